This is an optimization exercise on Yosys and OpenROAD, whose aim is small area, a short achievable clock period and few clock cycles per item, not a production implementation.
Where RTL was checked, it was by simulation tests only, not by an equivalence proof against the original.
Order is by start time. A run may have started before the one above it ended, and the first run may already hold edits.
The series may have gaps, and a smaller design here may also do less where the tests do not look.
No functional check of the RTL was part of runs 3 to 11, 18 to 25, 33, 38, 40, 44, 45, 49 and 50.

$ cat flow/run.sh
#!/bin/bash
# synth_recipe.tcl (not shown) runs the flow's synth.tcl, then flattens the netlist and writes it again
# the make line also repeats each setting of config.mk as NAME=value (left out here)
make -C /OpenROAD-flow-scripts/flow DESIGN_CONFIG=/design/flow/config.mk WORK_HOME=/design/flow/orfs CLKGATE_MAP_FILE= SYNTH_SCRIPT=/design/flow/synth_recipe.tcl finish
$ cat flow/config.mk
export PLATFORM = sky130hd
export DESIGN_NAME = mult_controller
export DESIGN_NICKNAME = mult_controller
export VERILOG_FILES = /design/flow/design.v
export SDC_FILE = /design/flow/constraint.sdc
export NUM_CORES = 4
export LEC_CHECK = 0
export CAP_MARGIN = 20
export CORE_MARGIN = 2
export CORE_UTILIZATION = 40
export SLEW_MARGIN = 20
$ cat flow/constraint.sdc
create_clock -name core_clock -period 4.5 [get_ports {clk}]
set_input_delay 0.9000 -clock core_clock [delete_from_list [all_inputs] [get_ports {clk}]]
set_output_delay 0.9000 -clock core_clock [all_outputs]
set_load 0.01 [all_outputs]
$ cat flow/design.v
module mult_controller #(
    parameter integer WIDTH = 32
)
(
    input logic clk,
    input logic rst_n,
    input logic start,
    input logic signed [WIDTH - 1: 0] multiplicand,
    input logic signed [WIDTH - 1: 0] multiplier,
    output logic signed [2 * WIDTH - 1: 0] product,   
    output logic done
);
    logic clear_product;
    logic shift_product;
    logic add_multiplicand;
    logic [$clog2(WIDTH)+1:0] bit_count;   
    logic signed [WIDTH-1:0] multiplicand_reg;   
    logic signed [2*WIDTH: 0] product_reg;  
    logic sign_adjustment_needed;  
    typedef enum logic [2:0] {
        IDLE,
        LOAD,
        CHECK,
        ADD,
        SHIFT,
        ADJUST,
        COMPLETE
    } state_t;
    state_t state;   
    always_ff @(posedge clk or negedge rst_n) begin
        if (!rst_n) begin
            state <= IDLE;
            bit_count <= '0;
            shift_product <= 1'b0;
            clear_product <= 1'b0;
            add_multiplicand <= 1'b0;
            done <= 1'b0;
            sign_adjustment_needed <= 1'b0;
        end else begin
            case (state) 
                IDLE: begin
                    if (start) begin
                        state <= LOAD;
                        clear_product <= 1'b1;
                        done <= 1'b0;
                    end
                end
                LOAD: begin
                    clear_product <= 1'b0;
                    state <= CHECK;
                    bit_count <= '0;   
                    sign_adjustment_needed <= multiplier[WIDTH-1];
                end
                CHECK: begin
                    if (product_reg[0]) begin
                        state <= ADD;
                        add_multiplicand <= 1'b1;
                    end else begin
                        state <= SHIFT;
                        shift_product <= 1'b1;   
                    end
                end
                ADD: begin   
                    add_multiplicand <= 1'b0;
                    state <= SHIFT;
                    shift_product <= 1'b1;
                end
                SHIFT: begin
                    shift_product <= 1'b0;
                    bit_count <= bit_count + 1;
                    if (bit_count == WIDTH-1) begin
                        state <= sign_adjustment_needed ? ADJUST : COMPLETE;   
                    end else begin
                        state <= CHECK;
                    end
                end
                ADJUST: begin
                    add_multiplicand <= 1'b1;
                    state <= COMPLETE;
                end
                COMPLETE: begin
                    add_multiplicand <= 1'b0;
                    state <= IDLE;
                    done <= 1'b1;
                end
            endcase
        end
    end
    always_ff @(posedge clk or negedge rst_n) begin
        if (!rst_n) begin
            multiplicand_reg <= '0;
            product_reg <= '0;
        end else begin
            if (clear_product) begin
                multiplicand_reg <= multiplicand;
                product_reg <= {{(WIDTH+1){1'b0}}, multiplier};
            end else if (add_multiplicand) begin
                if (state == COMPLETE) begin   
                    product_reg[2*WIDTH:WIDTH] <= product_reg[2*WIDTH:WIDTH] - {multiplicand_reg[WIDTH-1], multiplicand_reg};
                end else begin
                    product_reg[2*WIDTH:WIDTH] <= product_reg[2*WIDTH:WIDTH] + {multiplicand_reg[WIDTH-1], multiplicand_reg};
                end
            end else if (shift_product) begin
                product_reg <= product_reg >>> 1;
            end
        end
    end
    assign product = product_reg[2*WIDTH-1:0];
endmodule
==> summary.md, run 1 <==
| Metric | Value |
|---|---|
| Status | timing/DRC/antenna clean |
| Hold_ws | 540.2 ps |
| Detailed placement HPWL | 15630 um |
| Syn Area/Cell | slightly below 9 um2 |
| Total track usage | 19.97% |
| Post-Layout Cell Count | between 1000 and 1500 |
| Hold Fails Final Rpt | 0 |
| Synth top area share | a little over a third |
| Worst slew pin tran | around 860 ps |
| Register bit total from synthesis | 112 |
| Most frequent cell after synthesis | dfrtp_1 |
| Antenna viol nets, final | 0 |
| Footprint of the multi-input gates | roughly 4500 um2 |
| Min cycle time layout | 4226 ps |
| First-pass GRT wire length | 34210 um |
| Number of port buffers | 131 |
| P&R area growth vs syn | 18.71% |
| Max frequency | around 0.24 GHz |
| Met1 Resource Use GR | 26.95% |
| Worst path buffer plus inverter count | 1 |
| Final nets | 1062 |
| Slowest-stage cell, CP | or4_1 |
| Startpoint class of the critical path | register |
| Sequential area share after synthesis | 35.02% |
| Drt total wl | ~21000 um |
| 1st-pass router iterations | 7 |
| Clock slew at reported path FFs | 80 ps |
| Synthesized area | between 8000 and 9000 um2 |
| Setup Crit Path Kind | reg2reg |
| TritonCTS clock tree | done |
| Row count | 51 |
| Synth Flop Type | dfrtp_1 |
| Distinct cell type count after synthesis | 57 |
| EDFF count, synth | 0 |
| CP required | 4730 ps |
| CP delay by family, top | simple AND/OR/NAND/NOR gates |
| Synth area leader | dfrtp_1 |
| Ant diodes | 0 |
| WL/cell | between 15 and 20 um |
| Ys Warns | 1 |
| Num CTS Buffers | 9 |
| Cells after Synth | approximately 910 |
| Critical-path cell list | or4_1 -> or4_1 -> or4_4 -> nor2_1 -> a21oi_1 -> xnor2_1 -> ha_2 -> nand2_1 -> or3_2 -> a211oi_1 -> buf_4 -> mux2i_1 -> o2111ai_1 |
| Number of remaining DRC errors | 0 |
| Die X | 145.5 um |
| RSZ-0062 raised after global routing | false |
| Synth top area cells | dfrtp_1, buf_4, mux2i_1 |
| Via density per instance | 5.391 |
| Initial Utilization | 40.99% |
| Crit end category | register |
| Drt initial violations | 488 |
| Placed cells | 1214 |
| Met3 Use GR | under 10% |
| Ratio of cells with drive above 1 in the final layout | ~10% |
| Final core occ | around 50% |
| Gr busiest metal | met2 |
| Fin crit share | between 90% and 100% |
| Sequential standard cell area | 2808 um2 |
| Max Slew Vio Count | 0 |
| Max-cap violations | 0 |
| Commonest cells post-synth | dfrtp_1, o21ai_0, nand2_1 |
| Number of global-route vias before repair | 6360 |
| Ports | 132 |
| CTS root buf | clkbuf_16 |
| CP arrival | between 4000 and 5000 ps |
| Fin Setup TNS | 0 ps |
| Finish-stage setup viols | 0 |
| Die height | 145.5 um |
| Full die area | 21160 um2 |
| Worst path max stage delay | ~540 ps |
| GR Overflow Total | 0 |
| Gpl congestion | between 0.8 and 0.9 |
| Layout fillers | 1890 |
| CTS Sinks | 112 |
| Via count | 6631 |
| Worst-Skew Late Latency | between 300 and 400 ps |
| GRT met2 Usage | around 32% |
| CORE AREA | 19530 um2 |
| Syn Nets | 1008 |
| Worst slew margin | 42.85% |
| CTS H-Tree Depth | 3 |
| Clock Tree Buf Depth | 2 |
| Share of synthesized flip-flops with an asynchronous set or reset | 100.0% |
| Antenna violations before repair | 0 |
| Top cell by count, worst path | or4_1 |
| Worst hold path type | reg2reg |
| Final Skew | 12.85 ps |
| Crit-path max FO | 11 |
| Largest net degree at the start of global routing | 91 |
| Max FFs per register | 65 |
[metrics by stage]
stage	area [um2]	setup WS [ps]
finish	9502	273.6
global route	9502	60.90
CTS	9482	65.26
detailed placement	9164	92.45
global placement	9164	163.6
floorplan	8004	170.0
[cell usage in the layout (no fill, tap or decap), types with 13 or more instances in the layout]
master and instances:
a21o_1 21, a211oi_1 25, inv_1 20, nand3_1 15, dfrtp_1 110, o21ai_0 88, mux2i_1 44, nand2_1 85
a21oi_1 61, mux2_2 37, buf_4 27, nor2_1 60, clkdlybuf4s50_1 130, xnor2_1 23, ha_1 33, nor3_1 13
xor2_1 27
[final timing paths]
| kind | cells after the start | end | startpoint | slack, ps |
|---|---|---|---|---|
| setup / recovery | 13 | product_reg[64] | multiplicand_reg[21] | 270 |
| hold / removal | 1 | sign_adjustment_needed | sign_adjustment_needed | 540 |
| setup reg to reg | 13 | product_reg[64] | multiplicand_reg[21] | 270 |
| hold reg to reg | 1 | sign_adjustment_needed | sign_adjustment_needed | 540 |
| max in group asynchronous | 2 | product_reg[64] | rst_n | 2940 |
| min in group asynchronous | 1 | product_reg[45] | rst_n | 610 |
[what timing repair did]
action | CTS | global route
hold buffers | 0 | 0
buffers inserted | 0 | 0
endpoints found under the setup margin | 0 | 4
gates resized for setup | 0 | 5
[cells by family after synthesis]
| kind of cell | count (synthesis) | share of synthesized area (%) |
|---|---|---|
| AOI/OAI and AO/OA | 259 | 20.03 |
| xor gates and xnor gates | 50 | 5.471 |
| adders and majority gates | 36 | 5.690 |
| buffers and inverters | 135 | 9.520 |
| DFF | 112 | 35.02 |
| muxes | 81 | 10.71 |
| and+or+nand+nor | 233 | 13.57 |
[final cells by class]
class	instances	area share, %
clock buffers	9	2.370
well taps	265	3.490
flip-flops and latches	112	29.55
clock inverters	7	0.9745
inverters	21	0.8296
repair buffers	157	15.83
multi-input cells	659	46.96
[per-layer routing]
layer,vias up,wire [um]
met5,-,0
met4,0,363
met3,27,1179
met2,182,9758
met1,3120,9942
li1,3302,-
Testbench counts, summed over its fixed seeds: cycles 133,720, items 1,600.
Power of run 1 is not shown: the default activity estimate is doubtful for this run.
==> run 2, diff against run 1 <==
==> flow/design.v (replaced) <==
module mult_controller #(
    parameter integer WIDTH = 32
)
(
    input logic clk,
    input logic rst_n,
    input logic start,
    input logic signed [WIDTH - 1: 0] multiplicand,
    input logic signed [WIDTH - 1: 0] multiplier,
    output logic signed [2 * WIDTH - 1: 0] product,
    output logic done
);
    localparam integer D  = 2;                
    localparam integer N  = WIDTH / (2 * D);  
    localparam integer CW = (N > 1) ? $clog2(N) : 1;
    localparam integer SW = WIDTH + 2 * D;    
    logic [2*WIDTH-1:0] p;       
    logic               busy;
    logic [CW-1:0]      cnt;
    logic [WIDTH:0]     bx;
    logic [2*D:0]       win;
    assign bx  = {multiplier, 1'b0};
    assign win = bx[2*D*cnt +: 2*D+1];
    logic signed [SW-1:0] sum;
    always_comb begin
        logic [2:0] w;
        logic signed [WIDTH:0] mag;
        logic signed [WIDTH-1:0] acc;
        logic signed [SW-1:0] pp, ng;
        acc = p[2*WIDTH-1:WIDTH] & {WIDTH{busy}};
        sum = acc;
        for (int i = 0; i < D; i++) begin
            w = win[2*i +: 3];
            if (w == 3'b001 || w == 3'b010 || w == 3'b101 || w == 3'b110)
                mag = {multiplicand[WIDTH-1], multiplicand};
            else if (w == 3'b011 || w == 3'b100)
                mag = {multiplicand, 1'b0};
            else
                mag = '0;
            if (w[2]) mag = ~mag;
            pp = mag;
            ng = '0;
            ng[0] = w[2];
            sum = sum + (pp <<< (2*i)) + (ng <<< (2*i));
        end
    end
    always_ff @(posedge clk or negedge rst_n) begin
        if (!rst_n) begin
            busy <= 1'b0;
            done <= 1'b0;
            cnt  <= '0;
        end else if (busy) begin
            cnt <= cnt + 1'b1;
            if (cnt == CW'(N-1)) begin
                busy <= 1'b0;
                done <= 1'b1;
            end
        end else if (start) begin
            if (N > 1) begin
                cnt  <= 1;
                busy <= 1'b1;
                done <= 1'b0;
            end else begin
                done <= 1'b1;
            end
        end
    end
    always_ff @(posedge clk) begin
        if (busy || start)
            p <= {sum[SW-1:2*D], sum[2*D-1:0], p[WIDTH-1:2*D]};
    end
    assign product = p;
endmodule
==> run 2 against run 1 <==
  * The layout now fails its checks (setup timing)
  * Clock skew rose by 6.2 ps
  * Cell count grew 22%
  * Wire length is 36% higher
  * Area after synthesis down 2.1%
  * Largest cell class unchanged
  * Highest routed layer unchanged
==> summary.md, run 2 <==
| Metric | Value |
|---|---|
| Status | complete, but fails checks |
| Violated Checks | setup timing |
| Antenna violations before repair | 0 (unchanged) |
| Worst slew margin | 53.20% (+10 points) |
| Register bit total from synthesis | 69 (-38%) |
| Distinct cell type count after synthesis | 64 (+12%) |
| Gpl congestion | 0.9250 (+4.2%) |
| Met3 Wirelength | 1777 um (+51%) |
| Fin crit share | 111.5% (+18 points) |
| Syn Area/Cell | 9.071 um2 (+2.7%) |
| Ant diodes | 0 (unchanged) |
| Hold-fix buffers, CTS | 0 (unchanged) |
| Initial Utilization | 40.54% (-0.45 points) |
| Detailed placement HPWL | 20310 um (+30%) |
| Crit-path max FO | 5 (-6) |
| CP startpoint | multiplier[22] |
| WL/cell | 19.22 um (+11%) |
| R2R depth | 20 (+7) |
| Hold_ws | 445.3 ps (-94.84 ps) |
| CTS root buf | clkbuf_16 |
| TritonCTS clock tree | done |
| Commonest cells after routing, fill and taps aside | buf_4, clkdlybuf4s50_1, nand2_1, edfxtp_1, o21ai_0 |
| Hold Path Depth | 0 (-1) |
| Die height | 144.0 um (-1.0%) |
| P&R area growth vs syn | 73.16% |
| EDFF count, synth | 64 (+64) |
| Startpoint class of the critical path | primary input |
| Drt initial violations | 575 (+18%) |
| Min-delay src | p[18] |
| Slowest-stage cell, CP | fa_1 |
| RSZ-0062 raised after global routing | true |
| First-pass GRT wire length | 44140 um (+29%) |
| Worst path buffer plus inverter count | 4 (+3) |
| Synth top area cells | edfxtp_1, ha_1, fa_1 |
| Drt total wl | 28940 um (+36%) |
| Sequential area share after synthesis | 26.12% (-8.9 points) |
| Final nets | 1406 (+32%) |
| Met2 wire length | 13730 um (+41%) |
| CORE AREA | 19330 um2 (-0.98%) |
| Finish-stage setup viols | 27 (+27) |
| Commonest non-fill, non-tap cell in the layout | buf_4 |
| Hold Path End | p[14] |
| Cells after Synth | 864 (-4.6%) |
| Post-Place Setup Slack | -1375 ps (-1468 ps) |
| Flop-to-flop setup slack | -410 ps (-680 ps) |
| Setup Crit Path Kind | in2reg |
| Via count | 8440 (+27%) |
| Largest net degree at the start of global routing | 44 (-52%) |
| Highest routed layer | met4 |
| Ports | 132 (unchanged) |
| Clock slew at reported path FFs | 60 ps (-20 ps) |
| Num CTS Buffers | 9 (unchanged) |
| Full die area | 20730 um2 (-2.0%) |
| Number of global-route vias before repair | 8249 (+30%) |
| 1st-pass router iterations | 6 (-1) |
| Most frequent cell after synthesis | o21ai_0 |
| Ys Warns | 1 (unchanged) |
| Clock Tree Buf Depth | 2 (unchanged) |
| Placed cell area | 11390 um2 (+24%) |
| Commonest cells post-synth | o21ai_0, nand2_1, ha_1 |
| CTS Sinks | 69 (-38%) |
| Synth Flop Type | edfxtp_1 |
| Via density per instance | 5.604 (+4.0%) |
| Ratio of cells with drive above 1 in the final layout | 44.88% (+35 points) |
| CTS H-Tree Depth | 3 (unchanged) |
| Syn Nets | 1034 (+2.6%) |
| Worst hold path type | reg2reg |
| Synthesized area | 7838 um2 (-2.1%) |
| Worst slew pin tran | 702.0 ps (-155.2 ps) |
| Final Instance Area | 13570 um2 (+43%) |
| Crit end category | register |
| Max-cap violations | 0 (unchanged) |
| Worst path max stage delay | 590 ps (+50 ps) |
| Critical-path cell list | clkdlybuf4s15_1 -> mux4_2 -> mux2i_4 -> buf_6 -> or2_4 -> buf_12 -> buf_8 -> o21ai_2 -> o21ai_2 -> nand2_2 -> fa_1 -> ha_4 -> ha_4 -> nand4_1 -> o221ai_4 -> a31oi_4 -> a31o_4 -> a2111oi_4 -> a311oi_1 |
| Synth area leader | edfxtp_1 |
| Die X | 144.0 um (-1.0%) |
| Max FFs per register | 64 (-1.5%) |
| Antenna viol nets, final | 0 (unchanged) |
| Number of remaining DRC errors | 0 (unchanged) |
| GR Overflow Total | 0 (unchanged) |
| Met1 wire length | 12630 um (+27%) |
| Synth top area share | 24.52% (-10 points) |
| RR Startpoint | cnt[0] |
| Number of port buffers | 131 (unchanged) |
| Min cycle time layout | 5017 ps (+790.6 ps) |
| Reg2reg end | p[55] |
| Worst-Skew Late Latency | 360 ps (about the same) |
| Row count | 51 (unchanged) |
| Share of synthesized flip-flops with an asynchronous set or reset | 7.246% (-93 points) |
| Total track usage | 27.45% (+7.5 points) |
| CP arrival | 5110 ps (+650 ps) |
| CP delay by family, top | compound AO/OA/AOI/OAI gates |
| Final Skew | 19.03 ps (+6.184 ps) |
| CP required | 4590 ps (-140 ps) |
| Max Slew Vio Count | 0 (unchanged) |
| Max frequency | 0.1993 GHz (-16%) |
| Hold Fails Final Rpt | 0 (unchanged) |
| Setup WS post-layout | -517.0 ps (-790.6 ps) |
-- run 2: cell types whose count changed in the layout (fill, tap and decap cells not counted), sizes merged, moves of 17 or more --
cell | previous run | this run
a22oi | 2 | 34
mux2i | 44 | 10
ha | 34 | 69
dfrtp | 112 | 5
a221oi | 2 | 31
a211oi | 25 | 8
edfxtp | 0 | 64
buf | 27 | 311
clkdlybuf4s50 | 130 | 99
fa | 1 | 34
xor2 | 27 | 9
and2 | 1 | 30
-- run 2: cell type report --
class                      instances  area [um2]
tap                              265       331.6
clock buffer                       9       225.2
fill                            1440        5763
clock inverter                     7       103.9
inverter                          31       116.4
multi-input combinational        702        6893
sequential                        69        2047
timing repair buffer             423        3855
-- run 2: worst reg2reg max path, delay by kind of cell (launching register included) --
| kind | cells | cell delay, ps |
|---|---|---|
| AOI/OAI and AO/OA | 7 | 1320 |
| adders and majority gates | 3 | 1090 |
| buffers and inverters | 5 | 650 |
| DFF | 1 | 370 |
| muxes | 2 | 710 |
| and+or+nand+nor | 3 | 510 |
-- run 2: logic make-up after synthesis --
family | after synthesis | synth area share, %
AO/OA/AOI/OAI | 292 | 24.01
flip-flops | 69 | 26.12
buffers and inverters | 93 | 5.156
adder cells (fa/ha/maj) | 103 | 19.70
multiplexers | 47 | 8.046
AND/OR/NAND/NOR | 232 | 13.84
XOR/XNOR | 28 | 3.129
-- run 2: how the worst max path moves through the flow --
| stage | endpoint | cells after the start |
|---|---|---|
| 4_1_cts | p[63] | 20 |
| 3_3_place_gp | p[60] | 20 |
| 3_5_place_dp | p[63] | 19 |
| 5_1_grt | p[49] | 21 |
| 2_1_floorplan | p[63] | 19 |
| 6_report | p[55] | 19 |
-- run 2: routing by layer --
layer	track usage, %	vias up
met3	4.735	59
met2	45.19	300
met4	10.17	0
met1	36.32	4097
met5	0	-
li1	-	3984
-- run 2: per-stage QoR --
stage               TNS, ps  instances  util (%)
finish                -9242       1506     70.19
global route         -12670       1506     70.19
CTS                   -7473       1490     68.27
detailed placement   -33620       1426     58.91
global placement     -33250       1426     58.91
floorplan             -4226        864         -
-- run 2: what timing repair did --
item,CTS,global route
gates cloned,5,0
endpoints found under the setup margin,30,28
setup buffers,53,27
pin swaps,90,62
resized for setup,299,70
Testbench counts for the RTL of run 2, summed over its fixed seeds: cycles 12,808, items 1,600.
Power of run 2 is left out: the tool's default activity adds up to more than one toggle a clock period on the data nets, which glitch-free logic cannot reach.
--- run 3: outline of the changes from run 2 ---
flow/design.v: 73 -> 593 lines; modules unchanged: 0
  mult_controller: edited, 73 -> 593 lines, shown in part
==> module mult_controller, changes in run 3, first 28 of 627 lines <==
@@ -12,36 +12,565 @@
 );
-    localparam integer D  = 2;                
-    localparam integer N  = WIDTH / (2 * D);  
-    localparam integer CW = (N > 1) ? $clog2(N) : 1;
-    localparam integer SW = WIDTH + 2 * D;    
-    logic [2*WIDTH-1:0] p;       
-    logic               busy;
-    logic [CW-1:0]      cnt;
-    logic [WIDTH:0]     bx;
-    logic [2*D:0]       win;
-    assign bx  = {multiplier, 1'b0};
-    assign win = bx[2*D*cnt +: 2*D+1];
-    logic signed [SW-1:0] sum;
-    always_comb begin
-        logic [2:0] w;
-        logic signed [WIDTH:0] mag;
-        logic signed [WIDTH-1:0] acc;
-        logic signed [SW-1:0] pp, ng;
-        acc = p[2*WIDTH-1:WIDTH] & {WIDTH{busy}};
-        sum = acc;
-        for (int i = 0; i < D; i++) begin
-            w = win[2*i +: 3];
-            if (w == 3'b001 || w == 3'b010 || w == 3'b101 || w == 3'b110)
-                mag = {multiplicand[WIDTH-1], multiplicand};
-            else if (w == 3'b011 || w == 3'b100)
-                mag = {multiplicand, 1'b0};
-            else
==> run 3 against run 2 <==
  * Highest routed layer is now met5
  * Still fails the layout checks on setup timing
  * Clock-buffer cell count unchanged
  * Global-route usage up 6.4 points
  * Cell count up 140%
  * Critical path depth up 6
  * Critical endpoint is now p[50]
  * Wire length rose to 2.8 times the previous value
  * Worst hold slack better by 4.1 ps
==> summary.md, run 3 <==
| Metric | Value |
|---|---|
| Violated Checks | setup timing |
| Register bit total from synthesis | 66 (-4.3%) |
| Number of global-route vias before repair | 20731 (+150%) |
| Drt initial violations | 2030 (+250%) |
| Status | complete, but fails checks |
| Finish-stage setup viols | 42 (+56%) |
| Worst-Skew Late Latency | 380 ps (+20 ps) |
| Min cycle time layout | 6368 ps (+1351 ps) |
| Worst hold path type | reg2reg |
| GRT met2 Usage | 55.57% (+10 points) |
| Num CTS Buffers | 9 (unchanged) |
| Ant diodes | 0 (unchanged) |
| Antenna violations before repair | 2 (+2) |
| Met3 Use GR | 6.906% (+2.2 points) |
| Setup Crit Path Kind | reg2reg |
| Total track usage | 33.80% (+6.4 points) |
| Cells after Synth | 2468 (+190%) |
| Fin crit share | 141.5% (+30 points) |
| Final Skew | 13.73 ps (-5.297 ps) |
| 1st-pass router iterations | 8 (+2) |
| Worst path max stage delay | 560 ps (-30 ps) |
| Commonest cells after routing, fill and taps aside | nor2_1, buf_4, inv_1, fa_1, o21ai_0 |
| CP required | 4620 ps (+30 ps) |
| Antenna viol nets, final | 0 (unchanged) |
| Footprint of the multi-input gates | 16360 um2 (+140%) |
| Placed cell area | 24220 um2 (+110%) |
| Synth top area share | 23.52% (-1.0 points) |
| Via count | 21141 (+150%) |
| Synth top area cells | fa_1, nor2_1, edfxtp_1 |
| Detailed placement HPWL | 58920 um (+190%) |
| Number of port buffers | 131 (unchanged) |
| EDFF count, synth | 64 (unchanged) |
| Final Instance Area | 27680 um2 (+100%) |
| Ys Warns | 1 (unchanged) |
| Max FFs per register | 64 (unchanged) |
| Startpoint class of the critical path | register |
| Clock slew at reported path FFs | 60 ps (about the same) |
| Die height | 215.9 um (+50%) |
| Setup WS post-layout | -1868 ps (-1351 ps) |
| Sequential area share after synthesis | 10.98% (-15 points) |
| Synth Flop Type | edfxtp_1 |
| TritonCTS clock tree | done |
| Drt total wl | 80740 um (+180%) |
| WL/cell | 22.48 um (+17%) |
| Gr busiest metal | met2 |
| Synth area leader | fa_1 |
| Gpl congestion | 0.9714 (+5.0%) |
| Via density per instance | 5.886 (+5.0%) |
| Ratio of cells with drive above 1 in the final layout | 33.77% (-11 points) |
| Worst path buffer plus inverter count | 7 (+3) |
| Worst slew margin | 55.05% (+1.9 points) |
| Distinct cell type count after synthesis | 66 (+3.1%) |
| CORE AREA | 44320 um2 (+130%) |
| RSZ-0062 raised after global routing | true |
| GR Overflow Total | 0 (unchanged) |
| Worst slew pin tran | 674.2 ps (-27.76 ps) |
| Die X | 215.9 um (+50%) |
| Commonest cells post-synth | nor2_1, inv_1, clkbuf_1 |
| Final nets | 3358 (+140%) |
| Full die area | 46620 um2 (+120%) |
| Ports | 132 (unchanged) |
| Most frequent cell after synthesis | nor2_1 |
| Syn Nets | 2831 (+170%) |
| First-pass GRT wire length | 120900 um (+170%) |
| Max-cap violations | 0 (unchanged) |
| Max Slew Vio Count | 0 (unchanged) |
| CP arrival | 6480 ps (+1370 ps) |
| Met1 Resource Use GR | 40.89% (+4.6 points) |
| Share of synthesized flip-flops with an asynchronous set or reset | 3.030% (-4.2 points) |
| Top cell by count, worst path | fa_1 |
| Crit-path max FO | 12 (+7) |
| Commonest non-fill, non-tap cell in the layout | nor2_1 |
| Syn Area/Cell | 7.278 um2 (-20%) |
| P&R area growth vs syn | 54.07% |
| CP delay by family, top | adder cells |
| CTS root buf | clkbuf_16 |
| Layout fillers | 3775 (+160%) |
| Synthesized area | 17960 um2 (+130%) |
| CTS Sinks | 66 (-4.3%) |
| Sequential standard cell area | 1973 um2 (-3.6%) |
| Clock Tree Buf Depth | 2 (unchanged) |
| Initial Utilization | 40.53% (about the same) |
| CTS H-Tree Depth | 3 (unchanged) |
| Largest net degree at the start of global routing | 38 (-14%) |
| Hold Fails Final Rpt | 0 (unchanged) |
| Max frequency | 0.1570 GHz (-21%) |
| Row count | 77 (+51%) |
| Crit end category | register |
| Number of remaining DRC errors | 0 (unchanged) |
| Slowest-stage cell, CP | fa_1 |
==> run 3: cell types whose count changed after synthesis, moves of 97 or more <==
| cell | previous run | this run |
|---|---|---|
| o21ai_0 | 93 | 217 |
| clkbuf_1 | 41 | 224 |
| inv_1 | 31 | 226 |
| nor2_1 | 59 | 539 |
| a22oi_1 | 33 | 130 |
| fa_1 | 34 | 211 |
==> run 3: per-layer routing <==
| layer | part of all wire [%] | vias up |
|---|---|---|
| met1 | 37 | 10285 |
| met3 | 8.8 | 305 |
| met5 | 0.015 | - |
| met4 | 6.8 | 2 |
| met2 | 47 | 1141 |
| li1 | - | 9408 |
==> run 3: logic make-up after synthesis <==
logic type / after synthesis / synth area share, %
simple gates: 864 / 20.03
xor+xnor: 88 / 4.291
flops: 66 / 10.98
compound gates: 645 / 23.58
fa+ha+maj: 296 / 29.44
mux: 20 / 1.233
buf+inv: 489 / 10.45
==> run 3: final timing paths <==
path,startpoint,end,slack [ps],cells after the start
setup / recovery,busy,p[50],-1870,25
max in group asynchronous,rst_n,busy,3670,1
hold / removal,p[23],p[7],450,0
hold reg to reg,p[23],p[7],450,0
min in group asynchronous,rst_n,done,690,1
setup reg to reg,busy,p[50],-1870,25
==> run 3: worst register-to-register path: stages (launching register included) <==
cell and delay [ps]:
dfrtp_2 480, buf_12 180, buf_4 140, mux2_4 320
xnor2_2 150, and2_4 190, buf_12 160, buf_4 140
a22oi_1 180, o21ai_2 110, fa_1 520, fa_1 560
inv_1 60, fa_1 560, inv_2 50, fa_1 530
ha_4 330, nand4_1 250, nor3_2 300, nand2_1 130
nor3_4 170, buf_12 150, nor2_4 30, nand3b_1 140
a41oi_2 120, xnor2_1 160
==> run 3: area by class of cell <==
type | count | area share [%]
tap | 592 | 2.676
timing repair buffer | 778 | 26.92
sequential | 66 | 7.130
clock buffer | 9 | 0.8138
inverter | 226 | 3.074
clock inverter | 7 | 0.2758
multi-input combinational | 1914 | 59.11
==> run 3: timing repair <==
item	4_1_cts	5_1_grt
pin swaps	204	39
setup endpoints to repair	43	43
hold buffers	0	0
cloned	12	0
buffers inserted	86	8
resized for setup	483	79
==> run 3: stage by stage <==
step	TNS (ps)	hold WS (ps)	instances	setup WS (ps)	util [%]
after global placement	-95910	432.4	3483	-2854	54.64
final	-58580	449.5	3592	-1868	62.45
after detailed placement	-98020	437.4	3483	-2930	54.64
after global routing	-66440	466.6	3592	-2060	62.45
after floorplan	-49750	499.0	2468	-1784	-
after CTS	-57100	452.1	3585	-1869	61.57
Power of run 3 is left out for the same reason.
## Run 4: large edit since run 3, in outline
flow/design.v: 593 -> 323 lines; modules unchanged: 0
  mult_controller: edited, 593 -> 323 lines, shown in part
==> module mult_controller, changes in run 4, first 26 of 831 lines <==
@@ -13,8 +13,9 @@
     logic [63:0] p;      
-    logic busy;          
+    logic busy;
+    logic [1:0] cnt;
     wire [32:0] bx = {multiplier, 1'b0};
-    wire [16:0] win = busy ? bx[32:16] : bx[16:0];
+    wire [8:0] win = bx[8*cnt +: 9];
     wire [32:0] am = {multiplicand[31], multiplicand};   
     wire [32:0] a2 = {multiplicand, 1'b0};               
-    wire [7:0] ng;
+    wire [3:0] ng;
     wire [2:0] w0 = win[2:0];
@@ -39,538 +40,262 @@
     wire [32:0] x3 = ((am & {33{one3}}) | (a2 & {33{two3}})) ^ {33{ng[3]}};
-    wire [2:0] w4 = win[10:8];
-    wire one4 = w4[0] ^ w4[1];
-    wire two4 = (w4[2] & ~w4[1] & ~w4[0]) | (~w4[2] & w4[1] & w4[0]);
-    assign ng[4] = w4[2];
-    wire [32:0] x4 = ((am & {33{one4}}) | (a2 & {33{two4}})) ^ {33{ng[4]}};
-    wire [2:0] w5 = win[12:10];
-    wire one5 = w5[0] ^ w5[1];
-    wire two5 = (w5[2] & ~w5[1] & ~w5[0]) | (~w5[2] & w5[1] & w5[0]);
-    assign ng[5] = w5[2];
-    wire [32:0] x5 = ((am & {33{one5}}) | (a2 & {33{two5}})) ^ {33{ng[5]}};
-    wire [2:0] w6 = win[14:12];
==> run 4 against run 3 <==
  * Still fails the layout checks on setup timing
  * Maximum frequency up 10%
  * Die area decreased by 34%
  * Clock-buffer cell count unchanged
  * Clock skew grew 2.3 ps
  * Sequential share of layout area rose by 3.8 points
  * Register-to-register slack gained 710 ps
  * Synthesized cell count shrank 43%
  * Utilization grew 1.8 points
  * First-iteration DRC count down 58%
  * Worst hold slack worse by 1.6 ps
  * Setup slack improved by 600 ps
  * Critical endpoint is now p[61]
  * Largest cell class unchanged
==> summary.md, run 4 <==
| Metric | Value |
|---|---|
| Status | complete, but fails checks |
| Violated Checks | setup timing |
| Flop-to-flop setup slack | -1160 ps (+710 ps) |
| Top cell by count, worst path | fa_1 |
| Distinct cell type count after synthesis | 62 (-6.1%) |
| Num CTS Buffers | 9 (unchanged) |
| Post-Place Setup Slack | -1953 ps (+976.4 ps) |
| RSZ-0062 raised after global routing | true |
| Number of remaining DRC errors | 0 (unchanged) |
| Placed cell area | 15660 um2 (-35%) |
| Die X | 175.8 um (-19%) |
| Largest net degree at the start of global routing | 36 (-5.3%) |
| Commonest cells after routing, fill and taps aside | buf_4, nand2_1, a21oi_1, nor2_1, clkdlybuf4s50_1 |
| P&R area growth vs syn | 56.97% |
| Ports | 132 (unchanged) |
| Synth top area share | 16.28% (-7.2 points) |
| EDFF count, synth | 64 (unchanged) |
| Commonest non-fill, non-tap cell in the layout | buf_4 |
| Synth area leader | edfxtp_1 |
| Final nets | 2042 (-39%) |
| Worst slew margin | 64.63% (+9.6 points) |
| Setup Crit Path Kind | in2reg |
| Placed cells | 2092 (-40%) |
| WL/cell | 19.06 um (-15%) |
| Ant diodes | 0 (unchanged) |
| Worst path max stage delay | 640 ps (+80 ps) |
| Antenna violations before repair | 2 (unchanged) |
| First-pass GRT wire length | 63850 um (-47%) |
| Number of global-route vias before repair | 12120 (-42%) |
| Sequential area share after synthesis | 17.13% (+6.2 points) |
| Full die area | 30900 um2 (-34%) |
| Clock slew at reported path FFs | 60 ps (about the same) |
| CTS Sinks | 68 (+3.0%) |
| Clock Tree Buf Depth | 2 (unchanged) |
| Fin Setup TNS | -33120 ps (+25460 ps) |
| Setup WS post-layout | -1270 ps (+598.1 ps) |
| Ys Warns | 1 (unchanged) |
| Syn Nets | 1641 (-42%) |
| Drt initial violations | 859 (-58%) |
| Syn Area/Cell | 8.383 um2 (+15%) |
| Share of synthesized flip-flops with an asynchronous set or reset | 5.882% (+2.9 points) |
| Number of port buffers | 131 (unchanged) |
| Worst path buffer plus inverter count | 6 (-1) |
| Final Skew | 16.06 ps (+2.325 ps) |
| Fin crit share | 128.2% (-13 points) |
| CP required | 4580 ps (-40 ps) |
| Final core occ | 64.20% (+1.8 points) |
| Critical-path cell list | buf_6 -> mux4_2 -> xnor2_4 -> nor2_4 -> buf_12 -> buf_8 -> a221oi_4 -> fa_1 -> fa_1 -> inv_1 -> fa_1 -> inv_2 -> ha_4 -> buf_6 -> nand4_1 -> nor2_1 -> o21ai_1 -> nor3b_4 -> a21oi_4 -> a21oi_4 -> o41ai_2 -> xor2_1 |
| Hold-fix buffers, CTS | 0 (unchanged) |
| Synth Flop Type | edfxtp_1 |
| Total track usage | 25.97% (-7.8 points) |
| Hold_ws | 447.8 ps (-1.649 ps) |
| Die height | 175.8 um (-19%) |
| Worst slew pin tran | 530.6 ps (-143.7 ps) |
| Initial Utilization | 40.90% (+0.37 points) |
| GR Overflow Total | 0 (unchanged) |
| Synthesized area | 11800 um2 (-34%) |
| Max-cap violations | 0 (unchanged) |
| 1st-pass router iterations | 5 (-3) |
| CP delay by family, top | adder cells |
| Row count | 62 (-19%) |
| Startpoint class of the critical path | primary input |
| Via density per instance | 5.589 (-5.0%) |
| Min cycle time layout | 5770 ps (-598.1 ps) |
| Antenna viol nets, final | 0 (unchanged) |
| Crit end category | register |
| Crit-path max FO | 7 (-5) |
| Layout fillers | 2289 (-39%) |
| Post-Layout Cell Count | 2198 (-39%) |
| Drt total wl | 41890 um (-48%) |
| CP arrival | 5850 ps (-630 ps) |
| Ratio of cells with drive above 1 in the final layout | 43.16% (+9.4 points) |
| Via count | 12285 (-42%) |
| Hold Fails Final Rpt | 0 (unchanged) |
| CORE AREA | 28860 um2 (-35%) |
| Register bit total from synthesis | 68 (+3.0%) |
| Detailed placement HPWL | 30060 um (-49%) |
| Finish-stage setup viols | 35 (-17%) |
| Gpl congestion | 0.9203 (-5.3%) |
| Worst hold path type | reg2reg |
| Max FFs per register | 64 (unchanged) |
| Synth top area cells | edfxtp_1, fa_1, a221oi_2 |
| Commonest cells post-synth | nand2_1, a21oi_1, nor2_1 |
| Worst-Skew Late Latency | 340 ps (-40 ps) |
| Most frequent cell after synthesis | nand2_1 |
| CTS root buf | clkbuf_16 |
| Cells after Synth | 1408 (-43%) |
| Slowest-stage cell, CP | mux4_2 |
| Max frequency | 0.1733 GHz (+10%) |
| Max Slew Vio Count | 0 (unchanged) |
| Final Instance Area | 18530 um2 (-33%) |
| CTS H-Tree Depth | 3 (unchanged) |
| TritonCTS clock tree | done |
## run 4: cell types whose count changed after synthesis, moves of 97 or more
cell / delta
a221oi_1: -109
a221oi_2: +102
a22oi_1: -120
clkbuf_1: -179
fa_1: -121
inv_1: -184
nand2_1: +155
nor2_1: -396
nor3_1: -97
o21ai_0: -193
## run 4: worst register-to-register path: stages, from the launching register on
cell and delay, ps:
dfrtp_1 360, buf_4 180, mux4_2 610, buf_6 170, xnor2_4 140, nor2b_4 280
buf_12 200, a221oi_4 80, fa_1 620, fa_2 480, fa_1 510, ha_4 320
buf_6 90, nand4_1 140, or3_4 390, o211ai_1 180, buf_4 180, a31oi_4 120
o21ai_1 150, a21oi_1 90, xnor2_1 130
## run 4: kinds of logic (layout without fill, tap and decap cells)
family                     after synthesis  in the layout  synth area share [%]
DFF                                     68             68                 17.13
AOI/OAI and AO/OA                      391            391                 27.55
xor gates and xnor gates                45             45                 3.403
buffers and inverters                  201            605                 7.951
and+or+nand+nor                        522            524                 18.50
muxes                                   14             14                 2.057
adders and majority gates              167            167                 23.41
## run 4: what timing repair did
item / CTS / global route
cloned: 9 / 1
setup buffers: 63 / 29
gates resized for setup: 315 / 130
setup endpoints to repair: 35 / 36
pin swaps: 132 / 102
## run 4: final timing paths
kind / start / to / cells past startpoint
worst max-delay path: multiplier[27] / p[61] / 22
worst min-delay path: p[20] / p[12] / 0
worst max register to register: cnt[0] / p[62] / 20
worst min register to register: p[20] / p[12] / 0
max in group asynchronous: rst_n / cnt[0] / 1
min in group asynchronous: rst_n / cnt[1] / 1
## run 4: cell type report
| type | instances | area (um2) | share of cell area, % |
|---|---|---|---|
| Clock inverter | 7 | 75.07 | 0.4052 |
| Multi-Input combinational cell | 1141 | 10490 | 56.60 |
| Timing Repair Buffer | 547 | 5081 | 27.43 |
| Sequential cell | 68 | 2022 | 10.91 |
| Inverter | 42 | 157.7 | 0.8509 |
| Tap cell | 384 | 480.5 | 2.593 |
| Clock buffer | 9 | 225.2 | 1.216 |
## run 4: layer usage
layer / vias up / routed length (um) / track usage [%]
met2: 415 / 21800 / 46.93
li1: 5754 / - / -
met3: 104 / 1793 / 2.554
met5: - / 13 / 0
met4: 2 / 1788 / 11.19
met1: 6010 / 16490 / 31.34
Power of run 4 is left out for the same reason.
==> run 5, diff against run 4 <==
==> flow/design.v (replaced) <==
module mult_controller #(
    parameter integer WIDTH = 32
)
(
    input logic clk,
    input logic rst_n,
    input logic start,
    input logic signed [WIDTH - 1: 0] multiplicand,
    input logic signed [WIDTH - 1: 0] multiplier,
    output logic signed [2 * WIDTH - 1: 0] product,
    output logic done
);
    logic busy;                   
    logic [2:0] cnt;             
    logic [31:0] pl;              
    logic bprev;                  
    logic [32:0] s, c;          
    logic cy;                     
    wire [31:0] msrc = busy ? pl : multiplier;
    wire [4:0] win = {msrc[3:0], bprev & busy};
    wire [32:0] am = {multiplicand[31], multiplicand};   
    wire [32:0] a2 = {multiplicand, 1'b0};               
    wire [1:0] ng;
    wire [2:0] w0 = win[2:0];
    wire one0 = w0[0] ^ w0[1];
    wire two0 = (w0[2] & ~w0[1] & ~w0[0]) | (~w0[2] & w0[1] & w0[0]);
    assign ng[0] = w0[2];
    wire [32:0] x0 = ((am & {33{one0}}) | (a2 & {33{two0}})) ^ {33{ng[0]}};
    wire [2:0] w1 = win[4:2];
    wire one1 = w1[0] ^ w1[1];
    wire two1 = (w1[2] & ~w1[1] & ~w1[0]) | (~w1[2] & w1[1] & w1[0]);
    assign ng[1] = w1[2];
    wire [32:0] x1 = ((am & {33{one1}}) | (a2 & {33{two1}})) ^ {33{ng[1]}};
    wire [32:0] as = s & {33{busy}};
    wire [32:0] ac = c & {33{busy}};
    wire s1 = x0[2] ^ x1[0];
    wire c2 = x0[2] & x1[0];
    wire s3 = x0[3] ^ x1[1];
    wire c4 = x0[3] & x1[1];
    wire s5 = x0[4] ^ x1[2];
    wire c6 = x0[4] & x1[2];
    wire s7 = x0[5] ^ x1[3];
    wire c8 = x0[5] & x1[3];
    wire s9 = x0[6] ^ x1[4];
    wire c10 = x0[6] & x1[4];
    wire s11 = x0[7] ^ x1[5];
    wire c12 = x0[7] & x1[5];
    wire s13 = x0[8] ^ x1[6];
    wire c14 = x0[8] & x1[6];
    wire s15 = x0[9] ^ x1[7];
    wire c16 = x0[9] & x1[7];
    wire s17 = x0[10] ^ x1[8];
    wire c18 = x0[10] & x1[8];
    wire s19 = x0[11] ^ x1[9];
    wire c20 = x0[11] & x1[9];
    wire s21 = x0[12] ^ x1[10];
    wire c22 = x0[12] & x1[10];
    wire s23 = x0[13] ^ x1[11];
    wire c24 = x0[13] & x1[11];
    wire s25 = x0[14] ^ x1[12];
    wire c26 = x0[14] & x1[12];
    wire s27 = x0[15] ^ x1[13];
    wire c28 = x0[15] & x1[13];
    wire s29 = x0[16] ^ x1[14];
    wire c30 = x0[16] & x1[14];
    wire s31 = x0[17] ^ x1[15];
    wire c32 = x0[17] & x1[15];
    wire s33 = x0[18] ^ x1[16];
    wire c34 = x0[18] & x1[16];
    wire s35 = x0[19] ^ x1[17];
    wire c36 = x0[19] & x1[17];
    wire s37 = x0[20] ^ x1[18];
    wire c38 = x0[20] & x1[18];
    wire s39 = x0[21] ^ x1[19];
    wire c40 = x0[21] & x1[19];
    wire s41 = x0[22] ^ x1[20];
    wire c42 = x0[22] & x1[20];
    wire s43 = x0[23] ^ x1[21];
    wire c44 = x0[23] & x1[21];
    wire s45 = x0[24] ^ x1[22];
    wire c46 = x0[24] & x1[22];
    wire s47 = x0[25] ^ x1[23];
    wire c48 = x0[25] & x1[23];
    wire s49 = x0[26] ^ x1[24];
    wire c50 = x0[26] & x1[24];
    wire s51 = x0[27] ^ x1[25];
    wire c52 = x0[27] & x1[25];
    wire s53 = x0[28] ^ x1[26];
    wire c54 = x0[28] & x1[26];
    wire s55 = x0[29] ^ x1[27];
    wire c56 = x0[29] & x1[27];
    wire s57 = x0[30] ^ x1[28];
    wire c58 = x0[30] & x1[28];
    wire s59 = x0[31] ^ x1[29];
    wire c60 = x0[31] & x1[29];
    wire s61 = ~x0[32] ^ x1[30];
    wire c62 = ~x0[32] & x1[30];
    wire s63 = x0[0] ^ ng[0];
    wire c64 = x0[0] & ng[0];
    wire s65 = x0[1] ^ as[1];
    wire c66 = x0[1] & as[1];
    wire s67 = s1 ^ ng[1] ^ as[2];
    wire c68 = (s1 & ng[1]) | (s1 & as[2]) | (ng[1] & as[2]);
    wire s69 = s3 ^ as[3] ^ ac[3];
    wire c70 = (s3 & as[3]) | (s3 & ac[3]) | (as[3] & ac[3]);
    wire s71 = s5 ^ as[4] ^ ac[4];
    wire c72 = (s5 & as[4]) | (s5 & ac[4]) | (as[4] & ac[4]);
    wire s73 = s7 ^ as[5] ^ ac[5];
    wire c74 = (s7 & as[5]) | (s7 & ac[5]) | (as[5] & ac[5]);
    wire s75 = s9 ^ as[6] ^ ac[6];
    wire c76 = (s9 & as[6]) | (s9 & ac[6]) | (as[6] & ac[6]);
    wire s77 = s11 ^ as[7] ^ ac[7];
    wire c78 = (s11 & as[7]) | (s11 & ac[7]) | (as[7] & ac[7]);
    wire s79 = s13 ^ as[8] ^ ac[8];
    wire c80 = (s13 & as[8]) | (s13 & ac[8]) | (as[8] & ac[8]);
    wire s81 = s15 ^ as[9] ^ ac[9];
    wire c82 = (s15 & as[9]) | (s15 & ac[9]) | (as[9] & ac[9]);
    wire s83 = s17 ^ as[10] ^ ac[10];
    wire c84 = (s17 & as[10]) | (s17 & ac[10]) | (as[10] & ac[10]);
    wire s85 = s19 ^ as[11] ^ ac[11];
    wire c86 = (s19 & as[11]) | (s19 & ac[11]) | (as[11] & ac[11]);
    wire s87 = s21 ^ as[12] ^ ac[12];
    wire c88 = (s21 & as[12]) | (s21 & ac[12]) | (as[12] & ac[12]);
    wire s89 = s23 ^ as[13] ^ ac[13];
    wire c90 = (s23 & as[13]) | (s23 & ac[13]) | (as[13] & ac[13]);
    wire s91 = s25 ^ as[14] ^ ac[14];
    wire c92 = (s25 & as[14]) | (s25 & ac[14]) | (as[14] & ac[14]);
    wire s93 = s27 ^ as[15] ^ ac[15];
    wire c94 = (s27 & as[15]) | (s27 & ac[15]) | (as[15] & ac[15]);
    wire s95 = s29 ^ as[16] ^ ac[16];
    wire c96 = (s29 & as[16]) | (s29 & ac[16]) | (as[16] & ac[16]);
    wire s97 = s31 ^ as[17] ^ ac[17];
    wire c98 = (s31 & as[17]) | (s31 & ac[17]) | (as[17] & ac[17]);
    wire s99 = s33 ^ as[18] ^ ac[18];
    wire c100 = (s33 & as[18]) | (s33 & ac[18]) | (as[18] & ac[18]);
    wire s101 = s35 ^ as[19] ^ ac[19];
    wire c102 = (s35 & as[19]) | (s35 & ac[19]) | (as[19] & ac[19]);
    wire s103 = s37 ^ as[20] ^ ac[20];
    wire c104 = (s37 & as[20]) | (s37 & ac[20]) | (as[20] & ac[20]);
    wire s105 = s39 ^ as[21] ^ ac[21];
    wire c106 = (s39 & as[21]) | (s39 & ac[21]) | (as[21] & ac[21]);
    wire s107 = s41 ^ as[22] ^ ac[22];
    wire c108 = (s41 & as[22]) | (s41 & ac[22]) | (as[22] & ac[22]);
    wire s109 = s43 ^ as[23] ^ ac[23];
    wire c110 = (s43 & as[23]) | (s43 & ac[23]) | (as[23] & ac[23]);
    wire s111 = s45 ^ as[24] ^ ac[24];
    wire c112 = (s45 & as[24]) | (s45 & ac[24]) | (as[24] & ac[24]);
    wire s113 = s47 ^ as[25] ^ ac[25];
    wire c114 = (s47 & as[25]) | (s47 & ac[25]) | (as[25] & ac[25]);
    wire s115 = s49 ^ as[26] ^ ac[26];
    wire c116 = (s49 & as[26]) | (s49 & ac[26]) | (as[26] & ac[26]);
    wire s117 = s51 ^ as[27] ^ ac[27];
    wire c118 = (s51 & as[27]) | (s51 & ac[27]) | (as[27] & ac[27]);
    wire s119 = s53 ^ as[28] ^ ac[28];
    wire c120 = (s53 & as[28]) | (s53 & ac[28]) | (as[28] & ac[28]);
    wire s121 = s55 ^ as[29] ^ ac[29];
    wire c122 = (s55 & as[29]) | (s55 & ac[29]) | (as[29] & ac[29]);
    wire s123 = s57 ^ as[30] ^ ac[30];
    wire c124 = (s57 & as[30]) | (s57 & ac[30]) | (as[30] & ac[30]);
    wire s125 = s59 ^ as[31] ^ ac[31];
    wire c126 = (s59 & as[31]) | (s59 & ac[31]) | (as[31] & ac[31]);
    wire s127 = s61 ^ as[32] ^ ac[32];
    wire c128 = (s61 & as[32]) | (s61 & ac[32]) | (as[32] & ac[32]);
    wire s129 = s63 ^ as[0];
    wire c130 = s63 & as[0];
    wire s131 = s65 ^ ac[1] ^ c64;
    wire c132 = (s65 & ac[1]) | (s65 & c64) | (ac[1] & c64);
    wire s133 = s67 ^ ac[2] ^ c66;
    wire c134 = (s67 & ac[2]) | (s67 & c66) | (ac[2] & c66);
    wire s135 = s69 ^ c2 ^ c68;
    wire c136 = (s69 & c2) | (s69 & c68) | (c2 & c68);
    wire s137 = s71 ^ c4 ^ c70;
    wire c138 = (s71 & c4) | (s71 & c70) | (c4 & c70);
    wire s139 = s73 ^ c6 ^ c72;
    wire c140 = (s73 & c6) | (s73 & c72) | (c6 & c72);
    wire s141 = s75 ^ c8 ^ c74;
    wire c142 = (s75 & c8) | (s75 & c74) | (c8 & c74);
    wire s143 = s77 ^ c10 ^ c76;
    wire c144 = (s77 & c10) | (s77 & c76) | (c10 & c76);
    wire s145 = s79 ^ c12 ^ c78;
    wire c146 = (s79 & c12) | (s79 & c78) | (c12 & c78);
    wire s147 = s81 ^ c14 ^ c80;
    wire c148 = (s81 & c14) | (s81 & c80) | (c14 & c80);
    wire s149 = s83 ^ c16 ^ c82;
    wire c150 = (s83 & c16) | (s83 & c82) | (c16 & c82);
    wire s151 = s85 ^ c18 ^ c84;
    wire c152 = (s85 & c18) | (s85 & c84) | (c18 & c84);
    wire s153 = s87 ^ c20 ^ c86;
    wire c154 = (s87 & c20) | (s87 & c86) | (c20 & c86);
    wire s155 = s89 ^ c22 ^ c88;
    wire c156 = (s89 & c22) | (s89 & c88) | (c22 & c88);
    wire s157 = s91 ^ c24 ^ c90;
    wire c158 = (s91 & c24) | (s91 & c90) | (c24 & c90);
    wire s159 = s93 ^ c26 ^ c92;
    wire c160 = (s93 & c26) | (s93 & c92) | (c26 & c92);
    wire s161 = s95 ^ c28 ^ c94;
    wire c162 = (s95 & c28) | (s95 & c94) | (c28 & c94);
    wire s163 = s97 ^ c30 ^ c96;
    wire c164 = (s97 & c30) | (s97 & c96) | (c30 & c96);
    wire s165 = s99 ^ c32 ^ c98;
    wire c166 = (s99 & c32) | (s99 & c98) | (c32 & c98);
    wire s167 = s101 ^ c34 ^ c100;
    wire c168 = (s101 & c34) | (s101 & c100) | (c34 & c100);
    wire s169 = s103 ^ c36 ^ c102;
    wire c170 = (s103 & c36) | (s103 & c102) | (c36 & c102);
    wire s171 = s105 ^ c38 ^ c104;
    wire c172 = (s105 & c38) | (s105 & c104) | (c38 & c104);
    wire s173 = s107 ^ c40 ^ c106;
    wire c174 = (s107 & c40) | (s107 & c106) | (c40 & c106);
    wire s175 = s109 ^ c42 ^ c108;
    wire c176 = (s109 & c42) | (s109 & c108) | (c42 & c108);
    wire s177 = s111 ^ c44 ^ c110;
    wire c178 = (s111 & c44) | (s111 & c110) | (c44 & c110);
    wire s179 = s113 ^ c46 ^ c112;
    wire c180 = (s113 & c46) | (s113 & c112) | (c46 & c112);
    wire s181 = s115 ^ c48 ^ c114;
    wire c182 = (s115 & c48) | (s115 & c114) | (c48 & c114);
    wire s183 = s117 ^ c50 ^ c116;
    wire c184 = (s117 & c50) | (s117 & c116) | (c50 & c116);
    wire s185 = s119 ^ c52 ^ c118;
    wire c186 = (s119 & c52) | (s119 & c118) | (c52 & c118);
    wire s187 = s121 ^ c54 ^ c120;
    wire c188 = (s121 & c54) | (s121 & c120) | (c54 & c120);
    wire s189 = s123 ^ c56 ^ c122;
    wire c190 = (s123 & c56) | (s123 & c122) | (c56 & c122);
    wire s191 = s125 ^ c58 ^ c124;
    wire c192 = (s125 & c58) | (s125 & c124) | (c58 & c124);
    wire s193 = s127 ^ c60 ^ c126;
    wire c194 = (s127 & c60) | (s127 & c126) | (c60 & c126);
    wire s195 = x1[31] ^ c62 ^ c128;
    wire c196 = (x1[31] & c62) | (x1[31] & c128) | (c62 & c128);
    wire [36:0] r0 = {1'b0, 1'b0, ~x1[32], s195, s193, s191, s189, s187, s185, s183, s181, s179, s177, s175, s173, s171, s169, s167, s165, s163, s161, s159, s157, s155, s153, s151, s149, s147, s145, s143, s141, s139, s137, s135, s133, s131, s129};
    wire [36:0] r1 = {1'b0, 1'b0, c196, c194, c192, c190, c188, c186, c184, c182, c180, c178, c176, c174, c172, c170, c168, c166, c164, c162, c160, c158, c156, c154, c152, c150, c148, c146, c144, c142, c140, c138, c136, c134, c132, c130, ac[0]};
    wire [4:0] lo = r0[3:0] + r1[3:0] + (cy & busy);
    always_ff @(posedge clk or negedge rst_n) begin
        if (!rst_n) begin
            busy <= 1'b0;
            cnt  <= '0;
            done <= 1'b0;
        end else if (busy) begin
            cnt <= cnt + 1'b1;
            if (cnt == 3'd7) begin
                busy <= 1'b0;
                done <= 1'b1;
            end
        end else if (start) begin
            cnt  <= 3'd1;
            busy <= 1'b1;
            done <= 1'b0;
        end
    end
    always_ff @(posedge clk) begin
        if (busy || start) begin
            pl <= {lo[3:0], msrc[31:4]};
            s  <= r0[36:4];
            c  <= r1[36:4];
            cy <= lo[4];
            bprev <= msrc[3];
        end
    end
    wire [31:0] ph = s[31:0] + c[31:0] + 32'hAAAAAAAB + cy;
    assign product = {ph, pl};
endmodule
==> run 5 against run 4 <==
  * Critical path type is now reg2out
  * Now clean on timing, DRC and antenna
  * Clock skew down 4.2 ps
  * Maximum frequency up 31%
  * Critical path depth down 12
  * Critical endpoint is now product[63]
  * Die area down 16%
==> summary.md, run 5 <==
| Metric | Value |
|---|---|
| Synth area leader | edfxtp_1 |
| Startpoint class of the critical path | register |
| R2R depth | 13 (-35%) |
| Crit-path max FO | 6 (-1) |
| Drt initial violations | 555 (-35%) |
| First-pass GRT wire length | 38280 um (-40%) |
| Clock slew at reported path FFs | 70 ps (about the same) |
| GR Overflow Total | 0 (unchanged) |
| Via count | 7649 (-38%) |
| P&R area growth vs syn | 21.37% |
| Initial Utilization | 40.64% (-0.26 points) |
| CORE AREA | 24320 um2 (-16%) |
| Worst-Skew Late Latency | 360 ps (+20 ps) |
| Largest net degree at the start of global routing | 51 (+42%) |
| Number of remaining DRC errors | 0 (unchanged) |
| Final Instance Area | 12000 um2 (-35%) |
| Met3 Use GR | 2.491% (-0.063 points) |
| Reg2reg end | cy |
| Max frequency | 0.2273 GHz (+31%) |
| Hold Path End | cnt[0] |
| GRT met2 Usage | 30.16% (-17 points) |
| Final core occ | 49.33% (-15 points) |
| WL/cell | 15.57 um (-18%) |
| Number of port buffers | 131 (unchanged) |
| Share of synthesized flip-flops with an asynchronous set or reset | 4.950% (-0.93 points) |
| CTS Sinks | 101 (+49%) |
| Flop-to-flop setup slack | 810 ps (+1970 ps) |
| Layout fillers | 2298 (+0.39%) |
| Ant diodes | 0 (unchanged) |
| CTS H-Tree Depth | 3 (unchanged) |
| Drt total wl | 23390 um (-44%) |
| Ratio of cells with drive above 1 in the final layout | 8.829% (-34 points) |
| Ys Warns | 1 (unchanged) |
| Synth top area cells | edfxtp_1, ha_1, fa_1 |
| Max-cap violations | 0 (unchanged) |
| Die height | 161.2 um (-8.3%) |
| Commonest cells post-synth | inv_1, ha_1, edfxtp_1 |
| RSZ-0062 raised after global routing | true |
| Hold_ws | 486.1 ps (+38.28 ps) |
| Synth Flop Type | edfxtp_1 |
| Ports | 132 (unchanged) |
| RR Startpoint | busy |
| Syn Area/Cell | 9.396 um2 (+12%) |
| Distinct cell type count after synthesis | 65 (+4.8%) |
| Setup Crit Path Kind | reg2out |
| Synth top area share | 29.16% (+13 points) |
| Hold Fails Final Rpt | 0 (unchanged) |
| Full die area | 25980 um2 (-16%) |
| EDFF count, synth | 96 (+50%) |
| CP arrival | 3500 ps (-2350 ps) |
| Die X | 161.2 um (-8.3%) |
| Register bit total from synthesis | 101 (+49%) |
| Final nets | 1406 (-31%) |
| Gpl congestion | 0.8278 (-10%) |
| Hold Path Depth | 1 (+1) |
| Most frequent cell after synthesis | inv_1 |
| Row count | 57 (-8.1%) |
| Antenna viol nets, final | 0 (unchanged) |
| Min cycle time layout | 4399 ps (-1371 ps) |
| Max Slew Vio Count | 0 (unchanged) |
| Hold-fix buffers, CTS | 0 (unchanged) |
| Antenna violations before repair | 0 (-2) |
| 1st-pass router iterations | 7 (+2) |
| Max FFs per register | 32 (-50%) |
| Clock Tree Buf Depth | 2 (unchanged) |
| Worst slew pin tran | 614.2 ps (+83.60 ps) |
| CP required | 3600 ps (-980 ps) |
| Detailed placement HPWL | 18480 um (-39%) |
| Num CTS Buffers | 9 (unchanged) |
| Final Skew | 11.90 ps (-4.162 ps) |
| Number of global-route vias before repair | 7478 (-38%) |
| Status | timing/DRC/antenna clean |
| Commonest cells after routing, fill and taps aside | inv_1, clkdlybuf4s50_1, ha_1, edfxtp_1, nand2_1 |
| TritonCTS clock tree | done |
| Worst slew margin | 58.62% (-6.0 points) |
| Fin crit share | 97.76% (-30 points) |
| Via density per instance | 5.093 (-8.9%) |
| Gr busiest metal | met2 |
| Sequential area share after synthesis | 30.43% (+13 points) |
| Worst hold path type | reg2reg |
| Placed cell area | 11620 um2 (-26%) |
| CTS root buf | clkbuf_16 |
| Met1 Resource Use GR | 25.63% (-5.7 points) |
| Fin Setup TNS | 0 ps (+33120 ps) |
| Cells after Synth | 1052 (-25%) |
| Finish-stage setup viols | 0 (-100%) |
| Crit end category | output port |
| Syn Nets | 1285 (-22%) |
| Commonest non-fill, non-tap cell in the layout | inv_1 |
| Synthesized area | 9884 um2 (-16%) |
| Total track usage | 18.44% (-7.5 points) |
| Min-delay src | cnt[0] |
==> run 5: cell types whose count changed in the layout (fill, tap and decap cells not counted), moves of 37 or more <==
cell / previous run / this run
a21oi_2: 41 / 3
xnor2_1: 17 / 56
a221oi_2: 81 / 0
buf_4: 320 / 25
nand2_1: 271 / 82
inv_1: 35 / 193
a22oi_1: 10 / 62
buf_6: 61 / 0
o21ai_0: 12 / 49
ha_1: 52 / 101
a21oi_1: 124 / 29
nor2_1: 124 / 78
==> run 5: logic make-up after synthesis <==
kind of cell | synth area share [%]
AND/OR/NAND/NOR | 11.11
buffers and inverters | 9.494
AO/OA/AOI/OAI | 14.00
flip-flops | 30.43
multiplexers | 3.494
XOR/XNOR | 5.671
adder cells (fa/ha/maj) | 25.80
==> run 5: critical path, cell delays in order (launching register included) <==
cell	delay (ps)
edfxtp_1	420
ha_1	310
ha_1	440
and3_1	260
nand4_1	240
nor3b_2	300
o21ai_2	140
nand2_1	140
o221ai_1	130
a41oi_2	190
clkdlybuf4s50_1	570
==> run 5: area by class of cell <==
cell class,count,area [um2],share of cell area (%)
inverters,195,733.2,6.112
well taps,324,405.4,3.379
clock buffers,10,229.0,1.909
repair buffers,157,1511,12.60
multi-input cells,709,6051,50.44
flip-flops and latches,101,3012,25.10
clock inverters,6,55.05,0.4589
==> run 5: worst max path at each step <==
stage,depth (start not counted),slack (ps),endpoint,start
after global routing,13,-40,product[61],c[1]
after CTS,10,10,product[63],c[22]
after floorplan,15,490,cy,multiplier[1]
after global placement,14,190,product[58],c[0]
final,10,100,product[63],c[22]
after detailed placement,14,140,product[58],c[0]
==> run 5: routing by layer <==
metal / wire, um / share of wire, %
met1: 10850 / 46
met2: 11190 / 48
met3: 949 / 4.1
met4: 403 / 1.7
met5: 0 / 0
==> run 5: metrics by stage <==
step           instances  setup slack (ps)
3_3_place_gp        1484             189.6
6_report            1502             100.9
5_1_grt             1502            -38.64
3_5_place_dp        1484             144.2
2_1_floorplan       1052             488.8
4_1_cts             1502             14.88
==> run 5: repair_timing <==
action,CTS,global route
resized for setup,10,19
endpoints found under the hold margin,0,0
setup endpoints to repair,10,14
buffers inserted,2,0
pin swaps,4,4
Power of run 5 is left out for the same reason.
==> run 6, diff against run 5 <==
==> flow/design.v (replaced) <==
module mult_controller #(
    parameter integer WIDTH = 32
)
(
    input logic clk,
    input logic rst_n,
    input logic start,
    input logic signed [WIDTH - 1: 0] multiplicand,
    input logic signed [WIDTH - 1: 0] multiplier,
    output logic signed [2 * WIDTH - 1: 0] product,
    output logic done
);
    logic busy;                   
    logic [2:0] cnt;             
    logic [31:0] pl;              
    logic bprev;                  
    logic [31:0] ph;              
    wire [31:0] msrc = busy ? pl : multiplier;
    wire [4:0] win = {msrc[3:0], bprev & busy};
    wire [32:0] am = {multiplicand[31], multiplicand};   
    wire [32:0] a2 = {multiplicand, 1'b0};               
    wire [1:0] ng;
    wire [2:0] w0 = win[2:0];
    wire one0 = w0[0] ^ w0[1];
    wire two0 = (w0[2] & ~w0[1] & ~w0[0]) | (~w0[2] & w0[1] & w0[0]);
    assign ng[0] = w0[2];
    wire [32:0] x0 = ((am & {33{one0}}) | (a2 & {33{two0}})) ^ {33{ng[0]}};
    wire [2:0] w1 = win[4:2];
    wire one1 = w1[0] ^ w1[1];
    wire two1 = (w1[2] & ~w1[1] & ~w1[0]) | (~w1[2] & w1[1] & w1[0]);
    assign ng[1] = w1[2];
    wire [32:0] x1 = ((am & {33{one1}}) | (a2 & {33{two1}})) ^ {33{ng[1]}};
    wire [31:0] acc = ph & {32{busy}};
    wire s1 = x0[2] ^ x1[0];
    wire c2 = x0[2] & x1[0];
    wire s3 = x0[3] ^ x1[1];
    wire c4 = x0[3] & x1[1];
    wire s5 = x0[4] ^ x1[2];
    wire c6 = x0[4] & x1[2];
    wire s7 = x0[5] ^ x1[3];
    wire c8 = x0[5] & x1[3];
    wire s9 = x0[6] ^ x1[4];
    wire c10 = x0[6] & x1[4];
    wire s11 = x0[7] ^ x1[5];
    wire c12 = x0[7] & x1[5];
    wire s13 = x0[8] ^ x1[6];
    wire c14 = x0[8] & x1[6];
    wire s15 = x0[9] ^ x1[7];
    wire c16 = x0[9] & x1[7];
    wire s17 = x0[10] ^ x1[8];
    wire c18 = x0[10] & x1[8];
    wire s19 = x0[11] ^ x1[9];
    wire c20 = x0[11] & x1[9];
    wire s21 = x0[12] ^ x1[10];
    wire c22 = x0[12] & x1[10];
    wire s23 = x0[13] ^ x1[11];
    wire c24 = x0[13] & x1[11];
    wire s25 = x0[14] ^ x1[12];
    wire c26 = x0[14] & x1[12];
    wire s27 = x0[15] ^ x1[13];
    wire c28 = x0[15] & x1[13];
    wire s29 = x0[16] ^ x1[14];
    wire c30 = x0[16] & x1[14];
    wire s31 = x0[17] ^ x1[15];
    wire c32 = x0[17] & x1[15];
    wire s33 = x0[18] ^ x1[16];
    wire c34 = x0[18] & x1[16];
    wire s35 = x0[19] ^ x1[17];
    wire c36 = x0[19] & x1[17];
    wire s37 = x0[20] ^ x1[18];
    wire c38 = x0[20] & x1[18];
    wire s39 = x0[21] ^ x1[19];
    wire c40 = x0[21] & x1[19];
    wire s41 = x0[22] ^ x1[20];
    wire c42 = x0[22] & x1[20];
    wire s43 = x0[23] ^ x1[21];
    wire c44 = x0[23] & x1[21];
    wire s45 = x0[24] ^ x1[22];
    wire c46 = x0[24] & x1[22];
    wire s47 = x0[25] ^ x1[23];
    wire c48 = x0[25] & x1[23];
    wire s49 = x0[26] ^ x1[24];
    wire c50 = x0[26] & x1[24];
    wire s51 = x0[27] ^ x1[25];
    wire c52 = x0[27] & x1[25];
    wire s53 = x0[28] ^ x1[26];
    wire c54 = x0[28] & x1[26];
    wire s55 = x0[29] ^ x1[27];
    wire c56 = x0[29] & x1[27];
    wire s57 = x0[30] ^ x1[28];
    wire c58 = x0[30] & x1[28];
    wire s59 = x0[31] ^ x1[29] ^ ~acc[31];
    wire c60 = (x0[31] & x1[29]) | (x0[31] & ~acc[31]) | (x1[29] & ~acc[31]);
    wire s61 = x0[0] ^ ng[0];
    wire c62 = x0[0] & ng[0];
    wire s63 = x0[1] ^ acc[1];
    wire c64 = x0[1] & acc[1];
    wire s65 = s1 ^ ng[1] ^ acc[2];
    wire c66 = (s1 & ng[1]) | (s1 & acc[2]) | (ng[1] & acc[2]);
    wire s67 = s3 ^ acc[3] ^ c2;
    wire c68 = (s3 & acc[3]) | (s3 & c2) | (acc[3] & c2);
    wire s69 = s5 ^ acc[4] ^ c4;
    wire c70 = (s5 & acc[4]) | (s5 & c4) | (acc[4] & c4);
    wire s71 = s7 ^ acc[5] ^ c6;
    wire c72 = (s7 & acc[5]) | (s7 & c6) | (acc[5] & c6);
    wire s73 = s9 ^ acc[6] ^ c8;
    wire c74 = (s9 & acc[6]) | (s9 & c8) | (acc[6] & c8);
    wire s75 = s11 ^ acc[7] ^ c10;
    wire c76 = (s11 & acc[7]) | (s11 & c10) | (acc[7] & c10);
    wire s77 = s13 ^ acc[8] ^ c12;
    wire c78 = (s13 & acc[8]) | (s13 & c12) | (acc[8] & c12);
    wire s79 = s15 ^ acc[9] ^ c14;
    wire c80 = (s15 & acc[9]) | (s15 & c14) | (acc[9] & c14);
    wire s81 = s17 ^ acc[10] ^ c16;
    wire c82 = (s17 & acc[10]) | (s17 & c16) | (acc[10] & c16);
    wire s83 = s19 ^ acc[11] ^ c18;
    wire c84 = (s19 & acc[11]) | (s19 & c18) | (acc[11] & c18);
    wire s85 = s21 ^ acc[12] ^ c20;
    wire c86 = (s21 & acc[12]) | (s21 & c20) | (acc[12] & c20);
    wire s87 = s23 ^ acc[13] ^ c22;
    wire c88 = (s23 & acc[13]) | (s23 & c22) | (acc[13] & c22);
    wire s89 = s25 ^ acc[14] ^ c24;
    wire c90 = (s25 & acc[14]) | (s25 & c24) | (acc[14] & c24);
    wire s91 = s27 ^ acc[15] ^ c26;
    wire c92 = (s27 & acc[15]) | (s27 & c26) | (acc[15] & c26);
    wire s93 = s29 ^ acc[16] ^ c28;
    wire c94 = (s29 & acc[16]) | (s29 & c28) | (acc[16] & c28);
    wire s95 = s31 ^ acc[17] ^ c30;
    wire c96 = (s31 & acc[17]) | (s31 & c30) | (acc[17] & c30);
    wire s97 = s33 ^ acc[18] ^ c32;
    wire c98 = (s33 & acc[18]) | (s33 & c32) | (acc[18] & c32);
    wire s99 = s35 ^ acc[19] ^ c34;
    wire c100 = (s35 & acc[19]) | (s35 & c34) | (acc[19] & c34);
    wire s101 = s37 ^ acc[20] ^ c36;
    wire c102 = (s37 & acc[20]) | (s37 & c36) | (acc[20] & c36);
    wire s103 = s39 ^ acc[21] ^ c38;
    wire c104 = (s39 & acc[21]) | (s39 & c38) | (acc[21] & c38);
    wire s105 = s41 ^ acc[22] ^ c40;
    wire c106 = (s41 & acc[22]) | (s41 & c40) | (acc[22] & c40);
    wire s107 = s43 ^ acc[23] ^ c42;
    wire c108 = (s43 & acc[23]) | (s43 & c42) | (acc[23] & c42);
    wire s109 = s45 ^ acc[24] ^ c44;
    wire c110 = (s45 & acc[24]) | (s45 & c44) | (acc[24] & c44);
    wire s111 = s47 ^ acc[25] ^ c46;
    wire c112 = (s47 & acc[25]) | (s47 & c46) | (acc[25] & c46);
    wire s113 = s49 ^ acc[26] ^ c48;
    wire c114 = (s49 & acc[26]) | (s49 & c48) | (acc[26] & c48);
    wire s115 = s51 ^ acc[27] ^ c50;
    wire c116 = (s51 & acc[27]) | (s51 & c50) | (acc[27] & c50);
    wire s117 = s53 ^ acc[28] ^ c52;
    wire c118 = (s53 & acc[28]) | (s53 & c52) | (acc[28] & c52);
    wire s119 = s55 ^ acc[29] ^ c54;
    wire c120 = (s55 & acc[29]) | (s55 & c54) | (acc[29] & c54);
    wire s121 = s57 ^ acc[30] ^ c56;
    wire c122 = (s57 & acc[30]) | (s57 & c56) | (acc[30] & c56);
    wire s123 = s59 ^ 1'b1 ^ c58;
    wire c124 = (s59 & 1'b1) | (s59 & c58) | (1'b1 & c58);
    wire s125 = ~x0[32] ^ x1[30] ^ c60;
    wire c126 = (~x0[32] & x1[30]) | (~x0[32] & c60) | (x1[30] & c60);
    wire s127 = x1[31] ^ 1'b1;
    wire c128 = x1[31] & 1'b1;
    wire [35:0] r0 = {1'b1, ~x1[32], s127, s125, s123, s121, s119, s117, s115, s113, s111, s109, s107, s105, s103, s101, s99, s97, s95, s93, s91, s89, s87, s85, s83, s81, s79, s77, s75, s73, s71, s69, s67, s65, s63, s61};
    wire [35:0] r1 = {1'b0, c128, c126, c124, c122, c120, c118, c116, c114, c112, c110, c108, c106, c104, c102, c100, c98, c96, c94, c92, c90, c88, c86, c84, c82, c80, c78, c76, c74, c72, c70, c68, c66, c64, c62, acc[0]};
    wire [35:0] sum = r0 + r1;
    always_ff @(posedge clk or negedge rst_n) begin
        if (!rst_n) begin
            busy <= 1'b0;
            cnt  <= '0;
            done <= 1'b0;
        end else if (busy) begin
            cnt <= cnt + 1'b1;
            if (cnt == 3'd7) begin
                busy <= 1'b0;
                done <= 1'b1;
            end
        end else if (start) begin
            cnt  <= 3'd1;
            busy <= 1'b1;
            done <= 1'b0;
        end
    end
    always_ff @(posedge clk) begin
        if (busy || start) begin
            pl <= {sum[3:0], msrc[31:4]};
            ph <= sum[35:4];
            bprev <= msrc[3];
        end
    end
    assign product = {ph, pl};
endmodule
==> run 6 against run 5 <==
  * Now fails the layout checks on setup timing
  * Setup slack worse by 250 ps
  * First-iteration DRC count fell by 23%
  * Largest cell class unchanged
  * Wire length is 0.76% higher
  * Critical endpoint is now ph[31]
==> summary.md, run 6 <==
| Metric | Value |
|---|---|
| Status | complete, but fails checks |
| Violated Checks | setup timing |
| Hold Path End | cnt[0] |
| Reg2reg end | ph[31] |
| Share of synthesized flip-flops with an asynchronous set or reset | 7.143% (+2.2 points) |
| Max Slew Vio Count | 0 (unchanged) |
| Layout fillers | 1440 (-37%) |
| Min cycle time layout | 4653 ps (+254.1 ps) |
| Post-synthesis adder-cell area fraction | 20.28% (-5.5 points) |
| Cells after Synth | 788 (-25%) |
| Worst slew margin | 50.40% (-8.2 points) |
| Finish-stage setup viols | 8 (+8) |
| Most frequent cell after synthesis | nor2_1 |
| Worst hold path type | reg2reg |
| Gr busiest metal | met2 |
| 1st-pass router iterations | 27 (+20) |
| Sequential area share after synthesis | 28.01% (-2.4 points) |
| Antenna viol nets, final | 0 (unchanged) |
| Max frequency | 0.2149 GHz (-5.5%) |
| Syn Area/Cell | 9.411 um2 (+0.16%) |
| Commonest cells post-synth | nor2_1, ha_1, edfxtp_1 |
| CP required | 4660 ps (+1060 ps) |
| Synth area leader | edfxtp_1 |
| Distinct cell type count after synthesis | 59 (-9.2%) |
| Final nets | 1262 (-10%) |
| Gpl congestion | 0.9156 (+11%) |
| Number of port buffers | 131 (unchanged) |
| Setup Crit Path Kind | in2reg |
| Largest net degree at the start of global routing | 68 (+33%) |
| WL/cell | 17.74 um (+14%) |
| Final core occ | 63.75% (+14 points) |
| Synth top area cells | edfxtp_1, ha_1, fa_1 |
| Met1 Resource Use GR | 32.84% (+7.2 points) |
| RSZ-0062 raised after global routing | true |
| GR Overflow Total | 0 (unchanged) |
| R2R depth | 16 (+3) |
| Commonest non-fill, non-tap cell in the layout | buf_4 |
| Ant diodes | 0 (unchanged) |
| Min-delay src | cnt[0] |
| EDFF count, synth | 65 (-32%) |
| Largest family of logic cells by synthesized area | compound AO/OA/AOI/OAI gates |
| Die X | 140.2 um (-13%) |
| Multiplexer share of the synthesized area | 4.825% (+1.3 points) |
| Startpoint class of the critical path | primary input |
| Number of global-route vias before repair | 7153 (-4.3%) |
| Register bit total from synthesis | 70 (-31%) |
| RR Startpoint | busy |
| Ports | 132 (unchanged) |
| Met3 Use GR | 4.171% (+1.7 points) |
| Hold Fails Final Rpt | 0 (unchanged) |
| Slowest-stage cell, CP | fa_1 |
| CTS root buf | clkbuf_16 |
| Worst path max stage delay | 600 ps (+30 ps) |
| Ys Warns | 1 (unchanged) |
| Hold Path Depth | 1 (unchanged) |
| CTS Sinks | 70 (-31%) |
| Die height | 140.2 um (-13%) |
| CORE AREA | 18090 um2 (-26%) |
| CP arrival | 4820 ps (+1320 ps) |
| Hold-fix buffers, CTS | 0 (unchanged) |
| Synth top area share | 26.32% (-2.8 points) |
| Critical-path cell list | buf_8 -> mux2i_4 -> buf_4 -> and2_0 -> buf_6 -> buf_4 -> a221oi_2 -> ha_1 -> fa_1 -> ha_4 -> a21o_1 -> a31oi_4 -> or3b_4 -> a311o_1 -> nand2_2 -> a21oi_4 -> a311oi_2 |
| Fin crit share | 103.4% (+5.6 points) |
| Complex-gate fraction of the synthesized area | 21.22% (+7.2 points) |
| Via density per instance | 5.377 (+5.6%) |
| Clock slew at reported path FFs | 60 ps (about the same) |
| Worst slew pin tran | 744.1 ps (+129.9 ps) |
| GRT met2 Usage | 38.18% (+8.0 points) |
| Detailed placement HPWL | 17660 um (-4.4%) |
| Setup WS post-layout | -153.2 ps (-254.1 ps) |
| First-pass GRT wire length | 36930 um (-3.5%) |
| Final Instance Area | 11530 um2 (-3.9%) |
| Antenna violations before repair | 0 (unchanged) |
| P&R area growth vs syn | 55.47% |
| Top cell by count, worst path | buf_4 |
| Num CTS Buffers | 9 (unchanged) |
| Synthesized area | 7416 um2 (-25%) |
| Full die area | 19640 um2 (-24%) |
| Worst path buffer plus inverter count | 4 (+3) |
| Placed cell area | 10290 um2 (-11%) |
| CTS H-Tree Depth | 3 (unchanged) |
| Max-cap violations | 0 (unchanged) |
| Simple-Gate Fraction of Synth Area | 12.65% (+1.5 points) |
| Syn Nets | 956 (-26%) |
| Row count | 49 (-14%) |
| Drt total wl | 23560 um (+0.76%) |
| Final Skew | 11.43 ps (-0.4724 ps) |
| Clock Tree Buf Depth | 2 (unchanged) |
| TritonCTS clock tree | done |
| Crit-path max FO | 9 (+3) |
| CP delay by family, top | compound AO/OA/AOI/OAI gates |
| Via count | 7141 (-6.6%) |
| Initial Utilization | 41.00% (+0.36 points) |
| Ratio of cells with drive above 1 in the final layout | 33.67% (+25 points) |
| Total track usage | 23.53% (+5.1 points) |
| Worst-Skew Late Latency | 350 ps (about the same) |
| Commonest cells after routing, fill and taps aside | buf_4, clkdlybuf4s50_1, nor2_1, edfxtp_1, xnor2_1 |
| Number of remaining DRC errors | 0 (unchanged) |
| Crit end category | register |
| Post-synthesis xor/xnor area fraction | 8.149% (+2.5 points) |
| Drt initial violations | 426 (-23%) |
| Synth Flop Type | edfxtp_1 |
| Flop-to-flop setup slack | -90 ps (-900 ps) |
run 6: timing repair:
item | 4_1_cts | 5_1_grt
buffers inserted | 14 | 22
setup endpoints to repair | 24 | 17
pin swaps | 31 | 41
resized for setup | 68 | 69
gates cloned | 3 | 0
run 6: final cells by class:
type	count	area, um2	share of cell area, %
Clock buffer	11	252.7	2.192
Clock inverter	5	56.30	0.4883
Inverter	37	141.4	1.226
Multi-Input combinational cell	631	5569	48.30
Sequential cell	70	2078	18.02
Tap cell	229	286.5	2.485
Timing Repair Buffer	345	3146	27.28
run 6: how the worst max path moves through the flow:
stage	endpoint	cells after the start	slack [ps]	startpoint
floorplan	ph[30]	18	-120	multiplier[1]
global route	ph[31]	19	-310	multiplier[2]
CTS	ph[31]	19	-110	multiplier[1]
detailed placement	ph[31]	19	-1010	multiplier[2]
global placement	ph[31]	19	-960	multiplier[2]
finish	ph[31]	17	-150	multiplier[1]
run 6: kinds of logic after synthesis:
kind of cell,Yosys count
multiplexers,31
adder cells (fa/ha/maj),101
AO/OA/AOI/OAI,220
AND/OR/NAND/NOR,210
buffers and inverters,87
XOR/XNOR,69
flip-flops,70
run 6: per-layer routing:
metal  vias to the layer above  part of all wire [%]
met3                        26                   5.8
met1                      3405                    46
met2                       245                    47
met4                         0                   1.6
li1                       3465                     -
met5                         -                     0
run 6: stage by stage:
stage	hold WS [ps]	std cells	setup slack (ps)	setup TNS (ps)
after CTS	491.0	1307	-111.2	-395.3
final	485.9	1328	-153.2	-860.5
after detailed placement	482.8	1274	-1013	-18800
after floorplan	453.7	788	-118.9	-390.5
after global placement	467.2	1274	-959.7	-16440
after global routing	516.9	1328	-310.2	-2440
Power of run 6 is left out for the same reason.
==> run 7, diff against run 6 <==
==> flow/design.v (replaced) <==
module mult_controller #(
    parameter integer WIDTH = 32
)
(
    input logic clk,
    input logic rst_n,
    input logic start,
    input logic signed [WIDTH - 1: 0] multiplicand,
    input logic signed [WIDTH - 1: 0] multiplier,
    output logic signed [2 * WIDTH - 1: 0] product,
    output logic done
);
    logic busy;                   
    logic [2:0] cnt;             
    logic [31:0] pl;              
    logic bprev;                  
    logic [31:0] ph;              
    logic [35:0] q0, q1;          
    wire [31:0] mx = multiplier;
    wire [3:0] mb = busy ? pl[3:0] : mx[3:0];
    wire [4:0] win = {mb, bprev & busy};
    wire [32:0] am = {multiplicand[31], multiplicand};   
    wire [32:0] a2 = {multiplicand, 1'b0};               
    wire [1:0] ng;
    wire [2:0] w0 = win[2:0];
    wire one0 = w0[0] ^ w0[1];
    wire two0 = (w0[2] & ~w0[1] & ~w0[0]) | (~w0[2] & w0[1] & w0[0]);
    assign ng[0] = w0[2];
    wire [32:0] x0 = ((am & {33{one0}}) | (a2 & {33{two0}})) ^ {33{ng[0]}};
    wire [2:0] w1 = win[4:2];
    wire one1 = w1[0] ^ w1[1];
    wire two1 = (w1[2] & ~w1[1] & ~w1[0]) | (~w1[2] & w1[1] & w1[0]);
    assign ng[1] = w1[2];
    wire [32:0] x1 = ((am & {33{one1}}) | (a2 & {33{two1}})) ^ {33{ng[1]}};
    wire s1 = x0[2] ^ x1[0];
    wire c2 = x0[2] & x1[0];
    wire s3 = x0[3] ^ x1[1];
    wire c4 = x0[3] & x1[1];
    wire s5 = x0[4] ^ x1[2];
    wire c6 = x0[4] & x1[2];
    wire s7 = x0[5] ^ x1[3];
    wire c8 = x0[5] & x1[3];
    wire s9 = x0[6] ^ x1[4];
    wire c10 = x0[6] & x1[4];
    wire s11 = x0[7] ^ x1[5];
    wire c12 = x0[7] & x1[5];
    wire s13 = x0[8] ^ x1[6];
    wire c14 = x0[8] & x1[6];
    wire s15 = x0[9] ^ x1[7];
    wire c16 = x0[9] & x1[7];
    wire s17 = x0[10] ^ x1[8];
    wire c18 = x0[10] & x1[8];
    wire s19 = x0[11] ^ x1[9];
    wire c20 = x0[11] & x1[9];
    wire s21 = x0[12] ^ x1[10];
    wire c22 = x0[12] & x1[10];
    wire s23 = x0[13] ^ x1[11];
    wire c24 = x0[13] & x1[11];
    wire s25 = x0[14] ^ x1[12];
    wire c26 = x0[14] & x1[12];
    wire s27 = x0[15] ^ x1[13];
    wire c28 = x0[15] & x1[13];
    wire s29 = x0[16] ^ x1[14];
    wire c30 = x0[16] & x1[14];
    wire s31 = x0[17] ^ x1[15];
    wire c32 = x0[17] & x1[15];
    wire s33 = x0[18] ^ x1[16];
    wire c34 = x0[18] & x1[16];
    wire s35 = x0[19] ^ x1[17];
    wire c36 = x0[19] & x1[17];
    wire s37 = x0[20] ^ x1[18];
    wire c38 = x0[20] & x1[18];
    wire s39 = x0[21] ^ x1[19];
    wire c40 = x0[21] & x1[19];
    wire s41 = x0[22] ^ x1[20];
    wire c42 = x0[22] & x1[20];
    wire s43 = x0[23] ^ x1[21];
    wire c44 = x0[23] & x1[21];
    wire s45 = x0[24] ^ x1[22];
    wire c46 = x0[24] & x1[22];
    wire s47 = x0[25] ^ x1[23];
    wire c48 = x0[25] & x1[23];
    wire s49 = x0[26] ^ x1[24];
    wire c50 = x0[26] & x1[24];
    wire s51 = x0[27] ^ x1[25];
    wire c52 = x0[27] & x1[25];
    wire s53 = x0[28] ^ x1[26];
    wire c54 = x0[28] & x1[26];
    wire s55 = x0[29] ^ x1[27];
    wire c56 = x0[29] & x1[27];
    wire s57 = x0[30] ^ x1[28];
    wire c58 = x0[30] & x1[28];
    wire s59 = x0[31] ^ x1[29] ^ 1'b1;
    wire c60 = (x0[31] & x1[29]) | (x0[31] & 1'b1) | (x1[29] & 1'b1);
    wire s61 = ~x0[32] ^ x1[30];
    wire c62 = ~x0[32] & x1[30];
    wire s63 = x1[31] ^ 1'b1;
    wire c64 = x1[31] & 1'b1;
    always_ff @(posedge clk) begin
        q0 <= {1'b1, ~x1[32], s63, s61, s59, s57, s55, s53, s51, s49, s47, s45, s43, s41, s39, s37, s35, s33, s31, s29, s27, s25, s23, s21, s19, s17, s15, s13, s11, s9, s7, s5, s3, s1, x0[1], x0[0]};
        q1 <= {1'b0, c64, c62, c60, c58, c56, c54, c52, c50, c48, c46, c44, c42, c40, c38, c36, c34, c32, c30, c28, c26, c24, c22, c20, c18, c16, c14, c12, c10, c8, c6, c4, c2, ng[1], 1'b0, ng[0]};
    end
    wire [35:0] acc = {4'd0, ~ph[31], ph[30:0]};
    wire [35:0] t0 = acc ^ q0 ^ q1;
    wire [35:0] t1 = {(acc[34:0] & q0[34:0]) | (acc[34:0] & q1[34:0]) | (q0[34:0] & q1[34:0]), 1'b0};
    wire [35:0] sum = t0 + t1;
    always_ff @(posedge clk or negedge rst_n) begin
        if (!rst_n) begin
            busy <= 1'b0;
            cnt  <= '0;
            done <= 1'b0;
        end else if (busy) begin
            cnt  <= cnt + 1'b1;
            if (cnt == 3'd7) begin
                busy <= 1'b0;
                done <= 1'b1;
            end
        end else if (start) begin
            busy <= 1'b1;
            cnt  <= '0;
            done <= 1'b0;
        end
    end
    always_ff @(posedge clk) begin
        if (busy) begin
            pl    <= {sum[3:0], pl[31:4]};
            ph    <= sum[35:4];
            bprev <= pl[3];
        end else if (start) begin
            ph    <= '0;
            pl    <= {4'd0, mx[31:4]};
            bprev <= mx[3];
        end
    end
    assign product = {ph, pl};
endmodule
==> run 7 against run 6 <==
  * The run now finishes clean
  * Synthesized cell count up 6.3%
  * Largest cell class unchanged
  * Cell count down 6.1%
  * Sequential share of layout area up 13 points
  * Worst hold slack better by 10 ps
  * Final area down 4.0%
  * First-iteration DRC count down 12%
  * Area after synthesis up 20%
  * Die area up 19%
==> summary.md, run 7 <==
| Metric | Value |
|---|---|
| Fin Setup TNS | 0 ps (+860.5 ps) |
| P&R area growth vs syn | 24.52% |
| Worst path buffer plus inverter count | 3 (-1) |
| Number of global-route vias before repair | 7065 (-1.2%) |
| Antenna violations before repair | 0 (unchanged) |
| Slowest-stage cell, CP | a2111oi_0 |
| EDFF count, synth | 65 (unchanged) |
| Hold Fails Final Rpt | 0 (unchanged) |
| Placed cells | 1215 (-4.6%) |
| Top cell by count, worst path | inv_1 |
| Commonest cells post-synth | a21oi_1, ha_1, dfxtp_1 |
| Synth top area share | 21.97% (-4.4 points) |
| Die X | 153.0 um (+9.2%) |
| Setup Buffers After CTS | 0 (-14) |
| Clock slew at reported path FFs | 80 ps (+20 ps) |
| Final Skew | 13.35 ps (+1.923 ps) |
| Drt total wl | 23840 um (+1.2%) |
| Status | timing/DRC/antenna clean |
| Antenna viol nets, final | 0 (unchanged) |
| TritonCTS clock tree | done |
| Min cycle time layout | 3665 ps (-988.1 ps) |
| Syn Nets | 1008 (+5.4%) |
| Initial Utilization | 40.71% (-0.29 points) |
| Crit end category | register |
| Hold-fix buffers, CTS | 0 (unchanged) |
| Worst slew margin | 39.68% (-11 points) |
| Startpoint class of the critical path | register |
| Ratio of cells with drive above 1 in the final layout | 12.51% (-21 points) |
| Synthesized area | 8885 um2 (+20%) |
| Syn Area/Cell | 10.60 um2 (+13%) |
| RSZ-0062 raised after global routing | false |
| Worst slew pin tran | 904.8 ps (+160.8 ps) |
| Gpl congestion | 0.8424 (-8.0%) |
| Post-Layout Cell Count | 1247 (-6.1%) |
| Max frequency | 0.2728 GHz (+27%) |
| CP required | 4670 ps (about the same) |
| Final nets | 1124 (-11%) |
| Via count | 6898 (-3.4%) |
| Largest net degree at the start of global routing | 55 (-19%) |
| Num CTS Buffers | 17 (+8) |
| Full die area | 23420 um2 (+19%) |
| CTS H-Tree Depth | 4 (+1) |
| Max FFs per register | 35 |
| GR Overflow Total | 0 (unchanged) |
| Flop-to-flop setup slack | 830 ps (+920 ps) |
| Commonest cells after routing, fill and taps aside | clkdlybuf4s50_1, a21oi_1, ha_1, dfxtp_1, edfxtp_1 |
| Ports | 132 (unchanged) |
| Critical-path cell list | inv_1 -> fa_1 -> inv_1 -> ha_1 -> inv_1 -> fa_1 -> nor2b_1 -> o2111a_1 -> o211ai_2 -> a2111oi_0 -> o21a_1 -> or3_1 -> nand3_1 |
| Row count | 54 (+10%) |
| CP arrival | 3840 ps (-980 ps) |
| CP delay by family, top | compound AO/OA/AOI/OAI gates |
| Commonest non-fill, non-tap cell in the layout | clkdlybuf4s50_1 |
| CORE AREA | 21820 um2 (+21%) |
| Synth Flop Type | dfxtp_1 |
| Sequential area share after synthesis | 38.92% (+11 points) |
| Synth top area cells | edfxtp_1, dfxtp_1, ha_1 |
| Number of remaining DRC errors | 0 (unchanged) |
| Post-CTS sizing | 0 (-100%) |
| Finish-stage setup viols | 0 (-8) |
| Setup Crit Path Kind | reg2reg |
| Total track usage | 20.80% (-2.7 points) |
| Detailed placement HPWL | 17200 um (-2.6%) |
| Drt initial violations | 373 (-12%) |
| 1st-pass router iterations | 5 (-81%) |
| Max Slew Vio Count | 0 (unchanged) |
| Most frequent cell after synthesis | a21oi_1 |
| Die height | 153.0 um (+9.2%) |
| Layout fillers | 2014 (+40%) |
| Worst-Skew Late Latency | 440 ps (+90 ps) |
| WL/cell | 19.12 um (+7.8%) |
| Ys Warns | 1 (unchanged) |
| Ant diodes | 0 (unchanged) |
| CTS root buf | clkbuf_16 |
| Via density per instance | 5.532 (+2.9%) |
| Register bit total from synthesis | 139 (+99%) |
| Crit-path max FO | 5 (-4) |
| Max-cap violations | 0 (unchanged) |
| Worst path max stage delay | 760 ps (+160 ps) |
| Fin crit share | 81.45% (-22 points) |
| Number of port buffers | 131 (unchanged) |
| Clock Tree Buf Depth | 2 (unchanged) |
| Distinct cell type count after synthesis | 67 (+14%) |
| Share of synthesized flip-flops with an asynchronous set or reset | 3.597% (-3.5 points) |
| Synth area leader | edfxtp_1 |
| First-pass GRT wire length | 38540 um (+4.4%) |
| CTS Sinks | 139 (+99%) |
| Worst hold path type | reg2reg |
| Cells after Synth | 838 (+6.3%) |
run 7: cell types whose count changed after synthesis, sizes merged, moves of 8 or more:
| cell | change |
|---|---|
| xor2 | -8 |
| nor3 | +8 |
| inv | -9 |
| o21ai | -27 |
| and2 | -25 |
| a21oi | +39 |
| mux2 | +30 |
| dfxtp | +69 |
| xnor2 | -8 |
| nor2 | -64 |
run 7: final cells by class:
type	count	area (um2)	share of cell area, %
inverter	27	101.3	0.9161
clock buffer	17	425.4	3.845
clock inverter	15	153.9	1.391
multi-input combinational	623	5136	46.43
sequential	139	3460	31.27
tap	280	350.3	3.167
timing repair buffer	146	1436	12.98
run 7: worst paths after layout:
kind	startpoint	end	cells after the start
min in group asynchronous	rst_n	cnt[0]	1
worst max register to register	ph[0]	ph[29]	13
max in group asynchronous	rst_n	busy	1
worst min register to register	cnt[0]	cnt[0]	1
worst min-delay path	cnt[0]	cnt[0]	1
worst max-delay path	ph[0]	ph[29]	13
run 7: cells by family (layout without fill, tap and decap cells):
family	Yosys count	count (layout)	share of synthesized area (%)
AOI/OAI and AO/OA	243	243	18.45
xor gates and xnor gates	53	53	5.225
adders and majority gates	104	104	17.32
buffers and inverters	76	205	3.380
DFF	139	139	38.92
muxes	65	65	8.140
and+or+nand+nor	158	158	8.562
run 7: worst reg2reg max path, cell delays in order, from the launching register on:
cell,delay (ps)
edfxtp_1,390
inv_1,80
fa_1,430
inv_1,60
ha_1,150
inv_1,60
fa_1,430
nor2b_1,200
o2111a_1,280
o211ai_2,140
a2111oi_0,760
o21a_1,250
or3_1,100
nand3_1,70
run 7: per-layer routing:
metal	vias to the layer above	part of all wire [%]	global-route usage, %
li1	3365	-	-
met1	3329	46	27.63
met2	185	47	33.99
met3	19	5.3	5.302
met4	0	1.4	5.247
met5	-	0	0
run 7: metrics by stage:
stage	utilization, %	hold slack, ps	cell area [um2]	worst slack [ps]
2_1_floorplan	-	453.6	8885	1236
3_3_place_gp	48.04	482.4	10480	711.0
3_5_place_dp	48.04	484.7	10480	650.4
4_1_cts	50.69	503.0	11060	879.3
5_1_grt	50.69	518.3	11060	545.1
6_report	50.69	496.0	11060	834.8
Power of run 7 is left out for the same reason.
==> run 8, diff against run 7 <==
--- a/flow/config.mk
+++ b/flow/config.mk
@@ -10,2 +10,3 @@
 export CORE_UTILIZATION = 40
+export SETUP_SLACK_MARGIN = 1.0
 export SLEW_MARGIN = 20
==> run 8 against run 7 <==
  * Final area is 0.60% higher
  * Maximum frequency is 8.7% higher
  * Worst hold slack hardly changed
  * Highest routed layer unchanged
==> summary.md, run 8 <==
| Metric | Value |
|---|---|
| Status | timing/DRC/antenna clean |
| Initial Utilization | 40.71% (unchanged) |
| Worst slew pin tran | 873.6 ps (-31.21 ps) |
| Number of remaining DRC errors | 0 (unchanged) |
| EDFF count, synth | 65 (unchanged) |
| Hold_ws | 495.8 ps (-0.1970 ps) |
| Max Slew Vio Count | 0 (unchanged) |
| Hold Path Depth | 1 (unchanged) |
| Slowest-stage cell, CP | fa_1 |
| Placed cells | 1215 (unchanged) |
| Critical path depth | 10 (-3) |
| Hold Fails Final Rpt | 0 (unchanged) |
| Via density per instance | 5.533 (about the same) |
| Number of global-route vias before repair | 7070 (+0.071%) |
| Post-Layout Cell Count | 1251 (+0.32%) |
| Fin Setup TNS | 0 ps (unchanged) |
| 1st-pass router iterations | 7 (+2) |
| R2R depth | 10 (-3) |
| Synth Flop Type | dfxtp_1 |
| CORE AREA | 21820 um2 (unchanged) |
| Drt total wl | 23880 um (+0.13%) |
| Ys Warns | 1 (unchanged) |
| Worst slew margin | 41.76% (+2.1 points) |
| Worst-Skew Late Latency | 440 ps (about the same) |
| Min cycle time layout | 3372 ps (-293.3 ps) |
| Setup Crit Path Kind | reg2reg |
| Worst path max stage delay | 590 ps (-170 ps) |
| Ratio of cells with drive above 1 in the final layout | 13.90% (+1.4 points) |
| Via count | 6922 (+0.35%) |
| Num CTS Buffers | 17 (unchanged) |
| Syn Area/Cell | 10.60 um2 (unchanged) |
| Worst hold path type | reg2reg |
| Clock slew at reported path FFs | 70 ps (about the same) |
| GR Overflow Total | 0 (unchanged) |
| Sequential area share after synthesis | 38.92% (unchanged) |
| Ant diodes | 0 (unchanged) |
| Synth top area share | 21.97% (unchanged) |
| CTS root buf | clkbuf_16 |
| Flop-to-flop setup slack | 1130 ps (+290 ps) |
| TritonCTS clock tree | done |
| Setup WS post-layout | 1128 ps (+293.3 ps) |
| Min-delay src | cnt[0] |
| Row count | 54 (unchanged) |
| Synth top area cells | edfxtp_1, dfxtp_1, ha_1 |
| First-pass GRT wire length | 38530 um (about the same) |
| Share of synthesized flip-flops with an asynchronous set or reset | 3.597% (unchanged) |
| Clock Tree Buf Depth | 2 (unchanged) |
| Fin crit share | 74.93% (-6.5 points) |
| Number of port buffers | 131 (unchanged) |
| RR Startpoint | ph[2] |
| CP required | 4680 ps (about the same) |
| Crit end category | register |
| Antenna violations before repair | 0 (unchanged) |
| Finish-stage setup viols | 0 (unchanged) |
| Critical-path cell list | fa_1 -> inv_1 -> fa_2 -> nor2b_2 -> o2111a_2 -> o211ai_4 -> a211o_1 -> a2111oi_4 -> or4_1 -> nand4_1 |
| Synthesized area | 8885 um2 (unchanged) |
| Distinct cell type count after synthesis | 67 (unchanged) |
| Max-cap violations | 0 (unchanged) |
| Total track usage | 20.79% (about the same) |
| Ports | 132 (unchanged) |
| Largest net degree at the start of global routing | 55 (unchanged) |
| P&R area growth vs syn | 25.26% |
| Syn Nets | 1008 (unchanged) |
| Commonest cells post-synth | a21oi_1, ha_1, dfxtp_1 |
| Max FFs per register | 35 (unchanged) |
| Cells after Synth | 838 (unchanged) |
| Final nets | 1128 (+0.36%) |
| Final Skew | 11.65 ps (-1.695 ps) |
| Crit-path max FO | 5 (unchanged) |
| Gpl congestion | 0.8424 (unchanged) |
| CP arrival | 3560 ps (-280 ps) |
| CTS Sinks | 139 (unchanged) |
| WL/cell | 19.08 um (-0.19%) |
| Register bit total from synthesis | 139 (unchanged) |
| CP delay by family, top | compound AO/OA/AOI/OAI gates |
| Worst path buffer plus inverter count | 1 (-2) |
| Startpoint class of the critical path | register |
| Synth area leader | edfxtp_1 |
| Reg2reg end | ph[31] |
| Drt initial violations | 396 (+6.2%) |
| Hold Path End | cnt[0] |
| Die height | 153.0 um (unchanged) |
| Detailed placement HPWL | 17200 um (unchanged) |
| RSZ-0062 raised after global routing | false |
| Full die area | 23420 um2 (unchanged) |
| Post-Place Setup Slack | 650.4 ps (unchanged) |
| Commonest non-fill, non-tap cell in the layout | clkdlybuf4s50_1 |
| Most frequent cell after synthesis | a21oi_1 |
| CTS H-Tree Depth | 4 (unchanged) |
| Die X | 153.0 um (unchanged) |
| Antenna viol nets, final | 0 (unchanged) |
| Max frequency | 0.2966 GHz (+8.7%) |
| Commonest cells after routing, fill and taps aside | clkdlybuf4s50_1, a21oi_1, dfxtp_1, ha_1, edfxtp_1 |
run 8: kinds of logic (layout without fill, tap and decap cells):
family	after synthesis	count (layout)	synth area share [%]
muxes	65	65	8.140
buffers and inverters	76	209	3.380
AOI/OAI and AO/OA	243	243	18.45
and+or+nand+nor	158	158	8.562
adders and majority gates	104	104	17.32
DFF	139	139	38.92
xor gates and xnor gates	53	53	5.225
run 8: routing by layer:
| layer | vias up | global-route usage [%] | wire length [um] | part of all wire [%] |
|---|---|---|---|---|
| li1 | 3375 | - | - | - |
| met1 | 3348 | 27.56 | 10930 | 46 |
| met2 | 181 | 33.99 | 11380 | 48 |
| met3 | 18 | 5.387 | 1230 | 5.2 |
| met4 | 0 | 5.247 | 330 | 1.4 |
| met5 | - | 0 | 0 | 0 |
run 8: through the flow:
stage / area [um2] / utilization [%]
after floorplan: 8885 / -
after global placement: 10480 / 48.04
after detailed placement: 10480 / 48.04
after CTS: 11070 / 50.71
after global routing: 11130 / 51.00
final: 11130 / 51.00
run 8: worst max path at each step:
stage | startpoint | end | slack [ps]
floorplan | ph[0] | ph[31] | 1240
detailed placement | multiplier[1] | q0[20] | 650
global placement | multiplier[1] | q0[18] | 710
global route | ph[15] | ph[31] | 1000
CTS | ph[0] | ph[31] | 1020
finish | ph[2] | ph[31] | 1130
run 8: cell type report:
cell class,count,area (um2)
inverters,27,101.3
clock inverters,15,153.9
fillers,2010,10690
well taps,280,350.3
clock buffers,17,425.4
flip-flops and latches,139,3460
repair buffers,150,1466
multi-input cells,623,5172
run 8: what timing repair did:
| action | CTS | global route |
|---|---|---|
| endpoints found under the setup margin | 6 | 22 |
| resized for setup | 3 | 10 |
| hold buffers | 0 | 0 |
| pin swaps | 1 | 4 |
| setup buffers | 0 | 4 |
Power of run 8 is left out for the same reason.
==> run 9, diff against run 8 <==
--- a/flow/config.mk
+++ b/flow/config.mk
@@ -10,3 +10,3 @@
 export CORE_UTILIZATION = 40
-export SETUP_SLACK_MARGIN = 1.0
+export SETUP_SLACK_MARGIN = 1.5
 export SLEW_MARGIN = 20
==> run 9 against run 8 <==
  * Still clean
  * Die area unchanged
  * Non-clock buffer count up 21
  * Setup slack better by 150 ps
  * Final area up 4.4%
  * Clock-buffer cell count unchanged
  * Area after synthesis unchanged
==> summary.md, run 9 <==
| Metric | Value |
|---|---|
| CTS Sinks | 139 (unchanged) |
| Worst path max stage delay | 540 ps (-50 ps) |
| Num CTS Buffers | 17 (unchanged) |
| Worst slew margin | 44.79% (+3.0 points) |
| CTS root buf | clkbuf_16 |
| Ports | 132 (unchanged) |
| Crit end category | register |
| Final Skew | 11.31 ps (-0.3477 ps) |
| Cells after Synth | 838 (unchanged) |
| R2R depth | 11 (+1) |
| Worst-Skew Late Latency | 430 ps (about the same) |
| Die X | 153.0 um (unchanged) |
| First-pass GRT wire length | 38770 um (+0.63%) |
| Hold Fails Final Rpt | 0 (unchanged) |
| Detailed placement HPWL | 17300 um (+0.53%) |
| Initial Utilization | 40.71% (unchanged) |
| Number of global-route vias before repair | 7188 (+1.7%) |
| P&R area growth vs syn | 30.76% |
| Ys Warns | 1 (unchanged) |
| Min-delay src | cnt[0] |
| Antenna viol nets, final | 0 (unchanged) |
| CP required | 4680 ps (about the same) |
| Commonest non-fill, non-tap cell in the layout | clkdlybuf4s50_1 |
| Post-Place Setup Slack | 757.4 ps (+107.0 ps) |
| Commonest cells post-synth | a21oi_1, ha_1, dfxtp_1 |
| CTS H-Tree Depth | 4 (unchanged) |
| Status | timing/DRC/antenna clean |
| Synth top area cells | edfxtp_1, dfxtp_1, ha_1 |
| CP arrival | 3410 ps (-150 ps) |
| Antenna violations before repair | 0 (unchanged) |
| Slowest-stage cell, CP | fa_1 |
| Synth Flop Type | dfxtp_1 |
| Setup WS post-layout | 1276 ps (+147.3 ps) |
| Max Slew Vio Count | 0 (unchanged) |
| Via count | 7109 (+2.7%) |
| Max FFs per register | 35 (unchanged) |
| Total track usage | 20.66% (-0.13 points) |
| WL/cell | 18.99 um (-0.51%) |
| Fin Setup TNS | 0 ps (unchanged) |
| Hold_ws | 490.0 ps (-5.774 ps) |
| Max-cap violations | 0 (unchanged) |
| Number of port buffers | 131 (unchanged) |
| Share of synthesized flip-flops with an asynchronous set or reset | 3.597% (unchanged) |
| Hold Path Depth | 1 (unchanged) |
| Finish-stage setup viols | 0 (unchanged) |
| Setup Crit Path Kind | reg2reg |
| Crit-path max FO | 4 (-1) |
| Clock slew at reported path FFs | 70 ps (about the same) |
| TritonCTS clock tree | done |
| Syn Area/Cell | 10.60 um2 (unchanged) |
| Max frequency | 0.3101 GHz (+4.6%) |
| Drt total wl | 24150 um (+1.2%) |
| Hold-fix buffers, CTS | 0 (unchanged) |
| Via density per instance | 5.589 (+1.0%) |
| Layout fillers | 1931 (-3.9%) |
| Row count | 54 (unchanged) |
| Fin crit share | 71.66% (-3.3 points) |
| Min cycle time layout | 3224 ps (-147.3 ps) |
| Drt initial violations | 507 (+28%) |
| RSZ-0062 raised after global routing | true |
| Startpoint class of the critical path | register |
| Hold Path End | cnt[0] |
| Largest net degree at the start of global routing | 58 (+5.5%) |
| Synth area leader | edfxtp_1 |
| GR Overflow Total | 0 (unchanged) |
| Reg2reg end | ph[19] |
| Gpl congestion | 0.8591 (+2.0%) |
| Ant diodes | 0 (unchanged) |
| Ratio of cells with drive above 1 in the final layout | 19.86% (+6.0 points) |
| Critical-path cell list | fa_1 -> inv_2 -> fa_2 -> nor2b_4 -> o2111a_2 -> o211ai_4 -> a211o_1 -> buf_4 -> a31o_1 -> and3_1 -> o21a_1 |
| CORE AREA | 21820 um2 (unchanged) |
| Final nets | 1149 (+1.9%) |
| Post-Layout Cell Count | 1272 (+1.7%) |
| Worst hold path type | reg2reg |
| Syn Nets | 1008 (unchanged) |
| Most frequent cell after synthesis | a21oi_1 |
| Die height | 153.0 um (unchanged) |
| Number of remaining DRC errors | 0 (unchanged) |
| EDFF count, synth | 65 (unchanged) |
| Distinct cell type count after synthesis | 67 (unchanged) |
| 1st-pass router iterations | 5 (-2) |
| Register bit total from synthesis | 139 (unchanged) |
| RR Startpoint | ph[2] |
| Commonest cells after routing, fill and taps aside | clkdlybuf4s50_1, a21oi_1, dfxtp_1, edfxtp_1, mux2_2 |
| Worst slew pin tran | 828.2 ps (-45.48 ps) |
| Synth top area share | 21.97% (unchanged) |
| Full die area | 23420 um2 (unchanged) |
| Synthesized area | 8885 um2 (unchanged) |
| Flop-to-flop setup slack | 1280 ps (+150 ps) |
| Sequential area share after synthesis | 38.92% (unchanged) |
| Placed cells | 1214 (-0.082%) |
| Clock Tree Buf Depth | 2 (unchanged) |
-- run 9: cell families after synthesis --
group | synth area share, %
buf+inv | 3.380
xor+xnor | 5.225
fa+ha+maj | 17.32
mux | 8.140
flops | 38.92
compound gates | 18.45
simple gates | 8.562
-- run 9: cell type report --
class	count	area (um2)	share of cell area, %
multi-input cells	623	5477	47.14
well taps	280	350.3	3.016
clock inverters	15	173.9	1.497
clock buffers	17	425.4	3.662
inverters	27	101.3	0.8724
flip-flops and latches	139	3462	29.80
repair buffers	171	1628	14.01
-- run 9: worst max-delay path, delay by kind of cell, from the launching register on --
kind / cells / cell delay [ps]
AOI/OAI and AO/OA: 5 / 1120
DFF: 1 / 430
buffers and inverters: 2 / 210
adders and majority gates: 2 / 920
and+or+nand+nor: 2 / 300
-- run 9: worst max path at each step --
stage	slack (ps)	from	endpoint
after floorplan	1440	ph[2]	ph[27]
after global placement	830	multiplier[1]	q0[17]
after detailed placement	760	multiplier[2]	q0[21]
after CTS	1320	ph[2]	ph[31]
after global routing	1250	ph[2]	ph[31]
final	1280	ph[2]	ph[19]
-- run 9: metrics by stage --
| stage | util (%) | instance area (um2) |
|---|---|---|
| after detailed placement | 48.06 | 10490 |
| after CTS | 52.12 | 11370 |
| after global routing | 53.23 | 11620 |
| after global placement | 48.06 | 10490 |
| final | 53.23 | 11620 |
| after floorplan | - | 8896 |
-- run 9: timing repair --
action / in CTS / in global routing
setup buffers: 14 / 12
gates resized for setup: 36 / 36
setup endpoints to repair: 47 / 52
pin swaps: 13 / 22
-- run 9: per-layer routing --
metal	share of wire, %	track usage [%]	up-vias
met5	0	0	-
met4	0.80	4.409	0
met3	5.5	5.472	17
met2	47	33.89	181
met1	46	27.56	3501
li1	-	-	3410
Power of run 9 is left out for the same reason.
==> run 10, diff against run 9 <==
--- a/flow/config.mk
+++ b/flow/config.mk
@@ -10,3 +10,3 @@
 export CORE_UTILIZATION = 40
-export SETUP_SLACK_MARGIN = 1.5
+export SETUP_SLACK_MARGIN = 2.0
 export SLEW_MARGIN = 20
==> run 10 against run 9 <==
  * Via count rose by 2.8%
  * Utilization rose by 4.2 points
  * Die area did not move
  * Highest routed layer unchanged
  * Critical path type unchanged
  * Largest cell class unchanged
  * Area after synthesis did not move
  * Worst hold slack improved by 0.50 ps
  * Setup slack improved by 66 ps
  * Global-route usage rose by 1.1 points
  * Final area rose by 7.8%
==> summary.md, run 10 <==
| Metric | Value |
|---|---|
| Status | timing/DRC/antenna clean |
| Hold Fails Final Rpt | 0 (unchanged) |
| Max Slew Vio Count | 0 (unchanged) |
| Synth Flop Type | dfxtp_1 |
| Clock slew at reported path FFs | 60 ps (about the same) |
| Antenna viol nets, final | 0 (unchanged) |
| Via count | 7305 (+2.8%) |
| Drt initial violations | 375 (-26%) |
| First-pass GRT wire length | 40240 um (+3.8%) |
| Ports | 132 (unchanged) |
| Detailed placement HPWL | 17780 um (+2.8%) |
| CP arrival | 3320 ps (-90 ps) |
| Synth top area cells | edfxtp_1, dfxtp_1, ha_1 |
| Hold-fix buffers, CTS | 0 (unchanged) |
| Commonest cells post-synth | a21oi_1, ha_1, dfxtp_1 |
| Num CTS Buffers | 17 (unchanged) |
| Worst-Skew Late Latency | 420 ps (about the same) |
| Share of synthesized flip-flops with an asynchronous set or reset | 3.597% (unchanged) |
| Row count | 54 (unchanged) |
| 1st-pass router iterations | 7 (+2) |
| Number of remaining DRC errors | 0 (unchanged) |
| WL/cell | 19.71 um (+3.8%) |
| Cells after Synth | 838 (unchanged) |
| TritonCTS clock tree | done |
| Worst hold path type | reg2reg |
| Die height | 153.0 um (unchanged) |
| Ratio of cells with drive above 1 in the final layout | 29.34% (+9.5 points) |
| Clock Tree Buf Depth | 2 (unchanged) |
| Max frequency | 0.3166 GHz (+2.1%) |
| Setup Crit Path Kind | reg2reg |
| Max-cap violations | 0 (unchanged) |
| Crit end category | register |
| CTS Sinks | 139 (unchanged) |
| Drt total wl | 25740 um (+6.6%) |
| RSZ-0062 raised after global routing | true |
| CTS H-Tree Depth | 4 (unchanged) |
| Max FFs per register | 35 (unchanged) |
| Crit-path max FO | 3 (-1) |
| Number of port buffers | 131 (unchanged) |
| Antenna violations before repair | 0 (unchanged) |
| Total track usage | 21.75% (+1.1 points) |
| Commonest cells after routing, fill and taps aside | clkdlybuf4s50_1, dfxtp_1, edfxtp_1, buf_4, a21oi_1 |
| Worst slew margin | 57.91% (+13 points) |
| Syn Area/Cell | 10.60 um2 (unchanged) |
| CP required | 4660 ps (-20 ps) |
| Ys Warns | 1 (unchanged) |
| Met1 Resource Use GR | 32.45% (+4.9 points) |
| Worst slew pin tran | 631.4 ps (-196.7 ps) |
| P&R area growth vs syn | 40.95% |
| Distinct cell type count after synthesis | 67 (unchanged) |
| Most frequent cell after synthesis | a21oi_1 |
| Synth area leader | edfxtp_1 |
| GRT met2 Usage | 32.53% (-1.4 points) |
| Sequential area share after synthesis | 38.92% (unchanged) |
| Die X | 153.0 um (unchanged) |
| Initial Utilization | 40.71% (unchanged) |
| Number of global-route vias before repair | 7280 (+1.3%) |
| Startpoint class of the critical path | register |
| Synth top area share | 21.97% (unchanged) |
| Final Skew | 8.273 ps (-3.033 ps) |
| Final nets | 1183 (+3.0%) |
| EDFF count, synth | 65 (unchanged) |
| Min cycle time layout | 3159 ps (-65.76 ps) |
| Met3 Use GR | 3.289% (-2.2 points) |
| Gr busiest metal | met2 |
| Synthesized area | 8885 um2 (unchanged) |
| CTS root buf | clkbuf_16 |
| CORE AREA | 21820 um2 (unchanged) |
| Fin Setup TNS | 0 ps (unchanged) |
| Syn Nets | 1008 (unchanged) |
| GR Overflow Total | 0 (unchanged) |
| Full die area | 23420 um2 (unchanged) |
| Fin crit share | 70.19% (-1.5 points) |
| Commonest non-fill, non-tap cell in the layout | clkdlybuf4s50_1 |
| Via density per instance | 5.593 (about the same) |
| Ant diodes | 0 (unchanged) |
| Gpl congestion | 0.8767 (+2.0%) |
| Largest net degree at the start of global routing | 55 (-5.2%) |
| Register bit total from synthesis | 139 (unchanged) |
| Finish-stage setup viols | 0 (unchanged) |
[run 10: changes by cell type in the layout (fill, tap and decap cells not counted), sizes merged]
cell / change
clkinv: +1
dlygate4sd2: +1
clkdlybuf4s50: -2
clkinvlp: +1
buf: +33
inv: -7
clkbuf: +7
[run 10: worst max-delay path, cell delays in order, from the launching register on]
cell       delay, ps
edfxtp_1         430
fa_1             520
inv_1             60
fa_2             360
nor2b_4          130
o2111a_2         230
o211ai_4          90
buf_6            140
buf_6            110
a2111oi_4        410
o21a_1           220
or3_1            120
nand3_1           80
[run 10: through the flow]
step / utilization, % / cell area, um2 / std cells / setup WS, ps / hold slack (ps)
5_1_grt: 57.38 / 12520 / 1306 / 1237 / 526.4
4_1_cts: 55.13 / 12030 / 1287 / 1270 / 489.0
3_5_place_dp: 49.05 / 10710 / 1213 / 841.6 / 483.9
6_report: 57.38 / 12520 / 1306 / 1341 / 490.6
3_3_place_gp: 49.05 / 10710 / 1213 / 818.8 / 479.3
2_1_floorplan: - / 9229 / 838 / 1455 / 453.6
[run 10: layer usage]
layer / part of all wire [%] / wire length (um)
met5: 0 / 0
met2: 43 / 11170
met1: 49 / 12630
met4: 2.2 / 555
met3: 5.4 / 1384
[run 10: layout make-up]
class / count / area (um2)
fillers: 1830 / 9300
multi-input cells: 623 / 6010
flip-flops and latches: 139 / 3460
repair buffers: 204 / 1997
clock buffers: 23 / 510.5
well taps: 280 / 350.3
inverters: 27 / 107.6
clock inverters: 9 / 81.33
repair inverters: 1 / 7.507
[run 10: cells by family (layout without fill, tap and decap cells)]
| family | Yosys count | count (layout) | synth area share (%) |
|---|---|---|---|
| AOI/OAI and AO/OA | 243 | 243 | 18.45 |
| xor gates and xnor gates | 53 | 53 | 5.225 |
| adders and majority gates | 104 | 104 | 17.32 |
| buffers and inverters | 76 | 264 | 3.380 |
| DFF | 139 | 139 | 38.92 |
| muxes | 65 | 65 | 8.140 |
| and+or+nand+nor | 158 | 158 | 8.562 |
[run 10: repair_timing]
action / CTS / global route
gates cloned: 3 / 1
pin swaps: 55 / 50
gates resized for setup: 85 / 74
endpoints found under the setup margin: 118 / 111
buffers inserted: 39 / 18
[run 10: final timing paths]
check | start | endpoint | slack (ps) | depth (start not counted)
worst max-delay path | ph[2] | ph[29] | 1340 | 12
worst max register to register | ph[2] | ph[29] | 1340 | 12
min in group asynchronous | rst_n | done | 720 | 1
worst min register to register | cnt[0] | cnt[0] | 490 | 1
worst min-delay path | cnt[0] | cnt[0] | 490 | 1
max in group asynchronous | rst_n | busy | 3540 | 1
Power of run 10 is left out for the same reason.
==> run 11, diff against run 10 <==
==> flow/design.v (replaced) <==
module mult_controller #(
    parameter integer WIDTH = 32
)
(
    input logic clk,
    input logic rst_n,
    input logic start,
    input logic signed [WIDTH - 1: 0] multiplicand,
    input logic signed [WIDTH - 1: 0] multiplier,
    output logic signed [2 * WIDTH - 1: 0] product,
    output logic done
);
    logic busy;                   
    logic [2:0] cnt;             
    logic [35:0] pl;              
    logic bprev;                  
    logic [31:0] ph;              
    logic [37:0] q0, q1;          
    wire [35:0] mx = {{4{multiplier[31]}}, multiplier};
    wire [5:0] mb = busy ? pl[5:0] : mx[5:0];
    wire [6:0] win = {mb, bprev & busy};
    wire [32:0] am = {multiplicand[31], multiplicand};   
    wire [32:0] a2 = {multiplicand, 1'b0};               
    wire [2:0] ng;
    wire [2:0] w0 = win[2:0];
    wire one0 = w0[0] ^ w0[1];
    wire two0 = (w0[2] & ~w0[1] & ~w0[0]) | (~w0[2] & w0[1] & w0[0]);
    assign ng[0] = w0[2];
    wire [32:0] x0 = ((am & {33{one0}}) | (a2 & {33{two0}})) ^ {33{ng[0]}};
    wire [2:0] w1 = win[4:2];
    wire one1 = w1[0] ^ w1[1];
    wire two1 = (w1[2] & ~w1[1] & ~w1[0]) | (~w1[2] & w1[1] & w1[0]);
    assign ng[1] = w1[2];
    wire [32:0] x1 = ((am & {33{one1}}) | (a2 & {33{two1}})) ^ {33{ng[1]}};
    wire [2:0] w2 = win[6:4];
    wire one2 = w2[0] ^ w2[1];
    wire two2 = (w2[2] & ~w2[1] & ~w2[0]) | (~w2[2] & w2[1] & w2[0]);
    assign ng[2] = w2[2];
    wire [32:0] x2 = ((am & {33{one2}}) | (a2 & {33{two2}})) ^ {33{ng[2]}};
    wire s1 = x0[4] ^ x1[2];
    wire c2 = x0[4] & x1[2];
    wire s3 = x0[5] ^ x1[3];
    wire c4 = x0[5] & x1[3];
    wire s5 = x0[6] ^ x1[4];
    wire c6 = x0[6] & x1[4];
    wire s7 = x0[7] ^ x1[5];
    wire c8 = x0[7] & x1[5];
    wire s9 = x0[8] ^ x1[6];
    wire c10 = x0[8] & x1[6];
    wire s11 = x0[9] ^ x1[7];
    wire c12 = x0[9] & x1[7];
    wire s13 = x0[10] ^ x1[8];
    wire c14 = x0[10] & x1[8];
    wire s15 = x0[11] ^ x1[9];
    wire c16 = x0[11] & x1[9];
    wire s17 = x0[12] ^ x1[10];
    wire c18 = x0[12] & x1[10];
    wire s19 = x0[13] ^ x1[11];
    wire c20 = x0[13] & x1[11];
    wire s21 = x0[14] ^ x1[12];
    wire c22 = x0[14] & x1[12];
    wire s23 = x0[15] ^ x1[13];
    wire c24 = x0[15] & x1[13];
    wire s25 = x0[16] ^ x1[14];
    wire c26 = x0[16] & x1[14];
    wire s27 = x0[17] ^ x1[15];
    wire c28 = x0[17] & x1[15];
    wire s29 = x0[18] ^ x1[16];
    wire c30 = x0[18] & x1[16];
    wire s31 = x0[19] ^ x1[17];
    wire c32 = x0[19] & x1[17];
    wire s33 = x0[20] ^ x1[18];
    wire c34 = x0[20] & x1[18];
    wire s35 = x0[21] ^ x1[19];
    wire c36 = x0[21] & x1[19];
    wire s37 = x0[22] ^ x1[20];
    wire c38 = x0[22] & x1[20];
    wire s39 = x0[23] ^ x1[21];
    wire c40 = x0[23] & x1[21];
    wire s41 = x0[24] ^ x1[22];
    wire c42 = x0[24] & x1[22];
    wire s43 = x0[25] ^ x1[23];
    wire c44 = x0[25] & x1[23];
    wire s45 = x0[26] ^ x1[24];
    wire c46 = x0[26] & x1[24];
    wire s47 = x0[27] ^ x1[25];
    wire c48 = x0[27] & x1[25];
    wire s49 = x0[28] ^ x1[26];
    wire c50 = x0[28] & x1[26];
    wire s51 = x0[29] ^ x1[27];
    wire c52 = x0[29] & x1[27];
    wire s53 = x0[30] ^ x1[28];
    wire c54 = x0[30] & x1[28];
    wire s55 = x0[31] ^ x1[29] ^ x2[27];
    wire c56 = (x0[31] & x1[29]) | (x0[31] & x2[27]) | (x1[29] & x2[27]);
    wire s57 = ~x0[32] ^ x1[30];
    wire c58 = ~x0[32] & x1[30];
    wire s59 = x1[31] ^ x2[29];
    wire c60 = x1[31] & x2[29];
    wire s61 = x0[2] ^ x1[0];
    wire c62 = x0[2] & x1[0];
    wire s63 = x0[3] ^ x1[1];
    wire c64 = x0[3] & x1[1];
    wire s65 = s1 ^ x2[0] ^ ng[2];
    wire c66 = (s1 & x2[0]) | (s1 & ng[2]) | (x2[0] & ng[2]);
    wire s67 = s3 ^ x2[1] ^ c2;
    wire c68 = (s3 & x2[1]) | (s3 & c2) | (x2[1] & c2);
    wire s69 = s5 ^ x2[2] ^ c4;
    wire c70 = (s5 & x2[2]) | (s5 & c4) | (x2[2] & c4);
    wire s71 = s7 ^ x2[3] ^ c6;
    wire c72 = (s7 & x2[3]) | (s7 & c6) | (x2[3] & c6);
    wire s73 = s9 ^ x2[4] ^ c8;
    wire c74 = (s9 & x2[4]) | (s9 & c8) | (x2[4] & c8);
    wire s75 = s11 ^ x2[5] ^ c10;
    wire c76 = (s11 & x2[5]) | (s11 & c10) | (x2[5] & c10);
    wire s77 = s13 ^ x2[6] ^ c12;
    wire c78 = (s13 & x2[6]) | (s13 & c12) | (x2[6] & c12);
    wire s79 = s15 ^ x2[7] ^ c14;
    wire c80 = (s15 & x2[7]) | (s15 & c14) | (x2[7] & c14);
    wire s81 = s17 ^ x2[8] ^ c16;
    wire c82 = (s17 & x2[8]) | (s17 & c16) | (x2[8] & c16);
    wire s83 = s19 ^ x2[9] ^ c18;
    wire c84 = (s19 & x2[9]) | (s19 & c18) | (x2[9] & c18);
    wire s85 = s21 ^ x2[10] ^ c20;
    wire c86 = (s21 & x2[10]) | (s21 & c20) | (x2[10] & c20);
    wire s87 = s23 ^ x2[11] ^ c22;
    wire c88 = (s23 & x2[11]) | (s23 & c22) | (x2[11] & c22);
    wire s89 = s25 ^ x2[12] ^ c24;
    wire c90 = (s25 & x2[12]) | (s25 & c24) | (x2[12] & c24);
    wire s91 = s27 ^ x2[13] ^ c26;
    wire c92 = (s27 & x2[13]) | (s27 & c26) | (x2[13] & c26);
    wire s93 = s29 ^ x2[14] ^ c28;
    wire c94 = (s29 & x2[14]) | (s29 & c28) | (x2[14] & c28);
    wire s95 = s31 ^ x2[15] ^ c30;
    wire c96 = (s31 & x2[15]) | (s31 & c30) | (x2[15] & c30);
    wire s97 = s33 ^ x2[16] ^ c32;
    wire c98 = (s33 & x2[16]) | (s33 & c32) | (x2[16] & c32);
    wire s99 = s35 ^ x2[17] ^ c34;
    wire c100 = (s35 & x2[17]) | (s35 & c34) | (x2[17] & c34);
    wire s101 = s37 ^ x2[18] ^ c36;
    wire c102 = (s37 & x2[18]) | (s37 & c36) | (x2[18] & c36);
    wire s103 = s39 ^ x2[19] ^ c38;
    wire c104 = (s39 & x2[19]) | (s39 & c38) | (x2[19] & c38);
    wire s105 = s41 ^ x2[20] ^ c40;
    wire c106 = (s41 & x2[20]) | (s41 & c40) | (x2[20] & c40);
    wire s107 = s43 ^ x2[21] ^ c42;
    wire c108 = (s43 & x2[21]) | (s43 & c42) | (x2[21] & c42);
    wire s109 = s45 ^ x2[22] ^ c44;
    wire c110 = (s45 & x2[22]) | (s45 & c44) | (x2[22] & c44);
    wire s111 = s47 ^ x2[23] ^ c46;
    wire c112 = (s47 & x2[23]) | (s47 & c46) | (x2[23] & c46);
    wire s113 = s49 ^ x2[24] ^ c48;
    wire c114 = (s49 & x2[24]) | (s49 & c48) | (x2[24] & c48);
    wire s115 = s51 ^ x2[25] ^ c50;
    wire c116 = (s51 & x2[25]) | (s51 & c50) | (x2[25] & c50);
    wire s117 = s53 ^ x2[26] ^ c52;
    wire c118 = (s53 & x2[26]) | (s53 & c52) | (x2[26] & c52);
    wire s119 = s55 ^ 1'b1 ^ c54;
    wire c120 = (s55 & 1'b1) | (s55 & c54) | (1'b1 & c54);
    wire s121 = s57 ^ x2[28] ^ c56;
    wire c122 = (s57 & x2[28]) | (s57 & c56) | (x2[28] & c56);
    wire s123 = s59 ^ 1'b1 ^ c58;
    wire c124 = (s59 & 1'b1) | (s59 & c58) | (1'b1 & c58);
    wire s125 = ~x1[32] ^ x2[30] ^ c60;
    wire c126 = (~x1[32] & x2[30]) | (~x1[32] & c60) | (x2[30] & c60);
    wire s127 = x2[31] ^ 1'b1;
    wire c128 = x2[31] & 1'b1;
    always_ff @(posedge clk) begin
        q0 <= {1'b1, ~x2[32], s127, s125, s123, s121, s119, s117, s115, s113, s111, s109, s107, s105, s103, s101, s99, s97, s95, s93, s91, s89, s87, s85, s83, s81, s79, s77, s75, s73, s71, s69, s67, s65, s63, s61, x0[1], x0[0]};
        q1 <= {1'b0, c128, c126, c124, c122, c120, c118, c116, c114, c112, c110, c108, c106, c104, c102, c100, c98, c96, c94, c92, c90, c88, c86, c84, c82, c80, c78, c76, c74, c72, c70, c68, c66, c64, c62, ng[1], 1'b0, ng[0]};
    end
    wire [37:0] acc = {6'd0, ~ph[31], ph[30:0]};
    wire [37:0] t0 = acc ^ q0 ^ q1;
    wire [37:0] t1 = {(acc[36:0] & q0[36:0]) | (acc[36:0] & q1[36:0]) | (q0[36:0] & q1[36:0]), 1'b0};
    wire [37:0] sum = t0 + t1;
    always_ff @(posedge clk or negedge rst_n) begin
        if (!rst_n) begin
            busy <= 1'b0;
            cnt  <= '0;
            done <= 1'b0;
        end else if (busy) begin
            cnt  <= cnt + 1'b1;
            if (cnt == 3'd5) begin
                busy <= 1'b0;
                done <= 1'b1;
            end
        end else if (start) begin
            busy <= 1'b1;
            cnt  <= '0;
            done <= 1'b0;
        end
    end
    always_ff @(posedge clk) begin
        if (busy) begin
            pl    <= {sum[5:0], pl[35:6]};
            ph    <= sum[37:6];
            bprev <= pl[5];
        end else if (start) begin
            ph    <= '0;
            pl    <= {6'd0, mx[35:6]};
            bprev <= mx[5];
        end
    end
    assign product = {ph[27:0], pl};
endmodule
--- a/flow/config.mk
+++ b/flow/config.mk
@@ -10,3 +10,3 @@
 export CORE_UTILIZATION = 40
-export SETUP_SLACK_MARGIN = 2.0
+export SETUP_SLACK_MARGIN = 1.0
 export SLEW_MARGIN = 20
==> run 11 against run 10 <==
  * Still clean on timing, DRC and antenna
  * Maximum frequency fell by 6.5%
  * Clock skew rose by 1.4 ps
  * Area after synthesis increased by 24%
  * Worst hold slack improved by 30 ps
  * Sequential cell count grew 8
  * Sequential share of layout area increased by 0.66 points
  * Clock-buffer cell count decreased by 3
  * Synthesized cell count grew 25%
  * Largest cell class unchanged
==> summary.md, run 11 <==
| Metric | Value |
|---|---|
| CP arrival | 3520 ps (+200 ps) |
| Most frequent cell after synthesis | a21oi_1 |
| Number of remaining DRC errors | 0 (unchanged) |
| Ports | 132 (unchanged) |
| Sequential area share after synthesis | 33.25% (-5.7 points) |
| P&R area growth vs syn | 17.68% |
| Slowest-stage cell, CP | fa_1 |
| Number of global-route vias before repair | 7872 (+8.1%) |
| Crit-path max FO | 5 (+2) |
| Via density per instance | 5.655 (+1.1%) |
| Worst path max stage delay | 500 ps (-20 ps) |
| Ratio of cells with drive above 1 in the final layout | 14.57% (-15 points) |
| Drt initial violations | 779 (+110%) |
| CTS root buf | clkbuf_16 |
| Fin crit share | 75.04% (+4.8 points) |
| Flop-to-flop setup slack | 1120 ps (-220 ps) |
| Initial Utilization | 40.83% (+0.12 points) |
| Max Slew Vio Count | 0 (unchanged) |
| Final Skew | 9.656 ps (+1.383 ps) |
| Drt total wl | 28600 um (+11%) |
| Startpoint class of the critical path | register |
| CTS H-Tree Depth | 4 (unchanged) |
| 1st-pass router iterations | 5 (-2) |
| Worst slew pin tran | 788.2 ps (+156.8 ps) |
| WL/cell | 19.68 um (-0.16%) |
| Distinct cell type count after synthesis | 69 (+3.0%) |
| Hold Fails Final Rpt | 0 (unchanged) |
| Final nets | 1304 (+10%) |
| Worst path buffer plus inverter count | 0 (-3) |
| CP delay by family, top | compound AO/OA/AOI/OAI gates |
| RSZ-0062 raised after global routing | false |
| Hold_ws | 520.6 ps (+30.06 ps) |
| Post-synthesis xor/xnor area fraction | 5.173% (-0.051 points) |
| Placed cells | 1420 (+17%) |
| Clock Tree Buf Depth | 2 (unchanged) |
| Gpl congestion | 0.8541 (-2.6%) |
| Cells after Synth | 1049 (+25%) |
| Total track usage | 19.89% (-1.9 points) |
| Share of synthesized flip-flops with an asynchronous set or reset | 3.401% (-0.20 points) |
| Setup Crit Path Kind | reg2reg |
| Worst-Skew Late Latency | 420 ps (about the same) |
| Highest routed layer | met4 |
| Syn Area/Cell | 10.49 um2 (-1.1%) |
| Max frequency | 0.2961 GHz (-6.5%) |
| Ys Warns | 1 (unchanged) |
| Die height | 169.9 um (+11%) |
| Register bit total from synthesis | 147 (+5.8%) |
| Commonest non-fill, non-tap cell in the layout | clkdlybuf4s50_1 |
| Met2 wire length | 12410 um (+11%) |
| Post-Layout Cell Count | 1453 (+11%) |
| Synth top area share | 18.83% (-3.1 points) |
| Commonest cells post-synth | a21oi_1, ha_1, mux2_2 |
| Row count | 60 (+11%) |
| CTS Sinks | 147 (+5.8%) |
| Antenna viol nets, final | 0 (unchanged) |
| Critical-path cell list | ha_1 -> ha_1 -> fa_1 -> a211oi_2 -> o211ai_2 -> a221oi_4 -> o21a_2 -> o211ai_1 -> mux2i_1 -> o311ai_1 |
| Max-cap violations | 0 (unchanged) |
| Min cycle time layout | 3377 ps (+218.0 ps) |
| Simple-Gate Fraction of Synth Area | 6.481% (-2.1 points) |
| TritonCTS clock tree | done |
| Status | timing/DRC/antenna clean |
| Top cell by count, worst path | ha_1 |
| Largest net degree at the start of global routing | 37 (-33%) |
| Antenna violations before repair | 0 (unchanged) |
| Die X | 169.9 um (+11%) |
| Fin Setup TNS | 0 ps (unchanged) |
| Synthesized area | 11000 um2 (+24%) |
| Post-synthesis adder-cell area fraction | 19.94% (+2.6 points) |
| Detailed placement HPWL | 21440 um (+21%) |
| Via count | 8217 (+12%) |
| Met3 Wirelength | 1580 um (+14%) |
| Synth area leader | edfxtp_1 |
| First-pass GRT wire length | 44620 um (+11%) |
| Clock slew at reported path FFs | 60 ps (about the same) |
| Complex-gate fraction of the synthesized area | 18.66% (+0.21 points) |
| Worst hold path type | reg2reg |
| Syn Nets | 1254 (+24%) |
| Multiplexer share of the synthesized area | 10.15% (+2.0 points) |
| Full die area | 28850 um2 (+23%) |
| Worst slew margin | 47.37% (-11 points) |
| GR Overflow Total | 0 (unchanged) |
| Max FFs per register | 37 (+5.7%) |
| Synth top area cells | edfxtp_1, dfxtp_1, fa_1 |
| Hold-fix buffers, CTS | 0 (unchanged) |
| EDFF count, synth | 69 (+6.2%) |
| Number of port buffers | 131 (unchanged) |
| Finish-stage setup viols | 0 (unchanged) |
| Met1 wire length | 14260 um (+13%) |
| Largest family of logic cells by synthesized area | adder cells |
| Ant diodes | 0 (unchanged) |
| CORE AREA | 26950 um2 (+23%) |
| Synth Flop Type | dfxtp_1 |
| Num CTS Buffers | 17 (unchanged) |
| Commonest cells after routing, fill and taps aside | clkdlybuf4s50_1, a21oi_1, ha_1, mux2_2, dfxtp_1 |
| CP required | 4650 ps (about the same) |
| Crit end category | register |
[run 11: logic make-up after synthesis]
family / Yosys count
multiplexers: 99
adder cells (fa/ha/maj): 139
XOR/XNOR: 65
buffers and inverters: 148
AND/OR/NAND/NOR: 161
flip-flops: 147
AO/OA/AOI/OAI: 290
[run 11: through the flow]
| step | instance area (um2) | setup slack, ps | utilization [%] |
|---|---|---|---|
| finish | 12950 | 1123 | 48.05 |
| CTS | 12930 | 1017 | 47.97 |
| global route | 12950 | 1015 | 48.05 |
| detailed placement | 12330 | 742.7 | 45.76 |
| global placement | 12330 | 688.4 | 45.76 |
| floorplan | 11000 | 1468 | - |
[run 11: path summary, 6_finish.rpt]
path / start / to / depth (start not counted)
min in group asynchronous: rst_n / busy / 1
max in group asynchronous: rst_n / busy / 1
worst min register to register: cnt[0] / cnt[0] / 1
worst max-delay path: ph[1] / ph[27] / 10
worst min-delay path: cnt[0] / cnt[0] / 1
worst max register to register: ph[1] / ph[27] / 10
[run 11: layout make-up]
cell class / count / area [um2]
clock buffer: 20 / 479.2
clock inverter: 12 / 112.6
fill: 2456 / 14000
inverter: 26 / 100.1
multi-input combinational: 754 / 6676
sequential: 147 / 3662
tap: 341 / 426.7
timing repair buffer: 153 / 1493
[run 11: repair_timing]
action                                  CTS  global route
resized for setup                         1             1
endpoints found under the setup margin    1             8
setup buffers                             0             1
pin swaps                                 0             1
[run 11: per-layer routing]
layer	GRT usage (%)	up-vias
li1	-	3918
met1	29.80	3979
met2	30.08	295
met3	2.814	25
met4	5.165	0
met5	0	-
Power of run 11 is left out for the same reason.
--- run 12: outline of the changes from run 11 ---
flow/design.v: 205 -> 274 lines; modules unchanged: 0
  mult_controller: edited, 205 -> 274 lines, shown in part
==> module mult_controller, changes in run 12, first 28 of 387 lines <==
@@ -13,13 +13,13 @@
     logic busy;                   
-    logic [2:0] cnt;             
-    logic [35:0] pl;              
+    logic [1:0] cnt;             
+    logic [31:0] pl;              
     logic bprev;                  
     logic [31:0] ph;              
-    logic [37:0] q0, q1;          
-    wire [35:0] mx = {{4{multiplier[31]}}, multiplier};
-    wire [5:0] mb = busy ? pl[5:0] : mx[5:0];
-    wire [6:0] win = {mb, bprev & busy};
+    logic [39:0] q0, q1;          
+    wire [31:0] mx = multiplier;
+    wire [7:0] mb = busy ? pl[7:0] : mx[7:0];
+    wire [8:0] win = {mb, bprev & busy};
     wire [32:0] am = {multiplicand[31], multiplicand};   
     wire [32:0] a2 = {multiplicand, 1'b0};               
-    wire [2:0] ng;
+    wire [3:0] ng;
     wire [2:0] w0 = win[2:0];
@@ -39,138 +39,207 @@
     wire [32:0] x2 = ((am & {33{one2}}) | (a2 & {33{two2}})) ^ {33{ng[2]}};
-    wire s1 = x0[4] ^ x1[2];
-    wire c2 = x0[4] & x1[2];
-    wire s3 = x0[5] ^ x1[3];
-    wire c4 = x0[5] & x1[3];
-    wire s5 = x0[6] ^ x1[4];
==> run 12 against run 11 <==
  * Area after synthesis is 15% higher
  * Largest cell class unchanged
  * Worst hold slack worse by 43 ps
  * Setup slack worse by 120 ps
  * Sequential cell count is 1 lower
  * First-iteration DRC count is 55% higher
  * Clock skew is 0.79 ps lower
  * Register-to-register slack worse by 100 ps
  * Global-route usage is 4.8 points higher
  * Wire length is 51% higher
  * Via count is 42% higher
  * Critical path depth stayed put
==> summary.md, run 12 <==
| Metric | Value |
|---|---|
| Status | timing/DRC/antenna clean |
| Hold_ws | 478.1 ps (-42.55 ps) |
| Ratio of cells with drive above 1 in the final layout | 17.67% (+3.1 points) |
| Flop-to-flop setup slack | 1020 ps (-100 ps) |
| Largest net degree at the start of global routing | 38 (+2.7%) |
| Most frequent cell after synthesis | nor2_1 |
| Max FFs per register | 39 (+5.4%) |
| Die height | 182.2 um (+7.3%) |
| RSZ-0062 raised after global routing | true |
| CORE AREA | 31390 um2 (+16%) |
| RR Startpoint | busy |
| Row count | 65 (+8.3%) |
| Syn Area/Cell | 8.522 um2 (-19%) |
| Worst slew pin tran | 761.0 ps (-27.25 ps) |
| Antenna violations before repair | 2 (+2) |
| Reg2reg end | q0[20] |
| Synthesized area | 12710 um2 (+15%) |
| CTS root buf | clkbuf_16 |
| Number of remaining DRC errors | 0 (unchanged) |
| Final Instance Area | 16600 um2 (+28%) |
| Hold Path Depth | 1 (unchanged) |
| TritonCTS clock tree | done |
| Footprint of the multi-input gates | 8816 um2 (+32%) |
| R2R depth | 15 (+5) |
| Num CTS Buffers | 17 (unchanged) |
| Min cycle time layout | 3502 ps (+124.8 ps) |
| Hold Fails Final Rpt | 0 (unchanged) |
| Drt initial violations | 1208 (+55%) |
| Commonest cells after routing, fill and taps aside | nor2_1, inv_1, clkdlybuf4s50_1, nand2_1, fa_1 |
| Max frequency | 0.2856 GHz (-3.6%) |
| Startpoint class of the critical path | primary input |
| Cells after Synth | 1491 (+42%) |
| Setup Crit Path Kind | in2reg |
| Total track usage | 24.67% (+4.8 points) |
| Synth top area share | 15.36% (-3.5 points) |
| CP required | 4830 ps (+180 ps) |
| Placed cell area | 14570 um2 (+18%) |
| Antenna viol nets, final | 0 (unchanged) |
| Share of synthesized flip-flops with an asynchronous set or reset | 2.740% (-0.66 points) |
| Crit-path max FO | 14 (+9) |
| First-pass GRT wire length | 63810 um (+43%) |
| Layout fillers | 2832 (+15%) |
| Clock slew at reported path FFs | 60 ps (about the same) |
| Ant diodes | 0 (unchanged) |
| 1st-pass router iterations | 6 (+1) |
| CP startpoint | multiplicand[17] |
| WL/cell | 21.20 um (+7.7%) |
| P&R area growth vs syn | 30.63% |
| Synth area leader | edfxtp_1 |
| Full die area | 33210 um2 (+15%) |
| Final nets | 1857 (+42%) |
| Syn Nets | 1731 (+38%) |
| Commonest cells post-synth | nor2_1, inv_1, clkbuf_1 |
| Sequential area share after synthesis | 28.28% (-5.0 points) |
| CTS Sinks | 146 (-0.68%) |
| Final Skew | 8.870 ps (-0.7861 ps) |
| Finish-stage setup viols | 0 (unchanged) |
| Number of port buffers | 131 (unchanged) |
| Via count | 11683 (+42%) |
| CP arrival | 3830 ps (+310 ps) |
| Max-cap violations | 0 (unchanged) |
| Drt total wl | 43080 um (+51%) |
| Sequential standard cell area | 3597 um2 (-1.8%) |
| Register bit total from synthesis | 146 (-0.68%) |
| GR Overflow Total | 0 (unchanged) |
| Worst-Skew Late Latency | 430 ps (about the same) |
| Ports | 132 (unchanged) |
| Ys Warns | 1 (unchanged) |
| Hold-fix buffers, CTS | 0 (unchanged) |
| Hold Path End | cnt[0] |
| Detailed placement HPWL | 28450 um (+33%) |
| EDFF count, synth | 65 (-5.8%) |
| Final core occ | 52.87% (+4.8 points) |
| Die X | 182.2 um (+7.3%) |
| Distinct cell type count after synthesis | 64 (-7.2%) |
| Worst slew margin | 49.18% (+1.8 points) |
| Number of global-route vias before repair | 11177 (+42%) |
| CTS H-Tree Depth | 4 (unchanged) |
| Clock Tree Buf Depth | 2 (unchanged) |
| Commonest non-fill, non-tap cell in the layout | nor2_1 |
| Gpl congestion | 0.9204 (+7.8%) |
| Fin Setup TNS | 0 ps (unchanged) |
| Via density per instance | 5.750 (+1.7%) |
| Crit end category | register |
| Synth Flop Type | dfxtp_1 |
| Worst hold path type | reg2reg |
| Synth top area cells | edfxtp_1, fa_1, dfxtp_1 |
| Max Slew Vio Count | 0 (unchanged) |
| Min-delay src | cnt[0] |
| Fin crit share | 77.81% (+2.8 points) |
| Initial Utilization | 40.47% (-0.36 points) |
==> run 12: cell types whose count changed after synthesis, moves of 37 or more <==
cell	delta
mux2_2	-51
nor2_1	+198
inv_1	+114
o21ai_0	+70
nand2_1	+37
clkbuf_1	+40
==> run 12: cell type report <==
| cell class | count | area share [%] |
|---|---|---|
| multi-input combinational | 1080 | 53.12 |
| sequential | 146 | 21.67 |
| timing repair buffer | 232 | 15.47 |
| inverter | 140 | 3.189 |
| tap | 402 | 3.031 |
| clock buffer | 22 | 2.933 |
| clock inverter | 10 | 0.5880 |
==> run 12: routing by layer <==
metal  share of wire (%)  up-vias  global-route usage [%]
li1                    -     5376                       -
met1                  45     5622                   35.13
met2                  44      598                   38.18
met3                 8.9       83                   4.929
met4                 2.6        4                   6.742
met5               0.049        -                       0
==> run 12: worst max path at each step <==
stage                     endpoint  slack (ps)  cells past startpoint
after floorplan             q0[28]         990                     13
after global placement      q0[18]         280                     13
after detailed placement    q0[28]         210                     12
after CTS                   q0[25]         960                     11
after global routing        q0[20]         920                     18
final                       q0[20]        1000                     10
==> run 12: what timing repair did <==
item,in CTS,in global routing
cloned,5,8
endpoints found under the hold margin,0,0
buffers inserted,14,29
resized for setup,75,106
setup endpoints to repair,71,56
pin swaps,27,63
==> run 12: cell families (layout without fill, tap and decap cells) <==
kind of cell	after synthesis	count (layout)	synth area share, %
muxes	35	35	3.003
xor gates and xnor gates	66	66	4.550
buffers and inverters	265	404	7.957
and+or+nand+nor	450	450	14.95
AOI/OAI and AO/OA	356	356	18.85
DFF	146	146	28.28
adders and majority gates	173	173	22.41
==> run 12: critical path, cell delays in order <==
cell and delay (ps):
clkdlybuf4s50_1 920, o21ai_0 230, nor2_1 160, nor2_1 70, a221oi_2 190, ha_1 280, inv_2 60, fa_1 430
fa_1 540, inv_1 40
==> run 12: per-stage QoR <==
stage | cells | setup slack, ps
finish | 2032 | 998.4
global route | 2032 | 920.6
CTS | 1995 | 957.6
detailed placement | 1944 | 211.6
global placement | 1944 | 278.4
floorplan | 1491 | 991.1
Testbench counts for the RTL of run 12, summed over its fixed seeds: cycles 8,008, items 1,600.
Power of run 12 is left out for the same reason.
==> run 13, diff against run 12 <==
--- a/flow/config.mk
+++ b/flow/config.mk
@@ -10,3 +10,3 @@
 export CORE_UTILIZATION = 40
-export SETUP_SLACK_MARGIN = 1.0
+export SETUP_SLACK_MARGIN = 1.5
 export SLEW_MARGIN = 20
==> run 13 against run 12 <==
  * Setup slack improved by 90 ps
  * Clock-buffer cell count decreased by 2
  * Highest routed layer is now met4
  * Final area increased by 7.1%
  * Largest cell class unchanged
  * Wire length increased by 3.0%
  * Cell count increased by 2.2%
==> summary.md, run 13 <==
| Metric | Value |
|---|---|
| Drt total wl | 44390 um (+3.0%) |
| Worst slew margin | 47.84% (-1.3 points) |
| Num CTS Buffers | 17 (unchanged) |
| Total track usage | 25.79% (+1.1 points) |
| Ports | 132 (unchanged) |
| R2R depth | 15 (unchanged) |
| CTS root buf | clkbuf_16 |
| Largest net degree at the start of global routing | 43 (+13%) |
| CP arrival | 3750 ps (-80 ps) |
| Max Slew Vio Count | 0 (unchanged) |
| Status | timing/DRC/antenna clean |
| Worst hold path type | reg2reg |
| Hold Path Depth | 1 (unchanged) |
| RSZ-0062 raised after global routing | true |
| Initial Utilization | 40.47% (unchanged) |
| Cells after Synth | 1491 (unchanged) |
| Final nets | 1902 (+2.4%) |
| Min cycle time layout | 3411 ps (-90.13 ps) |
| TritonCTS clock tree | done |
| Via count | 12121 (+3.7%) |
| Max frequency | 0.2931 GHz (+2.6%) |
| Share of synthesized flip-flops with an asynchronous set or reset | 2.740% (unchanged) |
| Fin Setup TNS | 0 ps (unchanged) |
| Layout fillers | 2732 (-3.5%) |
| First-pass GRT wire length | 66410 um (+4.1%) |
| Distinct cell type count after synthesis | 64 (unchanged) |
| Post-Place Setup Slack | 98.06 ps (-113.5 ps) |
| GR Overflow Total | 0 (unchanged) |
| Die X | 182.2 um (unchanged) |
| Startpoint class of the critical path | register |
| Final Skew | 13.15 ps (+4.277 ps) |
| Number of remaining DRC errors | 0 (unchanged) |
| Number of global-route vias before repair | 11686 (+4.6%) |
| Fin crit share | 75.81% (-2.0 points) |
| Number of port buffers | 131 (unchanged) |
| Crit end category | register |
| Crit-path max FO | 8 (-6) |
| CORE AREA | 31390 um2 (unchanged) |
| Synth area leader | edfxtp_1 |
| Commonest non-fill, non-tap cell in the layout | nor2_1 |
| Worst slew pin tran | 780.0 ps (+18.99 ps) |
| Max-cap violations | 0 (unchanged) |
| CP startpoint | busy |
| Syn Nets | 1731 (unchanged) |
| Gpl congestion | 0.8967 (-2.6%) |
| Ys Warns | 1 (unchanged) |
| Worst-Skew Late Latency | 440 ps (about the same) |
| 1st-pass router iterations | 5 (-1) |
| Clock slew at reported path FFs | 60 ps (about the same) |
| RR Startpoint | busy |
| Synth Flop Type | dfxtp_1 |
| Antenna violations before repair | 0 (-2) |
| Setup Crit Path Kind | reg2reg |
| CTS Sinks | 146 (unchanged) |
| Die height | 182.2 um (unchanged) |
| Ant diodes | 0 (unchanged) |
| WL/cell | 21.37 um (+0.81%) |
| Finish-stage setup viols | 0 (unchanged) |
| CP required | 4830 ps (about the same) |
| Hold Fails Final Rpt | 0 (unchanged) |
| Synthesized area | 12710 um2 (unchanged) |
| Commonest cells after routing, fill and taps aside | nor2_1, clkdlybuf4s50_1, nand2_1, inv_1, buf_4 |
| Sequential area share after synthesis | 28.28% (unchanged) |
| Antenna viol nets, final | 0 (unchanged) |
| Worst setup path end | q0[27] |
| Syn Area/Cell | 8.522 um2 (unchanged) |
| Commonest cells post-synth | nor2_1, inv_1, clkbuf_1 |
| Synth top area cells | edfxtp_1, fa_1, dfxtp_1 |
| Hold-fix buffers, CTS | 0 (unchanged) |
| Via density per instance | 5.836 (+1.5%) |
| Drt initial violations | 1313 (+8.7%) |
| Clock Tree Buf Depth | 2 (unchanged) |
| Setup WS post-layout | 1089 ps (+90.13 ps) |
| EDFF count, synth | 65 (unchanged) |
| Flop-to-flop setup slack | 1090 ps (+70 ps) |
| Detailed placement HPWL | 28400 um (-0.19%) |
| Register bit total from synthesis | 146 (unchanged) |
| Most frequent cell after synthesis | nor2_1 |
| CTS H-Tree Depth | 4 (unchanged) |
| Full die area | 33210 um2 (unchanged) |
| Row count | 65 (unchanged) |
| Ratio of cells with drive above 1 in the final layout | 29.73% (+12 points) |
| Max FFs per register | 39 (unchanged) |
| Reg2reg end | q0[27] |
| Synth top area share | 15.36% (unchanged) |
| P&R area growth vs syn | 39.85% |
## run 13: changes by cell type in the layout (fill, tap and decap cells not counted), sizes merged, moves of 2 or more
cell,previous run,this run
inv,140,137
clkdlybuf4s50,123,108
dlygate4sd2,1,6
bufinv,1,4
clkbuf,31,23
clkinvlp,1,3
buf,92,139
or2,6,9
dlymetal6s2s,6,16
## run 13: cell families after synthesis
family                     count (synthesis)  synth area share [%]
adders and majority gates                173                 22.41
AOI/OAI and AO/OA                        356                 18.85
and+or+nand+nor                          450                 14.95
muxes                                     35                 3.003
xor gates and xnor gates                  66                 4.550
DFF                                      146                 28.28
buffers and inverters                    265                 7.957
## run 13: worst min-delay path by stage
| stage | from | endpoint |
|---|---|---|
| final | cnt[0] | cnt[0] |
| after detailed placement | cnt[0] | cnt[0] |
| after CTS | cnt[0] | cnt[0] |
| after global placement | cnt[0] | cnt[0] |
| after floorplan | cnt[0] | cnt[0] |
| after global routing | cnt[0] | cnt[0] |
## run 13: cell type report
class	count	area, um2	area share, %
Inverter	140	534.3	3.007
Clock buffer	20	436.7	2.457
Multi-Input combinational cell	1084	9620	54.14
Sequential cell	146	3597	20.24
Tap cell	402	503.0	2.831
Clock inverter	12	163.9	0.9224
Timing Repair Buffer	273	2914	16.40
## run 13: timing repair
action                     CTS  global route
cloned                       9             4
setup endpoints to repair   93            91
gates resized for setup    217           200
pin swaps                   91           118
buffers inserted            63            31
## run 13: layer usage
metal  track usage [%]  wire length (um)  vias to the layer above
li1                  -                 -                     5468
met1             34.75             18930                     5855
met2             41.22             20260                      672
met3             5.129              3683                      126
met4             9.387              1513                        0
met5                 0                 0                        -
## run 13: through the flow
| stage | std cells | area, um2 | hold WS, ps | utilization [%] |
|---|---|---|---|---|
| floorplan | 1491 | 12950 | 453.6 | - |
| global placement | 1938 | 14650 | 470.5 | 46.66 |
| detailed placement | 1938 | 14650 | 481.1 | 46.66 |
| CTS | 2042 | 16850 | 489.4 | 53.68 |
| global route | 2077 | 17770 | 518.5 | 56.60 |
| finish | 2077 | 17770 | 483.3 | 56.60 |
## run 13: critical path, cell delays in order (launching register included)
cell and delay, ps:
dfrtp_4 550, buf_8 150, a21boi_4 290, buf_6 180, nor2_4 50, buf_6 120
buf_16 150, nor2_4 90, nor2_2 50, nor2_1 130, a221oi_2 50, ha_1 320
inv_2 40, fa_1 510, fa_2 590, inv_1 40
Power of run 13 is left out for the same reason.
==> run 14, diff against run 13 <==
--- a/flow/config.mk
+++ b/flow/config.mk
@@ -10,3 +10,3 @@
 export CORE_UTILIZATION = 40
-export SETUP_SLACK_MARGIN = 1.5
+export SETUP_SLACK_MARGIN = 0.5
 export SLEW_MARGIN = 20
==> run 14 against run 13 <==
  * Clock skew is 0.75 ps lower
  * Cell count down 5.2%
  * Die area stayed put
  * Final area fell by 15%
  * Utilization down 8.5 points
  * Still clean on timing, DRC and antenna
  * Critical endpoint is now q0[8]
  * Synthesized cell count stayed put
  * Largest cell class unchanged
==> summary.md, run 14 <==
| Metric | Value |
|---|---|
| Status | timing/DRC/antenna clean |
| Clock Tree Buf Depth | 2 (unchanged) |
| EDFF count, synth | 65 (unchanged) |
| Clock slew at reported path FFs | 70 ps (about the same) |
| Antenna violations before repair | 0 (unchanged) |
| Layout fillers | 2981 (+9.1%) |
| CTS Sinks | 146 (unchanged) |
| Die X | 182.2 um (unchanged) |
| Full die area | 33210 um2 (unchanged) |
| Setup WS post-layout | 598.8 ps (-489.8 ps) |
| Worst hold path type | reg2reg |
| Number of port buffers | 131 (unchanged) |
| Commonest cells after routing, fill and taps aside | nor2_1, inv_1, clkdlybuf4s50_1, nand2_1, o21ai_0 |
| Fin crit share | 86.69% (+11 points) |
| CTS H-Tree Depth | 4 (unchanged) |
| WL/cell | 19.12 um (-11%) |
| Commonest cells post-synth | nor2_1, inv_1, clkbuf_1 |
| Final Skew | 12.39 ps (-0.7541 ps) |
| Via density per instance | 5.626 (-3.6%) |
| Synthesized area | 12710 um2 (unchanged) |
| Drt total wl | 37650 um (-15%) |
| Total track usage | 22.88% (-2.9 points) |
| TritonCTS clock tree | done |
| Ant diodes | 0 (unchanged) |
| Crit-path max FO | 31 (+23) |
| Post-Layout Cell Count | 1969 (-5.2%) |
| Worst-Skew Late Latency | 430 ps (about the same) |
| Row count | 65 (unchanged) |
| CP arrival | 4240 ps (+490 ps) |
| Sequential standard cell area | 3595 um2 (about the same) |
| Fin Setup TNS | 0 ps (unchanged) |
| 1st-pass router iterations | 7 (+2) |
| Number of remaining DRC errors | 0 (unchanged) |
| Detailed placement HPWL | 27760 um (-2.3%) |
| Ys Warns | 1 (unchanged) |
| GR Overflow Total | 0 (unchanged) |
| First-pass GRT wire length | 59820 um (-9.9%) |
| Hold_ws | 484.8 ps (+1.519 ps) |
| Synth area leader | edfxtp_1 |
| Startpoint class of the critical path | primary input |
| Hold-fix buffers, CTS | 0 (unchanged) |
| Setup Crit Path Kind | in2reg |
| Footprint of the multi-input gates | 8149 um2 (-15%) |
| Largest net degree at the start of global routing | 64 (+49%) |
| Distinct cell type count after synthesis | 64 (unchanged) |
| CTS root buf | clkbuf_16 |
| Ports | 132 (unchanged) |
| Initial Utilization | 40.47% (unchanged) |
| Placed cells | 1937 (-0.052%) |
| CP required | 4830 ps (about the same) |
| Antenna viol nets, final | 0 (unchanged) |
| Ratio of cells with drive above 1 in the final layout | 7.466% (-22 points) |
| CP delay by family, top | adder cells |
| Synth top area cells | edfxtp_1, fa_1, dfxtp_1 |
| Number of global-route vias before repair | 10640 (-9.0%) |
| Gpl congestion | 0.9249 (+3.1%) |
| Worst path buffer plus inverter count | 5 (-1) |
| Synth Flop Type | dfxtp_1 |
| CORE AREA | 31390 um2 (unchanged) |
| Slowest-stage cell, CP | fa_1 |
| Num CTS Buffers | 17 (unchanged) |
| Cells after Synth | 1491 (unchanged) |
| P&R area growth vs syn | 18.74% |
| Worst path max stage delay | 510 ps (-80 ps) |
| Min cycle time layout | 3901 ps (+489.8 ps) |
| Hold Fails Final Rpt | 0 (unchanged) |
| Die height | 182.2 um (unchanged) |
| Max-cap violations | 0 (unchanged) |
| Max FFs per register | 39 (unchanged) |
| Max frequency | 0.2563 GHz (-13%) |
| Sequential area share after synthesis | 28.28% (unchanged) |
| Post-Place Setup Slack | 151.6 ps (+53.55 ps) |
| Commonest non-fill, non-tap cell in the layout | nor2_1 |
| Synth top area share | 15.36% (unchanged) |
| Final nets | 1794 (-5.7%) |
| Worst slew pin tran | 647.6 ps (-132.4 ps) |
| Syn Nets | 1731 (unchanged) |
| Drt initial violations | 1016 (-23%) |
| Share of synthesized flip-flops with an asynchronous set or reset | 2.740% (unchanged) |
| Register bit total from synthesis | 146 (unchanged) |
| Most frequent cell after synthesis | nor2_1 |
| Critical-path cell list | clkdlybuf4s50_1 -> mux2i_1 -> buf_4 -> or2_2 -> buf_12 -> o21ai_0 -> nor2_1 -> nor2_1 -> a221oi_1 -> ha_1 -> inv_1 -> fa_1 -> fa_1 -> inv_1 |
| Via count | 11078 (-8.6%) |
| Max Slew Vio Count | 0 (unchanged) |
| RSZ-0062 raised after global routing | true |
| Syn Area/Cell | 8.522 um2 (unchanged) |
| Crit end category | register |
| Worst slew margin | 56.83% (+9.0 points) |
| Finish-stage setup viols | 0 (unchanged) |
-- run 14: cell counts after synthesis --
No cell type changed its count.
-- run 14: final cells by class --
cell class                 count  share of cell area [%]
timing repair buffer         169                   11.49
multi-input combinational   1080                   54.01
tap                          402                   3.334
inverter                     140                   3.483
clock buffer                  17                   2.820
clock inverter                15                   1.028
sequential                   146                   23.83
-- run 14: routing by layer --
layer	global-route usage, %	wire length, um	up-vias	share of wire [%]
met3	3.412	3004	39	8.0
met2	35.44	16530	525	44
met1	33.30	17550	5280	47
met4	6.226	573	0	1.5
li1	-	-	5234	-
met5	0	0	-	0
-- run 14: per-stage QoR --
| step | util (%) | instance area, um2 |
|---|---|---|
| 2_1_floorplan | - | 12710 |
| 3_5_place_dp | 46.19 | 14500 |
| 5_1_grt | 48.06 | 15090 |
| 6_report | 48.06 | 15090 |
| 3_3_place_gp | 46.19 | 14500 |
| 4_1_cts | 48.04 | 15080 |
-- run 14: worst paths after layout --
| path | startpoint | endpoint | slack, ps | cells after the start |
|---|---|---|---|---|
| setup / recovery | multiplier[2] | q0[8] | 600 | 14 |
| hold / removal | cnt[0] | cnt[0] | 480 | 1 |
| setup reg to reg | busy | q0[19] | 650 | 12 |
| hold reg to reg | cnt[0] | cnt[0] | 480 | 1 |
| max in group asynchronous | rst_n | busy | 3630 | 1 |
| min in group asynchronous | rst_n | done | 680 | 1 |
-- run 14: kinds of logic after synthesis --
logic type / Yosys count / share of synthesized area, %
xor+xnor: 66 / 4.550
simple gates: 450 / 14.95
mux: 35 / 3.003
buf+inv: 265 / 7.957
fa+ha+maj: 173 / 22.41
flops: 146 / 28.28
compound gates: 356 / 18.85
-- run 14: what timing repair did --
action,in CTS,in global routing
resized for setup,0,2
setup endpoints to repair,0,16
buffers inserted,0,0
endpoints found under the hold margin,0,0
Power of run 14 is left out for the same reason.
==> run 15, diff against run 14 <==
--- a/flow/config.mk
+++ b/flow/config.mk
@@ -9,4 +9,4 @@
 export CORE_MARGIN = 2
-export CORE_UTILIZATION = 40
-export SETUP_SLACK_MARGIN = 0.5
+export CORE_UTILIZATION = 60
+export SETUP_SLACK_MARGIN = 1.0
 export SLEW_MARGIN = 20
==> run 15 against run 14 <==
  * Still clean on timing, DRC and antenna
  * Critical path type is now reg2reg
  * Non-clock buffer count increased by 63
  * Via count up 7.1%
  * Clock skew barely moved
  * Critical path depth increased by 1
  * Highest routed layer unchanged
==> summary.md, run 15 <==
| Metric | Value |
|---|---|
| Via count | 11868 (+7.1%) |
| Share of synthesized flip-flops with an asynchronous set or reset | 2.740% (unchanged) |
| Most frequent cell after synthesis | nor2_1 |
| Syn Nets | 1731 (unchanged) |
| Min-delay src | cnt[0] |
| Clock slew at reported path FFs | 60 ps (about the same) |
| Finish-stage setup viols | 0 (unchanged) |
| Sequential area share after synthesis | 28.28% (unchanged) |
| Die height | 149.5 um (-18%) |
| Register bit total from synthesis | 146 (unchanged) |
| Commonest cells post-synth | nor2_1, inv_1, clkbuf_1 |
| 1st-pass router iterations | 9 (+2) |
| First-pass GRT wire length | 60240 um (+0.69%) |
| Number of port buffers | 131 (unchanged) |
| Ratio of cells with drive above 1 in the final layout | 16.50% (+9.0 points) |
| Drt initial violations | 1238 (+22%) |
| Number of remaining DRC errors | 0 (unchanged) |
| TritonCTS clock tree | done |
| Commonest non-fill, non-tap cell in the layout | nor2_1 |
| CORE AREA | 20890 um2 (-33%) |
| Crit end category | register |
| Max Slew Vio Count | 0 (unchanged) |
| CP required | 4820 ps (about the same) |
| Crit-path max FO | 8 (-74%) |
| Largest net degree at the start of global routing | 41 (-36%) |
| Final nets | 1857 (+3.5%) |
| Gpl congestion | 0.9193 (-0.61%) |
| Synth top area share | 15.36% (unchanged) |
| Synth area leader | edfxtp_1 |
| Full die area | 22360 um2 (-33%) |
| Detailed placement HPWL | 27170 um (-2.1%) |
| Worst slew margin | 42.26% (-15 points) |
| Hold-fix buffers, CTS | 0 (unchanged) |
| Synth Flop Type | dfxtp_1 |
| Slowest-stage cell, CP | dfrtp_4 |
| Max FFs per register | 39 (unchanged) |
| EDFF count, synth | 65 (unchanged) |
| P&R area growth vs syn | 28.02% |
| Ant diodes | 0 (unchanged) |
| Row count | 53 (-18%) |
| Ys Warns | 1 (unchanged) |
| Worst path max stage delay | 540 ps (+30 ps) |
| Max-cap violations | 0 (unchanged) |
| Min cycle time layout | 3542 ps (-359.6 ps) |
| Worst-Skew Late Latency | 430 ps (about the same) |
| Fin Setup TNS | 0 ps (unchanged) |
| Max frequency | 0.2824 GHz (+10%) |
| Worst hold path type | reg2reg |
| Worst slew pin tran | 864.9 ps (+217.3 ps) |
| Cells after Synth | 1491 (unchanged) |
| Hold Fails Final Rpt | 0 (unchanged) |
| Synthesized area | 12710 um2 (unchanged) |
| Ports | 132 (unchanged) |
| Num CTS Buffers | 17 (unchanged) |
| Die X | 149.5 um (-18%) |
| CTS Sinks | 146 (unchanged) |
| Final core occ | 77.87% (+30 points) |
| Critical-path cell list | buf_12 -> mux2i_4 -> buf_6 -> or2_4 -> buf_6 -> buf_12 -> o21ai_2 -> nor2_1 -> nor2_1 -> a221oi_2 -> ha_1 -> inv_2 -> fa_1 -> fa_1 -> inv_1 |
| WL/cell | 21.50 um (+12%) |
| Setup Crit Path Kind | reg2reg |
| Initial Utilization | 60.83% (+20 points) |
| Final Skew | 11.99 ps (-0.4076 ps) |
| Via density per instance | 6.230 (+11%) |
| Antenna viol nets, final | 0 (unchanged) |
| Status | timing/DRC/antenna clean |
| Clock Tree Buf Depth | 2 (unchanged) |
| GR Overflow Total | 0 (unchanged) |
| Commonest cells after routing, fill and taps aside | nor2_1, inv_1, clkdlybuf4s50_1, nand2_1, fa_1 |
| Post-synthesis xor/xnor area fraction | 4.549% (unchanged) |
| Antenna violations before repair | 0 (unchanged) |
| Syn Area/Cell | 8.522 um2 (unchanged) |
| Layout fillers | 1439 (-52%) |
| Post-synthesis adder-cell area fraction | 22.41% (unchanged) |
| Fin crit share | 78.70% (-8.0 points) |
| Complex-gate fraction of the synthesized area | 18.85% (unchanged) |
| RSZ-0062 raised after global routing | true |
| Distinct cell type count after synthesis | 64 (unchanged) |
| Largest family of logic cells by synthesized area | adder cells |
| CP startpoint | busy |
| CTS root buf | clkbuf_16 |
| CTS H-Tree Depth | 4 (unchanged) |
| Startpoint class of the critical path | register |
| CP arrival | 3870 ps (-370 ps) |
| RR Startpoint | busy |
| Simple-Gate Fraction of Synth Area | 14.95% (unchanged) |
| Number of global-route vias before repair | 10863 (+2.1%) |
| Synth top area cells | edfxtp_1, fa_1, dfxtp_1 |
| Multiplexer share of the synthesized area | 3.003% (unchanged) |
| Total track usage | 35.12% (+12 points) |
| Drt total wl | 40950 um (+8.7%) |
## run 15: timing repair
item	CTS	global route
hold endpoints to repair	0	0
setup buffers	23	19
endpoints found under the setup margin	66	66
pin swaps	23	69
cloned	6	4
resized for setup	66	99
## run 15: through the flow
| step | instances | setup WS [ps] | instance area, um2 | hold slack, ps |
|---|---|---|---|---|
| floorplan | 1491 | 991.1 | 12730 | 453.6 |
| global placement | 1820 | 203.8 | 14380 | 480.7 |
| detailed placement | 1821 | 199.6 | 14390 | 490.1 |
| CTS | 1882 | 983.4 | 15700 | 502.3 |
| global route | 1905 | 902.8 | 16270 | 520.9 |
| finish | 1905 | 958.3 | 16270 | 500.2 |
## run 15: worst max-delay path, delay by kind of cell (launching register included)
| family | cells | cell delay, ps |
|---|---|---|
| AND/OR/NAND/NOR | 3 | 510 |
| AO/OA/AOI/OAI | 2 | 170 |
| buffers and inverters | 6 | 650 |
| flip-flops | 1 | 540 |
| adder cells (fa/ha/maj) | 3 | 1380 |
| multiplexers | 1 | 180 |
## run 15: cell families (layout without fill, tap and decap cells)
kind of cell / after synthesis / in the layout
compound gates: 356 / 356
xor+xnor: 66 / 66
fa+ha+maj: 173 / 173
buf+inv: 265 / 404
flops: 146 / 146
mux: 35 / 35
simple gates: 450 / 450
## run 15: per-layer routing
layer	wire (um)	track usage, %	vias to the layer above
met4	1446	10.90	0
li1	-	-	5380
met5	0	0	-
met2	18870	56.06	754
met3	4188	7.073	143
met1	16440	48.37	5591
## run 15: area by class of cell
type / instances / area [um2] / area share [%]
Sequential cell: 146 / 3597 / 22.12
Multi-Input combinational cell: 1080 / 8671 / 53.31
Tap cell: 275 / 344.1 / 2.115
Clock inverter: 15 / 205.2 / 1.262
Inverter: 140 / 526.8 / 3.238
Clock buffer: 17 / 425.4 / 2.615
Timing Repair Buffer: 232 / 2496 / 15.35
## run 15: path summary, 6_finish.rpt
path,endpoint,slack (ps),depth (start not counted)
max reg2reg,q0[23],960,15
max in group asynchronous,busy,3620,1
min,cnt[0],500,1
min reg2reg,cnt[0],500,1
min in group asynchronous,done,680,1
max,q0[23],960,15
Power of run 15 is left out for the same reason.
==> run 16, diff against run 15 <==
==> flow/flow/run.sh (new file) <==
#!/bin/bash
# The standard layout, except that the port buffers are plain buffers
# (sky130_fd_sc_hd__buf_1, which timing repair may resize) instead of the
# delay cells buffer_ports picks by default.
set -euo pipefail
echo 'export BUFFER_PORTS_ARGS = -buffer_cell sky130_fd_sc_hd__buf_1' >> config.mk
bash standard.sh > standard.log 2>&1
==> flow/standard.sh (new file) <==
#!/bin/bash
# synth_recipe.tcl (not shown) runs the flow's synth.tcl, then flattens the netlist and writes it again
# the make line also repeats each setting of config.mk as NAME=value (left out here)
make -C /OpenROAD-flow-scripts/flow DESIGN_CONFIG=/design/flow/config.mk WORK_HOME=/design/flow/orfs CLKGATE_MAP_FILE= SYNTH_SCRIPT=/design/flow/synth_recipe.tcl "${@:-finish}"
--- a/flow/config.mk
+++ b/flow/config.mk
@@ -9,4 +9,5 @@
 export CORE_MARGIN = 2
-export CORE_UTILIZATION = 60
-export SETUP_SLACK_MARGIN = 1.0
+export CORE_UTILIZATION = 40
+export SETUP_SLACK_MARGIN = 1.5
 export SLEW_MARGIN = 20
+export BUFFER_PORTS_ARGS = -buffer_cell sky130_fd_sc_hd__buf_1
removed: flow/run.sh
==> run 16 against run 15 <==
  * First-iteration DRC count fell by 9.1%
  * Register-to-register slack improved by 140 ps
  * Final area rose by 3.2%
  * Synthesized cell count did not move
  * Utilization fell by 24 points
  * Non-clock buffer count rose by 29
  * Sequential share of layout area fell by 0.69 points
  * Largest cell class unchanged
==> summary.md, run 16 <==
| Metric | Value |
|---|---|
| Status | timing/DRC/antenna clean |
| Full die area | 33210 um2 (+49%) |
| Drt total wl | 44770 um (+9.3%) |
| Most frequent cell after synthesis | nor2_1 |
| Ys Warns | 1 (unchanged) |
| P&R area growth vs syn | 32.14% |
| Syn Nets | 1731 (unchanged) |
| Commonest cells after routing, fill and taps aside | nor2_1, buf_1, inv_1, nand2_1, buf_4 |
| RSZ-0062 raised after global routing | true |
| Synth top area share | 15.36% (unchanged) |
| Layout fillers | 2767 (+92%) |
| Antenna violations before repair | 4 (+4) |
| CORE AREA | 31390 um2 (+50%) |
| Share of synthesized flip-flops with an asynchronous set or reset | 2.740% (unchanged) |
| Worst-Skew Late Latency | 440 ps (about the same) |
| Ratio of cells with drive above 1 in the final layout | 27.23% (+11 points) |
| Finish-stage setup viols | 0 (unchanged) |
| Fin crit share | 75.61% (-3.1 points) |
| Num CTS Buffers | 17 (unchanged) |
| Min cycle time layout | 3403 ps (-139.2 ps) |
| Crit-path max FO | 8 (unchanged) |
| Largest net degree at the start of global routing | 41 (unchanged) |
| Commonest non-fill, non-tap cell in the layout | nor2_1 |
| EDFF count, synth | 65 (unchanged) |
| Post-Layout Cell Count | 2070 (+8.7%) |
| Number of remaining DRC errors | 0 (unchanged) |
| Max FFs per register | 39 (unchanged) |
| Flop-to-flop setup slack | 1100 ps (+140 ps) |
| Syn Area/Cell | 8.522 um2 (unchanged) |
| Worst slew pin tran | 1005 ps (+140.1 ps) |
| Number of global-route vias before repair | 11586 (+6.7%) |
| Die X | 182.2 um (+22%) |
| Sequential area share after synthesis | 28.28% (unchanged) |
| TritonCTS clock tree | done |
| Synth Flop Type | dfxtp_1 |
| R2R depth | 13 (-2) |
| Setup Crit Path Kind | reg2reg |
| Antenna viol nets, final | 0 (unchanged) |
| Worst slew margin | 32.63% (-9.6 points) |
| Drt initial violations | 1125 (-9.1%) |
| Max-cap violations | 0 (unchanged) |
| Synth top area cells | edfxtp_1, fa_1, dfxtp_1 |
| Row count | 65 (+23%) |
| Clock slew at reported path FFs | 60 ps (about the same) |
| Startpoint class of the critical path | register |
| Gpl congestion | 0.8489 (-7.7%) |
| Synthesized area | 12710 um2 (unchanged) |
| RR Startpoint | busy |
| Fin Setup TNS | 0 ps (unchanged) |
| First-pass GRT wire length | 67280 um (+12%) |
| Initial Utilization | 40.47% (-20 points) |
| CTS Sinks | 146 (unchanged) |
| 1st-pass router iterations | 6 (-3) |
| Via density per instance | 5.796 (-7.0%) |
| Detailed placement HPWL | 27880 um (+2.6%) |
| Max frequency | 0.2939 GHz (+4.1%) |
| Worst hold path type | in2async |
| Die height | 182.2 um (+22%) |
| Placed cells | 1934 (+6.2%) |
| Via count | 11998 (+1.1%) |
| CTS H-Tree Depth | 4 (unchanged) |
| GR Overflow Total | 0 (unchanged) |
| Cells after Synth | 1491 (unchanged) |
| Reg2reg end | q0[9] |
| CTS root buf | clkbuf_16 |
| Number of port buffers | 131 (unchanged) |
| Final nets | 1894 (+2.0%) |
| Synth area leader | edfxtp_1 |
| Commonest cells post-synth | nor2_1, inv_1, clkbuf_1 |
| Total track usage | 26.37% (-8.7 points) |
| CP required | 4830 ps (about the same) |
| Distinct cell type count after synthesis | 64 (unchanged) |
| Register bit total from synthesis | 146 (unchanged) |
| WL/cell | 21.63 um (+0.61%) |
| Final Skew | 12.29 ps (+0.3035 ps) |
| Clock Tree Buf Depth | 2 (unchanged) |
| CP arrival | 3740 ps (-130 ps) |
| Crit end category | register |
| Hold Fails Final Rpt | 0 (unchanged) |
| Ports | 132 (unchanged) |
| Max Slew Vio Count | 0 (unchanged) |
[run 16: cell type report]
cell class                 count  area (um2)  share of cell area (%)
timing repair inverter         1       5.005                 0.02981
multi-input combinational   1087        9628                   57.34
inverter                     140       538.0                   3.204
tap                          402       503.0                   2.996
clock buffer                  21       440.4                   2.623
sequential                   146        3597                   21.42
clock inverter                11       137.6                  0.8197
timing repair buffer         261        1938                   11.54
antenna                        1       2.502                 0.01490
[run 16: through the flow]
stage / utilization (%) / instance area (um2) / hold slack [ps] / setup slack, ps
global route: 53.48 / 16790 / 297.3 / 1033
global placement: 43.68 / 13710 / 473.9 / 527.8
floorplan: - / 12950 / 453.6 / 1093
finish: 53.48 / 16790 / 295.6 / 1097
CTS: 51.42 / 16140 / 284.1 / 1196
detailed placement: 43.68 / 13710 / 485.7 / 501.3
[run 16: logic make-up after synthesis]
| logic type | count (synthesis) | synth area share [%] |
|---|---|---|
| muxes | 35 | 3.003 |
| buffers and inverters | 265 | 7.957 |
| and+or+nand+nor | 450 | 14.95 |
| DFF | 146 | 28.28 |
| AOI/OAI and AO/OA | 356 | 18.85 |
| xor gates and xnor gates | 66 | 4.550 |
| adders and majority gates | 173 | 22.41 |
[run 16: worst max-delay path, cell delays in order, from the launching register on]
cell      delay, ps
dfrtp_4         560
mux2i_4         250
buf_6           150
buf_6           130
or2_4           320
o21ai_1         160
nor2_1           60
nor2_1          200
a221oi_4         60
ha_1            320
inv_1            40
fa_1            450
fa_2            530
inv_1            50
[run 16: how the worst max path moves through the flow]
stage                   from  endpoint  slack (ps)
2_1_floorplan  multiplier[3]    q0[31]        1090
3_3_place_gp   multiplier[1]    q0[11]         530
3_5_place_dp   multiplier[1]    q0[11]         500
4_1_cts                 busy    q0[26]        1200
5_1_grt                 busy    q0[17]        1030
6_report                busy     q0[9]        1100
[run 16: routing by layer]
layer  global-route usage, %  share of wire (%)  vias up
met1                   35.42                 42     5798
met4                   9.484                3.4        8
met2                   41.98                 46      612
met3                   5.727                8.7      114
li1                        -                  -     5466
met5                       0              0.098        -
[run 16: what timing repair did]
item | in CTS | in global routing
gates resized for setup | 257 | 109
cloned | 15 | 2
hold buffers | 0 | 0
pin swaps | 107 | 68
endpoints found under the hold margin | 0 | 0
setup endpoints to repair | 89 | 114
buffers inserted | 67 | 19
Power of run 16 is left out for the same reason.
==> run 17, diff against run 16 <==
--- a/flow/config.mk
+++ b/flow/config.mk
@@ -10,3 +10,3 @@
 export CORE_UTILIZATION = 40
-export SETUP_SLACK_MARGIN = 1.5
+export SETUP_SLACK_MARGIN = 1.0
 export SLEW_MARGIN = 20
==> run 17 against run 16 <==
  * Via count decreased by 6.2%
  * Synthesized cell count unchanged
  * Critical endpoint is now ph[31]
  * First-iteration DRC count decreased by 8.5%
  * Setup slack got worse by 31 ps
  * Die area unchanged
  * Utilization decreased by 6.4 points
  * Worst hold slack got worse by 15 ps
  * Global-route usage decreased by 3.3 points
  * Clock-buffer cell count decreased by 4
  * Highest routed layer unchanged
  * Sequential share of layout area increased by 2.9 points
  * Wire length decreased by 12%
  * Critical path depth decreased by 3
  * Critical path type unchanged
==> summary.md, run 17 <==
| Metric | Value |
|---|---|
| Ratio of cells with drive above 1 in the final layout | 11.90% (-15 points) |
| Num CTS Buffers | 17 (unchanged) |
| Synth Flop Type | dfxtp_1 |
| Worst slew margin | 49.41% (+17 points) |
| Crit end category | register |
| Layout fillers | 3068 (+11%) |
| Synth top area share | 15.36% (unchanged) |
| Post-Layout Cell Count | 2001 (-3.3%) |
| Max-cap violations | 0 (unchanged) |
| Final nets | 1824 (-3.7%) |
| Row count | 65 (unchanged) |
| CP required | 4750 ps (-80 ps) |
| Fin crit share | 76.30% (+0.69 points) |
| Detailed placement HPWL | 27370 um (-1.8%) |
| Syn Area/Cell | 8.522 um2 (unchanged) |
| Number of global-route vias before repair | 10668 (-7.9%) |
| Antenna viol nets, final | 0 (unchanged) |
| EDFF count, synth | 65 (unchanged) |
| Syn Nets | 1731 (unchanged) |
| Ports | 132 (unchanged) |
| Commonest non-fill, non-tap cell in the layout | nor2_1 |
| Die height | 182.2 um (unchanged) |
| Fin Setup TNS | 0 ps (unchanged) |
| Distinct cell type count after synthesis | 64 (unchanged) |
| Worst path max stage delay | 600 ps (+40 ps) |
| CTS root buf | clkbuf_16 |
| Flop-to-flop setup slack | 1070 ps (-30 ps) |
| First-pass GRT wire length | 59890 um (-11%) |
| CTS Sinks | 146 (unchanged) |
| Synth top area cells | edfxtp_1, fa_1, dfxtp_1 |
| Via density per instance | 5.624 (-3.0%) |
| Ys Warns | 1 (unchanged) |
| Max Slew Vio Count | 0 (unchanged) |
| Largest net degree at the start of global routing | 51 (+24%) |
| Placed cells | 1934 (unchanged) |
| Commonest cells after routing, fill and taps aside | nor2_1, inv_1, buf_1, nand2_1 |
| CORE AREA | 31390 um2 (unchanged) |
| Die X | 182.2 um (unchanged) |
| Final core occ | 47.09% (-6.4 points) |
| R2R depth | 10 (-3) |
| Drt total wl | 39520 um (-12%) |
| Final Skew | 10.23 ps (-2.060 ps) |
| Crit-path max FO | 4 (-4) |
| 1st-pass router iterations | 5 (-1) |
| Sequential area share after synthesis | 28.28% (unchanged) |
| Share of synthesized flip-flops with an asynchronous set or reset | 2.740% (unchanged) |
| Worst hold path type | in2async |
| P&R area growth vs syn | 16.35% |
| Setup Crit Path Kind | reg2reg |
| Synthesized area | 12710 um2 (unchanged) |
| GR Overflow Total | 0 (unchanged) |
| Via count | 11253 (-6.2%) |
| Startpoint class of the critical path | register |
| Clock Tree Buf Depth | 2 (unchanged) |
| Register bit total from synthesis | 146 (unchanged) |
| TritonCTS clock tree | done |
| Cells after Synth | 1491 (unchanged) |
| Finish-stage setup viols | 0 (unchanged) |
| Max FFs per register | 39 (unchanged) |
| Hold-fix buffers, CTS | 0 (unchanged) |
| Hold_ws | 280.9 ps (-14.78 ps) |
| Clock slew at reported path FFs | 60 ps (about the same) |
| Worst-Skew Late Latency | 440 ps (about the same) |
| Drt initial violations | 1029 (-8.5%) |
| Antenna violations before repair | 4 (unchanged) |
| Critical-path cell list | fa_1 -> ha_4 -> nor2b_4 -> o21a_1 -> a311o_1 -> a21oi_4 -> o211ai_2 -> a221o_1 -> a41oi_2 -> mux2i_2 |
| Full die area | 33210 um2 (unchanged) |
| Total track usage | 23.05% (-3.3 points) |
| RSZ-0062 raised after global routing | true |
| Initial Utilization | 40.47% (unchanged) |
| Hold Fails Final Rpt | 0 (unchanged) |
| CP arrival | 3690 ps (-50 ps) |
| Max frequency | 0.2913 GHz (-0.90%) |
| Status | timing/DRC/antenna clean |
| Commonest cells post-synth | nor2_1, inv_1, clkbuf_1 |
| Number of remaining DRC errors | 0 (unchanged) |
| Synth area leader | edfxtp_1 |
| Number of port buffers | 131 (unchanged) |
| Worst slew pin tran | 758.9 ps (-246.1 ps) |
| Min cycle time layout | 3433 ps (+30.88 ps) |
| Most frequent cell after synthesis | nor2_1 |
| Slowest-stage cell, CP | fa_1 |
| Gpl congestion | 0.9388 (+11%) |
| WL/cell | 19.75 um (-8.7%) |
| CTS H-Tree Depth | 4 (unchanged) |
==> run 17: cell counts after synthesis <==
No cell type changed its count.
==> run 17: what timing repair did <==
action                     in CTS  in global routing
setup endpoints to repair      70                 56
setup buffers                   8                 19
resized for setup              15                 64
cloned                          0                  6
pin swaps                       3                 17
==> run 17: routing by layer <==
metal  GRT usage [%]  share of wire, %  vias up  wire (um)
li1                -                 -     5299          -
met1           33.05                47     5386      18460
met2           35.01                44      512      17230
met3           4.789               7.9       52       3121
met4           6.839               1.7        4        681
met5               0             0.078        -         31
==> run 17: cells by family (layout without fill, tap and decap cells) <==
family          count (synthesis)  count (layout)  share of synthesized area [%]
simple gates                  450             453                          14.95
compound gates                356             356                          18.85
buf+inv                       265             368                          7.957
fa+ha+maj                     173             173                          22.41
flops                         146             146                          28.28
xor+xnor                       66              66                          4.550
mux                            35              35                          3.003
other cells                     0               2                              0
==> run 17: metrics by stage <==
| step | area [um2] | setup slack, ps |
|---|---|---|
| floorplan | 12730 | 991.1 |
| global placement | 13570 | 512.3 |
| detailed placement | 13570 | 464.8 |
| CTS | 14250 | 969.1 |
| global route | 14780 | 961.4 |
| finish | 14780 | 1067 |
==> run 17: cell type report <==
class	count	area [um2]	area share (%)
Clock buffer	17	425.4	2.878
Inverter	140	530.5	3.589
Sequential cell	146	3597	24.33
Clock inverter	15	143.9	0.9733
Multi-Input combinational cell	1083	8416	56.93
Antenna cell	2	5.005	0.03386
Timing Repair Buffer	196	1162	7.863
Tap cell	402	503.0	3.402
==> run 17: final timing paths <==
kind | from | endpoint
hold reg to reg | cnt[0] | cnt[0]
min in group core_clock | cnt[0] | cnt[0]
setup / recovery | ph[3] | ph[31]
max in group asynchronous | rst_n | busy
hold / removal | rst_n | cnt[1]
setup reg to reg | ph[3] | ph[31]
==> run 17: critical path, delay by kind of cell (launching register included) <==
kind,cells,cell delay (ps)
mux,1,310
flops,1,420
compound gates,6,1560
simple gates,1,130
fa+ha+maj,2,830
Power of run 17 is left out for the same reason.
==> run 18: too many edits to list; what changed since run 17 <==
flow/design.v: 274 -> 550 lines; modules unchanged: 0
  mult_controller: edited, 274 -> 550 lines, shown in part
==> module mult_controller, changes in run 18, first 29 of 716 lines <==
@@ -13,3 +13,3 @@
     logic busy;                   
-    logic [1:0] cnt;             
+    logic [0:0] cnt;             
     logic [31:0] pl;              
@@ -17,9 +17,9 @@
     logic [31:0] ph;              
-    logic [39:0] q0, q1;          
+    logic [47:0] q0, q1;          
     wire [31:0] mx = multiplier;
-    wire [7:0] mb = busy ? pl[7:0] : mx[7:0];
-    wire [8:0] win = {mb, bprev & busy};
+    wire [15:0] mb = busy ? pl[15:0] : mx[15:0];
+    wire [16:0] win = {mb, bprev & busy};
     wire [32:0] am = {multiplicand[31], multiplicand};   
     wire [32:0] a2 = {multiplicand, 1'b0};               
-    wire [3:0] ng;
+    wire [7:0] ng;
     wire [2:0] w0 = win[2:0];
@@ -44,202 +44,478 @@
     wire [32:0] x3 = ((am & {33{one3}}) | (a2 & {33{two3}})) ^ {33{ng[3]}};
-    wire s1 = x0[6] ^ x1[4];
-    wire c2 = x0[6] & x1[4];
-    wire s3 = x0[7] ^ x1[5];
-    wire c4 = x0[7] & x1[5];
-    wire s5 = x0[8] ^ x1[6];
-    wire c6 = x0[8] & x1[6];
-    wire s7 = x0[9] ^ x1[7];
-    wire c8 = x0[9] & x1[7];
==> run 18 against run 17 <==
  * Still clean on timing, DRC and antenna
  * Sequential cell count increased by 15
  * Non-clock buffer count rose by 189
  * Via count up 80%
  * Area after synthesis up 59%
  * First-iteration DRC count rose to 2.8 times the previous value
  * Global-route usage rose by 6.8 points
  * Synthesized cell count grew 70%
  * Register-to-register slack worse by 900 ps
  * Final area grew 73%
  * Wire length up 100%
  * Sequential share of layout area fell by 9.2 points
  * Utilization increased by 4.1 points
  * Critical endpoint is now q0[12]
==> summary.md, run 18 <==
| Metric | Value |
|---|---|
| Share of synthesized flip-flops with an asynchronous set or reset | 1.863% (-0.88 points) |
| Crit end category | register |
| CP required | 4910 ps (+160 ps) |
| Placed cells | 3213 (+66%) |
| Commonest cells after routing, fill and taps aside | nor2_1, nand2_1, a21oi_1, buf_4, fa_1 |
| Sequential area share after synthesis | 19.22% (-9.1 points) |
| Worst-Skew Late Latency | 460 ps (+20 ps) |
| Min cycle time layout | 4334 ps (+900.9 ps) |
| Ys Warns | 1 (unchanged) |
| TritonCTS clock tree | done |
| Worst hold path type | in2async |
| Syn Area/Cell | 7.988 um2 (-6.3%) |
| Max frequency | 0.2307 GHz (-21%) |
| CTS Sinks | 161 (+10%) |
| Number of port buffers | 131 (unchanged) |
| Syn Nets | 2912 (+68%) |
| Number of remaining DRC errors | 0 (unchanged) |
| Worst path buffer plus inverter count | 8 (+8) |
| CORE AREA | 50070 um2 (+59%) |
| Synth area leader | fa_1 |
| Full die area | 52400 um2 (+58%) |
| Slowest-stage cell, CP | fa_1 |
| Worst slew pin tran | 842.7 ps (+83.74 ps) |
| Critical-path cell list | buf_12 -> buf_12 -> mux2i_4 -> buf_6 -> nor2_4 -> buf_12 -> buf_16 -> nand2_4 -> a21oi_2 -> o21ai_2 -> fa_1 -> inv_1 -> fa_2 -> inv_2 -> fa_2 -> inv_2 -> fa_2 |
| Max Slew Vio Count | 0 (unchanged) |
| Die X | 228.9 um (+26%) |
| Num CTS Buffers | 17 (unchanged) |
| WL/cell | 23.94 um (+21%) |
| EDFF count, synth | 65 (unchanged) |
| Status | timing/DRC/antenna clean |
| Drt initial violations | 2835 (+180%) |
| Number of global-route vias before repair | 18981 (+78%) |
| Via density per instance | 6.051 (+7.6%) |
| RSZ-0062 raised after global routing | true |
| Via count | 20294 (+80%) |
| Startpoint class of the critical path | register |
| 1st-pass router iterations | 10 (+5) |
| Final Skew | 15.01 ps (+4.783 ps) |
| Worst path max stage delay | 560 ps (-40 ps) |
| CP delay by family, top | adder cells |
| Drt total wl | 80300 um (+100%) |
| Fin Setup TNS | 0 ps (unchanged) |
| Synth top area cells | fa_1, edfxtp_1, dfxtp_1 |
| Final nets | 3048 (+67%) |
| Total track usage | 29.82% (+6.8 points) |
| Hold-fix buffers, CTS | 0 (unchanged) |
| Commonest non-fill, non-tap cell in the layout | nor2_1 |
| Antenna violations before repair | 0 (-4) |
| Antenna viol nets, final | 0 (unchanged) |
| Finish-stage setup viols | 0 (unchanged) |
| Ant diodes | 0 (-2) |
| Max FFs per register | 47 (+21%) |
| GR Overflow Total | 0 (unchanged) |
| Setup Crit Path Kind | reg2reg |
| Fin crit share | 96.32% (+20 points) |
| Detailed placement HPWL | 55560 um (+100%) |
| Clock slew at reported path FFs | 70 ps (about the same) |
| Cells after Synth | 2533 (+70%) |
| Commonest cells post-synth | nor2_1, nand2_1, clkbuf_1 |
| First-pass GRT wire length | 119500 um (+100%) |
| CTS root buf | clkbuf_16 |
| Distinct cell type count after synthesis | 76 (+19%) |
| Ratio of cells with drive above 1 in the final layout | 23.79% (+12 points) |
| Hold Fails Final Rpt | 0 (unchanged) |
| Register bit total from synthesis | 161 (+10%) |
| Die height | 228.9 um (+26%) |
| Most frequent cell after synthesis | nor2_1 |
| CP arrival | 4740 ps (+1050 ps) |
| Clock Tree Buf Depth | 2 (unchanged) |
| Layout fillers | 4686 (+53%) |
| Synth top area share | 20.78% (+5.4 points) |
| Crit-path max FO | 6 (+2) |
| Gpl congestion | 0.9189 (-2.1%) |
| Synthesized area | 20230 um2 (+59%) |
| P&R area growth vs syn | 26.72% |
| Max-cap violations | 0 (unchanged) |
| CTS H-Tree Depth | 4 (unchanged) |
| Ports | 132 (unchanged) |
| Largest net degree at the start of global routing | 64 (+25%) |
| Post-Layout Cell Count | 3354 (+68%) |
| Synth Flop Type | dfxtp_1 |
| Worst slew margin | 43.23% (-6.2 points) |
| Initial Utilization | 40.41% (-0.060 points) |
| Row count | 82 (+26%) |
run 18: changes by cell type after synthesis, moves of 16 or more:
cell      delta
nand2_1    +214
nor2_1     +135
fa_1       +119
clkbuf_1   +106
a21oi_1    +102
a221oi_1    +80
o21ai_0     +77
a22oi_1     +45
buf_2       +25
a21o_1      +20
ha_1        +20
dfxtp_1     +16
run 18: cell families after synthesis:
family | count (synthesis) | share of synthesized area, %
AND/OR/NAND/NOR | 832 | 16.93
XOR/XNOR | 77 | 3.333
multiplexers | 44 | 2.399
flip-flops | 161 | 19.22
buffers and inverters | 408 | 8.057
AO/OA/AOI/OAI | 698 | 22.93
adder cells (fa/ha/maj) | 313 | 27.13
run 18: area by class of cell:
cell class,instances,area (um2),share of cell area [%]
clock buffer,19,442.9,1.727
clock inverter,13,126.4,0.4929
multi-input combinational,1969,16230,63.29
tap,672,840.8,3.279
sequential,161,3892,15.18
timing repair buffer,385,3592,14.01
inverter,135,516.7,2.015
run 18: final timing paths:
check | start | endpoint | slack [ps] | cells after the start
max reg2reg | busy | q0[12] | 170 | 17
max | busy | q0[12] | 170 | 17
min reg2reg | cnt | busy | 500 | 1
min | rst_n | done | 240 | 1
min in group core_clock | cnt | busy | 500 | 1
max in group asynchronous | rst_n | busy | 4080 | 1
run 18: routing by layer:
layer  global-route usage, %  vias to the layer above  share of wire [%]
li1                        -                     9007                  -
met1                   41.93                     9876                 42
met2                   44.79                     1193                 43
met3                   6.075                      218                9.8
met4                   12.03                        0                4.9
met5                       0                        -                  0
run 18: what timing repair did:
| action | CTS | global route |
|---|---|---|
| setup endpoints to repair | 85 | 97 |
| resized for setup | 194 | 105 |
| setup buffers | 66 | 21 |
| pin swaps | 61 | 68 |
| cloned | 18 | 4 |
run 18: metrics by stage:
step	setup slack, ps	utilization (%)	hold slack, ps	cell area, um2
CTS	266.1	50.01	222.9	25040
global route	99.96	51.21	238.4	25640
detailed placement	-324.0	45.38	486.7	22720
floorplan	508.3	-	457.1	21010
finish	165.7	51.21	241.3	25640
global placement	-323.6	45.38	472.9	22720
Power of run 18 is left out for the same reason.
--- run 19: outline of the changes from run 18 ---
flow/design.v: 550 -> 283 lines; modules unchanged: 0
  mult_controller: edited, 550 -> 283 lines, shown in part
==> module mult_controller, changes in run 19, first 26 of 729 lines <==
@@ -13,3 +13,3 @@
     logic busy;                   
-    logic [0:0] cnt;             
+    logic [1:0] cnt;             
     logic [31:0] pl;              
@@ -17,9 +17,10 @@
     logic [31:0] ph;              
-    logic [47:0] q0, q1;          
+    logic kc;                     
+    logic [39:0] q0, q1;          
     wire [31:0] mx = multiplier;
-    wire [15:0] mb = busy ? pl[15:0] : mx[15:0];
-    wire [16:0] win = {mb, bprev & busy};
+    wire [7:0] mb = busy ? pl[7:0] : mx[7:0];
+    wire [8:0] win = {mb, bprev & busy};
     wire [32:0] am = {multiplicand[31], multiplicand};   
     wire [32:0] a2 = {multiplicand, 1'b0};               
-    wire [7:0] ng;
+    wire [3:0] ng;
     wire [2:0] w0 = win[2:0];
@@ -44,478 +45,207 @@
     wire [32:0] x3 = ((am & {33{one3}}) | (a2 & {33{two3}})) ^ {33{ng[3]}};
-    wire [2:0] w4 = win[10:8];
-    wire one4 = w4[0] ^ w4[1];
-    wire two4 = (w4[2] & ~w4[1] & ~w4[0]) | (~w4[2] & w4[1] & w4[0]);
-    assign ng[4] = w4[2];
==> run 19 against run 18 <==
  * First-iteration DRC count is 56% lower
  * Global-route usage is 7.9 points lower
  * Area after synthesis is 36% lower
  * Utilization is 3.6 points lower
  * Non-clock buffer count is 170 lower
  * Sequential cell count is 15 lower
  * Clock skew is 2.4 ps lower
  * Maximum frequency is 27% higher
  * Still clean on timing, DRC and antenna
  * Largest cell class unchanged
  * Critical path depth is 6 lower
  * Highest routed layer is now met5
  * Sequential share of layout area is 8.3 points higher
  * Worst hold slack better by 68 ps
==> summary.md, run 19 <==
| Metric | Value |
|---|---|
| Status | timing/DRC/antenna clean |
| Sequential area share after synthesis | 27.69% (+8.5 points) |
| Number of global-route vias before repair | 10555 (-44%) |
| Largest net degree at the start of global routing | 64 (unchanged) |
| CTS Sinks | 146 (-9.3%) |
| Number of remaining DRC errors | 0 (unchanged) |
| Met2 wire length | 17250 um (-50%) |
| First-pass GRT wire length | 58390 um (-51%) |
| Drt initial violations | 1240 (-56%) |
| Max frequency | 0.2923 GHz (+27%) |
| CTS H-Tree Depth | 4 (unchanged) |
| Ys Warns | 1 (unchanged) |
| Synth top area cells | fa_1, edfxtp_1, dfxtp_1 |
| Commonest non-fill, non-tap cell in the layout | nor2_1 |
| Commonest cells after routing, fill and taps aside | nor2_1, buf_1, nand2_1, fa_1, inv_1 |
| CTS root buf | clkbuf_16 |
| Syn Nets | 1714 (-41%) |
| Complex-gate fraction of the synthesized area | 15.69% (-7.2 points) |
| Hold-fix buffers, CTS | 0 (unchanged) |
| Met3 Wirelength | 2938 um (-63%) |
| Simple-Gate Fraction of Synth Area | 17.66% (+0.73 points) |
| Finish-stage setup viols | 0 (unchanged) |
| Max FFs per register | 39 (-17%) |
| Antenna violations before repair | 3 (+3) |
| Synthesized area | 13010 um2 (-36%) |
| Placed cells | 1961 (-39%) |
| Synth top area share | 15.69% (-5.1 points) |
| Worst hold path type | in2async |
| Hold Fails Final Rpt | 0 (unchanged) |
| Setup Crit Path Kind | reg2reg |
| RR Startpoint | busy |
| Ratio of cells with drive above 1 in the final layout | 13.35% (-10 points) |
| Full die area | 33990 um2 (-35%) |
| Final core occ | 47.64% (-3.6 points) |
| Met1 wire length | 17900 um (-47%) |
| Crit-path max FO | 8 (+2) |
| P&R area growth vs syn | 18.21% |
| Fin crit share | 76.02% (-20 points) |
| Number of port buffers | 131 (unchanged) |
| Commonest cells post-synth | nor2_1, nand2_1, fa_1 |
| Drt total wl | 38750 um (-52%) |
| Crit end category | register |
| Register bit total from synthesis | 146 (-9.3%) |
| Final nets | 1827 (-40%) |
| Worst-Skew Late Latency | 430 ps (-30 ps) |
| Share of synthesized flip-flops with an asynchronous set or reset | 2.740% (+0.88 points) |
| Gpl congestion | 0.8622 (-6.2%) |
| R2R depth | 11 (-6) |
| Startpoint class of the critical path | register |
| CP arrival | 3730 ps (-1010 ps) |
| WL/cell | 19.01 um (-21%) |
| Post-Layout Cell Count | 2039 (-39%) |
| Synth Flop Type | dfxtp_1 |
| Max Slew Vio Count | 0 (unchanged) |
| Num CTS Buffers | 17 (unchanged) |
| Detailed placement HPWL | 26870 um (-52%) |
| Fin Setup TNS | 0 ps (unchanged) |
| Distinct cell type count after synthesis | 65 (-14%) |
| Row count | 66 (-20%) |
| Total track usage | 21.87% (-7.9 points) |
| Via count | 11190 (-45%) |
| CP required | 4810 ps (-100 ps) |
| Syn Area/Cell | 8.853 um2 (+11%) |
| Cells after Synth | 1470 (-42%) |
| CORE AREA | 32290 um2 (-36%) |
| Clock Tree Buf Depth | 2 (unchanged) |
| Post-synthesis xor/xnor area fraction | 6.249% (+2.9 points) |
| Most frequent cell after synthesis | nor2_1 |
| CP startpoint | busy |
| Largest family of logic cells by synthesized area | adder cells |
| Min cycle time layout | 3421 ps (-913.5 ps) |
| Clock slew at reported path FFs | 70 ps (about the same) |
| Multiplexer share of the synthesized area | 3.144% (+0.74 points) |
| Post-synthesis adder-cell area fraction | 22.90% (-4.2 points) |
| Die X | 184.4 um (-19%) |
| Max-cap violations | 0 (unchanged) |
| Final Skew | 12.59 ps (-2.420 ps) |
| Die height | 184.4 um (-19%) |
| GR Overflow Total | 0 (unchanged) |
| Highest routed layer | met5 |
| Synth area leader | fa_1 |
| Ports | 132 (unchanged) |
| Worst slew pin tran | 781.9 ps (-60.80 ps) |
| Worst slew margin | 47.88% (+4.6 points) |
| EDFF count, synth | 66 (+1.5%) |
| Via density per instance | 5.488 (-9.3%) |
| Placed cell area | 14000 um2 (-38%) |
| TritonCTS clock tree | done |
| Initial Utilization | 40.30% (-0.11 points) |
| 1st-pass router iterations | 6 (-4) |
| Final Instance Area | 15380 um2 (-40%) |
| RSZ-0062 raised after global routing | true |
| Antenna viol nets, final | 0 (unchanged) |
-- run 19: cell types whose count changed after synthesis, moves of 108 or more --
cell	change
a21oi_1	-111
nand2_1	-210
fa_1	-108
o21ai_0	-145
nor2_1	-165
clkbuf_1	-136
-- run 19: worst paths after layout --
path | to | slack (ps)
worst max register to register | q1[14] | 1080
min in group core_clock | cnt[0] | 490
max in group asynchronous | busy | 3950
worst min register to register | cnt[0] | 490
worst max-delay path | q1[14] | 1080
worst min-delay path | cnt[0] | 310
-- run 19: metal layers --
layer	global-route usage [%]	vias to the layer above
li1	-	5321
met2	33.02	461
met3	3.715	52
met5	0	-
met1	32.35	5352
met4	5.600	4
-- run 19: cells by family after synthesis --
| kind of cell | after synthesis |
|---|---|
| AO/OA/AOI/OAI | 302 |
| buffers and inverters | 212 |
| XOR/XNOR | 92 |
| flip-flops | 146 |
| adder cells (fa/ha/maj) | 177 |
| multiplexers | 37 |
| AND/OR/NAND/NOR | 504 |
-- run 19: what timing repair did --
action                                  in CTS  in global routing
setup buffers                               10                 27
pin swaps                                    0                 22
gates cloned                                 0                  8
endpoints found under the setup margin      62                 65
resized for setup                            8                 71
-- run 19: area by class of cell --
class / count / area (um2)
diodes: 1 / 2.502
multi-input cells: 1112 / 8886
clock inverters: 14 / 127.6
fillers: 3064 / 16910
flip-flops and latches: 146 / 3607
well taps: 442 / 553.0
repair buffers: 215 / 1426
clock buffers: 18 / 439.2
inverters: 91 / 341.6
-- run 19: critical path, cell delays in order (launching register included) --
cell and delay, ps:
dfrtp_4 560, buf_6 150, mux2i_4 330, buf_4 180, and2_4 250, clkbuf_16 210, a21oi_1 50, o21ai_1 220
fa_1 460, fa_1 550, inv_1 40, ha_1 270
-- run 19: through the flow --
stage          setup WS, ps  hold slack (ps)
2_1_floorplan          1009            456.2
3_3_place_gp          464.1            474.0
3_5_place_dp          428.0            479.9
4_1_cts               978.4            295.5
5_1_grt               897.9            304.1
6_report               1079            309.0
Power of run 19 is left out for the same reason.
==> run 20, diff against run 19 <==
--- a/flow/design.v
+++ b/flow/design.v
@@ -51,8 +51,8 @@
     wire c6 = (ng[2] & x0[4]) | (ng[2] & x1[2]) | (x0[4] & x1[2]);
-    wire s7 = x2[0] ^ c4 ^ s5;
-    wire c8 = (x2[0] & c4) | (x2[0] & s5) | (c4 & s5);
+    wire s7 = x2[0] ^ c4;
+    wire c8 = x2[0] & c4;
     wire s9 = x0[5] ^ x1[3] ^ x2[1];
     wire c10 = (x0[5] & x1[3]) | (x0[5] & x2[1]) | (x1[3] & x2[1]);
-    wire s11 = c6 ^ s9;
-    wire c12 = c6 & s9;
+    wire s11 = c6 ^ c8 ^ s9;
+    wire c12 = (c6 & c8) | (c6 & s9) | (c8 & s9);
     wire s13 = ng[3] ^ x0[6] ^ x1[4];
@@ -67,4 +67,4 @@
     wire c22 = (x3[1] & c14) | (x3[1] & s19) | (c14 & s19);
-    wire s23 = c16 ^ c18;
-    wire c24 = c16 & c18;
+    wire s23 = c16 ^ s21;
+    wire c24 = c16 & s21;
     wire s25 = x0[8] ^ x1[6] ^ x2[4];
@@ -240,12 +240,12 @@
     always_ff @(posedge clk) begin
-        q0 <= {1'b1, ~x3[32], c192, c190, c186, c180, c174, c168, c162, c156, c150, c144, c138, c132, c126, c120, c114, c108, c102, c96, c90, c84, c78, c72, c66, c60, c54, c48, c42, c36, c30, c24, s21, s15, c8, s7, c2, x1[0], x0[1], x0[0]};
-        q1 <= {1'b0, c194, s193, s191, s189, s185, s179, s173, s167, s161, s155, s149, s143, s137, s131, s125, s119, s113, s107, s101, s95, s89, s83, s77, s71, s65, s59, s53, s47, s41, s35, s29, s23, s17, s11, 1'b0, s3, s1, 1'b0, ng[0]};
+        q0 <= {1'b1, ~x3[32], c192, c190, c186, c180, c174, c168, c162, c156, c150, c144, c138, c132, c126, c120, c114, c108, c102, c96, c90, c84, c78, c72, c66, c60, c54, c48, c42, c36, c30, c24, c18, s15, s11, s5, c2, x1[0], x0[1], x0[0]};
+        q1 <= {1'b0, c194, s193, s191, s189, s185, s179, s173, s167, s161, s155, s149, s143, s137, s131, s125, s119, s113, s107, s101, s95, s89, s83, s77, s71, s65, s59, s53, s47, s41, s35, s29, s23, s17, 1'b0, s7, s3, s1, 1'b0, ng[0]};
     end
     wire [39:0] acc = {{8{ph[31]}}, ph};
-    wire [39:0] qk = {q1[39:5], kc, q1[3:0]};
+    wire [39:0] qk = {q1[39:6], kc, q1[4:0]};
     wire [39:0] t0 = acc ^ q0 ^ qk;
     wire [39:0] t1 = {(acc[38:0] & q0[38:0]) | (acc[38:0] & qk[38:0]) | (q0[38:0] & qk[38:0]), 1'b0};
-    wire [12:0] lo = t0[11:0] + t1[11:0];
-    wire [27:0] hi = t0[39:12] + t1[39:12];
-    wire [39:0] sum = {hi, lo[11:0]};
+    wire [13:0] lo = t0[12:0] + t1[12:0];
+    wire [26:0] hi = t0[39:13] + t1[39:13];
+    wire [39:0] sum = {hi, lo[12:0]};
     always_ff @(posedge clk or negedge rst_n) begin
@@ -271,3 +271,3 @@
             ph    <= sum[39:8];
-            kc    <= lo[12];
+            kc    <= lo[13];
             bprev <= pl[7];
@@ -280,3 +280,3 @@
     end
-    wire [31:0] phr = {ph[31:4] + kc, ph[3:0]};
+    wire [31:0] phr = {ph[31:5] + kc, ph[4:0]};
     assign product = {phr, pl};
==> run 20 against run 19 <==
  * Utilization is 1.1 points lower
  * Non-clock buffer count is 27 lower
  * Wire length decreased by 2.7%
  * Die area grew 0.33%
  * Area after synthesis rose by 0.34%
  * Maximum frequency is 1.2% higher
  * First-iteration DRC count decreased by 26%
  * Global-route usage grew 0.082 points
  * Critical endpoint unchanged
  * Highest routed layer is now met4
==> summary.md, run 20 <==
| Metric | Value |
|---|---|
| Top cell by count, worst path | fa_1 |
| Number of port buffers | 131 (unchanged) |
| RR Startpoint | busy |
| Hold Fails Final Rpt | 0 (unchanged) |
| Reg2reg end | q1[14] |
| GR Overflow Total | 0 (unchanged) |
| Synth Flop Type | dfxtp_1 |
| Worst hold path type | in2async |
| Die X | 184.7 um (+0.17%) |
| Ratio of cells with drive above 1 in the final layout | 12.18% (-1.2 points) |
| Crit-path max FO | 8 (unchanged) |
| Drt total wl | 37690 um (-2.7%) |
| Slowest-stage cell, CP | fa_1 |
| RSZ-0062 raised after global routing | true |
| Cells after Synth | 1469 (-0.068%) |
| Commonest cells after routing, fill and taps aside | nor2_1, buf_1, fa_1, nand2_1, inv_1 |
| Synthesized area | 13060 um2 (+0.34%) |
| Clock Tree Buf Depth | 2 (unchanged) |
| Fin Setup TNS | 0 ps (unchanged) |
| Initial Utilization | 40.34% (about the same) |
| Largest net degree at the start of global routing | 64 (unchanged) |
| Flop-to-flop setup slack | 1120 ps (+40 ps) |
| Worst slew pin tran | 862.3 ps (+80.41 ps) |
| Status | timing/DRC/antenna clean |
| WL/cell | 18.74 um (-1.4%) |
| CTS root buf | clkbuf_16 |
| EDFF count, synth | 66 (unchanged) |
| Max FFs per register | 39 (unchanged) |
| Hold-fix buffers, CTS | 0 (unchanged) |
| TritonCTS clock tree | done |
| Min cycle time layout | 3380 ps (-40.60 ps) |
| Register bit total from synthesis | 146 (unchanged) |
| Detailed placement HPWL | 26570 um (-1.1%) |
| Worst slew margin | 42.51% (-5.4 points) |
| Synth top area cells | fa_1, edfxtp_1, dfxtp_1 |
| Most frequent cell after synthesis | nor2_1 |
| Number of global-route vias before repair | 10472 (-0.79%) |
| Full die area | 34100 um2 (+0.33%) |
| Die height | 184.7 um (+0.17%) |
| CP arrival | 3700 ps (-30 ps) |
| Critical-path cell list | buf_8 -> buf_6 -> inv_4 -> nand2_1 -> o22ai_4 -> buf_12 -> a22oi_1 -> xnor2_1 -> fa_1 -> fa_1 -> inv_1 -> ha_1 |
| GRT met2 Usage | 34.33% (+1.3 points) |
| Worst path max stage delay | 560 ps (about the same) |
| Crit end category | register |
| Max Slew Vio Count | 0 (unchanged) |
| 1st-pass router iterations | 5 (-1) |
| Antenna viol nets, final | 0 (unchanged) |
| Commonest cells post-synth | nor2_1, fa_1, nand2_1 |
| Gpl congestion | 0.8798 (+2.0%) |
| Number of remaining DRC errors | 0 (unchanged) |
| Finish-stage setup viols | 0 (unchanged) |
| Commonest non-fill, non-tap cell in the layout | nor2_1 |
| Fin crit share | 75.12% (-0.90 points) |
| Syn Nets | 1712 (-0.12%) |
| Synth area leader | fa_1 |
| Final core occ | 46.55% (-1.1 points) |
| R2R depth | 12 (+1) |
| CORE AREA | 32370 um2 (+0.26%) |
| Share of synthesized flip-flops with an asynchronous set or reset | 2.740% (unchanged) |
| CTS H-Tree Depth | 4 (unchanged) |
| Final Skew | 16.83 ps (+4.239 ps) |
| Total track usage | 21.96% (+0.082 points) |
| CP required | 4820 ps (about the same) |
| Worst-Skew Late Latency | 440 ps (about the same) |
| Max frequency | 0.2958 GHz (+1.2%) |
| Max-cap violations | 0 (unchanged) |
| Ys Warns | 1 (unchanged) |
| Ports | 132 (unchanged) |
| Via count | 11107 (-0.74%) |
| Met1 Resource Use GR | 30.14% (-2.2 points) |
| Num CTS Buffers | 17 (unchanged) |
| Setup Crit Path Kind | reg2reg |
| Distinct cell type count after synthesis | 66 (+1.5%) |
| Met3 Use GR | 3.715% (unchanged) |
| Sequential area share after synthesis | 27.60% (-0.093 points) |
| Syn Area/Cell | 8.889 um2 (+0.40%) |
| Drt initial violations | 915 (-26%) |
| Row count | 66 (unchanged) |
| Synth top area share | 15.64% (-0.053 points) |
| Via density per instance | 5.523 (+0.64%) |
| CTS Sinks | 146 (unchanged) |
| Startpoint class of the critical path | register |
| Antenna violations before repair | 2 (-1) |
| First-pass GRT wire length | 57950 um (-0.76%) |
| Gr busiest metal | met2 |
| Clock slew at reported path FFs | 60 ps (about the same) |
| Final nets | 1799 (-1.5%) |
| P&R area growth vs syn | 15.41% |
-- run 20: worst max path at each step --
stage	slack, ps	cells past startpoint	to	from
6_report	1120	12	q1[14]	busy
5_1_grt	970	12	q1[22]	busy
4_1_cts	980	11	q1[8]	busy
3_5_place_dp	560	10	q1[21]	multiplier[3]
3_3_place_gp	610	11	q1[31]	multiplier[3]
2_1_floorplan	1000	10	q1[14]	multiplier[2]
-- run 20: worst max-delay path: cells and delay by family (launching register included) --
kind            cells  cell delay [ps]
buf+inv             5              610
simple gates        1               80
flops               1              540
xor+xnor            1              280
fa+ha+maj           3             1320
compound gates      2              410
-- run 20: final cells by class --
cell class	count	area (um2)
Fill cell	3162	17300
Timing Repair Buffer	188	1121
Sequential cell	146	3607
Tap cell	442	553.0
Antenna cell	1	2.502
Inverter	101	381.6
Multi-Input combinational cell	1102	8775
Clock buffer	21	483.0
Clock inverter	10	146.4
-- run 20: logic make-up after synthesis --
| logic type | count (synthesis) | share of synthesized area [%] |
|---|---|---|
| simple gates | 503 | 16.71 |
| buf+inv | 222 | 7.225 |
| mux | 35 | 3.402 |
| compound gates | 299 | 16.42 |
| fa+ha+maj | 177 | 22.81 |
| flops | 146 | 27.60 |
| xor+xnor | 87 | 5.836 |
-- run 20: stage by stage --
| step | hold WS (ps) | area [um2] | std cells | worst slack [ps] |
|---|---|---|---|---|
| floorplan | 453.6 | 13110 | 1469 | 1002 |
| global placement | 470.2 | 13900 | 1951 | 612.8 |
| detailed placement | 484.1 | 13900 | 1951 | 561.2 |
| CTS | 278.5 | 14590 | 1985 | 975.5 |
| global route | 279.3 | 15070 | 2011 | 970.9 |
| finish | 288.9 | 15070 | 2011 | 1120 |
-- run 20: what timing repair did --
action,in CTS,in global routing
gates resized for setup,10,51
pin swaps,0,17
gates cloned,0,6
buffers inserted,3,19
endpoints found under the setup margin,67,66
-- run 20: metal layers --
metal	routed length [um]	part of all wire [%]	up-vias
li1	-	-	5255
met1	16530	44	5418
met2	17520	46	361
met3	2255	6.0	73
met4	1384	3.7	0
met5	0	0	-
Power of run 20 is left out for the same reason.
==> run 21, diff against run 20 <==
--- a/flow/design.v
+++ b/flow/design.v
@@ -13,2 +13,3 @@
     logic busy;                   
+    logic idle;                   
     logic [1:0] cnt;             
@@ -20,4 +21,4 @@
     wire [31:0] mx = multiplier;
-    wire [7:0] mb = busy ? pl[7:0] : mx[7:0];
-    wire [8:0] win = {mb, bprev & busy};
+    wire [7:0] mb = idle ? mx[7:0] : pl[7:0];
+    wire [8:0] win = {mb, bprev & ~idle};
     wire [32:0] am = {multiplicand[31], multiplicand};   
@@ -51,8 +52,8 @@
     wire c6 = (ng[2] & x0[4]) | (ng[2] & x1[2]) | (x0[4] & x1[2]);
-    wire s7 = x2[0] ^ c4;
-    wire c8 = x2[0] & c4;
+    wire s7 = x2[0] ^ c4 ^ s5;
+    wire c8 = (x2[0] & c4) | (x2[0] & s5) | (c4 & s5);
     wire s9 = x0[5] ^ x1[3] ^ x2[1];
     wire c10 = (x0[5] & x1[3]) | (x0[5] & x2[1]) | (x1[3] & x2[1]);
-    wire s11 = c6 ^ c8 ^ s9;
-    wire c12 = (c6 & c8) | (c6 & s9) | (c8 & s9);
+    wire s11 = c6 ^ s9;
+    wire c12 = c6 & s9;
     wire s13 = ng[3] ^ x0[6] ^ x1[4];
@@ -67,4 +68,4 @@
     wire c22 = (x3[1] & c14) | (x3[1] & s19) | (c14 & s19);
-    wire s23 = c16 ^ s21;
-    wire c24 = c16 & s21;
+    wire s23 = c16 ^ c18;
+    wire c24 = c16 & c18;
     wire s25 = x0[8] ^ x1[6] ^ x2[4];
@@ -240,12 +241,12 @@
     always_ff @(posedge clk) begin
-        q0 <= {1'b1, ~x3[32], c192, c190, c186, c180, c174, c168, c162, c156, c150, c144, c138, c132, c126, c120, c114, c108, c102, c96, c90, c84, c78, c72, c66, c60, c54, c48, c42, c36, c30, c24, c18, s15, s11, s5, c2, x1[0], x0[1], x0[0]};
-        q1 <= {1'b0, c194, s193, s191, s189, s185, s179, s173, s167, s161, s155, s149, s143, s137, s131, s125, s119, s113, s107, s101, s95, s89, s83, s77, s71, s65, s59, s53, s47, s41, s35, s29, s23, s17, 1'b0, s7, s3, s1, 1'b0, ng[0]};
+        q0 <= {1'b1, ~x3[32], c192, c190, c186, c180, c174, c168, c162, c156, c150, c144, c138, c132, c126, c120, c114, c108, c102, c96, c90, c84, c78, c72, c66, c60, c54, c48, c42, c36, c30, c24, s21, s15, c8, s7, c2, x1[0], x0[1], x0[0]};
+        q1 <= {1'b0, c194, s193, s191, s189, s185, s179, s173, s167, s161, s155, s149, s143, s137, s131, s125, s119, s113, s107, s101, s95, s89, s83, s77, s71, s65, s59, s53, s47, s41, s35, s29, s23, s17, s11, 1'b0, s3, s1, 1'b0, ng[0]};
     end
     wire [39:0] acc = {{8{ph[31]}}, ph};
-    wire [39:0] qk = {q1[39:6], kc, q1[4:0]};
+    wire [39:0] qk = {q1[39:5], kc, q1[3:0]};
     wire [39:0] t0 = acc ^ q0 ^ qk;
     wire [39:0] t1 = {(acc[38:0] & q0[38:0]) | (acc[38:0] & qk[38:0]) | (q0[38:0] & qk[38:0]), 1'b0};
-    wire [13:0] lo = t0[12:0] + t1[12:0];
-    wire [26:0] hi = t0[39:13] + t1[39:13];
-    wire [39:0] sum = {hi, lo[12:0]};
+    wire [12:0] lo = t0[11:0] + t1[11:0];
+    wire [27:0] hi = t0[39:12] + t1[39:12];
+    wire [39:0] sum = {hi, lo[11:0]};
     always_ff @(posedge clk or negedge rst_n) begin
@@ -253,2 +254,3 @@
             busy <= 1'b0;
+            idle <= 1'b1;
             cnt  <= '0;
@@ -259,2 +261,3 @@
                 busy <= 1'b0;
+                idle <= 1'b1;
                 done <= 1'b1;
@@ -263,2 +266,3 @@
             busy <= 1'b1;
+            idle <= 1'b0;
             cnt  <= '0;
@@ -271,3 +275,3 @@
             ph    <= sum[39:8];
-            kc    <= lo[13];
+            kc    <= lo[12];
             bprev <= pl[7];
@@ -280,3 +284,3 @@
     end
-    wire [31:0] phr = {ph[31:5] + kc, ph[4:0]};
+    wire [31:0] phr = {ph[31:4] + kc, ph[3:0]};
     assign product = {phr, pl};
==> run 21 against run 20 <==
  * Utilization rose by 2.1 points
  * Clock skew fell by 5.3 ps
  * Worst hold slack improved by 39 ps
  * Largest cell class unchanged
  * Cell count rose by 0.65%
  * Still clean on timing, DRC and antenna
  * Die area fell by 0.51%
  * Synthesized cell count fell by 0.34%
  * Register-to-register slack got worse by 160 ps
  * Non-clock buffer count rose by 24
  * Critical endpoint is now q1[21]
==> summary.md, run 21 <==
| Metric | Value |
|---|---|
| Worst hold path type | in2async |
| Hold-fix buffers, CTS | 0 (unchanged) |
| Max frequency | 0.2826 GHz (-4.5%) |
| TritonCTS clock tree | done |
| EDFF count, synth | 66 (unchanged) |
| Commonest non-fill, non-tap cell in the layout | nor2_1 |
| Finish-stage setup viols | 0 (unchanged) |
| Number of port buffers | 131 (unchanged) |
| Synthesized area | 12990 um2 (-0.53%) |
| Via density per instance | 5.546 (+0.41%) |
| Met1 wire length | 18300 um (+11%) |
| P&R area growth vs syn | 19.08% |
| GR Overflow Total | 0 (unchanged) |
| Number of global-route vias before repair | 10263 (-2.0%) |
| Max FFs per register | 39 (unchanged) |
| First-pass GRT wire length | 58710 um (+1.3%) |
| Met2 wire length | 17600 um (+0.46%) |
| R2R depth | 11 (-1) |
| CP startpoint | idle |
| Final Skew | 11.54 ps (-5.285 ps) |
| Highest routed layer | met5 |
| Max Slew Vio Count | 0 (unchanged) |
| Fin crit share | 78.64% (+3.5 points) |
| Clock Tree Buf Depth | 2 (unchanged) |
| CP arrival | 3850 ps (+150 ps) |
| Critical-path cell list | buf_8 -> mux2i_4 -> xor2_1 -> and2_4 -> buf_12 -> a22oi_1 -> o21ai_1 -> fa_1 -> fa_1 -> inv_1 -> ha_1 |
| Full die area | 33930 um2 (-0.51%) |
| Worst path buffer plus inverter count | 3 (-2) |
| Die X | 184.2 um (-0.26%) |
| Ant diodes | 0 (-1) |
| Slowest-stage cell, CP | dfstp_4 |
| Worst setup path end | q1[21] |
| Commonest cells after routing, fill and taps aside | nor2_1, buf_1, nand2_1, fa_1, inv_1 |
| Initial Utilization | 40.85% (+0.51 points) |
| Antenna violations before repair | 1 (-1) |
| Setup WS post-layout | 961.0 ps (-158.8 ps) |
| CTS root buf | clkbuf_16 |
| Worst slew margin | 35.20% (-7.3 points) |
| Layout fillers | 2977 (-5.9%) |
| Post-Place Setup Slack | 478.8 ps (-82.42 ps) |
| Synth top area share | 15.72% (+0.083 points) |
| Drt initial violations | 935 (+2.2%) |
| Min cycle time layout | 3539 ps (+158.8 ps) |
| Footprint of the multi-input gates | 8927 um2 (+1.7%) |
| Top cell by count, worst path | fa_1 |
| Syn Area/Cell | 8.872 um2 (-0.19%) |
| Fin Setup TNS | 0 ps (unchanged) |
| Sequential area share after synthesis | 27.95% (+0.35 points) |
| RSZ-0062 raised after global routing | true |
| Crit end category | register |
| CTS Sinks | 147 (+0.68%) |
| Row count | 65 (-1.5%) |
| Status | timing/DRC/antenna clean |
| 1st-pass router iterations | 7 (+2) |
| Register bit total from synthesis | 147 (+0.68%) |
| Worst slew pin tran | 966.1 ps (+103.8 ps) |
| Largest family of logic cells by synthesized area | adder cells |
| Number of remaining DRC errors | 0 (unchanged) |
| Drt total wl | 39610 um (+5.1%) |
| Synth Flop Type | dfxtp_1 |
| WL/cell | 19.57 um (+4.4%) |
| CORE AREA | 31800 um2 (-1.8%) |
| Setup Crit Path Kind | reg2reg |
| Worst path max stage delay | 650 ps (+90 ps) |
| Sequential standard cell area | 3635 um2 (+0.76%) |
| Ys Warns | 1 (unchanged) |
| Hold Fails Final Rpt | 0 (unchanged) |
| Most frequent cell after synthesis | nor2_1 |
| Detailed placement HPWL | 27250 um (+2.5%) |
| Largest net degree at the start of global routing | 50 (-22%) |
| Startpoint class of the critical path | register |
| Num CTS Buffers | 17 (unchanged) |
| Share of synthesized flip-flops with an asynchronous set or reset | 3.401% (+0.66 points) |
| Gpl congestion | 0.8844 (+0.52%) |
| RR Startpoint | idle |
| Antenna viol nets, final | 0 (unchanged) |
| Final nets | 1820 (+1.2%) |
| Max-cap violations | 0 (unchanged) |
| Distinct cell type count after synthesis | 65 (-1.5%) |
| Complex-gate fraction of the synthesized area | 16.27% (-0.15 points) |
| Reg2reg end | q1[21] |
| Met3 Wirelength | 3007 um (+33%) |
| Ratio of cells with drive above 1 in the final layout | 15.23% (+3.0 points) |
| Ports | 132 (unchanged) |
| Critical path depth | 11 (-1) |
| CTS H-Tree Depth | 4 (unchanged) |
| Simple-Gate Fraction of Synth Area | 16.40% (-0.31 points) |
| Die height | 184.2 um (-0.26%) |
| Multiplexer share of the synthesized area | 3.497% (+0.095 points) |
| Crit-path max FO | 8 (unchanged) |
| Worst-Skew Late Latency | 430 ps (about the same) |
| CP delay by family, top | adder cells |
| Cells after Synth | 1464 (-0.34%) |
| Syn Nets | 1708 (-0.23%) |
| Flop-to-flop setup slack | 960 ps (-160 ps) |
| Synth top area cells | fa_1, edfxtp_1, dfxtp_1 |
| Post-synthesis xor/xnor area fraction | 6.069% (+0.23 points) |
| Post-synthesis adder-cell area fraction | 22.95% (+0.14 points) |
| CP required | 4810 ps (about the same) |
| Synth area leader | fa_1 |
| Total track usage | 22.21% (+0.25 points) |
| Via count | 11225 (+1.1%) |
| Clock slew at reported path FFs | 70 ps (about the same) |
| Commonest cells post-synth | nor2_1, nand2_1, fa_1 |
-- run 21: cell types whose count changed in the layout (fill, tap and decap cells not counted), sizes merged, moves of 4 or more --
cell | previous run | this run
nor2 | 246 | 240
nor3 | 78 | 68
xor2 | 21 | 15
nand2 | 102 | 110
and4 | 4 | 0
mux2i | 9 | 13
xnor2 | 66 | 75
a31oi | 7 | 2
a21o | 11 | 18
buf | 183 | 205
o21a | 9 | 4
-- run 21: worst min path at each step --
stage	startpoint	to	slack, ps	cells after the start
6_report	rst_n	cnt[0]	330	1
5_1_grt	rst_n	cnt[0]	340	1
4_1_cts	rst_n	cnt[0]	320	1
3_5_place_dp	cnt[0]	cnt[0]	490	1
3_3_place_gp	cnt[0]	cnt[0]	470	1
2_1_floorplan	cnt[0]	cnt[0]	450	1
-- run 21: cell families after synthesis --
| family | after synthesis |
|---|---|
| AOI/OAI and AO/OA | 302 |
| xor gates and xnor gates | 90 |
| adders and majority gates | 177 |
| buffers and inverters | 214 |
| DFF | 147 |
| muxes | 40 |
| and+or+nand+nor | 494 |
-- run 21: per-layer routing --
layer,vias up,GRT usage [%]
met5,-,0
met4,2,5.184
met3,49,3.517
met2,519,33.69
met1,5370,33.09
li1,5285,-
-- run 21: what timing repair did --
action                                  in CTS  in global routing
setup buffers                               19                 20
resized for setup                           32                 89
hold endpoints to repair                     0                  0
cloned                                       1                  8
endpoints found under the setup margin      67                 64
pin swaps                                    6                 34
-- run 21: layout make-up --
| class | instances | area share, % |
|---|---|---|
| Inverter | 95 | 2.305 |
| Multi-Input combinational cell | 1103 | 57.72 |
| Timing Repair Buffer | 212 | 9.214 |
| Clock buffer | 20 | 3.163 |
| Clock inverter | 12 | 0.5824 |
| Sequential cell | 147 | 23.50 |
| Tap cell | 435 | 3.519 |
-- run 21: per-stage QoR --
stage | util, % | area, um2 | hold slack [ps] | instances
2_1_floorplan | - | 13050 | 453.6 | 1464
5_1_grt | 48.64 | 15470 | 336.0 | 2024
4_1_cts | 46.44 | 14770 | 315.1 | 1996
3_5_place_dp | 43.73 | 13910 | 491.1 | 1944
6_report | 48.64 | 15470 | 328.2 | 2024
3_3_place_gp | 43.73 | 13910 | 474.1 | 1944
Power of run 21 is left out for the same reason.
==> run 22, diff against run 21 <==
--- a/flow/config.mk
+++ b/flow/config.mk
@@ -10,3 +10,3 @@
 export CORE_UTILIZATION = 40
-export SETUP_SLACK_MARGIN = 1.0
+export SETUP_SLACK_MARGIN = 1.3
 export SLEW_MARGIN = 20
==> run 22 against run 21 <==
  * Register-to-register slack worse by 40 ps
  * Final area is 8.2% higher
  * Wire length rose by 7.4%
  * Non-clock buffer count is 55 higher
==> summary.md, run 22 <==
| Metric | Value |
|---|---|
| Die height | 184.2 um (unchanged) |
| Drt total wl | 42550 um (+7.4%) |
| Worst hold path type | in2async |
| Flop-to-flop setup slack | 920 ps (-40 ps) |
| Crit end category | register |
| Reg2reg end | q1[31] |
| Fin Setup TNS | 0 ps (unchanged) |
| Min cycle time layout | 3579 ps (+40.41 ps) |
| Initial Utilization | 40.85% (unchanged) |
| RSZ-0062 raised after global routing | true |
| Max Slew Vio Count | 0 (unchanged) |
| Share of synthesized flip-flops with an asynchronous set or reset | 3.401% (unchanged) |
| Number of remaining DRC errors | 0 (unchanged) |
| CORE AREA | 31800 um2 (unchanged) |
| Register bit total from synthesis | 147 (unchanged) |
| Met1 Resource Use GR | 34.23% (+1.1 points) |
| Detailed placement HPWL | 27550 um (+1.1%) |
| Met3 Use GR | 4.189% (+0.67 points) |
| R2R depth | 13 (+2) |
| Clock slew at reported path FFs | 70 ps (about the same) |
| Die X | 184.2 um (unchanged) |
| CTS root buf | clkbuf_16 |
| Max FFs per register | 39 (unchanged) |
| Finish-stage setup viols | 0 (unchanged) |
| CP delay by family, top | adder cells |
| GR Overflow Total | 0 (unchanged) |
| CTS H-Tree Depth | 4 (unchanged) |
| Gpl congestion | 0.8679 (-1.9%) |
| Cells after Synth | 1464 (unchanged) |
| Most frequent cell after synthesis | nor2_1 |
| Slowest-stage cell, CP | dfstp_4 |
| Drt initial violations | 1011 (+8.1%) |
| TritonCTS clock tree | done |
| GRT met2 Usage | 36.65% (+3.0 points) |
| Status | timing/DRC/antenna clean |
| Final nets | 1877 (+3.1%) |
| Commonest cells post-synth | nor2_1, nand2_1, fa_1 |
| Setup Crit Path Kind | reg2reg |
| Max-cap violations | 0 (unchanged) |
| Via density per instance | 5.676 (+2.3%) |
| Number of global-route vias before repair | 11200 (+9.1%) |
| Via count | 11812 (+5.2%) |
| Synth Flop Type | dfxtp_1 |
| Worst slew pin tran | 977.4 ps (+11.32 ps) |
| 1st-pass router iterations | 6 (-1) |
| Synth top area share | 15.72% (unchanged) |
| Syn Area/Cell | 8.872 um2 (unchanged) |
| Final Skew | 13.29 ps (+1.750 ps) |
| Commonest non-fill, non-tap cell in the layout | nor2_1 |
| Commonest cells after routing, fill and taps aside | nor2_1, buf_1, nand2_1, fa_1, inv_1 |
| Antenna viol nets, final | 0 (unchanged) |
| Critical-path cell list | mux2i_4 -> buf_6 -> and2_4 -> buf_12 -> buf_12 -> nor2_1 -> nor3_1 -> nor2_1 -> a221oi_4 -> fa_2 -> fa_2 -> inv_1 -> ha_1 |
| WL/cell | 20.45 um (+4.5%) |
| CP arrival | 3900 ps (+50 ps) |
| Largest net degree at the start of global routing | 39 (-22%) |
| Fin crit share | 79.54% (+0.90 points) |
| Syn Nets | 1708 (unchanged) |
| Ys Warns | 1 (unchanged) |
| Crit-path max FO | 8 (unchanged) |
| Full die area | 33930 um2 (unchanged) |
| First-pass GRT wire length | 62440 um (+6.4%) |
| Total track usage | 23.93% (+1.7 points) |
| Worst slew margin | 34.84% (-0.36 points) |
| Ports | 132 (unchanged) |
| Ratio of cells with drive above 1 in the final layout | 24.18% (+9.0 points) |
| Antenna violations before repair | 1 (unchanged) |
| Hold Fails Final Rpt | 0 (unchanged) |
| Distinct cell type count after synthesis | 65 (unchanged) |
| Worst setup path end | q1[31] |
| Row count | 65 (unchanged) |
| Post-Layout Cell Count | 2081 (+2.8%) |
| Num CTS Buffers | 17 (unchanged) |
| Number of port buffers | 131 (unchanged) |
| Max frequency | 0.2794 GHz (-1.1%) |
| EDFF count, synth | 66 (unchanged) |
| Critical path depth | 13 (+2) |
| Gr busiest metal | met2 |
| Synth area leader | fa_1 |
| Worst path buffer plus inverter count | 4 (+1) |
| CP required | 4820 ps (about the same) |
| Ant diodes | 0 (unchanged) |
| Synth top area cells | fa_1, edfxtp_1, dfxtp_1 |
| Startpoint class of the critical path | register |
| P&R area growth vs syn | 28.86% |
| Synthesized area | 12990 um2 (unchanged) |
| Clock Tree Buf Depth | 2 (unchanged) |
| Placed cells | 1951 (+0.36%) |
| Worst-Skew Late Latency | 430 ps (about the same) |
| Sequential area share after synthesis | 27.95% (unchanged) |
| CTS Sinks | 147 (unchanged) |
| CP startpoint | idle |
| Worst path max stage delay | 690 ps (+40 ps) |
| RR Startpoint | idle |
==> run 22: cell counts after synthesis <==
Identical to the previous run, type by type.
==> run 22: layout make-up <==
class / instances / area [um2]
Clock inverter: 14 / 88.84
Timing Repair Buffer: 267 / 2043
Clock buffer: 18 / 429.2
Multi-Input combinational cell: 1105 / 9633
Sequential cell: 147 / 3635
Tap cell: 435 / 544.3
Inverter: 95 / 364.1
Fill cell: 2829 / 15060
==> run 22: how the worst min path moves through the flow <==
stage | cells after the start | slack (ps) | startpoint | end
2_1_floorplan | 1 | 450 | cnt[0] | cnt[0]
3_3_place_gp | 1 | 470 | cnt[0] | cnt[0]
3_5_place_dp | 1 | 490 | cnt[0] | cnt[0]
4_1_cts | 1 | 310 | rst_n | done
5_1_grt | 1 | 330 | rst_n | done
6_report | 1 | 320 | rst_n | done
==> run 22: metrics by stage <==
stage | area, um2 | setup WS [ps] | hold WS [ps] | utilization (%)
final | 16740 | 920.6 | 323.2 | 52.63
after global routing | 16740 | 839.4 | 328.6 | 52.63
after CTS | 15600 | 1016 | 311.1 | 49.06
after detailed placement | 14120 | 362.3 | 491.8 | 44.41
after global placement | 14120 | 404.0 | 474.0 | 44.41
after floorplan | 13280 | 1158 | 453.6 | -
==> run 22: what timing repair did <==
item | in CTS | in global routing
hold buffers | 0 | 0
buffers inserted | 51 | 33
pin swaps | 36 | 65
endpoints found under the hold margin | 0 | 0
cloned | 6 | 8
resized for setup | 98 | 159
setup endpoints to repair | 83 | 86
==> run 22: cell families after synthesis <==
logic type	count (synthesis)	synth area share (%)
xor gates and xnor gates	90	6.069
and+or+nand+nor	494	16.41
adders and majority gates	177	22.95
DFF	147	27.95
AOI/OAI and AO/OA	302	16.27
buffers and inverters	214	6.868
muxes	40	3.497
==> run 22: metal layers <==
metal | vias to the layer above | wire length, um
met5 | - | 13
met4 | 2 | 1044
met3 | 92 | 3557
met2 | 572 | 19220
met1 | 5735 | 18710
li1 | 5411 | -
Power of run 22 is left out for the same reason.
==> run 23, diff against run 22 <==
--- a/flow/design.v
+++ b/flow/design.v
@@ -13,3 +13,2 @@
     logic busy;                   
-    logic idle;                   
     logic [1:0] cnt;             
@@ -21,4 +20,4 @@
     wire [31:0] mx = multiplier;
-    wire [7:0] mb = idle ? mx[7:0] : pl[7:0];
-    wire [8:0] win = {mb, bprev & ~idle};
+    wire [7:0] mb = start ? mx[7:0] : pl[7:0];
+    wire [8:0] win = {mb, bprev & ~start};
     wire [32:0] am = {multiplicand[31], multiplicand};   
@@ -254,3 +253,2 @@
             busy <= 1'b0;
-            idle <= 1'b1;
             cnt  <= '0;
@@ -261,3 +259,2 @@
                 busy <= 1'b0;
-                idle <= 1'b1;
                 done <= 1'b1;
@@ -266,3 +263,2 @@
             busy <= 1'b1;
-            idle <= 1'b0;
             cnt  <= '0;
==> flow/flow/run.sh (replaced) <==
#!/bin/bash
# The standard layout, except that the port buffers are plain buffers
# (sky130_fd_sc_hd__buf_1, which timing repair may resize) instead of the
# delay cells buffer_ports picks by default, and timing repair may swap a
# cell for one of another footprint.
set -euo pipefail
bash standard.sh "BUFFER_PORTS_ARGS=-buffer_cell sky130_fd_sc_hd__buf_1" MATCH_CELL_FOOTPRINT=0 finish > standard.log 2>&1
--- a/flow/config.mk
+++ b/flow/config.mk
@@ -10,4 +10,3 @@
 export CORE_UTILIZATION = 40
-export SETUP_SLACK_MARGIN = 1.3
+export SETUP_SLACK_MARGIN = 1.0
 export SLEW_MARGIN = 20
-export BUFFER_PORTS_ARGS = -buffer_cell sky130_fd_sc_hd__buf_1
==> run 23 against run 22 <==
  * Wire length is 11% lower
  * Die area fell by 0.28%
  * Cell count decreased by 3.7%
  * Final area fell by 7.4%
  * Critical path depth increased by 2
  * Highest routed layer unchanged
  * Via count is 3.9% lower
  * Still clean
  * Setup slack improved by 120 ps
  * First-iteration DRC count increased by 2.2%
==> summary.md, run 23 <==
| Metric | Value |
|---|---|
| Synth Flop Type | dfxtp_1 |
| Layout fillers | 3021 (+6.8%) |
| Gpl congestion | 0.9123 (+5.1%) |
| Setup Crit Path Kind | in2reg |
| Final Skew | 18.28 ps (+4.988 ps) |
| Ratio of cells with drive above 1 in the final layout | 14.80% (-9.4 points) |
| Synthesized area | 12950 um2 (-0.29%) |
| Top cell by count, worst path | buf_12 |
| Status | timing/DRC/antenna clean |
| CP arrival | 3760 ps (-140 ps) |
| Met3 Use GR | 3.467% (-0.72 points) |
| TritonCTS clock tree | done |
| CP required | 4800 ps (-20 ps) |
| Worst slew margin | 37.54% (+2.7 points) |
| Number of remaining DRC errors | 0 (unchanged) |
| Fin crit share | 76.79% (-2.8 points) |
| Crit-path max FO | 8 (unchanged) |
| Drt initial violations | 1033 (+2.2%) |
| Startpoint class of the critical path | primary input |
| Number of global-route vias before repair | 10330 (-7.8%) |
| CTS H-Tree Depth | 4 (unchanged) |
| Fin Setup TNS | 0 ps (unchanged) |
| Distinct cell type count after synthesis | 60 (-7.7%) |
| Max FFs per register | 39 (unchanged) |
| Number of port buffers | 131 (unchanged) |
| Sequential area share after synthesis | 27.82% (-0.12 points) |
| Footprint of the multi-input gates | 8956 um2 (-7.0%) |
| Worst slew pin tran | 936.9 ps (-40.51 ps) |
| Clock slew at reported path FFs | 70 ps (about the same) |
| Ys Warns | 1 (unchanged) |
| Hold-fix buffers, CTS | 0 (unchanged) |
| Register bit total from synthesis | 146 (-0.68%) |
| Max frequency | 0.2894 GHz (+3.6%) |
| Commonest non-fill, non-tap cell in the layout | nor2_1 |
| GR Overflow Total | 0 (unchanged) |
| Drt total wl | 37850 um (-11%) |
| Antenna viol nets, final | 0 (unchanged) |
| Synth top area cells | fa_1, edfxtp_1, dfxtp_1 |
| Largest net degree at the start of global routing | 84 (+120%) |
| Worst path max stage delay | 510 ps (-180 ps) |
| Crit end category | register |
| Commonest cells after routing, fill and taps aside | nor2_1, buf_1, nand2_1, fa_1, inv_1 |
| Antenna violations before repair | 3 (+2) |
| Syn Area/Cell | 8.822 um2 (-0.56%) |
| Max-cap violations | 0 (unchanged) |
| Via density per instance | 5.660 (-0.29%) |
| Finish-stage setup viols | 0 (unchanged) |
| Clock Tree Buf Depth | 2 (unchanged) |
| CTS Sinks | 146 (-0.68%) |
| Met1 Resource Use GR | 31.14% (-3.1 points) |
| RSZ-0062 raised after global routing | true |
| Synth top area share | 15.77% (+0.046 points) |
| Sequential standard cell area | 3605 um2 (-0.83%) |
| WL/cell | 18.88 um (-7.7%) |
| First-pass GRT wire length | 57530 um (-7.9%) |
| P&R area growth vs syn | 19.62% |
| Final nets | 1832 (-2.4%) |
| Syn Nets | 1712 (+0.23%) |
| Die height | 183.9 um (-0.14%) |
| Total track usage | 21.71% (-2.2 points) |
| EDFF count, synth | 66 (unchanged) |
| Synth area leader | fa_1 |
| 1st-pass router iterations | 8 (+2) |
| Row count | 65 (unchanged) |
| Detailed placement HPWL | 27050 um (-1.8%) |
| Worst hold path type | in2async |
| CTS root buf | clkbuf_16 |
| Cells after Synth | 1468 (+0.27%) |
| Min cycle time layout | 3456 ps (-123.9 ps) |
| Max Slew Vio Count | 0 (unchanged) |
| Worst-Skew Late Latency | 440 ps (about the same) |
| Share of synthesized flip-flops with an asynchronous set or reset | 2.740% (-0.66 points) |
| Most frequent cell after synthesis | nor2_1 |
| Num CTS Buffers | 17 (unchanged) |
| Commonest cells post-synth | nor2_1, fa_1, nand2_1 |
| Critical-path cell list | buf_8 -> buf_12 -> mux2i_4 -> and2_4 -> buf_12 -> clkbuf_16 -> buf_12 -> nor2_1 -> nor3_1 -> o21ai_1 -> fa_1 -> inv_1 -> fa_2 -> inv_1 -> fa_1 |
| Via count | 11348 (-3.9%) |
| Die X | 183.9 um (-0.14%) |
| Initial Utilization | 40.83% (about the same) |
| CP delay by family, top | adder cells |
| Ports | 132 (unchanged) |
| Full die area | 33830 um2 (-0.28%) |
| Gr busiest metal | met2 |
| Slowest-stage cell, CP | fa_1 |
| GRT met2 Usage | 33.37% (-3.3 points) |
| CORE AREA | 31720 um2 (-0.26%) |
| Hold Fails Final Rpt | 0 (unchanged) |
| Worst path buffer plus inverter count | 7 (+3) |
==> run 23: cell count changes after synthesis, sizes merged, moves of 7 or more <==
| cell | change |
|---|---|
| a31oi | +9 |
| and2 | +17 |
| nand2 | -8 |
| nor2 | -25 |
| o21ai | +7 |
==> run 23: logic make-up (layout without fill, tap and decap cells) <==
kind of cell | count (synthesis) | in the layout | synth area share (%)
and+or+nand+nor | 480 | 482 | 16.53
AOI/OAI and AO/OA | 309 | 309 | 16.17
buffers and inverters | 225 | 356 | 6.966
adders and majority gates | 177 | 177 | 23.01
DFF | 146 | 146 | 27.82
xor gates and xnor gates | 91 | 91 | 6.154
muxes | 40 | 40 | 3.343
other | 0 | 2 | 0
==> run 23: layer usage <==
layer,vias up,share of wire [%]
met5,-,0.029
met4,2,2.2
met3,52,7.0
met2,484,45
met1,5469,46
li1,5341,-
==> run 23: path summary, 6_finish.rpt <==
check | endpoint | startpoint | slack [ps] | depth (start not counted)
max | q1[35] | start | 1040 | 15
min | done | rst_n | 290 | 1
max reg2reg | ph[28] | ph[12] | 1140 | 11
min reg2reg | cnt[0] | cnt[0] | 490 | 1
max in group asynchronous | busy | rst_n | 4000 | 1
min in group core_clock | cnt[0] | cnt[0] | 490 | 1
==> run 23: cell type report <==
class                   count  share of cell area, %
clock inverters            15                 0.9772
clock buffers              17                  2.746
inverters                 101                  2.447
repair buffers            223                  9.473
well taps                 402                  3.247
multi-input cells        1099                  57.81
diodes                      2                0.03230
flip-flops and latches    146                  23.27
==> run 23: metrics by stage <==
step,setup slack [ps],hold WS (ps),util [%],cells,area (um2)
after floorplan,954.3,456.2,-,1468,13320
after CTS,987.3,276.4,46.70,1964,14810
after global placement,362.2,475.5,44.53,1924,14120
after global routing,956.2,293.1,48.83,2003,15490
final,1044,291.7,48.84,2005,15490
after detailed placement,315.9,480.6,44.53,1924,14120
==> run 23: what timing repair did <==
item	in CTS	in global routing
setup endpoints to repair	50	57
endpoints found under the hold margin	0	0
resized for setup	11	48
pin swaps	4	33
buffers inserted	7	34
cloned	1	5
Power of run 23 is left out for the same reason.
==> run 24, diff against run 23 <==
==> flow/flow/run.sh (replaced) <==
#!/bin/bash
# The standard layout, except that the port buffers are plain buffers
# (sky130_fd_sc_hd__buf_1, which timing repair may resize) instead of the
# delay cells buffer_ports picks by default.
set -euo pipefail
echo 'export BUFFER_PORTS_ARGS = -buffer_cell sky130_fd_sc_hd__buf_1' >> config.mk
bash standard.sh > standard.log 2>&1
--- a/flow/config.mk
+++ b/flow/config.mk
@@ -12 +12,2 @@
 export SLEW_MARGIN = 20
+export BUFFER_PORTS_ARGS = -buffer_cell sky130_fd_sc_hd__buf_1
==> run 24 against run 23 <==
  * Worst hold slack improved by 67 ps
  * Cell count is 0.30% higher
  * Setup slack worse by 100 ps
  * Die area unchanged
  * Synthesized cell count is the same
  * First-iteration DRC count is 13% higher
  * Critical endpoint is now q1[14]
==> summary.md, run 24 <==
| Metric | Value |
|---|---|
| Row count | 65 (unchanged) |
| First-pass GRT wire length | 60450 um (+5.1%) |
| Status | timing/DRC/antenna clean |
| Number of remaining DRC errors | 0 (unchanged) |
| P&R area growth vs syn | 20.60% |
| Post-synthesis xor/xnor area fraction | 6.154% (unchanged) |
| Min cycle time layout | 3559 ps (+103.7 ps) |
| CTS root buf | clkbuf_16 |
| Synth Flop Type | dfxtp_1 |
| Worst slew margin | 35.61% (-1.9 points) |
| Clock Tree Buf Depth | 2 (unchanged) |
| Max FFs per register | 39 (unchanged) |
| WL/cell | 19.13 um (+1.3%) |
| Clock slew at reported path FFs | 70 ps (about the same) |
| Drt total wl | 38460 um (+1.6%) |
| Setup WS post-layout | 940.8 ps (-103.7 ps) |
| Worst slew pin tran | 965.9 ps (+29.00 ps) |
| RR Startpoint | ph[12] |
| Via density per instance | 5.692 (+0.56%) |
| TritonCTS clock tree | done |
| Via count | 11446 (+0.86%) |
| Worst hold path type | in2async |
| Startpoint class of the critical path | primary input |
| Register bit total from synthesis | 146 (unchanged) |
| Hold_ws | 358.4 ps (+66.72 ps) |
| Fin crit share | 79.09% (+2.3 points) |
| Cells after Synth | 1468 (unchanged) |
| Reg2reg end | ph[28] |
| Multiplexer share of the synthesized area | 3.343% (unchanged) |
| Synth area leader | fa_1 |
| Total track usage | 23.03% (+1.3 points) |
| Fin Setup TNS | 0 ps (unchanged) |
| Ports | 132 (unchanged) |
| CORE AREA | 31720 um2 (unchanged) |
| CTS Sinks | 146 (unchanged) |
| Commonest cells after routing, fill and taps aside | nor2_1, buf_1, nand2_1, inv_1, fa_1 |
| Max-cap violations | 0 (unchanged) |
| GR Overflow Total | 0 (unchanged) |
| Most frequent cell after synthesis | nor2_1 |
| Antenna viol nets, final | 0 (unchanged) |
| CTS H-Tree Depth | 4 (unchanged) |
| Synth top area share | 15.77% (unchanged) |
| Detailed placement HPWL | 27300 um (+0.94%) |
| Gpl congestion | 0.9045 (-0.85%) |
| Antenna violations before repair | 2 (-1) |
| Setup Crit Path Kind | in2reg |
| Worst path max stage delay | 540 ps (+30 ps) |
| Die height | 183.9 um (unchanged) |
| RSZ-0062 raised after global routing | true |
| Largest net degree at the start of global routing | 70 (-17%) |
| Ratio of cells with drive above 1 in the final layout | 17.72% (+2.9 points) |
| CP required | 4810 ps (about the same) |
| Share of synthesized flip-flops with an asynchronous set or reset | 2.740% (unchanged) |
| Flop-to-flop setup slack | 1110 ps (-30 ps) |
| Synth top area cells | fa_1, edfxtp_1, dfxtp_1 |
| Final nets | 1839 (+0.38%) |
| Commonest non-fill, non-tap cell in the layout | nor2_1 |
| R2R depth | 11 (unchanged) |
| Sequential area share after synthesis | 27.82% (unchanged) |
| Hold Fails Final Rpt | 0 (unchanged) |
| Post-Place Setup Slack | 93.94 ps (-222.0 ps) |
| Layout fillers | 3036 (+0.50%) |
| Number of port buffers | 131 (unchanged) |
| Worst path buffer plus inverter count | 8 (+1) |
| Commonest cells post-synth | nor2_1, fa_1, nand2_1 |
| Full die area | 33830 um2 (unchanged) |
| Syn Nets | 1712 (unchanged) |
| EDFF count, synth | 66 (unchanged) |
| Drt initial violations | 1165 (+13%) |
| Complex-gate fraction of the synthesized area | 16.17% (unchanged) |
| Max Slew Vio Count | 0 (unchanged) |
| Worst-Skew Late Latency | 440 ps (about the same) |
| Distinct cell type count after synthesis | 60 (unchanged) |
| Critical-path cell list | buf_8 -> buf_8 -> buf_8 -> mux2i_4 -> buf_12 -> buf_12 -> nor2_4 -> buf_12 -> buf_8 -> nand2_2 -> a21oi_2 -> o21ai_2 -> fa_1 -> fa_1 -> inv_1 -> ha_1 |
| Initial Utilization | 40.83% (unchanged) |
| Final Skew | 13.33 ps (-4.951 ps) |
| Simple-Gate Fraction of Synth Area | 16.53% (unchanged) |
| Max frequency | 0.2810 GHz (-2.9%) |
| Die X | 183.9 um (unchanged) |
| Syn Area/Cell | 8.822 um2 (unchanged) |
| Slowest-stage cell, CP | fa_1 |
| Post-synthesis adder-cell area fraction | 23.01% (unchanged) |
| Number of global-route vias before repair | 10712 (+3.7%) |
| Finish-stage setup viols | 0 (unchanged) |
| Largest family of logic cells by synthesized area | adder cells |
| Num CTS Buffers | 17 (unchanged) |
| Crit end category | register |
| Top cell by count, worst path | buf_8 |
| Ys Warns | 1 (unchanged) |
| 1st-pass router iterations | 6 (-2) |
| Synthesized area | 12950 um2 (unchanged) |
| Crit-path max FO | 8 (unchanged) |
| CP arrival | 3870 ps (+110 ps) |
| CP delay by family, top | adder cells |
run 24: cell types whose count changed in the layout (fill, tap and decap cells not counted), sizes merged:
cell	previous run	this run
and2	30	29
buf	219	229
bufinv	0	1
clkbuf	21	20
clkinv	8	3
clkinvlp	2	3
diode	2	1
inv	106	107
nor2	216	217
run 24: cells by family after synthesis:
family                   count (synthesis)
AND/OR/NAND/NOR                        480
AO/OA/AOI/OAI                          309
buffers and inverters                  225
adder cells (fa/ha/maj)                177
flip-flops                             146
XOR/XNOR                                91
multiplexers                            40
run 24: area by class of cell:
cell class,count,area (um2),area share [%]
Multi-Input combinational cell,1099,9087,58.18
Sequential cell,146,3605,23.08
Timing Repair Buffer,230,1483,9.493
Tap cell,402,503.0,3.220
Clock buffer,19,432.9,2.772
Inverter,101,379.1,2.427
Clock inverter,13,126.4,0.8091
Antenna cell,1,2.502,0.01602
run 24: worst max-delay path by stage:
stage,from,to,slack [ps],cells past startpoint
after CTS,start,q1[18],980,15
after global routing,start,q1[14],890,16
after global placement,start,q1[34],140,12
final,start,q1[14],940,16
after floorplan,start,q1[18],950,12
after detailed placement,start,q1[34],90,12
run 24: layer usage:
metal  part of all wire [%]  vias up  GRT usage, %  wire length (um)
li1                       -     5337             -                 -
met1                     46     5584         33.27             17860
met2                     44      460         34.43             17000
met3                    7.1       63         4.437              2721
met4                    2.2        2         7.776               861
met5                  0.036        -             0                14
run 24: through the flow:
stage / utilization (%) / instances / instance area (um2)
detailed placement: 44.50 / 1925 / 14120
finish: 49.24 / 2011 / 15620
global route: 49.24 / 2011 / 15620
floorplan: - / 1468 / 13300
global placement: 44.50 / 1925 / 14120
CTS: 47.50 / 1978 / 15070
run 24: what timing repair did:
item | 4_1_cts | 5_1_grt
endpoints found under the setup margin | 70 | 68
buffers inserted | 14 | 31
hold buffers | 0 | 0
pin swaps | 14 | 39
resized for setup | 44 | 74
cloned | 7 | 1
Power of run 24 is left out for the same reason.
==> run 25, diff against run 24 <==
--- a/flow/design.v
+++ b/flow/design.v
@@ -18,2 +18,3 @@
     logic kc;                     
+    logic first;                  
     logic [39:0] q0, q1;          
@@ -243,4 +244,5 @@
     end
-    wire [39:0] acc = {{8{ph[31]}}, ph};
-    wire [39:0] qk = {q1[39:5], kc, q1[3:0]};
+    wire [31:0] pha = ph & {32{~first}};
+    wire [39:0] acc = {{8{pha[31]}}, pha};
+    wire [39:0] qk = {q1[39:5], kc & ~first, q1[3:0]};
     wire [39:0] t0 = acc ^ q0 ^ qk;
@@ -253,2 +255,3 @@
             busy <= 1'b0;
+            first <= 1'b0;
             cnt  <= '0;
@@ -256,2 +259,3 @@
         end else if (busy) begin
+            first <= 1'b0;
             cnt  <= cnt + 1'b1;
@@ -263,2 +267,3 @@
             busy <= 1'b1;
+            first <= 1'b1;
             cnt  <= '0;
@@ -269,9 +274,11 @@
         if (busy) begin
-            pl    <= {sum[7:0], pl[31:8]};
             ph    <= sum[39:8];
             kc    <= lo[12];
+        end
+    end
+    always_ff @(posedge clk) begin
+        if (busy) begin
+            pl    <= {sum[7:0], pl[31:8]};
             bprev <= pl[7];
         end else if (start) begin
-            ph    <= '0;
-            kc    <= 1'b0;
             pl    <= {8'd0, mx[31:8]};
==> run 25 against run 24 <==
  * Sequential cell count grew 1
  * Cell count grew 8.8%
  * First-iteration DRC count shrank 2.9%
  * Die area grew 4.8%
  * Largest cell class unchanged
  * Clock-buffer cell count grew 2
  * Critical endpoint is now q1[35]
  * Synthesized cell count grew 9.7%
  * Final area grew 4.7%
  * Global-route usage shrank 0.70 points
  * Area after synthesis grew 4.9%
==> summary.md, run 25 <==
| Metric | Value |
|---|---|
| Detailed placement HPWL | 28440 um (+4.2%) |
| P&R area growth vs syn | 20.31% |
| CTS Sinks | 147 (+0.68%) |
| Fin crit share | 78.01% (-1.1 points) |
| Ys Warns | 1 (unchanged) |
| Drt initial violations | 1131 (-2.9%) |
| Synthesized area | 13590 um2 (+4.9%) |
| Max frequency | 0.2849 GHz (+1.4%) |
| Share of synthesized flip-flops with an asynchronous set or reset | 3.401% (+0.66 points) |
| Ratio of cells with drive above 1 in the final layout | 14.86% (-2.9 points) |
| Initial Utilization | 40.53% (-0.31 points) |
| Finish-stage setup viols | 0 (unchanged) |
| 1st-pass router iterations | 7 (+1) |
| CORE AREA | 33530 um2 (+5.7%) |
| Layout fillers | 3123 (+2.9%) |
| Row count | 67 (+3.1%) |
| Commonest non-fill, non-tap cell in the layout | nor2_1 |
| Commonest cells after routing, fill and taps aside | nor2_1, inv_1, buf_1, nand2_1, fa_1 |
| Hold Fails Final Rpt | 0 (unchanged) |
| Syn Nets | 1854 (+8.3%) |
| Startpoint class of the critical path | primary input |
| Syn Area/Cell | 8.441 um2 (-4.3%) |
| Register bit total from synthesis | 147 (+0.68%) |
| Final Skew | 13.28 ps (-0.05620 ps) |
| CTS H-Tree Depth | 4 (unchanged) |
| Number of global-route vias before repair | 11317 (+5.6%) |
| Met3 Wirelength | 3033 um (+11%) |
| WL/cell | 18.57 um (-2.9%) |
| Final core occ | 48.76% (-0.49 points) |
| Final nets | 1968 (+7.0%) |
| Max Slew Vio Count | 0 (unchanged) |
| Highest routed layer | met4 |
| Die height | 188.3 um (+2.4%) |
| Setup Crit Path Kind | in2reg |
| Total track usage | 22.33% (-0.70 points) |
| Synth top area cells | fa_1, edfxtp_1, dfxtp_1 |
| R2R depth | 11 (unchanged) |
| Reg2reg end | ph[28] |
| Largest net degree at the start of global routing | 72 (+2.9%) |
| Antenna violations before repair | 4 (+2) |
| Most frequent cell after synthesis | nor2_1 |
| Worst path buffer plus inverter count | 6 (-2) |
| Met2 wire length | 17980 um (+5.7%) |
| Fin Setup TNS | 0 ps (unchanged) |
| Cells after Synth | 1610 (+9.7%) |
| Num CTS Buffers | 17 (unchanged) |
| Critical-path cell list | buf_8 -> buf_12 -> mux2i_4 -> buf_4 -> xnor2_2 -> nor2_4 -> buf_12 -> a22oi_1 -> o21ai_0 -> fa_1 -> inv_1 -> fa_1 -> inv_1 -> fa_1 |
| CTS root buf | clkbuf_16 |
| Placed cells | 2100 (+9.1%) |
| Distinct cell type count after synthesis | 61 (+1.7%) |
| Synth Flop Type | dfxtp_1 |
| Crit end category | register |
| First-pass GRT wire length | 63040 um (+4.3%) |
| Antenna viol nets, final | 0 (unchanged) |
| Max FFs per register | 39 (unchanged) |
| Number of remaining DRC errors | 0 (unchanged) |
| Via density per instance | 5.435 (-4.5%) |
| Max-cap violations | 0 (unchanged) |
| Via count | 11887 (+3.9%) |
| Flop-to-flop setup slack | 1060 ps (-50 ps) |
| CP delay by family, top | adder cells |
| RR Startpoint | first |
| TritonCTS clock tree | done |
| Post-Layout Cell Count | 2187 (+8.8%) |
| Synth top area share | 15.03% (-0.74 points) |
| Worst slew margin | 37.91% (+2.3 points) |
| RSZ-0062 raised after global routing | true |
| Full die area | 35460 um2 (+4.8%) |
| Clock Tree Buf Depth | 2 (unchanged) |
| Met1 wire length | 18600 um (+4.1%) |
| Sequential area share after synthesis | 26.70% (-1.1 points) |
| Commonest cells post-synth | nor2_1, inv_1, nand2_1 |
| Worst path max stage delay | 530 ps (about the same) |
| Status | timing/DRC/antenna clean |
| GR Overflow Total | 0 (unchanged) |
| Slowest-stage cell, CP | fa_1 |
| Worst slew pin tran | 931.4 ps (-34.53 ps) |
| EDFF count, synth | 66 (unchanged) |
| CP arrival | 3820 ps (-50 ps) |
| Worst hold path type | in2async |
| Top cell by count, worst path | fa_1 |
| Synth area leader | fa_1 |
| Gpl congestion | 0.8921 (-1.4%) |
| Clock slew at reported path FFs | 70 ps (about the same) |
| Crit-path max FO | 26 (+18) |
| Die X | 188.3 um (+2.4%) |
| Worst-Skew Late Latency | 430 ps (about the same) |
| Ports | 132 (unchanged) |
| CP required | 4810 ps (about the same) |
| Number of port buffers | 131 (unchanged) |
| Drt total wl | 40600 um (+5.6%) |
| Min cycle time layout | 3510 ps (-48.91 ps) |
run 25: cell types whose count changed after synthesis, moves of 7 or more:
cell | before | now
o21ai_1 | 49 | 6
clkbuf_1 | 83 | 92
mux2i_1 | 14 | 4
and2_1 | 29 | 16
o21ai_0 | 17 | 54
inv_1 | 99 | 211
nand2_1 | 102 | 109
nand2b_1 | 6 | 32
run 25: timing repair:
item | 4_1_cts | 5_1_grt
resized for setup | 25 | 93
cloned | 4 | 4
endpoints found under the setup margin | 56 | 64
pin swaps | 8 | 39
hold buffers | 0 | 0
setup buffers | 18 | 27
run 25: logic make-up after synthesis:
family / after synthesis / share of synthesized area (%)
xor gates and xnor gates: 100 / 6.445
adders and majority gates: 177 / 21.93
AOI/OAI and AO/OA: 311 / 15.58
and+or+nand+nor: 500 / 16.32
buffers and inverters: 339 / 9.833
muxes: 36 / 3.195
DFF: 147 / 26.70
run 25: worst max path at each step:
stage / from / endpoint / depth (start not counted)
2_1_floorplan: start / q1[32] / 13
3_3_place_gp: start / q1[14] / 13
3_5_place_dp: start / q1[16] / 12
4_1_cts: first / ph[28] / 11
5_1_grt: start / q1[30] / 14
6_report: start / q1[35] / 14
run 25: worst reg2reg max path: stages, from the launching register on:
cell,delay (ps)
dfrtp_4,520
nand2b_1,190
fa_1,480
inv_1,40
ha_1,220
fa_2,430
a211oi_2,290
o211ai_1,180
a41o_2,360
a21oi_4,170
o221ai_1,160
xnor2_1,150
run 25: routing by layer:
layer	GRT usage, %	up-vias
met5	0	-
met4	7.181	0
met3	3.781	65
met2	33.81	530
met1	32.43	5655
li1	-	5637
run 25: layout make-up:
class / count / area (um2) / share of cell area (%)
multi-input cells: 1125 / 9213 / 56.35
clock buffers: 21 / 504.2 / 3.084
clock inverters: 10 / 80.08 / 0.4898
diodes: 3 / 7.507 / 0.04592
inverters: 212 / 795.8 / 4.867
flip-flops and latches: 147 / 3633 / 22.22
well taps: 448 / 560.5 / 3.428
repair buffers: 221 / 1555 / 9.513
run 25: through the flow:
step	hold slack, ps	setup WS, ps	area (um2)
finish	339.4	989.7	16350
global route	340.7	842.6	16350
CTS	331.1	906.1	15640
detailed placement	489.2	382.8	14720
global placement	475.4	413.3	14720
floorplan	456.2	938.6	13850
Power of run 25 is left out for the same reason.
==> run 26, diff against run 25 <==
==> flow/design.v: back to that of run 12 <==
==> flow/flow/run.sh (replaced) <==
#!/bin/bash
# The standard layout, except that the port buffers are plain buffers
# (sky130_fd_sc_hd__buf_1, which timing repair may resize) instead of the
# delay cells buffer_ports picks by default, and timing repair may swap a
# cell for one of another footprint.
set -euo pipefail
bash standard.sh "BUFFER_PORTS_ARGS=-buffer_cell sky130_fd_sc_hd__buf_1" MATCH_CELL_FOOTPRINT=0 finish > standard.log 2>&1
--- a/flow/config.mk
+++ b/flow/config.mk
@@ -12,2 +12 @@
 export SLEW_MARGIN = 20
-export BUFFER_PORTS_ARGS = -buffer_cell sky130_fd_sc_hd__buf_1
==> run 26 against run 25 <==
  * Sequential cell count down 1
  * Sequential share of layout area up 1.9 points
  * Largest cell class unchanged
  * Via count down 4.3%
  * Worst hold slack worse by 51 ps
  * Still clean
  * Critical path type is now reg2reg
  * Highest routed layer is now met5
==> summary.md, run 26 <==
| Metric | Value |
|---|---|
| Max Slew Vio Count | 0 (unchanged) |
| Synthesized area | 12710 um2 (-6.5%) |
| Worst hold path type | in2async |
| Synth Flop Type | dfxtp_1 |
| Final core occ | 47.51% (-1.2 points) |
| Distinct cell type count after synthesis | 64 (+4.9%) |
| Crit end category | register |
| Sequential area share after synthesis | 28.28% (+1.6 points) |
| Startpoint class of the critical path | register |
| Largest family of logic cells by synthesized area | adder cells |
| Multiplexer share of the synthesized area | 3.003% (-0.19 points) |
| Crit-path max FO | 7 (-73%) |
| Layout fillers | 3057 (-2.1%) |
| CTS Sinks | 146 (-0.68%) |
| Drt total wl | 38630 um (-4.9%) |
| Flop-to-flop setup slack | 1030 ps (-30 ps) |
| Syn Area/Cell | 8.522 um2 (+0.96%) |
| Gpl congestion | 0.9077 (+1.7%) |
| Commonest non-fill, non-tap cell in the layout | nor2_1 |
| Ports | 132 (unchanged) |
| Synth top area share | 15.36% (+0.34 points) |
| Via count | 11378 (-4.3%) |
| Synth top area cells | edfxtp_1, fa_1, dfxtp_1 |
| CP startpoint | busy |
| Status | timing/DRC/antenna clean |
| RSZ-0062 raised after global routing | true |
| Hold Fails Final Rpt | 0 (unchanged) |
| Row count | 65 (-3.0%) |
| Reg2reg end | q0[30] |
| TritonCTS clock tree | done |
| Worst slew margin | 45.06% (+7.2 points) |
| Post-synthesis adder-cell area fraction | 22.41% (+0.48 points) |
| Detailed placement HPWL | 27530 um (-3.2%) |
| CP required | 4840 ps (+30 ps) |
| Fin Setup TNS | 0 ps (unchanged) |
| Complex-gate fraction of the synthesized area | 18.85% (+3.3 points) |
| Max FFs per register | 39 (unchanged) |
| First-pass GRT wire length | 59870 um (-5.0%) |
| Setup Crit Path Kind | reg2reg |
| Worst setup path end | q0[30] |
| Finish-stage setup viols | 0 (unchanged) |
| R2R depth | 15 (+4) |
| Synth area leader | edfxtp_1 |
| Antenna viol nets, final | 0 (unchanged) |
| EDFF count, synth | 65 (-1.5%) |
| Placed cell area | 13630 um2 (-7.4%) |
| CTS H-Tree Depth | 4 (unchanged) |
| Simple-Gate Fraction of Synth Area | 14.95% (-1.4 points) |
| Num CTS Buffers | 17 (unchanged) |
| Clock Tree Buf Depth | 2 (unchanged) |
| Syn Nets | 1731 (-6.6%) |
| Antenna violations before repair | 6 (+2) |
| CORE AREA | 31390 um2 (-6.4%) |
| Cells after Synth | 1491 (-7.4%) |
| Commonest cells after routing, fill and taps aside | nor2_1, inv_1, buf_1, nand2_1, fa_1 |
| Share of synthesized flip-flops with an asynchronous set or reset | 2.740% (-0.66 points) |
| CTS root buf | clkbuf_16 |
| Worst-Skew Late Latency | 440 ps (about the same) |
| Clock slew at reported path FFs | 70 ps (about the same) |
| CP arrival | 3810 ps (about the same) |
| GR Overflow Total | 0 (unchanged) |
| WL/cell | 19.23 um (+3.6%) |
| Total track usage | 22.74% (+0.41 points) |
| Number of global-route vias before repair | 10706 (-5.4%) |
| Final nets | 1831 (-7.0%) |
| Die X | 182.2 um (-3.2%) |
| Via density per instance | 5.664 (+4.2%) |
| Commonest cells post-synth | nor2_1, inv_1, clkbuf_1 |
| Max-cap violations | 0 (unchanged) |
| Setup WS post-layout | 1031 ps (+41.08 ps) |
| Number of port buffers | 131 (unchanged) |
| Min cycle time layout | 3469 ps (-41.08 ps) |
| Largest net degree at the start of global routing | 64 (-11%) |
| Final Skew | 14.68 ps (+1.409 ps) |
| Ratio of cells with drive above 1 in the final layout | 13.34% (-1.5 points) |
| Initial Utilization | 40.47% (-0.052 points) |
| Max frequency | 0.2882 GHz (+1.2%) |
| Post-Place Setup Slack | 414.1 ps (+31.33 ps) |
| Drt initial violations | 996 (-12%) |
| Die height | 182.2 um (-3.2%) |
| RR Startpoint | busy |
| Post-synthesis xor/xnor area fraction | 4.549% (-1.9 points) |
| Worst slew pin tran | 824.1 ps (-107.3 ps) |
| Register bit total from synthesis | 146 (-0.68%) |
| Ys Warns | 1 (unchanged) |
| 1st-pass router iterations | 5 (-2) |
| Final Instance Area | 14920 um2 (-8.8%) |
| P&R area growth vs syn | 17.39% |
| Most frequent cell after synthesis | nor2_1 |
| Full die area | 33210 um2 (-6.4%) |
| Number of remaining DRC errors | 0 (unchanged) |
| Fin crit share | 77.09% (-0.91 points) |
run 26: cell count changes after synthesis, sizes merged, moves of 11 or more:
cell    delta
buf       -19
clkbuf    +17
fa        -11
inv       -74
nand2b    -24
nor2      +27
nor3      -27
o21ai     +34
xnor2     -24
run 26: kinds of logic after synthesis:
| logic type | after synthesis |
|---|---|
| and+or+nand+nor | 450 |
| adders and majority gates | 173 |
| DFF | 146 |
| AOI/OAI and AO/OA | 356 |
| muxes | 35 |
| xor gates and xnor gates | 66 |
| buffers and inverters | 265 |
run 26: per-layer routing:
metal	part of all wire [%]	up-vias	wire length, um	GRT usage, %
li1	-	5327	-	-
met1	47	5519	18040	32.75
met2	44	473	16970	35.36
met3	7.7	53	2970	4.091
met4	1.6	6	610	5.677
met5	0.10	-	39	0
run 26: stage by stage:
stage,hold slack (ps),cells
floorplan,453.6,1491
global placement,471.4,1941
detailed placement,479.6,1941
CTS,283.4,1984
global route,298.4,2006
finish,288.0,2009
run 26: worst min-delay path by stage:
stage | from | to
after CTS | rst_n | busy
final | rst_n | done
after detailed placement | cnt[0] | cnt[0]
after floorplan | cnt[0] | cnt[0]
after global placement | cnt[0] | cnt[0]
after global routing | rst_n | done
run 26: worst max-delay path: stages, from the launching register on:
cell and delay (ps):
dfrtp_4 490, buf_4 170, buf_4 140, a21boi_4 260, buf_6 150, or2_4 190
buf_4 140, o21ai_0 60, nor2_1 130, nor2_1 40, a221oi_1 250, ha_1 290
inv_1 70, fa_1 430, fa_1 510, inv_1 40
run 26: final cells by class:
| type | instances | area, um2 | share of cell area (%) |
|---|---|---|---|
| multi-input cells | 1083 | 8511 | 57.06 |
| flip-flops and latches | 146 | 3597 | 24.12 |
| repair buffers | 203 | 1161 | 7.785 |
| inverters | 140 | 531.8 | 3.565 |
| well taps | 402 | 503.0 | 3.372 |
| clock buffers | 17 | 425.4 | 2.852 |
| clock inverters | 15 | 178.9 | 1.200 |
| diodes | 3 | 7.507 | 0.05033 |
run 26: what timing repair did:
action                                 in CTS  in global routing
pin swaps                                   4                 19
hold buffers                                0                  0
endpoints found under the hold margin       0                  0
setup buffers                              10                 20
gates resized for setup                    19                 87
cloned                                      1                  2
setup endpoints to repair                  69                 53
Testbench counts for the RTL of run 26, summed over its fixed seeds: cycles 8,008, items 1,600.
Power of run 26 is left out for the same reason.
==> run 27, diff against run 26 <==
==> flow/flow/run.sh (replaced) <==
#!/bin/bash
# The standard layout, except that the port buffers are plain buffers
# (sky130_fd_sc_hd__buf_1, which timing repair may resize) instead of the
# delay cells buffer_ports picks by default.
set -euo pipefail
echo 'export BUFFER_PORTS_ARGS = -buffer_cell sky130_fd_sc_hd__buf_1' >> config.mk
bash standard.sh > standard.log 2>&1
--- a/flow/config.mk
+++ b/flow/config.mk
@@ -10,3 +10,5 @@
 export CORE_UTILIZATION = 40
+export CTS_BUF_LIST = sky130_fd_sc_hd__clkbuf_8
 export SETUP_SLACK_MARGIN = 1.0
 export SLEW_MARGIN = 20
+export BUFFER_PORTS_ARGS = -buffer_cell sky130_fd_sc_hd__buf_1
==> run 27 against run 26 <==
  * Cell count is 0.15% lower
  * Maximum frequency is 0.87% higher
  * Utilization is 0.52 points lower
  * Setup slack better by 30 ps
  * First-iteration DRC count is 16% higher
  * Non-clock buffer count is 2 lower
  * Clock-buffer cell count stayed put
  * Register-to-register slack better by 30 ps
  * Largest cell class unchanged
==> summary.md, run 27 <==
| Metric | Value |
|---|---|
| Status | timing/DRC/antenna clean |
| 1st-pass router iterations | 5 (unchanged) |
| Distinct cell type count after synthesis | 64 (unchanged) |
| CP arrival | 3820 ps (about the same) |
| Synth top area share | 15.36% (unchanged) |
| Syn Nets | 1731 (unchanged) |
| Full die area | 33210 um2 (unchanged) |
| Commonest cells post-synth | nor2_1, inv_1, clkbuf_1 |
| Crit-path max FO | 8 (+1) |
| Post-Layout Cell Count | 2006 (-0.15%) |
| Max FFs per register | 39 (unchanged) |
| CTS Sinks | 146 (unchanged) |
| CTS root buf | clkbuf_8 |
| RR Startpoint | busy |
| WL/cell | 19.93 um (+3.6%) |
| First-pass GRT wire length | 59840 um (about the same) |
| Largest net degree at the start of global routing | 51 (-20%) |
| Min cycle time layout | 3439 ps (-29.98 ps) |
| Complex-gate fraction of the synthesized area | 18.85% (unchanged) |
| Row count | 65 (unchanged) |
| P&R area growth vs syn | 16.11% |
| Via density per instance | 5.692 (+0.50%) |
| Worst path max stage delay | 570 ps (+60 ps) |
| Commonest non-fill, non-tap cell in the layout | nor2_1 |
| Hold Fails Final Rpt | 0 (unchanged) |
| Max Slew Vio Count | 0 (unchanged) |
| Register bit total from synthesis | 146 (unchanged) |
| Final Skew | 21.81 ps (+7.131 ps) |
| Largest family of logic cells by synthesized area | adder cells |
| Top cell by count, worst path | nor2_1 |
| Ys Warns | 1 (unchanged) |
| RSZ-0062 raised after global routing | true |
| Clock slew at reported path FFs | 90 ps (+20 ps) |
| Detailed placement HPWL | 27370 um (-0.60%) |
| Post-Place Setup Slack | 464.8 ps (+50.67 ps) |
| Startpoint class of the critical path | register |
| TritonCTS clock tree | done |
| Worst slew pin tran | 786.0 ps (-38.11 ps) |
| GR Overflow Total | 0 (unchanged) |
| Finish-stage setup viols | 0 (unchanged) |
| Initial Utilization | 40.47% (unchanged) |
| Post-synthesis xor/xnor area fraction | 4.549% (unchanged) |
| Gpl congestion | 0.9388 (+3.4%) |
| Multiplexer share of the synthesized area | 3.003% (unchanged) |
| Crit end category | register |
| Layout fillers | 3078 (+0.69%) |
| Number of remaining DRC errors | 0 (unchanged) |
| Via count | 11418 (+0.35%) |
| Setup WS post-layout | 1061 ps (+29.98 ps) |
| CP required | 4880 ps (+40 ps) |
| Syn Area/Cell | 8.522 um2 (unchanged) |
| CORE AREA | 31390 um2 (unchanged) |
| Die height | 182.2 um (unchanged) |
| Slowest-stage cell, CP | fa_1 |
| Ports | 132 (unchanged) |
| Setup Crit Path Kind | reg2reg |
| Worst-Skew Late Latency | 480 ps (+40 ps) |
| Synth Flop Type | dfxtp_1 |
| Hold-fix buffers, CTS | 0 (unchanged) |
| Simple-Gate Fraction of Synth Area | 14.95% (unchanged) |
| Worst hold path type | in2async |
| Synth top area cells | edfxtp_1, fa_1, dfxtp_1 |
| Synth area leader | edfxtp_1 |
| Flop-to-flop setup slack | 1060 ps (+30 ps) |
| Worst slew margin | 47.60% (+2.5 points) |
| Cells after Synth | 1491 (unchanged) |
| CTS H-Tree Depth | 4 (unchanged) |
| Max frequency | 0.2908 GHz (+0.87%) |
| Num CTS Buffers | 17 (unchanged) |
| Total track usage | 23.03% (+0.29 points) |
| Post-synthesis adder-cell area fraction | 22.41% (unchanged) |
| Drt initial violations | 1160 (+16%) |
| Reg2reg end | q0[23] |
| Critical-path cell list | inv_2 -> nand2_2 -> a21boi_4 -> buf_6 -> nor2_4 -> clkbuf_16 -> nor2_1 -> nor2_1 -> nor2_1 -> a221oi_2 -> ha_1 -> inv_2 -> fa_1 -> fa_1 -> inv_1 |
| Share of synthesized flip-flops with an asynchronous set or reset | 2.740% (unchanged) |
| Antenna violations before repair | 4 (-2) |
| Number of global-route vias before repair | 10734 (+0.26%) |
| Max-cap violations | 0 (unchanged) |
| Ratio of cells with drive above 1 in the final layout | 13.05% (-0.30 points) |
| EDFF count, synth | 65 (unchanged) |
| Die X | 182.2 um (unchanged) |
| R2R depth | 15 (unchanged) |
| Commonest cells after routing, fill and taps aside | nor2_1, inv_1, buf_1, nand2_1 |
| Synthesized area | 12710 um2 (unchanged) |
| Antenna viol nets, final | 0 (unchanged) |
| Most frequent cell after synthesis | nor2_1 |
| Fin crit share | 76.43% (-0.67 points) |
| Number of port buffers | 131 (unchanged) |
| Placed cells | 1934 (-0.36%) |
| Drt total wl | 39980 um (+3.5%) |
| Fin Setup TNS | 0 ps (unchanged) |
| Clock Tree Buf Depth | 2 (unchanged) |
| Sequential area share after synthesis | 28.28% (unchanged) |
| Final nets | 1829 (-0.11%) |
-- run 27: cell counts after synthesis --
Identical to the previous run, type by type.
-- run 27: worst max-delay path, delay by kind of cell (launching register included) --
family | cells | cell delay, ps
fa+ha+maj | 3 | 1280
simple gates | 5 | 500
flops | 1 | 560
compound gates | 2 | 380
buf+inv | 5 | 600
-- run 27: logic make-up (layout without fill, tap and decap cells) --
| kind of cell | Yosys count | after routing |
|---|---|---|
| multiplexers | 35 | 35 |
| AO/OA/AOI/OAI | 356 | 356 |
| XOR/XNOR | 66 | 66 |
| other | 0 | 2 |
| AND/OR/NAND/NOR | 450 | 453 |
| buffers and inverters | 265 | 373 |
| flip-flops | 146 | 146 |
| adder cells (fa/ha/maj) | 173 | 173 |
-- run 27: metrics by stage --
stage               cell area, um2  hold slack, ps  util [%]
floorplan                    12730           453.6         -
global placement             13570           470.8     43.22
detailed placement           13570           478.6     43.22
CTS                          14080           225.4     44.85
global route                 14750           238.3     46.98
finish                       14750           240.5     46.99
-- run 27: area by class of cell --
type	count	area [um2]	area share, %
Antenna cell	2	5.005	0.03392
Clock buffer	17	234.0	1.586
Clock inverter	15	143.9	0.9753
Inverter	140	530.5	3.596
Multi-Input combinational cell	1083	8516	57.72
Sequential cell	146	3597	24.38
Tap cell	402	503.0	3.409
Timing Repair Buffer	201	1224	8.294
-- run 27: timing repair --
| item | CTS | global route |
|---|---|---|
| resized for setup | 16 | 83 |
| pin swaps | 3 | 19 |
| gates cloned | 0 | 8 |
| setup buffers | 9 | 21 |
| setup endpoints to repair | 70 | 59 |
-- run 27: how the worst max path moves through the flow --
| stage | cells past startpoint | to | from | slack, ps |
|---|---|---|---|---|
| floorplan | 13 | q0[28] | multiplier[1] | 990 |
| global placement | 13 | q0[30] | multiplier[1] | 510 |
| detailed placement | 13 | q0[30] | multiplier[2] | 460 |
| CTS | 10 | q0[25] | busy | 960 |
| global route | 15 | q0[25] | busy | 910 |
| finish | 15 | q0[23] | busy | 1060 |
-- run 27: metal layers --
layer  global-route usage, %  vias to the layer above  routed length [um]
li1                        -                     5315                   -
met1                   32.88                     5449               18320
met2                   35.13                      589               17340
met3                   4.750                       61                3485
met4                   7.000                        4                 801
met5                       0                        -                  31
Power of run 27 is left out for the same reason.
==> run 28, diff against run 27 <==
--- a/flow/config.mk
+++ b/flow/config.mk
@@ -7,8 +7,7 @@
 export LEC_CHECK = 0
-export CAP_MARGIN = 20
+export CAP_MARGIN = 0
 export CORE_MARGIN = 2
 export CORE_UTILIZATION = 40
-export CTS_BUF_LIST = sky130_fd_sc_hd__clkbuf_8
 export SETUP_SLACK_MARGIN = 1.0
-export SLEW_MARGIN = 20
+export SLEW_MARGIN = 0
 export BUFFER_PORTS_ARGS = -buffer_cell sky130_fd_sc_hd__buf_1
==> run 28 against run 27 <==
  * Utilization grew 0.096 points
  * Still clean
  * First-iteration DRC count is 11% lower
  * Final area increased by 0.20%
  * Global-route usage barely moved
  * Register-to-register slack about the same
  * Critical path depth decreased by 5
  * Area after synthesis stayed put
  * Sequential cell count did not move
  * Sequential share of layout area barely moved
  * Clock-buffer cell count did not move
  * Largest cell class unchanged
  * Worst hold slack better by 40 ps
==> summary.md, run 28 <==
| Metric | Value |
|---|---|
| Via density per instance | 5.624 (-1.2%) |
| CP required | 4750 ps (-130 ps) |
| Full die area | 33210 um2 (unchanged) |
| WL/cell | 19.75 um (-0.91%) |
| Hold Fails Final Rpt | 0 (unchanged) |
| Flop-to-flop setup slack | 1070 ps (about the same) |
| Antenna violations before repair | 4 (unchanged) |
| Clock Tree Buf Depth | 2 (unchanged) |
| Detailed placement HPWL | 27370 um (unchanged) |
| RR Startpoint | ph[3] |
| Number of port buffers | 131 (unchanged) |
| Max Slew Vio Count | 0 (unchanged) |
| Worst slew pin tran | 758.9 ps (-27.05 ps) |
| Synth top area share | 15.36% (unchanged) |
| TritonCTS clock tree | done |
| Sequential area share after synthesis | 28.28% (unchanged) |
| RSZ-0062 raised after global routing | true |
| Worst slew margin | 49.41% (+1.8 points) |
| Worst-Skew Late Latency | 440 ps (-40 ps) |
| Met2 wire length | 17230 um (-0.66%) |
| Highest routed layer | met5 |
| Final nets | 1824 (-0.27%) |
| Distinct cell type count after synthesis | 64 (unchanged) |
| Commonest non-fill, non-tap cell in the layout | nor2_1 |
| Worst setup path end | ph[31] |
| Syn Nets | 1731 (unchanged) |
| Antenna viol nets, final | 0 (unchanged) |
| Largest net degree at the start of global routing | 51 (unchanged) |
| Register bit total from synthesis | 146 (unchanged) |
| Met3 Wirelength | 3121 um (-10%) |
| Commonest cells after routing, fill and taps aside | nor2_1, inv_1, buf_1, nand2_1 |
| Crit-path max FO | 4 (-4) |
| Synthesized area | 12710 um2 (unchanged) |
| Reg2reg end | ph[31] |
| Syn Area/Cell | 8.522 um2 (unchanged) |
| R2R depth | 10 (-5) |
| P&R area growth vs syn | 16.35% |
| First-pass GRT wire length | 59890 um (about the same) |
| Number of remaining DRC errors | 0 (unchanged) |
| Initial Utilization | 40.47% (unchanged) |
| Status | timing/DRC/antenna clean |
| Share of synthesized flip-flops with an asynchronous set or reset | 2.740% (unchanged) |
| Setup Crit Path Kind | reg2reg |
| CTS Sinks | 146 (unchanged) |
| Row count | 65 (unchanged) |
| Die X | 182.2 um (unchanged) |
| Min cycle time layout | 3433 ps (-5.890 ps) |
| Num CTS Buffers | 17 (unchanged) |
| CTS root buf | clkbuf_16 |
| Cells after Synth | 1491 (unchanged) |
| Max-cap violations | 0 (unchanged) |
| GR Overflow Total | 0 (unchanged) |
| CTS H-Tree Depth | 4 (unchanged) |
| CP arrival | 3690 ps (-130 ps) |
| Drt initial violations | 1029 (-11%) |
| Synth Flop Type | dfxtp_1 |
| Drt total wl | 39520 um (-1.2%) |
| Final Skew | 10.23 ps (-11.59 ps) |
| Commonest cells post-synth | nor2_1, inv_1, clkbuf_1 |
| Startpoint class of the critical path | register |
| Die height | 182.2 um (unchanged) |
| Met1 wire length | 18460 um (+0.75%) |
| Ratio of cells with drive above 1 in the final layout | 11.90% (-1.1 points) |
| Worst hold path type | in2async |
| Ports | 132 (unchanged) |
| Ys Warns | 1 (unchanged) |
| Crit end category | register |
| Synth top area cells | edfxtp_1, fa_1, dfxtp_1 |
| Max FFs per register | 39 (unchanged) |
| Clock slew at reported path FFs | 60 ps (-30 ps) |
| Synth area leader | edfxtp_1 |
| Max frequency | 0.2913 GHz (+0.17%) |
| CORE AREA | 31390 um2 (unchanged) |
| Fin crit share | 76.30% (-0.13 points) |
| Fin Setup TNS | 0 ps (unchanged) |
| Via count | 11253 (-1.4%) |
| 1st-pass router iterations | 5 (unchanged) |
| Number of global-route vias before repair | 10668 (-0.61%) |
| Total track usage | 23.05% (about the same) |
| EDFF count, synth | 65 (unchanged) |
| Most frequent cell after synthesis | nor2_1 |
| Finish-stage setup viols | 0 (unchanged) |
| Gpl congestion | 0.9388 (unchanged) |
| CP startpoint | ph[3] |
## run 28: cell count changes in the layout (fill, tap and decap cells not counted), moves of 2 or more
cell,before,now
clkbuf_8,18,0
mux2i_4,6,3
mux2i_2,2,4
clkbuf_16,3,20
buf_6,8,6
a221oi_1,36,50
a221oi_2,25,11
## run 28: per-stage QoR
step                      util, %  cells  worst slack (ps)  area, um2  hold WS, ps
final                       47.09   2001              1067      14780        280.9
after global routing        47.07   1999             961.4      14780        288.2
after CTS                   45.41   1974             969.1      14250        277.4
after detailed placement    43.22   1934             464.8      13570        478.6
after global placement      43.22   1934             512.3      13570        470.8
after floorplan                 -   1491             991.1      12730        453.6
## run 28: final cells by class
class                   count  area (um2)
diodes                      2       5.005
clock inverters            15       143.9
clock buffers              17       425.4
inverters                 140       530.5
fillers                  3068       16610
well taps                 402       503.0
repair buffers            196        1162
multi-input cells        1083        8416
flip-flops and latches    146        3597
## run 28: critical path, cell delays in order (launching register included)
cell and delay [ps]:
edfxtp_1 420, fa_1 600, ha_4 230, nor2b_4 130
o21a_1 190, a311o_1 420, a21oi_4 210, o211ai_2 120
a221o_1 420, a41oi_2 200, mux2i_2 310
## run 28: worst min path at each step
stage                  end  slack (ps)
floorplan           cnt[0]         450
global placement    cnt[0]         470
detailed placement  cnt[0]         480
CTS                 cnt[1]         280
global route        cnt[1]         290
finish              cnt[1]         280
## run 28: routing by layer
metal	vias to the layer above	global-route usage, %
met5	-	0
met4	4	6.839
met3	52	4.789
met2	512	35.01
met1	5386	33.05
li1	5299	-
## run 28: logic make-up (layout without fill, tap and decap cells)
family                   count (synthesis)  in the layout  synth area share [%]
AND/OR/NAND/NOR                        450            453                 14.95
AO/OA/AOI/OAI                          356            356                 18.85
buffers and inverters                  265            368                 7.957
adder cells (fa/ha/maj)                173            173                 22.41
flip-flops                             146            146                 28.28
XOR/XNOR                                66             66                 4.550
multiplexers                            35             35                 3.003
other                                    0              2                     0
## run 28: timing repair
action / in CTS / in global routing
pin swaps: 3 / 17
hold buffers: 0 / 0
endpoints found under the setup margin: 70 / 56
resized for setup: 15 / 64
buffers inserted: 8 / 19
cloned: 0 / 6
Power of run 28 is left out for the same reason.
==> run 29, diff against run 28 <==
--- a/flow/config.mk
+++ b/flow/config.mk
@@ -7,7 +7,7 @@
 export LEC_CHECK = 0
-export CAP_MARGIN = 0
+export CAP_MARGIN = 20
 export CORE_MARGIN = 2
-export CORE_UTILIZATION = 40
+export CORE_UTILIZATION = 55
 export SETUP_SLACK_MARGIN = 1.0
-export SLEW_MARGIN = 0
+export SLEW_MARGIN = 20
 export BUFFER_PORTS_ARGS = -buffer_cell sky130_fd_sc_hd__buf_1
==> run 29 against run 28 <==
  * Final area up 1.6%
  * Die area down 27%
  * Wire length down 1.2%
  * Area after synthesis unchanged
  * Clock skew up 5.3 ps
  * Cell count down 5.7%
  * Global-route usage up 7.9 points
  * Via count up 1.9%
  * Still clean on timing, DRC and antenna
  * Largest cell class unchanged
  * Register-to-register slack worse by 50 ps
  * Sequential cell count unchanged
  * Worst hold slack worse by 1.4 ps
==> summary.md, run 29 <==
| Metric | Value |
|---|---|
| Worst path max stage delay | 570 ps (-30 ps) |
| Ports | 132 (unchanged) |
| Flop-to-flop setup slack | 1020 ps (-50 ps) |
| Hold Fails Final Rpt | 0 (unchanged) |
| Reg2reg end | q0[21] |
| Sequential area share after synthesis | 28.28% (unchanged) |
| Worst-Skew Late Latency | 430 ps (about the same) |
| Final nets | 1829 (+0.27%) |
| EDFF count, synth | 65 (unchanged) |
| Commonest cells post-synth | nor2_1, inv_1, clkbuf_1 |
| Most frequent cell after synthesis | nor2_1 |
| First-pass GRT wire length | 58030 um (-3.1%) |
| CORE AREA | 22640 um2 (-28%) |
| Largest net degree at the start of global routing | 48 (-5.9%) |
| Syn Area/Cell | 8.522 um2 (unchanged) |
| RSZ-0062 raised after global routing | true |
| CTS root buf | clkbuf_16 |
| Number of port buffers | 131 (unchanged) |
| WL/cell | 20.69 um (+4.8%) |
| Ys Warns | 1 (unchanged) |
| Synthesized area | 12710 um2 (unchanged) |
| Finish-stage setup viols | 0 (unchanged) |
| Register bit total from synthesis | 146 (unchanged) |
| Setup Crit Path Kind | reg2reg |
| Worst slew margin | 41.59% (-7.8 points) |
| Crit-path max FO | 24 (+20) |
| CP startpoint | busy |
| Clock Tree Buf Depth | 2 (unchanged) |
| Max-cap violations | 0 (unchanged) |
| Via count | 11469 (+1.9%) |
| CTS H-Tree Depth | 4 (unchanged) |
| Synth Flop Type | dfxtp_1 |
| Gpl congestion | 0.9000 (-4.1%) |
| Die X | 156.0 um (-14%) |
| Min cycle time layout | 3482 ps (+48.72 ps) |
| Worst hold path type | in2async |
| Total track usage | 30.94% (+7.9 points) |
| Clock slew at reported path FFs | 70 ps (about the same) |
| 1st-pass router iterations | 6 (+1) |
| Num CTS Buffers | 17 (unchanged) |
| Worst setup path end | q0[21] |
| Die height | 156.0 um (-14%) |
| Share of synthesized flip-flops with an asynchronous set or reset | 2.740% (unchanged) |
| Startpoint class of the critical path | register |
| Drt total wl | 39040 um (-1.2%) |
| Final Skew | 15.52 ps (+5.295 ps) |
| TritonCTS clock tree | done |
| Via density per instance | 6.078 (+8.1%) |
| Commonest non-fill, non-tap cell in the layout | nor2_1 |
| Antenna violations before repair | 0 (-4) |
| RR Startpoint | busy |
| CP arrival | 3810 ps (+120 ps) |
| R2R depth | 10 (unchanged) |
| Drt initial violations | 1247 (+21%) |
| Number of global-route vias before repair | 10325 (-3.2%) |
| CTS Sinks | 146 (unchanged) |
| Number of remaining DRC errors | 0 (unchanged) |
| Synth top area share | 15.36% (unchanged) |
| Max FFs per register | 39 (unchanged) |
| Distinct cell type count after synthesis | 64 (unchanged) |
| Max frequency | 0.2872 GHz (-1.4%) |
| Row count | 55 (-15%) |
| Hold-fix buffers, CTS | 0 (unchanged) |
| P&R area growth vs syn | 18.17% |
| GR Overflow Total | 0 (unchanged) |
| Crit end category | register |
| Initial Utilization | 56.12% (+16 points) |
| Slowest-stage cell, CP | dfrtp_4 |
| Cells after Synth | 1491 (unchanged) |
| Synth top area cells | edfxtp_1, fa_1, dfxtp_1 |
| Synth area leader | edfxtp_1 |
| Critical-path cell list | mux2i_4 -> buf_4 -> or2_2 -> buf_4 -> nand2_1 -> a21oi_1 -> o21ai_0 -> fa_1 -> fa_1 -> inv_1 |
| Fin crit share | 77.38% (+1.1 points) |
| Full die area | 24330 um2 (-27%) |
| Antenna viol nets, final | 0 (unchanged) |
| CP required | 4830 ps (+80 ps) |
| Ant diodes | 0 (-2) |
| Syn Nets | 1731 (unchanged) |
| Max Slew Vio Count | 0 (unchanged) |
| Fin Setup TNS | 0 ps (unchanged) |
| Commonest cells after routing, fill and taps aside | nor2_1, inv_1, buf_1, nand2_1 |
| Status | timing/DRC/antenna clean |
| Worst slew pin tran | 876.1 ps (+117.2 ps) |
| Ratio of cells with drive above 1 in the final layout | 14.67% (+2.8 points) |
| Detailed placement HPWL | 27160 um (-0.75%) |
==> run 29: cell counts after synthesis <==
No cell type changed its count.
==> run 29: what timing repair did <==
item | 4_1_cts | 5_1_grt
buffers inserted | 10 | 10
endpoints found under the setup margin | 68 | 69
gates cloned | 0 | 8
resized for setup | 22 | 100
pin swaps | 3 | 43
==> run 29: stage by stage <==
stage	area (um2)	hold WS [ps]	setup WS, ps	util, %	instances
6_report	15010	279.5	1018	66.32	1887
5_1_grt	15010	280.7	904.6	66.32	1887
4_1_cts	14270	269.8	981.3	63.01	1869
3_5_place_dp	13510	499.1	554.1	59.66	1827
3_3_place_gp	13510	477.6	522.5	59.66	1827
2_1_floorplan	12730	453.6	991.1	-	1491
==> run 29: cell type report <==
class / count / area (um2)
clock buffer: 17 / 425.4
clock inverter: 15 / 162.7
fill: 1896 / 7626
inverter: 140 / 526.8
multi-input combinational: 1080 / 8655
sequential: 146 / 3597
tap: 285 / 356.6
timing repair buffer: 204 / 1291
==> run 29: how the worst min path moves through the flow <==
stage	depth (start not counted)	end	slack, ps
after floorplan	1	cnt[0]	450
after global placement	1	cnt[0]	480
after detailed placement	1	cnt[0]	500
after CTS	1	busy	270
after global routing	1	busy	280
final	1	busy	280
==> run 29: logic make-up (layout without fill, tap and decap cells) <==
logic type | count (synthesis) | after routing | synth area share, %
flip-flops | 146 | 146 | 28.28
AND/OR/NAND/NOR | 450 | 450 | 14.95
adder cells (fa/ha/maj) | 173 | 173 | 22.41
XOR/XNOR | 66 | 66 | 4.550
AO/OA/AOI/OAI | 356 | 356 | 18.85
multiplexers | 35 | 35 | 3.003
buffers and inverters | 265 | 376 | 7.957
==> run 29: per-layer routing <==
| layer | up-vias | routed length, um | global-route usage, % | share of wire, % |
|---|---|---|---|---|
| met4 | 0 | 825 | 9.262 | 2.1 |
| met5 | - | 0 | 0 | 0 |
| met1 | 5478 | 17820 | 45.94 | 46 |
| met2 | 600 | 17380 | 47.81 | 45 |
| met3 | 72 | 3014 | 3.361 | 7.7 |
| li1 | 5319 | - | - | - |
==> run 29: worst max-delay path: cells and delay by family, from the launching register on <==
kind	cells	cell delay (ps)
muxes	1	230
buffers and inverters	3	500
and+or+nand+nor	2	520
AOI/OAI and AO/OA	2	510
adders and majority gates	2	1010
DFF	1	570
Power of run 29 is left out for the same reason.
==> run 30, diff against run 29 <==
--- a/flow/config.mk
+++ b/flow/config.mk
@@ -7,6 +7,7 @@
 export LEC_CHECK = 0
+export ABC_AREA = 1
 export CAP_MARGIN = 20
 export CORE_MARGIN = 2
-export CORE_UTILIZATION = 55
-export SETUP_SLACK_MARGIN = 1.0
+export CORE_UTILIZATION = 40
+export SETUP_SLACK_MARGIN = 1.5
 export SLEW_MARGIN = 20
==> run 30 against run 29 <==
  * Worst hold slack improved by 14 ps
  * Maximum frequency increased by 9.3%
  * Clock-buffer cell count increased by 1
  * Global-route usage decreased by 7.0 points
  * Critical path depth increased by 4
  * Wire length increased by 3.5%
  * Register-to-register slack improved by 290 ps
  * Clock skew increased by 1.4 ps
  * Critical path type unchanged
==> summary.md, run 30 <==
| Metric | Value |
|---|---|
| Share of synthesized flip-flops with an asynchronous set or reset | 2.740% (unchanged) |
| TritonCTS clock tree | done |
| Worst-Skew Late Latency | 440 ps (about the same) |
| CTS root buf | clkbuf_16 |
| Initial Utilization | 40.39% (-16 points) |
| Sequential standard cell area | 3595 um2 (about the same) |
| Syn Area/Cell | 8.370 um2 (-1.8%) |
| Sequential area share after synthesis | 28.41% (+0.13 points) |
| Synthesized area | 12650 um2 (-0.46%) |
| Status | timing/DRC/antenna clean |
| Distinct cell type count after synthesis | 29 (-55%) |
| Antenna violations before repair | 0 (unchanged) |
| Placed cells | 2012 (+10%) |
| CTS Sinks | 146 (unchanged) |
| Cells after Synth | 1511 (+1.3%) |
| Hold Fails Final Rpt | 0 (unchanged) |
| Commonest non-fill, non-tap cell in the layout | nand2_1 |
| Commonest cells post-synth | nand2_1, inv_1, xor2_1 |
| Worst slew pin tran | 774.5 ps (-101.7 ps) |
| Max-cap violations | 0 (unchanged) |
| Worst path max stage delay | 580 ps (about the same) |
| RR Startpoint | busy |
| Number of global-route vias before repair | 10785 (+4.5%) |
| Max frequency | 0.3138 GHz (+9.3%) |
| Footprint of the multi-input gates | 8848 um2 (+2.2%) |
| Final nets | 1941 (+6.1%) |
| Ys Warns | 1 (unchanged) |
| Syn Nets | 1751 (+1.2%) |
| GR Overflow Total | 0 (unchanged) |
| CORE AREA | 31310 um2 (+38%) |
| Fin crit share | 70.83% (-6.6 points) |
| Crit-path max FO | 8 (-67%) |
| Detailed placement HPWL | 28200 um (+3.8%) |
| Hold-fix buffers, CTS | 0 (unchanged) |
| Worst hold path type | in2async |
| Ant diodes | 0 (unchanged) |
| Via count | 10996 (-4.1%) |
| 1st-pass router iterations | 5 (-1) |
| Worst slew margin | 48.37% (+6.8 points) |
| Setup Crit Path Kind | reg2reg |
| R2R depth | 14 (+4) |
| Total track usage | 23.93% (-7.0 points) |
| Max Slew Vio Count | 0 (unchanged) |
| Layout fillers | 2811 (+48%) |
| Ratio of cells with drive above 1 in the final layout | 20.65% (+6.0 points) |
| Startpoint class of the critical path | register |
| Synth area leader | edfxtp_1 |
| Drt total wl | 40390 um (+3.5%) |
| Commonest cells after routing, fill and taps aside | nand2_1, inv_1, buf_1, xor2_1, o22ai_2 |
| Finish-stage setup viols | 0 (unchanged) |
| Ports | 132 (unchanged) |
| Antenna viol nets, final | 0 (unchanged) |
| Placed cell area | 13760 um2 (+1.9%) |
| Register bit total from synthesis | 146 (unchanged) |
| Synth Flop Type | dfxtp_1 |
| Gpl congestion | 0.9261 (+2.9%) |
| P&R area growth vs syn | 27.19% |
| Slowest-stage cell, CP | fa_2 |
| EDFF count, synth | 65 (unchanged) |
| Full die area | 33060 um2 (+36%) |
| Max FFs per register | 39 (unchanged) |
| Drt initial violations | 795 (-36%) |
| Crit end category | register |
| Min cycle time layout | 3187 ps (-294.9 ps) |
| Synth top area share | 15.43% (+0.071 points) |
| CTS H-Tree Depth | 4 (unchanged) |
| Number of port buffers | 131 (unchanged) |
| Row count | 65 (+18%) |
| RSZ-0062 raised after global routing | true |
| Post-Layout Cell Count | 2116 (+12%) |
| Reg2reg end | q0[13] |
| WL/cell | 19.09 um (-7.7%) |
| CP required | 4830 ps (about the same) |
| First-pass GRT wire length | 60640 um (+4.5%) |
| Synth top area cells | edfxtp_1, fa_1, dfxtp_1 |
| Final Instance Area | 16090 um2 (+7.1%) |
| Final Skew | 16.87 ps (+1.350 ps) |
| Clock slew at reported path FFs | 60 ps (about the same) |
| Flop-to-flop setup slack | 1310 ps (+290 ps) |
| CP arrival | 3520 ps (-290 ps) |
| Largest net degree at the start of global routing | 41 (-15%) |
| Clock Tree Buf Depth | 2 (unchanged) |
| Die height | 181.8 um (+17%) |
| Num CTS Buffers | 17 (unchanged) |
| Critical-path cell list | buf_12 -> buf_6 -> nor2_4 -> nor2_4 -> buf_6 -> nand2_8 -> nand2_8 -> o22ai_4 -> xor2_2 -> ha_1 -> inv_2 -> fa_2 -> fa_2 -> inv_1 |
| Via density per instance | 5.197 (-15%) |
| Most frequent cell after synthesis | nand2_1 |
| Fin Setup TNS | 0 ps (unchanged) |
| Number of remaining DRC errors | 0 (unchanged) |
| Die X | 181.8 um (+17%) |
[run 30: repair_timing]
item | in CTS | in global routing
gates resized for setup | 115 | 91
gates cloned | 12 | 2
pin swaps | 40 | 34
setup buffers | 32 | 26
endpoints found under the setup margin | 70 | 69
[run 30: area by class of cell]
cell class              count  share of cell area, %
clock inverters            14                 0.8479
multi-input cells        1041                  55.01
inverters                 284                  6.752
well taps                 402                  3.127
flip-flops and latches    146                  22.35
repair inverters            1                0.03889
repair buffers            210                  9.077
clock buffers              18                  2.800
[run 30: cell families (layout without fill, tap and decap cells)]
logic type	Yosys count	in the layout	synth area share [%]
fa+ha+maj	173	173	22.52
compound gates	228	228	13.48
simple gates	503	511	15.92
flops	146	146	28.41
xor+xnor	129	129	8.933
buf+inv	332	527	10.73
[run 30: worst max path at each step]
stage | endpoint | from
final | q0[13] | busy
after global routing | q0[13] | busy
after CTS | q0[22] | busy
after detailed placement | q0[28] | multiplier[1]
after global placement | q0[19] | multiplier[1]
after floorplan | q0[31] | multiplier[3]
[run 30: metal layers]
layer	GRT usage [%]	routed length [um]	up-vias
met1	33.37	18160	5303
met5	0	0	-
met3	3.189	2438	81
li1	-	-	5201
met4	7.935	1198	0
met2	38.42	18590	411
[run 30: worst max-delay path: cells and delay by family (launching register included)]
kind                       cells  cell delay [ps]
adders and majority gates      3             1310
buffers and inverters          5              560
DFF                            1              470
and+or+nand+nor                4              390
AOI/OAI and AO/OA              1              160
xor gates and xnor gates       1              190
[run 30: per-stage QoR]
| step | setup WS [ps] | hold WS (ps) | utilization, % |
|---|---|---|---|
| after CTS | 1444 | 282.2 | 49.32 |
| after floorplan | 1341 | 453.2 | - |
| final | 1313 | 293.9 | 51.37 |
| after detailed placement | 622.3 | 480.3 | 43.94 |
| after global placement | 691.9 | 467.4 | 43.94 |
| after global routing | 1243 | 283.4 | 51.37 |
Power of run 30 is left out for the same reason.
==> run 31, diff against run 30 <==
--- a/flow/config.mk
+++ b/flow/config.mk
@@ -11,3 +11,3 @@
 export CORE_UTILIZATION = 40
-export SETUP_SLACK_MARGIN = 1.5
+export SETUP_SLACK_MARGIN = 1.0
 export SLEW_MARGIN = 20
==> run 31 against run 30 <==
  * Still clean on timing, DRC and antenna
  * Setup slack worse by 150 ps
  * Via count decreased by 6.5%
  * Clock-buffer cell count is 1 lower
  * Worst hold slack lost 3.3 ps
  * Clock skew fell by 4.7 ps
  * Register-to-register slack got worse by 150 ps
  * Non-clock buffer count is 58 lower
  * Final area down 12%
  * Utilization shrank 6.0 points
  * Die area unchanged
  * Critical path type unchanged
  * Largest cell class unchanged
==> summary.md, run 31 <==
| Metric | Value |
|---|---|
| Min cycle time layout | 3336 ps (+148.4 ps) |
| Critical-path cell list | buf_4 -> nand2_2 -> nand2_4 -> inv_2 -> nand3_2 -> nand2_1 -> nand2_2 -> buf_12 -> o22ai_2 -> xor2_1 -> fa_1 -> ha_1 -> fa_1 -> inv_1 |
| Commonest non-fill, non-tap cell in the layout | nand2_1 |
| RSZ-0062 raised after global routing | false |
| Hold Fails Final Rpt | 0 (unchanged) |
| 1st-pass router iterations | 5 (unchanged) |
| Num CTS Buffers | 17 (unchanged) |
| Worst slew pin tran | 717.3 ps (-57.16 ps) |
| Synthesized area | 12650 um2 (unchanged) |
| Synth area leader | edfxtp_1 |
| Final Skew | 12.20 ps (-4.678 ps) |
| Crit-path max FO | 16 (+8) |
| Row count | 65 (unchanged) |
| Detailed placement HPWL | 27590 um (-2.2%) |
| Ys Warns | 1 (unchanged) |
| Worst-Skew Late Latency | 430 ps (about the same) |
| Max FFs per register | 39 (unchanged) |
| Worst path max stage delay | 540 ps (-40 ps) |
| Antenna violations before repair | 0 (unchanged) |
| CTS root buf | clkbuf_16 |
| First-pass GRT wire length | 56170 um (-7.4%) |
| CP arrival | 3670 ps (+150 ps) |
| Syn Nets | 1751 (unchanged) |
| Crit end category | register |
| P&R area growth vs syn | 12.33% |
| Status | timing/DRC/antenna clean |
| Register bit total from synthesis | 146 (unchanged) |
| Syn Area/Cell | 8.370 um2 (unchanged) |
| CP required | 4830 ps (about the same) |
| Startpoint class of the critical path | register |
| Slowest-stage cell, CP | fa_1 |
| Synth top area cells | edfxtp_1, fa_1, dfxtp_1 |
| Number of global-route vias before repair | 10267 (-4.8%) |
| Most frequent cell after synthesis | nand2_1 |
| Via density per instance | 5.020 (-3.4%) |
| CORE AREA | 31310 um2 (unchanged) |
| Worst path buffer plus inverter count | 4 (-1) |
| Share of synthesized flip-flops with an asynchronous set or reset | 2.740% (unchanged) |
| Ports | 132 (unchanged) |
| Via count | 10285 (-6.5%) |
| Setup Crit Path Kind | reg2reg |
| Sequential area share after synthesis | 28.41% (unchanged) |
| EDFF count, synth | 65 (unchanged) |
| Total track usage | 21.98% (-2.0 points) |
| CP delay by family, top | adder cells |
| Initial Utilization | 40.39% (unchanged) |
| Die height | 181.8 um (unchanged) |
| Antenna viol nets, final | 0 (unchanged) |
| Drt initial violations | 551 (-31%) |
| Ant diodes | 0 (unchanged) |
| Max Slew Vio Count | 0 (unchanged) |
| CTS H-Tree Depth | 4 (unchanged) |
| Number of port buffers | 131 (unchanged) |
| Number of remaining DRC errors | 0 (unchanged) |
| GR Overflow Total | 0 (unchanged) |
| Fin Setup TNS | 0 ps (unchanged) |
| Worst hold path type | in2async |
| Gpl congestion | 0.9142 (-1.3%) |
| Cells after Synth | 1511 (unchanged) |
| Distinct cell type count after synthesis | 29 (unchanged) |
| Ratio of cells with drive above 1 in the final layout | 8.561% (-12 points) |
| Die X | 181.8 um (unchanged) |
| Drt total wl | 35400 um (-12%) |
| Synth top area share | 15.43% (unchanged) |
| Layout fillers | 3075 (+9.4%) |
| WL/cell | 17.27 um (-9.5%) |
| CTS Sinks | 146 (unchanged) |
| Finish-stage setup viols | 0 (unchanged) |
| Worst slew margin | 52.18% (+3.8 points) |
| Final Instance Area | 14210 um2 (-12%) |
| Clock Tree Buf Depth | 2 (unchanged) |
| Fin crit share | 74.13% (+3.3 points) |
| Largest net degree at the start of global routing | 62 (+51%) |
| TritonCTS clock tree | done |
| Full die area | 33060 um2 (unchanged) |
| Placed cell area | 13510 um2 (-1.8%) |
| Final nets | 1874 (-3.5%) |
| Commonest cells post-synth | nand2_1, inv_1, xor2_1 |
| Hold-fix buffers, CTS | 0 (unchanged) |
| Max-cap violations | 0 (unchanged) |
| Clock slew at reported path FFs | 70 ps (about the same) |
| Max frequency | 0.2998 GHz (-4.5%) |
| Synth Flop Type | dfxtp_1 |
| Commonest cells after routing, fill and taps aside | nand2_1, inv_1, buf_1, xor2_1, nor2_1 |
==> run 31: path summary, 6_finish.rpt <==
| kind | startpoint | to | slack, ps | depth (start not counted) |
|---|---|---|---|---|
| min in group core_clock | cnt[0] | cnt[0] | 490 | 1 |
| worst min register to register | cnt[0] | cnt[0] | 490 | 1 |
| max in group asynchronous | rst_n | busy | 4000 | 1 |
| worst max-delay path | busy | q0[31] | 1160 | 14 |
| worst min-delay path | rst_n | busy | 290 | 1 |
| worst max register to register | busy | q0[31] | 1160 | 14 |
==> run 31: cell type report <==
cell class	count	area (um2)	area share [%]
clock inverter	15	156.4	1.101
sequential	146	3595	25.30
multi-input combinational	1033	7739	54.47
tap	402	503.0	3.541
clock buffer	17	425.4	2.995
inverter	284	1076	7.574
timing repair buffer	152	711.9	5.011
==> run 31: worst reg2reg max path, cell delays in order, from the launching register on <==
cell,delay (ps)
dfrtp_2,490
buf_4,180
nand2_2,70
nand2_4,110
inv_2,130
nand3_2,90
nand2_1,80
nand2_2,110
buf_12,180
o22ai_2,120
xor2_1,300
fa_1,480
ha_1,330
fa_1,540
inv_1,40
==> run 31: kinds of logic after synthesis <==
family,synth area share (%)
and+or+nand+nor,15.92
buffers and inverters,10.73
AOI/OAI and AO/OA,13.48
adders and majority gates,22.52
DFF,28.41
xor gates and xnor gates,8.933
==> run 31: through the flow <==
step	cells	hold WS [ps]	setup WS (ps)	utilization [%]
final	2049	290.5	1164	45.37
after global routing	2049	278.3	1002	45.37
after detailed placement	2014	482.0	587.7	43.16
after global placement	2014	471.9	662.5	43.15
after CTS	2048	271.3	1046	45.15
after floorplan	1511	453.2	1218	-
==> run 31: repair_timing <==
item | 4_1_cts | 5_1_grt
hold endpoints to repair | 0 | 0
gates cloned | 0 | 1
pin swaps | 1 | 2
setup buffers | 2 | 0
resized for setup | 9 | 11
endpoints found under the setup margin | 58 | 29
==> run 31: per-layer routing <==
metal	vias to the layer above	share of wire (%)	global-route usage, %
li1	5051	-	-
met1	4869	47	30.49
met2	319	45	34.74
met3	46	5.9	4.112
met4	0	2.5	6.959
met5	-	0	0
Power of run 31 is left out for the same reason.
==> run 32: too many edits to list; what changed since run 31 <==
flow/design.v: 274 -> 276 lines; modules unchanged: 0
  mult_controller: edited, 274 -> 276 lines, shown in part
==> module mult_controller as of run 32, first 30 of 276 lines <==
module mult_controller #(
    parameter integer WIDTH = 32
)
(
    input logic clk,
    input logic rst_n,
    input logic start,
    input logic signed [WIDTH - 1: 0] multiplicand,
    input logic signed [WIDTH - 1: 0] multiplier,
    output logic signed [2 * WIDTH - 1: 0] product,
    output logic done
);
    logic busy;                   
    logic [1:0] cnt;             
    logic [31:0] pl;              
    logic bprev;                  
    logic [31:0] ph;              
    logic [39:0] q0, q1;          
    wire [31:0] mx = multiplier;
    wire [7:0] mb = busy ? pl[7:0] : mx[7:0];
    wire [8:0] win = {mb, bprev & busy};
    wire [32:0] am = {multiplicand[31], multiplicand};   
    wire [32:0] a2 = {multiplicand, 1'b0};               
    wire [3:0] ng;
    wire [2:0] w0 = win[2:0];
    wire one0 = w0[0] ^ w0[1];
    wire two0 = (w0[2] & ~w0[1] & ~w0[0]) | (~w0[2] & w0[1] & w0[0]);
    assign ng[0] = w0[2];
    wire [32:0] x0 = ((am & {33{one0}}) | (a2 & {33{two0}})) ^ {33{ng[0]}};
    wire [2:0] w1 = win[4:2];
==> run 32 against run 31 <==
  * Still clean on timing, DRC and antenna
  * Area after synthesis is 3.8% lower
  * Sequential cell count stayed put
  * Global-route usage grew 0.74 points
  * Wire length fell by 2.1%
  * Critical path depth stayed put
  * Non-clock buffer count shrank 2
  * Clock-buffer cell count rose by 4
  * Setup slack got worse by 4.9 ps
  * Via count about the same
  * Final area is 3.6% lower
  * Highest routed layer unchanged
==> summary.md, run 32 <==
| Metric | Value |
|---|---|
| Sequential area share after synthesis | 29.54% (+1.1 points) |
| Number of remaining DRC errors | 0 (unchanged) |
| Antenna viol nets, final | 0 (unchanged) |
| Fin crit share | 74.23% (+0.11 points) |
| Cells after Synth | 1457 (-3.6%) |
| Commonest cells after routing, fill and taps aside | nand2_1, inv_1, buf_1, xor2_1, o22ai_1 |
| Worst slew margin | 51.06% (-1.1 points) |
| Status | timing/DRC/antenna clean |
| Drt total wl | 34670 um (-2.1%) |
| Num CTS Buffers | 17 (unchanged) |
| Setup Crit Path Kind | reg2reg |
| Clock slew at reported path FFs | 60 ps (about the same) |
| Final nets | 1821 (-2.8%) |
| Startpoint class of the critical path | register |
| Gpl congestion | 0.9094 (-0.53%) |
| Sequential standard cell area | 3595 um2 (unchanged) |
| Via density per instance | 5.188 (+3.4%) |
| Full die area | 31820 um2 (-3.7%) |
| Row count | 63 (-3.1%) |
| Worst-Skew Late Latency | 440 ps (about the same) |
| Commonest cells post-synth | nand2_1, inv_1, xor2_1 |
| Hold Fails Final Rpt | 0 (unchanged) |
| Largest net degree at the start of global routing | 39 (-37%) |
| Max Slew Vio Count | 0 (unchanged) |
| Layout fillers | 2973 (-3.3%) |
| CP required | 4820 ps (about the same) |
| Post-Layout Cell Count | 1982 (-3.3%) |
| Footprint of the multi-input gates | 7505 um2 (-3.0%) |
| Ys Warns | 1 (unchanged) |
| Final Skew | 13.10 ps (+0.9029 ps) |
| Detailed placement HPWL | 26830 um (-2.7%) |
| Synth area leader | fa_1 |
| Max frequency | 0.2994 GHz (-0.15%) |
| Final core occ | 45.96% (+0.59 points) |
| Synth top area cells | fa_1, edfxtp_1, dfxtp_1 |
| Share of synthesized flip-flops with an asynchronous set or reset | 2.740% (unchanged) |
| Min cycle time layout | 3341 ps (+4.860 ps) |
| GR Overflow Total | 0 (unchanged) |
| Register bit total from synthesis | 146 (unchanged) |
| TritonCTS clock tree | done |
| Most frequent cell after synthesis | nand2_1 |
| Die height | 178.4 um (-1.9%) |
| Final Instance Area | 13690 um2 (-3.6%) |
| RSZ-0062 raised after global routing | true |
| Synthesized area | 12160 um2 (-3.8%) |
| EDFF count, synth | 65 (unchanged) |
| CP arrival | 3660 ps (about the same) |
| Synth top area share | 16.62% (+1.2 points) |
| CTS root buf | clkbuf_16 |
| Drt initial violations | 849 (+54%) |
| Die X | 178.4 um (-1.9%) |
| Number of port buffers | 131 (unchanged) |
| Syn Area/Cell | 8.348 um2 (-0.26%) |
| Placed cells | 1947 (-3.3%) |
| Syn Nets | 1699 (-3.0%) |
| CTS Sinks | 146 (unchanged) |
| Finish-stage setup viols | 0 (unchanged) |
| Max FFs per register | 39 (unchanged) |
| Placed cell area | 13030 um2 (-3.6%) |
| Distinct cell type count after synthesis | 30 (+3.4%) |
| CTS H-Tree Depth | 4 (unchanged) |
| Ratio of cells with drive above 1 in the final layout | 5.151% (-3.4 points) |
| Ports | 132 (unchanged) |
| Total track usage | 22.73% (+0.74 points) |
| Crit-path max FO | 31 (+15) |
| Crit end category | register |
| Number of global-route vias before repair | 10054 (-2.1%) |
| P&R area growth vs syn | 12.58% |
| Initial Utilization | 40.82% (+0.43 points) |
| CORE AREA | 29800 um2 (-4.8%) |
| Worst slew pin tran | 733.0 ps (+15.75 ps) |
| Synth Flop Type | dfxtp_1 |
| 1st-pass router iterations | 5 (unchanged) |
| Commonest non-fill, non-tap cell in the layout | nand2_1 |
| Via count | 10283 (-0.019%) |
| Ant diodes | 0 (unchanged) |
| WL/cell | 17.49 um (+1.3%) |
| First-pass GRT wire length | 55260 um (-1.6%) |
| Clock Tree Buf Depth | 2 (unchanged) |
| Fin Setup TNS | 0 ps (unchanged) |
| Antenna violations before repair | 0 (unchanged) |
| Worst hold path type | in2async |
| Hold-fix buffers, CTS | 0 (unchanged) |
| Max-cap violations | 0 (unchanged) |
==> run 32: worst max-delay path, stage by stage, from the launching register on <==
cell and delay [ps]:
dfrtp_2 490, buf_12 200, nand2_1 120, nand2_4 90
inv_4 70, nand3_2 130, nand2_1 100, nand2_1 80
buf_12 170, o22ai_1 190, xor2_1 220, fa_1 480
fa_1 540, inv_1 40, ha_1 270
==> run 32: metal layers <==
metal  wire length [um]  up-vias  share of wire [%]  GRT usage [%]
met5                  0        -                  0              0
met4                645        0                1.9          6.165
met3               2748       38                7.9          3.346
met2              15110      396                 44          34.41
met1              16170     4918                 47          33.76
li1                   -     4931                  -              -
==> run 32: final cells by class <==
| class | count | share of cell area, % |
|---|---|---|
| multi-input combinational | 1035 | 54.81 |
| sequential | 146 | 26.25 |
| inverter | 229 | 6.314 |
| timing repair buffer | 150 | 4.843 |
| clock buffer | 21 | 3.591 |
| tap | 390 | 3.564 |
| clock inverter | 11 | 0.6305 |
==> run 32: repair_timing <==
action / 4_1_cts / 5_1_grt
gates resized for setup: 7 / 7
setup endpoints to repair: 58 / 38
buffers inserted: 1 / 2
pin swaps: 0 / 2
==> run 32: path summary, 6_finish.rpt <==
kind                       cells past startpoint  slack [ps]     end   start
setup / recovery                              14        1160  q1[31]    busy
max in group asynchronous                      1        4000    busy   rst_n
min in group core_clock                        1         490  cnt[0]  cnt[0]
hold / removal                                 1         290  cnt[1]   rst_n
hold reg to reg                                1         490  cnt[0]  cnt[0]
setup reg to reg                              14        1160  q1[31]    busy
==> run 32: metrics by stage <==
step | setup slack (ps) | hold WS [ps]
finish | 1159 | 291.8
floorplan | 1193 | 453.2
global placement | 556.3 | 471.6
global route | 991.1 | 288.3
CTS | 1054 | 283.7
detailed placement | 472.8 | 481.6
==> run 32: cell families after synthesis <==
logic type,share of synthesized area (%)
buffers and inverters,9.011
AND/OR/NAND/NOR,16.36
flip-flops,29.54
adder cells (fa/ha/maj),24.24
AO/OA/AOI/OAI,11.49
XOR/XNOR,9.361
Testbench counts for the RTL of run 32, summed over its fixed seeds: cycles 8,008, items 1,600.
Power of run 32 is left out for the same reason.
==> run 33, diff against run 32 <==
==> flow/design.v: back to that of run 20 <==
==> run 33 against run 32 <==
  * Via count is 4.8% higher
  * Critical endpoint is now q1[15]
  * Sequential share of layout area is 1.4 points lower
  * Cell count is 5.4% higher
  * Die area is 5.5% higher
  * Maximum frequency is 1.9% lower
  * Non-clock buffer count is 12 higher
  * Clock skew hardly changed
  * Largest cell class unchanged
  * First-iteration DRC count is 19% higher
==> summary.md, run 33 <==
| Metric | Value |
|---|---|
| Status | timing/DRC/antenna clean |
| Setup Crit Path Kind | reg2reg |
| Syn Nets | 1791 (+5.4%) |
| Antenna viol nets, final | 0 (unchanged) |
| Clock slew at reported path FFs | 70 ps (about the same) |
| Register bit total from synthesis | 146 (unchanged) |
| CP arrival | 3720 ps (+60 ps) |
| Final nets | 1918 (+5.3%) |
| Synthesized area | 12840 um2 (+5.6%) |
| Largest family of logic cells by synthesized area | adder cells |
| Ports | 132 (unchanged) |
| Fin crit share | 75.71% (+1.5 points) |
| Synth area leader | fa_1 |
| Ratio of cells with drive above 1 in the final layout | 6.872% (+1.7 points) |
| CP required | 4810 ps (about the same) |
| Post-synthesis adder-cell area fraction | 23.11% (-1.1 points) |
| CTS root buf | clkbuf_16 |
| Complex-gate fraction of the synthesized area | 11.43% (-0.062 points) |
| Multiplexer share of the synthesized area | 0% (unchanged) |
| WL/cell | 17.60 um (+0.63%) |
| Commonest non-fill, non-tap cell in the layout | nand2_1 |
| Num CTS Buffers | 17 (unchanged) |
| Number of remaining DRC errors | 0 (unchanged) |
| Initial Utilization | 40.70% (-0.12 points) |
| Detailed placement HPWL | 29150 um (+8.7%) |
| RR Startpoint | busy |
| Die X | 183.2 um (+2.7%) |
| Setup WS post-layout | 1093 ps (-66.27 ps) |
| P&R area growth vs syn | 13.17% |
| CTS Sinks | 146 (unchanged) |
| CORE AREA | 31560 um2 (+5.9%) |
| Placed cell area | 13690 um2 (+5.1%) |
| Synth top area share | 15.90% (-0.72 points) |
| Synth Flop Type | dfxtp_1 |
| Flop-to-flop setup slack | 1090 ps (-70 ps) |
| Drt initial violations | 1012 (+19%) |
| Reg2reg end | q1[15] |
| Number of port buffers | 131 (unchanged) |
| GR Overflow Total | 0 (unchanged) |
| Final Instance Area | 14530 um2 (+6.1%) |
| Via count | 10777 (+4.8%) |
| Synth top area cells | fa_1, edfxtp_1, dfxtp_1 |
| Critical-path cell list | buf_8 -> nand2_1 -> o21ai_4 -> buf_12 -> inv_6 -> nand2_1 -> nand2_4 -> buf_12 -> o22ai_2 -> xor2_1 -> fa_1 -> fa_1 -> inv_1 -> ha_1 |
| Distinct cell type count after synthesis | 40 (+33%) |
| Worst slew margin | 63.26% (+12 points) |
| Gpl congestion | 0.9136 (+0.46%) |
| Fin Setup TNS | 0 ps (unchanged) |
| Most frequent cell after synthesis | nand2_1 |
| Finish-stage setup viols | 0 (unchanged) |
| Startpoint class of the critical path | register |
| Ant diodes | 0 (unchanged) |
| First-pass GRT wire length | 57480 um (+4.0%) |
| Max FFs per register | 39 (unchanged) |
| Number of global-route vias before repair | 10571 (+5.1%) |
| Syn Area/Cell | 8.296 um2 (-0.62%) |
| 1st-pass router iterations | 7 (+2) |
| Post-synthesis xor/xnor area fraction | 10.30% (+0.94 points) |
| Row count | 65 (+3.2%) |
| RSZ-0062 raised after global routing | true |
| Largest net degree at the start of global routing | 36 (-7.7%) |
| Commonest cells after routing, fill and taps aside | nand2_1, inv_1, xor2_1, buf_1, nor2_1 |
| Max-cap violations | 0 (unchanged) |
| CP delay by family, top | adder cells |
| TritonCTS clock tree | done |
| Ys Warns | 1 (unchanged) |
| Crit end category | register |
| Hold Fails Final Rpt | 0 (unchanged) |
| Clock Tree Buf Depth | 2 (unchanged) |
| Crit-path max FO | 24 (-23%) |
| Slowest-stage cell, CP | fa_1 |
| Via density per instance | 5.156 (-0.61%) |
| Min cycle time layout | 3407 ps (+66.27 ps) |
| Antenna violations before repair | 0 (unchanged) |
| Post-Place Setup Slack | 612.1 ps (+139.3 ps) |
| Max Slew Vio Count | 0 (unchanged) |
| Worst hold path type | in2async |
| R2R depth | 14 (unchanged) |
| Worst slew pin tran | 551.1 ps (-181.9 ps) |
| Die height | 183.2 um (+2.7%) |
| Full die area | 33550 um2 (+5.5%) |
| Final Skew | 12.74 ps (-0.3534 ps) |
| Worst path buffer plus inverter count | 5 (+1) |
| Commonest cells post-synth | nand2_1, inv_1, xor2_1 |
| EDFF count, synth | 66 (+1.5%) |
| Worst path max stage delay | 590 ps (+50 ps) |
| Max frequency | 0.2935 GHz (-1.9%) |
| CTS H-Tree Depth | 4 (unchanged) |
| Cells after Synth | 1548 (+6.2%) |
| Worst-Skew Late Latency | 440 ps (about the same) |
| Total track usage | 21.98% (-0.75 points) |
| Simple-Gate Fraction of Synth Area | 17.99% (+1.6 points) |
| Sequential area share after synthesis | 28.06% (-1.5 points) |
| Drt total wl | 36790 um (+6.1%) |
| Share of synthesized flip-flops with an asynchronous set or reset | 2.740% (unchanged) |
[run 33: cell types whose count changed in the layout (fill, tap and decap cells not counted), sizes merged, moves of 9 or more]
cell / before / now
o21ai: 33 / 68
o22ai: 124 / 91
nand2: 356 / 380
xor2: 129 / 143
a21oi: 62 / 50
nand3: 39 / 51
nand4: 0 / 12
nor3: 6 / 18
buf: 150 / 159
[run 33: worst max-delay path by stage]
| stage | startpoint | end | slack (ps) | depth (start not counted) |
|---|---|---|---|---|
| finish | busy | q1[15] | 1090 | 14 |
| global route | busy | q1[15] | 980 | 13 |
| CTS | busy | q1[15] | 970 | 13 |
| detailed placement | multiplier[3] | q1[15] | 610 | 12 |
| global placement | multiplier[5] | q1[22] | 710 | 13 |
| floorplan | multiplier[5] | q1[35] | 1150 | 14 |
[run 33: through the flow]
stage | util, % | instances | hold WS, ps
detailed placement | 43.39 | 2046 | 491.9
global route | 46.06 | 2090 | 284.3
global placement | 43.39 | 2046 | 473.7
finish | 46.06 | 2090 | 290.2
CTS | 45.33 | 2078 | 274.2
floorplan | - | 1548 | 453.2
[run 33: final cells by class]
| class | count | area [um2] |
|---|---|---|
| clock buffers | 22 | 488.0 |
| clock inverters | 10 | 96.34 |
| fillers | 3149 | 17020 |
| inverters | 227 | 862.1 |
| multi-input cells | 1121 | 8113 |
| flip-flops and latches | 146 | 3605 |
| well taps | 402 | 503.0 |
| repair buffers | 162 | 867.1 |
[run 33: repair_timing]
action / 4_1_cts / 5_1_grt
resized for setup: 7 / 22
pin swaps: 1 / 2
hold buffers: 0 / 0
setup endpoints to repair: 53 / 58
gates cloned: 0 / 3
buffers inserted: 0 / 9
[run 33: kinds of logic after synthesis]
kind of cell,after synthesis
compound gates,222
xor+xnor,151
fa+ha+maj,176
buf+inv,281
flops,146
simple gates,572
[run 33: routing by layer]
metal	part of all wire [%]	up-vias	routed length (um)	track usage, %
met2	43	426	15840	33.27
met4	1.2	0	440	4.992
met1	49	5093	18200	32.93
met3	6.3	33	2313	3.455
met5	0	-	0	0
li1	-	5225	-	-
Power of run 33 is left out for the same reason.
==> run 34, diff against run 33 <==
--- a/flow/design.v
+++ b/flow/design.v
@@ -17,7 +17,6 @@
     logic [31:0] ph;              
-    logic kc;                     
     logic [39:0] q0, q1;          
     wire [31:0] mx = multiplier;
-    wire [7:0] mb = busy ? pl[7:0] : mx[7:0];
-    wire [8:0] win = {mb, bprev & busy};
+    wire [8:0] wp = {mx[7:0], 1'b0};
+    wire [8:0] wr = {pl[7:0], bprev};
     wire [32:0] am = {multiplicand[31], multiplicand};   
@@ -25,21 +24,41 @@
     wire [3:0] ng;
-    wire [2:0] w0 = win[2:0];
-    wire one0 = w0[0] ^ w0[1];
-    wire two0 = (w0[2] & ~w0[1] & ~w0[0]) | (~w0[2] & w0[1] & w0[0]);
-    assign ng[0] = w0[2];
+    wire [2:0] wp0 = wp[2:0];
+    wire onep0 = wp0[0] ^ wp0[1];
+    wire twop0 = (wp0[2] & ~wp0[1] & ~wp0[0]) | (~wp0[2] & wp0[1] & wp0[0]);
+    wire [2:0] wr0 = wr[2:0];
+    wire oner0 = wr0[0] ^ wr0[1];
+    wire twor0 = (wr0[2] & ~wr0[1] & ~wr0[0]) | (~wr0[2] & wr0[1] & wr0[0]);
+    wire one0 = busy ? oner0 : onep0;
+    wire two0 = busy ? twor0 : twop0;
+    assign ng[0] = busy ? wr0[2] : wp0[2];
     wire [32:0] x0 = ((am & {33{one0}}) | (a2 & {33{two0}})) ^ {33{ng[0]}};
-    wire [2:0] w1 = win[4:2];
-    wire one1 = w1[0] ^ w1[1];
-    wire two1 = (w1[2] & ~w1[1] & ~w1[0]) | (~w1[2] & w1[1] & w1[0]);
-    assign ng[1] = w1[2];
+    wire [2:0] wp1 = wp[4:2];
+    wire onep1 = wp1[0] ^ wp1[1];
+    wire twop1 = (wp1[2] & ~wp1[1] & ~wp1[0]) | (~wp1[2] & wp1[1] & wp1[0]);
+    wire [2:0] wr1 = wr[4:2];
+    wire oner1 = wr1[0] ^ wr1[1];
+    wire twor1 = (wr1[2] & ~wr1[1] & ~wr1[0]) | (~wr1[2] & wr1[1] & wr1[0]);
+    wire one1 = busy ? oner1 : onep1;
+    wire two1 = busy ? twor1 : twop1;
+    assign ng[1] = busy ? wr1[2] : wp1[2];
     wire [32:0] x1 = ((am & {33{one1}}) | (a2 & {33{two1}})) ^ {33{ng[1]}};
-    wire [2:0] w2 = win[6:4];
-    wire one2 = w2[0] ^ w2[1];
-    wire two2 = (w2[2] & ~w2[1] & ~w2[0]) | (~w2[2] & w2[1] & w2[0]);
-    assign ng[2] = w2[2];
+    wire [2:0] wp2 = wp[6:4];
+    wire onep2 = wp2[0] ^ wp2[1];
+    wire twop2 = (wp2[2] & ~wp2[1] & ~wp2[0]) | (~wp2[2] & wp2[1] & wp2[0]);
+    wire [2:0] wr2 = wr[6:4];
+    wire oner2 = wr2[0] ^ wr2[1];
+    wire twor2 = (wr2[2] & ~wr2[1] & ~wr2[0]) | (~wr2[2] & wr2[1] & wr2[0]);
+    wire one2 = busy ? oner2 : onep2;
+    wire two2 = busy ? twor2 : twop2;
+    assign ng[2] = busy ? wr2[2] : wp2[2];
     wire [32:0] x2 = ((am & {33{one2}}) | (a2 & {33{two2}})) ^ {33{ng[2]}};
-    wire [2:0] w3 = win[8:6];
-    wire one3 = w3[0] ^ w3[1];
-    wire two3 = (w3[2] & ~w3[1] & ~w3[0]) | (~w3[2] & w3[1] & w3[0]);
-    assign ng[3] = w3[2];
+    wire [2:0] wp3 = wp[8:6];
+    wire onep3 = wp3[0] ^ wp3[1];
+    wire twop3 = (wp3[2] & ~wp3[1] & ~wp3[0]) | (~wp3[2] & wp3[1] & wp3[0]);
+    wire [2:0] wr3 = wr[8:6];
+    wire oner3 = wr3[0] ^ wr3[1];
+    wire twor3 = (wr3[2] & ~wr3[1] & ~wr3[0]) | (~wr3[2] & wr3[1] & wr3[0]);
+    wire one3 = busy ? oner3 : onep3;
+    wire two3 = busy ? twor3 : twop3;
+    assign ng[3] = busy ? wr3[2] : wp3[2];
     wire [32:0] x3 = ((am & {33{one3}}) | (a2 & {33{two3}})) ^ {33{ng[3]}};
@@ -55,4 +74,4 @@
     wire c10 = (x0[5] & x1[3]) | (x0[5] & x2[1]) | (x1[3] & x2[1]);
-    wire s11 = c6 ^ c8 ^ s9;
-    wire c12 = (c6 & c8) | (c6 & s9) | (c8 & s9);
+    wire s11 = c6 ^ c8;
+    wire c12 = c6 & c8;
     wire s13 = ng[3] ^ x0[6] ^ x1[4];
@@ -67,4 +86,4 @@
     wire c22 = (x3[1] & c14) | (x3[1] & s19) | (c14 & s19);
-    wire s23 = c16 ^ s21;
-    wire c24 = c16 & s21;
+    wire s23 = c16 ^ c18;
+    wire c24 = c16 & c18;
     wire s25 = x0[8] ^ x1[6] ^ x2[4];
@@ -240,12 +259,9 @@
     always_ff @(posedge clk) begin
-        q0 <= {1'b1, ~x3[32], c192, c190, c186, c180, c174, c168, c162, c156, c150, c144, c138, c132, c126, c120, c114, c108, c102, c96, c90, c84, c78, c72, c66, c60, c54, c48, c42, c36, c30, c24, c18, s15, s11, s5, c2, x1[0], x0[1], x0[0]};
-        q1 <= {1'b0, c194, s193, s191, s189, s185, s179, s173, s167, s161, s155, s149, s143, s137, s131, s125, s119, s113, s107, s101, s95, s89, s83, s77, s71, s65, s59, s53, s47, s41, s35, s29, s23, s17, 1'b0, s7, s3, s1, 1'b0, ng[0]};
+        q0 <= {1'b1, ~x3[32], c192, c190, c186, c180, c174, c168, c162, c156, c150, c144, c138, c132, c126, c120, c114, c108, c102, c96, c90, c84, c78, c72, c66, c60, c54, c48, c42, c36, c30, c24, s21, s15, s9, s5, c2, x1[0], x0[1], x0[0]};
+        q1 <= {1'b0, c194, s193, s191, s189, s185, s179, s173, s167, s161, s155, s149, s143, s137, s131, s125, s119, s113, s107, s101, s95, s89, s83, s77, s71, s65, s59, s53, s47, s41, s35, s29, s23, s17, s11, s7, s3, s1, 1'b0, ng[0]};
     end
     wire [39:0] acc = {{8{ph[31]}}, ph};
-    wire [39:0] qk = {q1[39:6], kc, q1[4:0]};
-    wire [39:0] t0 = acc ^ q0 ^ qk;
-    wire [39:0] t1 = {(acc[38:0] & q0[38:0]) | (acc[38:0] & qk[38:0]) | (q0[38:0] & qk[38:0]), 1'b0};
-    wire [13:0] lo = t0[12:0] + t1[12:0];
-    wire [26:0] hi = t0[39:13] + t1[39:13];
-    wire [39:0] sum = {hi, lo[12:0]};
+    wire [39:0] t0 = acc ^ q0 ^ q1;
+    wire [39:0] t1 = {(acc[38:0] & q0[38:0]) | (acc[38:0] & q1[38:0]) | (q0[38:0] & q1[38:0]), 1'b0};
+    wire [39:0] sum = t0 + t1;
     always_ff @(posedge clk or negedge rst_n) begin
@@ -271,3 +287,2 @@
             ph    <= sum[39:8];
-            kc    <= lo[13];
             bprev <= pl[7];
@@ -275,3 +290,2 @@
             ph    <= '0;
-            kc    <= 1'b0;
             pl    <= {8'd0, mx[31:8]};
@@ -280,4 +294,3 @@
     end
-    wire [31:0] phr = {ph[31:5] + kc, ph[4:0]};
-    assign product = {phr, pl};
+    assign product = {ph, pl};
 endmodule
==> run 34 against run 33 <==
  * Still clean on timing, DRC and antenna
  * Maximum frequency is 2.1% higher
  * Critical path depth is 2 lower
  * Wire length decreased by 6.6%
  * Setup slack better by 69 ps
  * Cell count is 3.8% lower
  * Utilization down 0.87 points
  * Via count decreased by 5.5%
  * Register-to-register slack better by 70 ps
  * Clock-buffer cell count down 3
  * Non-clock buffer count is 13 lower
  * Clock skew hardly changed
  * Synthesized cell count shrank 4.4%
  * Largest cell class unchanged
==> summary.md, run 34 <==
| Metric | Value |
|---|---|
| Most frequent cell after synthesis | nand2_1 |
| Layout fillers | 3095 (-1.7%) |
| Worst path max stage delay | 470 ps (-120 ps) |
| Hold-fix buffers, CTS | 0 (unchanged) |
| Crit end category | register |
| Clock slew at reported path FFs | 70 ps (about the same) |
| Critical path depth | 12 (-2) |
| Sequential area share after synthesis | 29.26% (+1.2 points) |
| Die X | 179.2 um (-2.2%) |
| Largest family of logic cells by synthesized area | adder cells |
| CP required | 4790 ps (-20 ps) |
| Antenna viol nets, final | 0 (unchanged) |
| GR Overflow Total | 0 (unchanged) |
| P&R area growth vs syn | 11.99% |
| Via density per instance | 5.067 (-1.7%) |
| CTS root buf | clkbuf_16 |
| WL/cell | 17.10 um (-2.9%) |
| Ys Warns | 1 (unchanged) |
| Ratio of cells with drive above 1 in the final layout | 4.337% (-2.5 points) |
| Row count | 64 (-1.5%) |
| Multiplexer share of the synthesized area | 0% (unchanged) |
| Max-cap violations | 0 (unchanged) |
| Worst path buffer plus inverter count | 4 (-1) |
| Max FFs per register | 39 (unchanged) |
| Synth Flop Type | dfxtp_1 |
| Gpl congestion | 0.8999 (-1.5%) |
| Number of global-route vias before repair | 9991 (-5.5%) |
| Startpoint class of the critical path | register |
| Detailed placement HPWL | 26710 um (-8.4%) |
| CTS Sinks | 146 (unchanged) |
| Footprint of the multi-input gates | 7528 um2 (-7.2%) |
| Number of remaining DRC errors | 0 (unchanged) |
| CORE AREA | 30430 um2 (-3.6%) |
| CP arrival | 3620 ps (-100 ps) |
| Via count | 10184 (-5.5%) |
| Number of port buffers | 131 (unchanged) |
| Simple-Gate Fraction of Synth Area | 15.76% (-2.2 points) |
| Finish-stage setup viols | 0 (unchanged) |
| CTS H-Tree Depth | 4 (unchanged) |
| Fin crit share | 74.17% (-1.5 points) |
| First-pass GRT wire length | 55140 um (-4.1%) |
| Synth top area share | 16.47% (+0.57 points) |
| Initial Utilization | 40.35% (-0.34 points) |
| Total track usage | 22.25% (+0.27 points) |
| Post-synthesis adder-cell area fraction | 24.01% (+0.90 points) |
| Slowest-stage cell, CP | dfrtp_2 |
| Cells after Synth | 1480 (-4.4%) |
| Final Skew | 12.83 ps (+0.08960 ps) |
| Sequential standard cell area | 3595 um2 (-0.28%) |
| Synth area leader | fa_1 |
| Antenna violations before repair | 0 (unchanged) |
| Worst slew pin tran | 887.3 ps (+336.1 ps) |
| Max Slew Vio Count | 0 (unchanged) |
| Commonest cells after routing, fill and taps aside | nand2_1, inv_1, xor2_1, buf_1, o22ai_1 |
| Worst-Skew Late Latency | 430 ps (about the same) |
| Syn Nets | 1722 (-3.9%) |
| Syn Area/Cell | 8.297 um2 (about the same) |
| Synth top area cells | fa_1, edfxtp_1, dfxtp_1 |
| Largest net degree at the start of global routing | 66 (+83%) |
| Complex-gate fraction of the synthesized area | 11.77% (+0.34 points) |
| Top cell by count, worst path | fa_1 |
| Post-synthesis xor/xnor area fraction | 9.486% (-0.81 points) |
| Critical-path cell list | inv_2 -> buf_4 -> buf_12 -> nor2_1 -> a22oi_1 -> nand2_2 -> o22ai_1 -> xor2_1 -> fa_1 -> fa_1 -> inv_1 -> fa_1 |
| Setup Crit Path Kind | reg2reg |
| Synthesized area | 12280 um2 (-4.4%) |
| Clock Tree Buf Depth | 2 (unchanged) |
| Crit-path max FO | 32 (+33%) |
| Num CTS Buffers | 17 (unchanged) |
| Final nets | 1843 (-3.9%) |
| Register bit total from synthesis | 146 (unchanged) |
| Fin Setup TNS | 0 ps (unchanged) |
| Distinct cell type count after synthesis | 34 (-15%) |
| Full die area | 32120 um2 (-4.3%) |
| Min cycle time layout | 3338 ps (-69.24 ps) |
| EDFF count, synth | 65 (-1.5%) |
| RSZ-0062 raised after global routing | true |
| Drt initial violations | 964 (-4.7%) |
| Die height | 179.2 um (-2.2%) |
| Ports | 132 (unchanged) |
| TritonCTS clock tree | done |
| Commonest cells post-synth | nand2_1, inv_1, xor2_1 |
| Ant diodes | 0 (unchanged) |
| Status | timing/DRC/antenna clean |
| Worst slew margin | 40.85% (-22 points) |
| Share of synthesized flip-flops with an asynchronous set or reset | 2.740% (unchanged) |
| Hold Fails Final Rpt | 0 (unchanged) |
| Commonest non-fill, non-tap cell in the layout | nand2_1 |
| Max frequency | 0.2996 GHz (+2.1%) |
| 1st-pass router iterations | 5 (-2) |
| Worst hold path type | in2async |
| CP delay by family, top | adder cells |
| R2R depth | 12 (-2) |
| Drt total wl | 34370 um (-6.6%) |
-- run 34: kinds of logic (layout without fill, tap and decap cells) --
group | after synthesis | in the layout
buf+inv | 288 | 421
simple gates | 499 | 499
xor+xnor | 133 | 133
flops | 146 | 146
compound gates | 239 | 240
fa+ha+maj | 175 | 175
-- run 34: area by class of cell --
type | instances | share of cell area, %
Timing Repair Buffer | 149 | 4.704
Tap cell | 396 | 3.603
Sequential cell | 146 | 26.14
Multi-Input combinational cell | 1047 | 54.74
Clock buffer | 19 | 3.457
Clock inverter | 13 | 0.7643
Inverter | 240 | 6.587
-- run 34: repair_timing --
item,4_1_cts,5_1_grt
pin swaps,0,2
cloned,0,1
gates resized for setup,4,9
setup buffers,0,2
endpoints found under the setup margin,37,44
-- run 34: path summary, 6_finish.rpt --
path | from | end | slack (ps)
max in group asynchronous | rst_n | busy | 4010
min reg2reg | cnt[0] | cnt[0] | 500
max reg2reg | busy | q1[35] | 1160
min | rst_n | done | 290
max | busy | q1[35] | 1160
min in group core_clock | cnt[0] | cnt[0] | 500
-- run 34: per-layer routing --
metal / vias up / global-route usage, % / share of wire, %
met5: - / 0 / 0
met4: 0 / 6.821 / 2.4
met2: 356 / 33.09 / 44
met1: 4786 / 33.15 / 48
met3: 47 / 3.393 / 6.3
li1: 4995 / - / -
-- run 34: per-stage QoR --
stage / instances / setup slack, ps / area [um2] / utilization (%) / hold slack, ps
final: 2010 / 1162 / 13750 / 45.19 / 287.6
after global placement: 1975 / 496.1 / 13110 / 43.07 / 472.6
after detailed placement: 1975 / 483.7 / 13110 / 43.07 / 489.8
after floorplan: 1480 / 1241 / 12280 / - / 453.2
after CTS: 2007 / 1005 / 13710 / 45.04 / 281.4
after global routing: 2010 / 993.9 / 13750 / 45.19 / 291.7
Testbench counts for the RTL of run 34, summed over its fixed seeds: cycles 8,008, items 1,600.
Power of run 34 is left out for the same reason.
==> run 35, diff against run 34 <==
==> flow/design.v: back to that of run 32 <==
--- a/flow/config.mk
+++ b/flow/config.mk
@@ -11,3 +11,3 @@
 export CORE_UTILIZATION = 40
-export SETUP_SLACK_MARGIN = 1.0
+export SETUP_SLACK_MARGIN = 1.2
 export SLEW_MARGIN = 20
==> run 35 against run 34 <==
  * Setup slack improved by 86 ps
  * Sequential share of layout area down 0.31 points
  * Cell count is 1.0% lower
  * Still clean on timing, DRC and antenna
  * Largest cell class unchanged
  * First-iteration DRC count down 14%
==> summary.md, run 35 <==
| Metric | Value |
|---|---|
| Complex-gate fraction of the synthesized area | 11.49% (-0.28 points) |
| Synth area leader | fa_1 |
| Fin Setup TNS | 0 ps (unchanged) |
| Worst hold path type | in2async |
| CP arrival | 3580 ps (-40 ps) |
| EDFF count, synth | 65 (unchanged) |
| Commonest non-fill, non-tap cell in the layout | nand2_1 |
| Crit-path max FO | 15 (-53%) |
| Full die area | 31820 um2 (-0.93%) |
| Register bit total from synthesis | 146 (unchanged) |
| Distinct cell type count after synthesis | 30 (-12%) |
| Clock slew at reported path FFs | 70 ps (about the same) |
| Max FFs per register | 39 (unchanged) |
| Ports | 132 (unchanged) |
| Largest net degree at the start of global routing | 67 (+1.5%) |
| Number of remaining DRC errors | 0 (unchanged) |
| Post-synthesis adder-cell area fraction | 24.24% (+0.23 points) |
| Crit end category | register |
| Most frequent cell after synthesis | nand2_1 |
| 1st-pass router iterations | 7 (+2) |
| Setup Crit Path Kind | reg2reg |
| Fin crit share | 72.25% (-1.9 points) |
| Antenna viol nets, final | 0 (unchanged) |
| P&R area growth vs syn | 14.42% |
| Sequential area share after synthesis | 29.54% (+0.28 points) |
| Startpoint class of the critical path | register |
| Ratio of cells with drive above 1 in the final layout | 6.567% (+2.2 points) |
| Max frequency | 0.3076 GHz (+2.7%) |
| Number of port buffers | 131 (unchanged) |
| Worst slew pin tran | 736.1 ps (-151.1 ps) |
| Total track usage | 22.71% (+0.46 points) |
| RR Startpoint | busy |
| Layout fillers | 2978 (-3.8%) |
| Initial Utilization | 40.82% (+0.47 points) |
| Reg2reg end | q1[29] |
| Worst-Skew Late Latency | 450 ps (+20 ps) |
| Num CTS Buffers | 17 (unchanged) |
| Ys Warns | 1 (unchanged) |
| Share of synthesized flip-flops with an asynchronous set or reset | 2.740% (unchanged) |
| Largest family of logic cells by synthesized area | adder cells |
| Ant diodes | 0 (unchanged) |
| Hold Fails Final Rpt | 0 (unchanged) |
| CP required | 4830 ps (+40 ps) |
| Syn Nets | 1699 (-1.3%) |
| Final nets | 1828 (-0.81%) |
| Max Slew Vio Count | 0 (unchanged) |
| First-pass GRT wire length | 55230 um (+0.16%) |
| RSZ-0062 raised after global routing | true |
| Commonest cells after routing, fill and taps aside | nand2_1, inv_1, buf_1, xor2_1, o22ai_1 |
| Antenna violations before repair | 0 (unchanged) |
| R2R depth | 13 (+1) |
| Synth top area share | 16.62% (+0.16 points) |
| Placed cell area | 13030 um2 (-0.58%) |
| Syn Area/Cell | 8.348 um2 (+0.62%) |
| Final Skew | 15.23 ps (+2.393 ps) |
| TritonCTS clock tree | done |
| Commonest cells post-synth | nand2_1, inv_1, xor2_1 |
| Drt initial violations | 832 (-14%) |
| CTS Sinks | 146 (unchanged) |
| Post-synthesis xor/xnor area fraction | 9.361% (-0.13 points) |
| Die height | 178.4 um (-0.47%) |
| Clock Tree Buf Depth | 2 (unchanged) |
| CTS H-Tree Depth | 4 (unchanged) |
| Finish-stage setup viols | 0 (unchanged) |
| Hold-fix buffers, CTS | 0 (unchanged) |
| Min cycle time layout | 3251 ps (-86.24 ps) |
| Via density per instance | 5.217 (+3.0%) |
| CP startpoint | busy |
| Synth top area cells | fa_1, edfxtp_1, dfxtp_1 |
| Number of global-route vias before repair | 10179 (+1.9%) |
| Drt total wl | 35440 um (+3.1%) |
| Multiplexer share of the synthesized area | 0% (unchanged) |
| Synth Flop Type | dfxtp_1 |
| Detailed placement HPWL | 26780 um (+0.28%) |
| Via count | 10376 (+1.9%) |
| CORE AREA | 29800 um2 (-2.1%) |
| Worst setup path end | q1[29] |
| GR Overflow Total | 0 (unchanged) |
| Synthesized area | 12160 um2 (-0.95%) |
| Flop-to-flop setup slack | 1250 ps (+90 ps) |
| Simple-Gate Fraction of Synth Area | 16.36% (+0.59 points) |
| WL/cell | 17.82 um (+4.2%) |
| Worst slew margin | 50.92% (+10 points) |
| Gpl congestion | 0.8946 (-0.59%) |
| CTS root buf | clkbuf_16 |
| Max-cap violations | 0 (unchanged) |
| Row count | 63 (-1.6%) |
| Final Instance Area | 13920 um2 (+1.2%) |
| Die X | 178.4 um (-0.47%) |
| Status | timing/DRC/antenna clean |
| Cells after Synth | 1457 (-1.6%) |
[run 35: cell count changes after synthesis, moves of 6 or more]
cell | before | now
o22ai_2 | 0 | 11
nor2_1 | 109 | 97
nand3_1 | 31 | 37
buf_2 | 23 | 31
nand2_2 | 1 | 7
o22ai_1 | 121 | 113
buf_6 | 8 | 1
inv_1 | 234 | 224
[run 35: logic make-up (layout without fill, tap and decap cells)]
family	Yosys count	after routing
compound gates	229	229
xor+xnor	130	130
fa+ha+maj	175	175
simple gates	501	501
flops	146	146
buf+inv	276	418
[run 35: critical path, cell delays in order, from the launching register on]
cell and delay (ps):
dfrtp_2 470, buf_4 190, nand2_1 140, nand2_1 100, nand2_2 140, nand2_2 90, nand2_4 130, clkbuf_16 210
o22ai_2 80, xor2_1 180, fa_1 530, fa_1 540, inv_1 40, ha_1 280
[run 35: routing by layer]
layer  GRT usage [%]  wire [um]  vias to the layer above
met1           32.98      16470                     4965
li1                -          -                     4943
met2           35.15      15720                      406
met3           2.728       2312                       62
met5               0          0                        -
met4           7.419        939                        0
[run 35: what timing repair did]
action,in CTS,in global routing
gates cloned,0,3
endpoints found under the setup margin,63,52
gates resized for setup,14,29
setup buffers,1,6
pin swaps,0,14
[run 35: worst min path at each step]
| stage | end | slack [ps] |
|---|---|---|
| after global placement | cnt[0] | 470 |
| after floorplan | cnt[0] | 450 |
| after detailed placement | cnt[0] | 490 |
| final | done | 280 |
| after global routing | cnt[1] | 290 |
| after CTS | done | 270 |
[run 35: area by class of cell]
type                    count  area [um2]  share of cell area, %
well taps                 390       488.0                  3.506
flip-flops and latches    146        3595                  25.83
repair buffers            157       780.7                  5.610
multi-input cells        1035        7609                  54.67
clock inverters            15       145.1                  1.043
clock buffers              17       425.4                  3.057
inverters                 229       874.6                  6.284
[run 35: stage by stage]
stage	utilization, %	setup WS (ps)	instances	hold slack [ps]
after floorplan	-	1211	1457	453.2
after global placement	43.73	620.0	1947	474.5
after detailed placement	43.73	524.3	1947	488.5
after CTS	45.86	1200	1980	271.5
after global routing	46.71	1158	1989	293.1
final	46.71	1249	1989	280.3
Testbench counts for the RTL of run 35, summed over its fixed seeds: cycles 8,008, items 1,600.
Power of run 35 is left out for the same reason.
==> run 36, diff against run 35 <==
==> flow/design.v: back to that of run 34 <==
--- a/flow/config.mk
+++ b/flow/config.mk
@@ -11,3 +11,3 @@
 export CORE_UTILIZATION = 40
-export SETUP_SLACK_MARGIN = 1.2
+export SETUP_SLACK_MARGIN = 1.6
 export SLEW_MARGIN = 20
==> run 36 against run 35 <==
  * Maximum frequency increased by 3.6%
  * Wire length rose by 6.8%
  * Via count is 3.5% higher
  * Utilization is 4.3 points higher
  * Register-to-register slack gained 120 ps
  * Die area rose by 0.94%
==> summary.md, run 36 <==
| Metric | Value |
|---|---|
| Max frequency | 0.3185 GHz (+3.6%) |
| CP required | 4820 ps (about the same) |
| Ports | 132 (unchanged) |
| Drt total wl | 37850 um (+6.8%) |
| WL/cell | 18.29 um (+2.7%) |
| Final Skew | 9.987 ps (-5.240 ps) |
| Worst slew margin | 52.27% (+1.3 points) |
| Row count | 64 (+1.6%) |
| Finish-stage setup viols | 0 (unchanged) |
| Synth area leader | fa_1 |
| Total track usage | 23.28% (+0.57 points) |
| CTS H-Tree Depth | 4 (unchanged) |
| Worst slew pin tran | 716.0 ps (-20.17 ps) |
| Crit-path max FO | 15 (unchanged) |
| Final core occ | 51.00% (+4.3 points) |
| Register bit total from synthesis | 146 (unchanged) |
| Hold Fails Final Rpt | 0 (unchanged) |
| Post-synthesis xor/xnor area fraction | 9.486% (+0.13 points) |
| Multiplexer share of the synthesized area | 0% (unchanged) |
| Post-synthesis adder-cell area fraction | 24.01% (-0.23 points) |
| Drt initial violations | 798 (-4.1%) |
| Number of port buffers | 131 (unchanged) |
| Clock Tree Buf Depth | 2 (unchanged) |
| P&R area growth vs syn | 26.39% |
| Slowest-stage cell, CP | fa_1 |
| Complex-gate fraction of the synthesized area | 11.77% (+0.28 points) |
| Gpl congestion | 0.8930 (-0.18%) |
| EDFF count, synth | 65 (unchanged) |
| Most frequent cell after synthesis | nand2_1 |
| Worst path max stage delay | 540 ps (about the same) |
| Simple-Gate Fraction of Synth Area | 15.76% (-0.59 points) |
| Max-cap violations | 0 (unchanged) |
| Fin Setup TNS | 0 ps (unchanged) |
| Via density per instance | 5.189 (-0.52%) |
| First-pass GRT wire length | 56760 um (+2.8%) |
| Distinct cell type count after synthesis | 34 (+13%) |
| Clock slew at reported path FFs | 70 ps (about the same) |
| Sequential area share after synthesis | 29.26% (-0.28 points) |
| TritonCTS clock tree | done |
| Final nets | 1902 (+4.0%) |
| Syn Nets | 1722 (+1.4%) |
| Die X | 179.2 um (+0.47%) |
| Largest net degree at the start of global routing | 64 (-4.5%) |
| Worst path buffer plus inverter count | 3 (unchanged) |
| GR Overflow Total | 0 (unchanged) |
| Cells after Synth | 1480 (+1.6%) |
| Largest family of logic cells by synthesized area | adder cells |
| CTS root buf | clkbuf_16 |
| Min cycle time layout | 3140 ps (-111.7 ps) |
| Via count | 10737 (+3.5%) |
| Fin crit share | 69.77% (-2.5 points) |
| Commonest cells after routing, fill and taps aside | nand2_1, inv_1, buf_1, xor2_1, nor2_1 |
| Ys Warns | 1 (unchanged) |
| Detailed placement HPWL | 27050 um (+0.99%) |
| Commonest non-fill, non-tap cell in the layout | nand2_1 |
| Antenna violations before repair | 0 (unchanged) |
| Max FFs per register | 39 (unchanged) |
| Share of synthesized flip-flops with an asynchronous set or reset | 2.740% (unchanged) |
| CP delay by family, top | adder cells |
| Antenna viol nets, final | 0 (unchanged) |
| Crit end category | register |
| Syn Area/Cell | 8.297 um2 (-0.61%) |
| Synthesized area | 12280 um2 (+0.96%) |
| Status | timing/DRC/antenna clean |
| Synth Flop Type | dfxtp_1 |
| Commonest cells post-synth | nand2_1, inv_1, xor2_1 |
| CORE AREA | 30430 um2 (+2.1%) |
| Ant diodes | 0 (unchanged) |
| Max Slew Vio Count | 0 (unchanged) |
| Startpoint class of the critical path | primary input |
| Die height | 179.2 um (+0.47%) |
| CTS Sinks | 146 (unchanged) |
| RSZ-0062 raised after global routing | true |
| Initial Utilization | 40.35% (-0.47 points) |
| Full die area | 32120 um2 (+0.94%) |
| Ratio of cells with drive above 1 in the final layout | 18.59% (+12 points) |
| Critical-path cell list | buf_6 -> nor2_4 -> nor2_4 -> a22oi_2 -> nand2_4 -> buf_12 -> o22ai_2 -> xor2_1 -> fa_1 -> fa_1 -> inv_1 -> ha_1 |
| Synth top area cells | fa_1, edfxtp_1, dfxtp_1 |
| Synth top area share | 16.47% (-0.16 points) |
| Num CTS Buffers | 17 (unchanged) |
| Setup Crit Path Kind | in2reg |
| Number of global-route vias before repair | 10377 (+1.9%) |
| Number of remaining DRC errors | 0 (unchanged) |
| Worst hold path type | in2async |
| CP arrival | 3460 ps (-120 ps) |
| Worst-Skew Late Latency | 430 ps (-20 ps) |
| 1st-pass router iterations | 5 (-2) |
[run 36: cell count changes in the layout (fill, tap and decap cells not counted), moves of 8 or more]
cell     change
ha_1        -24
buf_4       +34
ha_2        +21
o22ai_1     -46
xor2_2      +24
buf_6        +9
nor2_4      +11
o22ai_2     +38
fa_2         +9
nand3_1     -11
xor2_1      -21
nand2_1     -12
fa_1         -9
nand2_2      +8
[run 36: through the flow]
step           cell area [um2]  instances  setup slack (ps)  hold WS [ps]
3_3_place_gp             13400       1975             796.6         474.0
3_5_place_dp             13400       1975             743.0         489.0
6_report                 15520       2069              1360         293.4
4_1_cts                  14810       2048              1462         284.2
5_1_grt                  15520       2069              1271         288.7
2_1_floorplan            12610       1480              1335         453.2
[run 36: cells by family (layout without fill, tap and decap cells)]
kind of cell	count (synthesis)	count (layout)
buffers and inverters	288	480
adder cells (fa/ha/maj)	175	175
XOR/XNOR	133	133
AND/OR/NAND/NOR	499	500
flip-flops	146	146
AO/OA/AOI/OAI	239	239
[run 36: what timing repair did]
| item | in CTS | in global routing |
|---|---|---|
| resized for setup | 103 | 99 |
| pin swaps | 24 | 36 |
| hold buffers | 0 | 0 |
| endpoints found under the setup margin | 70 | 80 |
| gates cloned | 7 | 4 |
| buffers inserted | 34 | 17 |
[run 36: area by class of cell]
cell class / instances / area (um2)
Fill cell: 2843 / 14910
Multi-Input combinational cell: 1047 / 8519
Sequential cell: 146 / 3595
Timing Repair Buffer: 207 / 1369
Inverter: 240 / 942.2
Tap cell: 396 / 495.5
Clock buffer: 18 / 450.4
Clock inverter: 14 / 137.6
Timing Repair inverter: 1 / 11.26
[run 36: path summary, 6_finish.rpt]
check | start | end | slack [ps] | cells past startpoint
max | multiplier[2] | q1[18] | 1360 | 12
min | rst_n | cnt[1] | 290 | 1
max reg2reg | busy | q1[18] | 1370 | 11
min reg2reg | done | done | 500 | 1
max in group asynchronous | rst_n | busy | 3990 | 1
min in group core_clock | done | done | 500 | 1
[run 36: routing by layer]
layer  vias to the layer above  routed length (um)  GRT usage [%]
li1                       5089                   -              -
met1                      5113               17100          33.40
met2                       461               17270          36.97
met3                        74                2404          2.672
met4                         0                1067          6.788
met5                         -                   0              0
Testbench counts for the RTL of run 36, summed over its fixed seeds: cycles 8,008, items 1,600.
Power of run 36 is left out for the same reason.
==> run 37, diff against run 36 <==
--- a/flow/config.mk
+++ b/flow/config.mk
@@ -11,3 +11,3 @@
 export CORE_UTILIZATION = 40
-export SETUP_SLACK_MARGIN = 1.6
+export SETUP_SLACK_MARGIN = 1.3
 export SLEW_MARGIN = 20
==> run 37 against run 36 <==
  * Clock-buffer cell count increased by 1
  * Still clean on timing, DRC and antenna
  * Setup slack improved by 26 ps
  * Critical path depth unchanged
  * First-iteration DRC count decreased by 2.9%
  * Area after synthesis did not move
  * Final area down 9.8%
  * Global-route usage down 1.6 points
  * Highest routed layer unchanged
==> summary.md, run 37 <==
| Metric | Value |
|---|---|
| Slowest-stage cell, CP | fa_1 |
| Die height | 179.2 um (unchanged) |
| Worst slew pin tran | 728.2 ps (+12.26 ps) |
| Post-synthesis xor/xnor area fraction | 9.486% (unchanged) |
| Worst slew margin | 51.45% (-0.82 points) |
| Hold_ws | 291.0 ps (-2.482 ps) |
| Full die area | 32120 um2 (unchanged) |
| Num CTS Buffers | 17 (unchanged) |
| Cells after Synth | 1480 (unchanged) |
| Synth top area share | 16.47% (unchanged) |
| Ports | 132 (unchanged) |
| Antenna violations before repair | 0 (unchanged) |
| CTS Sinks | 146 (unchanged) |
| Synthesized area | 12280 um2 (unchanged) |
| TritonCTS clock tree | done |
| Largest net degree at the start of global routing | 64 (unchanged) |
| Number of remaining DRC errors | 0 (unchanged) |
| Commonest non-fill, non-tap cell in the layout | nand2_1 |
| Ratio of cells with drive above 1 in the final layout | 6.238% (-12 points) |
| Row count | 64 (unchanged) |
| Share of synthesized flip-flops with an asynchronous set or reset | 2.740% (unchanged) |
| Total track usage | 21.71% (-1.6 points) |
| Final nets | 1848 (-2.8%) |
| Die X | 179.2 um (unchanged) |
| Detailed placement HPWL | 26620 um (-1.6%) |
| Max FFs per register | 39 (unchanged) |
| CTS H-Tree Depth | 4 (unchanged) |
| Antenna viol nets, final | 0 (unchanged) |
| Synth Flop Type | dfxtp_1 |
| Max-cap violations | 0 (unchanged) |
| Setup WS post-layout | 1386 ps (+26.02 ps) |
| Fin Setup TNS | 0 ps (unchanged) |
| RSZ-0062 raised after global routing | true |
| GR Overflow Total | 0 (unchanged) |
| Critical-path cell list | buf_4 -> nand2_1 -> nor2_1 -> a31oi_1 -> nand2_1 -> buf_12 -> o22ai_1 -> xor2_1 -> fa_1 -> fa_1 -> inv_1 -> ha_1 |
| Commonest cells after routing, fill and taps aside | nand2_1, inv_1, xor2_1, buf_1, o22ai_1 |
| Worst path buffer plus inverter count | 3 (unchanged) |
| CP arrival | 3430 ps (-30 ps) |
| Distinct cell type count after synthesis | 34 (unchanged) |
| Worst-Skew Late Latency | 440 ps (about the same) |
| Max frequency | 0.3212 GHz (+0.84%) |
| CORE AREA | 30430 um2 (unchanged) |
| Syn Nets | 1722 (unchanged) |
| Synth area leader | fa_1 |
| Setup Crit Path Kind | reg2reg |
| Final Skew | 15.53 ps (+5.541 ps) |
| Most frequent cell after synthesis | nand2_1 |
| Commonest cells post-synth | nand2_1, inv_1, xor2_1 |
| P&R area growth vs syn | 13.96% |
| Clock slew at reported path FFs | 70 ps (about the same) |
| Status | timing/DRC/antenna clean |
| Complex-gate fraction of the synthesized area | 11.77% (unchanged) |
| Multiplexer share of the synthesized area | 0% (unchanged) |
| Simple-Gate Fraction of Synth Area | 15.76% (unchanged) |
| Hold Fails Final Rpt | 0 (unchanged) |
| Crit end category | register |
| Ys Warns | 1 (unchanged) |
| Initial Utilization | 40.35% (unchanged) |
| Clock Tree Buf Depth | 2 (unchanged) |
| Hold-fix buffers, CTS | 0 (unchanged) |
| EDFF count, synth | 65 (unchanged) |
| Number of global-route vias before repair | 9929 (-4.3%) |
| Max Slew Vio Count | 0 (unchanged) |
| Drt total wl | 34080 um (-10%) |
| Via density per instance | 5.050 (-2.7%) |
| CP delay by family, top | adder cells |
| Sequential area share after synthesis | 29.26% (unchanged) |
| Via count | 10176 (-5.2%) |
| Crit-path max FO | 32 (+17) |
| First-pass GRT wire length | 53450 um (-5.8%) |
| 1st-pass router iterations | 5 (unchanged) |
| Number of port buffers | 131 (unchanged) |
| Post-synthesis adder-cell area fraction | 24.01% (unchanged) |
| Register bit total from synthesis | 146 (unchanged) |
| Largest family of logic cells by synthesized area | adder cells |
| Worst hold path type | in2async |
| Fin crit share | 69.19% (-0.58 points) |
| Drt initial violations | 775 (-2.9%) |
| Syn Area/Cell | 8.297 um2 (unchanged) |
| Startpoint class of the critical path | register |
| CP required | 4820 ps (about the same) |
| Worst path max stage delay | 550 ps (about the same) |
| Finish-stage setup viols | 0 (unchanged) |
| Post-Place Setup Slack | 787.6 ps (+44.63 ps) |
| Min cycle time layout | 3114 ps (-26.02 ps) |
| CTS root buf | clkbuf_16 |
| Synth top area cells | fa_1, edfxtp_1, dfxtp_1 |
| WL/cell | 16.91 um (-7.5%) |
| Ant diodes | 0 (unchanged) |
| Gpl congestion | 0.8971 (+0.46%) |
## run 37: layer usage
| layer | GRT usage, % | part of all wire, % | up-vias |
|---|---|---|---|
| met5 | 0 | 0 | - |
| met4 | 7.527 | 2.5 | 0 |
| met3 | 3.647 | 5.7 | 46 |
| met2 | 32.72 | 44 | 322 |
| met1 | 31.38 | 48 | 4800 |
| li1 | - | - | 5008 |
## run 37: cells by family after synthesis
family	Yosys count
buf+inv	288
xor+xnor	133
fa+ha+maj	175
simple gates	499
compound gates	239
flops	146
## run 37: worst paths after layout
| check | slack (ps) | depth (start not counted) | end | start |
|---|---|---|---|---|
| worst max-delay path | 1390 | 12 | q1[19] | busy |
| worst min-delay path | 290 | 1 | cnt[0] | rst_n |
| worst max register to register | 1390 | 12 | q1[19] | busy |
| worst min register to register | 490 | 1 | cnt[0] | cnt[0] |
| max in group asynchronous | 3990 | 1 | busy | rst_n |
| min in group core_clock | 490 | 1 | cnt[0] | cnt[0] |
## run 37: through the flow
stage	cell area, um2	util (%)	std cells
floorplan	12280	-	1480
global placement	13100	43.05	1974
detailed placement	13100	43.05	1974
CTS	13710	45.05	2008
global route	13990	45.99	2015
finish	13990	45.99	2015
## run 37: cell type report
cell class	instances	area, um2
multi-input combinational	1046	7662
inverter	240	918.4
clock buffer	19	442.9
sequential	146	3595
fill	3059	16440
clock inverter	13	123.9
tap	396	495.5
timing repair buffer	155	755.7
## run 37: what timing repair did
| action | in CTS | in global routing |
|---|---|---|
| resized for setup | 10 | 51 |
| pin swaps | 0 | 12 |
| setup buffers | 2 | 7 |
| setup endpoints to repair | 58 | 54 |
## run 37: worst reg2reg max path, stage by stage (launching register included)
cell	delay, ps
dfrtp_2	430
buf_4	180
nand2_1	90
nor2_1	50
a31oi_1	150
nand2_1	110
buf_12	190
o22ai_1	210
xor2_1	230
fa_1	500
fa_1	550
inv_1	40
ha_1	280
Power of run 37 is left out for the same reason.
## Run 38: large edit since run 37, in outline
flow/design.v: 296 -> 296 lines; modules unchanged: 0
  mult_controller: edited, 296 -> 296 lines, shown in part
==> module mult_controller as of run 38, first 30 of 296 lines <==
module mult_controller #(
    parameter integer WIDTH = 32
)
(
    input logic clk,
    input logic rst_n,
    input logic start,
    input logic signed [WIDTH - 1: 0] multiplicand,
    input logic signed [WIDTH - 1: 0] multiplier,
    output logic signed [2 * WIDTH - 1: 0] product,
    output logic done
);
    logic busy;                   
    logic [1:0] cnt;             
    logic [31:0] pl;              
    logic bprev;                  
    logic [31:0] ph;              
    logic [39:0] q0, q1;          
    wire [31:0] mx = multiplier;
    wire [8:0] wp = {mx[7:0], 1'b0};
    wire [8:0] wr = {pl[7:0], bprev};
    wire [32:0] am = {multiplicand[31], multiplicand};   
    wire [32:0] a2 = {multiplicand, 1'b0};               
    wire [3:0] ng;
    wire [2:0] wp0 = wp[2:0];
    wire onep0 = wp0[0] ^ wp0[1];
    wire twop0 = (wp0[2] & ~wp0[1] & ~wp0[0]) | (~wp0[2] & wp0[1] & wp0[0]);
    wire [2:0] wr0 = wr[2:0];
    wire oner0 = wr0[0] ^ wr0[1];
    wire twor0 = (wr0[2] & ~wr0[1] & ~wr0[0]) | (~wr0[2] & wr0[1] & wr0[0]);
==> run 38 against run 37 <==
  * Final area up 1.5%
  * Utilization up 0.47 points
  * Clock-buffer cell count up 6
  * Non-clock buffer count up 12
  * Register-to-register slack better by 50 ps
  * Synthesized cell count up 0.95%
  * Sequential cell count unchanged
  * Clock skew down 4.1 ps
  * Cell count up 1.3%
  * Critical path type is now in2reg
==> summary.md, run 38 <==
| Metric | Value |
|---|---|
| Syn Area/Cell | 8.330 um2 (+0.41%) |
| Distinct cell type count after synthesis | 43 (+26%) |
| GRT met2 Usage | 34.75% (+2.0 points) |
| Min cycle time layout | 3117 ps (+3.600 ps) |
| Most frequent cell after synthesis | nand2_1 |
| Register bit total from synthesis | 146 (unchanged) |
| Met3 Use GR | 4.365% (+0.72 points) |
| Row count | 64 (unchanged) |
| Num CTS Buffers | 17 (unchanged) |
| Crit-path max FO | 26 (-19%) |
| GR Overflow Total | 0 (unchanged) |
| Met1 Resource Use GR | 29.10% (-2.3 points) |
| Worst hold path type | in2async |
| Synth area leader | fa_1 |
| CTS Sinks | 146 (unchanged) |
| Total track usage | 22.09% (+0.38 points) |
| Max frequency | 0.3208 GHz (-0.12%) |
| Synthesized area | 12450 um2 (+1.4%) |
| WL/cell | 17.54 um (+3.7%) |
| Slowest-stage cell, CP | fa_1 |
| TritonCTS clock tree | done |
| Worst slew margin | 58.76% (+7.3 points) |
| Startpoint class of the critical path | primary input |
| First-pass GRT wire length | 56350 um (+5.4%) |
| Die X | 180.4 um (+0.66%) |
| Commonest non-fill, non-tap cell in the layout | nand2_1 |
| Ant diodes | 0 (unchanged) |
| Cells after Synth | 1494 (+0.95%) |
| Worst path buffer plus inverter count | 3 (unchanged) |
| CTS H-Tree Depth | 4 (unchanged) |
| CP required | 4800 ps (-20 ps) |
| Share of synthesized flip-flops with an asynchronous set or reset | 2.740% (unchanged) |
| Via count | 10373 (+1.9%) |
| Setup Crit Path Kind | in2reg |
| Antenna viol nets, final | 0 (unchanged) |
| CORE AREA | 30590 um2 (+0.53%) |
| Fin Setup TNS | 0 ps (unchanged) |
| Clock Tree Buf Depth | 2 (unchanged) |
| RSZ-0062 raised after global routing | true |
| Finish-stage setup viols | 0 (unchanged) |
| Antenna violations before repair | 0 (unchanged) |
| Drt total wl | 35810 um (+5.1%) |
| Final nets | 1874 (+1.4%) |
| Number of port buffers | 131 (unchanged) |
| CP delay by family, top | adder cells |
| Commonest cells post-synth | nand2_1, inv_1, xor2_1 |
| CTS root buf | clkbuf_16 |
| CP arrival | 3420 ps (about the same) |
| Hold Fails Final Rpt | 0 (unchanged) |
| Gpl congestion | 0.9506 (+6.0%) |
| Ys Warns | 1 (unchanged) |
| Detailed placement HPWL | 26860 um (+0.89%) |
| Initial Utilization | 40.69% (+0.33 points) |
| Worst slew pin tran | 618.6 ps (-109.6 ps) |
| Synth top area share | 16.25% (-0.22 points) |
| Sequential standard cell area | 3595 um2 (unchanged) |
| Syn Nets | 1736 (+0.81%) |
| Clock slew at reported path FFs | 60 ps (about the same) |
| Status | timing/DRC/antenna clean |
| Die height | 180.4 um (+0.66%) |
| Max Slew Vio Count | 0 (unchanged) |
| Synth Flop Type | dfxtp_1 |
| Layout fillers | 3016 (-1.4%) |
| P&R area growth vs syn | 14.18% |
| Full die area | 32540 um2 (+1.3%) |
| Top cell by count, worst path | fa_1 |
| Ratio of cells with drive above 1 in the final layout | 6.018% (-0.22 points) |
| 1st-pass router iterations | 5 (unchanged) |
| Fin crit share | 69.27% (+0.080 points) |
| Worst-Skew Late Latency | 440 ps (about the same) |
| Drt initial violations | 847 (+9.3%) |
| Crit end category | register |
| Largest net degree at the start of global routing | 45 (-30%) |
| Worst path max stage delay | 510 ps (-40 ps) |
| Final Skew | 11.39 ps (-4.135 ps) |
| Footprint of the multi-input gates | 7655 um2 (about the same) |
| Max FFs per register | 39 (unchanged) |
| Number of remaining DRC errors | 0 (unchanged) |
| Gr busiest metal | met2 |
| Ports | 132 (unchanged) |
| Max-cap violations | 0 (unchanged) |
| Synth top area cells | fa_1, edfxtp_1, dfxtp_1 |
| Via density per instance | 5.082 (+0.64%) |
| Commonest cells after routing, fill and taps aside | nand2_1, inv_1, xor2_1, buf_1, o22ai_1 |
| Number of global-route vias before repair | 10295 (+3.7%) |
| Critical-path cell list | buf_1 -> inv_1 -> nor3_1 -> a21oi_2 -> nand3_2 -> buf_4 -> o22ai_1 -> xor2_1 -> ha_1 -> fa_1 -> fa_1 |
| Sequential area share after synthesis | 28.87% (-0.39 points) |
| EDFF count, synth | 65 (unchanged) |
[run 38: changes by cell type in the layout (fill, tap and decap cells not counted), moves of 4 or more]
| cell | before | now |
|---|---|---|
| inv_1 | 232 | 249 |
| nand2_1 | 344 | 330 |
| o22ai_1 | 108 | 121 |
| nand3_1 | 31 | 41 |
| o22ai_2 | 13 | 3 |
| buf_4 | 16 | 25 |
| clkbuf_16 | 17 | 24 |
| o21ai_0 | 29 | 23 |
| inv_6 | 7 | 3 |
[run 38: kinds of logic after synthesis]
logic type	Yosys count	share of synthesized area, %
AND/OR/NAND/NOR	505	16.16
buffers and inverters	302	10.45
AO/OA/AOI/OAI	232	11.41
adder cells (fa/ha/maj)	175	23.69
flip-flops	146	28.87
XOR/XNOR	134	9.430
[run 38: path summary, 6_finish.rpt]
check / cells after the start / start / slack (ps) / to
max in group asynchronous: 1 / rst_n / 4020 / busy
worst max register to register: 10 / busy / 1440 / q1[12]
worst max-delay path: 11 / multiplier[5] / 1380 / q1[34]
worst min register to register: 1 / cnt[0] / 500 / cnt[0]
worst min-delay path: 1 / rst_n / 290 / done
min in group core_clock: 1 / cnt[0] / 500 / cnt[0]
[run 38: worst reg2reg max path, stage by stage, from the launching register on]
cell and delay (ps):
dfrtp_2 510, buf_4 190, a31oi_2 180, buf_4 450, o22ai_1 180, xor2_1 150, ha_1 160, inv_1 60
fa_1 530, inv_1 50, fa_1 490
[run 38: layout make-up]
type / instances / area share [%]
clock buffers: 25 / 3.962
clock inverters: 7 / 0.3698
inverters: 253 / 6.736
multi-input cells: 1047 / 53.87
flip-flops and latches: 146 / 25.30
well taps: 396 / 3.487
repair buffers: 167 / 6.278
[run 38: what timing repair did]
item                                    in CTS  in global routing
pin swaps                                    0                  3
resized for setup                            8                 20
endpoints found under the setup margin      57                 56
hold buffers                                 0                  0
endpoints found under the hold margin        0                  0
setup buffers                                3                 12
cloned                                       0                  3
[run 38: through the flow]
step                instance area [um2]  hold WS (ps)  cells  setup WS, ps  util [%]
detailed placement                13280         490.6   1991         846.0     43.40
global route                      14210         293.7   2041          1280     46.45
floorplan                         12450         453.2   1494          1441         -
finish                            14210         285.9   2041          1383     46.45
global placement                  13280         472.4   1991         919.5     43.40
CTS                               13950         280.0   2026          1320     45.62
[run 38: layer usage]
layer  vias to the layer above  routed length (um)
met5                         -                   0
li1                       5064                   -
met4                         0                1540
met2                       386               15750
met3                        67                2501
met1                      4856               16010
Power of run 38 is left out for the same reason.
==> run 39, diff against run 38 <==
==> flow/design.v: back to that of run 34 <==
--- a/flow/config.mk
+++ b/flow/config.mk
@@ -11,3 +11,4 @@
 export CORE_UTILIZATION = 40
-export SETUP_SLACK_MARGIN = 1.3
+export CTS_BUF_LIST = sky130_fd_sc_hd__clkbuf_8
+export SETUP_SLACK_MARGIN = 1.4
 export SLEW_MARGIN = 20
==> run 39 against run 38 <==
  * Area after synthesis decreased by 1.3%
  * Global-route usage increased by 0.66 points
  * Clock skew increased by 7.3 ps
  * Critical path type is now reg2reg
  * Clock-buffer cell count decreased by 7
  * Critical path depth increased by 1
  * Die area decreased by 1.3%
  * First-iteration DRC count increased by 5.2%
  * Setup slack got worse by 59 ps
==> summary.md, run 39 <==
| Metric | Value |
|---|---|
| Sequential standard cell area | 3597 um2 (about the same) |
| Synth Flop Type | dfxtp_1 |
| Cells after Synth | 1480 (-0.94%) |
| Clock slew at reported path FFs | 100 ps (+40 ps) |
| Commonest cells after routing, fill and taps aside | nand2_1, inv_1, buf_1, xor2_1, nor2_1 |
| Synth top area share | 16.47% (+0.22 points) |
| Footprint of the multi-input gates | 7888 um2 (+3.0%) |
| Detailed placement HPWL | 27650 um (+3.0%) |
| Synth top area cells | fa_1, edfxtp_1, dfxtp_1 |
| Hold-fix buffers, CTS | 0 (unchanged) |
| Distinct cell type count after synthesis | 34 (-21%) |
| Full die area | 32120 um2 (-1.3%) |
| Placed cell area | 13360 um2 (+0.62%) |
| CTS H-Tree Depth | 4 (unchanged) |
| Hold_ws | 234.8 ps (-51.08 ps) |
| Antenna viol nets, final | 0 (unchanged) |
| EDFF count, synth | 65 (unchanged) |
| First-pass GRT wire length | 55340 um (-1.8%) |
| Drt initial violations | 891 (+5.2%) |
| Number of global-route vias before repair | 10063 (-2.3%) |
| Sequential area share after synthesis | 29.26% (+0.39 points) |
| Number of port buffers | 131 (unchanged) |
| Startpoint class of the critical path | register |
| Final Instance Area | 14310 um2 (+0.70%) |
| Worst-Skew Late Latency | 470 ps (+30 ps) |
| Max FFs per register | 39 (unchanged) |
| Max-cap violations | 0 (unchanged) |
| Max frequency | 0.3148 GHz (-1.9%) |
| Gpl congestion | 0.8867 (-6.7%) |
| Syn Area/Cell | 8.297 um2 (-0.40%) |
| Ant diodes | 0 (unchanged) |
| Share of synthesized flip-flops with an asynchronous set or reset | 2.740% (unchanged) |
| Via density per instance | 5.163 (+1.6%) |
| Commonest cells post-synth | nand2_1, inv_1, xor2_1 |
| Row count | 64 (unchanged) |
| Via count | 10511 (+1.3%) |
| Die height | 179.2 um (-0.65%) |
| Crit-path max FO | 16 (-38%) |
| Ports | 132 (unchanged) |
| Finish-stage setup viols | 0 (unchanged) |
| P&R area growth vs syn | 16.54% |
| Ys Warns | 1 (unchanged) |
| Worst hold path type | in2async |
| Most frequent cell after synthesis | nand2_1 |
| Synth area leader | fa_1 |
| Worst slew pin tran | 693.3 ps (+74.63 ps) |
| Initial Utilization | 40.35% (-0.33 points) |
| WL/cell | 17.84 um (+1.7%) |
| Worst slew margin | 53.78% (-5.0 points) |
| Synthesized area | 12280 um2 (-1.3%) |
| Total track usage | 22.76% (+0.66 points) |
| CORE AREA | 30430 um2 (-0.52%) |
| Fin crit share | 70.58% (+1.3 points) |
| CP required | 4850 ps (+50 ps) |
| CTS Sinks | 146 (unchanged) |
| Final nets | 1869 (-0.27%) |
| Crit end category | register |
| Status | timing/DRC/antenna clean |
| Layout fillers | 2986 (-0.99%) |
| Syn Nets | 1722 (-0.81%) |
| CP arrival | 3530 ps (+110 ps) |
| Num CTS Buffers | 17 (unchanged) |
| Hold Fails Final Rpt | 0 (unchanged) |
| Max Slew Vio Count | 0 (unchanged) |
| Drt total wl | 36310 um (+1.4%) |
| Fin Setup TNS | 0 ps (unchanged) |
| Die X | 179.2 um (-0.65%) |
| Clock Tree Buf Depth | 2 (unchanged) |
| Number of remaining DRC errors | 0 (unchanged) |
| Final Skew | 18.70 ps (+7.309 ps) |
| CTS root buf | clkbuf_8 |
| Commonest non-fill, non-tap cell in the layout | nand2_1 |
| Setup Crit Path Kind | reg2reg |
| RSZ-0062 raised after global routing | true |
| TritonCTS clock tree | done |
| GR Overflow Total | 0 (unchanged) |
| Min cycle time layout | 3176 ps (+59.16 ps) |
| Antenna violations before repair | 1 (+1) |
| Register bit total from synthesis | 146 (unchanged) |
| 1st-pass router iterations | 5 (unchanged) |
| Ratio of cells with drive above 1 in the final layout | 9.573% (+3.6 points) |
| Largest net degree at the start of global routing | 60 (+33%) |
==> run 39: changes by cell type after synthesis, sizes merged, moves of 2 or more <==
cell	previous run	this run
a21oi	66	62
buf	40	37
clkbuf	9	11
inv	252	239
nand2	332	348
nand3	44	31
nor3	13	7
o21a	3	6
o21ai	27	35
o22ai	124	121
o31ai	0	2
or2	3	1
==> run 39: cell type report <==
cell class / count / area share [%]
inverters: 240 / 6.558
well taps: 396 / 3.462
repair buffers: 176 / 6.820
clock inverters: 14 / 1.172
clock buffers: 18 / 1.731
multi-input cells: 1046 / 55.12
flip-flops and latches: 146 / 25.14
==> run 39: what timing repair did <==
action	CTS	global route
cloned	0	2
pin swaps	7	12
gates resized for setup	44	22
endpoints found under the setup margin	67	65
setup buffers	13	11
==> run 39: logic make-up after synthesis <==
family / Yosys count / synth area share, %
buf+inv: 288 / 9.711
xor+xnor: 133 / 9.486
flops: 146 / 29.26
simple gates: 499 / 15.76
compound gates: 239 / 11.77
fa+ha+maj: 175 / 24.01
==> run 39: final timing paths <==
| kind | to | startpoint | slack [ps] | cells past startpoint |
|---|---|---|---|---|
| setup / recovery | q1[12] | busy | 1320 | 12 |
| hold / removal | busy | rst_n | 230 | 1 |
| setup reg to reg | q1[12] | busy | 1320 | 12 |
| hold reg to reg | cnt[0] | cnt[0] | 490 | 1 |
| max in group asynchronous | busy | rst_n | 4060 | 1 |
| min in group core_clock | cnt[0] | cnt[0] | 490 | 1 |
==> run 39: metrics by stage <==
stage	setup slack, ps	util, %	cells
final	1324	47.03	2036
after CTS	1358	46.22	2023
after floorplan	1327	-	1480
after global placement	780.3	43.90	1978
after detailed placement	738.6	43.90	1978
after global routing	1217	47.03	2036
==> run 39: routing by layer <==
layer | global-route usage [%] | routed length [um] | share of wire [%]
met3 | 3.244 | 2165 | 6.0
met5 | 0 | 12 | 0.033
met1 | 33.00 | 16830 | 46
met2 | 35.18 | 16430 | 45
met4 | 6.788 | 877 | 2.4
==> run 39: critical path, cell delays in order, from the launching register on <==
cell,delay (ps)
dfrtp_4,560
buf_6,180
nand2_2,80
o22ai_2,80
a21oi_2,150
buf_4,150
buf_12,140
o22ai_2,70
xor2_1,270
fa_1,500
fa_1,540
inv_1,50
ha_1,280
Testbench counts for the RTL of run 39, summed over its fixed seeds: cycles 8,008, items 1,600.
Power of run 39 is left out for the same reason.
==> run 40, diff against run 39 <==
--- a/flow/design.v
+++ b/flow/design.v
@@ -13,2 +13,3 @@
     logic busy;                   
+    logic sel;                    
     logic [1:0] cnt;             
@@ -30,5 +31,5 @@
     wire twor0 = (wr0[2] & ~wr0[1] & ~wr0[0]) | (~wr0[2] & wr0[1] & wr0[0]);
-    wire one0 = busy ? oner0 : onep0;
-    wire two0 = busy ? twor0 : twop0;
-    assign ng[0] = busy ? wr0[2] : wp0[2];
+    wire one0 = sel ? oner0 : onep0;
+    wire two0 = sel ? twor0 : twop0;
+    assign ng[0] = sel ? wr0[2] : wp0[2];
     wire [32:0] x0 = ((am & {33{one0}}) | (a2 & {33{two0}})) ^ {33{ng[0]}};
@@ -40,5 +41,5 @@
     wire twor1 = (wr1[2] & ~wr1[1] & ~wr1[0]) | (~wr1[2] & wr1[1] & wr1[0]);
-    wire one1 = busy ? oner1 : onep1;
-    wire two1 = busy ? twor1 : twop1;
-    assign ng[1] = busy ? wr1[2] : wp1[2];
+    wire one1 = sel ? oner1 : onep1;
+    wire two1 = sel ? twor1 : twop1;
+    assign ng[1] = sel ? wr1[2] : wp1[2];
     wire [32:0] x1 = ((am & {33{one1}}) | (a2 & {33{two1}})) ^ {33{ng[1]}};
@@ -50,5 +51,5 @@
     wire twor2 = (wr2[2] & ~wr2[1] & ~wr2[0]) | (~wr2[2] & wr2[1] & wr2[0]);
-    wire one2 = busy ? oner2 : onep2;
-    wire two2 = busy ? twor2 : twop2;
-    assign ng[2] = busy ? wr2[2] : wp2[2];
+    wire one2 = sel ? oner2 : onep2;
+    wire two2 = sel ? twor2 : twop2;
+    assign ng[2] = sel ? wr2[2] : wp2[2];
     wire [32:0] x2 = ((am & {33{one2}}) | (a2 & {33{two2}})) ^ {33{ng[2]}};
@@ -60,5 +61,5 @@
     wire twor3 = (wr3[2] & ~wr3[1] & ~wr3[0]) | (~wr3[2] & wr3[1] & wr3[0]);
-    wire one3 = busy ? oner3 : onep3;
-    wire two3 = busy ? twor3 : twop3;
-    assign ng[3] = busy ? wr3[2] : wp3[2];
+    wire one3 = sel ? oner3 : onep3;
+    wire two3 = sel ? twor3 : twop3;
+    assign ng[3] = sel ? wr3[2] : wp3[2];
     wire [32:0] x3 = ((am & {33{one3}}) | (a2 & {33{two3}})) ^ {33{ng[3]}};
@@ -269,2 +270,3 @@
             busy <= 1'b0;
+            sel  <= 1'b0;
             cnt  <= '0;
@@ -272,2 +274,3 @@
         end else if (busy) begin
+            sel  <= cnt < 2'd2;
             cnt  <= cnt + 1'b1;
@@ -279,2 +282,3 @@
             busy <= 1'b1;
+            sel  <= 1'b1;
             cnt  <= '0;
--- a/flow/config.mk
+++ b/flow/config.mk
@@ -12,3 +12,3 @@
 export CTS_BUF_LIST = sky130_fd_sc_hd__clkbuf_8
-export SETUP_SLACK_MARGIN = 1.4
+export SETUP_SLACK_MARGIN = 1.3
 export SLEW_MARGIN = 20
==> run 40 against run 39 <==
  * Still clean on timing, DRC and antenna
  * Wire length shrank 2.3%
  * Synthesized cell count fell by 0.41%
  * Critical path depth shrank 1
  * Sequential cell count increased by 1
  * Die area is 3.6% higher
  * Area after synthesis up 3.7%
  * Worst hold slack better by 27 ps
  * Critical path type unchanged
  * Critical endpoint is now q1[14]
  * Largest cell class unchanged
  * Highest routed layer is now met4
==> summary.md, run 40 <==
| Metric | Value |
|---|---|
| WL/cell | 17.51 um (-1.8%) |
| Ys Warns | 1 (unchanged) |
| Fin Setup TNS | 0 ps (unchanged) |
| Cells after Synth | 1474 (-0.41%) |
| Post-synthesis xor/xnor area fraction | 9.219% (-0.27 points) |
| Die X | 182.4 um (+1.8%) |
| Syn Nets | 1716 (-0.35%) |
| RSZ-0062 raised after global routing | true |
| Synth area leader | fa_1 |
| Commonest non-fill, non-tap cell in the layout | nand2_1 |
| Clock Tree Buf Depth | 2 (unchanged) |
| Worst slew margin | 32.77% (-21 points) |
| Drt initial violations | 811 (-9.0%) |
| Commonest cells post-synth | nand2_1, inv_1, xor2_1 |
| Worst setup path end | q1[14] |
| Finish-stage setup viols | 0 (unchanged) |
| Final Skew | 17.77 ps (-0.9337 ps) |
| Detailed placement HPWL | 27270 um (-1.4%) |
| Distinct cell type count after synthesis | 41 (+21%) |
| CTS H-Tree Depth | 4 (unchanged) |
| Die height | 182.4 um (+1.8%) |
| EDFF count, synth | 65 (unchanged) |
| Synth top area share | 15.88% (-0.58 points) |
| Simple-Gate Fraction of Synth Area | 15.26% (-0.50 points) |
| Number of global-route vias before repair | 10064 (+0.0099%) |
| Crit end category | register |
| Critical path depth | 11 (-1) |
| P&R area growth vs syn | 12.73% |
| Gpl congestion | 0.8906 (+0.44%) |
| Total track usage | 21.48% (-1.3 points) |
| Synthesized area | 12730 um2 (+3.7%) |
| Drt total wl | 35480 um (-2.3%) |
| Via density per instance | 5.104 (-1.1%) |
| Crit-path max FO | 12 (-4) |
| Top cell by count, worst path | fa_1 |
| CP delay by family, top | adder cells |
| Num CTS Buffers | 17 (unchanged) |
| Initial Utilization | 40.45% (+0.096 points) |
| Number of remaining DRC errors | 0 (unchanged) |
| Full die area | 33270 um2 (+3.6%) |
| Register bit total from synthesis | 147 (+0.68%) |
| Via count | 10341 (-1.6%) |
| TritonCTS clock tree | done |
| Worst path buffer plus inverter count | 2 (-2) |
| Ratio of cells with drive above 1 in the final layout | 10.10% (+0.53 points) |
| First-pass GRT wire length | 55660 um (+0.57%) |
| Worst slew pin tran | 1007 ps (+314.1 ps) |
| Ports | 132 (unchanged) |
| Largest net degree at the start of global routing | 52 (-13%) |
| Post-synthesis adder-cell area fraction | 23.15% (-0.85 points) |
| Worst path max stage delay | 550 ps (about the same) |
| Flop-to-flop setup slack | 1360 ps (+30 ps) |
| Commonest cells after routing, fill and taps aside | nand2_1, inv_1, buf_1, xor2_1, nor2_1 |
| Hold Fails Final Rpt | 0 (unchanged) |
| RR Startpoint | pl[1] |
| CORE AREA | 31470 um2 (+3.4%) |
| Sequential area share after synthesis | 28.42% (-0.84 points) |
| Hold-fix buffers, CTS | 0 (unchanged) |
| Max-cap violations | 0 (unchanged) |
| Number of port buffers | 131 (unchanged) |
| Largest family of logic cells by synthesized area | adder cells |
| Complex-gate fraction of the synthesized area | 14.52% (+2.7 points) |
| Max frequency | 0.3181 GHz (+1.0%) |
| Setup Crit Path Kind | reg2reg |
| Share of synthesized flip-flops with an asynchronous set or reset | 3.401% (+0.66 points) |
| Syn Area/Cell | 8.637 um2 (+4.1%) |
| Synth Flop Type | dfxtp_1 |
| Clock slew at reported path FFs | 100 ps (about the same) |
| Max FFs per register | 39 (unchanged) |
| CTS root buf | clkbuf_8 |
| Worst-Skew Late Latency | 470 ps (about the same) |
| Post-Place Setup Slack | 716.8 ps (-21.82 ps) |
| Multiplexer share of the synthesized area | 0% (unchanged) |
| Worst hold path type | in2async |
| Critical-path cell list | nor2_4 -> nor2_1 -> a31oi_1 -> nand2_2 -> clkbuf_16 -> o22ai_2 -> xor2_1 -> fa_1 -> fa_1 -> inv_1 -> ha_1 |
| 1st-pass router iterations | 6 (+1) |
| CP required | 4870 ps (+20 ps) |
| Min cycle time layout | 3143 ps (-32.91 ps) |
| R2R depth | 11 (-1) |
| Antenna violations before repair | 0 (-1) |
| Final nets | 1853 (-0.86%) |
| Max Slew Vio Count | 0 (unchanged) |
| Slowest-stage cell, CP | fa_1 |
| Status | timing/DRC/antenna clean |
| Antenna viol nets, final | 0 (unchanged) |
| Most frequent cell after synthesis | nand2_1 |
| Ant diodes | 0 (unchanged) |
| Startpoint class of the critical path | register |
| CTS Sinks | 147 (+0.68%) |
| Synth top area cells | fa_1, edfxtp_1, dfxtp_1 |
| CP arrival | 3510 ps (-20 ps) |
| GR Overflow Total | 0 (unchanged) |
| Fin crit share | 69.85% (-0.73 points) |
| Row count | 65 (+1.6%) |
| CP startpoint | pl[1] |
| Reg2reg end | q1[14] |
| Setup WS post-layout | 1357 ps (+32.91 ps) |
run 40: what timing repair did:
item                                   4_1_cts  5_1_grt
gates resized for setup                      8       33
pin swaps                                    1       14
buffers inserted                             5       13
setup endpoints to repair                   59       44
cloned                                       0        5
endpoints found under the hold margin        0        0
run 40: worst min-delay path by stage:
stage	cells after the start	slack, ps	to	startpoint
floorplan	1	450	cnt[0]	cnt[0]
global placement	1	470	cnt[0]	cnt[0]
detailed placement	1	490	cnt[0]	cnt[0]
CTS	1	240	done	rst_n
global route	1	270	busy	rst_n
finish	1	260	busy	rst_n
run 40: cell type report:
cell class / instances / area [um2]
clock buffers: 17 / 234.0
clock inverters: 15 / 167.7
fillers: 3058 / 17120
inverters: 233 / 899.6
multi-input cells: 1046 / 7984
flip-flops and latches: 147 / 3621
well taps: 402 / 503.0
repair buffers: 166 / 942.2
run 40: worst register-to-register path, stage by stage (launching register included):
cell	delay (ps)
edfxtp_1	520
nor2_4	160
nor2_1	60
a31oi_1	170
nand2_2	180
clkbuf_16	240
o22ai_2	160
xor2_1	230
fa_1	460
fa_1	550
inv_1	40
ha_1	280
run 40: layer usage:
metal / track usage [%] / up-vias / routed length [um] / part of all wire, %
met2: 34.52 / 318 / 16450 / 46
met1: 30.80 / 4965 / 16610 / 47
met5: 0 / - / 0 / 0
li1: - / 5019 / - / -
met3: 2.475 / 39 / 1668 / 4.7
met4: 5.710 / 0 / 753 / 2.1
run 40: kinds of logic (layout without fill, tap and decap cells):
logic type	count (synthesis)	count (layout)
adder cells (fa/ha/maj)	175	175
buffers and inverters	281	431
flip-flops	147	147
AND/OR/NAND/NOR	497	497
AO/OA/AOI/OAI	240	240
XOR/XNOR	134	134
run 40: stage by stage:
step | area, um2 | instances | util (%) | hold slack, ps
floorplan | 12730 | 1474 | - | 453.2
global placement | 13520 | 1971 | 42.95 | 468.7
detailed placement | 13520 | 1971 | 42.95 | 486.6
CTS | 13990 | 2008 | 44.44 | 243.1
global route | 14350 | 2026 | 45.60 | 270.0
finish | 14350 | 2026 | 45.60 | 261.8
Power of run 40 is left out for the same reason.
==> run 41, diff against run 40 <==
--- a/flow/design.v
+++ b/flow/design.v
@@ -13,3 +13,2 @@
     logic busy;                   
-    logic sel;                    
     logic [1:0] cnt;             
@@ -31,5 +30,5 @@
     wire twor0 = (wr0[2] & ~wr0[1] & ~wr0[0]) | (~wr0[2] & wr0[1] & wr0[0]);
-    wire one0 = sel ? oner0 : onep0;
-    wire two0 = sel ? twor0 : twop0;
-    assign ng[0] = sel ? wr0[2] : wp0[2];
+    wire one0 = busy ? oner0 : onep0;
+    wire two0 = busy ? twor0 : twop0;
+    assign ng[0] = busy ? wr0[2] : wp0[2];
     wire [32:0] x0 = ((am & {33{one0}}) | (a2 & {33{two0}})) ^ {33{ng[0]}};
@@ -41,5 +40,5 @@
     wire twor1 = (wr1[2] & ~wr1[1] & ~wr1[0]) | (~wr1[2] & wr1[1] & wr1[0]);
-    wire one1 = sel ? oner1 : onep1;
-    wire two1 = sel ? twor1 : twop1;
-    assign ng[1] = sel ? wr1[2] : wp1[2];
+    wire one1 = busy ? oner1 : onep1;
+    wire two1 = busy ? twor1 : twop1;
+    assign ng[1] = busy ? wr1[2] : wp1[2];
     wire [32:0] x1 = ((am & {33{one1}}) | (a2 & {33{two1}})) ^ {33{ng[1]}};
@@ -51,5 +50,5 @@
     wire twor2 = (wr2[2] & ~wr2[1] & ~wr2[0]) | (~wr2[2] & wr2[1] & wr2[0]);
-    wire one2 = sel ? oner2 : onep2;
-    wire two2 = sel ? twor2 : twop2;
-    assign ng[2] = sel ? wr2[2] : wp2[2];
+    wire one2 = busy ? oner2 : onep2;
+    wire two2 = busy ? twor2 : twop2;
+    assign ng[2] = busy ? wr2[2] : wp2[2];
     wire [32:0] x2 = ((am & {33{one2}}) | (a2 & {33{two2}})) ^ {33{ng[2]}};
@@ -61,5 +60,5 @@
     wire twor3 = (wr3[2] & ~wr3[1] & ~wr3[0]) | (~wr3[2] & wr3[1] & wr3[0]);
-    wire one3 = sel ? oner3 : onep3;
-    wire two3 = sel ? twor3 : twop3;
-    assign ng[3] = sel ? wr3[2] : wp3[2];
+    wire one3 = busy ? oner3 : onep3;
+    wire two3 = busy ? twor3 : twop3;
+    assign ng[3] = busy ? wr3[2] : wp3[2];
     wire [32:0] x3 = ((am & {33{one3}}) | (a2 & {33{two3}})) ^ {33{ng[3]}};
@@ -270,3 +269,2 @@
             busy <= 1'b0;
-            sel  <= 1'b0;
             cnt  <= '0;
@@ -274,3 +272,2 @@
         end else if (busy) begin
-            sel  <= cnt < 2'd2;
             cnt  <= cnt + 1'b1;
@@ -282,3 +279,2 @@
             busy <= 1'b1;
-            sel  <= 1'b1;
             cnt  <= '0;
--- a/flow/config.mk
+++ b/flow/config.mk
@@ -12,2 +12,3 @@
 export CTS_BUF_LIST = sky130_fd_sc_hd__clkbuf_8
+export GPL_TIMING_DRIVEN = 0
 export SETUP_SLACK_MARGIN = 1.3
==> run 41 against run 40 <==
  * Setup slack got worse by 72 ps
  * Wire length increased by 2.4%
  * Sequential cell count fell by 1
  * Clock skew increased by 1.9 ps
  * Via count is 2.1% higher
  * Global-route usage increased by 1.0 points
  * Synthesized cell count rose by 0.41%
  * Cell count up 1.9%
  * Maximum frequency fell by 2.2%
  * Critical path depth grew 1
  * Area after synthesis shrank 3.5%
  * Largest cell class unchanged
==> summary.md, run 41 <==
| Metric | Value |
|---|---|
| Status | timing/DRC/antenna clean |
| Worst-Skew Late Latency | 460 ps (about the same) |
| Worst hold path type | in2async |
| EDFF count, synth | 65 (unchanged) |
| Crit-path max FO | 7 (-5) |
| Fin Setup TNS | 0 ps (unchanged) |
| Synth Flop Type | dfxtp_1 |
| Met1 wire length | 16920 um (+1.9%) |
| Clock Tree Buf Depth | 2 (unchanged) |
| Commonest cells post-synth | nand2_1, inv_1, xor2_1 |
| Worst slew margin | 51.76% (+19 points) |
| Sequential area share after synthesis | 29.26% (+0.84 points) |
| Synth top area cells | fa_1, edfxtp_1, dfxtp_1 |
| Initial Utilization | 40.35% (-0.096 points) |
| CORE AREA | 30430 um2 (-3.3%) |
| Ratio of cells with drive above 1 in the final layout | 10.19% (+0.087 points) |
| CTS Sinks | 146 (-0.68%) |
| Drt initial violations | 865 (+6.7%) |
| Antenna viol nets, final | 0 (unchanged) |
| Synth area leader | fa_1 |
| Min cycle time layout | 3215 ps (+71.98 ps) |
| Commonest non-fill, non-tap cell in the layout | nand2_1 |
| Max Slew Vio Count | 0 (unchanged) |
| Cells after Synth | 1480 (+0.41%) |
| Setup Crit Path Kind | reg2reg |
| Highest routed layer | met4 |
| Met2 wire length | 16410 um (-0.26%) |
| P&R area growth vs syn | 17.59% |
| Via density per instance | 5.112 (+0.15%) |
| Max frequency | 0.3110 GHz (-2.2%) |
| CP required | 4840 ps (-30 ps) |
| Total track usage | 22.50% (+1.0 points) |
| Number of remaining DRC errors | 0 (unchanged) |
| Max-cap violations | 0 (unchanged) |
| CP arrival | 3560 ps (+50 ps) |
| Via count | 10556 (+2.1%) |
| Clock slew at reported path FFs | 90 ps (about the same) |
| Worst slew pin tran | 723.6 ps (-283.8 ps) |
| Detailed placement HPWL | 28910 um (+6.0%) |
| Ant diodes | 0 (unchanged) |
| Startpoint class of the critical path | register |
| Share of synthesized flip-flops with an asynchronous set or reset | 2.740% (-0.66 points) |
| Finish-stage setup viols | 0 (unchanged) |
| Full die area | 32120 um2 (-3.5%) |
| Syn Nets | 1722 (+0.35%) |
| Ys Warns | 1 (unchanged) |
| Most frequent cell after synthesis | nand2_1 |
| Number of port buffers | 130 (-0.76%) |
| Final core occ | 47.45% (+1.9 points) |
| RSZ-0062 raised after global routing | true |
| CTS H-Tree Depth | 4 (unchanged) |
| Max FFs per register | 39 (unchanged) |
| Row count | 64 (-1.5%) |
| Distinct cell type count after synthesis | 34 (-17%) |
| 1st-pass router iterations | 6 (unchanged) |
| Ports | 132 (unchanged) |
| Synth top area share | 16.47% (+0.58 points) |
| Largest net degree at the start of global routing | 36 (-31%) |
| Commonest cells after routing, fill and taps aside | nand2_1, inv_1, buf_1, xor2_1, nor2_1 |
| First-pass GRT wire length | 54660 um (-1.8%) |
| Final Skew | 19.67 ps (+1.905 ps) |
| TritonCTS clock tree | done |
| WL/cell | 17.60 um (+0.48%) |
| Register bit total from synthesis | 146 (-0.68%) |
| CTS root buf | clkbuf_8 |
| Final nets | 1898 (+2.4%) |
| Num CTS Buffers | 17 (unchanged) |
| Number of global-route vias before repair | 9997 (-0.67%) |
| Layout fillers | 3043 (-0.49%) |
| Met3 Wirelength | 1932 um (+16%) |
| Die X | 179.2 um (-1.7%) |
| Hold Fails Final Rpt | 0 (unchanged) |
| Syn Area/Cell | 8.297 um2 (-3.9%) |
| Fin crit share | 71.45% (+1.6 points) |
| GR Overflow Total | 0 (unchanged) |
| Crit end category | register |
| Antenna violations before repair | 0 (unchanged) |
| Gpl congestion | 0.9553 (+7.3%) |
| Synthesized area | 12280 um2 (-3.5%) |
| Die height | 179.2 um (-1.7%) |
| Drt total wl | 36340 um (+2.4%) |
==> run 41: cell types whose count changed after synthesis, moves of 5 or more <==
cell / previous run / this run
o22ai_1: 61 / 121
buf_2: 14 / 23
inv_1: 225 / 234
nand2_1: 340 / 347
nand3_1: 36 / 31
buf_4: 12 / 6
o22ai_2: 60 / 0
==> run 41: through the flow <==
step | worst slack (ps) | hold WS, ps | cell area (um2) | std cells
floorplan | 1271 | 453.2 | 12280 | 1480
global placement | 549.4 | 473.8 | 13270 | 2006
detailed placement | 547.3 | 490.4 | 13290 | 2007
CTS | 1278 | 223.5 | 13790 | 2040
global route | 1202 | 234.1 | 14440 | 2065
finish | 1285 | 252.4 | 14440 | 2065
==> run 41: logic make-up after synthesis <==
family | Yosys count | share of synthesized area [%]
fa+ha+maj | 175 | 24.01
buf+inv | 288 | 9.711
simple gates | 499 | 15.76
compound gates | 239 | 11.77
xor+xnor | 133 | 9.486
flops | 146 | 29.26
==> run 41: path summary, 6_finish.rpt <==
check,startpoint,to,slack (ps),cells after the start
max,pl[1],q1[9],1280,12
min,rst_n,done,250,1
max reg2reg,pl[1],q1[9],1280,12
min reg2reg,cnt[0],cnt[0],530,1
max in group asynchronous,rst_n,busy,4040,1
min in group core_clock,cnt[0],cnt[0],530,1
==> run 41: routing by layer <==
metal / vias up / GRT usage, %
met5: - / 0
met4: 0 / 6.317
met2: 352 / 35.10
li1: 5100 / -
met3: 68 / 2.672
met1: 5036 / 32.84
==> run 41: final cells by class <==
| class | instances | area (um2) | share of cell area [%] |
|---|---|---|---|
| buffer | 48 | 394.1 | 2.730 |
| clock buffer | 19 | 261.5 | 1.811 |
| clock inverter | 13 | 110.1 | 0.7626 |
| inverter | 240 | 910.9 | 6.309 |
| multi-input combinational | 1046 | 7926 | 54.90 |
| sequential | 146 | 3595 | 24.90 |
| tap | 396 | 495.5 | 3.432 |
| timing repair buffer | 157 | 745.7 | 5.165 |
==> run 41: critical path, stage by stage, from the launching register on <==
cell and delay, ps:
edfxtp_1 530, buf_6 180, nand2_4 80, o22ai_4 80, a21oi_4 270, buf_6 190, buf_6 110, o22ai_1 70
xor2_1 240, fa_1 470, fa_1 560, inv_1 50, ha_1 260
==> run 41: timing repair <==
item / CTS / global route
setup endpoints to repair: 57 / 54
endpoints found under the hold margin: 0 / 0
pin swaps: 5 / 48
hold buffers: 0 / 0
gates cloned: 0 / 5
gates resized for setup: 28 / 99
buffers inserted: 1 / 20
Testbench counts for the RTL of run 41, summed over its fixed seeds: cycles 8,008, items 1,600.
Power of run 41 is left out for the same reason.
==> run 42, diff against run 41 <==
--- a/flow/config.mk
+++ b/flow/config.mk
@@ -12,3 +12,3 @@
 export CTS_BUF_LIST = sky130_fd_sc_hd__clkbuf_8
-export GPL_TIMING_DRIVEN = 0
+export PLACE_DENSITY = 0.7
 export SETUP_SLACK_MARGIN = 1.3
==> run 42 against run 41 <==
  * Die area is the same
  * Critical path type unchanged
  * Global-route usage is 0.72 points lower
  * Critical endpoint is now q1[21]
  * Sequential cell count did not move
  * Area after synthesis unchanged
  * Highest routed layer unchanged
  * Still clean on timing, DRC and antenna
==> summary.md, run 42 <==
| Metric | Value |
|---|---|
| GR Overflow Total | 0 (unchanged) |
| Number of remaining DRC errors | 0 (unchanged) |
| Max Slew Vio Count | 0 (unchanged) |
| TritonCTS clock tree | done |
| Startpoint class of the critical path | register |
| CTS root buf | clkbuf_8 |
| Placed cells | 1973 (-1.7%) |
| Worst-Skew Late Latency | 470 ps (about the same) |
| Layout fillers | 2897 (-4.8%) |
| Antenna violations before repair | 0 (unchanged) |
| RSZ-0062 raised after global routing | true |
| Status | timing/DRC/antenna clean |
| Share of synthesized flip-flops with an asynchronous set or reset | 2.740% (unchanged) |
| Most frequent cell after synthesis | nand2_1 |
| Commonest cells post-synth | nand2_1, inv_1, xor2_1 |
| Finish-stage setup viols | 0 (unchanged) |
| Number of global-route vias before repair | 10106 (+1.1%) |
| Syn Nets | 1722 (unchanged) |
| Distinct cell type count after synthesis | 34 (unchanged) |
| Max-cap violations | 0 (unchanged) |
| Min cycle time layout | 3227 ps (+11.66 ps) |
| CTS H-Tree Depth | 4 (unchanged) |
| Via density per instance | 5.266 (+3.0%) |
| Ant diodes | 0 (unchanged) |
| Drt total wl | 35510 um (-2.3%) |
| Synth top area cells | fa_1, edfxtp_1, dfxtp_1 |
| Antenna viol nets, final | 0 (unchanged) |
| Largest net degree at the start of global routing | 64 (+78%) |
| Row count | 64 (unchanged) |
| CP arrival | 3570 ps (about the same) |
| Cells after Synth | 1480 (unchanged) |
| Total track usage | 21.78% (-0.72 points) |
| Detailed placement HPWL | 26490 um (-8.4%) |
| Synth Flop Type | dfxtp_1 |
| Die height | 179.2 um (unchanged) |
| CP required | 4840 ps (about the same) |
| Worst slew pin tran | 860.3 ps (+136.7 ps) |
| Setup Crit Path Kind | reg2reg |
| EDFF count, synth | 65 (unchanged) |
| Post-Layout Cell Count | 2024 (-2.0%) |
| Via count | 10658 (+0.97%) |
| P&R area growth vs syn | 14.64% |
| Ratio of cells with drive above 1 in the final layout | 7.740% (-2.4 points) |
| Fin Setup TNS | 0 ps (unchanged) |
| Register bit total from synthesis | 146 (unchanged) |
| Sequential area share after synthesis | 29.26% (unchanged) |
| Synth top area share | 16.47% (unchanged) |
| Final nets | 1857 (-2.2%) |
| Fin crit share | 71.71% (+0.26 points) |
| Crit-path max FO | 8 (+1) |
| Max frequency | 0.3099 GHz (-0.36%) |
| CORE AREA | 30430 um2 (unchanged) |
| Clock slew at reported path FFs | 100 ps (about the same) |
| Full die area | 32120 um2 (unchanged) |
| Commonest non-fill, non-tap cell in the layout | nand2_1 |
| Crit end category | register |
| Gpl congestion | 0.9390 (-1.7%) |
| Synthesized area | 12280 um2 (unchanged) |
| Ports | 132 (unchanged) |
| Worst hold path type | in2async |
| Worst slew margin | 42.56% (-9.2 points) |
| Max FFs per register | 39 (unchanged) |
| Ys Warns | 1 (unchanged) |
| Syn Area/Cell | 8.297 um2 (unchanged) |
| Hold Fails Final Rpt | 0 (unchanged) |
| CTS Sinks | 146 (unchanged) |
| Final Skew | 20.26 ps (+0.5906 ps) |
| WL/cell | 17.54 um (-0.31%) |
| 1st-pass router iterations | 7 (+1) |
| Clock Tree Buf Depth | 2 (unchanged) |
| Initial Utilization | 40.35% (unchanged) |
| Die X | 179.2 um (unchanged) |
| Drt initial violations | 1200 (+39%) |
| First-pass GRT wire length | 53930 um (-1.3%) |
| Num CTS Buffers | 17 (unchanged) |
| Commonest cells after routing, fill and taps aside | nand2_1, inv_1, xor2_1, buf_1, nor2_1 |
| Hold-fix buffers, CTS | 0 (unchanged) |
| Flop-to-flop setup slack | 1270 ps (about the same) |
| Synth area leader | fa_1 |
| Number of port buffers | 131 (+0.77%) |
run 42: cell counts after synthesis:
Identical to the previous run, type by type.
run 42: per-stage QoR:
stage	setup slack (ps)	util [%]	hold WS [ps]	area, um2
global route	1167	46.26	233.0	14080
finish	1273	46.26	234.1	14080
floorplan	1271	-	453.2	12280
global placement	821.6	43.02	471.5	13090
detailed placement	771.4	43.02	492.3	13090
CTS	1271	44.70	208.5	13600
run 42: final cells by class:
type                    instances  area (um2)  area share, %
clock buffers                  18       247.7          1.760
well taps                     396       495.5          3.520
multi-input cells            1046        7756          55.10
clock inverters                14       140.1         0.9955
repair inverters                2       17.52         0.1244
flip-flops and latches        146        3595          25.54
repair buffers                162       875.8          6.222
inverters                     240       949.7          6.746
run 42: path summary, 6_finish.rpt:
kind	start	to	cells past startpoint
min	rst_n	done	1
min reg2reg	cnt[0]	cnt[0]	1
max reg2reg	pl[1]	q1[21]	10
max	pl[1]	q1[21]	10
min in group core_clock	cnt[0]	cnt[0]	1
max in group asynchronous	rst_n	busy	1
run 42: cells by family after synthesis:
group | Yosys count | synth area share [%]
buffers and inverters | 288 | 9.711
AOI/OAI and AO/OA | 239 | 11.77
xor gates and xnor gates | 133 | 9.486
adders and majority gates | 175 | 24.01
and+or+nand+nor | 499 | 15.76
DFF | 146 | 29.26
run 42: timing repair:
action	CTS	global route
pin swaps	0	23
cloned	0	5
gates resized for setup	19	68
endpoints found under the setup margin	64	60
setup buffers	6	8
run 42: metal layers:
metal  global-route usage (%)  vias to the layer above  part of all wire [%]
met1                    29.94                     5079                    43
met4                    8.233                        0                   3.5
met5                        0                        -                     0
met2                    34.28                      473                    46
met3                    3.774                       85                   7.1
li1                         -                     5021                     -
run 42: worst max-delay path: stages, from the launching register on:
cell and delay, ps:
edfxtp_1 520, nand2_2 130, inv_2 50, o31ai_4 410, bufinv_16 250, o22ai_2 120, xor2_1 240, fa_1 490
fa_1 560, inv_1 50, ha_1 290
Power of run 42 is left out for the same reason.
==> run 43, diff against run 42 <==
==> flow/flow/run.sh (replaced) <==
#!/bin/bash
# The standard layout, except that:
# - the port buffers are plain buffers (sky130_fd_sc_hd__buf_1, which timing
#   repair may resize) instead of the delay cells buffer_ports picks;
# - synthesis maps adders with yosys's own Brent-Kung carry lookahead instead
#   of the Kogge-Stone extra map (any non-empty SYNTH_OPERATIONS_ARGS drops
#   it; -noshare is already on every synth call).
set -euo pipefail
echo 'export BUFFER_PORTS_ARGS = -buffer_cell sky130_fd_sc_hd__buf_1' >> config.mk
echo 'export SYNTH_OPERATIONS_ARGS = -noshare' >> config.mk
bash standard.sh > standard.log 2>&1
--- a/flow/config.mk
+++ b/flow/config.mk
@@ -12,3 +12,2 @@
 export CTS_BUF_LIST = sky130_fd_sc_hd__clkbuf_8
-export PLACE_DENSITY = 0.7
 export SETUP_SLACK_MARGIN = 1.3
@@ -16 +15,2 @@
 export BUFFER_PORTS_ARGS = -buffer_cell sky130_fd_sc_hd__buf_1
+export SYNTH_OPERATIONS_ARGS = -noshare
==> run 43 against run 42 <==
  * Still clean
  * Sequential share of layout area decreased by 0.95 points
  * Clock skew about the same
  * Final area increased by 3.9%
  * Setup slack about the same
  * Worst hold slack improved by 6.9 ps
  * Synthesized cell count decreased by 25%
  * Via count decreased by 21%
  * Largest cell class unchanged
==> summary.md, run 43 <==
| Metric | Value |
|---|---|
| CTS H-Tree Depth | 4 (unchanged) |
| Met3 Use GR | 3.465% (-0.31 points) |
| Worst slew margin | 51.72% (+9.2 points) |
| Drt total wl | 30250 um (-15%) |
| Synth area leader | fa_1 |
| Max Slew Vio Count | 0 (unchanged) |
| Via count | 8424 (-21%) |
| Synth Flop Type | dfxtp_1 |
| Worst slew pin tran | 723.1 ps (-137.2 ps) |
| Commonest cells after routing, fill and taps aside | inv_1, nand2_1, buf_1, xor2_1, fa_1 |
| Crit end category | register |
| Fin Setup TNS | 0 ps (unchanged) |
| Worst path max stage delay | 550 ps (about the same) |
| Setup Crit Path Kind | reg2reg |
| Syn Nets | 1365 (-21%) |
| CTS Sinks | 146 (unchanged) |
| Critical-path cell list | buf_12 -> nor2_4 -> nor2_4 -> nor2_4 -> a31oi_4 -> buf_6 -> buf_12 -> o22ai_2 -> xor2_1 -> fa_1 -> inv_1 -> fa_1 -> ha_1 |
| TritonCTS clock tree | done |
| Crit-path max FO | 9 (+1) |
| Synth top area cells | fa_1, edfxtp_1, dfxtp_1 |
| Worst hold path type | in2async |
| P&R area growth vs syn | 27.55% |
| Syn Area/Cell | 10.37 um2 (+25%) |
| WL/cell | 17.89 um (+2.0%) |
| CP arrival | 3580 ps (about the same) |
| GR Overflow Total | 0 (unchanged) |
| Worst path buffer plus inverter count | 4 (+1) |
| CTS root buf | clkbuf_8 |
| Setup WS post-layout | 1273 ps (-0.2200 ps) |
| Drt initial violations | 607 (-49%) |
| Clock Tree Buf Depth | 2 (unchanged) |
| Met1 Resource Use GR | 26.24% (-3.7 points) |
| Via density per instance | 4.982 (-5.4%) |
| Ys Warns | 1 (unchanged) |
| Number of remaining DRC errors | 0 (unchanged) |
| Fin crit share | 71.72% (about the same) |
| Most frequent cell after synthesis | inv_1 |
| Top cell by count, worst path | nor2_4 |
| Synth top area share | 20.77% (+4.3 points) |
| Layout fillers | 2484 (-14%) |
| 1st-pass router iterations | 7 (unchanged) |
| Gpl congestion | 0.8425 (-10%) |
| Distinct cell type count after synthesis | 44 (+29%) |
| Antenna viol nets, final | 0 (unchanged) |
| Final Instance Area | 14630 um2 (+3.9%) |
| Min cycle time layout | 3227 ps (+0.2200 ps) |
| Commonest non-fill, non-tap cell in the layout | inv_1 |
| Max frequency | 0.3099 GHz (about the same) |
| Slowest-stage cell, CP | fa_1 |
| CP startpoint | busy |
| Cells after Synth | 1106 (-25%) |
| Antenna violations before repair | 0 (unchanged) |
| Synthesized area | 11470 um2 (-6.6%) |
| Number of port buffers | 131 (unchanged) |
| Status | timing/DRC/antenna clean |
| Die X | 173.3 um (-3.3%) |
| Max FFs per register | 39 (unchanged) |
| Ratio of cells with drive above 1 in the final layout | 24.22% (+16 points) |
| CP delay by family, top | adder cells |
| Final Skew | 20.28 ps (+0.01660 ps) |
| Row count | 61 (-4.7%) |
| Detailed placement HPWL | 20830 um (-21%) |
| CP required | 4850 ps (about the same) |
| EDFF count, synth | 65 (unchanged) |
| Worst-Skew Late Latency | 480 ps (about the same) |
| Full die area | 30050 um2 (-6.4%) |
| Startpoint class of the critical path | register |
| First-pass GRT wire length | 46040 um (-15%) |
| Sequential area share after synthesis | 31.33% (+2.1 points) |
| Commonest cells post-synth | inv_1, nand2_1, xor2_1 |
| Number of global-route vias before repair | 8505 (-16%) |
| Ant diodes | 0 (unchanged) |
| Gr busiest metal | met2 |
| Largest net degree at the start of global routing | 34 (-47%) |
| RR Startpoint | busy |
| Share of synthesized flip-flops with an asynchronous set or reset | 2.740% (unchanged) |
| Hold Fails Final Rpt | 0 (unchanged) |
| Total track usage | 19.51% (-2.3 points) |
| Finish-stage setup viols | 0 (unchanged) |
| Placed cell area | 12520 um2 (-4.4%) |
| Post-Place Setup Slack | 593.7 ps (-177.8 ps) |
| Clock slew at reported path FFs | 100 ps (about the same) |
| Register bit total from synthesis | 146 (unchanged) |
| Final nets | 1559 (-16%) |
| Ports | 132 (unchanged) |
| Max-cap violations | 0 (unchanged) |
| RSZ-0062 raised after global routing | true |
| Die height | 173.3 um (-3.3%) |
| CORE AREA | 28010 um2 (-7.9%) |
| GRT met2 Usage | 32.60% (-1.7 points) |
| Num CTS Buffers | 17 (unchanged) |
| Initial Utilization | 40.95% (+0.60 points) |
[run 43: cell type report]
type	count	area (um2)	area share, %
tap	378	473.0	3.232
sequential	146	3597	24.59
timing repair inverter	2	20.02	0.1368
timing repair buffer	221	1543	10.54
clock inverter	15	182.7	1.249
multi-input combinational	743	7906	54.04
inverter	169	675.6	4.618
clock buffer	17	234.0	1.599
[run 43: worst paths after layout]
check	cells after the start	slack, ps	endpoint
max	13	1270	q1[8]
min	1	240	done
max reg2reg	13	1270	q1[8]
min reg2reg	1	500	cnt[0]
max in group asynchronous	1	4050	busy
min in group core_clock	1	500	cnt[0]
[run 43: per-layer routing]
metal	routed length, um	part of all wire, %
met1	13320	44
met2	15020	50
met3	1214	4.0
met4	686	2.3
met5	0	0
[run 43: stage by stage]
stage                     utilization (%)  hold slack (ps)  cells
after detailed placement            44.68            485.7   1587
after global routing                52.24            221.1   1691
after global placement              44.68            474.3   1587
after CTS                           47.89            216.7   1639
after floorplan                         -            453.2   1106
final                               52.24            240.9   1691
[run 43: kinds of logic after synthesis]
family                   Yosys count  share of synthesized area, %
adder cells (fa/ha/maj)          192                         28.73
flip-flops                       146                         31.33
buffers and inverters            217                         8.497
XOR/XNOR                         151                         11.53
AND/OR/NAND/NOR                  228                         7.875
AO/OA/AOI/OAI                    172                         12.04
[run 43: timing repair]
item	4_1_cts	5_1_grt
gates resized for setup	56	117
endpoints found under the setup margin	76	68
hold buffers	0	0
buffers inserted	18	40
pin swaps	31	68
gates cloned	2	12
Power of run 43 is left out for the same reason.
==> run 44, diff against run 43 <==
--- a/flow/design.v
+++ b/flow/design.v
@@ -17,2 +17,3 @@
     logic [31:0] ph;              
+    logic kc;                     
     logic [39:0] q0, q1;          
@@ -74,4 +75,4 @@
     wire c10 = (x0[5] & x1[3]) | (x0[5] & x2[1]) | (x1[3] & x2[1]);
-    wire s11 = c6 ^ c8;
-    wire c12 = c6 & c8;
+    wire s11 = c6 ^ c8 ^ s9;
+    wire c12 = (c6 & c8) | (c6 & s9) | (c8 & s9);
     wire s13 = ng[3] ^ x0[6] ^ x1[4];
@@ -86,4 +87,4 @@
     wire c22 = (x3[1] & c14) | (x3[1] & s19) | (c14 & s19);
-    wire s23 = c16 ^ c18;
-    wire c24 = c16 & c18;
+    wire s23 = c16 ^ s21;
+    wire c24 = c16 & s21;
     wire s25 = x0[8] ^ x1[6] ^ x2[4];
@@ -259,9 +260,12 @@
     always_ff @(posedge clk) begin
-        q0 <= {1'b1, ~x3[32], c192, c190, c186, c180, c174, c168, c162, c156, c150, c144, c138, c132, c126, c120, c114, c108, c102, c96, c90, c84, c78, c72, c66, c60, c54, c48, c42, c36, c30, c24, s21, s15, s9, s5, c2, x1[0], x0[1], x0[0]};
-        q1 <= {1'b0, c194, s193, s191, s189, s185, s179, s173, s167, s161, s155, s149, s143, s137, s131, s125, s119, s113, s107, s101, s95, s89, s83, s77, s71, s65, s59, s53, s47, s41, s35, s29, s23, s17, s11, s7, s3, s1, 1'b0, ng[0]};
+        q0 <= {1'b1, ~x3[32], c192, c190, c186, c180, c174, c168, c162, c156, c150, c144, c138, c132, c126, c120, c114, c108, c102, c96, c90, c84, c78, c72, c66, c60, c54, c48, c42, c36, c30, c24, c18, s15, s11, s5, c2, x1[0], x0[1], x0[0]};
+        q1 <= {1'b0, c194, s193, s191, s189, s185, s179, s173, s167, s161, s155, s149, s143, s137, s131, s125, s119, s113, s107, s101, s95, s89, s83, s77, s71, s65, s59, s53, s47, s41, s35, s29, s23, s17, 1'b0, s7, s3, s1, 1'b0, ng[0]};
     end
     wire [39:0] acc = {{8{ph[31]}}, ph};
-    wire [39:0] t0 = acc ^ q0 ^ q1;
-    wire [39:0] t1 = {(acc[38:0] & q0[38:0]) | (acc[38:0] & q1[38:0]) | (q0[38:0] & q1[38:0]), 1'b0};
-    wire [39:0] sum = t0 + t1;
+    wire [39:0] qk = {q1[39:6], kc, q1[4:0]};
+    wire [39:0] t0 = acc ^ q0 ^ qk;
+    wire [39:0] t1 = {(acc[38:0] & q0[38:0]) | (acc[38:0] & qk[38:0]) | (q0[38:0] & qk[38:0]), 1'b0};
+    wire [13:0] lo = t0[12:0] + t1[12:0];
+    wire [26:0] hi = t0[39:13] + t1[39:13];
+    wire [39:0] sum = {hi, lo[12:0]};
     always_ff @(posedge clk or negedge rst_n) begin
@@ -287,2 +291,3 @@
             ph    <= sum[39:8];
+            kc    <= lo[13];
             bprev <= pl[7];
@@ -290,2 +295,3 @@
             ph    <= '0;
+            kc    <= 1'b0;
             pl    <= {8'd0, mx[31:8]};
@@ -294,3 +300,4 @@
     end
-    assign product = {ph, pl};
+    wire [31:0] phr = {ph[31:5] + kc, ph[4:0]};
+    assign product = {phr, pl};
 endmodule
==> run 44 against run 43 <==
  * Still clean on timing, DRC and antenna
  * Register-to-register slack lost 150 ps
  * First-iteration DRC count increased by 24%
  * Via count grew 8.3%
  * Maximum frequency is 8.3% lower
  * Clock skew is 9.9 ps higher
  * Wire length up 14%
  * Sequential cell count unchanged
  * Final area grew 5.1%
  * Non-clock buffer count increased by 15
  * Setup slack got worse by 290 ps
  * Utilization up 1.3 points
  * Global-route usage rose by 1.4 points
  * Critical path type is now in2reg
  * Critical endpoint is now q1[35]
  * Largest cell class unchanged
==> summary.md, run 44 <==
| Metric | Value |
|---|---|
| Crit end category | register |
| Setup Crit Path Kind | in2reg |
| Number of remaining DRC errors | 0 (unchanged) |
| Initial Utilization | 40.67% (-0.29 points) |
| 1st-pass router iterations | 5 (-2) |
| EDFF count, synth | 66 (+1.5%) |
| Share of synthesized flip-flops with an asynchronous set or reset | 2.740% (unchanged) |
| Final Skew | 30.22 ps (+9.944 ps) |
| Via count | 9123 (+8.3%) |
| Synth top area cells | fa_1, edfxtp_1, dfxtp_1 |
| Die height | 174.8 um (+0.85%) |
| Max frequency | 0.2843 GHz (-8.3%) |
| Num CTS Buffers | 17 (unchanged) |
| CP delay by family, top | adder cells |
| Synth Flop Type | dfxtp_1 |
| Largest net degree at the start of global routing | 37 (+8.8%) |
| Detailed placement HPWL | 22320 um (+7.2%) |
| Status | timing/DRC/antenna clean |
| Via density per instance | 5.261 (+5.6%) |
| Post-CTS sizing | 91 (+63%) |
| Slowest-stage cell, CP | fa_1 |
| Distinct cell type count after synthesis | 42 (-4.5%) |
| Max FFs per register | 39 (unchanged) |
| Number of global-route vias before repair | 8914 (+4.8%) |
| TritonCTS clock tree | done |
| RSZ-0062 raised after global routing | true |
| Commonest non-fill, non-tap cell in the layout | inv_1 |
| Total track usage | 20.88% (+1.4 points) |
| Commonest cells post-synth | inv_1, xor2_1, nand2_1 |
| Worst-Skew Late Latency | 470 ps (about the same) |
| Worst slew margin | 44.65% (-7.1 points) |
| Drt initial violations | 754 (+24%) |
| Setup Buffers After CTS | 30 (+12) |
| Synth top area share | 20.58% (-0.19 points) |
| Sequential area share after synthesis | 30.87% (-0.45 points) |
| Critical path depth | 14 (+1) |
| Hold-fix buffers, CTS | 0 (unchanged) |
| CP arrival | 3920 ps (+340 ps) |
| Row count | 62 (+1.6%) |
| Worst slew pin tran | 830.2 ps (+107.1 ps) |
| Clock Tree Buf Depth | 2 (unchanged) |
| Synth area leader | fa_1 |
| Register bit total from synthesis | 146 (unchanged) |
| Antenna viol nets, final | 0 (unchanged) |
| Hold Fails Final Rpt | 0 (unchanged) |
| Fin Setup TNS | 0 ps (unchanged) |
| Ys Warns | 1 (unchanged) |
| Worst path buffer plus inverter count | 7 (+3) |
| Syn Area/Cell | 10.28 um2 (-0.84%) |
| Max-cap violations | 0 (unchanged) |
| Full die area | 30560 um2 (+1.7%) |
| Final nets | 1610 (+3.3%) |
| GR Overflow Total | 0 (unchanged) |
| Syn Nets | 1407 (+3.1%) |
| Crit-path max FO | 8 (-1) |
| Fin crit share | 78.17% (+6.5 points) |
| CTS Sinks | 146 (unchanged) |
| Finish-stage setup viols | 0 (unchanged) |
| Die X | 174.8 um (+0.85%) |
| Max Slew Vio Count | 0 (unchanged) |
| CTS H-Tree Depth | 4 (unchanged) |
| Antenna violations before repair | 0 (unchanged) |
| Commonest cells after routing, fill and taps aside | inv_1, nand2_1, xor2_1, buf_1, fa_1 |
| Critical-path cell list | buf_8 -> or2_4 -> buf_6 -> a32oi_4 -> buf_12 -> buf_6 -> buf_8 -> buf_16 -> o22ai_4 -> xor2_2 -> fa_1 -> inv_2 -> fa_2 -> fa_2 |
| Clock slew at reported path FFs | 80 ps (-20 ps) |
| Most frequent cell after synthesis | inv_1 |
| First-pass GRT wire length | 49530 um (+7.6%) |
| CP required | 4900 ps (+50 ps) |
| Gpl congestion | 0.8276 (-1.8%) |
| R2R depth | 14 (+1) |
| P&R area growth vs syn | 31.75% |
| Worst hold path type | in2async |
| CTS root buf | clkbuf_8 |
| Layout fillers | 2469 (-0.60%) |
| Ant diodes | 0 (unchanged) |
| Ratio of cells with drive above 1 in the final layout | 28.00% (+3.8 points) |
| WL/cell | 19.84 um (+11%) |
| Min cycle time layout | 3518 ps (+290.5 ps) |
| Number of port buffers | 131 (unchanged) |
| Worst path max stage delay | 550 ps (about the same) |
| Startpoint class of the critical path | primary input |
| Drt total wl | 34410 um (+14%) |
| Synthesized area | 11670 um2 (+1.8%) |
| Cells after Synth | 1135 (+2.6%) |
| Ports | 132 (unchanged) |
| CORE AREA | 28700 um2 (+2.5%) |
==> run 44: changes by cell type after synthesis, moves of 4 or more <==
| cell | delta |
|---|---|
| ha_1 | +12 |
| nand2_1 | -6 |
| xnor2_1 | +4 |
| buf_4 | +10 |
| nand3_1 | +10 |
| nor2_1 | -6 |
| nor2_2 | -4 |
| nand4_1 | +7 |
| xor2_1 | +9 |
| buf_6 | -10 |
==> run 44: layout make-up <==
| class | count | area (um2) | share of cell area, % |
|---|---|---|---|
| multi-input combinational | 768 | 8371 | 54.43 |
| clock inverter | 13 | 146.4 | 0.9519 |
| sequential | 146 | 3608 | 23.46 |
| clock buffer | 18 | 247.7 | 1.611 |
| timing repair buffer | 236 | 1881 | 12.23 |
| tap | 384 | 480.5 | 3.124 |
| inverter | 169 | 644.4 | 4.190 |
==> run 44: path summary, 6_finish.rpt <==
kind / startpoint / end / slack (ps)
max: multiplier[3] / q1[35] / 980
min: rst_n / cnt[1] / 250
max reg2reg: busy / q1[26] / 1120
min reg2reg: cnt[0] / cnt[0] / 500
max in group asynchronous: rst_n / busy / 4040
min in group core_clock: cnt[0] / cnt[0] / 500
==> run 44: per-stage QoR <==
step	setup slack (ps)	hold WS, ps	std cells	util [%]	instance area [um2]
after global placement	644.8	472.4	1621	44.36	12730
after detailed placement	553.0	481.0	1621	44.36	12730
after global routing	943.9	251.9	1734	53.58	15380
after CTS	1125	232.4	1688	48.37	13880
final	982.2	249.7	1734	53.58	15380
after floorplan	1169	453.2	1135	-	11910
==> run 44: kinds of logic (layout without fill, tap and decap cells) <==
family                   count (synthesis)  count (layout)  share of synthesized area, %
flip-flops                             146             146                         30.87
AND/OR/NAND/NOR                        231             231                         7.954
AO/OA/AOI/OAI                          168             168                         11.03
buffers and inverters                  221             436                         8.147
XOR/XNOR                               164             164                         12.31
adder cells (fa/ha/maj)                205             205                         29.69
==> run 44: worst reg2reg max path: cells and delay by family (launching register included) <==
kind	cells	cell delay, ps
AOI/OAI and AO/OA	2	270
DFF	1	550
buffers and inverters	8	990
xor gates and xnor gates	1	210
adders and majority gates	3	1310
==> run 44: per-layer routing <==
| metal | global-route usage [%] | vias to the layer above | wire length (um) | part of all wire (%) |
|---|---|---|---|---|
| met2 | 32.95 | 439 | 15610 | 45 |
| met4 | 5.382 | 0 | 1059 | 3.1 |
| met5 | 0 | - | 0 | 0 |
| li1 | - | 4113 | - | - |
| met3 | 3.547 | 82 | 2436 | 7.1 |
| met1 | 29.86 | 4489 | 15300 | 44 |
Power of run 44 is left out for the same reason.
==> run 45, diff against run 44 <==
==> flow/flow/run.sh (replaced) <==
#!/bin/bash
# The standard layout, except that the port buffers are plain buffers
# (sky130_fd_sc_hd__buf_1, which timing repair may resize) instead of the
# delay cells buffer_ports picks by default.
set -euo pipefail
echo 'export BUFFER_PORTS_ARGS = -buffer_cell sky130_fd_sc_hd__buf_1' >> config.mk
bash standard.sh > standard.log 2>&1
--- a/flow/config.mk
+++ b/flow/config.mk
@@ -15,2 +15 @@
 export BUFFER_PORTS_ARGS = -buffer_cell sky130_fd_sc_hd__buf_1
-export SYNTH_OPERATIONS_ARGS = -noshare
==> run 45 against run 44 <==
  * Still clean on timing, DRC and antenna
  * Worst hold slack gained 1.2 ps
  * Utilization shrank 6.9 points
  * Clock-buffer cell count shrank 1
  * Cell count grew 25%
  * Clock skew shrank 16 ps
  * Sequential share of layout area grew 0.40 points
  * Critical path depth shrank 2
  * Global-route usage grew 0.51 points
  * Register-to-register slack gained 220 ps
  * Critical path type is now reg2reg
  * Critical endpoint is now q1[17]
==> summary.md, run 45 <==
| Metric | Value |
|---|---|
| Largest net degree at the start of global routing | 67 (+81%) |
| Placed cell area | 13880 um2 (+9.0%) |
| TritonCTS clock tree | done |
| CP required | 4870 ps (-30 ps) |
| Cells after Synth | 1557 (+37%) |
| Worst hold path type | in2async |
| Max-cap violations | 0 (unchanged) |
| Row count | 66 (+6.5%) |
| Via count | 10929 (+20%) |
| Final Skew | 14.64 ps (-15.58 ps) |
| Via density per instance | 5.025 (-4.5%) |
| P&R area growth vs syn | 15.27% |
| Num CTS Buffers | 17 (unchanged) |
| Syn Nets | 1802 (+28%) |
| Worst slew pin tran | 778.6 ps (-51.66 ps) |
| CP arrival | 3520 ps (-400 ps) |
| Drt total wl | 36730 um (+6.7%) |
| Max frequency | 0.3166 GHz (+11%) |
| Fin crit share | 70.19% (-8.0 points) |
| CTS H-Tree Depth | 4 (unchanged) |
| Number of port buffers | 131 (unchanged) |
| Die X | 185.0 um (+5.8%) |
| Post-Layout Cell Count | 2175 (+25%) |
| Crit-path max FO | 16 (+8) |
| Final Instance Area | 15110 um2 (-1.7%) |
| Synth top area cells | fa_1, edfxtp_1, dfxtp_1 |
| Synth area leader | fa_1 |
| Most frequent cell after synthesis | nand2_1 |
| Worst-Skew Late Latency | 470 ps (about the same) |
| Fin Setup TNS | 0 ps (unchanged) |
| Register bit total from synthesis | 146 (unchanged) |
| Startpoint class of the critical path | register |
| Complex-gate fraction of the synthesized area | 11.83% (+0.80 points) |
| Clock Tree Buf Depth | 2 (unchanged) |
| Crit end category | register |
| Min cycle time layout | 3159 ps (-359.0 ps) |
| WL/cell | 16.89 um (-15%) |
| Synthesized area | 13110 um2 (+12%) |
| Full die area | 34240 um2 (+12%) |
| Post-synthesis xor/xnor area fraction | 10.62% (-1.7 points) |
| CTS root buf | clkbuf_8 |
| Number of remaining DRC errors | 0 (unchanged) |
| Finish-stage setup viols | 0 (unchanged) |
| Placed cells | 2090 (+29%) |
| Status | timing/DRC/antenna clean |
| Ratio of cells with drive above 1 in the final layout | 13.23% (-15 points) |
| Worst slew margin | 48.02% (+3.4 points) |
| Multiplexer share of the synthesized area | 0% (unchanged) |
| Share of synthesized flip-flops with an asynchronous set or reset | 2.740% (unchanged) |
| Largest family of logic cells by synthesized area | adder cells |
| Layout fillers | 3218 (+30%) |
| Final core occ | 46.69% (-6.9 points) |
| Max FFs per register | 39 (unchanged) |
| CORE AREA | 32370 um2 (+13%) |
| Synth top area share | 15.73% (-4.9 points) |
| Syn Area/Cell | 8.421 um2 (-18%) |
| Final nets | 1963 (+22%) |
| EDFF count, synth | 66 (unchanged) |
| Antenna viol nets, final | 0 (unchanged) |
| Clock slew at reported path FFs | 90 ps (about the same) |
| Gpl congestion | 0.8935 (+8.0%) |
| Sequential area share after synthesis | 27.48% (-3.4 points) |
| Commonest cells after routing, fill and taps aside | nand2_1, inv_1, xor2_1, buf_1 |
| Commonest non-fill, non-tap cell in the layout | nand2_1 |
| Initial Utilization | 40.50% (-0.16 points) |
| 1st-pass router iterations | 8 (+3) |
| GR Overflow Total | 0 (unchanged) |
| Ports | 132 (unchanged) |
| Antenna violations before repair | 2 (+2) |
| Ys Warns | 1 (unchanged) |
| Max Slew Vio Count | 0 (unchanged) |
| Distinct cell type count after synthesis | 45 (+7.1%) |
| Simple-Gate Fraction of Synth Area | 17.08% (+9.1 points) |
| CTS Sinks | 146 (unchanged) |
| Detailed placement HPWL | 27050 um (+21%) |
| Number of global-route vias before repair | 10514 (+18%) |
| RSZ-0062 raised after global routing | true |
| Commonest cells post-synth | nand2_1, inv_1, xor2_1 |
| Hold Fails Final Rpt | 0 (unchanged) |
| First-pass GRT wire length | 56300 um (+14%) |
| Total track usage | 21.39% (+0.51 points) |
| Setup Crit Path Kind | reg2reg |
| Die height | 185.0 um (+5.8%) |
| Synth Flop Type | dfxtp_1 |
| Post-synthesis adder-cell area fraction | 22.88% (-6.8 points) |
| Drt initial violations | 979 (+30%) |
[run 45: worst paths after layout]
path                            cells after the start  slack (ps)      to  startpoint
worst max-delay path                               12        1340  q1[17]        busy
worst min-delay path                                1         250    done       rst_n
worst max register to register                     12        1340  q1[17]        busy
worst min register to register                      1         510    done        done
max in group asynchronous                           1        4020    busy       rst_n
min in group core_clock                             1         510    done        done
[run 45: routing by layer]
metal,wire [um],GRT usage (%)
met3,2176,3.382
met2,17560,35.10
met4,768,6.381
met1,16220,29.09
met5,0,0
[run 45: logic make-up after synthesis]
logic type                 Yosys count
adders and majority gates          178
buffers and inverters              295
DFF                                146
xor gates and xnor gates           159
AOI/OAI and AO/OA                  226
and+or+nand+nor                    553
[run 45: worst max-delay path, stage by stage, from the launching register on]
cell	delay [ps]
dfrtp_4	590
buf_12	180
nand2_2	80
nor2_1	80
a21oi_4	140
buf_12	140
nand2_8	120
o22ai_1	180
xor2_1	210
fa_1	480
fa_1	510
inv_1	40
ha_1	280
[run 45: final cells by class]
cell class | count | area [um2] | share of cell area, %
clock inverters | 15 | 166.4 | 1.101
flip-flops and latches | 146 | 3607 | 23.87
diodes | 2 | 5.005 | 0.03312
repair inverters | 3 | 26.28 | 0.1739
multi-input cells | 1117 | 8482 | 56.12
well taps | 442 | 553.0 | 3.659
inverters | 243 | 944.7 | 6.251
clock buffers | 17 | 234.0 | 1.548
repair buffers | 190 | 1095 | 7.244
[run 45: metrics by stage]
stage / setup WS (ps) / hold slack (ps)
after floorplan: 1284 / 453.2
after global placement: 646.7 / 475.4
after detailed placement: 642.8 / 485.7
after CTS: 1278 / 235.3
after global routing: 1223 / 259.7
final: 1341 / 250.9
[run 45: timing repair]
item / in CTS / in global routing
buffers inserted: 6 / 38
hold buffers: 0 / 0
resized for setup: 37 / 35
setup endpoints to repair: 74 / 53
cloned: 3 / 4
pin swaps: 3 / 7
Power of run 45 is left out for the same reason.
==> run 46, diff against run 45 <==
==> flow/design.v: back to that of run 34 <==
--- a/flow/config.mk
+++ b/flow/config.mk
@@ -12,3 +12,3 @@
 export CTS_BUF_LIST = sky130_fd_sc_hd__clkbuf_8
-export SETUP_SLACK_MARGIN = 1.3
+export SETUP_SLACK_MARGIN = 1.2
 export SLEW_MARGIN = 20
==> run 46 against run 45 <==
  * Wire length is 5.3% lower
  * Clock skew is 5.8 ps higher
  * Synthesized cell count is 4.9% lower
  * Final area is 8.2% lower
  * Critical path type unchanged
==> summary.md, run 46 <==
| Metric | Value |
|---|---|
| Status | timing/DRC/antenna clean |
| Antenna viol nets, final | 0 (unchanged) |
| CORE AREA | 30430 um2 (-6.0%) |
| Most frequent cell after synthesis | nand2_1 |
| Initial Utilization | 40.35% (-0.15 points) |
| Ant diodes | 0 (-2) |
| TritonCTS clock tree | done |
| Syn Area/Cell | 8.297 um2 (-1.5%) |
| Die height | 179.2 um (-3.2%) |
| Ports | 132 (unchanged) |
| Worst-Skew Late Latency | 470 ps (about the same) |
| Max FFs per register | 39 (unchanged) |
| Worst path max stage delay | 590 ps (about the same) |
| Via density per instance | 5.117 (+1.8%) |
| Commonest non-fill, non-tap cell in the layout | nand2_1 |
| Worst hold path type | in2async |
| CTS Sinks | 146 (unchanged) |
| Total track usage | 22.47% (+1.1 points) |
| Crit end category | register |
| Startpoint class of the critical path | register |
| Commonest cells post-synth | nand2_1, inv_1, xor2_1 |
| Full die area | 32120 um2 (-6.2%) |
| CTS H-Tree Depth | 4 (unchanged) |
| GR Overflow Total | 0 (unchanged) |
| Die X | 179.2 um (-3.2%) |
| Synth top area cells | fa_1, edfxtp_1, dfxtp_1 |
| Top cell by count, worst path | buf_4 |
| Number of remaining DRC errors | 0 (unchanged) |
| P&R area growth vs syn | 12.94% |
| Register bit total from synthesis | 146 (unchanged) |
| Antenna violations before repair | 0 (-2) |
| Synth area leader | fa_1 |
| Largest net degree at the start of global routing | 66 (-1.5%) |
| Finish-stage setup viols | 0 (unchanged) |
| Critical-path cell list | buf_4 -> nand2_1 -> o21ai_2 -> buf_4 -> clkinv_1 -> buf_4 -> xor2_1 -> fa_1 -> fa_1 -> inv_1 -> ha_1 |
| Final Skew | 20.40 ps (+5.758 ps) |
| CP required | 4840 ps (-30 ps) |
| RSZ-0062 raised after global routing | true |
| Min cycle time layout | 3201 ps (+42.25 ps) |
| CTS root buf | clkbuf_8 |
| Fin Setup TNS | 0 ps (unchanged) |
| Worst slew margin | 40.92% (-7.1 points) |
| Via count | 10341 (-5.4%) |
| Synth Flop Type | dfxtp_1 |
| Number of port buffers | 131 (unchanged) |
| CP arrival | 3540 ps (+20 ps) |
| Detailed placement HPWL | 26710 um (-1.3%) |
| Slowest-stage cell, CP | fa_1 |
| Ratio of cells with drive above 1 in the final layout | 6.338% (-6.9 points) |
| Drt total wl | 34800 um (-5.3%) |
| Max frequency | 0.3124 GHz (-1.3%) |
| Synthesized area | 12280 um2 (-6.3%) |
| Clock slew at reported path FFs | 100 ps (about the same) |
| Hold Fails Final Rpt | 0 (unchanged) |
| Max-cap violations | 0 (unchanged) |
| Synth top area share | 16.47% (+0.74 points) |
| EDFF count, synth | 65 (-1.5%) |
| Sequential area share after synthesis | 29.26% (+1.8 points) |
| Clock Tree Buf Depth | 2 (unchanged) |
| Cells after Synth | 1480 (-4.9%) |
| Fin crit share | 71.13% (+0.94 points) |
| Share of synthesized flip-flops with an asynchronous set or reset | 2.740% (unchanged) |
| Max Slew Vio Count | 0 (unchanged) |
| 1st-pass router iterations | 5 (-3) |
| Commonest cells after routing, fill and taps aside | nand2_1, inv_1, buf_1, xor2_1 |
| Final nets | 1854 (-5.6%) |
| Number of global-route vias before repair | 10085 (-4.1%) |
| WL/cell | 17.22 um (+2.0%) |
| Setup Crit Path Kind | reg2reg |
| Syn Nets | 1722 (-4.4%) |
| First-pass GRT wire length | 55500 um (-1.4%) |
| Worst slew pin tran | 886.3 ps (+107.7 ps) |
| Row count | 64 (-3.0%) |
| Drt initial violations | 898 (-8.3%) |
| Num CTS Buffers | 17 (unchanged) |
| Crit-path max FO | 21 (+5) |
| Ys Warns | 1 (unchanged) |
| Gpl congestion | 0.8999 (+0.72%) |
| Distinct cell type count after synthesis | 34 (-24%) |
run 46: changes by cell type in the layout (fill, tap and decap cells not counted), sizes merged, moves of 7 or more:
cell	before	now
o22ai	62	121
xor2	150	132
buf	187	158
o21ai	91	35
xnor2	9	1
a21oi	56	63
nand2	378	348
nand3	42	31
run 46: critical path, delay by kind of cell, from the launching register on:
| kind | cells | cell delay (ps) |
|---|---|---|
| adder cells (fa/ha/maj) | 3 | 1350 |
| flip-flops | 1 | 490 |
| XOR/XNOR | 1 | 250 |
| buffers and inverters | 5 | 830 |
| AO/OA/AOI/OAI | 1 | 70 |
| AND/OR/NAND/NOR | 1 | 100 |
run 46: worst paths after layout:
kind / startpoint / endpoint / slack (ps) / cells after the start
min in group core_clock: cnt[0] / cnt[0] / 510 / 1
setup reg to reg: busy / q1[14] / 1300 / 11
hold reg to reg: cnt[0] / cnt[0] / 510 / 1
max in group asynchronous: rst_n / busy / 4050 / 1
setup / recovery: busy / q1[14] / 1300 / 11
hold / removal: rst_n / done / 250 / 1
run 46: layer usage:
metal | track usage, % | wire length, um
met3 | 2.969 | 2246
met4 | 7.897 | 911
met1 | 33.33 | 16470
met2 | 33.45 | 15170
met5 | 0 | 0
run 46: kinds of logic after synthesis:
family,after synthesis,share of synthesized area [%]
AO/OA/AOI/OAI,239,11.77
XOR/XNOR,133,9.486
adder cells (fa/ha/maj),175,24.01
buffers and inverters,288,9.711
flip-flops,146,29.26
AND/OR/NAND/NOR,499,15.76
run 46: repair_timing:
action | 4_1_cts | 5_1_grt
gates cloned | 2 | 0
hold buffers | 0 | 0
pin swaps | 3 | 18
setup endpoints to repair | 60 | 47
setup buffers | 8 | 4
gates resized for setup | 15 | 37
run 46: cell type report:
cell class / count / area, um2
Timing Repair Buffer: 160 / 804.5
Clock inverter: 15 / 165.2
Tap cell: 396 / 495.5
Inverter: 240 / 917.1
Sequential cell: 146 / 3595
Fill cell: 3094 / 16560
Multi-Input combinational cell: 1047 / 7657
Clock buffer: 17 / 234.0
run 46: per-stage QoR:
stage | cells | hold WS (ps) | setup WS (ps) | area (um2) | utilization [%]
CTS | 2017 | 225.5 | 1210 | 13660 | 44.88
global route | 2021 | 244.7 | 1171 | 13870 | 45.58
global placement | 1975 | 472.6 | 496.1 | 13110 | 43.07
floorplan | 1480 | 453.2 | 1241 | 12280 | -
finish | 2021 | 247.5 | 1299 | 13870 | 45.58
detailed placement | 1975 | 489.8 | 483.7 | 13110 | 43.07
Testbench counts for the RTL of run 46, summed over its fixed seeds: cycles 8,008, items 1,600.
Power of run 46 is left out for the same reason.
==> run 47, diff against run 46 <==
==> flow/flow/run.sh (replaced) <==
#!/bin/bash
# The standard layout, except that the port buffers are plain buffers
# (sky130_fd_sc_hd__buf_1, which timing repair may resize) instead of the
# delay cells buffer_ports picks by default, and timing repair may swap a
# cell for one of another footprint.
set -euo pipefail
bash standard.sh "BUFFER_PORTS_ARGS=-buffer_cell sky130_fd_sc_hd__buf_1" MATCH_CELL_FOOTPRINT=0 finish > standard.log 2>&1
--- a/flow/config.mk
+++ b/flow/config.mk
@@ -12,4 +12,3 @@
 export CTS_BUF_LIST = sky130_fd_sc_hd__clkbuf_8
-export SETUP_SLACK_MARGIN = 1.2
+export SETUP_SLACK_MARGIN = 1.3
 export SLEW_MARGIN = 20
-export BUFFER_PORTS_ARGS = -buffer_cell sky130_fd_sc_hd__buf_1
==> run 47 against run 46 <==
  * Via count is 2.4% lower
  * Sequential cell count unchanged
  * Clock skew rose by 2.7 ps
  * Non-clock buffer count decreased by 6
  * Still clean on timing, DRC and antenna
==> summary.md, run 47 <==
| Metric | Value |
|---|---|
| Status | timing/DRC/antenna clean |
| Crit-path max FO | 32 (+52%) |
| Via density per instance | 5.013 (-2.0%) |
| RR Startpoint | busy |
| Syn Area/Cell | 8.297 um2 (unchanged) |
| Worst setup path end | q1[29] |
| Footprint of the multi-input gates | 7666 um2 (+0.11%) |
| Total track usage | 21.58% (-0.89 points) |
| Worst-Skew Late Latency | 470 ps (about the same) |
| Flop-to-flop setup slack | 1390 ps (+90 ps) |
| Sequential standard cell area | 3595 um2 (unchanged) |
| Min cycle time layout | 3113 ps (-87.65 ps) |
| Most frequent cell after synthesis | nand2_1 |
| Final nets | 1847 (-0.38%) |
| Critical-path cell list | buf_6 -> nand2_1 -> nor2_1 -> a31oi_1 -> nand2_1 -> buf_12 -> o22ai_2 -> xor2_1 -> fa_1 -> fa_1 -> inv_1 -> ha_1 |
| WL/cell | 16.83 um (-2.3%) |
| Fin Setup TNS | 0 ps (unchanged) |
| Initial Utilization | 40.35% (unchanged) |
| Worst slew margin | 52.78% (+12 points) |
| CP startpoint | busy |
| Setup Crit Path Kind | reg2reg |
| Worst hold path type | in2async |
| Drt total wl | 33890 um (-2.6%) |
| Hold Fails Final Rpt | 0 (unchanged) |
| Via count | 10096 (-2.4%) |
| Crit end category | register |
| Gpl congestion | 0.8971 (-0.31%) |
| Commonest cells post-synth | nand2_1, inv_1, xor2_1 |
| Clock slew at reported path FFs | 90 ps (about the same) |
| GR Overflow Total | 0 (unchanged) |
| Detailed placement HPWL | 26620 um (-0.33%) |
| Startpoint class of the critical path | register |
| Number of global-route vias before repair | 9912 (-1.7%) |
| Commonest cells after routing, fill and taps aside | nand2_1, inv_1, buf_1, xor2_1, o22ai_1 |
| Ratio of cells with drive above 1 in the final layout | 6.180% (-0.16 points) |
| Reg2reg end | q1[29] |
| RSZ-0062 raised after global routing | true |
| Sequential area share after synthesis | 29.26% (unchanged) |
| Synth Flop Type | dfxtp_1 |
| First-pass GRT wire length | 53230 um (-4.1%) |
| Final Skew | 23.11 ps (+2.711 ps) |
| Drt initial violations | 894 (-0.45%) |
| Met1 Resource Use GR | 31.63% (-1.7 points) |
| Met3 Use GR | 3.181% (+0.21 points) |
| Ports | 132 (unchanged) |
| Max-cap violations | 0 (unchanged) |
| Worst path max stage delay | 550 ps (-40 ps) |
| Synth area leader | fa_1 |
| Max FFs per register | 39 (unchanged) |
| CP arrival | 3450 ps (-90 ps) |
| Synth top area share | 16.47% (unchanged) |
| Die X | 179.2 um (unchanged) |
| Ys Warns | 1 (unchanged) |
| Register bit total from synthesis | 146 (unchanged) |
| Layout fillers | 3093 (-0.032%) |
| Commonest non-fill, non-tap cell in the layout | nand2_1 |
| Max Slew Vio Count | 0 (unchanged) |
| Antenna violations before repair | 0 (unchanged) |
| Hold-fix buffers, CTS | 0 (unchanged) |
| 1st-pass router iterations | 5 (unchanged) |
| Die height | 179.2 um (unchanged) |
| CTS root buf | clkbuf_8 |
| Row count | 64 (unchanged) |
| Finish-stage setup viols | 0 (unchanged) |
| Gr busiest metal | met2 |
| CP required | 4840 ps (about the same) |
| Max frequency | 0.3212 GHz (+2.8%) |
| Num CTS Buffers | 17 (unchanged) |
| Distinct cell type count after synthesis | 34 (unchanged) |
| CORE AREA | 30430 um2 (unchanged) |
| Syn Nets | 1722 (unchanged) |
| Synthesized area | 12280 um2 (unchanged) |
| Slowest-stage cell, CP | fa_1 |
| Share of synthesized flip-flops with an asynchronous set or reset | 2.740% (unchanged) |
| TritonCTS clock tree | done |
| CTS Sinks | 146 (unchanged) |
| R2R depth | 12 (+1) |
| Synth top area cells | fa_1, edfxtp_1, dfxtp_1 |
| Number of port buffers | 131 (unchanged) |
| Worst slew pin tran | 708.3 ps (-178.0 ps) |
| CTS H-Tree Depth | 4 (unchanged) |
| EDFF count, synth | 65 (unchanged) |
| GRT met2 Usage | 32.45% (-0.99 points) |
| Largest net degree at the start of global routing | 64 (-3.0%) |
| Ant diodes | 0 (unchanged) |
| P&R area growth vs syn | 12.40% |
| Full die area | 32120 um2 (unchanged) |
| Cells after Synth | 1480 (unchanged) |
| Fin crit share | 69.19% (-1.9 points) |
| Clock Tree Buf Depth | 2 (unchanged) |
| Antenna viol nets, final | 0 (unchanged) |
| Number of remaining DRC errors | 0 (unchanged) |
## run 47: how the worst min path moves through the flow
stage,from,endpoint,slack [ps],cells past startpoint
final,rst_n,cnt[0],260,1
after global routing,rst_n,done,250,1
after CTS,rst_n,cnt[0],230,1
after detailed placement,cnt[0],cnt[0],490,1
after global placement,cnt[0],cnt[0],480,1
after floorplan,cnt[0],cnt[0],450,1
## run 47: routing by layer
metal	vias to the layer above	part of all wire [%]	wire length [um]
met5	-	0	0
met4	0	2.6	872
met3	44	5.5	1850
met2	291	44	14940
met1	4750	48	16220
li1	5011	-	-
## run 47: metrics by stage
| step | util [%] | hold slack, ps | std cells | setup slack [ps] | area, um2 |
|---|---|---|---|---|---|
| final | 45.36 | 257.8 | 2014 | 1387 | 13800 |
| after global routing | 45.36 | 248.5 | 2014 | 1278 | 13800 |
| after CTS | 44.39 | 234.1 | 2008 | 1304 | 13510 |
| after detailed placement | 43.05 | 485.7 | 1974 | 787.6 | 13100 |
| after global placement | 43.05 | 480.3 | 1974 | 826.8 | 13100 |
| after floorplan | - | 453.2 | 1480 | 1271 | 12280 |
## run 47: cells by family after synthesis
| group | share of synthesized area, % |
|---|---|
| AND/OR/NAND/NOR | 15.76 |
| buffers and inverters | 9.711 |
| flip-flops | 29.26 |
| adder cells (fa/ha/maj) | 24.01 |
| AO/OA/AOI/OAI | 11.77 |
| XOR/XNOR | 9.486 |
## run 47: layout make-up
class | count | area share [%]
inverters | 240 | 6.654
flip-flops and latches | 146 | 26.04
clock inverters | 14 | 0.9247
multi-input cells | 1046 | 55.54
repair buffers | 154 | 5.448
well taps | 396 | 3.590
clock buffers | 18 | 1.795
## run 47: critical path, delay by kind of cell (launching register included)
kind            cells  cell delay (ps)
buf+inv             3              390
simple gates        3              260
xor+xnor            1              210
compound gates      2              330
flops               1              440
fa+ha+maj           3             1340
## run 47: timing repair
action	in CTS	in global routing
endpoints found under the setup margin	58	60
pin swaps	0	18
buffers inserted	2	6
resized for setup	10	53
gates cloned	0	0
Power of run 47 is left out for the same reason.
==> run 48, diff against run 47 <==
==> flow/flow/run.sh (replaced) <==
#!/bin/bash
# The standard layout, except that the port buffers are plain buffers
# (sky130_fd_sc_hd__buf_1, which timing repair may resize) instead of the
# delay cells buffer_ports picks by default.
set -euo pipefail
echo 'export BUFFER_PORTS_ARGS = -buffer_cell sky130_fd_sc_hd__buf_1' >> config.mk
bash standard.sh > standard.log 2>&1
--- a/flow/config.mk
+++ b/flow/config.mk
@@ -14 +14,2 @@
 export SLEW_MARGIN = 20
+export BUFFER_PORTS_ARGS = -buffer_cell sky130_fd_sc_hd__buf_1
==> run 48 against run 47 <==
  * Via count unchanged
  * First-iteration DRC count unchanged
  * Sequential share of layout area did not move
  * Wire length unchanged
  * Maximum frequency unchanged
  * Highest routed layer unchanged
==> summary.md, run 48 <==
| Metric | Value |
|---|---|
| Status | timing/DRC/antenna clean |
| Hold_ws | 257.8 ps (unchanged) |
| Complex-gate fraction of the synthesized area | 11.77% (unchanged) |
| Finish-stage setup viols | 0 (unchanged) |
| Clock Tree Buf Depth | 2 (unchanged) |
| Cells after Synth | 1480 (unchanged) |
| Ratio of cells with drive above 1 in the final layout | 6.180% (unchanged) |
| Max frequency | 0.3212 GHz (unchanged) |
| CORE AREA | 30430 um2 (unchanged) |
| Syn Area/Cell | 8.297 um2 (unchanged) |
| RR Startpoint | busy |
| Synthesized area | 12280 um2 (unchanged) |
| Register bit total from synthesis | 146 (unchanged) |
| Max-cap violations | 0 (unchanged) |
| Ports | 132 (unchanged) |
| Largest net degree at the start of global routing | 64 (unchanged) |
| Sequential area share after synthesis | 29.26% (unchanged) |
| CP arrival | 3450 ps (about the same) |
| Full die area | 32120 um2 (unchanged) |
| Detailed placement HPWL | 26620 um (unchanged) |
| GR Overflow Total | 0 (unchanged) |
| Ant diodes | 0 (unchanged) |
| Final Instance Area | 13800 um2 (unchanged) |
| Synth top area share | 16.47% (unchanged) |
| Commonest cells post-synth | nand2_1, inv_1, xor2_1 |
| CTS Sinks | 146 (unchanged) |
| Distinct cell type count after synthesis | 34 (unchanged) |
| Commonest non-fill, non-tap cell in the layout | nand2_1 |
| CP required | 4840 ps (about the same) |
| First-pass GRT wire length | 53230 um (unchanged) |
| TritonCTS clock tree | done |
| Share of synthesized flip-flops with an asynchronous set or reset | 2.740% (unchanged) |
| Hold-fix buffers, CTS | 0 (unchanged) |
| Number of port buffers | 131 (unchanged) |
| Fin crit share | 69.19% (unchanged) |
| Worst hold path type | in2async |
| CTS H-Tree Depth | 4 (unchanged) |
| CP startpoint | busy |
| Post-synthesis adder-cell area fraction | 24.01% (unchanged) |
| Gpl congestion | 0.8971 (unchanged) |
| R2R depth | 12 (unchanged) |
| Crit end category | register |
| Post-synthesis xor/xnor area fraction | 9.486% (unchanged) |
| Flop-to-flop setup slack | 1390 ps (about the same) |
| Hold Fails Final Rpt | 0 (unchanged) |
| Via count | 10096 (unchanged) |
| Most frequent cell after synthesis | nand2_1 |
| Setup Crit Path Kind | reg2reg |
| Worst slew margin | 52.78% (unchanged) |
| Drt total wl | 33890 um (unchanged) |
| Clock slew at reported path FFs | 90 ps (about the same) |
| Layout fillers | 3093 (unchanged) |
| Ys Warns | 1 (unchanged) |
| Multiplexer share of the synthesized area | 0% (unchanged) |
| Row count | 64 (unchanged) |
| Antenna viol nets, final | 0 (unchanged) |
| CTS root buf | clkbuf_8 |
| Final Skew | 23.11 ps (unchanged) |
| Placed cell area | 13100 um2 (unchanged) |
| RSZ-0062 raised after global routing | true |
| Antenna violations before repair | 0 (unchanged) |
| Reg2reg end | q1[29] |
| Number of global-route vias before repair | 9912 (unchanged) |
| Worst slew pin tran | 708.3 ps (unchanged) |
| Die X | 179.2 um (unchanged) |
| Max FFs per register | 39 (unchanged) |
| EDFF count, synth | 65 (unchanged) |
| Synth top area cells | fa_1, edfxtp_1, dfxtp_1 |
| P&R area growth vs syn | 12.40% (unchanged) |
| WL/cell | 16.83 um (unchanged) |
| Die height | 179.2 um (unchanged) |
| 1st-pass router iterations | 5 (unchanged) |
| Syn Nets | 1722 (unchanged) |
| Min cycle time layout | 3113 ps (unchanged) |
| Commonest cells after routing, fill and taps aside | nand2_1, inv_1, buf_1, xor2_1, o22ai_1 |
| Total track usage | 21.58% (unchanged) |
| Num CTS Buffers | 17 (unchanged) |
| Synth Flop Type | dfxtp_1 |
| Max Slew Vio Count | 0 (unchanged) |
| Simple-Gate Fraction of Synth Area | 15.76% (unchanged) |
| Fin Setup TNS | 0 ps (unchanged) |
| Startpoint class of the critical path | register |
| Initial Utilization | 40.35% (unchanged) |
| Via density per instance | 5.013 (unchanged) |
| Final nets | 1847 (unchanged) |
| Synth area leader | fa_1 |
| Worst setup path end | q1[29] |
| Final core occ | 45.36% (unchanged) |
| Crit-path max FO | 32 (unchanged) |
| Drt initial violations | 894 (unchanged) |
| Number of remaining DRC errors | 0 (unchanged) |
| Largest family of logic cells by synthesized area | adder cells |
| Worst-Skew Late Latency | 470 ps (about the same) |
[run 48: critical path, cell delays in order (launching register included)]
cell and delay (ps):
dfrtp_2 440, buf_6 160, nand2_1 90, nor2_1 60, a31oi_1 150, nand2_1 110, buf_12 190, o22ai_2 180
xor2_1 210, fa_1 480, fa_1 550, inv_1 40, ha_1 310
[run 48: timing repair]
item | in CTS | in global routing
pin swaps | 0 | 18
setup buffers | 2 | 6
gates resized for setup | 7 | 53
setup endpoints to repair | 58 | 60
[run 48: cell families (layout without fill, tap and decap cells)]
group | after synthesis | in the layout
AOI/OAI and AO/OA | 239 | 239
buffers and inverters | 288 | 426
and+or+nand+nor | 499 | 499
adders and majority gates | 175 | 175
xor gates and xnor gates | 133 | 133
DFF | 146 | 146
[run 48: worst min-delay path by stage]
stage	startpoint	to	slack, ps
finish	rst_n	cnt[0]	260
global route	rst_n	done	250
CTS	rst_n	cnt[0]	230
detailed placement	cnt[0]	cnt[0]	490
global placement	cnt[0]	cnt[0]	480
floorplan	cnt[0]	cnt[0]	450
[run 48: routing by layer]
layer,vias to the layer above,part of all wire (%),global-route usage [%]
met5,-,0,0
met4,0,2.6,7.191
met3,44,5.5,3.181
met2,291,44,32.45
met1,4750,48,31.63
li1,5011,-,-
[run 48: stage by stage]
stage,setup slack [ps],std cells
finish,1387,2014
global route,1278,2014
CTS,1304,2008
detailed placement,787.6,1974
global placement,826.8,1974
floorplan,1271,1480
[run 48: cell type report]
type	count	area, um2	area share, %
clock buffer	18	247.7	1.795
clock inverter	14	127.6	0.9247
inverter	240	918.4	6.654
multi-input combinational	1046	7666	55.54
sequential	146	3595	26.04
tap	396	495.5	3.590
timing repair buffer	154	752.0	5.448
Power of run 48 is left out for the same reason.
==> run 49, diff against run 48 <==
--- a/flow/design.v
+++ b/flow/design.v
@@ -30,5 +30,5 @@
     wire twor0 = (wr0[2] & ~wr0[1] & ~wr0[0]) | (~wr0[2] & wr0[1] & wr0[0]);
-    wire one0 = busy ? oner0 : onep0;
-    wire two0 = busy ? twor0 : twop0;
-    assign ng[0] = busy ? wr0[2] : wp0[2];
+    wire one0 = start ? onep0 : oner0;
+    wire two0 = start ? twop0 : twor0;
+    assign ng[0] = start ? wp0[2] : wr0[2];
     wire [32:0] x0 = ((am & {33{one0}}) | (a2 & {33{two0}})) ^ {33{ng[0]}};
@@ -40,5 +40,5 @@
     wire twor1 = (wr1[2] & ~wr1[1] & ~wr1[0]) | (~wr1[2] & wr1[1] & wr1[0]);
-    wire one1 = busy ? oner1 : onep1;
-    wire two1 = busy ? twor1 : twop1;
-    assign ng[1] = busy ? wr1[2] : wp1[2];
+    wire one1 = start ? onep1 : oner1;
+    wire two1 = start ? twop1 : twor1;
+    assign ng[1] = start ? wp1[2] : wr1[2];
     wire [32:0] x1 = ((am & {33{one1}}) | (a2 & {33{two1}})) ^ {33{ng[1]}};
@@ -50,5 +50,5 @@
     wire twor2 = (wr2[2] & ~wr2[1] & ~wr2[0]) | (~wr2[2] & wr2[1] & wr2[0]);
-    wire one2 = busy ? oner2 : onep2;
-    wire two2 = busy ? twor2 : twop2;
-    assign ng[2] = busy ? wr2[2] : wp2[2];
+    wire one2 = start ? onep2 : oner2;
+    wire two2 = start ? twop2 : twor2;
+    assign ng[2] = start ? wp2[2] : wr2[2];
     wire [32:0] x2 = ((am & {33{one2}}) | (a2 & {33{two2}})) ^ {33{ng[2]}};
@@ -60,5 +60,5 @@
     wire twor3 = (wr3[2] & ~wr3[1] & ~wr3[0]) | (~wr3[2] & wr3[1] & wr3[0]);
-    wire one3 = busy ? oner3 : onep3;
-    wire two3 = busy ? twor3 : twop3;
-    assign ng[3] = busy ? wr3[2] : wp3[2];
+    wire one3 = start ? onep3 : oner3;
+    wire two3 = start ? twop3 : twor3;
+    assign ng[3] = start ? wp3[2] : wr3[2];
     wire [32:0] x3 = ((am & {33{one3}}) | (a2 & {33{two3}})) ^ {33{ng[3]}};
==> run 49 against run 48 <==
  * Global-route usage rose by 0.31 points
  * Clock skew decreased by 8.9 ps
  * Synthesized cell count increased by 0.41%
  * Area after synthesis grew 2.3%
  * Maximum frequency decreased by 0.87%
  * First-iteration DRC count decreased by 6.8%
  * Final area up 5.6%
  * Setup slack got worse by 27 ps
  * Register-to-register slack better by 50 ps
  * Clock-buffer cell count is 1 lower
  * Utilization rose by 2.0 points
==> summary.md, run 49 <==
| Metric | Value |
|---|---|
| Placed cell area | 13610 um2 (+3.9%) |
| Ratio of cells with drive above 1 in the final layout | 11.93% (+5.7 points) |
| Drt initial violations | 833 (-6.8%) |
| Worst-Skew Late Latency | 480 ps (about the same) |
| Worst slew margin | 33.33% (-19 points) |
| Max Slew Vio Count | 0 (unchanged) |
| Worst slew pin tran | 999.0 ps (+290.7 ps) |
| Worst hold path type | in2async |
| Placed cells | 1980 (+0.30%) |
| Sequential area share after synthesis | 28.60% (-0.66 points) |
| CTS H-Tree Depth | 4 (unchanged) |
| Ant diodes | 0 (unchanged) |
| P&R area growth vs syn | 15.96% |
| Most frequent cell after synthesis | nand2_1 |
| Hold Fails Final Rpt | 0 (unchanged) |
| Clock Tree Buf Depth | 2 (unchanged) |
| Cells after Synth | 1486 (+0.41%) |
| Setup Crit Path Kind | in2reg |
| Final Instance Area | 14570 um2 (+5.6%) |
| Synth area leader | fa_1 |
| CP required | 4860 ps (+20 ps) |
| Total track usage | 21.89% (+0.31 points) |
| Via count | 10406 (+3.1%) |
| Post-Place Setup Slack | 279.4 ps (-508.2 ps) |
| Commonest cells after routing, fill and taps aside | nand2_1, inv_1, buf_1, xor2_1, nor2_1 |
| CTS root buf | clkbuf_8 |
| Clock slew at reported path FFs | 90 ps (about the same) |
| Crit end category | register |
| WL/cell | 17.97 um (+6.8%) |
| TritonCTS clock tree | done |
| Commonest cells post-synth | nand2_1, inv_1, xor2_1 |
| First-pass GRT wire length | 55880 um (+5.0%) |
| Via density per instance | 5.124 (+2.2%) |
| Synth Flop Type | dfxtp_1 |
| Distinct cell type count after synthesis | 35 (+2.9%) |
| Synth top area cells | fa_1, edfxtp_1, dfxtp_1 |
| Finish-stage setup viols | 0 (unchanged) |
| Final Skew | 14.21 ps (-8.895 ps) |
| Max-cap violations | 0 (unchanged) |
| Gpl congestion | 0.8943 (-0.31%) |
| Number of remaining DRC errors | 0 (unchanged) |
| Antenna violations before repair | 0 (unchanged) |
| Row count | 64 (unchanged) |
| Die X | 181.2 um (+1.1%) |
| Synth top area share | 16.09% (-0.37 points) |
| 1st-pass router iterations | 5 (unchanged) |
| Setup WS post-layout | 1359 ps (-27.47 ps) |
| GR Overflow Total | 0 (unchanged) |
| Drt total wl | 36500 um (+7.7%) |
| Max frequency | 0.3184 GHz (-0.87%) |
| Final nets | 1864 (+0.92%) |
| Full die area | 32840 um2 (+2.3%) |
| Fin Setup TNS | 0 ps (unchanged) |
| Min cycle time layout | 3141 ps (+27.47 ps) |
| Fin crit share | 69.80% (+0.61 points) |
| Startpoint class of the critical path | primary input |
| EDFF count, synth | 65 (unchanged) |
| Num CTS Buffers | 17 (unchanged) |
| Antenna viol nets, final | 0 (unchanged) |
| Commonest non-fill, non-tap cell in the layout | nand2_1 |
| Ports | 132 (unchanged) |
| Share of synthesized flip-flops with an asynchronous set or reset | 2.740% (unchanged) |
| CTS Sinks | 146 (unchanged) |
| Crit-path max FO | 15 (-53%) |
| RSZ-0062 raised after global routing | true |
| CP arrival | 3500 ps (+50 ps) |
| Detailed placement HPWL | 27130 um (+1.9%) |
| Syn Area/Cell | 8.454 um2 (+1.9%) |
| Largest net degree at the start of global routing | 62 (-3.1%) |
| Syn Nets | 1728 (+0.35%) |
| Number of port buffers | 131 (unchanged) |
| Synthesized area | 12560 um2 (+2.3%) |
| Number of global-route vias before repair | 10257 (+3.5%) |
| Max FFs per register | 39 (unchanged) |
| Die height | 181.2 um (+1.1%) |
| Register bit total from synthesis | 146 (unchanged) |
| Post-Layout Cell Count | 2031 (+0.84%) |
| Initial Utilization | 40.86% (+0.50 points) |
| Status | timing/DRC/antenna clean |
| CORE AREA | 30750 um2 (+1.1%) |
| Ys Warns | 1 (unchanged) |
[run 49: changes by cell type after synthesis, moves of 3 or more]
cell,change
buf_2,-10
o21ai_1,+3
o22ai_2,+31
nand3_1,+4
buf_6,+13
o21a_1,-3
o22ai_1,-32
o21ai_0,+4
[run 49: area by class of cell]
cell class	count	area [um2]
fillers	2995	16180
multi-input cells	1050	8202
flip-flops and latches	146	3595
inverters	242	963.4
repair buffers	162	883.3
well taps	396	495.5
clock buffers	17	234.0
clock inverters	15	170.2
repair inverters	3	26.28
[run 49: worst max-delay path, cell delays in order]
cell,delay (ps)
buf_8,130
inv_8,130
nand2_2,110
o21ai_4,210
clkinv_4,150
clkbuf_16,200
o22ai_2,120
xor2_1,220
fa_1,470
fa_1,540
inv_1,40
ha_1,280
[run 49: final timing paths]
| kind | startpoint | to | slack (ps) | cells past startpoint |
|---|---|---|---|---|
| max | start | q1[18] | 1360 | 12 |
| min | rst_n | cnt[1] | 240 | 1 |
| max reg2reg | pl[1] | q1[18] | 1440 | 11 |
| min reg2reg | cnt[0] | cnt[0] | 520 | 1 |
| max in group asynchronous | rst_n | busy | 4050 | 1 |
| min in group core_clock | cnt[0] | cnt[0] | 520 | 1 |
[run 49: what timing repair did]
action / CTS / global route
hold buffers: 0 / 0
gates resized for setup: 17 / 64
pin swaps: 9 / 28
buffers inserted: 5 / 7
gates cloned: 2 / 5
endpoints found under the setup margin: 63 / 61
[run 49: logic make-up after synthesis]
family | share of synthesized area, %
adder cells (fa/ha/maj) | 23.46
XOR/XNOR | 9.272
AO/OA/AOI/OAI | 12.99
buffers and inverters | 10.20
flip-flops | 28.60
AND/OR/NAND/NOR | 15.48
[run 49: through the flow]
step	util (%)	hold WS, ps
6_report	47.38	242.9
3_5_place_dp	44.27	496.5
5_1_grt	47.38	223.4
4_1_cts	46.03	213.9
2_1_floorplan	-	453.2
3_3_place_gp	44.27	473.5
[run 49: metal layers]
layer | vias to the layer above | wire, um | GRT usage (%)
met4 | 0 | 1136 | 7.382
met3 | 73 | 2181 | 3.225
li1 | 5036 | - | -
met1 | 4916 | 16930 | 31.34
met5 | - | 0 | 0
met2 | 381 | 16260 | 33.87
Power of run 49 is left out for the same reason.
==> run 50, diff against run 49 <==
--- a/flow/config.mk
+++ b/flow/config.mk
@@ -12,3 +12,3 @@
 export CTS_BUF_LIST = sky130_fd_sc_hd__clkbuf_8
-export SETUP_SLACK_MARGIN = 1.3
+export SETUP_SLACK_MARGIN = 1.5
 export SLEW_MARGIN = 20
==> run 50 against run 49 <==
  * Still clean
  * Non-clock buffer count up 40
  * Maximum frequency down 0.13%
  * Synthesized cell count did not move
  * Die area stayed put
  * Register-to-register slack about the same
  * Highest routed layer unchanged
  * Clock-buffer cell count unchanged
  * First-iteration DRC count fell by 8.2%
==> summary.md, run 50 <==
| Metric | Value |
|---|---|
| Status | timing/DRC/antenna clean |
| Total track usage | 22.66% (+0.76 points) |
| CTS root buf | clkbuf_8 |
| Antenna viol nets, final | 0 (unchanged) |
| Worst hold path type | in2async |
| Commonest cells after routing, fill and taps aside | nand2_1, inv_1, buf_1, xor2_1, nor2_1 |
| Synth top area share | 16.09% (unchanged) |
| Synth top area cells | fa_1, edfxtp_1, dfxtp_1 |
| Flop-to-flop setup slack | 1440 ps (about the same) |
| Worst-Skew Late Latency | 470 ps (about the same) |
| Final core occ | 51.46% (+4.1 points) |
| Hold Fails Final Rpt | 0 (unchanged) |
| Ratio of cells with drive above 1 in the final layout | 21.12% (+9.2 points) |
| Final Skew | 21.23 ps (+7.019 ps) |
| Ant diodes | 0 (unchanged) |
| Largest net degree at the start of global routing | 64 (+3.2%) |
| Layout fillers | 2888 (-3.6%) |
| Setup Crit Path Kind | in2reg |
| Fin Setup TNS | 0 ps (unchanged) |
| Num CTS Buffers | 17 (unchanged) |
| Commonest cells post-synth | nand2_1, inv_1, xor2_1 |
| Fin crit share | 69.89% (+0.091 points) |
| Synthesized area | 12560 um2 (unchanged) |
| CTS Sinks | 146 (unchanged) |
| Syn Area/Cell | 8.454 um2 (unchanged) |
| Number of remaining DRC errors | 0 (unchanged) |
| GR Overflow Total | 0 (unchanged) |
| Max Slew Vio Count | 0 (unchanged) |
| EDFF count, synth | 65 (unchanged) |
| Detailed placement HPWL | 27400 um (+0.99%) |
| Commonest non-fill, non-tap cell in the layout | nand2_1 |
| Hold-fix buffers, CTS | 0 (unchanged) |
| Crit-path max FO | 8 (-7) |
| Finish-stage setup viols | 0 (unchanged) |
| P&R area growth vs syn | 25.94% |
| Row count | 64 (unchanged) |
| RSZ-0062 raised after global routing | true |
| Sequential area share after synthesis | 28.60% (unchanged) |
| Startpoint class of the critical path | primary input |
| CP arrival | 3510 ps (about the same) |
| WL/cell | 18.28 um (+1.7%) |
| Distinct cell type count after synthesis | 35 (unchanged) |
| Drt initial violations | 765 (-8.2%) |
| Number of port buffers | 131 (unchanged) |
| Clock Tree Buf Depth | 2 (unchanged) |
| Max FFs per register | 39 (unchanged) |
| Ports | 132 (unchanged) |
| Worst slew margin | 31.71% (-1.6 points) |
| Share of synthesized flip-flops with an asynchronous set or reset | 2.740% (unchanged) |
| Gpl congestion | 0.9169 (+2.5%) |
| Die X | 181.2 um (unchanged) |
| Worst slew pin tran | 1023 ps (+24.21 ps) |
| Die height | 181.2 um (unchanged) |
| Antenna violations before repair | 0 (unchanged) |
| Number of global-route vias before repair | 10408 (+1.5%) |
| Clock slew at reported path FFs | 100 ps (about the same) |
| Max-cap violations | 0 (unchanged) |
| Via count | 10746 (+3.3%) |
| TritonCTS clock tree | done |
| Initial Utilization | 40.86% (unchanged) |
| Drt total wl | 37870 um (+3.7%) |
| Final nets | 1905 (+2.2%) |
| Cells after Synth | 1486 (unchanged) |
| Full die area | 32840 um2 (unchanged) |
| Most frequent cell after synthesis | nand2_1 |
| Synth area leader | fa_1 |
| First-pass GRT wire length | 57500 um (+2.9%) |
| Synth Flop Type | dfxtp_1 |
| CTS H-Tree Depth | 4 (unchanged) |
| CP required | 4860 ps (about the same) |
| Crit end category | register |
| 1st-pass router iterations | 5 (unchanged) |
| Max frequency | 0.3180 GHz (-0.13%) |
| Register bit total from synthesis | 146 (unchanged) |
| CORE AREA | 30750 um2 (unchanged) |
| Syn Nets | 1728 (unchanged) |
| Min cycle time layout | 3145 ps (+4.080 ps) |
| Ys Warns | 1 (unchanged) |
| Via density per instance | 5.186 (+1.2%) |
-- run 50: cell count changes in the layout (fill, tap and decap cells not counted), moves of 13 or more --
cell	delta
buf_4	+20
xor2_2	+22
o22ai_1	-31
o22ai_2	+16
inv_1	-13
xor2_1	-22
o22ai_4	+15
ha_1	-25
ha_2	+14
-- run 50: logic make-up after synthesis --
family	after synthesis	share of synthesized area [%]
and+or+nand+nor	500	15.48
xor gates and xnor gates	133	9.272
DFF	146	28.60
adders and majority gates	175	23.46
buffers and inverters	291	10.20
AOI/OAI and AO/OA	241	12.99
-- run 50: timing repair --
action / in CTS / in global routing
buffers inserted: 29 / 22
cloned: 7 / 0
pin swaps: 51 / 55
resized for setup: 102 / 120
setup endpoints to repair: 70 / 74
-- run 50: per-stage QoR --
step                worst slack (ps)  hold WS (ps)  instances  area (um2)
floorplan                       1235         453.2       1486       12980
global route                    1318         204.1       2072       15820
global placement               360.5         473.3       1982       13740
detailed placement             285.7         493.9       1982       13740
CTS                             1422         212.7       2050       14980
finish                          1355         234.2       2072       15820
-- run 50: cell type report --
class / instances / area (um2) / share of cell area, %
Multi-Input combinational cell: 1052 / 8990 / 56.82
Sequential cell: 146 / 3595 / 22.72
Timing Repair inverter: 2 / 17.52 / 0.1107
Tap cell: 396 / 495.5 / 3.131
Timing Repair Buffer: 202 / 1350 / 8.532
Clock inverter: 15 / 170.2 / 1.075
Inverter: 242 / 970.9 / 6.136
Clock buffer: 17 / 234.0 / 1.479
-- run 50: final timing paths --
kind / start / endpoint / depth (start not counted)
setup / recovery: start / q1[8] / 14
hold / removal: rst_n / busy / 1
setup reg to reg: pl[1] / q1[8] / 11
hold reg to reg: cnt[0] / cnt[0] / 1
max in group asynchronous: rst_n / cnt[1] / 1
min in group core_clock: cnt[0] / cnt[0] / 1
-- run 50: per-layer routing --
layer | GRT usage [%] | wire, um | vias up
li1 | - | - | 5103
met1 | 32.10 | 17240 | 5187
met2 | 35.19 | 17330 | 390
met3 | 3.084 | 2085 | 66
met4 | 8.650 | 1215 | 0
met5 | 0 | 0 | -
-- run 50: worst max-delay path, cell delays in order --
cell,delay [ps]
buf_12,130
buf_8,140
nand2_4,50
nor2_2,30
a31oi_2,190
o21ai_4,120
clkinv_4,130
buf_8,160
o22ai_4,80
xor2_2,180
fa_1,540
inv_2,50
fa_1,570
ha_4,220
Power of run 50 is left out for the same reason.
==> run 51, diff against run 50 <==
--- a/flow/design.v
+++ b/flow/design.v
@@ -30,5 +30,5 @@
     wire twor0 = (wr0[2] & ~wr0[1] & ~wr0[0]) | (~wr0[2] & wr0[1] & wr0[0]);
-    wire one0 = start ? onep0 : oner0;
-    wire two0 = start ? twop0 : twor0;
-    assign ng[0] = start ? wp0[2] : wr0[2];
+    wire one0 = busy ? oner0 : onep0;
+    wire two0 = busy ? twor0 : twop0;
+    assign ng[0] = busy ? wr0[2] : wp0[2];
     wire [32:0] x0 = ((am & {33{one0}}) | (a2 & {33{two0}})) ^ {33{ng[0]}};
@@ -40,5 +40,5 @@
     wire twor1 = (wr1[2] & ~wr1[1] & ~wr1[0]) | (~wr1[2] & wr1[1] & wr1[0]);
-    wire one1 = start ? onep1 : oner1;
-    wire two1 = start ? twop1 : twor1;
-    assign ng[1] = start ? wp1[2] : wr1[2];
+    wire one1 = busy ? oner1 : onep1;
+    wire two1 = busy ? twor1 : twop1;
+    assign ng[1] = busy ? wr1[2] : wp1[2];
     wire [32:0] x1 = ((am & {33{one1}}) | (a2 & {33{two1}})) ^ {33{ng[1]}};
@@ -50,5 +50,5 @@
     wire twor2 = (wr2[2] & ~wr2[1] & ~wr2[0]) | (~wr2[2] & wr2[1] & wr2[0]);
-    wire one2 = start ? onep2 : oner2;
-    wire two2 = start ? twop2 : twor2;
-    assign ng[2] = start ? wp2[2] : wr2[2];
+    wire one2 = busy ? oner2 : onep2;
+    wire two2 = busy ? twor2 : twop2;
+    assign ng[2] = busy ? wr2[2] : wp2[2];
     wire [32:0] x2 = ((am & {33{one2}}) | (a2 & {33{two2}})) ^ {33{ng[2]}};
@@ -60,5 +60,5 @@
     wire twor3 = (wr3[2] & ~wr3[1] & ~wr3[0]) | (~wr3[2] & wr3[1] & wr3[0]);
-    wire one3 = start ? onep3 : oner3;
-    wire two3 = start ? twop3 : twor3;
-    assign ng[3] = start ? wp3[2] : wr3[2];
+    wire one3 = busy ? oner3 : onep3;
+    wire two3 = busy ? twor3 : twop3;
+    assign ng[3] = busy ? wr3[2] : wp3[2];
     wire [32:0] x3 = ((am & {33{one3}}) | (a2 & {33{two3}})) ^ {33{ng[3]}};
--- a/flow/config.mk
+++ b/flow/config.mk
@@ -12,4 +12,5 @@
 export CTS_BUF_LIST = sky130_fd_sc_hd__clkbuf_8
-export SETUP_SLACK_MARGIN = 1.5
+export SETUP_SLACK_MARGIN = 1.3
 export SLEW_MARGIN = 20
+export TNS_END_PERCENT = 30
 export BUFFER_PORTS_ARGS = -buffer_cell sky130_fd_sc_hd__buf_1
==> run 51 against run 50 <==
  * Die area fell by 2.2%
  * Sequential share of layout area up 2.7 points
  * Wire length decreased by 5.6%
  * Critical endpoint is now q1[27]
  * Largest cell class unchanged
==> summary.md, run 51 <==
| Metric | Value |
|---|---|
| EDFF count, synth | 65 (unchanged) |
| Full die area | 32120 um2 (-2.2%) |
| Fin Setup TNS | 0 ps (unchanged) |
| Gpl congestion | 0.8837 (-3.6%) |
| Synth Flop Type | dfxtp_1 |
| Worst hold path type | in2async |
| Max Slew Vio Count | 0 (unchanged) |
| CTS root buf | clkbuf_8 |
| CTS Sinks | 146 (unchanged) |
| Layout fillers | 3013 (+4.3%) |
| Detailed placement HPWL | 26650 um (-2.7%) |
| Ratio of cells with drive above 1 in the final layout | 7.598% (-14 points) |
| Footprint of the multi-input gates | 7727 um2 (-14%) |
| GR Overflow Total | 0 (unchanged) |
| 1st-pass router iterations | 5 (unchanged) |
| Antenna viol nets, final | 0 (unchanged) |
| RR Startpoint | busy |
| GRT met2 Usage | 34.36% (-0.83 points) |
| Sequential standard cell area | 3595 um2 (unchanged) |
| Synth top area share | 16.47% (+0.37 points) |
| RSZ-0062 raised after global routing | true |
| Via count | 10296 (-4.2%) |
| Die X | 179.2 um (-1.1%) |
| Ys Warns | 1 (unchanged) |
| Flop-to-flop setup slack | 1250 ps (-190 ps) |
| Cells after Synth | 1480 (-0.40%) |
| WL/cell | 17.63 um (-3.6%) |
| First-pass GRT wire length | 54990 um (-4.4%) |
| Synth top area cells | fa_1, edfxtp_1, dfxtp_1 |
| Worst-Skew Late Latency | 480 ps (about the same) |
| Ant diodes | 0 (unchanged) |
| Min cycle time layout | 3250 ps (+104.9 ps) |
| Synthesized area | 12280 um2 (-2.3%) |
| Row count | 64 (unchanged) |
| Distinct cell type count after synthesis | 34 (-2.9%) |
| Final nets | 1861 (-2.3%) |
| Initial Utilization | 40.35% (-0.50 points) |
| Antenna violations before repair | 0 (unchanged) |
| Syn Area/Cell | 8.297 um2 (-1.9%) |
| Num CTS Buffers | 17 (unchanged) |
| Fin crit share | 72.22% (+2.3 points) |
| Clock Tree Buf Depth | 2 (unchanged) |
| Commonest non-fill, non-tap cell in the layout | nand2_1 |
| Max frequency | 0.3077 GHz (-3.2%) |
| Max FFs per register | 39 (unchanged) |
| CP startpoint | busy |
| Final Skew | 23.28 ps (+2.046 ps) |
| R2R depth | 12 (+1) |
| Met3 Use GR | 3.265% (+0.18 points) |
| Largest net degree at the start of global routing | 65 (+1.6%) |
| Commonest cells after routing, fill and taps aside | nand2_1, inv_1, xor2_1, buf_1, nor2_1 |
| Ports | 132 (unchanged) |
| Share of synthesized flip-flops with an asynchronous set or reset | 2.740% (unchanged) |
| P&R area growth vs syn | 15.09% |
| TritonCTS clock tree | done |
| Sequential area share after synthesis | 29.26% (+0.66 points) |
| Worst slew pin tran | 954.0 ps (-69.16 ps) |
| Finish-stage setup viols | 0 (unchanged) |
| Number of port buffers | 131 (unchanged) |
| Crit-path max FO | 8 (unchanged) |
| Drt total wl | 35750 um (-5.6%) |
| Die height | 179.2 um (-1.1%) |
| CP arrival | 3600 ps (+90 ps) |
| Number of global-route vias before repair | 10005 (-3.9%) |
| Via density per instance | 5.077 (-2.1%) |
| CORE AREA | 30430 um2 (-1.0%) |
| Max-cap violations | 0 (unchanged) |
| Setup WS post-layout | 1250 ps (-104.9 ps) |
| Worst setup path end | q1[27] |
| Reg2reg end | q1[27] |
| Syn Nets | 1722 (-0.35%) |
| Crit end category | register |
| Post-Place Setup Slack | 478.8 ps (+193.2 ps) |
| Setup Crit Path Kind | reg2reg |
| Register bit total from synthesis | 146 (unchanged) |
| Synth area leader | fa_1 |
| Startpoint class of the critical path | register |
| CP required | 4850 ps (about the same) |
| Status | timing/DRC/antenna clean |
| Commonest cells post-synth | nand2_1, inv_1, xor2_1 |
| Number of remaining DRC errors | 0 (unchanged) |
| Worst slew margin | 36.40% (+4.7 points) |
| CTS H-Tree Depth | 4 (unchanged) |
| Most frequent cell after synthesis | nand2_1 |
| Gr busiest metal | met2 |
| Total track usage | 22.43% (-0.22 points) |
| Clock slew at reported path FFs | 100 ps (about the same) |
| Hold Fails Final Rpt | 0 (unchanged) |
| Drt initial violations | 1107 (+45%) |
| Met1 Resource Use GR | 33.11% (+1.0 points) |
-- run 51: cell types whose count changed after synthesis, moves of 3 or more --
| cell | delta |
|---|---|
| buf_2 | +10 |
| o21ai_1 | -3 |
| buf_6 | -13 |
| nand3_1 | -4 |
| o21ai_0 | -4 |
| o22ai_1 | +32 |
| o22ai_2 | -31 |
| o21a_1 | +3 |
-- run 51: worst max-delay path, stage by stage, from the launching register on --
cell and delay (ps):
dfrtp_2 490, inv_4 130, buf_12 120, nor2_1 50, a22oi_2 240, nand2_4 130
buf_12 180, o22ai_2 160, xor2_1 270, fa_1 490, fa_1 550, inv_1 50
ha_1 280
-- run 51: layout make-up --
class / count / share of cell area [%]
clock buffer: 17 / 1.656
clock inverter: 15 / 1.186
inverter: 240 / 6.711
multi-input combinational: 1046 / 54.68
sequential: 146 / 25.44
tap: 396 / 3.506
timing repair buffer: 167 / 6.764
timing repair inverter: 1 / 0.06197
-- run 51: worst min-delay path by stage --
| stage | endpoint | from | depth (start not counted) | slack, ps |
|---|---|---|---|---|
| floorplan | cnt[0] | cnt[0] | 1 | 450 |
| global placement | cnt[0] | cnt[0] | 1 | 480 |
| detailed placement | done | done | 1 | 490 |
| CTS | done | rst_n | 1 | 210 |
| global route | done | rst_n | 1 | 220 |
| finish | done | rst_n | 1 | 240 |
-- run 51: kinds of logic (layout without fill, tap and decap cells) --
kind of cell             after synthesis  in the layout  synth area share, %
AND/OR/NAND/NOR                      499            499                15.76
buffers and inverters                288            440                9.711
AO/OA/AOI/OAI                        239            239                11.77
flip-flops                           146            146                29.26
adder cells (fa/ha/maj)              175            175                24.01
XOR/XNOR                             133            133                9.486
-- run 51: per-stage QoR --
| stage | cell area, um2 | utilization, % | hold slack (ps) | instances |
|---|---|---|---|---|
| 4_1_cts | 13690 | 44.98 | 213.7 | 2014 |
| 2_1_floorplan | 12280 | - | 453.2 | 1480 |
| 5_1_grt | 14130 | 46.44 | 218.4 | 2028 |
| 3_5_place_dp | 13080 | 43.00 | 485.7 | 1972 |
| 6_report | 14130 | 46.44 | 235.6 | 2028 |
| 3_3_place_gp | 13080 | 43.00 | 477.1 | 1972 |
-- run 51: routing by layer --
metal  up-vias  wire length [um]
met2       364             15870
li1       5031                 -
met3        49              2304
met5         -                 0
met1      4852             16720
met4         0               852
-- run 51: timing repair --
item / CTS / global route
hold buffers: 0 / 0
gates resized for setup: 22 / 55
hold endpoints to repair: 0 / 0
setup buffers: 8 / 9
setup endpoints to repair: 68 / 53
pin swaps: 1 / 18
cloned: 2 / 5
Testbench counts for the RTL of run 51, summed over its fixed seeds: cycles 8,008, items 1,600.
Power of run 51 is left out for the same reason.
==> run 52, diff against run 51 <==
--- a/flow/config.mk
+++ b/flow/config.mk
@@ -14,3 +14,3 @@
 export SLEW_MARGIN = 20
-export TNS_END_PERCENT = 30
+export TNS_END_PERCENT = 60
 export BUFFER_PORTS_ARGS = -buffer_cell sky130_fd_sc_hd__buf_1
==> run 52 against run 51 <==
  * Still clean
  * Clock-buffer cell count rose by 1
  * Sequential share of layout area barely moved
  * Critical path depth fell by 1
  * Non-clock buffer count fell by 3
  * Wire length fell by 1.0%
  * Area after synthesis did not move
  * Largest cell class unchanged
==> summary.md, run 52 <==
| Metric | Value |
|---|---|
| Status | timing/DRC/antenna clean |
| Crit-path max FO | 10 (+2) |
| Die X | 179.2 um (unchanged) |
| Post-Layout Cell Count | 2027 (-0.049%) |
| Syn Area/Cell | 8.297 um2 (unchanged) |
| Drt initial violations | 1000 (-9.7%) |
| CTS Sinks | 146 (unchanged) |
| Ratio of cells with drive above 1 in the final layout | 7.787% (+0.19 points) |
| Synthesized area | 12280 um2 (unchanged) |
| Antenna violations before repair | 0 (unchanged) |
| Clock slew at reported path FFs | 90 ps (about the same) |
| Syn Nets | 1722 (unchanged) |
| Via count | 10440 (+1.4%) |
| P&R area growth vs syn | 15.14% (about the same) |
| Gpl congestion | 0.8857 (+0.23%) |
| Max-cap violations | 0 (unchanged) |
| Clock Tree Buf Depth | 2 (unchanged) |
| Ports | 132 (unchanged) |
| Most frequent cell after synthesis | nand2_1 |
| GR Overflow Total | 0 (unchanged) |
| Gr busiest metal | met2 |
| TritonCTS clock tree | done |
| Commonest cells after routing, fill and taps aside | nand2_1, inv_1, buf_1, xor2_1, nor2_1 |
| Commonest cells post-synth | nand2_1, inv_1, xor2_1 |
| Row count | 64 (unchanged) |
| Total track usage | 22.24% (-0.20 points) |
| GRT met2 Usage | 34.25% (-0.11 points) |
| CP required | 4850 ps (about the same) |
| Distinct cell type count after synthesis | 34 (unchanged) |
| Max frequency | 0.3154 GHz (+2.5%) |
| CTS H-Tree Depth | 4 (unchanged) |
| 1st-pass router iterations | 5 (unchanged) |
| Met1 Resource Use GR | 32.81% (-0.29 points) |
| Via density per instance | 5.150 (+1.4%) |
| First-pass GRT wire length | 54890 um (-0.19%) |
| Min cycle time layout | 3171 ps (-79.28 ps) |
| Final Skew | 29.13 ps (+5.852 ps) |
| Cells after Synth | 1480 (unchanged) |
| Met3 Use GR | 3.159% (-0.11 points) |
| Hold-fix buffers, CTS | 0 (unchanged) |
| R2R depth | 11 (-1) |
| CP arrival | 3520 ps (-80 ps) |
| RSZ-0062 raised after global routing | true |
| RR Startpoint | busy |
| Fin crit share | 70.46% (-1.8 points) |
| CTS root buf | clkbuf_8 |
| Commonest non-fill, non-tap cell in the layout | nand2_1 |
| Drt total wl | 35390 um (-1.0%) |
| WL/cell | 17.46 um (-0.97%) |
| Synth Flop Type | dfxtp_1 |
| Final nets | 1860 (-0.054%) |
| Register bit total from synthesis | 146 (unchanged) |
| Num CTS Buffers | 17 (unchanged) |
| Setup Crit Path Kind | reg2reg |
| Startpoint class of the critical path | register |
| Crit end category | register |
| Largest net degree at the start of global routing | 64 (-1.5%) |
| Detailed placement HPWL | 26730 um (+0.28%) |
| Worst slew margin | 53.55% (+17 points) |
| Synth top area cells | fa_1, edfxtp_1, dfxtp_1 |
| Fin Setup TNS | 0 ps (unchanged) |
| EDFF count, synth | 65 (unchanged) |
| CORE AREA | 30430 um2 (unchanged) |
| Max FFs per register | 39 (unchanged) |
| Flop-to-flop setup slack | 1330 ps (+80 ps) |
| Synth area leader | fa_1 |
| Initial Utilization | 40.35% (unchanged) |
| Sequential area share after synthesis | 29.26% (unchanged) |
| Worst slew pin tran | 696.8 ps (-257.2 ps) |
| Share of synthesized flip-flops with an asynchronous set or reset | 2.740% (unchanged) |
| Worst-Skew Late Latency | 490 ps (about the same) |
| Worst hold path type | in2async |
| Ys Warns | 1 (unchanged) |
| Number of global-route vias before repair | 10003 (-0.020%) |
| Full die area | 32120 um2 (unchanged) |
| Reg2reg end | q1[22] |
| Placed cells | 1975 (+0.15%) |
| Hold Fails Final Rpt | 0 (unchanged) |
| Max Slew Vio Count | 0 (unchanged) |
| Final core occ | 46.46% (about the same) |
| Antenna viol nets, final | 0 (unchanged) |
| Finish-stage setup viols | 0 (unchanged) |
| Number of remaining DRC errors | 0 (unchanged) |
| Die height | 179.2 um (unchanged) |
| Number of port buffers | 131 (unchanged) |
| Synth top area share | 16.47% (unchanged) |
| Ant diodes | 0 (unchanged) |
==> run 52: cell counts after synthesis <==
Identical to the previous run, type by type.
==> run 52: layer usage <==
metal	wire, um	part of all wire [%]
met1	16770	47
met2	15740	44
met3	2225	6.3
met4	651	1.8
met5	0	0
==> run 52: per-stage QoR <==
stage	hold WS [ps]	cell area, um2	setup slack, ps
floorplan	453.2	12280	1271
global placement	472.0	13110	519.5
detailed placement	485.2	13110	499.9
CTS	217.5	13660	1295
global route	249.1	14140	1230
finish	242.2	14140	1330
==> run 52: worst max-delay path: stages, from the launching register on <==
cell and delay, ps:
dfrtp_2 450, clkinv_4 90, buf_12 150, o31ai_4 410
buf_6 180, inv_6 60, o22ai_1 140, xor2_1 250
fa_1 460, fa_1 540, inv_1 40, ha_1 270
==> run 52: cells by family (layout without fill, tap and decap cells) <==
family                     count (synthesis)  after routing  share of synthesized area [%]
and+or+nand+nor                          499            499                          15.76
buffers and inverters                    288            438                          9.711
AOI/OAI and AO/OA                        239            240                          11.77
adders and majority gates                175            175                          24.01
DFF                                      146            146                          29.26
xor gates and xnor gates                 133            133                          9.486
==> run 52: worst max-delay path by stage <==
| stage | from | to | slack (ps) | cells after the start |
|---|---|---|---|---|
| 2_1_floorplan | multiplier[2] | q1[22] | 1270 | 11 |
| 3_3_place_gp | multiplier[1] | q1[29] | 520 | 11 |
| 3_5_place_dp | multiplier[1] | q1[29] | 500 | 11 |
| 4_1_cts | ph[0] | ph[25] | 1300 | 16 |
| 5_1_grt | busy | q1[20] | 1230 | 12 |
| 6_report | busy | q1[22] | 1330 | 11 |
==> run 52: timing repair <==
| action | CTS | global route |
|---|---|---|
| pin swaps | 1 | 30 |
| gates resized for setup | 14 | 64 |
| setup buffers | 3 | 11 |
| endpoints found under the setup margin | 64 | 51 |
| cloned | 2 | 4 |
==> run 52: cell type report <==
class,count,area (um2)
Clock buffer,18,247.7
Inverter,240,937.1
Fill cell,2993,16290
Multi-Input combinational cell,1047,7780
Clock inverter,14,188.9
Sequential cell,146,3595
Tap cell,396,495.5
Timing Repair inverter,2,17.52
Timing Repair Buffer,164,877.1
Power of run 52 is left out for the same reason.

[afterwards: timing with drivers on the ports]
The results above use ideal ports. As a check the final layouts listed here were re-extracted and re-timed, cells and wires unchanged.
Step 1 sets driving cells, clkbuf_16 on the clock port and buf_2 on the other inputs (assumed; they add their load-dependent delay and slew).
Step 2 moves the port delays by t, midway between the first and last clock arrival at a register: inputs arrive t later, outputs are due t later. That takes back most of the time a late clock gives input paths.
a / b / c = no drivers / after step 1 / after step 2; a / b = the first two.
run	t, ns	slack for setup (ns)	worst setup path after step 2
run 1	0.409	0.274 / 0.274 / 0.274	register to register
run 2	0.400	-0.517 / -0.497 / -0.897	input to register
run 3	0.426	-1.868 / -1.868 / -2.251	input to register
run 4	0.373	-1.270 / -1.273 / -1.646	input to register
run 5	0.399	0.101 / 0.055 / 0.102	input to register
run 6	0.386	-0.153 / -0.172 / -0.558	input to register
run 7	0.475	0.835 / 0.835 / 0.687	input to register
run 8	0.475	1.128 / 1.128 / 0.972	input to register
run 9	0.473	1.276 / 1.276 / 1.094	input to register
run 10	0.461	1.341 / 1.341 / 1.341	register to register
run 11	0.466	1.123 / 1.123 / 0.716	input to register
run 12	0.464	0.998 / 1.014 / 0.551	input to register
run 13	0.481	1.089 / 1.089 / 0.619	input to register
run 14	0.474	0.599 / 0.619 / 0.145	input to register
run 15	0.478	0.958 / 0.958 / 0.585	input to register
run 16	0.486	1.097 / 1.097 / 0.692	input to register
run 17	0.474	1.067 / 1.067 / 0.716	input to register
run 18	0.518	0.166 / 0.166 / -0.150	input to register
run 19	0.470	1.079 / 1.074 / 0.752	input to register
run 20	0.487	1.120 / 1.119 / 0.646	input to register
run 21	0.470	0.961 / 0.961 / 0.681	input to register
run 22	0.471	0.921 / 0.921 / 0.560	input to register
run 23	0.473	1.044 / 1.040 / 0.567	input to register
run 24	0.480	0.941 / 0.945 / 0.465	input to register
run 25	0.475	0.990 / 0.980 / 0.505	input to register
run 26	0.481	1.031 / 1.031 / 0.664	input to register
run 27	0.512	1.061 / 1.061 / 0.658	input to register
run 28	0.474	1.067 / 1.067 / 0.716	input to register
run 29	0.464	1.018 / 1.018 / 0.653	input to register
run 30	0.478	1.313 / 1.313 / 0.897	input to register
run 31	0.477	1.164 / 1.164 / 0.795	input to register
run 32	0.479	1.159 / 1.159 / 0.785	input to register
run 33	0.479	1.093 / 1.093 / 0.685	input to register
run 34	0.473	1.162 / 1.162 / 0.717	input to register
run 35	0.485	1.249 / 1.249 / 0.847	input to register
run 36	0.477	1.360 / 1.371 / 0.894	input to register
run 37	0.477	1.386 / 1.386 / 0.952	input to register
run 38	0.476	1.383 / 1.375 / 0.899	input to register
run 39	0.508	1.324 / 1.324 / 0.853	input to register
run 40	0.509	1.357 / 1.357 / 0.854	input to register
run 41	0.495	1.285 / 1.285 / 0.852	input to register
run 42	0.511	1.273 / 1.273 / 0.850	input to register
run 43	0.510	1.273 / 1.273 / 0.796	input to register
run 44	0.492	0.982 / 0.983 / 0.491	input to register
run 45	0.510	1.341 / 1.338 / 0.879	input to register
run 46	0.500	1.299 / 1.299 / 0.862	input to register
run 47	0.500	1.387 / 1.387 / 0.933	input to register
run 48	0.500	1.387 / 1.387 / 0.933	input to register
run 49	0.519	1.359 / 1.366 / 0.847	input to register
run 50	0.508	1.355 / 1.353 / 0.845	input to register
run 51	0.516	1.250 / 1.250 / 0.862	input to register
run 52	0.518	1.329 / 1.330 / 0.906	input to register
Met with ideal ports but missed after step 2: setup timing in run 18. The setup slack of run 49, which loses most, moves by +0.007 ns with the drivers and by -0.512 ns with both steps.
